This design comes from an exercise in tuning for small area on the open sky130 flow, not from production work.
RTL that was checked went through simulation tests only; none was proved equivalent to the original.
Order is by start time. A run may have started before the one above it ended, and the first run may already hold edits.
Not every run is shown, and edits may drop behaviour that the tests do not exercise.
The RTL of run 3 was laid out without a check of its function.
No activity file was given, so power comes from the tool's default toggle rates.

==> design/flow/design.v <==
`timescale 1ns / 1ps
module clk_divider
    (
        input clk,  
        input rst,
        output tick  
    );
    integer counter_value;  
    reg divided_clk;
    localparam division_value = 2; 
    always@ (posedge clk)
        begin 
            if(rst)
                counter_value <= 0;
            else if(counter_value == division_value) 
                counter_value <= 1; 
            else
                counter_value <= counter_value + 1 ;     
        end
    always@(posedge clk)
        begin 
            if(rst)
                divided_clk <= 0;
            else if (counter_value == division_value) 
                divided_clk <= ~divided_clk;  
            else 
                divided_clk <= divided_clk;     
        end           
    assign tick = (counter_value == division_value) && !divided_clk;
endmodule
`timescale 1ns / 1ps
module horizontal_counter
    (
        input clk, 
        input rst, 
        input en, 
        output reg enable_v_counter, 
        output reg [15:0] h_count_value
    );
    always@(posedge clk)
     begin 
        if(rst)
            begin
                h_count_value <= 0;
                enable_v_counter <= 0;
            end
        else if(en)
        begin
        if(h_count_value < 799) 
            begin
                h_count_value <=  h_count_value + 1; 
                enable_v_counter <= 0;  
            end
        else 
            begin
                h_count_value <= 0;  
                enable_v_counter <= 1; 
            end
        end
     end               
endmodule
`timescale 1ns / 1ps
module vertical_counter
    (
        input clk, 
        input rst, 
        input en, 
        input enable_v_counter, 
        output reg [15:0] v_count_value
    );
    always@(posedge clk)
     begin 
     if(rst)
        v_count_value <= 0;
     else if(en && enable_v_counter) 
     begin   
        if(v_count_value < 524) 
            begin
                v_count_value <=  v_count_value + 1; 
            end
        else 
            begin
                v_count_value <= 0; 
            end
     end       
     end               
endmodule
`timescale 1ns / 1ps
module Draw_FSM_Rectangle # 
    (
        parameter horizontal_start_limit = 1,
        parameter vertical_start_limit = 1,
        parameter horizontal_end_limit = 1,
        parameter vertical_end_limit = 1, 
        parameter color = 0 
    )
    (
        input clk,
        input rst,
        input en,
        input [15:0] horizontal_actual_position,
        input [15:0] vertical_actual_position,
        output [18:0] addr, 
        output reg [11:0] data_out
    );
        reg [11:0] data; 
    always @(posedge clk)
    begin
                if(rst)
                data <= 12'b000000000000;
            else if(en)
            case(color)
                    0: data <= 12'b000000000000;   
                    1: data <= 12'b111100000000;   
                    2: data <= 12'b000011110000;   
                    3: data <= 12'b000000001111;   
                    4: data <= 12'b111111111111;   
                endcase    
    end
   always@(posedge clk)
        begin
            if(rst)
                data_out <= 12'b000000000000;
            else if(en)
            if(horizontal_actual_position >= horizontal_start_limit && 
               horizontal_actual_position <= horizontal_end_limit && 
               vertical_actual_position >= vertical_start_limit && 
               vertical_actual_position <= vertical_end_limit) 
               begin 
                    data_out <= data; 
               end
            else 
                begin
                    data_out <= 12'b000000000000; 
                end    
        end      
   assign addr = (vertical_actual_position * 800) + horizontal_actual_position;     
endmodule
`timescale 1ns / 1ps
module Draw_FSM_Left_Diagonal # 
    (
        parameter horizontal_start_limit = 1,
        parameter vertical_start_limit = 1,
        parameter horizontal_end_limit = 1,
        parameter vertical_end_limit = 1, 
        parameter color = 0, 
        parameter width = 1
    )
    (
        input clk,
        input rst,
        input en,
        input [15:0] horizontal_actual_position,
        input [15:0] vertical_actual_position,
        output [18:0] addr, 
        output reg [11:0] data_out
    );
        reg [11:0] data; 
    always @(posedge clk)
        begin
            if(rst)
                data <= 12'b000000000000;
            else if(en)
            case(color)
                0: data <= 12'b000000000000;   
                1: data <= 12'b111100000000;   
                2: data <= 12'b000011110000;   
                3: data <= 12'b000000001111;   
                4: data <= 12'b111111111111;   
            endcase    
        end    
    always @(posedge clk) 
        begin
            if(rst)
                data_out <= 12'b000000000000;
            else if(en)
            if(((horizontal_actual_position - horizontal_start_limit) == (vertical_actual_position - vertical_start_limit)) &&
                horizontal_actual_position   >=  horizontal_start_limit && 
                horizontal_actual_position  <=  horizontal_end_limit && 
                vertical_actual_position  >= vertical_start_limit && 
                vertical_actual_position  <= vertical_end_limit  )
                data_out <= data;
            else 
                data_out <= 12'b000000000000;
        end      
      assign addr = (vertical_actual_position * 800) + horizontal_actual_position;     
endmodule
`timescale 1ns / 1ps
module Draw_FSM_Right_Diagonal # 
    (
        parameter horizontal_start_limit = 1,
        parameter vertical_start_limit = 1,
        parameter horizontal_end_limit = 1,
        parameter vertical_end_limit = 1, 
        parameter color = 0, 
        parameter width = 1
    )
    (
        input clk,
        input rst,
        input en,
        input [15:0] horizontal_actual_position,
        input [15:0] vertical_actual_position,
        output [18:0] addr, 
        output reg [11:0] data_out
    );
        reg [11:0] data; 
    always @(posedge clk)
        begin
            if(rst)
                data <= 12'b000000000000;
            else if(en)
            case(color)
                0: data <= 12'b000000000000;   
                1: data <= 12'b111100000000;   
                2: data <= 12'b000011110000;   
                3: data <= 12'b000000001111;   
                4: data <= 12'b111111111111;   
            endcase    
        end    
    always @(posedge clk) 
        begin
            if(rst)
                data_out <= 12'b000000000000;
            else if(en)
            if(( -(horizontal_actual_position - horizontal_end_limit) == (vertical_actual_position - vertical_start_limit)) &&
                horizontal_actual_position   >=  horizontal_start_limit && 
                horizontal_actual_position  <=  horizontal_end_limit && 
                vertical_actual_position  >= vertical_start_limit && 
                vertical_actual_position  <= vertical_end_limit  )
                data_out <= data;
            else 
                data_out <= 12'b000000000000;
        end      
      assign addr = (vertical_actual_position * 800) + horizontal_actual_position;     
endmodule
`timescale 1ns / 1ps
module Draw_Symbol #
    (     
        parameter horizontal_start_limit = 1,
        parameter vertical_start_limit = 1,
        parameter color = 4,
        parameter offset = 1, 
        parameter isactive = 1,
        parameter number_of_fsm = 16
    )
    (
        input clk,
        input rst,
        output [18:0] address_write,
        output [11:0] data_write
    );
    wire tick_25Mhz;
    wire enable_v_counter; 
    wire [15:0] h_count_value; 
    wire [15:0] v_count_value;
    wire[11:0] data_write_wire[number_of_fsm-1 : 0];
    wire[18:0] address_write_wire[number_of_fsm-1 : 0];
    reg [18:0] address_test [number_of_fsm - 1 : 0]; 
    reg [11:0] data_test [number_of_fsm - 1 : 0];
    integer j;
    clk_divider m0
    (
        .clk(clk), 
        .rst(rst),
        .tick(tick_25Mhz)      
    );
    horizontal_counter m1
    (
        .clk(clk),
        .rst(rst),
        .en(tick_25Mhz), 
        .enable_v_counter(enable_v_counter), 
        .h_count_value(h_count_value)
    );
    vertical_counter m2
    (
        .clk(clk),
        .rst(rst),
        .en(tick_25Mhz), 
        .enable_v_counter(enable_v_counter), 
        .v_count_value(v_count_value)
    );
    generate
    case(offset)
     1:    
     begin
        Draw_FSM_Rectangle # 
          (.horizontal_start_limit(horizontal_start_limit), .vertical_start_limit(vertical_start_limit), .horizontal_end_limit(horizontal_start_limit), .vertical_end_limit(vertical_start_limit + 60), .color(color))
          m77
          ( .clk(clk), .rst(rst), .en(tick_25Mhz), .horizontal_actual_position(h_count_value), .vertical_actual_position(v_count_value), .addr(address_write_wire[0]), .data_out(data_write_wire[0]));   
        Draw_FSM_Left_Diagonal # 
          (.horizontal_start_limit(horizontal_start_limit), .vertical_start_limit(vertical_start_limit), .horizontal_end_limit(horizontal_start_limit + 60), .vertical_end_limit(vertical_start_limit + 60), .color(color), .width(2))
          m78
         (.clk(clk), .rst(rst), .en(tick_25Mhz), .horizontal_actual_position(h_count_value), .vertical_actual_position(v_count_value), .addr(address_write_wire[1]), .data_out(data_write_wire[1]));
        Draw_FSM_Right_Diagonal # 
          (.horizontal_start_limit(horizontal_start_limit + 60), .vertical_start_limit(vertical_start_limit), .horizontal_end_limit(horizontal_start_limit + 120), .vertical_end_limit(vertical_start_limit + 60), .color(color), .width(2))
          m79
         (.clk(clk), .rst(rst), .en(tick_25Mhz), .horizontal_actual_position(h_count_value), .vertical_actual_position(v_count_value), .addr(address_write_wire[2]), .data_out(data_write_wire[2]));
        Draw_FSM_Rectangle # 
          (.horizontal_start_limit(horizontal_start_limit + 120), .vertical_start_limit(vertical_start_limit), .horizontal_end_limit(horizontal_start_limit + 120), .vertical_end_limit(vertical_start_limit + 60), .color(color))
          m775
          ( .clk(clk), .rst(rst), .en(tick_25Mhz), .horizontal_actual_position(h_count_value), .vertical_actual_position(v_count_value), .addr(address_write_wire[3]), .data_out(data_write_wire[3]));   
     end                
     2:  
     begin
        Draw_FSM_Rectangle # 
          (.horizontal_start_limit(horizontal_start_limit), .vertical_start_limit(vertical_start_limit), .horizontal_end_limit(horizontal_start_limit), .vertical_end_limit(vertical_start_limit + 60), .color(color))
          m77
          ( .clk(clk), .rst(rst), .en(tick_25Mhz), .horizontal_actual_position(h_count_value), .vertical_actual_position(v_count_value), .addr(address_write_wire[0]), .data_out(data_write_wire[0]));   
        Draw_FSM_Rectangle # 
          (.horizontal_start_limit(horizontal_start_limit), .vertical_start_limit(vertical_start_limit), .horizontal_end_limit(horizontal_start_limit + 60), .vertical_end_limit(vertical_start_limit), .color(color))
          m78
          ( .clk(clk), .rst(rst), .en(tick_25Mhz), .horizontal_actual_position(h_count_value), .vertical_actual_position(v_count_value), .addr(address_write_wire[1]), .data_out(data_write_wire[1]));   
        Draw_FSM_Rectangle # 
          (.horizontal_start_limit(horizontal_start_limit), .vertical_start_limit(vertical_start_limit + 30), .horizontal_end_limit(horizontal_start_limit + 60), .vertical_end_limit(vertical_start_limit + 30), .color(color))
          m772
          ( .clk(clk), .rst(rst), .en(tick_25Mhz), .horizontal_actual_position(h_count_value), .vertical_actual_position(v_count_value), .addr(address_write_wire[2]), .data_out(data_write_wire[2]));   
        Draw_FSM_Rectangle # 
          (.horizontal_start_limit(horizontal_start_limit), .vertical_start_limit(vertical_start_limit + 60), .horizontal_end_limit(horizontal_start_limit + 60), .vertical_end_limit(vertical_start_limit + 60), .color(color))
          m771
          ( .clk(clk), .rst(rst), .en(tick_25Mhz), .horizontal_actual_position(h_count_value), .vertical_actual_position(v_count_value), .addr(address_write_wire[3]), .data_out(data_write_wire[3]));   
     end 
     3:  
     begin
        Draw_FSM_Rectangle # 
          (.horizontal_start_limit(horizontal_start_limit), .vertical_start_limit(vertical_start_limit), .horizontal_end_limit(horizontal_start_limit), .vertical_end_limit(vertical_start_limit + 60), .color(color))
          m77
          ( .clk(clk), .rst(rst), .en(tick_25Mhz), .horizontal_actual_position(h_count_value), .vertical_actual_position(v_count_value), .addr(address_write_wire[0]), .data_out(data_write_wire[0]));   
         Draw_FSM_Left_Diagonal # 
          (.horizontal_start_limit(horizontal_start_limit), .vertical_start_limit(vertical_start_limit), .horizontal_end_limit(horizontal_start_limit + 60), .vertical_end_limit(vertical_start_limit + 60), .color(color), .width(2))
          m78
         (.clk(clk), .rst(rst), .en(tick_25Mhz), .horizontal_actual_position(h_count_value), .vertical_actual_position(v_count_value), .addr(address_write_wire[1]), .data_out(data_write_wire[1]));
        Draw_FSM_Rectangle # 
          (.horizontal_start_limit(horizontal_start_limit + 60), .vertical_start_limit(vertical_start_limit), .horizontal_end_limit(horizontal_start_limit + 60), .vertical_end_limit(vertical_start_limit + 60), .color(color))
          m772
          ( .clk(clk), .rst(rst), .en(tick_25Mhz), .horizontal_actual_position(h_count_value), .vertical_actual_position(v_count_value), .addr(address_write_wire[2]), .data_out(data_write_wire[2]));   
     end
     4:  
     begin
        Draw_FSM_Rectangle # 
          (.horizontal_start_limit(horizontal_start_limit), .vertical_start_limit(vertical_start_limit), .horizontal_end_limit(horizontal_start_limit), .vertical_end_limit(vertical_start_limit + 60), .color(color))
          m771
          ( .clk(clk), .rst(rst), .en(tick_25Mhz), .horizontal_actual_position(h_count_value), .vertical_actual_position(v_count_value), .addr(address_write_wire[0]), .data_out(data_write_wire[0]));   
        Draw_FSM_Rectangle # 
          (.horizontal_start_limit(horizontal_start_limit), .vertical_start_limit(vertical_start_limit + 60), .horizontal_end_limit(horizontal_start_limit + 60), .vertical_end_limit(vertical_start_limit + 60), .color(color))
          m772
          ( .clk(clk), .rst(rst), .en(tick_25Mhz), .horizontal_actual_position(h_count_value), .vertical_actual_position(v_count_value), .addr(address_write_wire[1]), .data_out(data_write_wire[1]));   
        Draw_FSM_Rectangle # 
          (.horizontal_start_limit(horizontal_start_limit + 60), .vertical_start_limit(vertical_start_limit), .horizontal_end_limit(horizontal_start_limit + 60), .vertical_end_limit(vertical_start_limit + 60), .color(color))
          m773
          ( .clk(clk), .rst(rst), .en(tick_25Mhz), .horizontal_actual_position(h_count_value), .vertical_actual_position(v_count_value), .addr(address_write_wire[2]), .data_out(data_write_wire[2]));   
     end
     5:  
     begin
        Draw_FSM_Rectangle # 
          (.horizontal_start_limit(horizontal_start_limit), .vertical_start_limit(vertical_start_limit), .horizontal_end_limit(horizontal_start_limit), .vertical_end_limit(vertical_start_limit + 40), .color(color))
          m771
          ( .clk(clk), .rst(rst), .en(tick_25Mhz), .horizontal_actual_position(h_count_value), .vertical_actual_position(v_count_value), .addr(address_write_wire[0]), .data_out(data_write_wire[0]));   
        Draw_FSM_Rectangle # 
          (.horizontal_start_limit(horizontal_start_limit), .vertical_start_limit(vertical_start_limit), .horizontal_end_limit(horizontal_start_limit + 20), .vertical_end_limit(vertical_start_limit), .color(color))
          m772
          ( .clk(clk), .rst(rst), .en(tick_25Mhz), .horizontal_actual_position(h_count_value), .vertical_actual_position(v_count_value), .addr(address_write_wire[1]), .data_out(data_write_wire[1]));   
        Draw_FSM_Rectangle # 
          (.horizontal_start_limit(horizontal_start_limit + 20), .vertical_start_limit(vertical_start_limit), .horizontal_end_limit(horizontal_start_limit + 20), .vertical_end_limit(vertical_start_limit + 20), .color(color))
          m773
          ( .clk(clk), .rst(rst), .en(tick_25Mhz), .horizontal_actual_position(h_count_value), .vertical_actual_position(v_count_value), .addr(address_write_wire[2]), .data_out(data_write_wire[2]));   
        Draw_FSM_Rectangle # 
          (.horizontal_start_limit(horizontal_start_limit), .vertical_start_limit(vertical_start_limit + 20), .horizontal_end_limit(horizontal_start_limit + 20), .vertical_end_limit(vertical_start_limit + 20), .color(color))
          m774
          ( .clk(clk), .rst(rst), .en(tick_25Mhz), .horizontal_actual_position(h_count_value), .vertical_actual_position(v_count_value), .addr(address_write_wire[3]), .data_out(data_write_wire[3]));   
     end 
     6:  
     begin
        Draw_FSM_Rectangle # 
          (.horizontal_start_limit(horizontal_start_limit), .vertical_start_limit(vertical_start_limit), .horizontal_end_limit(horizontal_start_limit), .vertical_end_limit(vertical_start_limit + 40), .color(color))
          m771
          ( .clk(clk), .rst(rst), .en(tick_25Mhz), .horizontal_actual_position(h_count_value), .vertical_actual_position(v_count_value), .addr(address_write_wire[0]), .data_out(data_write_wire[0]));   
        Draw_FSM_Rectangle # 
          (.horizontal_start_limit(horizontal_start_limit), .vertical_start_limit(vertical_start_limit), .horizontal_end_limit(horizontal_start_limit + 40), .vertical_end_limit(vertical_start_limit), .color(color))
          m772
          ( .clk(clk), .rst(rst), .en(tick_25Mhz), .horizontal_actual_position(h_count_value), .vertical_actual_position(v_count_value), .addr(address_write_wire[1]), .data_out(data_write_wire[1]));   
        Draw_FSM_Rectangle # 
          (.horizontal_start_limit(horizontal_start_limit + 40), .vertical_start_limit(vertical_start_limit), .horizontal_end_limit(horizontal_start_limit + 40), .vertical_end_limit(vertical_start_limit + 40), .color(color))
          m773
          ( .clk(clk), .rst(rst), .en(tick_25Mhz), .horizontal_actual_position(h_count_value), .vertical_actual_position(v_count_value), .addr(address_write_wire[2]), .data_out(data_write_wire[2]));   
        Draw_FSM_Rectangle # 
          (.horizontal_start_limit(horizontal_start_limit), .vertical_start_limit(vertical_start_limit + 40), .horizontal_end_limit(horizontal_start_limit + 40), .vertical_end_limit(vertical_start_limit + 40), .color(color))
          m774
          ( .clk(clk), .rst(rst), .en(tick_25Mhz), .horizontal_actual_position(h_count_value), .vertical_actual_position(v_count_value), .addr(address_write_wire[3]), .data_out(data_write_wire[3]));   
     end
     7:  
     begin
        Draw_FSM_Rectangle # 
          (.horizontal_start_limit(horizontal_start_limit), .vertical_start_limit(vertical_start_limit), .horizontal_end_limit(horizontal_start_limit), .vertical_end_limit(vertical_start_limit + 40), .color(color))
          m77
          ( .clk(clk), .rst(rst), .en(tick_25Mhz), .horizontal_actual_position(h_count_value), .vertical_actual_position(v_count_value), .addr(address_write_wire[0]), .data_out(data_write_wire[0]));   
         Draw_FSM_Left_Diagonal # 
          (.horizontal_start_limit(horizontal_start_limit), .vertical_start_limit(vertical_start_limit), .horizontal_end_limit(horizontal_start_limit + 40), .vertical_end_limit(vertical_start_limit + 40), .color(color), .width(2))
          m78
         (.clk(clk), .rst(rst), .en(tick_25Mhz), .horizontal_actual_position(h_count_value), .vertical_actual_position(v_count_value), .addr(address_write_wire[1]), .data_out(data_write_wire[1]));
        Draw_FSM_Rectangle # 
          (.horizontal_start_limit(horizontal_start_limit + 40), .vertical_start_limit(vertical_start_limit), .horizontal_end_limit(horizontal_start_limit + 40), .vertical_end_limit(vertical_start_limit + 40), .color(color))
          m772
          ( .clk(clk), .rst(rst), .en(tick_25Mhz), .horizontal_actual_position(h_count_value), .vertical_actual_position(v_count_value), .addr(address_write_wire[2]), .data_out(data_write_wire[2]));   
     end
     8:  
     begin
        Draw_FSM_Rectangle # 
          (.horizontal_start_limit(horizontal_start_limit), .vertical_start_limit(vertical_start_limit), .horizontal_end_limit(horizontal_start_limit + 40), .vertical_end_limit(vertical_start_limit), .color(color))
          m771
          ( .clk(clk), .rst(rst), .en(tick_25Mhz), .horizontal_actual_position(h_count_value), .vertical_actual_position(v_count_value), .addr(address_write_wire[0]), .data_out(data_write_wire[0]));   
        Draw_FSM_Rectangle # 
          (.horizontal_start_limit(horizontal_start_limit), .vertical_start_limit(vertical_start_limit), .horizontal_end_limit(horizontal_start_limit), .vertical_end_limit(vertical_start_limit + 40), .color(color))
          m772
          ( .clk(clk), .rst(rst), .en(tick_25Mhz), .horizontal_actual_position(h_count_value), .vertical_actual_position(v_count_value), .addr(address_write_wire[1]), .data_out(data_write_wire[1]));   
        Draw_FSM_Rectangle # 
          (.horizontal_start_limit(horizontal_start_limit), .vertical_start_limit(vertical_start_limit + 40), .horizontal_end_limit(horizontal_start_limit + 40), .vertical_end_limit(vertical_start_limit + 40), .color(color))
          m773
          ( .clk(clk), .rst(rst), .en(tick_25Mhz), .horizontal_actual_position(h_count_value), .vertical_actual_position(v_count_value), .addr(address_write_wire[2]), .data_out(data_write_wire[2]));   
        Draw_FSM_Rectangle # 
          (.horizontal_start_limit(horizontal_start_limit + 40), .vertical_start_limit(vertical_start_limit + 20), .horizontal_end_limit(horizontal_start_limit + 40), .vertical_end_limit(vertical_start_limit + 40), .color(color))
          m774
          ( .clk(clk), .rst(rst), .en(tick_25Mhz), .horizontal_actual_position(h_count_value), .vertical_actual_position(v_count_value), .addr(address_write_wire[3]), .data_out(data_write_wire[3]));   
        Draw_FSM_Rectangle # 
          (.horizontal_start_limit(horizontal_start_limit + 35), .vertical_start_limit(vertical_start_limit + 20), .horizontal_end_limit(horizontal_start_limit + 45), .vertical_end_limit(vertical_start_limit + 20), .color(color))
          m777
          ( .clk(clk), .rst(rst), .en(tick_25Mhz), .horizontal_actual_position(h_count_value), .vertical_actual_position(v_count_value), .addr(address_write_wire[4]), .data_out(data_write_wire[4]));   
     end
     9:  
     begin
        Draw_FSM_Rectangle # 
          (.horizontal_start_limit(horizontal_start_limit), .vertical_start_limit(vertical_start_limit), .horizontal_end_limit(horizontal_start_limit + 40), .vertical_end_limit(vertical_start_limit), .color(color))
          m771
          ( .clk(clk), .rst(rst), .en(tick_25Mhz), .horizontal_actual_position(h_count_value), .vertical_actual_position(v_count_value), .addr(address_write_wire[0]), .data_out(data_write_wire[0]));   
        Draw_FSM_Rectangle # 
          (.horizontal_start_limit(horizontal_start_limit), .vertical_start_limit(vertical_start_limit), .horizontal_end_limit(horizontal_start_limit), .vertical_end_limit(vertical_start_limit + 20), .color(color))
          m772
          ( .clk(clk), .rst(rst), .en(tick_25Mhz), .horizontal_actual_position(h_count_value), .vertical_actual_position(v_count_value), .addr(address_write_wire[1]), .data_out(data_write_wire[1]));   
        Draw_FSM_Rectangle # 
          (.horizontal_start_limit(horizontal_start_limit), .vertical_start_limit(vertical_start_limit + 20), .horizontal_end_limit(horizontal_start_limit + 40), .vertical_end_limit(vertical_start_limit + 20), .color(color))
          m773
          ( .clk(clk), .rst(rst), .en(tick_25Mhz), .horizontal_actual_position(h_count_value), .vertical_actual_position(v_count_value), .addr(address_write_wire[2]), .data_out(data_write_wire[2]));   
        Draw_FSM_Rectangle # 
          (.horizontal_start_limit(horizontal_start_limit + 40), .vertical_start_limit(vertical_start_limit + 20), .horizontal_end_limit(horizontal_start_limit + 40), .vertical_end_limit(vertical_start_limit + 40), .color(color))
          m774
          ( .clk(clk), .rst(rst), .en(tick_25Mhz), .horizontal_actual_position(h_count_value), .vertical_actual_position(v_count_value), .addr(address_write_wire[3]), .data_out(data_write_wire[3]));   
        Draw_FSM_Rectangle # 
          (.horizontal_start_limit(horizontal_start_limit), .vertical_start_limit(vertical_start_limit + 40), .horizontal_end_limit(horizontal_start_limit + 40), .vertical_end_limit(vertical_start_limit + 40), .color(color))
          m777
          ( .clk(clk), .rst(rst), .en(tick_25Mhz), .horizontal_actual_position(h_count_value), .vertical_actual_position(v_count_value), .addr(address_write_wire[4]), .data_out(data_write_wire[4]));   
     end 
     10:  
     begin
         Draw_FSM_Right_Diagonal # 
          (.horizontal_start_limit(horizontal_start_limit), .vertical_start_limit(vertical_start_limit), .horizontal_end_limit(horizontal_start_limit + 40), .vertical_end_limit(vertical_start_limit + 40), .color(color), .width(2))
          m79
         (.clk(clk), .rst(rst), .en(tick_25Mhz), .horizontal_actual_position(h_count_value), .vertical_actual_position(v_count_value), .addr(address_write_wire[0]), .data_out(data_write_wire[0]));
        Draw_FSM_Left_Diagonal # 
          (.horizontal_start_limit(horizontal_start_limit+40), .vertical_start_limit(vertical_start_limit), .horizontal_end_limit(horizontal_start_limit + 80), .vertical_end_limit(vertical_start_limit + 40), .color(color), .width(2))
          m78
         (.clk(clk), .rst(rst), .en(tick_25Mhz), .horizontal_actual_position(h_count_value), .vertical_actual_position(v_count_value), .addr(address_write_wire[1]), .data_out(data_write_wire[1]));
         Draw_FSM_Rectangle # 
          (.horizontal_start_limit(horizontal_start_limit + 20), .vertical_start_limit(vertical_start_limit + 20), .horizontal_end_limit(horizontal_start_limit + 60), .vertical_end_limit(vertical_start_limit + 20), .color(color))
          m77
          ( .clk(clk), .rst(rst), .en(tick_25Mhz), .horizontal_actual_position(h_count_value), .vertical_actual_position(v_count_value), .addr(address_write_wire[2]), .data_out(data_write_wire[2]));   
     end
     11:  
     begin
        Draw_FSM_Rectangle # 
          (.horizontal_start_limit(horizontal_start_limit), .vertical_start_limit(vertical_start_limit), .horizontal_end_limit(horizontal_start_limit), .vertical_end_limit(vertical_start_limit + 40), .color(color))
          m771
          ( .clk(clk), .rst(rst), .en(tick_25Mhz), .horizontal_actual_position(h_count_value), .vertical_actual_position(v_count_value), .addr(address_write_wire[0]), .data_out(data_write_wire[0]));   
        Draw_FSM_Right_Diagonal # 
          (.horizontal_start_limit(horizontal_start_limit), .vertical_start_limit(vertical_start_limit), .horizontal_end_limit(horizontal_start_limit + 20), .vertical_end_limit(vertical_start_limit + 20), .color(color), .width(2))
          m79
         (.clk(clk), .rst(rst), .en(tick_25Mhz), .horizontal_actual_position(h_count_value), .vertical_actual_position(v_count_value), .addr(address_write_wire[1]), .data_out(data_write_wire[1]));
        Draw_FSM_Left_Diagonal # 
          (.horizontal_start_limit(horizontal_start_limit), .vertical_start_limit(vertical_start_limit + 20), .horizontal_end_limit(horizontal_start_limit + 20), .vertical_end_limit(vertical_start_limit + 40), .color(color), .width(2))
          m78
         (.clk(clk), .rst(rst), .en(tick_25Mhz), .horizontal_actual_position(h_count_value), .vertical_actual_position(v_count_value), .addr(address_write_wire[2]), .data_out(data_write_wire[2]));
     end
     12:  
     begin
        Draw_FSM_Rectangle # 
          (.horizontal_start_limit(horizontal_start_limit), .vertical_start_limit(vertical_start_limit), .horizontal_end_limit(horizontal_start_limit), .vertical_end_limit(vertical_start_limit + 40), .color(color))
          m77
          ( .clk(clk), .rst(rst), .en(tick_25Mhz), .horizontal_actual_position(h_count_value), .vertical_actual_position(v_count_value), .addr(address_write_wire[0]), .data_out(data_write_wire[0]));   
        Draw_FSM_Rectangle # 
          (.horizontal_start_limit(horizontal_start_limit), .vertical_start_limit(vertical_start_limit), .horizontal_end_limit(horizontal_start_limit + 40), .vertical_end_limit(vertical_start_limit), .color(color))
          m78
          ( .clk(clk), .rst(rst), .en(tick_25Mhz), .horizontal_actual_position(h_count_value), .vertical_actual_position(v_count_value), .addr(address_write_wire[1]), .data_out(data_write_wire[1]));   
        Draw_FSM_Rectangle # 
          (.horizontal_start_limit(horizontal_start_limit), .vertical_start_limit(vertical_start_limit + 20), .horizontal_end_limit(horizontal_start_limit + 40), .vertical_end_limit(vertical_start_limit + 20), .color(color))
          m772
          ( .clk(clk), .rst(rst), .en(tick_25Mhz), .horizontal_actual_position(h_count_value), .vertical_actual_position(v_count_value), .addr(address_write_wire[2]), .data_out(data_write_wire[2]));   
        Draw_FSM_Rectangle # 
          (.horizontal_start_limit(horizontal_start_limit), .vertical_start_limit(vertical_start_limit + 40), .horizontal_end_limit(horizontal_start_limit + 40), .vertical_end_limit(vertical_start_limit + 40), .color(color))
          m771
          ( .clk(clk), .rst(rst), .en(tick_25Mhz), .horizontal_actual_position(h_count_value), .vertical_actual_position(v_count_value), .addr(address_write_wire[3]), .data_out(data_write_wire[3]));   
     end
     13:  
     begin
        Draw_FSM_Rectangle # 
          (.horizontal_start_limit(horizontal_start_limit), .vertical_start_limit(vertical_start_limit), .horizontal_end_limit(horizontal_start_limit), .vertical_end_limit(vertical_start_limit + 40), .color(color))
          m77
          ( .clk(clk), .rst(rst), .en(tick_25Mhz), .horizontal_actual_position(h_count_value), .vertical_actual_position(v_count_value), .addr(address_write_wire[0]), .data_out(data_write_wire[0]));   
        Draw_FSM_Rectangle # 
          (.horizontal_start_limit(horizontal_start_limit), .vertical_start_limit(vertical_start_limit), .horizontal_end_limit(horizontal_start_limit + 40), .vertical_end_limit(vertical_start_limit), .color(color))
          m78
          ( .clk(clk), .rst(rst), .en(tick_25Mhz), .horizontal_actual_position(h_count_value), .vertical_actual_position(v_count_value), .addr(address_write_wire[1]), .data_out(data_write_wire[1]));   
        Draw_FSM_Rectangle # 
          (.horizontal_start_limit(horizontal_start_limit), .vertical_start_limit(vertical_start_limit + 40), .horizontal_end_limit(horizontal_start_limit + 40), .vertical_end_limit(vertical_start_limit + 40), .color(color))
          m771
          ( .clk(clk), .rst(rst), .en(tick_25Mhz), .horizontal_actual_position(h_count_value), .vertical_actual_position(v_count_value), .addr(address_write_wire[2]), .data_out(data_write_wire[2]));   
     end 
     14:  
     begin
        Draw_FSM_Rectangle # 
          (.horizontal_start_limit(horizontal_start_limit + 20), .vertical_start_limit(vertical_start_limit), .horizontal_end_limit(horizontal_start_limit + 20), .vertical_end_limit(vertical_start_limit), .color(color))
          m77
          ( .clk(clk), .rst(rst), .en(tick_25Mhz), .horizontal_actual_position(h_count_value), .vertical_actual_position(v_count_value), .addr(address_write_wire[0]), .data_out(data_write_wire[0]));   
        Draw_FSM_Rectangle # 
          (.horizontal_start_limit(horizontal_start_limit + 20), .vertical_start_limit(vertical_start_limit + 3), .horizontal_end_limit(horizontal_start_limit + 20), .vertical_end_limit(vertical_start_limit + 40), .color(color))
          m773
          ( .clk(clk), .rst(rst), .en(tick_25Mhz), .horizontal_actual_position(h_count_value), .vertical_actual_position(v_count_value), .addr(address_write_wire[1]), .data_out(data_write_wire[1]));   
     end
     15:  
     begin
        Draw_FSM_Left_Diagonal # 
          (.horizontal_start_limit(horizontal_start_limit), .vertical_start_limit(vertical_start_limit), .horizontal_end_limit(horizontal_start_limit + 40), .vertical_end_limit(vertical_start_limit + 40), .color(color), .width(2))
          m78
         (.clk(clk), .rst(rst), .en(tick_25Mhz), .horizontal_actual_position(h_count_value), .vertical_actual_position(v_count_value), .addr(address_write_wire[0]), .data_out(data_write_wire[0]));
        Draw_FSM_Right_Diagonal # 
          (.horizontal_start_limit(horizontal_start_limit + 40), .vertical_start_limit(vertical_start_limit), .horizontal_end_limit(horizontal_start_limit + 80), .vertical_end_limit(vertical_start_limit + 40), .color(color), .width(2))
          m79
         (.clk(clk), .rst(rst), .en(tick_25Mhz), .horizontal_actual_position(h_count_value), .vertical_actual_position(v_count_value), .addr(address_write_wire[1]), .data_out(data_write_wire[1]));
     end
     16:  
     begin
        Draw_FSM_Rectangle # 
          (.horizontal_start_limit(horizontal_start_limit + 40), .vertical_start_limit(vertical_start_limit), .horizontal_end_limit(horizontal_start_limit + 40), .vertical_end_limit(vertical_start_limit + 40), .color(color))
          m77
          ( .clk(clk), .rst(rst), .en(tick_25Mhz), .horizontal_actual_position(h_count_value), .vertical_actual_position(v_count_value), .addr(address_write_wire[0]), .data_out(data_write_wire[0]));   
        Draw_FSM_Rectangle # 
          (.horizontal_start_limit(horizontal_start_limit + 20), .vertical_start_limit(vertical_start_limit + 20), .horizontal_end_limit(horizontal_start_limit + 40), .vertical_end_limit(vertical_start_limit + 20), .color(color))
          m78
          ( .clk(clk), .rst(rst), .en(tick_25Mhz), .horizontal_actual_position(h_count_value), .vertical_actual_position(v_count_value), .addr(address_write_wire[1]), .data_out(data_write_wire[1]));   
        Draw_FSM_Rectangle # 
          (.horizontal_start_limit(horizontal_start_limit + 20), .vertical_start_limit(vertical_start_limit + 20), .horizontal_end_limit(horizontal_start_limit + 20), .vertical_end_limit(vertical_start_limit + 40), .color(color))
          m772
          ( .clk(clk), .rst(rst), .en(tick_25Mhz), .horizontal_actual_position(h_count_value), .vertical_actual_position(v_count_value), .addr(address_write_wire[2]), .data_out(data_write_wire[2]));   
        Draw_FSM_Rectangle # 
          (.horizontal_start_limit(horizontal_start_limit + 20), .vertical_start_limit(vertical_start_limit + 40), .horizontal_end_limit(horizontal_start_limit + 40), .vertical_end_limit(vertical_start_limit + 40), .color(color))
          m771
          ( .clk(clk), .rst(rst), .en(tick_25Mhz), .horizontal_actual_position(h_count_value), .vertical_actual_position(v_count_value), .addr(address_write_wire[3]), .data_out(data_write_wire[3]));   
     end
     17:  
     begin
        Draw_FSM_Rectangle # 
          (.horizontal_start_limit(horizontal_start_limit), .vertical_start_limit(vertical_start_limit), .horizontal_end_limit(horizontal_start_limit), .vertical_end_limit(vertical_start_limit + 40), .color(color))
          m771
          ( .clk(clk), .rst(rst), .en(tick_25Mhz), .horizontal_actual_position(h_count_value), .vertical_actual_position(v_count_value), .addr(address_write_wire[0]), .data_out(data_write_wire[0]));   
        Draw_FSM_Rectangle # 
          (.horizontal_start_limit(horizontal_start_limit), .vertical_start_limit(vertical_start_limit), .horizontal_end_limit(horizontal_start_limit + 20), .vertical_end_limit(vertical_start_limit), .color(color))
          m772
          ( .clk(clk), .rst(rst), .en(tick_25Mhz), .horizontal_actual_position(h_count_value), .vertical_actual_position(v_count_value), .addr(address_write_wire[1]), .data_out(data_write_wire[1]));   
        Draw_FSM_Rectangle # 
          (.horizontal_start_limit(horizontal_start_limit + 20), .vertical_start_limit(vertical_start_limit), .horizontal_end_limit(horizontal_start_limit + 20), .vertical_end_limit(vertical_start_limit + 20), .color(color))
          m773
          ( .clk(clk), .rst(rst), .en(tick_25Mhz), .horizontal_actual_position(h_count_value), .vertical_actual_position(v_count_value), .addr(address_write_wire[2]), .data_out(data_write_wire[2]));   
        Draw_FSM_Rectangle # 
          (.horizontal_start_limit(horizontal_start_limit), .vertical_start_limit(vertical_start_limit + 20), .horizontal_end_limit(horizontal_start_limit + 20), .vertical_end_limit(vertical_start_limit + 20), .color(color))
          m774
          ( .clk(clk), .rst(rst), .en(tick_25Mhz), .horizontal_actual_position(h_count_value), .vertical_actual_position(v_count_value), .addr(address_write_wire[3]), .data_out(data_write_wire[3]));   
        Draw_FSM_Left_Diagonal # 
          (.horizontal_start_limit(horizontal_start_limit), .vertical_start_limit(vertical_start_limit + 20), .horizontal_end_limit(horizontal_start_limit + 20), .vertical_end_limit(vertical_start_limit + 40), .color(color), .width(2))
          m78
         (.clk(clk), .rst(rst), .en(tick_25Mhz), .horizontal_actual_position(h_count_value), .vertical_actual_position(v_count_value), .addr(address_write_wire[4]), .data_out(data_write_wire[4]));
     end
     18:  
     begin
        Draw_FSM_Rectangle # 
          (.horizontal_start_limit(horizontal_start_limit), .vertical_start_limit(vertical_start_limit + 20), .horizontal_end_limit(horizontal_start_limit + 40), .vertical_end_limit(vertical_start_limit + 20), .color(color))
          m774
          ( .clk(clk), .rst(rst), .en(tick_25Mhz), .horizontal_actual_position(h_count_value), .vertical_actual_position(v_count_value), .addr(address_write_wire[0]), .data_out(data_write_wire[0]));   
        Draw_FSM_Left_Diagonal # 
          (.horizontal_start_limit(horizontal_start_limit + 20), .vertical_start_limit(vertical_start_limit), .horizontal_end_limit(horizontal_start_limit + 40), .vertical_end_limit(vertical_start_limit + 20), .color(color), .width(2))
          m78
         (.clk(clk), .rst(rst), .en(tick_25Mhz), .horizontal_actual_position(h_count_value), .vertical_actual_position(v_count_value), .addr(address_write_wire[1]), .data_out(data_write_wire[1]));
        Draw_FSM_Right_Diagonal # 
          (.horizontal_start_limit(horizontal_start_limit + 20), .vertical_start_limit(vertical_start_limit + 20), .horizontal_end_limit(horizontal_start_limit + 40), .vertical_end_limit(vertical_start_limit + 40), .color(color), .width(2))
          m79
         (.clk(clk), .rst(rst), .en(tick_25Mhz), .horizontal_actual_position(h_count_value), .vertical_actual_position(v_count_value), .addr(address_write_wire[2]), .data_out(data_write_wire[2]));
     end
     19:  
     begin
        Draw_FSM_Rectangle # 
          (.horizontal_start_limit(horizontal_start_limit + 20), .vertical_start_limit(vertical_start_limit), .horizontal_end_limit(horizontal_start_limit + 20), .vertical_end_limit(vertical_start_limit + 32), .color(color))
          m77
          ( .clk(clk), .rst(rst), .en(tick_25Mhz), .horizontal_actual_position(h_count_value), .vertical_actual_position(v_count_value), .addr(address_write_wire[0]), .data_out(data_write_wire[0]));   
        Draw_FSM_Rectangle # 
          (.horizontal_start_limit(horizontal_start_limit + 21), .vertical_start_limit(vertical_start_limit + 40), .horizontal_end_limit(horizontal_start_limit + 21), .vertical_end_limit(vertical_start_limit + 40), .color(color))
          m773
          ( .clk(clk), .rst(rst), .en(tick_25Mhz), .horizontal_actual_position(h_count_value), .vertical_actual_position(v_count_value), .addr(address_write_wire[1]), .data_out(data_write_wire[1]));   
     end
     20:  
     begin 
        Draw_FSM_Rectangle # 
          (.horizontal_start_limit(horizontal_start_limit + 20), .vertical_start_limit(vertical_start_limit + 10), .horizontal_end_limit(horizontal_start_limit + 20), .vertical_end_limit(vertical_start_limit + 10), .color(color))
          m77
          ( .clk(clk), .rst(rst), .en(tick_25Mhz), .horizontal_actual_position(h_count_value), .vertical_actual_position(v_count_value), .addr(address_write_wire[0]), .data_out(data_write_wire[0]));   
        Draw_FSM_Rectangle # 
          (.horizontal_start_limit(horizontal_start_limit + 20), .vertical_start_limit(vertical_start_limit + 30), .horizontal_end_limit(horizontal_start_limit + 20), .vertical_end_limit(vertical_start_limit + 30), .color(color))
          m773
          ( .clk(clk), .rst(rst), .en(tick_25Mhz), .horizontal_actual_position(h_count_value), .vertical_actual_position(v_count_value), .addr(address_write_wire[1]), .data_out(data_write_wire[1]));   
     end 
     21:  
     begin 
        Draw_FSM_Left_Diagonal # 
          (.horizontal_start_limit(horizontal_start_limit), .vertical_start_limit(vertical_start_limit), .horizontal_end_limit(horizontal_start_limit + 20), .vertical_end_limit(vertical_start_limit + 20), .color(color), .width(2))
          m78
         (.clk(clk), .rst(rst), .en(tick_25Mhz), .horizontal_actual_position(h_count_value), .vertical_actual_position(v_count_value), .addr(address_write_wire[0]), .data_out(data_write_wire[0]));
        Draw_FSM_Right_Diagonal # 
          (.horizontal_start_limit(horizontal_start_limit + 20), .vertical_start_limit(vertical_start_limit), .horizontal_end_limit(horizontal_start_limit + 40), .vertical_end_limit(vertical_start_limit + 20), .color(color), .width(2))
          m79
         (.clk(clk), .rst(rst), .en(tick_25Mhz), .horizontal_actual_position(h_count_value), .vertical_actual_position(v_count_value), .addr(address_write_wire[1]), .data_out(data_write_wire[1]));
        Draw_FSM_Rectangle # 
          (.horizontal_start_limit(horizontal_start_limit + 20), .vertical_start_limit(vertical_start_limit + 20), .horizontal_end_limit(horizontal_start_limit + 20), .vertical_end_limit(vertical_start_limit + 40), .color(color))
          m77
          ( .clk(clk), .rst(rst), .en(tick_25Mhz), .horizontal_actual_position(h_count_value), .vertical_actual_position(v_count_value), .addr(address_write_wire[2]), .data_out(data_write_wire[2]));   
     end
     22:  
     begin
        Draw_FSM_Rectangle # 
          (.horizontal_start_limit(horizontal_start_limit), .vertical_start_limit(vertical_start_limit), .horizontal_end_limit(horizontal_start_limit), .vertical_end_limit(vertical_start_limit + 40), .color(color))
          m771
          ( .clk(clk), .rst(rst), .en(tick_25Mhz), .horizontal_actual_position(h_count_value), .vertical_actual_position(v_count_value), .addr(address_write_wire[0]), .data_out(data_write_wire[0]));   
        Draw_FSM_Rectangle # 
          (.horizontal_start_limit(horizontal_start_limit), .vertical_start_limit(vertical_start_limit + 40), .horizontal_end_limit(horizontal_start_limit + 20), .vertical_end_limit(vertical_start_limit + 40), .color(color))
          m772
          ( .clk(clk), .rst(rst), .en(tick_25Mhz), .horizontal_actual_position(h_count_value), .vertical_actual_position(v_count_value), .addr(address_write_wire[1]), .data_out(data_write_wire[1]));   
        Draw_FSM_Rectangle # 
          (.horizontal_start_limit(horizontal_start_limit + 20), .vertical_start_limit(vertical_start_limit), .horizontal_end_limit(horizontal_start_limit + 20), .vertical_end_limit(vertical_start_limit + 40), .color(color))
          m773
          ( .clk(clk), .rst(rst), .en(tick_25Mhz), .horizontal_actual_position(h_count_value), .vertical_actual_position(v_count_value), .addr(address_write_wire[2]), .data_out(data_write_wire[2]));   
     end
     23:  
     begin
        Draw_FSM_Left_Diagonal # 
          (.horizontal_start_limit(horizontal_start_limit), .vertical_start_limit(vertical_start_limit), .horizontal_end_limit(horizontal_start_limit + 40), .vertical_end_limit(vertical_start_limit + 40), .color(color), .width(2))
          m78
         (.clk(clk), .rst(rst), .en(tick_25Mhz), .horizontal_actual_position(h_count_value), .vertical_actual_position(v_count_value), .addr(address_write_wire[0]), .data_out(data_write_wire[0]));
        Draw_FSM_Right_Diagonal # 
          (.horizontal_start_limit(horizontal_start_limit + 40), .vertical_start_limit(vertical_start_limit), .horizontal_end_limit(horizontal_start_limit + 80), .vertical_end_limit(vertical_start_limit + 40), .color(color), .width(2))
          m79
         (.clk(clk), .rst(rst), .en(tick_25Mhz), .horizontal_actual_position(h_count_value), .vertical_actual_position(v_count_value), .addr(address_write_wire[1]), .data_out(data_write_wire[1]));
        Draw_FSM_Left_Diagonal # 
          (.horizontal_start_limit(horizontal_start_limit + 20), .vertical_start_limit(vertical_start_limit), .horizontal_end_limit(horizontal_start_limit + 60), .vertical_end_limit(vertical_start_limit + 40), .color(color), .width(2))
          m782
         (.clk(clk), .rst(rst), .en(tick_25Mhz), .horizontal_actual_position(h_count_value), .vertical_actual_position(v_count_value), .addr(address_write_wire[2]), .data_out(data_write_wire[2]));
        Draw_FSM_Right_Diagonal # 
          (.horizontal_start_limit(horizontal_start_limit + 60), .vertical_start_limit(vertical_start_limit), .horizontal_end_limit(horizontal_start_limit + 100), .vertical_end_limit(vertical_start_limit + 40), .color(color), .width(2))
          m794
         (.clk(clk), .rst(rst), .en(tick_25Mhz), .horizontal_actual_position(h_count_value), .vertical_actual_position(v_count_value), .addr(address_write_wire[3]), .data_out(data_write_wire[3]));
     end
     24:  
     begin
        Draw_FSM_Rectangle # 
          (.horizontal_start_limit(horizontal_start_limit), .vertical_start_limit(vertical_start_limit), .horizontal_end_limit(horizontal_start_limit + 20), .vertical_end_limit(vertical_start_limit), .color(color))
          m771
          ( .clk(clk), .rst(rst), .en(tick_25Mhz), .horizontal_actual_position(h_count_value), .vertical_actual_position(v_count_value), .addr(address_write_wire[0]), .data_out(data_write_wire[0]));   
        Draw_FSM_Rectangle # 
          (.horizontal_start_limit(horizontal_start_limit), .vertical_start_limit(vertical_start_limit), .horizontal_end_limit(horizontal_start_limit), .vertical_end_limit(vertical_start_limit + 40), .color(color))
          m7712
          ( .clk(clk), .rst(rst), .en(tick_25Mhz), .horizontal_actual_position(h_count_value), .vertical_actual_position(v_count_value), .addr(address_write_wire[1]), .data_out(data_write_wire[1]));   
        Draw_FSM_Rectangle # 
          (.horizontal_start_limit(horizontal_start_limit + 20), .vertical_start_limit(vertical_start_limit), .horizontal_end_limit(horizontal_start_limit + 20), .vertical_end_limit(vertical_start_limit + 40), .color(color))
          m7713
          ( .clk(clk), .rst(rst), .en(tick_25Mhz), .horizontal_actual_position(h_count_value), .vertical_actual_position(v_count_value), .addr(address_write_wire[2]), .data_out(data_write_wire[2]));   
        Draw_FSM_Rectangle # 
          (.horizontal_start_limit(horizontal_start_limit), .vertical_start_limit(vertical_start_limit + 40 ), .horizontal_end_limit(horizontal_start_limit + 20), .vertical_end_limit(vertical_start_limit + 40), .color(color))
          m7715
          ( .clk(clk), .rst(rst), .en(tick_25Mhz), .horizontal_actual_position(h_count_value), .vertical_actual_position(v_count_value), .addr(address_write_wire[3]), .data_out(data_write_wire[3]));   
     end
     25:  
     begin 
        Draw_FSM_Rectangle # 
          (.horizontal_start_limit(horizontal_start_limit + 20), .vertical_start_limit(vertical_start_limit), .horizontal_end_limit(horizontal_start_limit + 20), .vertical_end_limit(vertical_start_limit + 40), .color(color))
          m771
          ( .clk(clk), .rst(rst), .en(tick_25Mhz), .horizontal_actual_position(h_count_value), .vertical_actual_position(v_count_value), .addr(address_write_wire[0]), .data_out(data_write_wire[0]));        
     end
     26:  
     begin 
        Draw_FSM_Rectangle # 
          (.horizontal_start_limit(horizontal_start_limit), .vertical_start_limit(vertical_start_limit), .horizontal_end_limit(horizontal_start_limit + 20), .vertical_end_limit(vertical_start_limit), .color(color))
          m771
          ( .clk(clk), .rst(rst), .en(tick_25Mhz), .horizontal_actual_position(h_count_value), .vertical_actual_position(v_count_value), .addr(address_write_wire[0]), .data_out(data_write_wire[0]));   
        Draw_FSM_Rectangle # 
          (.horizontal_start_limit(horizontal_start_limit + 20), .vertical_start_limit(vertical_start_limit), .horizontal_end_limit(horizontal_start_limit + 20), .vertical_end_limit(vertical_start_limit + 20), .color(color))
          m7712
          ( .clk(clk), .rst(rst), .en(tick_25Mhz), .horizontal_actual_position(h_count_value), .vertical_actual_position(v_count_value), .addr(address_write_wire[1]), .data_out(data_write_wire[1]));   
        Draw_FSM_Rectangle # 
          (.horizontal_start_limit(horizontal_start_limit), .vertical_start_limit(vertical_start_limit + 20), .horizontal_end_limit(horizontal_start_limit + 20), .vertical_end_limit(vertical_start_limit + 20), .color(color))
          m7713
          ( .clk(clk), .rst(rst), .en(tick_25Mhz), .horizontal_actual_position(h_count_value), .vertical_actual_position(v_count_value), .addr(address_write_wire[2]), .data_out(data_write_wire[2]));   
        Draw_FSM_Rectangle # 
          (.horizontal_start_limit(horizontal_start_limit), .vertical_start_limit(vertical_start_limit + 20), .horizontal_end_limit(horizontal_start_limit), .vertical_end_limit(vertical_start_limit + 40), .color(color))
          m7715
          ( .clk(clk), .rst(rst), .en(tick_25Mhz), .horizontal_actual_position(h_count_value), .vertical_actual_position(v_count_value), .addr(address_write_wire[3]), .data_out(data_write_wire[3]));   
        Draw_FSM_Rectangle # 
          (.horizontal_start_limit(horizontal_start_limit), .vertical_start_limit(vertical_start_limit + 40), .horizontal_end_limit(horizontal_start_limit + 20), .vertical_end_limit(vertical_start_limit + 40), .color(color))
          m7714
          ( .clk(clk), .rst(rst), .en(tick_25Mhz), .horizontal_actual_position(h_count_value), .vertical_actual_position(v_count_value), .addr(address_write_wire[4]), .data_out(data_write_wire[4]));   
     end 
     27:  
     begin 
        Draw_FSM_Rectangle # 
          (.horizontal_start_limit(horizontal_start_limit), .vertical_start_limit(vertical_start_limit), .horizontal_end_limit(horizontal_start_limit + 20), .vertical_end_limit(vertical_start_limit), .color(color))
          m771
          ( .clk(clk), .rst(rst), .en(tick_25Mhz), .horizontal_actual_position(h_count_value), .vertical_actual_position(v_count_value), .addr(address_write_wire[0]), .data_out(data_write_wire[0]));   
        Draw_FSM_Rectangle # 
          (.horizontal_start_limit(horizontal_start_limit), .vertical_start_limit(vertical_start_limit + 20), .horizontal_end_limit(horizontal_start_limit + 20), .vertical_end_limit(vertical_start_limit + 20), .color(color))
          m7713
          ( .clk(clk), .rst(rst), .en(tick_25Mhz), .horizontal_actual_position(h_count_value), .vertical_actual_position(v_count_value), .addr(address_write_wire[1]), .data_out(data_write_wire[1]));   
        Draw_FSM_Rectangle # 
          (.horizontal_start_limit(horizontal_start_limit), .vertical_start_limit(vertical_start_limit + 40), .horizontal_end_limit(horizontal_start_limit + 20), .vertical_end_limit(vertical_start_limit + 40), .color(color))
          m7714
          ( .clk(clk), .rst(rst), .en(tick_25Mhz), .horizontal_actual_position(h_count_value), .vertical_actual_position(v_count_value), .addr(address_write_wire[2]), .data_out(data_write_wire[2]));   
        Draw_FSM_Rectangle # 
          (.horizontal_start_limit(horizontal_start_limit + 20), .vertical_start_limit(vertical_start_limit), .horizontal_end_limit(horizontal_start_limit + 20), .vertical_end_limit(vertical_start_limit + 40), .color(color))
          m7715
          ( .clk(clk), .rst(rst), .en(tick_25Mhz), .horizontal_actual_position(h_count_value), .vertical_actual_position(v_count_value), .addr(address_write_wire[3]), .data_out(data_write_wire[3]));   
     end 
     28:  
     begin
        Draw_FSM_Rectangle # 
          (.horizontal_start_limit(horizontal_start_limit), .vertical_start_limit(vertical_start_limit), .horizontal_end_limit(horizontal_start_limit), .vertical_end_limit(vertical_start_limit + 20), .color(color))
          m771
          ( .clk(clk), .rst(rst), .en(tick_25Mhz), .horizontal_actual_position(h_count_value), .vertical_actual_position(v_count_value), .addr(address_write_wire[0]), .data_out(data_write_wire[0]));   
        Draw_FSM_Rectangle # 
          (.horizontal_start_limit(horizontal_start_limit + 20), .vertical_start_limit(vertical_start_limit), .horizontal_end_limit(horizontal_start_limit + 20), .vertical_end_limit(vertical_start_limit + 40), .color(color))
          m7714
          ( .clk(clk), .rst(rst), .en(tick_25Mhz), .horizontal_actual_position(h_count_value), .vertical_actual_position(v_count_value), .addr(address_write_wire[1]), .data_out(data_write_wire[1]));   
        Draw_FSM_Rectangle # 
          (.horizontal_start_limit(horizontal_start_limit), .vertical_start_limit(vertical_start_limit + 20), .horizontal_end_limit(horizontal_start_limit + 20), .vertical_end_limit(vertical_start_limit + 20), .color(color))
          m7715
          ( .clk(clk), .rst(rst), .en(tick_25Mhz), .horizontal_actual_position(h_count_value), .vertical_actual_position(v_count_value), .addr(address_write_wire[2]), .data_out(data_write_wire[2]));   
     end
     29:  
     begin 
        Draw_FSM_Rectangle # 
          (.horizontal_start_limit(horizontal_start_limit), .vertical_start_limit(vertical_start_limit), .horizontal_end_limit(horizontal_start_limit + 20), .vertical_end_limit(vertical_start_limit), .color(color))
          m771
          ( .clk(clk), .rst(rst), .en(tick_25Mhz), .horizontal_actual_position(h_count_value), .vertical_actual_position(v_count_value), .addr(address_write_wire[0]), .data_out(data_write_wire[0]));   
        Draw_FSM_Rectangle # 
          (.horizontal_start_limit(horizontal_start_limit), .vertical_start_limit(vertical_start_limit), .horizontal_end_limit(horizontal_start_limit), .vertical_end_limit(vertical_start_limit + 20), .color(color))
          m7712
          ( .clk(clk), .rst(rst), .en(tick_25Mhz), .horizontal_actual_position(h_count_value), .vertical_actual_position(v_count_value), .addr(address_write_wire[1]), .data_out(data_write_wire[1]));   
        Draw_FSM_Rectangle # 
          (.horizontal_start_limit(horizontal_start_limit), .vertical_start_limit(vertical_start_limit + 20), .horizontal_end_limit(horizontal_start_limit + 20), .vertical_end_limit(vertical_start_limit + 20), .color(color))
          m7713
          ( .clk(clk), .rst(rst), .en(tick_25Mhz), .horizontal_actual_position(h_count_value), .vertical_actual_position(v_count_value), .addr(address_write_wire[2]), .data_out(data_write_wire[2]));   
        Draw_FSM_Rectangle # 
          (.horizontal_start_limit(horizontal_start_limit + 20), .vertical_start_limit(vertical_start_limit + 20), .horizontal_end_limit(horizontal_start_limit + 20), .vertical_end_limit(vertical_start_limit + 40), .color(color))
          m7715
          ( .clk(clk), .rst(rst), .en(tick_25Mhz), .horizontal_actual_position(h_count_value), .vertical_actual_position(v_count_value), .addr(address_write_wire[3]), .data_out(data_write_wire[3]));   
        Draw_FSM_Rectangle # 
          (.horizontal_start_limit(horizontal_start_limit), .vertical_start_limit(vertical_start_limit + 40), .horizontal_end_limit(horizontal_start_limit + 20), .vertical_end_limit(vertical_start_limit + 40), .color(color))
          m7716
          ( .clk(clk), .rst(rst), .en(tick_25Mhz), .horizontal_actual_position(h_count_value), .vertical_actual_position(v_count_value), .addr(address_write_wire[4]), .data_out(data_write_wire[4]));   
     end
     30:  
     begin 
        Draw_FSM_Rectangle # 
          (.horizontal_start_limit(horizontal_start_limit), .vertical_start_limit(vertical_start_limit), .horizontal_end_limit(horizontal_start_limit + 20), .vertical_end_limit(vertical_start_limit), .color(color))
          m771
          ( .clk(clk), .rst(rst), .en(tick_25Mhz), .horizontal_actual_position(h_count_value), .vertical_actual_position(v_count_value), .addr(address_write_wire[0]), .data_out(data_write_wire[0]));   
        Draw_FSM_Rectangle # 
          (.horizontal_start_limit(horizontal_start_limit), .vertical_start_limit(vertical_start_limit), .horizontal_end_limit(horizontal_start_limit), .vertical_end_limit(vertical_start_limit + 40), .color(color))
          m7714
          ( .clk(clk), .rst(rst), .en(tick_25Mhz), .horizontal_actual_position(h_count_value), .vertical_actual_position(v_count_value), .addr(address_write_wire[1]), .data_out(data_write_wire[1]));   
        Draw_FSM_Rectangle # 
          (.horizontal_start_limit(horizontal_start_limit), .vertical_start_limit(vertical_start_limit + 20), .horizontal_end_limit(horizontal_start_limit + 20), .vertical_end_limit(vertical_start_limit + 20), .color(color))
          m7715
          ( .clk(clk), .rst(rst), .en(tick_25Mhz), .horizontal_actual_position(h_count_value), .vertical_actual_position(v_count_value), .addr(address_write_wire[2]), .data_out(data_write_wire[2]));   
        Draw_FSM_Rectangle # 
          (.horizontal_start_limit(horizontal_start_limit), .vertical_start_limit(vertical_start_limit + 40), .horizontal_end_limit(horizontal_start_limit + 20), .vertical_end_limit(vertical_start_limit + 40), .color(color))
          m7716
          ( .clk(clk), .rst(rst), .en(tick_25Mhz), .horizontal_actual_position(h_count_value), .vertical_actual_position(v_count_value), .addr(address_write_wire[3]), .data_out(data_write_wire[3]));   
        Draw_FSM_Rectangle # 
          (.horizontal_start_limit(horizontal_start_limit + 20), .vertical_start_limit(vertical_start_limit + 20), .horizontal_end_limit(horizontal_start_limit + 20), .vertical_end_limit(vertical_start_limit + 40), .color(color))
          m77161
          ( .clk(clk), .rst(rst), .en(tick_25Mhz), .horizontal_actual_position(h_count_value), .vertical_actual_position(v_count_value), .addr(address_write_wire[4]), .data_out(data_write_wire[4]));   
     end
     31:  
     begin
        Draw_FSM_Rectangle # 
          (.horizontal_start_limit(horizontal_start_limit), .vertical_start_limit(vertical_start_limit), .horizontal_end_limit(horizontal_start_limit + 20), .vertical_end_limit(vertical_start_limit), .color(color))
          m771
          ( .clk(clk), .rst(rst), .en(tick_25Mhz), .horizontal_actual_position(h_count_value), .vertical_actual_position(v_count_value), .addr(address_write_wire[0]), .data_out(data_write_wire[0]));   
        Draw_FSM_Rectangle # 
          (.horizontal_start_limit(horizontal_start_limit + 20), .vertical_start_limit(vertical_start_limit), .horizontal_end_limit(horizontal_start_limit + 20), .vertical_end_limit(vertical_start_limit + 40), .color(color))
          m7712
          ( .clk(clk), .rst(rst), .en(tick_25Mhz), .horizontal_actual_position(h_count_value), .vertical_actual_position(v_count_value), .addr(address_write_wire[1]), .data_out(data_write_wire[1]));   
     end 
     32:  
     begin
        Draw_FSM_Rectangle # 
          (.horizontal_start_limit(horizontal_start_limit), .vertical_start_limit(vertical_start_limit), .horizontal_end_limit(horizontal_start_limit + 20), .vertical_end_limit(vertical_start_limit), .color(color))
          m771
          ( .clk(clk), .rst(rst), .en(tick_25Mhz), .horizontal_actual_position(h_count_value), .vertical_actual_position(v_count_value), .addr(address_write_wire[0]), .data_out(data_write_wire[0]));   
        Draw_FSM_Rectangle # 
          (.horizontal_start_limit(horizontal_start_limit), .vertical_start_limit(vertical_start_limit + 20), .horizontal_end_limit(horizontal_start_limit + 20), .vertical_end_limit(vertical_start_limit + 20), .color(color))
          m7714
          ( .clk(clk), .rst(rst), .en(tick_25Mhz), .horizontal_actual_position(h_count_value), .vertical_actual_position(v_count_value), .addr(address_write_wire[1]), .data_out(data_write_wire[1]));   
        Draw_FSM_Rectangle # 
          (.horizontal_start_limit(horizontal_start_limit), .vertical_start_limit(vertical_start_limit + 40), .horizontal_end_limit(horizontal_start_limit + 20), .vertical_end_limit(vertical_start_limit + 40), .color(color))
          m7715
          ( .clk(clk), .rst(rst), .en(tick_25Mhz), .horizontal_actual_position(h_count_value), .vertical_actual_position(v_count_value), .addr(address_write_wire[2]), .data_out(data_write_wire[2]));   
        Draw_FSM_Rectangle # 
          (.horizontal_start_limit(horizontal_start_limit), .vertical_start_limit(vertical_start_limit), .horizontal_end_limit(horizontal_start_limit), .vertical_end_limit(vertical_start_limit + 40), .color(color))
          m7716
          ( .clk(clk), .rst(rst), .en(tick_25Mhz), .horizontal_actual_position(h_count_value), .vertical_actual_position(v_count_value), .addr(address_write_wire[3]), .data_out(data_write_wire[3]));   
        Draw_FSM_Rectangle # 
          (.horizontal_start_limit(horizontal_start_limit + 20), .vertical_start_limit(vertical_start_limit), .horizontal_end_limit(horizontal_start_limit + 20), .vertical_end_limit(vertical_start_limit + 40), .color(color))
          m7719
          ( .clk(clk), .rst(rst), .en(tick_25Mhz), .horizontal_actual_position(h_count_value), .vertical_actual_position(v_count_value), .addr(address_write_wire[4]), .data_out(data_write_wire[4]));   
     end
     33:  
     begin
        Draw_FSM_Rectangle # 
          (.horizontal_start_limit(horizontal_start_limit), .vertical_start_limit(vertical_start_limit), .horizontal_end_limit(horizontal_start_limit + 20), .vertical_end_limit(vertical_start_limit), .color(color))
          m771
          ( .clk(clk), .rst(rst), .en(tick_25Mhz), .horizontal_actual_position(h_count_value), .vertical_actual_position(v_count_value), .addr(address_write_wire[0]), .data_out(data_write_wire[0]));   
        Draw_FSM_Rectangle # 
          (.horizontal_start_limit(horizontal_start_limit), .vertical_start_limit(vertical_start_limit), .horizontal_end_limit(horizontal_start_limit), .vertical_end_limit(vertical_start_limit + 20), .color(color))
          m7715
          ( .clk(clk), .rst(rst), .en(tick_25Mhz), .horizontal_actual_position(h_count_value), .vertical_actual_position(v_count_value), .addr(address_write_wire[1]), .data_out(data_write_wire[1]));   
        Draw_FSM_Rectangle # 
          (.horizontal_start_limit(horizontal_start_limit), .vertical_start_limit(vertical_start_limit + 20), .horizontal_end_limit(horizontal_start_limit + 20), .vertical_end_limit(vertical_start_limit + 20), .color(color))
          m7716
          ( .clk(clk), .rst(rst), .en(tick_25Mhz), .horizontal_actual_position(h_count_value), .vertical_actual_position(v_count_value), .addr(address_write_wire[2]), .data_out(data_write_wire[2]));   
        Draw_FSM_Rectangle # 
          (.horizontal_start_limit(horizontal_start_limit + 20), .vertical_start_limit(vertical_start_limit), .horizontal_end_limit(horizontal_start_limit + 20), .vertical_end_limit(vertical_start_limit + 40), .color(color))
          m77111
          ( .clk(clk), .rst(rst), .en(tick_25Mhz), .horizontal_actual_position(h_count_value), .vertical_actual_position(v_count_value), .addr(address_write_wire[3]), .data_out(data_write_wire[3]));   
        Draw_FSM_Rectangle # 
          (.horizontal_start_limit(horizontal_start_limit), .vertical_start_limit(vertical_start_limit + 40), .horizontal_end_limit(horizontal_start_limit + 20), .vertical_end_limit(vertical_start_limit + 40), .color(color))
          m77142
          ( .clk(clk), .rst(rst), .en(tick_25Mhz), .horizontal_actual_position(h_count_value), .vertical_actual_position(v_count_value), .addr(address_write_wire[4]), .data_out(data_write_wire[4]));   
     end
     34:  
     begin
        Draw_FSM_Rectangle # 
          (.horizontal_start_limit(horizontal_start_limit), .vertical_start_limit(vertical_start_limit), .horizontal_end_limit(horizontal_start_limit), .vertical_end_limit(vertical_start_limit + 40), .color(color))
          m7716
          ( .clk(clk), .rst(rst), .en(tick_25Mhz), .horizontal_actual_position(h_count_value), .vertical_actual_position(v_count_value), .addr(address_write_wire[0]), .data_out(data_write_wire[0]));   
        Draw_FSM_Rectangle # 
          (.horizontal_start_limit(horizontal_start_limit), .vertical_start_limit(vertical_start_limit + 40), .horizontal_end_limit(horizontal_start_limit + 20), .vertical_end_limit(vertical_start_limit + 40), .color(color))
          m77164
          ( .clk(clk), .rst(rst), .en(tick_25Mhz), .horizontal_actual_position(h_count_value), .vertical_actual_position(v_count_value), .addr(address_write_wire[1]), .data_out(data_write_wire[1]));   
     end
    endcase    
    endgenerate
    reg [11:0] data_chain;
    always@(*)
        begin
            data_chain = data_test[0];
            for(j = 1; j < number_of_fsm; j = j + 1)
                data_chain = (data_chain != 0) ? ((data_write_wire[j] != 0) ? (data_chain & data_write_wire[j]) : data_chain) : data_write_wire[j];
        end
    always@(posedge clk)
        begin
            if(rst)
                begin
                    address_test[0] <= 0;
                    data_test[0] <= 0;
                    data_test[number_of_fsm - 1] <= 0;
                end
            else if(tick_25Mhz)
                begin
                    address_test[0] <= address_write_wire[0];
                    data_test[0] <= data_write_wire[0];
                    data_test[number_of_fsm - 1] <= data_chain;
                end
        end
  assign address_write = address_test[0]; 
  assign data_write = (isactive) ? data_test[number_of_fsm - 1] : 12'b000000000000 ;    
endmodule
`timescale 1ns / 1ps
module Draw_Frame # 
    (
        parameter select = 0,
        parameter number_of_fsm = 20 
    )
    (
        input clk,
        input rst,
        input isactive,
        output [18:0] address_write,
        output [11:0] data_write
    );
    wire tick_25Mhz;
    wire enable_v_counter; 
    wire [15:0] h_count_value; 
    wire [15:0] v_count_value; 
    wire[11:0] data_write_wire[number_of_fsm-1 : 0];
    wire[18:0] address_write_wire[number_of_fsm-1 : 0];
    reg [18:0] address_test [number_of_fsm - 1 : 0]; 
    reg [11:0] data_test [number_of_fsm - 1 : 0];
    integer j;
    clk_divider m0
    (
        .clk(clk), 
        .rst(rst),
        .tick(tick_25Mhz)      
    );
    horizontal_counter m1
    (
        .clk(clk),
        .rst(rst),
        .en(tick_25Mhz), 
        .enable_v_counter(enable_v_counter), 
        .h_count_value(h_count_value)
    );
    vertical_counter m2
    (
        .clk(clk),
        .rst(rst),
        .en(tick_25Mhz), 
        .enable_v_counter(enable_v_counter), 
        .v_count_value(v_count_value)
    );
    generate 
        case(select)
        1:   
            begin 
                Draw_FSM_Rectangle # 
                  (.horizontal_start_limit(144), .vertical_start_limit(35), .horizontal_end_limit(783), .vertical_end_limit(50), .color(2))
                  Up_Border
                  ( .clk(clk), .rst(rst), .en(tick_25Mhz), .horizontal_actual_position(h_count_value), .vertical_actual_position(v_count_value), .addr(address_write_wire[0]), .data_out(data_write_wire[0]));   
                Draw_FSM_Rectangle # 
                  (.horizontal_start_limit(144), .vertical_start_limit(499), .horizontal_end_limit(783), .vertical_end_limit(514), .color(2))
                  Down_Border
                  ( .clk(clk), .rst(rst), .en(tick_25Mhz), .horizontal_actual_position(h_count_value), .vertical_actual_position(v_count_value), .addr(address_write_wire[1]), .data_out(data_write_wire[1]));   
                Draw_FSM_Rectangle # 
                  (.horizontal_start_limit(144), .vertical_start_limit(35), .horizontal_end_limit(164), .vertical_end_limit(514), .color(2))
                  Left_Border
                  ( .clk(clk), .rst(rst), .en(tick_25Mhz), .horizontal_actual_position(h_count_value), .vertical_actual_position(v_count_value), .addr(address_write_wire[2]), .data_out(data_write_wire[2]));   
                Draw_FSM_Rectangle # 
                  (.horizontal_start_limit(763), .vertical_start_limit(35), .horizontal_end_limit(783), .vertical_end_limit(514), .color(2))
                  Right_Border
                  ( .clk(clk), .rst(rst), .en(tick_25Mhz), .horizontal_actual_position(h_count_value), .vertical_actual_position(v_count_value), .addr(address_write_wire[3]), .data_out(data_write_wire[3]));   
                Draw_Symbol #
                ( .horizontal_start_limit(284), .vertical_start_limit(70), .color(2), .offset(1), .isactive(1), .number_of_fsm(4))
                M_high
                ( .clk(clk), .rst(rst), .address_write(address_write_wire[4]), .data_write(data_write_wire[4]));
                Draw_Symbol #
                ( .horizontal_start_limit(424), .vertical_start_limit(70), .color(2), .offset(2), .isactive(1), .number_of_fsm(4))
                E_high
                ( .clk(clk), .rst(rst), .address_write(address_write_wire[5]), .data_write(data_write_wire[5]));   
                Draw_Symbol #
                ( .horizontal_start_limit(504), .vertical_start_limit(70), .color(2), .offset(3), .isactive(1), .number_of_fsm(3))
                N_high
                ( .clk(clk), .rst(rst), .address_write(address_write_wire[6]), .data_write(data_write_wire[6]));   
                Draw_Symbol #
                ( .horizontal_start_limit(580), .vertical_start_limit(70), .color(2), .offset(4), .isactive(1), .number_of_fsm(3))
                U_high
                ( .clk(clk), .rst(rst), .address_write(address_write_wire[7]), .data_write(data_write_wire[7]));
                Draw_Symbol #
                ( .horizontal_start_limit(354), .vertical_start_limit(200), .color(2), .offset(5), .isactive(1), .number_of_fsm(4))
                P
                ( .clk(clk), .rst(rst), .address_write(address_write_wire[8]), .data_write(data_write_wire[8]));   
                Draw_Symbol #
                ( .horizontal_start_limit(404), .vertical_start_limit(200), .color(2), .offset(6), .isactive(1), .number_of_fsm(4))
                O
                ( .clk(clk), .rst(rst), .address_write(address_write_wire[9]), .data_write(data_write_wire[9])); 
                Draw_Symbol #
                ( .horizontal_start_limit(474), .vertical_start_limit(200), .color(2), .offset(7), .isactive(1), .number_of_fsm(3))
                N
                ( .clk(clk), .rst(rst), .address_write(address_write_wire[10]), .data_write(data_write_wire[10]));
                Draw_Symbol #
                ( .horizontal_start_limit(534), .vertical_start_limit(200), .color(2), .offset(8), .isactive(1), .number_of_fsm(5))
                G
                ( .clk(clk), .rst(rst), .address_write(address_write_wire[11]), .data_write(data_write_wire[11]));   
                Draw_Symbol #
                ( .horizontal_start_limit(324), .vertical_start_limit(300), .color(2), .offset(9), .isactive(1), .number_of_fsm(5))
                S
                ( .clk(clk), .rst(rst), .address_write(address_write_wire[12]), .data_write(data_write_wire[12])); 
                Draw_Symbol #
                ( .horizontal_start_limit(384), .vertical_start_limit(300), .color(2), .offset(7), .isactive(1), .number_of_fsm(3))
                N2
                ( .clk(clk), .rst(rst), .address_write(address_write_wire[13]), .data_write(data_write_wire[13]));
                Draw_Symbol #
                ( .horizontal_start_limit(430), .vertical_start_limit(300), .color(2), .offset(10), .isactive(1), .number_of_fsm(3))
                A
                ( .clk(clk), .rst(rst), .address_write(address_write_wire[14]), .data_write(data_write_wire[14]));
                Draw_Symbol #
                ( .horizontal_start_limit(520), .vertical_start_limit(300), .color(2), .offset(11), .isactive(1), .number_of_fsm(3))
                K
                ( .clk(clk), .rst(rst), .address_write(address_write_wire[15]), .data_write(data_write_wire[15]));   
                Draw_Symbol #
                ( .horizontal_start_limit(564), .vertical_start_limit(300), .color(2), .offset(12), .isactive(1), .number_of_fsm(4))
                E
                ( .clk(clk), .rst(rst), .address_write(address_write_wire[16]), .data_write(data_write_wire[16])); 
                Draw_Symbol #
                ( .horizontal_start_limit(344), .vertical_start_limit(400), .color(2), .offset(16), .isactive(1), .number_of_fsm(4))
                D
                ( .clk(clk), .rst(rst), .address_write(address_write_wire[17]), .data_write(data_write_wire[17]));   
                Draw_Symbol #
                ( .horizontal_start_limit(404), .vertical_start_limit(400), .color(2), .offset(14), .isactive(1), .number_of_fsm(2))
                I
                ( .clk(clk), .rst(rst), .address_write(address_write_wire[18]), .data_write(data_write_wire[18])); 
                Draw_Symbol #
                ( .horizontal_start_limit(474), .vertical_start_limit(400), .color(2), .offset(7), .isactive(1), .number_of_fsm(3))
                N_2
                ( .clk(clk), .rst(rst), .address_write(address_write_wire[19]), .data_write(data_write_wire[19]));
                Draw_Symbol #
                ( .horizontal_start_limit(534), .vertical_start_limit(400), .color(2), .offset(6), .isactive(1), .number_of_fsm(4))
                O_2
                ( .clk(clk), .rst(rst), .address_write(address_write_wire[20]), .data_write(data_write_wire[20])); 
                Draw_FSM_Rectangle # 
                  (.horizontal_start_limit(334), .vertical_start_limit(180), .horizontal_end_limit(594), .vertical_end_limit(190), .color(2))
                  Up_Border_2
                  ( .clk(clk), .rst(rst), .en(tick_25Mhz), .horizontal_actual_position(h_count_value), .vertical_actual_position(v_count_value), .addr(address_write_wire[21]), .data_out(data_write_wire[21]));   
                Draw_FSM_Rectangle # 
                  (.horizontal_start_limit(334), .vertical_start_limit(250), .horizontal_end_limit(594), .vertical_end_limit(260), .color(2))
                  Down_Border_2
                  ( .clk(clk), .rst(rst), .en(tick_25Mhz), .horizontal_actual_position(h_count_value), .vertical_actual_position(v_count_value), .addr(address_write_wire[22]), .data_out(data_write_wire[22]));   
                Draw_FSM_Rectangle # 
                  (.horizontal_start_limit(334), .vertical_start_limit(180), .horizontal_end_limit(344), .vertical_end_limit(260), .color(2))
                  Left_Border_2
                  ( .clk(clk), .rst(rst), .en(tick_25Mhz), .horizontal_actual_position(h_count_value), .vertical_actual_position(v_count_value), .addr(address_write_wire[23]), .data_out(data_write_wire[23]));   
                Draw_FSM_Rectangle # 
                  (.horizontal_start_limit(584), .vertical_start_limit(180), .horizontal_end_limit(594), .vertical_end_limit(260), .color(2))
                  Right_Border_2
                  ( .clk(clk), .rst(rst), .en(tick_25Mhz), .horizontal_actual_position(h_count_value), .vertical_actual_position(v_count_value), .addr(address_write_wire[24]), .data_out(data_write_wire[24]));   
                Draw_Symbol #
                ( .horizontal_start_limit(284), .vertical_start_limit(200), .color(2), .offset(18), .isactive(1), .number_of_fsm(3))
                Arrow
                ( .clk(clk), .rst(rst), .address_write(address_write_wire[25]), .data_write(data_write_wire[25])); 
            end
        2:  
            begin 
                Draw_FSM_Rectangle # 
                  (.horizontal_start_limit(144), .vertical_start_limit(35), .horizontal_end_limit(783), .vertical_end_limit(50), .color(2))
                  Up_Border
                  ( .clk(clk), .rst(rst), .en(tick_25Mhz), .horizontal_actual_position(h_count_value), .vertical_actual_position(v_count_value), .addr(address_write_wire[0]), .data_out(data_write_wire[0]));   
                Draw_FSM_Rectangle # 
                  (.horizontal_start_limit(144), .vertical_start_limit(499), .horizontal_end_limit(783), .vertical_end_limit(514), .color(2))
                  Down_Border
                  ( .clk(clk), .rst(rst), .en(tick_25Mhz), .horizontal_actual_position(h_count_value), .vertical_actual_position(v_count_value), .addr(address_write_wire[1]), .data_out(data_write_wire[1]));   
                Draw_FSM_Rectangle # 
                  (.horizontal_start_limit(144), .vertical_start_limit(35), .horizontal_end_limit(164), .vertical_end_limit(514), .color(2))
                  Left_Border
                  ( .clk(clk), .rst(rst), .en(tick_25Mhz), .horizontal_actual_position(h_count_value), .vertical_actual_position(v_count_value), .addr(address_write_wire[2]), .data_out(data_write_wire[2]));   
                Draw_FSM_Rectangle # 
                  (.horizontal_start_limit(763), .vertical_start_limit(35), .horizontal_end_limit(783), .vertical_end_limit(514), .color(2))
                  Right_Border
                  ( .clk(clk), .rst(rst), .en(tick_25Mhz), .horizontal_actual_position(h_count_value), .vertical_actual_position(v_count_value), .addr(address_write_wire[3]), .data_out(data_write_wire[3]));   
                Draw_Symbol #
                ( .horizontal_start_limit(284), .vertical_start_limit(70), .color(2), .offset(1), .isactive(1), .number_of_fsm(4))
                M_high
                ( .clk(clk), .rst(rst), .address_write(address_write_wire[4]), .data_write(data_write_wire[4]));
                Draw_Symbol #
                ( .horizontal_start_limit(424), .vertical_start_limit(70), .color(2), .offset(2), .isactive(1), .number_of_fsm(4))
                E_high
                ( .clk(clk), .rst(rst), .address_write(address_write_wire[5]), .data_write(data_write_wire[5]));   
                Draw_Symbol #
                ( .horizontal_start_limit(504), .vertical_start_limit(70), .color(2), .offset(3), .isactive(1), .number_of_fsm(3))
                N_high
                ( .clk(clk), .rst(rst), .address_write(address_write_wire[6]), .data_write(data_write_wire[6]));   
                Draw_Symbol #
                ( .horizontal_start_limit(580), .vertical_start_limit(70), .color(2), .offset(4), .isactive(1), .number_of_fsm(3))
                U_high
                ( .clk(clk), .rst(rst), .address_write(address_write_wire[7]), .data_write(data_write_wire[7]));
                Draw_Symbol #
                ( .horizontal_start_limit(354), .vertical_start_limit(200), .color(2), .offset(5), .isactive(1), .number_of_fsm(4))
                P
                ( .clk(clk), .rst(rst), .address_write(address_write_wire[8]), .data_write(data_write_wire[8]));   
                Draw_Symbol #
                ( .horizontal_start_limit(404), .vertical_start_limit(200), .color(2), .offset(6), .isactive(1), .number_of_fsm(4))
                O
                ( .clk(clk), .rst(rst), .address_write(address_write_wire[9]), .data_write(data_write_wire[9])); 
                Draw_Symbol #
                ( .horizontal_start_limit(474), .vertical_start_limit(200), .color(2), .offset(7), .isactive(1), .number_of_fsm(3))
                N
                ( .clk(clk), .rst(rst), .address_write(address_write_wire[10]), .data_write(data_write_wire[10]));
                Draw_Symbol #
                ( .horizontal_start_limit(534), .vertical_start_limit(200), .color(2), .offset(8), .isactive(1), .number_of_fsm(5))
                G
                ( .clk(clk), .rst(rst), .address_write(address_write_wire[11]), .data_write(data_write_wire[11]));   
                Draw_Symbol #
                ( .horizontal_start_limit(324), .vertical_start_limit(300), .color(2), .offset(9), .isactive(1), .number_of_fsm(5))
                S
                ( .clk(clk), .rst(rst), .address_write(address_write_wire[12]), .data_write(data_write_wire[12])); 
                Draw_Symbol #
                ( .horizontal_start_limit(384), .vertical_start_limit(300), .color(2), .offset(7), .isactive(1), .number_of_fsm(3))
                N2
                ( .clk(clk), .rst(rst), .address_write(address_write_wire[13]), .data_write(data_write_wire[13]));
                Draw_Symbol #
                ( .horizontal_start_limit(430), .vertical_start_limit(300), .color(2), .offset(10), .isactive(1), .number_of_fsm(3))
                A
                ( .clk(clk), .rst(rst), .address_write(address_write_wire[14]), .data_write(data_write_wire[14]));
                Draw_Symbol #
                ( .horizontal_start_limit(520), .vertical_start_limit(300), .color(2), .offset(11), .isactive(1), .number_of_fsm(3))
                K
                ( .clk(clk), .rst(rst), .address_write(address_write_wire[15]), .data_write(data_write_wire[15]));   
                Draw_Symbol #
                ( .horizontal_start_limit(564), .vertical_start_limit(300), .color(2), .offset(12), .isactive(1), .number_of_fsm(4))
                E
                ( .clk(clk), .rst(rst), .address_write(address_write_wire[16]), .data_write(data_write_wire[16])); 
                Draw_Symbol #
                ( .horizontal_start_limit(344), .vertical_start_limit(400), .color(2), .offset(16), .isactive(1), .number_of_fsm(4))
                D
                ( .clk(clk), .rst(rst), .address_write(address_write_wire[17]), .data_write(data_write_wire[17]));   
                Draw_Symbol #
                ( .horizontal_start_limit(404), .vertical_start_limit(400), .color(2), .offset(14), .isactive(1), .number_of_fsm(2))
                I
                ( .clk(clk), .rst(rst), .address_write(address_write_wire[18]), .data_write(data_write_wire[18])); 
                Draw_Symbol #
                ( .horizontal_start_limit(474), .vertical_start_limit(400), .color(2), .offset(7), .isactive(1), .number_of_fsm(3))
                N_2
                ( .clk(clk), .rst(rst), .address_write(address_write_wire[19]), .data_write(data_write_wire[19]));
                Draw_Symbol #
                ( .horizontal_start_limit(534), .vertical_start_limit(400), .color(2), .offset(6), .isactive(1), .number_of_fsm(4))
                O_2
                ( .clk(clk), .rst(rst), .address_write(address_write_wire[20]), .data_write(data_write_wire[20]));
                Draw_FSM_Rectangle # 
                  (.horizontal_start_limit(314), .vertical_start_limit(280), .horizontal_end_limit(624), .vertical_end_limit(290), .color(2))
                  Up_Border_2
                  ( .clk(clk), .rst(rst), .en(tick_25Mhz), .horizontal_actual_position(h_count_value), .vertical_actual_position(v_count_value), .addr(address_write_wire[21]), .data_out(data_write_wire[21]));   
                Draw_FSM_Rectangle # 
                  (.horizontal_start_limit(314), .vertical_start_limit(350), .horizontal_end_limit(624), .vertical_end_limit(360), .color(2))
                  Down_Border_2
                  ( .clk(clk), .rst(rst), .en(tick_25Mhz), .horizontal_actual_position(h_count_value), .vertical_actual_position(v_count_value), .addr(address_write_wire[22]), .data_out(data_write_wire[22]));   
                Draw_FSM_Rectangle # 
                  (.horizontal_start_limit(314), .vertical_start_limit(280), .horizontal_end_limit(320), .vertical_end_limit(360), .color(2))
                  Left_Border_2
                  ( .clk(clk), .rst(rst), .en(tick_25Mhz), .horizontal_actual_position(h_count_value), .vertical_actual_position(v_count_value), .addr(address_write_wire[23]), .data_out(data_write_wire[23]));   
                Draw_FSM_Rectangle # 
                  (.horizontal_start_limit(618), .vertical_start_limit(280), .horizontal_end_limit(624), .vertical_end_limit(360), .color(2))
                  Right_Border_2
                  ( .clk(clk), .rst(rst), .en(tick_25Mhz), .horizontal_actual_position(h_count_value), .vertical_actual_position(v_count_value), .addr(address_write_wire[24]), .data_out(data_write_wire[24]));   
                Draw_Symbol #
                ( .horizontal_start_limit(264), .vertical_start_limit(300), .color(2), .offset(18), .isactive(1), .number_of_fsm(3))
                Arrow
                ( .clk(clk), .rst(rst), .address_write(address_write_wire[25]), .data_write(data_write_wire[25])); 
           end
        3:  
            begin
                Draw_FSM_Rectangle # 
                  (.horizontal_start_limit(144), .vertical_start_limit(35), .horizontal_end_limit(783), .vertical_end_limit(50), .color(2))
                  Up_Border
                  ( .clk(clk), .rst(rst), .en(tick_25Mhz), .horizontal_actual_position(h_count_value), .vertical_actual_position(v_count_value), .addr(address_write_wire[0]), .data_out(data_write_wire[0]));   
                Draw_FSM_Rectangle # 
                  (.horizontal_start_limit(144), .vertical_start_limit(499), .horizontal_end_limit(783), .vertical_end_limit(514), .color(2))
                  Down_Border
                  ( .clk(clk), .rst(rst), .en(tick_25Mhz), .horizontal_actual_position(h_count_value), .vertical_actual_position(v_count_value), .addr(address_write_wire[1]), .data_out(data_write_wire[1]));   
                Draw_FSM_Rectangle # 
                  (.horizontal_start_limit(144), .vertical_start_limit(35), .horizontal_end_limit(164), .vertical_end_limit(514), .color(2))
                  Left_Border
                  ( .clk(clk), .rst(rst), .en(tick_25Mhz), .horizontal_actual_position(h_count_value), .vertical_actual_position(v_count_value), .addr(address_write_wire[2]), .data_out(data_write_wire[2]));   
                Draw_FSM_Rectangle # 
                  (.horizontal_start_limit(763), .vertical_start_limit(35), .horizontal_end_limit(783), .vertical_end_limit(514), .color(2))
                  Right_Border
                  ( .clk(clk), .rst(rst), .en(tick_25Mhz), .horizontal_actual_position(h_count_value), .vertical_actual_position(v_count_value), .addr(address_write_wire[3]), .data_out(data_write_wire[3]));   
                Draw_Symbol #
                ( .horizontal_start_limit(284), .vertical_start_limit(70), .color(2), .offset(1), .isactive(1), .number_of_fsm(4))
                M_high
                ( .clk(clk), .rst(rst), .address_write(address_write_wire[4]), .data_write(data_write_wire[4]));
                Draw_Symbol #
                ( .horizontal_start_limit(424), .vertical_start_limit(70), .color(2), .offset(2), .isactive(1), .number_of_fsm(4))
                E_high
                ( .clk(clk), .rst(rst), .address_write(address_write_wire[5]), .data_write(data_write_wire[5]));   
                Draw_Symbol #
                ( .horizontal_start_limit(504), .vertical_start_limit(70), .color(2), .offset(3), .isactive(1), .number_of_fsm(3))
                N_high
                ( .clk(clk), .rst(rst), .address_write(address_write_wire[6]), .data_write(data_write_wire[6]));   
                Draw_Symbol #
                ( .horizontal_start_limit(580), .vertical_start_limit(70), .color(2), .offset(4), .isactive(1), .number_of_fsm(3))
                U_high
                ( .clk(clk), .rst(rst), .address_write(address_write_wire[7]), .data_write(data_write_wire[7]));
                Draw_Symbol #
                ( .horizontal_start_limit(354), .vertical_start_limit(200), .color(2), .offset(5), .isactive(1), .number_of_fsm(4))
                P
                ( .clk(clk), .rst(rst), .address_write(address_write_wire[8]), .data_write(data_write_wire[8]));   
                Draw_Symbol #
                ( .horizontal_start_limit(404), .vertical_start_limit(200), .color(2), .offset(6), .isactive(1), .number_of_fsm(4))
                O
                ( .clk(clk), .rst(rst), .address_write(address_write_wire[9]), .data_write(data_write_wire[9])); 
                Draw_Symbol #
                ( .horizontal_start_limit(474), .vertical_start_limit(200), .color(2), .offset(7), .isactive(1), .number_of_fsm(3))
                N
                ( .clk(clk), .rst(rst), .address_write(address_write_wire[10]), .data_write(data_write_wire[10]));
                Draw_Symbol #
                ( .horizontal_start_limit(534), .vertical_start_limit(200), .color(2), .offset(8), .isactive(1), .number_of_fsm(5))
                G
                ( .clk(clk), .rst(rst), .address_write(address_write_wire[11]), .data_write(data_write_wire[11]));   
                Draw_Symbol #
                ( .horizontal_start_limit(324), .vertical_start_limit(300), .color(2), .offset(9), .isactive(1), .number_of_fsm(5))
                S
                ( .clk(clk), .rst(rst), .address_write(address_write_wire[12]), .data_write(data_write_wire[12])); 
                Draw_Symbol #
                ( .horizontal_start_limit(384), .vertical_start_limit(300), .color(2), .offset(7), .isactive(1), .number_of_fsm(3))
                N2
                ( .clk(clk), .rst(rst), .address_write(address_write_wire[13]), .data_write(data_write_wire[13]));
                Draw_Symbol #
                ( .horizontal_start_limit(430), .vertical_start_limit(300), .color(2), .offset(10), .isactive(1), .number_of_fsm(3))
                A
                ( .clk(clk), .rst(rst), .address_write(address_write_wire[14]), .data_write(data_write_wire[14]));
                Draw_Symbol #
                ( .horizontal_start_limit(520), .vertical_start_limit(300), .color(2), .offset(11), .isactive(1), .number_of_fsm(3))
                K
                ( .clk(clk), .rst(rst), .address_write(address_write_wire[15]), .data_write(data_write_wire[15]));   
                Draw_Symbol #
                ( .horizontal_start_limit(564), .vertical_start_limit(300), .color(2), .offset(12), .isactive(1), .number_of_fsm(4))
                E
                ( .clk(clk), .rst(rst), .address_write(address_write_wire[16]), .data_write(data_write_wire[16])); 
                Draw_Symbol #
                ( .horizontal_start_limit(344), .vertical_start_limit(400), .color(2), .offset(16), .isactive(1), .number_of_fsm(4))
                D
                ( .clk(clk), .rst(rst), .address_write(address_write_wire[17]), .data_write(data_write_wire[17]));   
                Draw_Symbol #
                ( .horizontal_start_limit(404), .vertical_start_limit(400), .color(2), .offset(14), .isactive(1), .number_of_fsm(2))
                I
                ( .clk(clk), .rst(rst), .address_write(address_write_wire[18]), .data_write(data_write_wire[18])); 
                Draw_Symbol #
                ( .horizontal_start_limit(474), .vertical_start_limit(400), .color(2), .offset(7), .isactive(1), .number_of_fsm(3))
                N_2
                ( .clk(clk), .rst(rst), .address_write(address_write_wire[19]), .data_write(data_write_wire[19]));
                Draw_Symbol #
                ( .horizontal_start_limit(534), .vertical_start_limit(400), .color(2), .offset(6), .isactive(1), .number_of_fsm(4))
                O_2
                ( .clk(clk), .rst(rst), .address_write(address_write_wire[20]), .data_write(data_write_wire[20])); 
                Draw_FSM_Rectangle # 
                  (.horizontal_start_limit(334), .vertical_start_limit(380), .horizontal_end_limit(594), .vertical_end_limit(390), .color(2))
                  Up_Border_2
                  ( .clk(clk), .rst(rst), .en(tick_25Mhz), .horizontal_actual_position(h_count_value), .vertical_actual_position(v_count_value), .addr(address_write_wire[21]), .data_out(data_write_wire[21]));   
                Draw_FSM_Rectangle # 
                  (.horizontal_start_limit(334), .vertical_start_limit(450), .horizontal_end_limit(594), .vertical_end_limit(460), .color(2))
                  Down_Border_2
                  ( .clk(clk), .rst(rst), .en(tick_25Mhz), .horizontal_actual_position(h_count_value), .vertical_actual_position(v_count_value), .addr(address_write_wire[22]), .data_out(data_write_wire[22]));   
                Draw_FSM_Rectangle # 
                  (.horizontal_start_limit(334), .vertical_start_limit(380), .horizontal_end_limit(344), .vertical_end_limit(460), .color(2))
                  Left_Border_2
                  ( .clk(clk), .rst(rst), .en(tick_25Mhz), .horizontal_actual_position(h_count_value), .vertical_actual_position(v_count_value), .addr(address_write_wire[23]), .data_out(data_write_wire[23]));   
                Draw_FSM_Rectangle # 
                  (.horizontal_start_limit(584), .vertical_start_limit(380), .horizontal_end_limit(594), .vertical_end_limit(460), .color(2))
                  Right_Border_2
                  ( .clk(clk), .rst(rst), .en(tick_25Mhz), .horizontal_actual_position(h_count_value), .vertical_actual_position(v_count_value), .addr(address_write_wire[24]), .data_out(data_write_wire[24]));   
                Draw_Symbol #
                ( .horizontal_start_limit(284), .vertical_start_limit(400), .color(2), .offset(18), .isactive(1), .number_of_fsm(3))
                Arrow
                ( .clk(clk), .rst(rst), .address_write(address_write_wire[25]), .data_write(data_write_wire[25])); 
           end       
           4:   Draw_FSM_Rectangle # 
                  (.horizontal_start_limit(144), .vertical_start_limit(35), .horizontal_end_limit(783), .vertical_end_limit(50), .color(1))
                  Up_Border
                  ( .clk(clk), .rst(rst), .en(tick_25Mhz), .horizontal_actual_position(h_count_value), .vertical_actual_position(v_count_value), .addr(address_write_wire[0]), .data_out(data_write_wire[0]));   
           5: Draw_FSM_Rectangle # 
                  (.horizontal_start_limit(144), .vertical_start_limit(35), .horizontal_end_limit(783), .vertical_end_limit(50), .color(2))
                  Up_Border
                  ( .clk(clk), .rst(rst), .en(tick_25Mhz), .horizontal_actual_position(h_count_value), .vertical_actual_position(v_count_value), .addr(address_write_wire[0]), .data_out(data_write_wire[0]));   
           6: Draw_FSM_Rectangle # 
                  (.horizontal_start_limit(144), .vertical_start_limit(35), .horizontal_end_limit(783), .vertical_end_limit(50), .color(3))
                  Up_Border
                  ( .clk(clk), .rst(rst), .en(tick_25Mhz), .horizontal_actual_position(h_count_value), .vertical_actual_position(v_count_value), .addr(address_write_wire[0]), .data_out(data_write_wire[0]));   
        endcase
    endgenerate
    reg [11:0] data_chain;
    always@(*)
        begin
            data_chain = data_test[0];
            for(j = 1; j < number_of_fsm; j = j + 1)
                data_chain = (data_chain != 0) ? ((data_write_wire[j] != 0) ? (data_chain & data_write_wire[j]) : data_chain) : data_write_wire[j];
        end
    always@(posedge clk)
        begin
            if(rst)
                begin
                    address_test[0] <= 0;
                    data_test[0] <= 0;
                    data_test[number_of_fsm - 1] <= 0;
                end
            else if(tick_25Mhz)
                begin
                    address_test[0] <= address_write_wire[0];
                    data_test[0] <= data_write_wire[0];
                    data_test[number_of_fsm - 1] <= data_chain;
                end
        end
  assign address_write = address_test[0];
  assign data_write = (isactive) ? data_test[number_of_fsm - 1] : 12'b000000000000 ; 
endmodule
`timescale 1ns / 1ps
module menu_frames
    (
        input clk,
        input rst,
        input [1:0] frame_sel,
        output [18:0] address_write,
        output [11:0] data_write
    );
    wire [11:0] data_write_wire [2:0];
    wire [18:0] address_write_wire [2:0];
    wire sel_f1 = (frame_sel == 2'd0);
    wire sel_f2 = (frame_sel == 2'd1);
    wire sel_f3 = (frame_sel == 2'd2);
    Draw_Frame #
    (
        .select(1),
        .number_of_fsm(26)
    )
     Frame_1
    (
        .clk(clk),
        .rst(rst),
        .isactive(sel_f1),
        .address_write(address_write_wire[0]),
        .data_write(data_write_wire[0])
    );
    Draw_Frame #
    (
        .select(2),
        .number_of_fsm(26)
    )
     Frame_2
    (
        .clk(clk),
        .rst(rst),
        .isactive(sel_f2),
        .address_write(address_write_wire[1]),
        .data_write(data_write_wire[1])
    );
    Draw_Frame #
    (
        .select(3),
        .number_of_fsm(26)
    )
     Frame_3
    (
        .clk(clk),
        .rst(rst),
        .isactive(sel_f3),
        .address_write(address_write_wire[2]),
        .data_write(data_write_wire[2])
    );
    assign address_write = address_write_wire[0];
    assign data_write = (sel_f1) ? data_write_wire[0] : (sel_f2) ? data_write_wire[1] : (sel_f3) ? data_write_wire[2] : 12'b000000000000;
endmodule
==> design/flow/run.sh <==
#!/bin/bash
# synth_recipe.tcl (not shown) runs the flow's synth.tcl, then flattens the netlist and writes it again
# the make line also repeats each setting of config.mk as NAME=value (left out here)
make -C /OpenROAD-flow-scripts/flow DESIGN_CONFIG=/design/flow/config.mk WORK_HOME=/design/flow/orfs CLKGATE_MAP_FILE= SYNTH_SCRIPT=/design/flow/synth_recipe.tcl finish
==> design/flow/config.mk <==
export PLATFORM = sky130hd
export DESIGN_NAME = menu_frames
export DESIGN_NICKNAME = menu_frames
export VERILOG_FILES = /design/flow/design.v
export SDC_FILE = /design/flow/constraint.sdc
export NUM_CORES = 4
export LEC_CHECK = 0
export CAP_MARGIN = 20
export CORE_MARGIN = 2
export CORE_UTILIZATION = 40
export PLACE_DENSITY = 0.6
export SLEW_MARGIN = 20
==> design/flow/constraint.sdc <==
create_clock -name core_clock -period 10.0 [get_ports {clk}]
set_input_delay 2.0000 -clock core_clock [delete_from_list [all_inputs] [get_ports {clk}]]
set_output_delay 2.0000 -clock core_clock [all_outputs]
set_load 0.01 [all_outputs]
==> run_results.csv, run 1 <==
group,metric,value,unit
run_status,status,"finished clean",
global_routing,grt_pass1_wl,716,mm
clock_network,cts_hold_buf,0,
synth,async_flop_share,0,%
placed_design,portBuffers,26,
finish,postLayoutCoreUtil,44.4,%
global_routing,grt.total_usage,15.6,%
synth,synth_area,201000,sq um
synth,synth_edf_count,0,
global_routing,grt_max_degree,103,
sta,fin_setup_tns,0,ps
setup_path,arrival,3550,ps
sta,clock_skew,64.6,ps
placed_design,globalplace.congestion,0.836,
sta,setup_violations,0,
setup_path,end_kind,"output port",
floorplan,pin_count,35,
floorplan,coreArea,501000,sq um
clock_network,clk_path_buf_depth,4,
finish,drive_gt1_share,4.34,%
sta,tightestPinTransition,1070,ps
floorplan,initial_core_util,40.1,%
clock_network,cts.sinks,4168,
setup_path,worstSetupPathType,"in2out",
placed_design,hpwl,278,mm
synth,synthDistinctLibCells,114,
setup_path,start_kind,"input pin",
sta,max_slew_margin,28.0,%
drt,drtIter0Drc,8656,
sta,hold_viol_final,0,
sta,fin_crit,5550,ps
clock_network,cts_tree,"yes",
finish,nNetsFinal,24906,
power_and_ir_drop,worst_ir_drop_vdd,0.000146,V
drt,wl_per_cell,13.2,um
synth,synth_area_per_cell,8.11,sq um
synth,yosysSeqAreaShare,41.6,%
finish,fill_cells,49451,
run,maxCapViolations,0,
global_routing,grt-ovfl-total,0,
finish,final_cell_mix,"nor2_1 (4744), dfxtp_1 (4168), nand2_1 (2230)",
global_routing,grt_pass1_vias,151251,
clock_network,cts_buffers,456,
power_and_ir_drop,leakage,0.0794,uW
drt,drc,0,
power_and_ir_drop,powerDensity,162,nW/um^2
floorplan,dieArea,507000,sq um
clock_network,clk_latency,1010,ps
synth,synth_seq_cells,4168,
sta,fmax,180,MHz
drt,num_vias,161709,
finish,ff_latch_area,83400,sq um
sta,min_period_over_period,55.5,%
floorplan,num_rows,260,
floorplan,die_w,712,um
hold_path,hold_path_class,"reg2reg",
finish,syn_to_final_growth,10.7,%
sta,slew_viol_final,0,
drt,viasPerCell,5.15,
finish,final_common_cell,"nor2_1",
setup_path,required,8000,ps
synth,ys.warnings.count,205,
clock_network,clk_pin_slew,60,ps
drt,totalWireLength,415,mm
setup_path,cp_max_fo,4,
drt,dr.pass1.iters,5,
sta,grt_setup_unrepaired,"false",
clock_network,htreeDepth,5,
floorplan,die_h,712,um
clock_network,cts_setup_buffers,0,
synth,dominantRegCellSynth,"dfxtp_1",
global_routing,antenna_found_initial,8,
synth,syn_inst,24738,
clock_network,ctsRootBufferMaster,"clkbuf_16",
finish,multi_input_area,111000,sq um
clock_network,cts_resized,0,
drt,ant_nets,0,
## worst paths after layout
check             cells after the start  slack (ps)                           endpoint                                 startpoint
setup / recovery                      4        4450                      data_write[7]                               frame_sel[0]
hold / removal                        2         450  Frame_2.genblk1.E.data_test[0][6]  Frame_2.genblk1.E.genblk1.m77.data_out[6]
setup reg to reg                     18        5550        Frame_1.address_test[0][17]                Frame_1.m2.v_count_value[5]
hold reg to reg                       2         450  Frame_2.genblk1.E.data_test[0][6]  Frame_2.genblk1.E.genblk1.m77.data_out[6]
## worst max-delay path, cell delays in order
cell and delay [ps]:
clkdlybuf4s50_1 520, mux2i_1 110, o22ai_1 320, clkdlybuf4s50_1 600
## power by group
part	switching [uW]	total (uW)	internal, uW
sequential	275	17100	16800
clock	7020	17300	10300
combinational	1070	1540	466
total	8370	35900	27600
## area by class of cell
type                       instances  area share (%)
multi-input combinational      18850            49.9
timing repair buffer             125           0.518
sequential                      4168            37.5
clock buffer                     650            5.88
antenna                            1         0.00113
tap                             6681            3.76
inverter                         719            1.22
clock inverter                   189            1.13
## per-layer routing
metal  up-vias  global-route usage (%)  share of wire (%)
met3       601                    2.19                3.5
li1      84227                       -                  -
met4         4                    3.66                2.1
met2      1847                    25.8                 44
met5         -                       0             0.0058
met1     75030                    21.5                 50
## cells by family after synthesis
family | share of synthesized area (%)
compound gates | 8.57
xor+xnor | 13.4
fa+ha+maj | 3.66
buf+inv | 3.28
flops | 41.6
mux | 0.253
other cells | 0.00187
simple gates | 29.2
## cell usage after synthesis (all sizes together) (14+ instances only)
| master | instances | area share [%] |
|---|---|---|
| a21o | 33 | 0.12 |
| clkbuf | 914 | 1.7 |
| and3 | 627 | 2.0 |
| nor2 | 4751 | 8.9 |
| a41oi | 103 | 0.45 |
| nand2 | 2235 | 4.2 |
| mux2i | 44 | 0.22 |
| buf | 94 | 0.22 |
| nor4 | 721 | 2.4 |
| a2111o | 14 | 0.079 |
| a21boi | 16 | 0.060 |
| or4 | 70 | 0.26 |
| a21oi | 1251 | 3.1 |
| and2 | 169 | 0.53 |
| xor2 | 1648 | 7.2 |
| a22oi | 51 | 0.19 |
| a31oi | 380 | 1.2 |
| o31ai | 31 | 0.12 |
| o41ai | 34 | 0.15 |
| nor2b | 96 | 0.30 |
| nor3b | 36 | 0.13 |
| nand3 | 1145 | 2.9 |
| o21a | 41 | 0.15 |
| ha | 573 | 3.6 |
| nand4b | 40 | 0.17 |
| inv | 718 | 1.3 |
| o21ai | 570 | 1.4 |
| nand4 | 777 | 2.4 |
| a2111oi | 45 | 0.21 |
| nand3b | 36 | 0.13 |
| o22ai | 23 | 0.072 |
| dfxtp | 4168 | 42 |
| a32oi | 15 | 0.065 |
| a211oi | 98 | 0.37 |
| o2111ai | 22 | 0.096 |
| or3 | 362 | 1.1 |
| and4 | 202 | 0.88 |
| nand2b | 82 | 0.26 |
| nor4b | 122 | 0.56 |
| o211ai | 36 | 0.13 |
| xnor2 | 1424 | 6.2 |
| or2 | 57 | 0.18 |
| nor3 | 671 | 1.8 |
## through the flow
stage	hold slack, ps	total power, uW	cells	area, sq um	setup WS (ps)
2_1_floorplan	426	18500	24745	201000	5370
3_3_place_gp	434	19000	30523	206000	4450
3_5_place_dp	442	19000	30523	206000	4410
4_1_cts	446	36500	31362	222000	4400
5_1_grt	458	37500	31383	222000	4370
6_report	445	35900	31383	222000	4450
==> inputs of run 2 (changes only) <==
==> design/flow/design.v (replaced) <==
`timescale 1ns / 1ps
module menu_frames
    (
        input clk,
        input rst,
        input [1:0] frame_sel,
        output [18:0] address_write,
        output [11:0] data_write
    );
    reg [1:0] c;
    wire tick = (c == 2'd0);
    always @(posedge clk)
        if (rst) c <= 2'd2;
        else c <= c + 2'd1;
    reg [9:0] hp, vp;
    reg k1, k0;
    always @(posedge clk)
        if (rst) begin
            hp <= 10'd0; vp <= 10'd0; k1 <= 1'b1; k0 <= 1'b1;
        end else if (tick) begin
            k1 <= 1'b0;
            if (!k1) begin
                k0 <= 1'b0;
                hp <= (hp == 10'd799) ? 10'd0 : hp + 10'd1;
                if (hp == 10'd0 && !k0)
                    vp <= (vp == 10'd524) ? 10'd0 : vp + 10'd1;
            end
        end
    assign address_write = {({4'b0,vp} << 4) + ({4'b0,vp} << 3) + {4'b0,vp} + {9'b0,hp[9:5]}, hp[4:0]};
    wire [9:0] dl = hp - vp;
    wire [9:0] dr = hp + vp;
    wire common =
        (((vp[9] | (vp[8] | (vp[7] | (vp[6] | (vp[5] & (vp[4] | (vp[3] | (vp[2] | (vp[1] & vp[0]))))))))) & ~(vp[9] | (vp[8] | (vp[7] | (vp[6] | (vp[5] & (vp[4] & (vp[3] | (vp[2] | (vp[1] & vp[0])))))))))) & (((hp[9] | (hp[8] | (hp[7] & (hp[6] | (hp[5] | (hp[4] & (hp[3] | (hp[2] | (hp[1] | hp[0]))))))))) & ~(hp[9] & (hp[8] & (hp[7] | (hp[6] | (hp[5] | (hp[4] & (hp[3] | (hp[2] | hp[1]))))))))))) |
        (((vp[9] | (vp[8] | (vp[7] | (vp[6] | (vp[5] & (vp[4] & (vp[3] | (vp[2] | (vp[1] & vp[0]))))))))) & ~(vp[9] | (vp[8] | (vp[7] | (vp[6] & (vp[5] | (vp[4] | (vp[3] | (vp[2] & vp[1]))))))))) & (((hp[9] | (hp[8] | (hp[7] & (hp[6] | (hp[5] | (hp[4] & (hp[3] | (hp[2] | (hp[1] | hp[0]))))))))) & ~(hp[9] | (hp[8] | (hp[7] & (hp[6] | (hp[5] & (hp[4] | (hp[3] | (hp[2] & hp[1]))))))))) | ((hp[9] & (hp[8] | (hp[7] & (hp[6] & (hp[5] & (hp[4] & (hp[3] & hp[2]))))))) & ~(hp[9] & (hp[8] & (hp[7] | (hp[6] | (hp[5] | (hp[4] & (hp[3] | (hp[2] | (hp[1] | hp[0])))))))))))) |
        ((~vp[0] & vp[1] & vp[2] & ~vp[3] & ~vp[4] & ~vp[5] & vp[6] & ~vp[7] & ~vp[8] & ~vp[9]) & (((hp[9] | (hp[8] | (hp[7] & (hp[6] | (hp[5] | (hp[4] & (hp[3] | (hp[2] | (hp[1] | hp[0]))))))))) & ~(hp[9] | (hp[8] | (hp[7] & (hp[6] | (hp[5] & (hp[4] | (hp[3] | (hp[2] & hp[1]))))))))) | (hp[0] & hp[1] & hp[2] & hp[3] & hp[4] & ~hp[5] & ~hp[6] & ~hp[7] & hp[8] & ~hp[9]) | (~hp[0] & hp[1] & hp[2] & ~hp[3] & hp[4] & ~hp[5] & ~hp[6] & hp[7] & hp[8] & ~hp[9]) | ((hp[9] | (hp[8] & (hp[7] & (hp[6] | (hp[5] & (hp[4] | (hp[3] & (hp[2] | hp[1])))))))) & ~(hp[9] | (hp[8] & (hp[7] & (hp[6] & (hp[5] & (hp[4] | (hp[3] | (hp[2] & (hp[1] & hp[0])))))))))) | (hp[0] & hp[1] & ~hp[2] & hp[3] & hp[4] & hp[5] & hp[6] & hp[7] & hp[8] & ~hp[9]) | (~hp[0] & hp[1] & hp[2] & ~hp[3] & hp[4] & hp[5] & ~hp[6] & ~hp[7] & ~hp[8] & hp[9]) | (hp[0] & hp[1] & hp[2] & ~hp[3] & ~hp[4] & ~hp[5] & hp[6] & ~hp[7] & ~hp[8] & hp[9]) | (~hp[0] & hp[1] & ~hp[2] & ~hp[3] & ~hp[4] & ~hp[5] & ~hp[6] & hp[7] & ~hp[8] & hp[9]) | ((hp[9] & (hp[8] | (hp[7] & (hp[6] & (hp[5] & (hp[4] & (hp[3] & hp[2]))))))) & ~(hp[9] & (hp[8] & (hp[7] | (hp[6] | (hp[5] | (hp[4] & (hp[3] | (hp[2] | (hp[1] | hp[0])))))))))))) |
        (((vp[9] | (vp[8] | (vp[7] | (vp[6] & (vp[5] | (vp[4] | (vp[3] | (vp[2] & (vp[1] & vp[0]))))))))) & ~(vp[9] | (vp[8] | (vp[7] | (vp[6] & (vp[5] & (vp[4] | (vp[3] | vp[2])))))))) & (((hp[9] | (hp[8] | (hp[7] & (hp[6] | (hp[5] | (hp[4] & (hp[3] | (hp[2] | (hp[1] | hp[0]))))))))) & ~(hp[9] | (hp[8] | (hp[7] & (hp[6] | (hp[5] & (hp[4] | (hp[3] | (hp[2] & hp[1]))))))))) | (hp[0] & hp[1] & hp[2] & hp[3] & hp[4] & ~hp[5] & ~hp[6] & ~hp[7] & hp[8] & ~hp[9]) | (~hp[0] & hp[1] & hp[2] & ~hp[3] & hp[4] & ~hp[5] & ~hp[6] & hp[7] & hp[8] & ~hp[9]) | (hp[0] & hp[1] & ~hp[2] & hp[3] & ~hp[4] & hp[5] & ~hp[6] & hp[7] & hp[8] & ~hp[9]) | (hp[0] & hp[1] & ~hp[2] & hp[3] & hp[4] & hp[5] & hp[6] & hp[7] & hp[8] & ~hp[9]) | (~hp[0] & hp[1] & hp[2] & ~hp[3] & hp[4] & hp[5] & ~hp[6] & ~hp[7] & ~hp[8] & hp[9]) | (hp[0] & hp[1] & hp[2] & ~hp[3] & ~hp[4] & ~hp[5] & hp[6] & ~hp[7] & ~hp[8] & hp[9]) | (~hp[0] & hp[1] & ~hp[2] & ~hp[3] & ~hp[4] & ~hp[5] & ~hp[6] & hp[7] & ~hp[8] & hp[9]) | ((hp[9] & (hp[8] | (hp[7] & (hp[6] & (hp[5] & (hp[4] & (hp[3] & hp[2]))))))) & ~(hp[9] & (hp[8] & (hp[7] | (hp[6] | (hp[5] | (hp[4] & (hp[3] | (hp[2] | (hp[1] | hp[0])))))))))))) |
        ((~vp[0] & ~vp[1] & vp[2] & ~vp[3] & ~vp[4] & vp[5] & vp[6] & ~vp[7] & ~vp[8] & ~vp[9]) & (((hp[9] | (hp[8] | (hp[7] & (hp[6] | (hp[5] | (hp[4] & (hp[3] | (hp[2] | (hp[1] | hp[0]))))))))) & ~(hp[9] | (hp[8] | (hp[7] & (hp[6] | (hp[5] & (hp[4] | (hp[3] | (hp[2] & hp[1]))))))))) | (hp[0] & hp[1] & hp[2] & hp[3] & hp[4] & ~hp[5] & ~hp[6] & ~hp[7] & hp[8] & ~hp[9]) | (~hp[0] & hp[1] & hp[2] & ~hp[3] & hp[4] & ~hp[5] & ~hp[6] & hp[7] & hp[8] & ~hp[9]) | ((hp[9] | (hp[8] & (hp[7] & (hp[6] | (hp[5] & (hp[4] | (hp[3] & (hp[2] | hp[1])))))))) & ~(hp[9] | (hp[8] & (hp[7] & (hp[6] & (hp[5] & (hp[4] | (hp[3] | (hp[2] & (hp[1] & hp[0])))))))))) | (hp[0] & hp[1] & ~hp[2] & hp[3] & hp[4] & hp[5] & hp[6] & hp[7] & hp[8] & ~hp[9]) | (~hp[0] & hp[1] & hp[2] & ~hp[3] & hp[4] & hp[5] & ~hp[6] & ~hp[7] & ~hp[8] & hp[9]) | (hp[0] & hp[1] & hp[2] & ~hp[3] & ~hp[4] & ~hp[5] & hp[6] & ~hp[7] & ~hp[8] & hp[9]) | (~hp[0] & hp[1] & ~hp[2] & ~hp[3] & ~hp[4] & ~hp[5] & ~hp[6] & hp[7] & ~hp[8] & hp[9]) | ((hp[9] & (hp[8] | (hp[7] & (hp[6] & (hp[5] & (hp[4] & (hp[3] & hp[2]))))))) & ~(hp[9] & (hp[8] & (hp[7] | (hp[6] | (hp[5] | (hp[4] & (hp[3] | (hp[2] | (hp[1] | hp[0])))))))))))) |
        (((vp[9] | (vp[8] | (vp[7] | (vp[6] & (vp[5] & (vp[4] | (vp[3] | (vp[2] & (vp[1] | vp[0]))))))))) & ~(vp[9] | (vp[8] | (vp[7] & (vp[6] | (vp[5] | (vp[4] | (vp[3] | (vp[2] | vp[1]))))))))) & (((hp[9] | (hp[8] | (hp[7] & (hp[6] | (hp[5] | (hp[4] & (hp[3] | (hp[2] | (hp[1] | hp[0]))))))))) & ~(hp[9] | (hp[8] | (hp[7] & (hp[6] | (hp[5] & (hp[4] | (hp[3] | (hp[2] & hp[1]))))))))) | (hp[0] & hp[1] & hp[2] & hp[3] & hp[4] & ~hp[5] & ~hp[6] & ~hp[7] & hp[8] & ~hp[9]) | (~hp[0] & hp[1] & hp[2] & ~hp[3] & hp[4] & ~hp[5] & ~hp[6] & hp[7] & hp[8] & ~hp[9]) | (hp[0] & hp[1] & ~hp[2] & hp[3] & ~hp[4] & hp[5] & ~hp[6] & hp[7] & hp[8] & ~hp[9]) | (hp[0] & hp[1] & ~hp[2] & hp[3] & hp[4] & hp[5] & hp[6] & hp[7] & hp[8] & ~hp[9]) | (~hp[0] & hp[1] & hp[2] & ~hp[3] & hp[4] & hp[5] & ~hp[6] & ~hp[7] & ~hp[8] & hp[9]) | (hp[0] & hp[1] & hp[2] & ~hp[3] & ~hp[4] & ~hp[5] & hp[6] & ~hp[7] & ~hp[8] & hp[9]) | (~hp[0] & hp[1] & ~hp[2] & ~hp[3] & ~hp[4] & ~hp[5] & ~hp[6] & hp[7] & ~hp[8] & hp[9]) | ((hp[9] & (hp[8] | (hp[7] & (hp[6] & (hp[5] & (hp[4] & (hp[3] & hp[2]))))))) & ~(hp[9] & (hp[8] & (hp[7] | (hp[6] | (hp[5] | (hp[4] & (hp[3] | (hp[2] | (hp[1] | hp[0])))))))))))) |
        ((~vp[0] & vp[1] & ~vp[2] & ~vp[3] & ~vp[4] & ~vp[5] & ~vp[6] & vp[7] & ~vp[8] & ~vp[9]) & (((hp[9] | (hp[8] | (hp[7] & (hp[6] | (hp[5] | (hp[4] & (hp[3] | (hp[2] | (hp[1] | hp[0]))))))))) & ~(hp[9] | (hp[8] | (hp[7] & (hp[6] | (hp[5] & (hp[4] | (hp[3] | (hp[2] & hp[1]))))))))) | (hp[0] & hp[1] & hp[2] & hp[3] & hp[4] & ~hp[5] & ~hp[6] & ~hp[7] & hp[8] & ~hp[9]) | (~hp[0] & hp[1] & hp[2] & ~hp[3] & hp[4] & ~hp[5] & ~hp[6] & hp[7] & hp[8] & ~hp[9]) | ((hp[9] | (hp[8] & (hp[7] & (hp[6] | (hp[5] & (hp[4] | (hp[3] & (hp[2] | hp[1])))))))) & ~(hp[9] | (hp[8] & (hp[7] & (hp[6] & (hp[5] & (hp[4] | (hp[3] | (hp[2] & (hp[1] & hp[0])))))))))) | (hp[0] & hp[1] & ~hp[2] & hp[3] & hp[4] & hp[5] & hp[6] & hp[7] & hp[8] & ~hp[9]) | (~hp[0] & hp[1] & hp[2] & ~hp[3] & hp[4] & hp[5] & ~hp[6] & ~hp[7] & ~hp[8] & hp[9]) | ((hp[9] & (hp[8] | (hp[7] | (hp[6] & (hp[5] | (hp[4] | (hp[3] | (hp[2] & hp[1])))))))) & ~(hp[9] & (hp[8] | (hp[7] & (hp[6] | (hp[5] | (hp[4] | (hp[3] | (hp[2] | (hp[1] & hp[0])))))))))) | ((hp[9] & (hp[8] | (hp[7] & (hp[6] & (hp[5] & (hp[4] & (hp[3] & hp[2]))))))) & ~(hp[9] & (hp[8] & (hp[7] | (hp[6] | (hp[5] | (hp[4] & (hp[3] | (hp[2] | (hp[1] | hp[0])))))))))))) |
        (((vp[9] | (vp[8] | (vp[7] & (vp[6] | (vp[5] | (vp[4] | (vp[3] | (vp[2] | (vp[1] & vp[0]))))))))) & ~(vp[9] | (vp[8] | (vp[7] & (vp[6] & (vp[5] | (vp[4] | vp[3]))))))) & (((hp[9] | (hp[8] | (hp[7] & (hp[6] | (hp[5] | (hp[4] & (hp[3] | (hp[2] | (hp[1] | hp[0]))))))))) & ~(hp[9] | (hp[8] | (hp[7] & (hp[6] | (hp[5] & (hp[4] | (hp[3] | (hp[2] & hp[1]))))))))) | ((hp[9] & (hp[8] | (hp[7] & (hp[6] & (hp[5] & (hp[4] & (hp[3] & hp[2]))))))) & ~(hp[9] & (hp[8] & (hp[7] | (hp[6] | (hp[5] | (hp[4] & (hp[3] | (hp[2] | (hp[1] | hp[0])))))))))))) |
        ((~vp[0] & ~vp[1] & ~vp[2] & vp[3] & ~vp[4] & ~vp[5] & vp[6] & vp[7] & ~vp[8] & ~vp[9]) & (((hp[9] | (hp[8] | (hp[7] & (hp[6] | (hp[5] | (hp[4] & (hp[3] | (hp[2] | (hp[1] | hp[0]))))))))) & ~(hp[9] | (hp[8] | (hp[7] & (hp[6] | (hp[5] & (hp[4] | (hp[3] | (hp[2] & hp[1]))))))))) | ((hp[9] | (hp[8] & (hp[7] | (hp[6] & (hp[5] & (hp[4] | (hp[3] | hp[2]))))))) & ~(hp[9] | (hp[8] & (hp[7] | (hp[6] & (hp[5] & (hp[4] & (hp[3] & (hp[2] | (hp[1] | hp[0])))))))))) | ((hp[9] | (hp[8] & (hp[7] & (hp[6] | (hp[5] | (hp[4] & (hp[3] | (hp[2] & hp[1])))))))) & ~(hp[9] | (hp[8] & (hp[7] & (hp[6] | (hp[5] & (hp[4] & (hp[3] & (hp[2] & (hp[1] & hp[0])))))))))) | (hp[0] & ~hp[1] & hp[2] & hp[3] & hp[4] & ~hp[5] & hp[6] & hp[7] & hp[8] & ~hp[9]) | (~hp[0] & ~hp[1] & hp[2] & ~hp[3] & ~hp[4] & ~hp[5] & ~hp[6] & ~hp[7] & ~hp[8] & hp[9]) | ((hp[9] & (hp[8] | (hp[7] | (hp[6] | (hp[5] | (hp[4] & hp[3])))))) & ~(hp[9] & (hp[8] | (hp[7] | (hp[6] & (hp[5] | (hp[4] | (hp[3] | (hp[2] | hp[1]))))))))) | ((hp[9] & (hp[8] | (hp[7] & (hp[6] & (hp[5] & (hp[4] & (hp[3] & hp[2]))))))) & ~(hp[9] & (hp[8] & (hp[7] | (hp[6] | (hp[5] | (hp[4] & (hp[3] | (hp[2] | (hp[1] | hp[0])))))))))))) |
        (((vp[9] | (vp[8] | (vp[7] & (vp[6] & (vp[5] | (vp[4] | (vp[3] & (vp[2] | (vp[1] | vp[0]))))))))) & ~(vp[9] | (vp[8] | (vp[7] & (vp[6] & (vp[5] | (vp[4] & (vp[3] & vp[2])))))))) & (((hp[9] | (hp[8] | (hp[7] & (hp[6] | (hp[5] | (hp[4] & (hp[3] | (hp[2] | (hp[1] | hp[0]))))))))) & ~(hp[9] | (hp[8] | (hp[7] & (hp[6] | (hp[5] & (hp[4] | (hp[3] | (hp[2] & hp[1]))))))))) | (hp[0] & ~hp[1] & hp[2] & ~hp[3] & ~hp[4] & hp[5] & hp[6] & ~hp[7] & hp[8] & ~hp[9]) | (~hp[0] & ~hp[1] & ~hp[2] & hp[3] & hp[4] & hp[5] & hp[6] & ~hp[7] & hp[8] & ~hp[9]) | (hp[0] & hp[1] & hp[2] & ~hp[3] & hp[4] & ~hp[5] & ~hp[6] & hp[7] & hp[8] & ~hp[9]) | (~hp[0] & hp[1] & hp[2] & hp[3] & hp[4] & hp[5] & ~hp[6] & hp[7] & hp[8] & ~hp[9]) | (hp[0] & ~hp[1] & hp[2] & hp[3] & hp[4] & ~hp[5] & hp[6] & hp[7] & hp[8] & ~hp[9]) | (~hp[0] & ~hp[1] & hp[2] & ~hp[3] & ~hp[4] & ~hp[5] & ~hp[6] & ~hp[7] & ~hp[8] & hp[9]) | (~hp[0] & ~hp[1] & ~hp[2] & hp[3] & hp[4] & ~hp[5] & ~hp[6] & ~hp[7] & ~hp[8] & hp[9]) | ((hp[9] & (hp[8] | (hp[7] & (hp[6] & (hp[5] & (hp[4] & (hp[3] & hp[2]))))))) & ~(hp[9] & (hp[8] & (hp[7] | (hp[6] | (hp[5] | (hp[4] & (hp[3] | (hp[2] | (hp[1] | hp[0])))))))))))) |
        ((~vp[0] & ~vp[1] & vp[2] & vp[3] & vp[4] & ~vp[5] & vp[6] & vp[7] & ~vp[8] & ~vp[9]) & (((hp[9] | (hp[8] | (hp[7] & (hp[6] | (hp[5] | (hp[4] & (hp[3] | (hp[2] | (hp[1] | hp[0]))))))))) & ~(hp[9] | (hp[8] | (hp[7] & (hp[6] | (hp[5] & (hp[4] | (hp[3] | (hp[2] & hp[1]))))))))) | ((hp[9] | (hp[8] & (hp[7] | (hp[6] & (hp[5] & (hp[4] | (hp[3] | hp[2]))))))) & ~(hp[9] | (hp[8] & (hp[7] | (hp[6] & (hp[5] & (hp[4] & (hp[3] & (hp[2] | (hp[1] | hp[0])))))))))) | (hp[0] & hp[1] & hp[2] & ~hp[3] & hp[4] & ~hp[5] & ~hp[6] & hp[7] & hp[8] & ~hp[9]) | (~hp[0] & hp[1] & hp[2] & hp[3] & hp[4] & hp[5] & ~hp[6] & hp[7] & hp[8] & ~hp[9]) | (hp[0] & ~hp[1] & hp[2] & hp[3] & hp[4] & ~hp[5] & hp[6] & hp[7] & hp[8] & ~hp[9]) | (~hp[0] & ~hp[1] & hp[2] & ~hp[3] & ~hp[4] & ~hp[5] & ~hp[6] & ~hp[7] & ~hp[8] & hp[9]) | (~hp[0] & ~hp[1] & ~hp[2] & hp[3] & hp[4] & ~hp[5] & ~hp[6] & ~hp[7] & ~hp[8] & hp[9]) | ((hp[9] & (hp[8] | (hp[7] | (hp[6] | (hp[5] & (hp[4] & (hp[3] & (hp[2] | (hp[1] & hp[0]))))))))) & ~(hp[9] & (hp[8] | (hp[7] | (hp[6] & (hp[5] | (hp[4] | (hp[3] | (hp[2] & hp[1]))))))))) | ((hp[9] & (hp[8] | (hp[7] & (hp[6] & (hp[5] & (hp[4] & (hp[3] & hp[2]))))))) & ~(hp[9] & (hp[8] & (hp[7] | (hp[6] | (hp[5] | (hp[4] & (hp[3] | (hp[2] | (hp[1] | hp[0])))))))))))) |
        (((vp[9] | (vp[8] | (vp[7] & (vp[6] & (vp[5] | (vp[4] & (vp[3] & (vp[2] & (vp[1] | vp[0]))))))))) & ~(vp[9] | (vp[8] | (vp[7] & (vp[6] & (vp[5] & vp[4])))))) & (((hp[9] | (hp[8] | (hp[7] & (hp[6] | (hp[5] | (hp[4] & (hp[3] | (hp[2] | (hp[1] | hp[0]))))))))) & ~(hp[9] | (hp[8] | (hp[7] & (hp[6] | (hp[5] & (hp[4] | (hp[3] | (hp[2] & hp[1]))))))))) | (hp[0] & ~hp[1] & hp[2] & ~hp[3] & ~hp[4] & hp[5] & hp[6] & ~hp[7] & hp[8] & ~hp[9]) | (hp[0] & hp[1] & hp[2] & ~hp[3] & hp[4] & ~hp[5] & ~hp[6] & hp[7] & hp[8] & ~hp[9]) | (~hp[0] & hp[1] & hp[2] & hp[3] & hp[4] & hp[5] & ~hp[6] & hp[7] & hp[8] & ~hp[9]) | (hp[0] & ~hp[1] & hp[2] & hp[3] & hp[4] & ~hp[5] & hp[6] & hp[7] & hp[8] & ~hp[9]) | (~hp[0] & ~hp[1] & hp[2] & ~hp[3] & ~hp[4] & ~hp[5] & ~hp[6] & ~hp[7] & ~hp[8] & hp[9]) | (~hp[0] & ~hp[1] & ~hp[2] & hp[3] & hp[4] & ~hp[5] & ~hp[6] & ~hp[7] & ~hp[8] & hp[9]) | (~hp[0] & ~hp[1] & ~hp[2] & ~hp[3] & ~hp[4] & ~hp[5] & hp[6] & ~hp[7] & ~hp[8] & hp[9]) | ((hp[9] & (hp[8] | (hp[7] & (hp[6] & (hp[5] & (hp[4] & (hp[3] & hp[2]))))))) & ~(hp[9] & (hp[8] & (hp[7] | (hp[6] | (hp[5] | (hp[4] & (hp[3] | (hp[2] | (hp[1] | hp[0])))))))))))) |
        ((~vp[0] & ~vp[1] & ~vp[2] & ~vp[3] & vp[4] & vp[5] & vp[6] & vp[7] & ~vp[8] & ~vp[9]) & (((hp[9] | (hp[8] | (hp[7] & (hp[6] | (hp[5] | (hp[4] & (hp[3] | (hp[2] | (hp[1] | hp[0]))))))))) & ~(hp[9] | (hp[8] | (hp[7] & (hp[6] | (hp[5] & (hp[4] | (hp[3] | (hp[2] & hp[1]))))))))) | (hp[0] & ~hp[1] & hp[2] & ~hp[3] & ~hp[4] & hp[5] & hp[6] & ~hp[7] & hp[8] & ~hp[9]) | ((hp[9] | (hp[8] & (hp[7] & (hp[6] | (hp[5] | (hp[4] & (hp[3] | (hp[2] & hp[1])))))))) & ~(hp[9] | (hp[8] & (hp[7] & (hp[6] | (hp[5] & (hp[4] & (hp[3] & (hp[2] & (hp[1] & hp[0])))))))))) | (hp[0] & ~hp[1] & hp[2] & hp[3] & hp[4] & ~hp[5] & hp[6] & hp[7] & hp[8] & ~hp[9]) | (~hp[0] & ~hp[1] & hp[2] & ~hp[3] & ~hp[4] & ~hp[5] & ~hp[6] & ~hp[7] & ~hp[8] & hp[9]) | ((hp[9] & (hp[8] | (hp[7] | (hp[6] | (hp[5] | (hp[4] & hp[3])))))) & ~(hp[9] & (hp[8] | (hp[7] | (hp[6] & (hp[5] | (hp[4] | (hp[3] | (hp[2] | (hp[1] | hp[0])))))))))) | ((hp[9] & (hp[8] | (hp[7] & (hp[6] & (hp[5] & (hp[4] & (hp[3] & hp[2]))))))) & ~(hp[9] & (hp[8] & (hp[7] | (hp[6] | (hp[5] | (hp[4] & (hp[3] | (hp[2] | (hp[1] | hp[0])))))))))))) |
        (((vp[9] | (vp[8] | (vp[7] & (vp[6] & (vp[5] & (vp[4] & (vp[3] | (vp[2] | (vp[1] | vp[0]))))))))) & ~(vp[9] | (vp[8] & (vp[7] | (vp[6] | (vp[5] & (vp[4] | (vp[3] & vp[2])))))))) & (((hp[9] | (hp[8] | (hp[7] & (hp[6] | (hp[5] | (hp[4] & (hp[3] | (hp[2] | (hp[1] | hp[0]))))))))) & ~(hp[9] | (hp[8] | (hp[7] & (hp[6] | (hp[5] & (hp[4] | (hp[3] | (hp[2] & hp[1]))))))))) | ((hp[9] & (hp[8] | (hp[7] & (hp[6] & (hp[5] & (hp[4] & (hp[3] & hp[2]))))))) & ~(hp[9] & (hp[8] & (hp[7] | (hp[6] | (hp[5] | (hp[4] & (hp[3] | (hp[2] | (hp[1] | hp[0])))))))))))) |
        ((~vp[0] & ~vp[1] & vp[2] & vp[3] & ~vp[4] & vp[5] & ~vp[6] & ~vp[7] & vp[8] & ~vp[9]) & (((hp[9] | (hp[8] | (hp[7] & (hp[6] | (hp[5] | (hp[4] & (hp[3] | (hp[2] | (hp[1] | hp[0]))))))))) & ~(hp[9] | (hp[8] | (hp[7] & (hp[6] | (hp[5] & (hp[4] | (hp[3] | (hp[2] & hp[1]))))))))) | ((hp[9] | (hp[8] & (hp[7] | (hp[6] & (hp[5] | (hp[4] | (hp[3] | (hp[2] & hp[1])))))))) & ~(hp[9] | (hp[8] & (hp[7] | (hp[6] & (hp[5] & hp[4])))))) | (hp[0] & hp[1] & ~hp[2] & ~hp[3] & ~hp[4] & ~hp[5] & ~hp[6] & hp[7] & hp[8] & ~hp[9]) | (~hp[0] & hp[1] & ~hp[2] & hp[3] & ~hp[4] & hp[5] & ~hp[6] & hp[7] & hp[8] & ~hp[9]) | (hp[0] & hp[1] & ~hp[2] & hp[3] & ~hp[4] & ~hp[5] & ~hp[6] & ~hp[7] & ~hp[8] & hp[9]) | ((hp[9] & (hp[8] | (hp[7] | (hp[6] | (hp[5] & (hp[4] & (hp[3] | (hp[2] & hp[1])))))))) & ~(hp[9] & (hp[8] | (hp[7] | (hp[6] & (hp[5] | (hp[4] & (hp[3] & (hp[2] & (hp[1] & hp[0])))))))))) | ((hp[9] & (hp[8] | (hp[7] & (hp[6] & (hp[5] & (hp[4] & (hp[3] & hp[2]))))))) & ~(hp[9] & (hp[8] & (hp[7] | (hp[6] | (hp[5] | (hp[4] & (hp[3] | (hp[2] | (hp[1] | hp[0])))))))))))) |
        (((vp[9] | (vp[8] & (vp[7] | (vp[6] | (vp[5] & (vp[4] | (vp[3] & (vp[2] & (vp[1] | vp[0]))))))))) & ~(vp[9] | (vp[8] & (vp[7] | vp[6])))) & (((hp[9] | (hp[8] | (hp[7] & (hp[6] | (hp[5] | (hp[4] & (hp[3] | (hp[2] | (hp[1] | hp[0]))))))))) & ~(hp[9] | (hp[8] | (hp[7] & (hp[6] | (hp[5] & (hp[4] | (hp[3] | (hp[2] & hp[1]))))))))) | (~hp[0] & hp[1] & hp[2] & ~hp[3] & ~hp[4] & ~hp[5] & hp[6] & ~hp[7] & hp[8] & ~hp[9]) | (hp[0] & hp[1] & ~hp[2] & ~hp[3] & ~hp[4] & ~hp[5] & ~hp[6] & hp[7] & hp[8] & ~hp[9]) | (~hp[0] & hp[1] & ~hp[2] & hp[3] & ~hp[4] & hp[5] & ~hp[6] & hp[7] & hp[8] & ~hp[9]) | (hp[0] & hp[1] & ~hp[2] & hp[3] & ~hp[4] & ~hp[5] & ~hp[6] & ~hp[7] & ~hp[8] & hp[9]) | (hp[0] & hp[1] & hp[2] & ~hp[3] & hp[4] & hp[5] & ~hp[6] & ~hp[7] & ~hp[8] & hp[9]) | ((hp[9] & (hp[8] | (hp[7] & (hp[6] & (hp[5] & (hp[4] & (hp[3] & hp[2]))))))) & ~(hp[9] & (hp[8] & (hp[7] | (hp[6] | (hp[5] | (hp[4] & (hp[3] | (hp[2] | (hp[1] | hp[0])))))))))))) |
        ((~vp[0] & ~vp[1] & ~vp[2] & ~vp[3] & ~vp[4] & ~vp[5] & vp[6] & ~vp[7] & vp[8] & ~vp[9]) & (((hp[9] | (hp[8] | (hp[7] & (hp[6] | (hp[5] | (hp[4] & (hp[3] | (hp[2] | (hp[1] | hp[0]))))))))) & ~(hp[9] | (hp[8] | (hp[7] & (hp[6] | (hp[5] & (hp[4] | (hp[3] | (hp[2] & hp[1]))))))))) | ((hp[9] | (hp[8] & (hp[7] | (hp[6] & (hp[5] | (hp[4] | (hp[3] | (hp[2] & hp[1])))))))) & ~(hp[9] | (hp[8] & (hp[7] | (hp[6] & (hp[5] & (hp[4] | (hp[3] & (hp[2] & (hp[1] & hp[0])))))))))) | (hp[0] & hp[1] & ~hp[2] & ~hp[3] & ~hp[4] & ~hp[5] & ~hp[6] & hp[7] & hp[8] & ~hp[9]) | (~hp[0] & hp[1] & ~hp[2] & hp[3] & ~hp[4] & hp[5] & ~hp[6] & hp[7] & hp[8] & ~hp[9]) | ((hp[9] | (hp[8] & (hp[7] & (hp[6] & (hp[5] | (hp[4] | (hp[3] | hp[2]))))))) & ~(hp[9] | (hp[8] & (hp[7] & (hp[6] & (hp[5] & (hp[4] | (hp[3] & (hp[2] & (hp[1] | hp[0])))))))))) | (hp[0] & hp[1] & ~hp[2] & hp[3] & ~hp[4] & ~hp[5] & ~hp[6] & ~hp[7] & ~hp[8] & hp[9]) | ((hp[9] & (hp[8] | (hp[7] | (hp[6] | (hp[5] & (hp[4] & (hp[3] | (hp[2] & hp[1])))))))) & ~(hp[9] & (hp[8] | (hp[7] | (hp[6] & (hp[5] | (hp[4] & (hp[3] & (hp[2] & (hp[1] & hp[0])))))))))) | ((hp[9] & (hp[8] | (hp[7] & (hp[6] & (hp[5] & (hp[4] & (hp[3] & hp[2]))))))) & ~(hp[9] & (hp[8] & (hp[7] | (hp[6] | (hp[5] | (hp[4] & (hp[3] | (hp[2] | (hp[1] | hp[0])))))))))))) |
        (((vp[9] | (vp[8] & (vp[7] | (vp[6] & (vp[5] | (vp[4] | (vp[3] | (vp[2] | (vp[1] | vp[0]))))))))) & ~(vp[9] | (vp[8] & (vp[7] | (vp[6] & (vp[5] | (vp[4] & (vp[3] | vp[2])))))))) & (((hp[9] | (hp[8] | (hp[7] & (hp[6] | (hp[5] | (hp[4] & (hp[3] | (hp[2] | (hp[1] | hp[0]))))))))) & ~(hp[9] | (hp[8] | (hp[7] & (hp[6] | (hp[5] & (hp[4] | (hp[3] | (hp[2] & hp[1]))))))))) | (~hp[0] & hp[1] & hp[2] & hp[3] & ~hp[4] & hp[5] & hp[6] & ~hp[7] & hp[8] & ~hp[9]) | (hp[0] & hp[1] & ~hp[2] & ~hp[3] & ~hp[4] & ~hp[5] & ~hp[6] & hp[7] & hp[8] & ~hp[9]) | (~hp[0] & hp[1] & ~hp[2] & hp[3] & ~hp[4] & hp[5] & ~hp[6] & hp[7] & hp[8] & ~hp[9]) | (hp[0] & hp[1] & ~hp[2] & hp[3] & ~hp[4] & ~hp[5] & ~hp[6] & ~hp[7] & ~hp[8] & hp[9]) | (hp[0] & hp[1] & hp[2] & ~hp[3] & hp[4] & hp[5] & ~hp[6] & ~hp[7] & ~hp[8] & hp[9]) | ((hp[9] & (hp[8] | (hp[7] & (hp[6] & (hp[5] & (hp[4] & (hp[3] & hp[2]))))))) & ~(hp[9] & (hp[8] & (hp[7] | (hp[6] | (hp[5] | (hp[4] & (hp[3] | (hp[2] | (hp[1] | hp[0])))))))))))) |
        ((~vp[0] & ~vp[1] & vp[2] & ~vp[3] & vp[4] & ~vp[5] & vp[6] & ~vp[7] & vp[8] & ~vp[9]) & (((hp[9] | (hp[8] | (hp[7] & (hp[6] | (hp[5] | (hp[4] & (hp[3] | (hp[2] | (hp[1] | hp[0]))))))))) & ~(hp[9] | (hp[8] | (hp[7] & (hp[6] | (hp[5] & (hp[4] | (hp[3] | (hp[2] & hp[1]))))))))) | ((hp[9] | (hp[8] & (hp[7] | (hp[6] & (hp[5] | (hp[4] | (hp[3] | (hp[2] & hp[1])))))))) & ~(hp[9] | (hp[8] & (hp[7] | (hp[6] & (hp[5] & (hp[4] | (hp[3] & (hp[2] & (hp[1] & hp[0])))))))))) | (hp[0] & hp[1] & ~hp[2] & ~hp[3] & ~hp[4] & ~hp[5] & ~hp[6] & hp[7] & hp[8] & ~hp[9]) | (~hp[0] & hp[1] & ~hp[2] & hp[3] & ~hp[4] & hp[5] & ~hp[6] & hp[7] & hp[8] & ~hp[9]) | (hp[0] & hp[1] & ~hp[2] & hp[3] & ~hp[4] & ~hp[5] & ~hp[6] & ~hp[7] & ~hp[8] & hp[9]) | ((hp[9] & (hp[8] | (hp[7] | (hp[6] | (hp[5] & (hp[4] & (hp[3] | (hp[2] & hp[1])))))))) & ~(hp[9] & (hp[8] | (hp[7] | (hp[6] & (hp[5] | (hp[4] & (hp[3] & (hp[2] & (hp[1] & hp[0])))))))))) | ((hp[9] & (hp[8] | (hp[7] & (hp[6] & (hp[5] & (hp[4] & (hp[3] & hp[2]))))))) & ~(hp[9] & (hp[8] & (hp[7] | (hp[6] | (hp[5] | (hp[4] & (hp[3] | (hp[2] | (hp[1] | hp[0])))))))))))) |
        (((vp[9] | (vp[8] & (vp[7] | (vp[6] & (vp[5] | (vp[4] & (vp[3] | (vp[2] & (vp[1] | vp[0]))))))))) & ~(vp[9] | (vp[8] & (vp[7] & (vp[6] | (vp[5] | vp[4])))))) & (((hp[9] | (hp[8] | (hp[7] & (hp[6] | (hp[5] | (hp[4] & (hp[3] | (hp[2] | (hp[1] | hp[0]))))))))) & ~(hp[9] | (hp[8] | (hp[7] & (hp[6] | (hp[5] & (hp[4] | (hp[3] | (hp[2] & hp[1]))))))))) | ((hp[9] & (hp[8] | (hp[7] & (hp[6] & (hp[5] & (hp[4] & (hp[3] & hp[2]))))))) & ~(hp[9] & (hp[8] & (hp[7] | (hp[6] | (hp[5] | (hp[4] & (hp[3] | (hp[2] | (hp[1] | hp[0])))))))))))) |
        ((~vp[0] & ~vp[1] & ~vp[2] & ~vp[3] & vp[4] & ~vp[5] & ~vp[6] & vp[7] & vp[8] & ~vp[9]) & (((hp[9] | (hp[8] | (hp[7] & (hp[6] | (hp[5] | (hp[4] & (hp[3] | (hp[2] | (hp[1] | hp[0]))))))))) & ~(hp[9] | (hp[8] | (hp[7] & (hp[6] | (hp[5] & (hp[4] | (hp[3] | (hp[2] & hp[1]))))))))) | (hp[0] & hp[1] & ~hp[2] & ~hp[3] & ~hp[4] & ~hp[5] & ~hp[6] & hp[7] & hp[8] & ~hp[9]) | (hp[0] & hp[1] & ~hp[2] & hp[3] & ~hp[4] & hp[5] & ~hp[6] & hp[7] & hp[8] & ~hp[9]) | (hp[0] & ~hp[1] & hp[2] & hp[3] & hp[4] & ~hp[5] & hp[6] & hp[7] & hp[8] & ~hp[9]) | (~hp[0] & ~hp[1] & hp[2] & ~hp[3] & ~hp[4] & ~hp[5] & ~hp[6] & ~hp[7] & ~hp[8] & hp[9]) | ((hp[9] & (hp[8] | (hp[7] | (hp[6] | (hp[5] | (hp[4] & hp[3])))))) & ~(hp[9] & (hp[8] | (hp[7] | (hp[6] & (hp[5] | (hp[4] | (hp[3] | (hp[2] | (hp[1] | hp[0])))))))))) | ((hp[9] & (hp[8] | (hp[7] & (hp[6] & (hp[5] & (hp[4] & (hp[3] & hp[2]))))))) & ~(hp[9] & (hp[8] & (hp[7] | (hp[6] | (hp[5] | (hp[4] & (hp[3] | (hp[2] | (hp[1] | hp[0])))))))))))) |
        (((vp[9] | (vp[8] & (vp[7] & (vp[6] | (vp[5] | (vp[4] & (vp[3] | (vp[2] | (vp[1] | vp[0]))))))))) & ~(vp[9] | (vp[8] & (vp[7] & (vp[6] | (vp[5] | (vp[4] & (vp[3] | (vp[2] | (vp[1] & vp[0])))))))))) & (((hp[9] | (hp[8] | (hp[7] & (hp[6] | (hp[5] | (hp[4] & (hp[3] | (hp[2] | (hp[1] | hp[0]))))))))) & ~(hp[9] | (hp[8] | (hp[7] & (hp[6] | (hp[5] & (hp[4] | (hp[3] | (hp[2] & hp[1]))))))))) | (hp[0] & hp[1] & ~hp[2] & ~hp[3] & ~hp[4] & ~hp[5] & ~hp[6] & hp[7] & hp[8] & ~hp[9]) | (hp[0] & ~hp[1] & hp[2] & hp[3] & hp[4] & ~hp[5] & hp[6] & hp[7] & hp[8] & ~hp[9]) | (~hp[0] & ~hp[1] & hp[2] & ~hp[3] & ~hp[4] & ~hp[5] & ~hp[6] & ~hp[7] & ~hp[8] & hp[9]) | (hp[0] & ~hp[1] & ~hp[2] & hp[3] & hp[4] & ~hp[5] & ~hp[6] & ~hp[7] & ~hp[8] & hp[9]) | (~hp[0] & ~hp[1] & ~hp[2] & ~hp[3] & ~hp[4] & ~hp[5] & hp[6] & ~hp[7] & ~hp[8] & hp[9]) | ((hp[9] & (hp[8] | (hp[7] & (hp[6] & (hp[5] & (hp[4] & (hp[3] & hp[2]))))))) & ~(hp[9] & (hp[8] & (hp[7] | (hp[6] | (hp[5] | (hp[4] & (hp[3] | (hp[2] | (hp[1] | hp[0])))))))))))) |
        (((vp[9] | (vp[8] & (vp[7] & (vp[6] | (vp[5] | (vp[4] & (vp[3] | (vp[2] | (vp[1] & vp[0]))))))))) & ~(vp[9] | (vp[8] & (vp[7] & (vp[6] | (vp[5] & (vp[4] | (vp[3] | vp[2])))))))) & (((hp[9] | (hp[8] | (hp[7] & (hp[6] | (hp[5] | (hp[4] & (hp[3] | (hp[2] | (hp[1] | hp[0]))))))))) & ~(hp[9] | (hp[8] | (hp[7] & (hp[6] | (hp[5] & (hp[4] | (hp[3] | (hp[2] & hp[1]))))))))) | (hp[0] & hp[1] & ~hp[2] & ~hp[3] & ~hp[4] & ~hp[5] & ~hp[6] & hp[7] & hp[8] & ~hp[9]) | (~hp[0] & hp[1] & ~hp[2] & hp[3] & ~hp[4] & hp[5] & ~hp[6] & hp[7] & hp[8] & ~hp[9]) | (hp[0] & ~hp[1] & hp[2] & hp[3] & hp[4] & ~hp[5] & hp[6] & hp[7] & hp[8] & ~hp[9]) | (~hp[0] & ~hp[1] & hp[2] & ~hp[3] & ~hp[4] & ~hp[5] & ~hp[6] & ~hp[7] & ~hp[8] & hp[9]) | (hp[0] & ~hp[1] & ~hp[2] & hp[3] & hp[4] & ~hp[5] & ~hp[6] & ~hp[7] & ~hp[8] & hp[9]) | (~hp[0] & ~hp[1] & ~hp[2] & ~hp[3] & ~hp[4] & ~hp[5] & hp[6] & ~hp[7] & ~hp[8] & hp[9]) | ((hp[9] & (hp[8] | (hp[7] & (hp[6] & (hp[5] & (hp[4] & (hp[3] & hp[2]))))))) & ~(hp[9] & (hp[8] & (hp[7] | (hp[6] | (hp[5] | (hp[4] & (hp[3] | (hp[2] | (hp[1] | hp[0])))))))))))) |
        ((~vp[0] & ~vp[1] & vp[2] & ~vp[3] & ~vp[4] & vp[5] & ~vp[6] & vp[7] & vp[8] & ~vp[9]) & (((hp[9] | (hp[8] | (hp[7] & (hp[6] | (hp[5] | (hp[4] & (hp[3] | (hp[2] | (hp[1] | hp[0]))))))))) & ~(hp[9] | (hp[8] | (hp[7] & (hp[6] | (hp[5] & (hp[4] | (hp[3] | (hp[2] & hp[1]))))))))) | ((hp[9] | (hp[8] & (hp[7] | (hp[6] & (hp[5] & (hp[4] | (hp[3] & (hp[2] & hp[1])))))))) & ~(hp[9] | (hp[8] & (hp[7] & (hp[6] | (hp[5] | (hp[4] | (hp[3] | hp[2])))))))) | (~hp[0] & hp[1] & ~hp[2] & hp[3] & ~hp[4] & hp[5] & ~hp[6] & hp[7] & hp[8] & ~hp[9]) | (hp[0] & ~hp[1] & hp[2] & hp[3] & hp[4] & ~hp[5] & hp[6] & hp[7] & hp[8] & ~hp[9]) | (~hp[0] & ~hp[1] & hp[2] & ~hp[3] & ~hp[4] & ~hp[5] & ~hp[6] & ~hp[7] & ~hp[8] & hp[9]) | (hp[0] & ~hp[1] & ~hp[2] & hp[3] & hp[4] & ~hp[5] & ~hp[6] & ~hp[7] & ~hp[8] & hp[9]) | (~hp[0] & ~hp[1] & ~hp[2] & ~hp[3] & ~hp[4] & ~hp[5] & hp[6] & ~hp[7] & ~hp[8] & hp[9]) | ((hp[9] & (hp[8] | (hp[7] & (hp[6] & (hp[5] & (hp[4] & (hp[3] & hp[2]))))))) & ~(hp[9] & (hp[8] & (hp[7] | (hp[6] | (hp[5] | (hp[4] & (hp[3] | (hp[2] | (hp[1] | hp[0])))))))))))) |
        (((vp[9] | (vp[8] & (vp[7] & (vp[6] | (vp[5] & (vp[4] | (vp[3] | (vp[2] & (vp[1] | vp[0]))))))))) & ~(vp[9] | (vp[8] & (vp[7] & (vp[6] | (vp[5] & (vp[4] & vp[3]))))))) & (((hp[9] | (hp[8] | (hp[7] & (hp[6] | (hp[5] | (hp[4] & (hp[3] | (hp[2] | (hp[1] | hp[0]))))))))) & ~(hp[9] | (hp[8] | (hp[7] & (hp[6] | (hp[5] & (hp[4] | (hp[3] | (hp[2] & hp[1]))))))))) | (~hp[0] & hp[1] & hp[2] & hp[3] & ~hp[4] & hp[5] & hp[6] & ~hp[7] & hp[8] & ~hp[9]) | (hp[0] & hp[1] & ~hp[2] & ~hp[3] & ~hp[4] & ~hp[5] & ~hp[6] & hp[7] & hp[8] & ~hp[9]) | (~hp[0] & hp[1] & ~hp[2] & hp[3] & ~hp[4] & hp[5] & ~hp[6] & hp[7] & hp[8] & ~hp[9]) | (hp[0] & ~hp[1] & hp[2] & hp[3] & hp[4] & ~hp[5] & hp[6] & hp[7] & hp[8] & ~hp[9]) | (~hp[0] & ~hp[1] & hp[2] & ~hp[3] & ~hp[4] & ~hp[5] & ~hp[6] & ~hp[7] & ~hp[8] & hp[9]) | (hp[0] & ~hp[1] & ~hp[2] & hp[3] & hp[4] & ~hp[5] & ~hp[6] & ~hp[7] & ~hp[8] & hp[9]) | (~hp[0] & ~hp[1] & ~hp[2] & ~hp[3] & ~hp[4] & ~hp[5] & hp[6] & ~hp[7] & ~hp[8] & hp[9]) | ((hp[9] & (hp[8] | (hp[7] & (hp[6] & (hp[5] & (hp[4] & (hp[3] & hp[2]))))))) & ~(hp[9] & (hp[8] & (hp[7] | (hp[6] | (hp[5] | (hp[4] & (hp[3] | (hp[2] | (hp[1] | hp[0])))))))))))) |
        ((~vp[0] & ~vp[1] & ~vp[2] & vp[3] & vp[4] & vp[5] & ~vp[6] & vp[7] & vp[8] & ~vp[9]) & (((hp[9] | (hp[8] | (hp[7] & (hp[6] | (hp[5] | (hp[4] & (hp[3] | (hp[2] | (hp[1] | hp[0]))))))))) & ~(hp[9] | (hp[8] | (hp[7] & (hp[6] | (hp[5] & (hp[4] | (hp[3] | (hp[2] & hp[1]))))))))) | ((hp[9] | (hp[8] & (hp[7] | (hp[6] & (hp[5] & (hp[4] | (hp[3] & (hp[2] & hp[1])))))))) & ~(hp[9] | (hp[8] & (hp[7] & (hp[6] | (hp[5] | (hp[4] | (hp[3] | hp[2])))))))) | (~hp[0] & hp[1] & ~hp[2] & hp[3] & ~hp[4] & hp[5] & ~hp[6] & hp[7] & hp[8] & ~hp[9]) | (hp[0] & ~hp[1] & hp[2] & hp[3] & hp[4] & ~hp[5] & hp[6] & hp[7] & hp[8] & ~hp[9]) | (~hp[0] & ~hp[1] & hp[2] & ~hp[3] & ~hp[4] & ~hp[5] & ~hp[6] & ~hp[7] & ~hp[8] & hp[9]) | ((hp[9] & (hp[8] | (hp[7] | (hp[6] | (hp[5] | (hp[4] & hp[3])))))) & ~(hp[9] & (hp[8] | (hp[7] | (hp[6] & (hp[5] | (hp[4] | (hp[3] | (hp[2] | (hp[1] | hp[0])))))))))) | ((hp[9] & (hp[8] | (hp[7] & (hp[6] & (hp[5] & (hp[4] & (hp[3] & hp[2]))))))) & ~(hp[9] & (hp[8] & (hp[7] | (hp[6] | (hp[5] | (hp[4] & (hp[3] | (hp[2] | (hp[1] | hp[0])))))))))))) |
        (((vp[9] | (vp[8] & (vp[7] & (vp[6] | (vp[5] & (vp[4] & (vp[3] & (vp[2] | (vp[1] | vp[0]))))))))) & ~(vp[9] | (vp[8] & (vp[7] & (vp[6] & (vp[5] & (vp[4] & (vp[3] | (vp[2] | (vp[1] & vp[0])))))))))) & (((hp[9] | (hp[8] | (hp[7] & (hp[6] | (hp[5] | (hp[4] & (hp[3] | (hp[2] | (hp[1] | hp[0]))))))))) & ~(hp[9] | (hp[8] | (hp[7] & (hp[6] | (hp[5] & (hp[4] | (hp[3] | (hp[2] & hp[1]))))))))) | ((hp[9] & (hp[8] | (hp[7] & (hp[6] & (hp[5] & (hp[4] & (hp[3] & hp[2]))))))) & ~(hp[9] & (hp[8] & (hp[7] | (hp[6] | (hp[5] | (hp[4] & (hp[3] | (hp[2] | (hp[1] | hp[0])))))))))))) |
        (((vp[9] | (vp[8] & (vp[7] & (vp[6] & (vp[5] & (vp[4] & (vp[3] | (vp[2] | (vp[1] & vp[0]))))))))) & ~(vp[9] & (vp[8] | (vp[7] | (vp[6] | (vp[5] | (vp[4] | (vp[3] | (vp[2] | (vp[1] & vp[0])))))))))) & (((hp[9] | (hp[8] | (hp[7] & (hp[6] | (hp[5] | (hp[4] & (hp[3] | (hp[2] | (hp[1] | hp[0]))))))))) & ~(hp[9] & (hp[8] & (hp[7] | (hp[6] | (hp[5] | (hp[4] & (hp[3] | (hp[2] | (hp[1] | hp[0])))))))))))) |
        (((vp[9] | (vp[8] | (vp[7] | (vp[6] & (vp[5] | (vp[4] | (vp[3] | (vp[2] & vp[1])))))))) & ~(vp[9] | (vp[8] | (vp[7] & (vp[6] | (vp[5] | (vp[4] | (vp[3] | (vp[2] | (vp[1] & vp[0])))))))))) & (~dl[0] & ~dl[1] & ~dl[2] & dl[3] & dl[4] & ~dl[5] & dl[6] & dl[7] & ~dl[8] & ~dl[9])) |
        (((vp[9] | (vp[8] | (vp[7] | (vp[6] & (vp[5] | (vp[4] | (vp[3] | (vp[2] & vp[1])))))))) & ~(vp[9] | (vp[8] | (vp[7] & (vp[6] | (vp[5] | (vp[4] | (vp[3] | (vp[2] | (vp[1] & vp[0])))))))))) & (~dr[0] & ~dr[1] & dr[2] & dr[3] & dr[4] & ~dr[5] & dr[6] & dr[7] & dr[8] & ~dr[9])) |
        (((vp[9] | (vp[8] | (vp[7] | (vp[6] & (vp[5] | (vp[4] | (vp[3] | (vp[2] & vp[1])))))))) & ~(vp[9] | (vp[8] | (vp[7] & (vp[6] | (vp[5] | (vp[4] | (vp[3] | (vp[2] | (vp[1] & vp[0])))))))))) & (~dl[0] & ~dl[1] & dl[2] & ~dl[3] & dl[4] & dl[5] & ~dl[6] & dl[7] & dl[8] & ~dl[9])) |
        (((vp[9] | (vp[8] | (vp[7] & (vp[6] & (vp[5] | (vp[4] | vp[3])))))) & ~(vp[9] | (vp[8] | (vp[7] & (vp[6] & (vp[5] & (vp[4] & (vp[3] | (vp[2] | (vp[1] | vp[0])))))))))) & (~dl[0] & ~dl[1] & dl[2] & ~dl[3] & dl[4] & ~dl[5] & ~dl[6] & ~dl[7] & dl[8] & ~dl[9])) |
        (((vp[9] | (vp[8] & (vp[7] | (vp[6] | (vp[5] & (vp[4] | (vp[3] & vp[2]))))))) & ~(vp[9] | (vp[8] & (vp[7] | (vp[6] & (vp[5] | (vp[4] & (vp[3] | (vp[2] & (vp[1] | vp[0])))))))))) & (~dl[0] & dl[1] & dl[2] & ~dl[3] & dl[4] & ~dl[5] & dl[6] & ~dl[7] & ~dl[8] & ~dl[9])) |
        (((vp[9] | (vp[8] & (vp[7] | (vp[6] | (vp[5] & (vp[4] | (vp[3] & vp[2]))))))) & ~(vp[9] | (vp[8] & (vp[7] | (vp[6] & (vp[5] | (vp[4] & (vp[3] | (vp[2] & (vp[1] | vp[0])))))))))) & (dr[0] & ~dr[1] & dr[2] & ~dr[3] & ~dr[4] & ~dr[5] & ~dr[6] & ~dr[7] & dr[8] & dr[9])) |
        (((vp[9] | (vp[8] & (vp[7] | (vp[6] | (vp[5] & (vp[4] | (vp[3] & vp[2]))))))) & ~(vp[9] | (vp[8] & (vp[7] | (vp[6] & (vp[5] | (vp[4] & (vp[3] | (vp[2] & (vp[1] | vp[0])))))))))) & (~dl[0] & ~dl[1] & dl[2] & dl[3] & ~dl[4] & dl[5] & ~dl[6] & dl[7] & ~dl[8] & ~dl[9])) |
        (((vp[9] | (vp[8] & (vp[7] | (vp[6] | (vp[5] & (vp[4] | (vp[3] & vp[2]))))))) & ~(vp[9] | (vp[8] & (vp[7] | (vp[6] & (vp[5] | (vp[4] | (vp[3] | (vp[2] | (vp[1] | vp[0])))))))))) & (~dr[0] & dr[1] & ~dr[2] & dr[3] & ~dr[4] & ~dr[5] & dr[6] & ~dr[7] & dr[8] & dr[9])) |
        (((vp[9] | (vp[8] & (vp[7] | vp[6]))) & ~(vp[9] | (vp[8] & (vp[7] | (vp[6] & (vp[5] | (vp[4] & (vp[3] | (vp[2] & (vp[1] | vp[0])))))))))) & (~dl[0] & dl[1] & ~dl[2] & dl[3] & ~dl[4] & ~dl[5] & dl[6] & dl[7] & ~dl[8] & ~dl[9])) |
        (((vp[9] | (vp[8] & (vp[7] & (vp[6] | (vp[5] | vp[4]))))) & ~(vp[9] | (vp[8] & (vp[7] & (vp[6] | (vp[5] & (vp[4] & (vp[3] & (vp[2] | (vp[1] | vp[0])))))))))) & (~dl[0] & ~dl[1] & dl[2] & dl[3] & ~dl[4] & ~dl[5] & dl[6] & ~dl[7] & ~dl[8] & ~dl[9]));
    wire f1 =
        (((vp[9] | (vp[8] | (vp[7] & (vp[6] | (vp[5] & (vp[4] & (vp[3] | vp[2]))))))) & ~(vp[9] | (vp[8] | (vp[7] & (vp[6] | (vp[5] & (vp[4] & (vp[3] & (vp[2] & (vp[1] & vp[0])))))))))) & (((hp[9] | (hp[8] & (hp[7] | (hp[6] & (hp[5] | (hp[4] | (hp[3] & (hp[2] & (hp[1] & hp[0]))))))))) & ~(hp[9] & (hp[8] | (hp[7] | (hp[6] & (hp[5] | (hp[4] & (hp[3] | hp[2])))))))))) |
        (((vp[9] | (vp[8] | (vp[7] & (vp[6] | (vp[5] & (vp[4] & (vp[3] & (vp[2] & (vp[1] & vp[0]))))))))) & ~(vp[9] | (vp[8] | (vp[7] & (vp[6] & (vp[5] | (vp[4] & (vp[3] & vp[2])))))))) & (((hp[9] | (hp[8] & (hp[7] | (hp[6] & (hp[5] | (hp[4] | (hp[3] & (hp[2] & (hp[1] & hp[0]))))))))) & ~(hp[9] | (hp[8] & (hp[7] | (hp[6] & (hp[5] | (hp[4] & (hp[3] & (hp[2] | hp[1]))))))))) | ((hp[9] & (hp[8] | (hp[7] | (hp[6] & (hp[5] | (hp[4] | (hp[3] & (hp[2] | (hp[1] | hp[0]))))))))) & ~(hp[9] & (hp[8] | (hp[7] | (hp[6] & (hp[5] | (hp[4] & (hp[3] | hp[2])))))))))) |
        ((~vp[0] & ~vp[1] & vp[2] & vp[3] & vp[4] & ~vp[5] & vp[6] & vp[7] & ~vp[8] & ~vp[9]) & (((hp[9] | (hp[8] & (hp[7] | (hp[6] | (hp[5] | (hp[4] & (hp[3] & (hp[2] & (hp[1] & hp[0]))))))))) & ~(hp[9] | (hp[8] & (hp[7] | (hp[6] & (hp[5] | (hp[4] | hp[3]))))))) | ((hp[9] | (hp[8] & (hp[7] | (hp[6] & (hp[5] | (hp[4] | (hp[3] & (hp[2] & (hp[1] & hp[0]))))))))) & ~(hp[9] | (hp[8] & (hp[7] | (hp[6] & (hp[5] | (hp[4] & (hp[3] & (hp[2] | hp[1]))))))))) | ((hp[9] & (hp[8] | (hp[7] | (hp[6] & (hp[5] | (hp[4] | (hp[3] & (hp[2] | (hp[1] | hp[0]))))))))) & ~(hp[9] & (hp[8] | (hp[7] | (hp[6] & (hp[5] | (hp[4] & (hp[3] | hp[2])))))))))) |
        (((vp[9] | (vp[8] | (vp[7] & (vp[6] & (vp[5] | (vp[4] & (vp[3] & (vp[2] & (vp[1] | vp[0]))))))))) & ~(vp[9] | (vp[8] | (vp[7] & (vp[6] & (vp[5] & (vp[4] & (vp[3] & (vp[2] | vp[1]))))))))) & (((hp[9] | (hp[8] & (hp[7] | (hp[6] & (hp[5] | (hp[4] | (hp[3] & (hp[2] & (hp[1] & hp[0]))))))))) & ~(hp[9] | (hp[8] & (hp[7] | (hp[6] & (hp[5] | (hp[4] & (hp[3] & (hp[2] | hp[1]))))))))) | ((hp[9] & (hp[8] | (hp[7] | (hp[6] & (hp[5] | (hp[4] | (hp[3] & (hp[2] | (hp[1] | hp[0]))))))))) & ~(hp[9] & (hp[8] | (hp[7] | (hp[6] & (hp[5] | (hp[4] & (hp[3] | hp[2])))))))))) |
        (((vp[9] | (vp[8] | (vp[7] & (vp[6] & (vp[5] & (vp[4] & (vp[3] & (vp[2] | vp[1])))))))) & ~(vp[9] | (vp[8] & (vp[7] | (vp[6] | (vp[5] | (vp[4] | (vp[3] | (vp[2] & (vp[1] | vp[0])))))))))) & (((hp[9] | (hp[8] & (hp[7] | (hp[6] & (hp[5] | (hp[4] | (hp[3] & (hp[2] & (hp[1] & hp[0]))))))))) & ~(hp[9] & (hp[8] | (hp[7] | (hp[6] & (hp[5] | (hp[4] & (hp[3] | hp[2])))))))))) |
        (((vp[9] | (vp[8] | (vp[7] & (vp[6] & (vp[5] | (vp[4] | vp[3])))))) & ~(vp[9] | (vp[8] | (vp[7] & (vp[6] & (vp[5] | (vp[4] & (vp[3] & (vp[2] & (vp[1] | vp[0])))))))))) & (~dl[0] & dl[1] & ~dl[2] & dl[3] & ~dl[4] & dl[5] & dl[6] & ~dl[7] & ~dl[8] & ~dl[9])) |
        (((vp[9] | (vp[8] | (vp[7] & (vp[6] & (vp[5] | (vp[4] & (vp[3] & vp[2]))))))) & ~(vp[9] | (vp[8] | (vp[7] & (vp[6] & (vp[5] & (vp[4] & (vp[3] | (vp[2] | (vp[1] | vp[0])))))))))) & (~dr[0] & dr[1] & ~dr[2] & ~dr[3] & ~dr[4] & dr[5] & ~dr[6] & ~dr[7] & ~dr[8] & dr[9]));
    wire f2 =
        (((vp[9] | (vp[8] & (vp[7] | (vp[6] | (vp[5] | (vp[4] & vp[3])))))) & ~(vp[9] | (vp[8] & (vp[7] | (vp[6] | (vp[5] & (vp[4] | (vp[3] | (vp[2] | (vp[1] & vp[0])))))))))) & (((hp[9] | (hp[8] & (hp[7] | (hp[6] | (hp[5] & (hp[4] & (hp[3] & (hp[2] | (hp[1] & hp[0]))))))))) & ~(hp[9] & (hp[8] | (hp[7] | (hp[6] & (hp[5] & (hp[4] & (hp[3] | (hp[2] | hp[1]))))))))))) |
        (((vp[9] | (vp[8] & (vp[7] | (vp[6] | (vp[5] & (vp[4] | (vp[3] | (vp[2] | (vp[1] & vp[0]))))))))) & ~(vp[9] | (vp[8] & (vp[7] | vp[6])))) & (((hp[9] | (hp[8] & (hp[7] | (hp[6] | (hp[5] & (hp[4] & (hp[3] & (hp[2] | (hp[1] & hp[0]))))))))) & ~(hp[9] | (hp[8] & (hp[7] | (hp[6] & (hp[5] | (hp[4] | (hp[3] | (hp[2] | hp[1]))))))))) | ((hp[9] & (hp[8] | (hp[7] | (hp[6] & (hp[5] & (hp[4] | (hp[3] & (hp[2] | (hp[1] & hp[0]))))))))) & ~(hp[9] & (hp[8] | (hp[7] | (hp[6] & (hp[5] & (hp[4] & (hp[3] | (hp[2] | hp[1]))))))))))) |
        ((~vp[0] & ~vp[1] & ~vp[2] & ~vp[3] & ~vp[4] & ~vp[5] & vp[6] & ~vp[7] & vp[8] & ~vp[9]) & (((hp[9] | (hp[8] & (hp[7] | (hp[6] | (hp[5] | (hp[4] | (hp[3] & (hp[2] | (hp[1] & hp[0]))))))))) & ~(hp[9] | (hp[8] & (hp[7] | (hp[6] | (hp[5] & (hp[4] & (hp[3] | hp[2])))))))) | ((hp[9] | (hp[8] & (hp[7] | (hp[6] | (hp[5] & (hp[4] & (hp[3] & (hp[2] | (hp[1] & hp[0]))))))))) & ~(hp[9] | (hp[8] & (hp[7] | (hp[6] & (hp[5] | (hp[4] | (hp[3] | (hp[2] | hp[1]))))))))) | ((hp[9] & (hp[8] | (hp[7] | (hp[6] & (hp[5] & (hp[4] | (hp[3] & (hp[2] | (hp[1] & hp[0]))))))))) & ~(hp[9] & (hp[8] | (hp[7] | (hp[6] & (hp[5] & (hp[4] & (hp[3] | (hp[2] | hp[1]))))))))))) |
        (((vp[9] | (vp[8] & (vp[7] | (vp[6] & (vp[5] | (vp[4] | (vp[3] | (vp[2] | (vp[1] | vp[0]))))))))) & ~(vp[9] | (vp[8] & (vp[7] | (vp[6] & (vp[5] | (vp[4] & (vp[3] & (vp[2] & vp[1]))))))))) & (((hp[9] | (hp[8] & (hp[7] | (hp[6] | (hp[5] & (hp[4] & (hp[3] & (hp[2] | (hp[1] & hp[0]))))))))) & ~(hp[9] | (hp[8] & (hp[7] | (hp[6] & (hp[5] | (hp[4] | (hp[3] | (hp[2] | hp[1]))))))))) | ((hp[9] & (hp[8] | (hp[7] | (hp[6] & (hp[5] & (hp[4] | (hp[3] & (hp[2] | (hp[1] & hp[0]))))))))) & ~(hp[9] & (hp[8] | (hp[7] | (hp[6] & (hp[5] & (hp[4] & (hp[3] | (hp[2] | hp[1]))))))))))) |
        (((vp[9] | (vp[8] & (vp[7] | (vp[6] & (vp[5] | (vp[4] & (vp[3] & (vp[2] & vp[1])))))))) & ~(vp[9] | (vp[8] & (vp[7] | (vp[6] & (vp[5] & (vp[4] | (vp[3] & (vp[2] | (vp[1] | vp[0])))))))))) & (((hp[9] | (hp[8] & (hp[7] | (hp[6] | (hp[5] & (hp[4] & (hp[3] & (hp[2] | (hp[1] & hp[0]))))))))) & ~(hp[9] & (hp[8] | (hp[7] | (hp[6] & (hp[5] & (hp[4] & (hp[3] | (hp[2] | hp[1]))))))))))) |
        (((vp[9] | (vp[8] & (vp[7] | (vp[6] | (vp[5] & (vp[4] | (vp[3] & vp[2]))))))) & ~(vp[9] | (vp[8] & (vp[7] | (vp[6] & (vp[5] | (vp[4] | (vp[3] | (vp[2] | (vp[1] | vp[0])))))))))) & (~dl[0] & dl[1] & ~dl[2] & ~dl[3] & dl[4] & dl[5] & dl[6] & dl[7] & dl[8] & dl[9])) |
        (((vp[9] | (vp[8] & (vp[7] | vp[6]))) & ~(vp[9] | (vp[8] & (vp[7] | (vp[6] & (vp[5] | (vp[4] & (vp[3] | (vp[2] & (vp[1] | vp[0])))))))))) & (~dr[0] & dr[1] & ~dr[2] & ~dr[3] & dr[4] & dr[5] & dr[6] & ~dr[7] & ~dr[8] & dr[9]));
    wire f3 =
        (((vp[9] | (vp[8] & (vp[7] | (vp[6] & (vp[5] & (vp[4] & (vp[3] & vp[2]))))))) & ~(vp[9] | (vp[8] & (vp[7] & (vp[6] | (vp[5] | (vp[4] | (vp[3] | (vp[2] & (vp[1] & vp[0])))))))))) & (((hp[9] | (hp[8] & (hp[7] | (hp[6] & (hp[5] | (hp[4] | (hp[3] & (hp[2] & (hp[1] & hp[0]))))))))) & ~(hp[9] & (hp[8] | (hp[7] | (hp[6] & (hp[5] | (hp[4] & (hp[3] | hp[2])))))))))) |
        (((vp[9] | (vp[8] & (vp[7] & (vp[6] | (vp[5] | (vp[4] | (vp[3] | (vp[2] & (vp[1] & vp[0]))))))))) & ~(vp[9] | (vp[8] & (vp[7] & (vp[6] | (vp[5] & (vp[4] | (vp[3] | vp[2])))))))) & (((hp[9] | (hp[8] & (hp[7] | (hp[6] & (hp[5] | (hp[4] | (hp[3] & (hp[2] & (hp[1] & hp[0]))))))))) & ~(hp[9] | (hp[8] & (hp[7] | (hp[6] & (hp[5] | (hp[4] & (hp[3] & (hp[2] | hp[1]))))))))) | ((hp[9] & (hp[8] | (hp[7] | (hp[6] & (hp[5] | (hp[4] | (hp[3] & (hp[2] | (hp[1] | hp[0]))))))))) & ~(hp[9] & (hp[8] | (hp[7] | (hp[6] & (hp[5] | (hp[4] & (hp[3] | hp[2])))))))))) |
        ((~vp[0] & ~vp[1] & vp[2] & ~vp[3] & ~vp[4] & vp[5] & ~vp[6] & vp[7] & vp[8] & ~vp[9]) & (((hp[9] | (hp[8] & (hp[7] | (hp[6] | (hp[5] | (hp[4] & (hp[3] & (hp[2] & (hp[1] & hp[0]))))))))) & ~(hp[9] | (hp[8] & (hp[7] | (hp[6] & (hp[5] | (hp[4] | hp[3]))))))) | ((hp[9] | (hp[8] & (hp[7] | (hp[6] & (hp[5] | (hp[4] | (hp[3] & (hp[2] & (hp[1] & hp[0]))))))))) & ~(hp[9] | (hp[8] & (hp[7] | (hp[6] & (hp[5] | (hp[4] & (hp[3] & (hp[2] | hp[1]))))))))) | ((hp[9] & (hp[8] | (hp[7] | (hp[6] & (hp[5] | (hp[4] | (hp[3] & (hp[2] | (hp[1] | hp[0]))))))))) & ~(hp[9] & (hp[8] | (hp[7] | (hp[6] & (hp[5] | (hp[4] & (hp[3] | hp[2])))))))))) |
        (((vp[9] | (vp[8] & (vp[7] & (vp[6] | (vp[5] & (vp[4] | (vp[3] | (vp[2] & (vp[1] | vp[0]))))))))) & ~(vp[9] | (vp[8] & (vp[7] & (vp[6] & (vp[5] | (vp[4] | (vp[3] | (vp[2] | vp[1]))))))))) & (((hp[9] | (hp[8] & (hp[7] | (hp[6] & (hp[5] | (hp[4] | (hp[3] & (hp[2] & (hp[1] & hp[0]))))))))) & ~(hp[9] | (hp[8] & (hp[7] | (hp[6] & (hp[5] | (hp[4] & (hp[3] & (hp[2] | hp[1]))))))))) | ((hp[9] & (hp[8] | (hp[7] | (hp[6] & (hp[5] | (hp[4] | (hp[3] & (hp[2] | (hp[1] | hp[0]))))))))) & ~(hp[9] & (hp[8] | (hp[7] | (hp[6] & (hp[5] | (hp[4] & (hp[3] | hp[2])))))))))) |
        (((vp[9] | (vp[8] & (vp[7] & (vp[6] & (vp[5] | (vp[4] | (vp[3] | (vp[2] | vp[1])))))))) & ~(vp[9] | (vp[8] & (vp[7] & (vp[6] & (vp[5] | (vp[4] | (vp[3] & (vp[2] & (vp[1] | vp[0])))))))))) & (((hp[9] | (hp[8] & (hp[7] | (hp[6] & (hp[5] | (hp[4] | (hp[3] & (hp[2] & (hp[1] & hp[0]))))))))) & ~(hp[9] & (hp[8] | (hp[7] | (hp[6] & (hp[5] | (hp[4] & (hp[3] | hp[2])))))))))) |
        (((vp[9] | (vp[8] & (vp[7] & (vp[6] | (vp[5] | vp[4]))))) & ~(vp[9] | (vp[8] & (vp[7] & (vp[6] | (vp[5] & (vp[4] | (vp[3] | (vp[2] & (vp[1] | vp[0])))))))))) & (~dl[0] & dl[1] & ~dl[2] & ~dl[3] & ~dl[4] & dl[5] & ~dl[6] & dl[7] & dl[8] & dl[9])) |
        (((vp[9] | (vp[8] & (vp[7] & (vp[6] | (vp[5] & (vp[4] | (vp[3] | vp[2]))))))) & ~(vp[9] | (vp[8] & (vp[7] & (vp[6] | (vp[5] & (vp[4] & (vp[3] & (vp[2] | (vp[1] | vp[0])))))))))) & (~dr[0] & dr[1] & ~dr[2] & dr[3] & ~dr[4] & dr[5] & dr[6] & dr[7] & ~dr[8] & dr[9]));
    wire pix = (frame_sel == 2'd0) ? (common | f1) :
               (frame_sel == 2'd1) ? (common | f2) :
               (frame_sel == 2'd2) ? (common | f3) : 1'b0;
    assign data_write = {4'b0000, {4{pix}}, 4'b0000};
endmodule
==> run_results.csv, run 2 <==
group,metric,value,unit
synth,synthTopCellsByArea,"ha_1 (15%), dfxtp_1 (8.3%), xnor2_1 (5.4%)",
finish,n_antenna_cell,0,
synth,yosysSeqAreaShare,8.27,%
clock_network,cts_setup_buffers,0,
finish,fill_cells,1508,
floorplan,initial_core_util,40.5,%
clock_network,cts_hold_buf,0,
sta,setup_ws,2800,ps
hold_path,hold_path_class,"reg2reg",
sta,min_period_over_period,72.0,%
setup_path,end_kind,"output port",
placed_design,placed_cells,966,
clock_network,clk_pin_slew,70,ps
global_routing,grt_max_degree,40,
finish,syn_to_final_growth,6.26,%
clock_network,cts_resized,0,
run_status,status,"finished clean",
synth,synth_common_cells,"nor2_1 (75), ha_1 (69), nand2_1 (53)",
run,maxCapViolations,0,
synth,synth.top_cell.area_share,14.9,%
floorplan,coreArea,14400,sq um
synth,synthDistinctLibCells,95,
drt,num_vias,6251,
floorplan,die_w,125,um
clock_network,htreeDepth,1,
drt,drtIter0Drc,635,
clock_network,ctsRootBufferMaster,"clkbuf_16",
sta,fmax,139,MHz
synth,synth_seq_cells,24,
finish,ff_latch_area,480,sq um
placed_design,dp_slack,3270,ps
synth,yosysMostFrequentCell,"nor2_1",
synth,synth_edf_count,0,
floorplan,num_rows,44,
synth,syn_inst,799,
sta,grt_setup_unrepaired,"false",
drt,wl_per_cell,21.0,um
global_routing,antenna_found_initial,0,
floorplan,pin_count,35,
sta,clock_skew,3.04,ps
drt,dr.pass1.iters,5,
sta,slew_viol_final,0,
drt,viasPerCell,6.44,
synth,synth_area,5810,sq um
finish,final_common_cell,"nor2_1",
clock_network,clk_path_buf_depth,2,
synth,ys.warnings.count,1,
global_routing,grt_pass1_wl,32.8,mm
finish,nNetsFinal,870,
setup_path,cp_max_fo,26,
placed_design,globalplace.congestion,0.993,
synth,synth_area_per_cell,7.28,sq um
sta,fin_crit,7200,ps
global_routing,grt_pass1_vias,5770,
synth,yosysTopAreaCell,"ha_1",
setup_path,required,8000,ps
drt,totalWireLength,20.4,mm
sta,max_slew_margin,28.5,%
setup_path,start_kind,"flip-flop",
floorplan,dieArea,15500,sq um
finish,final_cell_mix,"nor2_1 (75), ha_1 (69), nand2_1 (53)",
sta,setup_violations,0,
synth,async_flop_share,0,%
setup_path,arrival,5200,ps
global_routing,grt-ovfl-total,0,
drt,drc,0,
drt,ant_nets,0,
finish,drive_gt1_share,5.73,%
sta,tightestPinTransition,1070,ps
clock_network,cts.sinks,24,
finish,multi_input_area,4900,sq um
clock_network,cts_tree,"yes",
global_routing,grt.total_usage,25.6,%
setup_path,worstSetupPathType,"reg2out",
global_routing,grtUsageMet2,38.8,%
synth,dominantRegCellSynth,"dfxtp_1",
global_routing,top_usage_layer,"met2",
clock_network,cts_buffers,3,
placed_design,portBuffers,26,
finish,finalNonFillerCells,970,
global_routing,grtUsageMet1,38.5,%
sta,hold_viol_final,0,
global_routing,use_met3,3.91,%
floorplan,die_h,125,um
placed_design,hpwl,15.7,mm
clock_network,clk_latency,270,ps
sta,fin_setup_tns,0,ps
## run 2: cell types whose count changed after synthesis, sizes merged, moves of 712 or more
cell,previous run,this run
xnor2,1424,37
xor2,1648,7
nor4,721,9
nand2,2235,53
nand4,777,22
nor2,4751,75
nand3,1145,39
dfxtp,4168,24
clkbuf,914,18
a21oi,1251,39
## run 2: logic make-up (layout without fill, tap and decap cells)
group / count (synthesis) / count (layout) / synth area share (%)
xor gates and xnor gates: 44 / 44 / 6.76
buffers and inverters: 95 / 75 / 7.86
AOI/OAI and AO/OA: 205 / 205 / 25.2
DFF: 24 / 24 / 8.27
and+or+nand+nor: 346 / 346 / 32.7
adders and majority gates: 79 / 79 / 18.3
other: 1 / 8 / 0.0645
muxes: 5 / 5 / 0.904
## run 2: path summary, 6_finish.rpt
check             start            end  slack [ps]  cells past startpoint
setup reg to reg  hp[3]          vp[9]        6750                      6
setup / recovery  vp[6]  data_write[6]        2800                     11
hold / removal     c[0]           c[0]         410                      1
hold reg to reg    c[0]           c[0]         410                      1
## run 2: final cells by class
| class | count | share of cell area, % |
|---|---|---|
| clock inverters | 1 | 0.486 |
| well taps | 184 | 3.73 |
| repair buffers | 34 | 5.19 |
| multi-input cells | 687 | 79.4 |
| inverters | 37 | 2.25 |
| flip-flops and latches | 24 | 7.78 |
| clock buffers | 3 | 1.22 |
## run 2: metrics by stage
| step | instance area (sq um) | hold slack [ps] | util, % |
|---|---|---|---|
| final | 6180 | 413 | 43.0 |
| after global routing | 6180 | 452 | 43.0 |
| after detailed placement | 6070 | 404 | 42.3 |
| after CTS | 6180 | 415 | 43.0 |
| after global placement | 6070 | 402 | 42.3 |
| after floorplan | 5840 | 388 | - |
## run 2: routing by layer
layer / vias to the layer above / part of all wire (%)
met5: - / 0
met4: 0 / 2.5
met3: 53 / 9.3
met2: 376 / 43
met1: 2892 / 45
li1: 2930 / -
## run 2: critical path: stages, from the launching register on
cell and delay (ps):
dfxtp_1 1030, inv_1 440, ha_1 570, clkinv_1 300, a221o_1 410, a211oi_1 380
nand3_1 190, o41ai_1 390, nor3b_1 100, and4_1 170, a32oi_1 340, clkdlybuf4s50_1 610
Power of run 2 is not shown: the default activity estimate is doubtful for this run.
==> inputs of run 3 (changes only) <==
==> design/flow/design.v (replaced) <==
module menu_frames(clk, rst, frame_sel, address_write, data_write);
  input clk;
  wire clk;
  input rst;
  wire rst;
  input [1:0] frame_sel;
  wire [1:0] frame_sel;
  output [18:0] address_write;
  wire [18:0] address_write;
  output [11:0] data_write;
  wire [11:0] data_write;
  wire _0000_;
  wire _0001_;
  wire _0002_;
  wire _0003_;
  wire _0004_;
  wire _0005_;
  wire _0006_;
  wire _0007_;
  wire _0008_;
  wire _0009_;
  wire _0010_;
  wire _0011_;
  wire _0012_;
  wire _0013_;
  wire _0014_;
  wire _0015_;
  wire _0016_;
  wire _0017_;
  wire _0018_;
  wire _0019_;
  wire _0020_;
  wire _0021_;
  wire _0022_;
  wire _0023_;
  wire _0024_;
  wire _0025_;
  wire _0026_;
  wire _0027_;
  wire _0028_;
  wire _0029_;
  wire _0030_;
  wire _0031_;
  wire _0032_;
  wire _0033_;
  wire _0034_;
  wire _0035_;
  wire _0036_;
  wire _0037_;
  wire _0038_;
  wire _0039_;
  wire _0040_;
  wire _0041_;
  wire _0042_;
  wire _0043_;
  wire _0044_;
  wire _0045_;
  wire _0046_;
  wire _0047_;
  wire _0048_;
  wire _0049_;
  wire _0050_;
  wire _0051_;
  wire _0052_;
  wire _0053_;
  wire _0054_;
  wire _0055_;
  wire _0056_;
  wire _0057_;
  wire _0058_;
  wire _0059_;
  wire _0060_;
  wire _0061_;
  wire _0062_;
  wire _0063_;
  wire _0064_;
  wire _0065_;
  wire _0066_;
  wire _0067_;
  wire _0068_;
  wire _0069_;
  wire _0070_;
  wire _0071_;
  wire _0072_;
  wire _0073_;
  wire _0074_;
  wire _0075_;
  wire _0076_;
  wire _0077_;
  wire _0078_;
  wire _0079_;
  wire _0080_;
  wire _0081_;
  wire _0082_;
  wire _0083_;
  wire _0084_;
  wire _0085_;
  wire _0086_;
  wire _0087_;
  wire _0088_;
  wire _0089_;
  wire _0090_;
  wire _0091_;
  wire _0092_;
  wire _0093_;
  wire _0094_;
  wire _0095_;
  wire _0096_;
  wire _0097_;
  wire _0098_;
  wire _0099_;
  wire _0100_;
  wire _0101_;
  wire _0102_;
  wire _0103_;
  wire _0104_;
  wire _0105_;
  wire _0106_;
  wire _0107_;
  wire _0108_;
  wire _0109_;
  wire _0110_;
  wire _0111_;
  wire _0112_;
  wire _0113_;
  wire _0114_;
  wire _0115_;
  wire _0116_;
  wire _0117_;
  wire _0118_;
  wire _0119_;
  wire _0120_;
  wire _0121_;
  wire _0122_;
  wire _0123_;
  wire _0124_;
  wire _0125_;
  wire _0126_;
  wire _0127_;
  wire _0128_;
  wire _0129_;
  wire _0130_;
  wire _0131_;
  wire _0132_;
  wire _0133_;
  wire _0134_;
  wire _0135_;
  wire _0136_;
  wire _0137_;
  wire _0138_;
  wire _0139_;
  wire _0140_;
  wire _0141_;
  wire _0142_;
  wire _0143_;
  wire _0144_;
  wire _0145_;
  wire _0146_;
  wire _0147_;
  wire _0148_;
  wire _0149_;
  wire _0150_;
  wire _0151_;
  wire _0152_;
  wire _0153_;
  wire _0154_;
  wire _0155_;
  wire _0156_;
  wire _0157_;
  wire _0158_;
  wire _0159_;
  wire _0160_;
  wire _0161_;
  wire _0162_;
  wire _0163_;
  wire _0164_;
  wire _0165_;
  wire _0166_;
  wire _0167_;
  wire _0168_;
  wire _0169_;
  wire _0170_;
  wire _0171_;
  wire _0172_;
  wire _0173_;
  wire _0174_;
  wire _0175_;
  wire _0176_;
  wire _0177_;
  wire _0178_;
  wire _0179_;
  wire _0180_;
  wire _0181_;
  wire _0182_;
  wire _0183_;
  wire _0184_;
  wire _0185_;
  wire _0186_;
  wire _0187_;
  wire _0188_;
  wire _0189_;
  wire _0190_;
  wire _0191_;
  wire _0192_;
  wire _0193_;
  wire _0194_;
  wire _0195_;
  wire _0196_;
  wire _0197_;
  wire _0198_;
  wire _0199_;
  wire _0200_;
  wire _0201_;
  wire _0202_;
  wire _0203_;
  wire _0204_;
  wire _0205_;
  wire _0206_;
  wire _0207_;
  wire _0208_;
  wire _0209_;
  wire _0210_;
  wire _0211_;
  wire _0212_;
  wire _0213_;
  wire _0214_;
  wire _0215_;
  wire _0216_;
  wire _0217_;
  wire _0218_;
  wire _0219_;
  wire _0220_;
  wire _0221_;
  wire _0222_;
  wire _0223_;
  wire _0224_;
  wire _0225_;
  wire _0226_;
  wire _0227_;
  wire _0228_;
  wire _0229_;
  wire _0230_;
  wire _0231_;
  wire _0232_;
  wire _0233_;
  wire _0234_;
  wire _0235_;
  wire _0236_;
  wire _0237_;
  wire _0238_;
  wire _0239_;
  wire _0240_;
  wire _0241_;
  wire _0242_;
  wire _0243_;
  wire _0244_;
  wire _0245_;
  wire _0246_;
  wire _0247_;
  wire _0248_;
  wire _0249_;
  wire _0250_;
  wire _0251_;
  wire _0252_;
  wire _0253_;
  wire _0254_;
  wire _0255_;
  wire _0256_;
  wire _0257_;
  wire _0258_;
  wire _0259_;
  wire _0260_;
  wire _0261_;
  wire _0262_;
  wire _0263_;
  wire _0264_;
  wire _0265_;
  wire _0266_;
  wire _0267_;
  wire _0268_;
  wire _0269_;
  wire _0270_;
  wire _0271_;
  wire _0272_;
  wire _0273_;
  wire _0274_;
  wire _0275_;
  wire _0276_;
  wire _0277_;
  wire _0278_;
  wire _0279_;
  wire _0280_;
  wire _0281_;
  wire _0282_;
  wire _0283_;
  wire _0284_;
  wire _0285_;
  wire _0286_;
  wire _0287_;
  wire _0288_;
  wire _0289_;
  wire _0290_;
  wire _0291_;
  wire _0292_;
  wire _0293_;
  wire _0294_;
  wire _0295_;
  wire _0296_;
  wire _0297_;
  wire _0298_;
  wire _0299_;
  wire _0300_;
  wire _0301_;
  wire _0302_;
  wire _0303_;
  wire _0304_;
  wire _0305_;
  wire _0306_;
  wire _0307_;
  wire _0308_;
  wire _0309_;
  wire _0310_;
  wire _0311_;
  wire _0312_;
  wire _0313_;
  wire _0314_;
  wire _0315_;
  wire _0316_;
  wire _0317_;
  wire _0318_;
  wire _0319_;
  wire _0320_;
  wire _0321_;
  wire _0322_;
  wire _0323_;
  wire _0324_;
  wire _0325_;
  wire _0326_;
  wire _0327_;
  wire _0328_;
  wire _0329_;
  wire _0330_;
  wire _0331_;
  wire _0332_;
  wire _0333_;
  wire _0334_;
  wire _0335_;
  wire _0336_;
  wire _0337_;
  wire _0338_;
  wire _0339_;
  wire _0340_;
  wire _0341_;
  wire _0342_;
  wire _0343_;
  wire _0344_;
  wire _0345_;
  wire _0346_;
  wire _0347_;
  wire _0348_;
  wire _0349_;
  wire _0350_;
  wire _0351_;
  wire _0352_;
  wire _0353_;
  wire _0354_;
  wire _0355_;
  wire _0356_;
  wire _0357_;
  wire _0358_;
  wire _0359_;
  wire _0360_;
  wire _0361_;
  wire _0362_;
  wire _0363_;
  wire _0364_;
  wire _0365_;
  wire _0366_;
  wire _0367_;
  wire _0368_;
  wire _0369_;
  wire _0370_;
  wire _0371_;
  wire _0372_;
  wire _0373_;
  wire _0374_;
  wire _0375_;
  wire _0376_;
  wire _0377_;
  wire _0378_;
  wire _0379_;
  wire _0380_;
  wire _0381_;
  wire _0382_;
  wire _0383_;
  wire _0384_;
  wire _0385_;
  wire _0386_;
  wire _0387_;
  wire _0388_;
  wire _0389_;
  wire _0390_;
  wire _0391_;
  wire _0392_;
  wire _0393_;
  wire _0394_;
  wire _0395_;
  wire _0396_;
  wire _0397_;
  wire _0398_;
  wire _0399_;
  wire _0400_;
  wire _0401_;
  wire _0402_;
  wire _0403_;
  wire _0404_;
  wire _0405_;
  wire _0406_;
  wire _0407_;
  wire _0408_;
  wire _0409_;
  wire _0410_;
  wire _0411_;
  wire _0412_;
  wire _0413_;
  wire _0414_;
  wire _0415_;
  wire _0416_;
  wire _0417_;
  wire _0418_;
  wire _0419_;
  wire _0420_;
  wire _0421_;
  wire _0422_;
  wire _0423_;
  wire _0424_;
  wire _0425_;
  wire _0426_;
  wire _0427_;
  wire _0428_;
  wire _0429_;
  wire _0430_;
  wire _0431_;
  wire _0432_;
  wire _0433_;
  wire _0434_;
  wire _0435_;
  wire _0436_;
  wire _0437_;
  wire _0438_;
  wire _0439_;
  wire _0440_;
  wire _0441_;
  wire _0442_;
  wire _0443_;
  wire _0444_;
  wire _0445_;
  wire _0446_;
  wire _0447_;
  wire _0448_;
  wire _0449_;
  wire _0450_;
  wire _0451_;
  wire _0452_;
  wire _0453_;
  wire _0454_;
  wire _0455_;
  wire _0456_;
  wire _0457_;
  wire _0458_;
  wire _0459_;
  wire _0460_;
  wire _0461_;
  wire _0462_;
  wire _0463_;
  wire _0464_;
  wire _0465_;
  wire _0466_;
  wire _0467_;
  wire _0468_;
  wire _0469_;
  wire _0470_;
  wire _0471_;
  wire _0472_;
  wire _0473_;
  wire _0474_;
  wire _0475_;
  wire _0476_;
  wire _0477_;
  wire _0478_;
  wire _0479_;
  wire _0480_;
  wire _0481_;
  wire _0482_;
  wire _0483_;
  wire _0484_;
  wire _0485_;
  wire _0486_;
  wire _0487_;
  wire _0488_;
  wire _0489_;
  wire _0490_;
  wire _0491_;
  wire _0492_;
  wire _0493_;
  wire _0494_;
  wire _0495_;
  wire _0496_;
  wire _0497_;
  wire _0498_;
  wire _0499_;
  wire _0500_;
  wire _0501_;
  wire _0502_;
  wire _0503_;
  wire _0504_;
  wire _0505_;
  wire _0506_;
  wire _0507_;
  wire _0508_;
  wire _0509_;
  wire _0510_;
  wire _0511_;
  wire _0512_;
  wire _0513_;
  wire _0514_;
  wire _0515_;
  wire _0516_;
  wire _0517_;
  wire _0518_;
  wire _0519_;
  wire _0520_;
  wire _0521_;
  wire _0522_;
  wire _0523_;
  wire _0524_;
  wire _0525_;
  wire _0526_;
  wire _0527_;
  wire _0528_;
  wire _0529_;
  wire _0530_;
  wire _0531_;
  wire _0532_;
  wire _0533_;
  wire _0534_;
  wire _0535_;
  wire _0536_;
  wire _0537_;
  wire _0538_;
  wire _0539_;
  wire _0540_;
  wire _0541_;
  wire _0542_;
  wire _0543_;
  wire _0544_;
  wire _0545_;
  wire _0546_;
  wire _0547_;
  wire _0548_;
  wire _0549_;
  wire _0550_;
  wire _0551_;
  wire _0552_;
  wire _0553_;
  wire _0554_;
  wire _0555_;
  wire _0556_;
  wire _0557_;
  wire _0558_;
  wire _0559_;
  wire _0560_;
  wire _0561_;
  wire _0562_;
  wire _0563_;
  wire _0564_;
  wire _0565_;
  wire _0566_;
  wire _0567_;
  wire _0568_;
  wire _0569_;
  wire _0570_;
  wire _0571_;
  wire _0572_;
  wire _0573_;
  wire _0574_;
  wire _0575_;
  wire _0576_;
  wire _0577_;
  wire _0578_;
  wire _0579_;
  wire _0580_;
  wire _0581_;
  wire _0582_;
  wire _0583_;
  wire _0584_;
  wire _0585_;
  wire _0586_;
  wire _0587_;
  wire _0588_;
  wire _0589_;
  wire _0590_;
  wire _0591_;
  wire _0592_;
  wire _0593_;
  wire _0594_;
  wire _0595_;
  wire _0596_;
  wire _0597_;
  wire _0598_;
  wire _0599_;
  wire _0600_;
  wire _0601_;
  wire _0602_;
  wire _0603_;
  wire _0604_;
  wire _0605_;
  wire _0606_;
  wire _0607_;
  wire _0608_;
  wire _0609_;
  wire _0610_;
  wire _0611_;
  wire _0612_;
  wire _0613_;
  wire _0614_;
  wire _0615_;
  wire _0616_;
  wire _0617_;
  wire _0618_;
  wire _0619_;
  wire _0620_;
  wire _0621_;
  wire _0622_;
  wire _0623_;
  wire _0624_;
  wire _0625_;
  wire _0626_;
  wire _0627_;
  wire _0628_;
  wire _0629_;
  wire _0630_;
  wire _0631_;
  wire [1:0] _0632_;
  wire [1:0] _0633_;
  reg [1:0] c;
  wire [9:0] hp;
  reg k0;
  reg k1;
  wire pix;
  reg [9:0] vp;
  assign _0558_ = vp[6] & ~(vp[5]);
  assign _0569_ = ~_0558_;
  assign _0580_ = vp[6] | ~(vp[5]);
  assign _0591_ = vp[9] ? _0580_ : _0569_;
  assign _0599_ = _0591_ ^ vp[7];
  assign _0604_ = _0580_ & ~(_0558_);
  assign _0605_ = _0604_ ^ vp[9];
  assign _0606_ = ~_0605_;
  assign _0607_ = ~vp[2];
  assign _0608_ = ~vp[6];
  assign _0609_ = ~vp[3];
  assign _0610_ = ~((_0607_ & _0608_) | _0609_);
  assign _0611_ = ~vp[4];
  assign _0612_ = ~((_0610_ | _0611_) & vp[7]);
  assign _0613_ = ~((vp[2] & vp[6]) | vp[3]);
  assign _0614_ = _0611_ & ~(_0610_);
  assign _0615_ = ~vp[7];
  assign _0616_ = ~((_0613_ & _0615_) | _0611_);
  assign _0617_ = ~((_0612_ | _0613_) & (_0614_ | _0616_));
  assign _0618_ = _0610_ | _0613_;
  assign _0619_ = ~(vp[2] & vp[5]);
  assign _0620_ = vp[3] ^ vp[6];
  assign _0621_ = ~(_0619_ | _0620_);
  assign _0622_ = _0618_ & ~(_0621_);
  assign _0623_ = vp[4] ^ vp[7];
  assign _0624_ = ~_0623_;
  assign _0625_ = _0622_ ^ _0624_;
  assign _0626_ = ~_0625_;
  assign _0627_ = vp[5] & ~(vp[2]);
  assign _0628_ = vp[2] & ~(vp[5]);
  assign _0629_ = ~(_0627_ | _0628_);
  assign _0630_ = hp[6] & vp[1];
  assign _0631_ = hp[5] & vp[0];
  assign _0023_ = hp[6] | vp[1];
  assign _0024_ = ~((_0630_ | _0631_) & _0023_);
  assign _0025_ = ~(hp[7] | vp[2]);
  assign _0026_ = ~(hp[7] & vp[2]);
  assign _0027_ = ~((_0024_ | _0025_) & _0026_);
  assign _0028_ = vp[0] & ~(_0027_);
  assign _0029_ = hp[8] | vp[3];
  assign _0030_ = _0028_ & ~(_0029_);
  assign _0031_ = ~(hp[9] ^ vp[1]);
  assign _0032_ = _0030_ | _0031_;
  assign _0033_ = ~(hp[8] & vp[3]);
  assign _0034_ = _0033_ | _0028_;
  assign _0035_ = _0027_ & ~(vp[0]);
  assign _0036_ = _0029_ ? _0035_ : _0028_;
  assign _0037_ = _0034_ & ~(_0036_);
  assign _0038_ = _0031_ ^ vp[4];
  assign _0039_ = _0037_ & ~(_0038_);
  assign _0040_ = ~vp[0];
  assign _0041_ = ~((_0032_ | _0039_) & (_0034_ | _0040_));
  assign _0042_ = _0031_ & ~(_0611_);
  assign _0043_ = ~hp[9];
  assign _0044_ = ~((_0043_ & vp[1]) | _0040_);
  assign _0045_ = _0037_ ? _0044_ : _0042_;
  assign _0046_ = ~_0031_;
  assign _0047_ = ~(vp[0] | vp[1]);
  assign _0048_ = vp[0] & vp[1];
  assign _0049_ = _0047_ | _0048_;
  assign _0050_ = _0046_ & ~(_0049_);
  assign _0051_ = ~(_0045_ | _0050_);
  assign _0052_ = ~(_0041_ ^ _0051_);
  assign _0053_ = _0051_ & ~(_0041_);
  assign _0054_ = ~((_0629_ & _0052_) | _0053_);
  assign _0055_ = vp[1] & ~(_0050_);
  assign _0056_ = _0628_ ^ _0620_;
  assign _0057_ = _0055_ & _0056_;
  assign _0058_ = ~(_0055_ | _0056_);
  assign _0059_ = ~_0058_;
  assign _0060_ = ~((_0054_ | _0057_) & _0059_);
  assign _0061_ = ~_0621_;
  assign _0062_ = ~((_0626_ | _0060_) & (_0061_ | _0624_));
  assign _0063_ = ~(_0617_ | _0062_);
  assign _0064_ = ~(vp[5] | vp[8]);
  assign _0065_ = vp[5] & vp[8];
  assign _0066_ = ~_0065_;
  assign _0067_ = ~((_0063_ | _0064_) & _0066_);
  assign _0068_ = _0617_ & _0062_;
  assign _0069_ = _0068_ ? _0066_ : _0067_;
  assign _0070_ = _0069_ ^ _0616_;
  assign _0071_ = _0616_ | ~(_0069_);
  assign _0072_ = ~((_0606_ & _0070_) | (_0071_ & _0067_));
  assign _0073_ = ~vp[8];
  assign _0074_ = ~((vp[6] & _0073_) | vp[5]);
  assign _0075_ = ~((_0599_ | _0072_) & _0074_);
  assign _0076_ = vp[8] & ~(vp[6]);
  assign _0077_ = ~_0076_;
  assign _0078_ = ~(_0075_ & _0077_);
  assign _0079_ = _0078_ | _0615_;
  assign _0080_ = ~((_0075_ & _0077_) | vp[7]);
  assign _0081_ = ~(_0080_ & vp[9]);
  assign _0082_ = ~((_0079_ | vp[4]) & _0081_);
  assign _0083_ = ~(vp[6] ^ vp[7]);
  assign _0084_ = _0591_ & ~(_0083_);
  assign _0085_ = _0084_ ^ _0073_;
  assign _0086_ = ~(_0069_ ^ _0616_);
  assign _0087_ = _0069_ & ~(_0616_);
  assign _0088_ = ~_0067_;
  assign _0089_ = ~((_0605_ | _0086_) & (_0087_ | _0088_));
  assign _0090_ = _0599_ | ~(_0089_);
  assign address_write[16] = _0085_ ^ _0090_;
  assign _0091_ = ~((address_write[16] & _0080_) | (_0079_ & vp[9]));
  assign _0092_ = _0079_ | vp[9];
  assign address_write[17] = ~((_0082_ & address_write[16]) | (_0091_ & _0092_));
  assign _0633_[1] = c[1] ^ c[0];
  assign _0093_ = vp[8] & ~(_0080_);
  assign _0094_ = _0079_ & vp[9];
  assign address_write[18] = _0094_ ? _0073_ : _0093_;
  assign _0095_ = _0605_ | _0086_;
  assign _0096_ = _0066_ | ~(_0068_);
  assign _0097_ = _0599_ ^ _0089_;
  assign address_write[15] = ~((_0095_ | _0096_) & _0097_);
  assign address_write[12] = _0626_ ^ _0060_;
  assign address_write[9] = _0038_ ^ _0037_;
  assign _0632_[0] = ~c[0];
  assign address_write[10] = ~(_0629_ ^ _0052_);
  assign _0098_ = hp[6] ^ vp[1];
  assign address_write[6] = _0098_ ^ _0631_;
  assign _0099_ = _0026_ & ~(_0025_);
  assign address_write[7] = ~(_0024_ ^ _0099_);
  assign address_write[5] = hp[5] ^ vp[0];
  assign _0100_ = _0048_ & ~(_0607_);
  assign _0101_ = vp[4] & vp[5];
  assign _0102_ = ~(_0101_ & vp[3]);
  assign _0103_ = _0100_ & ~(_0102_);
  assign _0104_ = _0103_ & ~(_0608_);
  assign _0105_ = _0104_ & ~(_0615_);
  assign _0021_ = _0105_ ^ vp[8];
  assign _0020_ = _0104_ ^ vp[7];
  assign _0019_ = _0103_ ^ vp[6];
  assign _0106_ = vp[3] & vp[4];
  assign _0107_ = ~(_0106_ & _0100_);
  assign _0108_ = ~vp[5];
  assign _0018_ = ~((_0107_ & _0108_) | _0103_);
  assign _0109_ = ~(_0100_ & vp[3]);
  assign _0017_ = ~((_0109_ & _0611_) | (_0106_ & _0100_));
  assign _0110_ = _0100_ ^ vp[3];
  assign _0111_ = _0047_ & ~(_0607_);
  assign _0112_ = ~(vp[4] | vp[5]);
  assign _0113_ = ~(_0112_ & vp[9]);
  assign _0114_ = vp[7] | vp[8];
  assign _0115_ = _0608_ & ~(_0114_);
  assign _0116_ = _0113_ | ~(_0115_);
  assign _0117_ = _0111_ & ~(_0116_);
  assign _0016_ = _0110_ & ~(_0117_);
  assign _0118_ = _0607_ & ~(_0048_);
  assign _0119_ = ~(_0118_ | _0100_);
  assign _0120_ = _0117_ & ~(_0609_);
  assign _0015_ = _0119_ & ~(_0120_);
  assign _0014_ = ~_0049_;
  assign _0013_ = _0040_ & ~(_0120_);
  assign _0121_ = address_write[4] & hp[5];
  assign _0122_ = ~address_write[3];
  assign _0123_ = _0121_ & ~(_0122_);
  assign _0124_ = address_write[1] & address_write[0];
  assign _0125_ = ~address_write[2];
  assign _0126_ = _0124_ & ~(_0125_);
  assign _0127_ = _0123_ & _0126_;
  assign _0128_ = ~hp[6];
  assign _0129_ = _0127_ & ~(_0128_);
  assign _0130_ = ~hp[7];
  assign _0131_ = _0129_ & ~(_0130_);
  assign _0132_ = ~hp[8];
  assign _0133_ = _0131_ ^ _0132_;
  assign _0134_ = address_write[3] & address_write[4];
  assign _0135_ = ~_0134_;
  assign _0136_ = _0126_ & ~(_0135_);
  assign _0137_ = _0125_ & ~(_0124_);
  assign _0138_ = _0137_ | ~(_0123_);
  assign _0139_ = ~(hp[6] | hp[7]);
  assign _0140_ = ~(_0138_ & _0139_);
  assign _0141_ = _0136_ & ~(_0140_);
  assign _0142_ = ~(hp[8] & hp[9]);
  assign _0143_ = _0141_ & ~(_0142_);
  assign _0011_ = ~(_0133_ | _0143_);
  assign _0010_ = _0129_ ^ hp[7];
  assign _0144_ = _0127_ | hp[6];
  assign _0009_ = _0144_ & ~(_0129_);
  assign _0145_ = ~_0136_;
  assign _0146_ = ~hp[5];
  assign _0147_ = ~((_0145_ & _0146_) | _0127_);
  assign _0008_ = _0147_ & ~(_0143_);
  assign _0148_ = ~((_0126_ & address_write[3]) | address_write[4]);
  assign _0007_ = ~(_0148_ | _0136_);
  assign _0006_ = _0126_ ^ address_write[3];
  assign _0005_ = ~(_0137_ | _0126_);
  assign _0004_ = address_write[1] ^ address_write[0];
  assign _0003_ = ~address_write[0];
  assign _0002_ = c[1] | c[0];
  assign _0000_ = ~(_0002_ | k1);
  assign _0149_ = ~(_0057_ | _0058_);
  assign address_write[11] = _0149_ ^ _0054_;
  assign _0150_ = _0139_ & ~(k0);
  assign _0151_ = ~(address_write[1] | address_write[2]);
  assign _0152_ = ~(hp[8] | hp[9]);
  assign _0153_ = ~(_0151_ & _0152_);
  assign _0154_ = _0150_ & ~(_0153_);
  assign _0155_ = address_write[0] | address_write[3];
  assign _0156_ = ~(address_write[4] | hp[5]);
  assign _0157_ = _0155_ | ~(_0156_);
  assign _0158_ = _0157_ | ~(_0000_);
  assign _0001_ = _0154_ & ~(_0158_);
  assign _0159_ = ~(_0063_ | _0068_);
  assign _0160_ = ~(_0064_ | _0065_);
  assign address_write[13] = _0159_ ^ _0160_;
  assign _0161_ = hp[8] & ~(hp[9]);
  assign _0162_ = _0161_ & ~(_0130_);
  assign _0163_ = ~(_0162_ & _0128_);
  assign _0164_ = address_write[1] & ~(_0163_);
  assign _0165_ = address_write[3] & hp[5];
  assign _0166_ = ~_0165_;
  assign _0167_ = _0164_ & ~(_0166_);
  assign _0168_ = _0167_ & ~(address_write[4]);
  assign _0169_ = _0168_ & _0137_;
  assign _0170_ = hp[9] & ~(hp[8]);
  assign _0171_ = _0170_ & _0139_;
  assign _0172_ = hp[5] ? address_write[4] : _0125_;
  assign _0173_ = ~(address_write[3] | address_write[2]);
  assign _0174_ = ~_0173_;
  assign _0175_ = ~(_0172_ & _0174_);
  assign _0176_ = _0175_ | _0134_;
  assign _0177_ = _0171_ & ~(_0176_);
  assign _0178_ = ~(_0173_ & _0156_);
  assign _0179_ = _0178_ | _0163_;
  assign _0180_ = _0124_ & ~(_0179_);
  assign _0181_ = ~((_0177_ & _0124_) | _0180_);
  assign _0182_ = _0169_ | ~(_0181_);
  assign _0183_ = ~(hp[5] & hp[6]);
  assign _0184_ = ~(hp[5] | hp[6]);
  assign _0185_ = _0183_ & ~(_0184_);
  assign _0186_ = ~_0151_;
  assign _0187_ = address_write[1] & address_write[2];
  assign _0188_ = _0607_ & ~(_0187_);
  assign _0189_ = _0186_ & ~(_0188_);
  assign _0190_ = ~(address_write[3] & vp[3]);
  assign _0191_ = ~(address_write[3] | vp[3]);
  assign _0192_ = _0190_ & ~(_0191_);
  assign _0193_ = ~(_0189_ ^ _0192_);
  assign _0194_ = ~(_0185_ & _0193_);
  assign _0195_ = _0189_ | ~(_0192_);
  assign _0196_ = _0195_ & ~(_0191_);
  assign _0197_ = ~(address_write[4] ^ vp[4]);
  assign _0198_ = ~_0197_;
  assign _0199_ = _0196_ ^ _0198_;
  assign _0200_ = ~(_0194_ | _0199_);
  assign _0201_ = ~(address_write[0] ^ vp[0]);
  assign _0202_ = hp[7] & ~(_0201_);
  assign _0203_ = ~(address_write[1] ^ vp[1]);
  assign _0204_ = ~(_0202_ & _0203_);
  assign _0205_ = vp[2] & ~(address_write[2]);
  assign _0206_ = address_write[2] & ~(vp[2]);
  assign _0207_ = ~(_0205_ | _0206_);
  assign _0208_ = _0207_ ^ address_write[1];
  assign _0209_ = _0204_ | _0208_;
  assign _0210_ = _0200_ & ~(_0209_);
  assign _0211_ = address_write[4] & vp[4];
  assign _0212_ = ~((_0196_ & _0198_) | _0211_);
  assign _0213_ = ~(hp[5] ^ vp[5]);
  assign _0214_ = ~_0213_;
  assign _0215_ = _0212_ ^ _0214_;
  assign _0216_ = hp[7] ^ vp[7];
  assign _0217_ = ~((hp[6] & _0608_) | hp[5]);
  assign _0218_ = _0151_ & ~(address_write[3]);
  assign _0219_ = address_write[3] & ~(vp[3]);
  assign _0220_ = _0197_ ? _0219_ : vp[3];
  assign _0221_ = _0192_ & ~(_0220_);
  assign _0222_ = ~address_write[4];
  assign _0223_ = ~((_0218_ | _0221_) & (_0222_ | vp[4]));
  assign _0224_ = ~((address_write[4] | _0611_) & _0223_);
  assign _0225_ = ~((_0217_ & _0224_) | (_0128_ & vp[6]));
  assign _0226_ = _0216_ ^ _0225_;
  assign _0227_ = _0198_ & ~(_0192_);
  assign _0228_ = ~_0227_;
  assign _0229_ = ~_0221_;
  assign _0230_ = ~((_0207_ & address_write[1]) | _0206_);
  assign _0231_ = _0230_ ? _0229_ : _0228_;
  assign _0232_ = _0231_ | _0203_;
  assign _0233_ = _0226_ & ~(_0232_);
  assign _0234_ = _0203_ | _0208_;
  assign _0235_ = ~(_0234_ & _0201_);
  assign _0236_ = _0224_ ^ _0214_;
  assign _0237_ = _0235_ | _0236_;
  assign _0238_ = _0213_ & ~(_0224_);
  assign _0239_ = ~((hp[5] & _0108_) | _0238_);
  assign _0240_ = ~(hp[6] ^ vp[6]);
  assign _0241_ = _0239_ ^ _0240_;
  assign _0242_ = ~(_0237_ | _0241_);
  assign _0243_ = ~((_0210_ & _0215_) | (_0233_ & _0242_));
  assign _0244_ = _0227_ | ~(_0220_);
  assign _0245_ = _0205_ ? _0228_ : _0244_;
  assign _0246_ = ~_0201_;
  assign _0247_ = _0246_ | _0207_;
  assign _0248_ = _0203_ & ~(_0247_);
  assign _0249_ = _0245_ | ~(_0248_);
  assign _0250_ = _0249_ | _0226_;
  assign _0251_ = ~_0236_;
  assign _0252_ = _0241_ & ~(_0251_);
  assign _0253_ = _0250_ | ~(_0252_);
  assign _0254_ = ~(hp[5] | hp[7]);
  assign _0255_ = ~(_0170_ & hp[6]);
  assign _0256_ = _0254_ & ~(_0255_);
  assign _0257_ = address_write[4] & ~(_0173_);
  assign _0258_ = _0256_ & ~(_0257_);
  assign _0259_ = _0171_ | _0258_;
  assign _0260_ = _0139_ | ~(_0161_);
  assign _0261_ = ~((_0254_ & _0148_) | _0260_);
  assign _0262_ = ~(_0259_ | _0261_);
  assign _0263_ = ~((_0243_ & _0253_) | _0262_);
  assign _0264_ = vp[9] | ~(vp[8]);
  assign _0265_ = _0264_ | vp[7];
  assign _0266_ = _0265_ | _0580_;
  assign _0267_ = ~(_0266_ | _0614_);
  assign _0268_ = vp[2] & ~(_0047_);
  assign _0269_ = ~((_0268_ | vp[3]) & vp[4]);
  assign _0270_ = _0265_ | _0569_;
  assign _0271_ = _0269_ & ~(_0270_);
  assign _0272_ = ~((_0182_ | _0263_) & (_0267_ | _0271_));
  assign _0273_ = _0112_ | vp[6];
  assign _0274_ = _0264_ | _0615_;
  assign _0275_ = ~(_0273_ | _0274_);
  assign _0276_ = ~(vp[2] | vp[3]);
  assign _0277_ = ~(_0276_ & _0108_);
  assign _0278_ = _0275_ & ~(_0277_);
  assign _0279_ = ~(address_write[3] | address_write[4]);
  assign _0280_ = ~((_0256_ & _0279_) | _0125_);
  assign _0281_ = ~_0280_;
  assign _0282_ = ~((_0281_ & _0124_) | (_0161_ & _0141_));
  assign _0283_ = _0282_ | ~(_0168_);
  assign _0284_ = ~(address_write[3] | hp[5]);
  assign _0285_ = _0284_ & ~(_0003_);
  assign _0286_ = _0128_ ? hp[5] : _0151_;
  assign _0287_ = _0279_ & ~(_0187_);
  assign _0288_ = ~((_0287_ & _0254_) | _0139_);
  assign _0289_ = _0170_ & ~(_0288_);
  assign _0290_ = ~((_0286_ | _0134_) & _0289_);
  assign _0291_ = _0285_ | _0290_;
  assign _0292_ = ~(_0283_ & _0291_);
  assign _0293_ = ~((_0166_ | _0125_) & _0178_);
  assign _0294_ = _0162_ & ~(_0128_);
  assign _0295_ = _0293_ | ~(_0294_);
  assign _0296_ = vp[3] | vp[4];
  assign _0297_ = _0607_ & ~(_0296_);
  assign _0298_ = _0121_ | ~(_0297_);
  assign _0299_ = _0298_ | _0270_;
  assign _0300_ = _0256_ & ~(_0136_);
  assign _0301_ = _0122_ & ~(_0187_);
  assign _0302_ = _0301_ | ~(_0121_);
  assign _0303_ = _0171_ & ~(_0302_);
  assign _0304_ = _0300_ | _0303_;
  assign _0305_ = _0161_ & ~(hp[7]);
  assign _0306_ = _0121_ | ~(_0305_);
  assign _0307_ = _0288_ & ~(_0306_);
  assign _0308_ = ~((_0118_ & _0609_) | _0611_);
  assign _0309_ = _0118_ & ~(_0296_);
  assign _0310_ = _0308_ | _0309_;
  assign _0311_ = _0310_ & _0271_;
  assign _0312_ = ~((_0165_ & _0187_) | _0121_);
  assign _0313_ = _0312_ | ~(_0305_);
  assign _0314_ = ~((_0313_ | _0128_) & _0179_);
  assign _0315_ = _0311_ & ~(_0314_);
  assign _0316_ = _0267_ & ~(vp[4]);
  assign _0317_ = ~((_0304_ | _0307_) & (_0315_ | _0316_));
  assign _0318_ = ~((_0295_ | _0299_) & _0317_);
  assign _0319_ = ~((_0278_ & _0292_) | _0318_);
  assign _0320_ = ~_0047_;
  assign _0321_ = ~(address_write[0] | address_write[4]);
  assign _0322_ = _0305_ & _0321_;
  assign _0323_ = _0297_ | _0108_;
  assign _0324_ = _0047_ & ~(vp[2]);
  assign _0325_ = ~((_0324_ | _0102_) & _0275_);
  assign _0326_ = ~(_0323_ | _0325_);
  assign _0327_ = ~((_0322_ | _0106_) & (_0326_ | _0271_));
  assign _0328_ = _0291_ & ~(_0314_);
  assign _0329_ = _0267_ & ~(_0157_);
  assign _0330_ = _0296_ | ~(_0275_);
  assign _0331_ = _0111_ & ~(_0330_);
  assign _0332_ = ~((_0329_ & _0307_) | (_0331_ & _0314_));
  assign _0333_ = ~((_0327_ | _0328_) & _0332_);
  assign _0334_ = ~(_0047_ & vp[4]);
  assign _0335_ = _0291_ | hp[5];
  assign _0336_ = _0289_ & _0140_;
  assign _0337_ = _0183_ | ~(_0305_);
  assign _0338_ = _0134_ & ~(_0151_);
  assign _0339_ = address_write[0] & address_write[4];
  assign _0340_ = _0339_ & ~(_0122_);
  assign _0341_ = ~((_0279_ & _0125_) | _0340_);
  assign _0342_ = _0338_ | ~(_0341_);
  assign _0343_ = ~(_0337_ | _0342_);
  assign _0344_ = _0106_ & ~(_0607_);
  assign _0345_ = _0344_ | vp[5];
  assign _0346_ = vp[8] | vp[9];
  assign _0347_ = _0346_ | _0615_;
  assign _0348_ = _0347_ | _0101_;
  assign _0349_ = _0112_ & ~(vp[3]);
  assign _0350_ = vp[6] & ~(_0349_);
  assign _0351_ = _0348_ | ~(_0350_);
  assign _0352_ = _0345_ & ~(_0351_);
  assign _0353_ = ~((_0336_ | _0343_) & _0352_);
  assign _0354_ = ~((_0334_ & _0335_) | _0353_);
  assign _0355_ = ~(_0333_ | _0354_);
  assign _0356_ = ~(_0287_ & address_write[0]);
  assign _0357_ = _0343_ & ~(_0356_);
  assign _0358_ = hp[5] | ~(address_write[2]);
  assign _0359_ = _0358_ | address_write[1];
  assign _0360_ = _0279_ & ~(address_write[0]);
  assign _0361_ = ~((_0294_ & _0340_) | (_0171_ & _0360_));
  assign _0362_ = ~(_0359_ | _0361_);
  assign _0363_ = _0357_ | _0362_;
  assign _0364_ = _0291_ & ~(_0363_);
  assign _0365_ = ~((_0301_ | _0222_) & _0146_);
  assign _0366_ = ~(_0365_ & _0162_);
  assign _0367_ = ~(_0366_ | _0144_);
  assign _0368_ = ~_0367_;
  assign _0369_ = vp[6] & ~(vp[3]);
  assign _0370_ = ~(_0324_ & _0369_);
  assign _0371_ = _0347_ | ~(_0101_);
  assign _0372_ = _0370_ | _0371_;
  assign _0373_ = ~((_0364_ & _0368_) | _0372_);
  assign _0374_ = _0355_ & ~(_0373_);
  assign _0375_ = ~((_0319_ | _0320_) & _0374_);
  assign _0376_ = _0343_ | ~(_0290_);
  assign _0377_ = ~(_0134_ & hp[6]);
  assign _0378_ = _0324_ & ~(vp[4]);
  assign _0379_ = _0377_ & ~(_0378_);
  assign _0380_ = ~(_0379_ | _0345_);
  assign _0381_ = ~((_0376_ | _0367_) & _0380_);
  assign _0382_ = _0003_ ? _0165_ : _0284_;
  assign _0383_ = address_write[2] & address_write[4];
  assign _0384_ = ~(_0382_ & _0383_);
  assign _0385_ = _0164_ & ~(_0384_);
  assign _0386_ = _0363_ | _0385_;
  assign _0387_ = _0381_ & ~(_0386_);
  assign _0388_ = _0342_ | _0335_;
  assign _0389_ = ~((_0387_ & _0388_) | _0351_);
  assign _0390_ = _0375_ | _0389_;
  assign _0391_ = _0218_ | _0222_;
  assign _0392_ = _0391_ & _0184_;
  assign _0393_ = ~_0339_;
  assign _0394_ = ~((_0392_ & _0393_) | _0130_);
  assign _0395_ = ~_0152_;
  assign _0396_ = _0392_ & ~(hp[7]);
  assign _0397_ = ~((_0394_ | _0395_) & (_0396_ | _0142_));
  assign _0398_ = ~(vp[4] & vp[7]);
  assign _0399_ = ~(vp[5] & vp[6]);
  assign _0400_ = ~(_0399_ | _0264_);
  assign _0401_ = _0398_ | ~(_0400_);
  assign _0402_ = _0339_ & ~(_0142_);
  assign _0403_ = ~((_0401_ & _0116_) | _0402_);
  assign _0404_ = ~(_0309_ | _0580_);
  assign _0405_ = ~_0404_;
  assign _0406_ = ~((_0405_ & _0115_) | vp[9]);
  assign _0407_ = _0132_ & ~(_0377_);
  assign _0408_ = ~((_0407_ & _0293_) | _0152_);
  assign _0409_ = _0408_ | _0130_;
  assign _0410_ = _0287_ | _0146_;
  assign _0411_ = ~((_0410_ & _0128_) | hp[9]);
  assign _0412_ = _0308_ | ~(_0115_);
  assign _0413_ = ~(_0142_ | _0339_);
  assign _0414_ = _0412_ & ~(_0413_);
  assign _0415_ = ~((_0409_ | _0411_) & _0414_);
  assign _0416_ = ~((_0403_ & _0310_) | (_0406_ & _0415_));
  assign _0417_ = _0193_ | ~(_0215_);
  assign _0418_ = ~(_0558_ & _0146_);
  assign _0419_ = hp[6] & ~(hp[7]);
  assign _0420_ = _0184_ & ~(_0130_);
  assign _0421_ = ~((_0418_ & _0419_) | (_0420_ & _0558_));
  assign _0422_ = ~_0161_;
  assign _0423_ = _0421_ | _0422_;
  assign _0424_ = ~vp[1];
  assign _0425_ = _0004_ | ~(_0201_);
  assign _0426_ = _0424_ & ~(_0425_);
  assign _0427_ = ~_0208_;
  assign _0428_ = ~(_0207_ & _0004_);
  assign _0429_ = ~(_0428_ | _0246_);
  assign _0430_ = ~((_0426_ & _0427_) | (_0429_ & vp[1]));
  assign _0431_ = _0423_ | _0430_;
  assign _0432_ = _0199_ & ~(_0431_);
  assign _0433_ = _0349_ & _0118_;
  assign _0434_ = _0615_ ? vp[6] : _0433_;
  assign _0435_ = vp[6] & ~(vp[1]);
  assign _0436_ = _0620_ & ~(_0628_);
  assign _0437_ = ~((_0435_ | _0436_) & _0349_);
  assign _0438_ = _0346_ | ~(_0437_);
  assign _0439_ = _0434_ & ~(_0438_);
  assign _0440_ = _0208_ & ~(_0425_);
  assign _0441_ = vp[1] ? _0440_ : _0429_;
  assign _0442_ = ~(_0267_ & _0171_);
  assign _0443_ = _0441_ & ~(_0442_);
  assign _0444_ = ~_0199_;
  assign _0445_ = ~((_0432_ & _0439_) | (_0443_ & _0444_));
  assign _0446_ = ~((_0397_ | _0416_) & (_0417_ | _0445_));
  assign _0447_ = ~((_0162_ & _0123_) | address_write[2]);
  assign _0448_ = ~(_0447_ ^ _0167_);
  assign _0449_ = ~_0282_;
  assign _0450_ = vp[5] | ~(vp[1]);
  assign _0451_ = ~((_0450_ | vp[0]) & (_0320_ | _0607_));
  assign _0452_ = _0296_ | ~(_0162_);
  assign _0453_ = _0451_ & ~(_0452_);
  assign _0454_ = ~(_0410_ | _0360_);
  assign _0455_ = _0128_ & ~(_0454_);
  assign _0456_ = _0453_ & ~(_0455_);
  assign _0457_ = ~((_0190_ | _0186_) & (_0197_ | vp[3]));
  assign _0458_ = ~((address_write[4] & vp[3]) | _0151_);
  assign _0459_ = _0458_ & ~(_0191_);
  assign _0460_ = ~(_0457_ | _0459_);
  assign _0461_ = ~((_0460_ | hp[6]) & _0454_);
  assign _0462_ = ~((_0448_ & _0449_) | (_0456_ & _0461_));
  assign _0463_ = ~(address_write[2] | address_write[4]);
  assign _0464_ = ~((_0383_ | _0170_) & (_0463_ | _0161_));
  assign _0465_ = _0420_ & ~(_0464_);
  assign _0466_ = address_write[1] & ~(_0155_);
  assign _0467_ = ~((_0465_ | _0303_) & _0466_);
  assign _0468_ = _0462_ & _0467_;
  assign _0469_ = ~_0439_;
  assign _0470_ = _0277_ | _0048_;
  assign _0471_ = _0362_ | _0180_;
  assign _0472_ = ~((_0470_ & _0169_) | _0471_);
  assign _0473_ = _0341_ | _0186_;
  assign _0474_ = _0473_ | _0335_;
  assign _0475_ = _0472_ & _0474_;
  assign _0476_ = ~((_0468_ | _0469_) & (_0475_ | _0325_));
  assign _0477_ = _0446_ | _0476_;
  assign _0478_ = _0390_ | _0477_;
  assign _0479_ = _0170_ & ~(hp[7]);
  assign _0480_ = ~((_0162_ | _0479_) & _0248_);
  assign _0481_ = ~(_0480_ | _0231_);
  assign _0482_ = _0481_ & ~(_0351_);
  assign _0483_ = ~_0226_;
  assign _0484_ = ~((_0482_ & _0241_) | _0483_);
  assign _0485_ = _0480_ | _0325_;
  assign _0486_ = _0245_ | _0241_;
  assign _0487_ = _0485_ | _0486_;
  assign _0488_ = ~_0170_;
  assign _0489_ = _0347_ | _0488_;
  assign _0490_ = _0288_ & ~(_0489_);
  assign _0491_ = ~((_0481_ & _0252_) | (_0490_ & vp[1]));
  assign _0492_ = ~((address_write[1] | _0424_) & _0161_);
  assign _0493_ = _0207_ & ~(_0492_);
  assign _0494_ = ~(_0493_ & _0221_);
  assign _0495_ = _0494_ | ~(_0242_);
  assign _0496_ = ~(_0491_ & _0495_);
  assign _0497_ = ~(_0271_ & hp[9]);
  assign _0498_ = ~(hp[8] ^ vp[8]);
  assign _0499_ = _0234_ | _0246_;
  assign _0500_ = _0498_ | _0499_;
  assign _0501_ = _0500_ | _0486_;
  assign _0502_ = ~((_0497_ | _0501_) & _0483_);
  assign _0503_ = ~((_0496_ & _0439_) | (_0502_ & _0251_));
  assign _0504_ = ~((_0484_ & _0487_) | _0503_);
  assign _0505_ = _0478_ | _0504_;
  assign _0506_ = _0272_ & ~(_0505_);
  assign _0507_ = ~(_0267_ & _0139_);
  assign _0508_ = _0499_ | _0422_;
  assign _0509_ = _0507_ | _0508_;
  assign _0510_ = _0509_ | _0251_;
  assign _0511_ = _0271_ & _0193_;
  assign _0512_ = _0511_ & _0199_;
  assign _0513_ = _0441_ & _0305_;
  assign _0514_ = hp[6] & vp[5];
  assign _0515_ = _0146_ & ~(_0211_);
  assign _0516_ = _0128_ & ~(_0515_);
  assign _0517_ = _0121_ | _0108_;
  assign _0518_ = ~((_0514_ & _0156_) | (_0516_ & _0517_));
  assign _0519_ = _0513_ & ~(_0518_);
  assign _0520_ = ~frame_sel[0];
  assign _0521_ = ~((_0512_ & _0519_) | _0520_);
  assign _0522_ = ~((_0510_ | _0231_) & _0521_);
  assign _0523_ = ~((_0174_ & _0121_) | (_0156_ & _0137_));
  assign _0524_ = ~(_0523_ & _0324_);
  assign _0525_ = _0524_ | _0422_;
  assign _0526_ = _0106_ | vp[5];
  assign _0527_ = _0399_ | ~(_0296_);
  assign _0528_ = ~((_0526_ | vp[6]) & (_0527_ | _0378_));
  assign _0529_ = _0391_ | _0183_;
  assign _0530_ = ~((_0529_ & _0479_) | (_0161_ & _0140_));
  assign _0531_ = ~((_0525_ | _0437_) & (_0528_ | _0530_));
  assign _0532_ = hp[5] & ~(_0161_);
  assign _0533_ = _0288_ ? _0532_ : _0161_;
  assign _0534_ = _0222_ & ~(_0161_);
  assign _0535_ = _0156_ & ~(_0151_);
  assign _0536_ = ~((_0534_ | _0535_) & (_0137_ | _0122_));
  assign _0537_ = _0344_ & ~(_0424_);
  assign _0538_ = _0537_ | _0569_;
  assign _0539_ = ~((_0533_ & _0536_) | (_0538_ & _0405_));
  assign _0540_ = _0539_ | _0265_;
  assign _0541_ = _0531_ & ~(_0540_);
  assign _0542_ = ~(_0522_ | _0541_);
  assign _0543_ = _0274_ | _0350_;
  assign _0544_ = ~((_0627_ | vp[4]) & _0460_);
  assign _0545_ = _0544_ | _0508_;
  assign _0546_ = _0262_ & ~(_0545_);
  assign _0547_ = ~((_0321_ & _0151_) | _0279_);
  assign _0548_ = ~(_0547_ & _0258_);
  assign _0549_ = _0254_ & ~(_0338_);
  assign _0550_ = ~(_0549_ & _0261_);
  assign _0551_ = _0548_ & _0550_;
  assign _0552_ = ~_0551_;
  assign _0553_ = ~((_0546_ & _0252_) | _0552_);
  assign _0554_ = _0193_ | ~(_0326_);
  assign _0555_ = ~(_0554_ | _0199_);
  assign _0556_ = _0305_ & _0111_;
  assign _0557_ = ~((_0284_ | _0128_) & _0556_);
  assign _0559_ = ~((_0184_ & _0145_) | _0557_);
  assign _0560_ = _0330_ | ~(_0559_);
  assign _0561_ = ~(_0560_ & frame_sel[1]);
  assign _0562_ = ~((_0555_ & _0519_) | _0561_);
  assign _0563_ = ~((_0543_ | _0553_) & _0562_);
  assign _0564_ = _0542_ & ~(_0563_);
  assign _0565_ = ~((_0268_ & vp[3]) | _0274_);
  assign _0566_ = ~(_0565_ & _0112_);
  assign _0567_ = ~((_0435_ & _0276_) | _0566_);
  assign _0568_ = ~(_0016_ & _0608_);
  assign _0570_ = ~((_0567_ & _0568_) | (_0400_ & _0344_));
  assign _0571_ = ~(_0570_ | _0262_);
  assign _0572_ = ~((_0571_ | _0563_) & (_0522_ | _0541_));
  assign _0573_ = _0019_ & ~(_0347_);
  assign _0574_ = ~(_0559_ & _0054_);
  assign _0575_ = ~(_0574_ & _0551_);
  assign _0576_ = _0345_ | hp[9];
  assign _0577_ = ~(_0576_ | _0351_);
  assign _0578_ = _0577_ & _0236_;
  assign _0579_ = ~(_0578_ & _0226_);
  assign _0581_ = ~(frame_sel[0] | frame_sel[1]);
  assign _0582_ = _0372_ & ~(_0352_);
  assign _0583_ = _0582_ | _0215_;
  assign _0584_ = ~(_0513_ & _0200_);
  assign _0585_ = ~(_0276_ | _0371_);
  assign _0586_ = _0607_ ? _0424_ : _0620_;
  assign _0587_ = ~(_0586_ & _0019_);
  assign _0588_ = ~(_0268_ | _0265_);
  assign _0589_ = _0349_ & ~(vp[6]);
  assign _0590_ = ~((_0585_ & _0587_) | (_0588_ & _0589_));
  assign _0592_ = ~((_0583_ | _0584_) & (_0590_ | _0262_));
  assign _0593_ = _0581_ & ~(_0592_);
  assign _0594_ = ~((_0579_ | _0501_) & _0593_);
  assign _0595_ = ~((_0573_ & _0575_) | _0594_);
  assign pix = ~((_0506_ | _0564_) & (_0572_ | _0595_));
  assign _0596_ = ~(_0028_ | _0035_);
  assign _0597_ = ~(_0033_ & _0029_);
  assign address_write[8] = _0596_ ^ _0597_;
  assign address_write[14] = _0605_ ^ _0086_;
  assign _0598_ = _0105_ & ~(_0073_);
  assign _0600_ = _0598_ ^ vp[9];
  assign _0022_ = _0600_ & ~(_0120_);
  assign _0601_ = ~(_0162_ & _0129_);
  assign _0602_ = ~(_0601_ & _0488_);
  assign _0603_ = _0011_ & ~(_0043_);
  assign _0012_ = _0602_ | _0603_;
  always @(posedge clk)
    if (rst) vp[0] <= 1'h0;
    else if (_0001_) vp[0] <= _0013_;
  always @(posedge clk)
    if (rst) vp[1] <= 1'h0;
    else if (_0001_) vp[1] <= _0014_;
  always @(posedge clk)
    if (rst) vp[2] <= 1'h0;
    else if (_0001_) vp[2] <= _0015_;
  always @(posedge clk)
    if (rst) vp[3] <= 1'h0;
    else if (_0001_) vp[3] <= _0016_;
  always @(posedge clk)
    if (rst) vp[4] <= 1'h0;
    else if (_0001_) vp[4] <= _0017_;
  always @(posedge clk)
    if (rst) vp[5] <= 1'h0;
    else if (_0001_) vp[5] <= _0018_;
  always @(posedge clk)
    if (rst) vp[6] <= 1'h0;
    else if (_0001_) vp[6] <= _0019_;
  always @(posedge clk)
    if (rst) vp[7] <= 1'h0;
    else if (_0001_) vp[7] <= _0020_;
  always @(posedge clk)
    if (rst) vp[8] <= 1'h0;
    else if (_0001_) vp[8] <= _0021_;
  always @(posedge clk)
    if (rst) vp[9] <= 1'h0;
    else if (_0001_) vp[9] <= _0022_;
  reg \address_write_reg[0] ;
  always @(posedge clk)
    if (rst) \address_write_reg[0]  <= 1'h0;
    else if (_0000_) \address_write_reg[0]  <= _0003_;
  assign address_write[0] = \address_write_reg[0] ;
  reg \address_write_reg[1] ;
  always @(posedge clk)
    if (rst) \address_write_reg[1]  <= 1'h0;
    else if (_0000_) \address_write_reg[1]  <= _0004_;
  assign address_write[1] = \address_write_reg[1] ;
  reg \address_write_reg[2] ;
  always @(posedge clk)
    if (rst) \address_write_reg[2]  <= 1'h0;
    else if (_0000_) \address_write_reg[2]  <= _0005_;
  assign address_write[2] = \address_write_reg[2] ;
  reg \address_write_reg[3] ;
  always @(posedge clk)
    if (rst) \address_write_reg[3]  <= 1'h0;
    else if (_0000_) \address_write_reg[3]  <= _0006_;
  assign address_write[3] = \address_write_reg[3] ;
  reg \address_write_reg[4] ;
  always @(posedge clk)
    if (rst) \address_write_reg[4]  <= 1'h0;
    else if (_0000_) \address_write_reg[4]  <= _0007_;
  assign address_write[4] = \address_write_reg[4] ;
  reg \hp_reg[5] ;
  always @(posedge clk)
    if (rst) \hp_reg[5]  <= 1'h0;
    else if (_0000_) \hp_reg[5]  <= _0008_;
  assign hp[5] = \hp_reg[5] ;
  reg \hp_reg[6] ;
  always @(posedge clk)
    if (rst) \hp_reg[6]  <= 1'h0;
    else if (_0000_) \hp_reg[6]  <= _0009_;
  assign hp[6] = \hp_reg[6] ;
  reg \hp_reg[7] ;
  always @(posedge clk)
    if (rst) \hp_reg[7]  <= 1'h0;
    else if (_0000_) \hp_reg[7]  <= _0010_;
  assign hp[7] = \hp_reg[7] ;
  reg \hp_reg[8] ;
  always @(posedge clk)
    if (rst) \hp_reg[8]  <= 1'h0;
    else if (_0000_) \hp_reg[8]  <= _0011_;
  assign hp[8] = \hp_reg[8] ;
  reg \hp_reg[9] ;
  always @(posedge clk)
    if (rst) \hp_reg[9]  <= 1'h0;
    else if (_0000_) \hp_reg[9]  <= _0012_;
  assign hp[9] = \hp_reg[9] ;
  always @(posedge clk)
    if (rst) k0 <= 1'h1;
    else if (_0000_) k0 <= 1'h0;
  always @(posedge clk)
    if (rst) c[0] <= 1'h0;
    else c[0] <= _0632_[0];
  always @(posedge clk)
    if (rst) c[1] <= 1'h1;
    else c[1] <= _0633_[1];
  always @(posedge clk)
    if (rst) k1 <= 1'h1;
    else if (!_0002_) k1 <= 1'h0;
  assign _0633_[0] = _0632_[0];
  assign _0632_[1] = c[1];
  assign hp[4:0] = address_write[4:0];
  assign data_write = { 4'h0, pix, pix, pix, pix, 4'h0 };
endmodule
==> run_results.csv, run 3 <==
group,metric,value,unit
sta,fin_crit,8920,ps
clock_network,cts_hold_buf,0,
setup_path,worstReg2RegStart,"address_write_reg[0]",
synth,synth_edf_count,0,
sta,setup_ws,1080,ps
sta,tightestPinTransition,1030,ps
synth,synth_seq_cells,24,
setup_path,crit_slowest_cell,"dfxtp_1",
clock_network,ctsRootBufferMaster,"clkbuf_8",
sta,fmax,112,MHz
global_routing,grtUsageMet1,41.9,%
floorplan,num_rows,38,
placed_design,globalplace.congestion,0.985,
drt,ant_nets,0,
drt,drtIter0Drc,678,
floorplan,pin_count,35,
sta,clock_skew,4.15,ps
sta,slew_viol_final,0,
sta,hold_viol_final,0,
synth,synthTopCellsByArea,"ha_1 (15%), dfxtp_1 (11%), nand2_1 (4.9%)",
synth,ys.warnings.count,1,
synth,synth_top_family_by_area,"simple AND/OR/NAND/NOR gates",
clock_network,cts.sinks,24,
finish,final_cell_mix,"nand2_1 (58), ha_1 (55), nor2_1 (53)",
synth,synthMuxAreaShare,0.901,%
global_routing,grt_pass1_wl,26.9,mm
run,maxCapViolations,0,
finish,syn_to_final_growth,6.98,%
drt,dr.pass1.iters,5,
finish,n_antenna_cell,0,
synth,synth.top_cell.area_share,15.5,%
global_routing,grt-ovfl-total,0,
placed_design,dp_slack,1470,ps
synth,synth_area,4440,sq um
floorplan,dieArea,12000,sq um
setup_path,required,8000,ps
setup_path,cpMostUsedCell,"ha_1",
sta,setup_violations,0,
clock_network,clk_latency,280,ps
drt,wl_per_cell,22.4,um
clock_network,htreeDepth,1,
synth,yosysSeqAreaShare,10.8,%
global_routing,grt_max_degree,38,
synth,synthSimpleGateAreaFrac,30.0,%
setup_path,worstSetupPathType,"reg2out",
synth,yosysTopAreaCell,"ha_1",
finish,ff_latch_area,480,sq um
drt,num_vias,4902,
drt,viasPerCell,6.38,
setup_path,startpoint,"vp[2]",
floorplan,initial_core_util,41.0,%
sta,max_slew_margin,30.1,%
setup_path,max_stage_delay,750,ps
floorplan,die_w,109,um
clock_network,cts_resized,0,
clock_network,cts_setup_buffers,0,
synth,synth_common_cells,"nand2_1 (58), ha_1 (55), nor2_1 (53), inv_1 (45), a21oi_1 (39)",
finish,largest_reg_flops,10,
hold_path,hp-start,"c[0]",
placed_design,hpwl,13.1,mm
finish,final_common_cell,"nand2_1",
finish,drive_gt1_share,4.30,%
synth,yosysMostFrequentCell,"nand2_1",
synth,synth_area_per_cell,6.98,sq um
setup_path,ff2ff_setup_slack,7110,ps
setup_path,end_kind,"output port",
global_routing,top_usage_layer,"met2",
global_routing,antenna_found_initial,0,
drt,drc,0,
hold_path,hold_path_class,"reg2reg",
synth,synthDistinctLibCells,70,
setup_path,cp_max_fo,18,
synth,async_flop_share,0,%
setup_path,arrival,6920,ps
clock_network,clk_pin_slew,90,ps
finish,nNetsFinal,697,
sta,min_period_over_period,89.2,%
floorplan,coreArea,10800,sq um
global_routing,use_met3,4.21,%
synth,synthAdderAreaFrac,19.5,%
sta,fin_setup_tns,0,ps
synth,dominantRegCellSynth,"dfxtp_1",
clock_network,cts_tree,"yes",
synth,syn_inst,637,
floorplan,die_h,109,um
global_routing,grt.total_usage,29.4,%
sta,grt_setup_unrepaired,"false",
drt,totalWireLength,17.2,mm
placed_design,portBuffers,26,
run_status,status,"finished clean",
global_routing,grt_pass1_vias,4444,
clock_network,clk_path_buf_depth,2,
synth,synth_compound_area_share,24.6,%
global_routing,grtUsageMet2,44.7,%
clock_network,cts_buffers,3,
synth,synthXorXnorAreaFrac,3.15,%
finish,fill_cells,1160,
finish,multi_input_area,3500,sq um
setup_path,start_kind,"flip-flop",
run 3: cell count changes after synthesis, sizes merged, moves of 12 or more:
cell / delta
nand2b: -13
nand3: -13
xnor2: -26
ha: -14
o21ai: -13
nor2: -20
inv: +12
run 3: path summary, 6_finish.rpt:
path                                           to  cells past startpoint
worst min register to register               c[0]                      1
worst max register to register          hp_reg[9]                     10
worst min-delay path                         c[0]                      1
worst max-delay path            address_write[17]                     28
run 3: area by class of cell:
| class | instances | share of cell area [%] |
|---|---|---|
| clock buffers | 3 | 0.868 |
| clock inverters | 1 | 0.632 |
| inverters | 48 | 3.79 |
| multi-input cells | 515 | 73.7 |
| flip-flops and latches | 24 | 10.1 |
| well taps | 140 | 3.68 |
| repair buffers | 37 | 7.21 |
run 3: kinds of logic (layout without fill, tap and decap cells):
logic type | count (synthesis) | after routing
and+or+nand+nor | 263 | 263
AOI/OAI and AO/OA | 160 | 160
buffers and inverters | 105 | 89
adders and majority gates | 64 | 64
DFF | 24 | 24
xor gates and xnor gates | 16 | 16
muxes | 4 | 4
other | 1 | 8
run 3: metrics by stage:
step	util [%]	hold WS [ps]	area, sq um	instances
6_report	43.9	414	4750	768
5_1_grt	43.9	451	4750	768
4_1_cts	43.9	420	4750	768
3_5_place_dp	43.2	407	4680	764
3_3_place_gp	43.2	405	4680	764
2_1_floorplan	-	393	4470	644
run 3: critical path, delay by kind of cell (launching register included):
kind	cells	cell delay, ps
fa+ha+maj	10	2670
compound gates	7	1180
buf+inv	5	1140
flops	1	750
simple gates	4	510
xor+xnor	2	370
run 3: per-layer routing:
layer	up-vias	routed length [um]
li1	2261	-
met1	2306	7470
met2	292	7470
met3	43	1580
met4	0	673
met5	-	0
Power of run 3 is not shown: the default activity estimate is doubtful for this run.
==> inputs of run 4 (changes only) <==
==> design/flow/design.v: back to that of run 2 <==
==> design/flow/flow/run.sh (new file) <==
#!/bin/bash
# Layout flow: the standard synthesis, then the combinational logic between
# the registers is re-mapped for area with ABC's deepsyn (registers, their names
# and cell types untouched), then the standard flow from floorplan to finish.
set -euo pipefail
HERE=$PWD
R=$HERE/orfs/results/$FLOW_PLATFORM/menu_frames/base
LIB=$FLOW_HOME/platforms/sky130hd/lib/sky130_fd_sc_hd__tt_025C_1v80.lib
T=${REOPT_SECONDS:-90}

bash standard.sh synth > log_standard_synth.txt 2>&1
cp $R/1_2_yosys.v $HERE/standard_1_2_yosys.v

# cells marked don't-use on the platform
DU=$(grep -o 'cell *( *"\?sky130_fd_sc_hd__\(probe\|lpflow\)[a-z0-9_]*' $LIB | sed 's/.*(\s*"\?//' | sort -u | sed 's/^/-dont_use /' | tr '\n' ' ')

pids=()
for s in 1 2 3 4; do
  sed -e "s/@T@/$T/" -e "s/@S@/$s/" flow/deep.abc.in > deep_$s.abc
  cat > reopt_$s.ys <<EOY
read_liberty -ignore_miss_func $LIB
read_verilog $HERE/standard_1_2_yosys.v
hierarchy -top $FLOW_TOP
setattr -mod -set keep_hierarchy 1 sky130_fd_sc_hd__dfxtp_1
flatten
abc -liberty $LIB $DU -script $HERE/deep_$s.abc
opt_clean -purge
hilomap -singleton -hicell sky130_fd_sc_hd__conb_1 HI -locell sky130_fd_sc_hd__conb_1 LO
insbuf -buf sky130_fd_sc_hd__buf_4 A X
opt_clean -purge
blackbox sky130_fd_sc_hd__dfxtp_1
tee -o $HERE/reopt_$s.stat stat -liberty $LIB
check -assert
write_verilog -noattr -nohex -nodec $HERE/reopt_$s.v
EOY
  yosys -s reopt_$s.ys > log_reopt_$s.txt 2>&1 &
  pids+=($!)
done
for p in "${pids[@]}"; do wait $p || true; done

best=""; besta=""
for s in 1 2 3 4; do
  [[ -s reopt_$s.v && -s reopt_$s.stat ]] || continue
  a=$(grep -i "chip area for module" reopt_$s.stat | awk '{print $NF}')
  echo "seed $s area $a" >> log_reopt_choice.txt
  if [[ -z "$besta" ]] || awk "BEGIN{exit !($a < $besta)}"; then best=$s; besta=$a; fi
done
if [[ -n "$best" ]]; then
  echo "using seed $best" >> log_reopt_choice.txt
  cp reopt_$best.v $R/1_2_yosys.v
  rm -f $R/1_synth.odb $R/1_synth.sdc
else
  echo "no re-mapped netlist, keeping the standard one" >> log_reopt_choice.txt
fi

bash standard.sh finish > log_standard_finish.txt 2>&1
==> design/flow/flow/deep.abc.in (new file) <==
strash
&get -n
&deepsyn -T @T@ -S @S@
&put
dch -f
map -a
topo
==> design/flow/standard.sh (new file) <==
#!/bin/bash
# synth_recipe.tcl (not shown) runs the flow's synth.tcl, then flattens the netlist and writes it again
# the make line also repeats each setting of config.mk as NAME=value (left out here)
make -C /OpenROAD-flow-scripts/flow DESIGN_CONFIG=/design/flow/config.mk WORK_HOME=/design/flow/orfs CLKGATE_MAP_FILE= SYNTH_SCRIPT=/design/flow/synth_recipe.tcl "${@:-finish}"
removed: design/flow/run.sh
==> run_results.csv, run 4 <==
group,metric,value,unit
setup_path,ff2ff_setup_slack,6750,ps
synth,synth_area,5810,sq um
sta,clock_skew,3.04,ps
sta,slew_viol_final,0,
clock_network,clk_latency,270,ps
finish,final_common_cell,"nor2_1",
sta,tightestPinTransition,1070,ps
synth,async_flop_share,0,%
sta,fmax,139,MHz
sta,max_slew_margin,28.5,%
drt,dr.pass1.iters,5,
run_status,status,"finished clean",
sta,fin_crit,7200,ps
clock_network,htreeDepth,1,
floorplan,num_rows,44,
setup_path,arrival,5200,ps
setup_path,end_kind,"output port",
placed_design,globalplace.congestion,0.993,
finish,final_cell_mix,"nor2_1 (75), ha_1 (69), nand2_1 (53)",
hold_path,min_path_cells,1,
sta,fin_setup_tns,0,ps
global_routing,grt_pass1_wl,32.8,mm
sta,hold_slack,413,ps
synth,yosysMostFrequentCell,"nor2_1",
drt,ant_nets,0,
clock_network,cts_tree,"yes",
floorplan,dieArea,15500,sq um
synth,ys.warnings.count,1,
synth,yosysSeqAreaShare,8.27,%
synth,synthDistinctLibCells,95,
synth,synth_seq_cells,24,
clock_network,cts_setup_buffers,0,
synth,synth_common_cells,"nor2_1 (75), ha_1 (69), nand2_1 (53)",
drt,drtIter0Drc,635,
placed_design,hpwl,15.7,mm
global_routing,antenna_found_initial,0,
sta,grt_setup_unrepaired,"false",
setup_path,required,8000,ps
global_routing,use_met3,3.91,%
finish,drive_gt1_share,5.73,%
setup_path,timing.rr.end,"vp[9]",
floorplan,die_h,125,um
clock_network,clk_path_buf_depth,2,
drt,drc,0,
floorplan,pin_count,35,
setup_path,r2r_cells,6,
global_routing,grtUsageMet2,38.8,%
setup_path,worstReg2RegStart,"hp[3]",
setup_path,worstSetupPathType,"reg2out",
clock_network,cts_buffers,3,
synth,synth.top_cell.area_share,14.9,%
synth,yosysTopAreaCell,"ha_1",
clock_network,ctsRootBufferMaster,"clkbuf_16",
global_routing,grt.total_usage,25.6,%
run,maxCapViolations,0,
clock_network,cts_hold_buf,0,
clock_network,clk_pin_slew,70,ps
floorplan,initial_core_util,40.5,%
floorplan,coreArea,14400,sq um
setup_path,cp_max_fo,26,
global_routing,grt_max_degree,40,
finish,syn_to_final_growth,6.26,%
synth,syn_inst,799,
drt,num_vias,6251,
synth,synth_area_per_cell,7.28,sq um
sta,min_period_over_period,72.0,%
global_routing,grt_pass1_vias,5770,
hold_path,hp-start,"c[0]",
finish,final_area,6180,sq um
clock_network,cts_resized,0,
finish,nNetsFinal,870,
global_routing,grtUsageMet1,38.5,%
hold_path,hold_path_class,"reg2reg",
drt,viasPerCell,6.44,
synth,synthTopCellsByArea,"ha_1 (15%), dfxtp_1 (8.3%), xnor2_1 (5.4%)",
drt,wl_per_cell,21.0,um
setup_path,start_kind,"flip-flop",
sta,setup_violations,0,
sta,hold_viol_final,0,
placed_design,portBuffers,26,
clock_network,cts.sinks,24,
global_routing,grt-ovfl-total,0,
global_routing,top_usage_layer,"met2",
placed_design,post_dp_cell_area,6070,sq um
synth,dominantRegCellSynth,"dfxtp_1",
floorplan,die_w,125,um
finish,n_antenna_cell,0,
hold_path,holdPathEnd,"c[0]",
synth,synth_edf_count,0,
drt,totalWireLength,20.4,mm
## run 4: worst max path at each step
stage / to / startpoint / slack (ps) / depth (start not counted)
floorplan: data_write[4] / vp[4] / 4420 / 14
global placement: data_write[6] / vp[6] / 3160 / 11
detailed placement: data_write[6] / vp[6] / 3270 / 11
CTS: data_write[6] / vp[6] / 2960 / 11
global route: data_write[6] / vp[6] / 2580 / 11
finish: data_write[6] / vp[6] / 2800 / 11
## run 4: kinds of logic after synthesis
group           count (synthesis)  share of synthesized area [%]
other cells                     1                         0.0645
simple gates                  346                           32.7
flops                          24                           8.27
buf+inv                        95                           7.86
fa+ha+maj                      79                           18.3
xor+xnor                       44                           6.76
mux                             5                          0.904
compound gates                205                           25.2
## run 4: metrics by stage
step	setup WS, ps	utilization (%)	instances
floorplan	4420	-	806
global placement	3160	42.3	966
detailed placement	3270	42.3	966
CTS	2960	43.0	970
global route	2580	43.0	970
finish	2800	43.0	970
## run 4: critical path, cell delays in order, from the launching register on
cell             delay [ps]
dfxtp_1                1030
inv_1                   440
ha_1                    570
clkinv_1                300
a221o_1                 410
a211oi_1                380
nand3_1                 190
o41ai_1                 390
nor3b_1                 100
and4_1                  170
a32oi_1                 340
clkdlybuf4s50_1         610
## run 4: final cells by class
type	instances	area, sq um
Clock buffer	3	75.1
Clock inverter	1	30.0
Fill cell	1508	8190
Inverter	37	139
Multi-Input combinational cell	687	4900
Sequential cell	24	480
Tap cell	184	230
Timing Repair Buffer	34	320
## run 4: per-layer routing
metal / vias to the layer above / wire length (um)
met3: 53 / 1880
met4: 0 / 516
met1: 2892 / 9140
met2: 376 / 8820
li1: 2930 / -
met5: - / 0
Power of run 4 is not shown: the default activity estimate is doubtful for this run.
==> inputs of run 5 (changes only) <==
--- a/design/flow/design.v
+++ b/design/flow/design.v
@@ -15,4 +15,6 @@
     reg [9:0] hp, vp;
     reg k1, k0;
+    wire h_end = hp[9] & hp[8] & (&hp[4:0]);    
+    wire v_end = vp[9] & vp[3] & vp[2];          
     always @(posedge clk)
         if (rst) begin
@@ -22,12 +24,12 @@
             if (!k1) begin
                 k0 <= 1'b0;
-                hp <= (hp == 10'd799) ? 10'd0 : hp + 10'd1;
+                hp <= h_end ? 10'd0 : hp + 10'd1;
                 if (hp == 10'd0 && !k0)
-                    vp <= (vp == 10'd524) ? 10'd0 : vp + 10'd1;
+                    vp <= v_end ? 10'd0 : vp + 10'd1;
             end
         end
     assign address_write = {({4'b0,vp} << 4) + ({4'b0,vp} << 3) + {4'b0,vp} + {9'b0,hp[9:5]}, hp[4:0]};
-    wire [9:0] dl = hp - vp;
-    wire [9:0] dr = hp + vp;
+    wire [6-1:0] dl = hp[6-1:0] - vp[6-1:0];
+    wire [6-1:0] dr = hp[6-1:0] + vp[6-1:0];
     wire common =
         (((vp[9] | (vp[8] | (vp[7] | (vp[6] | (vp[5] & (vp[4] | (vp[3] | (vp[2] | (vp[1] & vp[0]))))))))) & ~(vp[9] | (vp[8] | (vp[7] | (vp[6] | (vp[5] & (vp[4] & (vp[3] | (vp[2] | (vp[1] & vp[0])))))))))) & (((hp[9] | (hp[8] | (hp[7] & (hp[6] | (hp[5] | (hp[4] & (hp[3] | (hp[2] | (hp[1] | hp[0]))))))))) & ~(hp[9] & (hp[8] & (hp[7] | (hp[6] | (hp[5] | (hp[4] & (hp[3] | (hp[2] | hp[1]))))))))))) |
@@ -59,14 +61,14 @@
         (((vp[9] | (vp[8] & (vp[7] & (vp[6] | (vp[5] & (vp[4] & (vp[3] & (vp[2] | (vp[1] | vp[0]))))))))) & ~(vp[9] | (vp[8] & (vp[7] & (vp[6] & (vp[5] & (vp[4] & (vp[3] | (vp[2] | (vp[1] & vp[0])))))))))) & (((hp[9] | (hp[8] | (hp[7] & (hp[6] | (hp[5] | (hp[4] & (hp[3] | (hp[2] | (hp[1] | hp[0]))))))))) & ~(hp[9] | (hp[8] | (hp[7] & (hp[6] | (hp[5] & (hp[4] | (hp[3] | (hp[2] & hp[1]))))))))) | ((hp[9] & (hp[8] | (hp[7] & (hp[6] & (hp[5] & (hp[4] & (hp[3] & hp[2]))))))) & ~(hp[9] & (hp[8] & (hp[7] | (hp[6] | (hp[5] | (hp[4] & (hp[3] | (hp[2] | (hp[1] | hp[0])))))))))))) |
         (((vp[9] | (vp[8] & (vp[7] & (vp[6] & (vp[5] & (vp[4] & (vp[3] | (vp[2] | (vp[1] & vp[0]))))))))) & ~(vp[9] & (vp[8] | (vp[7] | (vp[6] | (vp[5] | (vp[4] | (vp[3] | (vp[2] | (vp[1] & vp[0])))))))))) & (((hp[9] | (hp[8] | (hp[7] & (hp[6] | (hp[5] | (hp[4] & (hp[3] | (hp[2] | (hp[1] | hp[0]))))))))) & ~(hp[9] & (hp[8] & (hp[7] | (hp[6] | (hp[5] | (hp[4] & (hp[3] | (hp[2] | (hp[1] | hp[0])))))))))))) |
-        (((vp[9] | (vp[8] | (vp[7] | (vp[6] & (vp[5] | (vp[4] | (vp[3] | (vp[2] & vp[1])))))))) & ~(vp[9] | (vp[8] | (vp[7] & (vp[6] | (vp[5] | (vp[4] | (vp[3] | (vp[2] | (vp[1] & vp[0])))))))))) & (~dl[0] & ~dl[1] & ~dl[2] & dl[3] & dl[4] & ~dl[5] & dl[6] & dl[7] & ~dl[8] & ~dl[9])) |
-        (((vp[9] | (vp[8] | (vp[7] | (vp[6] & (vp[5] | (vp[4] | (vp[3] | (vp[2] & vp[1])))))))) & ~(vp[9] | (vp[8] | (vp[7] & (vp[6] | (vp[5] | (vp[4] | (vp[3] | (vp[2] | (vp[1] & vp[0])))))))))) & (~dr[0] & ~dr[1] & dr[2] & dr[3] & dr[4] & ~dr[5] & dr[6] & dr[7] & dr[8] & ~dr[9])) |
-        (((vp[9] | (vp[8] | (vp[7] | (vp[6] & (vp[5] | (vp[4] | (vp[3] | (vp[2] & vp[1])))))))) & ~(vp[9] | (vp[8] | (vp[7] & (vp[6] | (vp[5] | (vp[4] | (vp[3] | (vp[2] | (vp[1] & vp[0])))))))))) & (~dl[0] & ~dl[1] & dl[2] & ~dl[3] & dl[4] & dl[5] & ~dl[6] & dl[7] & dl[8] & ~dl[9])) |
-        (((vp[9] | (vp[8] | (vp[7] & (vp[6] & (vp[5] | (vp[4] | vp[3])))))) & ~(vp[9] | (vp[8] | (vp[7] & (vp[6] & (vp[5] & (vp[4] & (vp[3] | (vp[2] | (vp[1] | vp[0])))))))))) & (~dl[0] & ~dl[1] & dl[2] & ~dl[3] & dl[4] & ~dl[5] & ~dl[6] & ~dl[7] & dl[8] & ~dl[9])) |
-        (((vp[9] | (vp[8] & (vp[7] | (vp[6] | (vp[5] & (vp[4] | (vp[3] & vp[2]))))))) & ~(vp[9] | (vp[8] & (vp[7] | (vp[6] & (vp[5] | (vp[4] & (vp[3] | (vp[2] & (vp[1] | vp[0])))))))))) & (~dl[0] & dl[1] & dl[2] & ~dl[3] & dl[4] & ~dl[5] & dl[6] & ~dl[7] & ~dl[8] & ~dl[9])) |
-        (((vp[9] | (vp[8] & (vp[7] | (vp[6] | (vp[5] & (vp[4] | (vp[3] & vp[2]))))))) & ~(vp[9] | (vp[8] & (vp[7] | (vp[6] & (vp[5] | (vp[4] & (vp[3] | (vp[2] & (vp[1] | vp[0])))))))))) & (dr[0] & ~dr[1] & dr[2] & ~dr[3] & ~dr[4] & ~dr[5] & ~dr[6] & ~dr[7] & dr[8] & dr[9])) |
-        (((vp[9] | (vp[8] & (vp[7] | (vp[6] | (vp[5] & (vp[4] | (vp[3] & vp[2]))))))) & ~(vp[9] | (vp[8] & (vp[7] | (vp[6] & (vp[5] | (vp[4] & (vp[3] | (vp[2] & (vp[1] | vp[0])))))))))) & (~dl[0] & ~dl[1] & dl[2] & dl[3] & ~dl[4] & dl[5] & ~dl[6] & dl[7] & ~dl[8] & ~dl[9])) |
-        (((vp[9] | (vp[8] & (vp[7] | (vp[6] | (vp[5] & (vp[4] | (vp[3] & vp[2]))))))) & ~(vp[9] | (vp[8] & (vp[7] | (vp[6] & (vp[5] | (vp[4] | (vp[3] | (vp[2] | (vp[1] | vp[0])))))))))) & (~dr[0] & dr[1] & ~dr[2] & dr[3] & ~dr[4] & ~dr[5] & dr[6] & ~dr[7] & dr[8] & dr[9])) |
-        (((vp[9] | (vp[8] & (vp[7] | vp[6]))) & ~(vp[9] | (vp[8] & (vp[7] | (vp[6] & (vp[5] | (vp[4] & (vp[3] | (vp[2] & (vp[1] | vp[0])))))))))) & (~dl[0] & dl[1] & ~dl[2] & dl[3] & ~dl[4] & ~dl[5] & dl[6] & dl[7] & ~dl[8] & ~dl[9])) |
-        (((vp[9] | (vp[8] & (vp[7] & (vp[6] | (vp[5] | vp[4]))))) & ~(vp[9] | (vp[8] & (vp[7] & (vp[6] | (vp[5] & (vp[4] & (vp[3] & (vp[2] | (vp[1] | vp[0])))))))))) & (~dl[0] & ~dl[1] & dl[2] & dl[3] & ~dl[4] & ~dl[5] & dl[6] & ~dl[7] & ~dl[8] & ~dl[9]));
+        (((hp[9] | (hp[8] & (hp[7] | (hp[6] | (hp[5] | (hp[4] & (hp[3] & (hp[2] & hp[1])))))))) & ~(hp[9] | (hp[8] & (hp[7] | (hp[6] & (hp[5] | (hp[4] & (hp[3] & (hp[2] | (hp[1] & hp[0])))))))))) & ((vp[9] | (vp[8] | (vp[7] | (vp[6] & (vp[5] | (vp[4] | (vp[3] | (vp[2] & vp[1])))))))) & ~(vp[9] | (vp[8] | (vp[7] & (vp[6] | (vp[5] | (vp[4] | (vp[3] | (vp[2] | (vp[1] & vp[0])))))))))) & (~dl[0] & ~dl[1] & ~dl[2] & dl[3] & dl[4] & ~dl[5])) |
+        (((hp[9] | (hp[8] & (hp[7] | (hp[6] & (hp[5] | (hp[4] & (hp[3] & (hp[2] | hp[1])))))))) & ~(hp[9] | (hp[8] & (hp[7] & (hp[6] | (hp[5] | (hp[4] & (hp[3] | (hp[2] & (hp[1] & hp[0])))))))))) & ((vp[9] | (vp[8] | (vp[7] | (vp[6] & (vp[5] | (vp[4] | (vp[3] | (vp[2] & vp[1])))))))) & ~(vp[9] | (vp[8] | (vp[7] & (vp[6] | (vp[5] | (vp[4] | (vp[3] | (vp[2] | (vp[1] & vp[0])))))))))) & (~dr[0] & ~dr[1] & dr[2] & dr[3] & dr[4] & ~dr[5])) |
+        (((hp[9] | (hp[8] & (hp[7] & (hp[6] & (hp[5] & (hp[4] & (hp[3] & (hp[2] | hp[1])))))))) & ~(hp[9] & (hp[8] | (hp[7] | (hp[6] | (hp[5] & (hp[4] & (hp[3] | (hp[2] & (hp[1] & hp[0])))))))))) & ((vp[9] | (vp[8] | (vp[7] | (vp[6] & (vp[5] | (vp[4] | (vp[3] | (vp[2] & vp[1])))))))) & ~(vp[9] | (vp[8] | (vp[7] & (vp[6] | (vp[5] | (vp[4] | (vp[3] | (vp[2] | (vp[1] & vp[0])))))))))) & (~dl[0] & ~dl[1] & dl[2] & ~dl[3] & dl[4] & dl[5])) |
+        (((hp[9] | (hp[8] & (hp[7] & (hp[6] & (hp[5] | (hp[4] & (hp[3] & hp[2]))))))) & ~(hp[9] & (hp[8] | (hp[7] | (hp[6] | (hp[5] | (hp[4] | (hp[3] | (hp[2] & (hp[1] | hp[0])))))))))) & ((vp[9] | (vp[8] | (vp[7] & (vp[6] & (vp[5] | (vp[4] | vp[3])))))) & ~(vp[9] | (vp[8] | (vp[7] & (vp[6] & (vp[5] & (vp[4] & (vp[3] | (vp[2] | (vp[1] | vp[0])))))))))) & (~dl[0] & ~dl[1] & dl[2] & ~dl[3] & dl[4] & ~dl[5])) |
+        (((hp[9] | (hp[8] & (hp[7] & (hp[6] | (hp[5] | (hp[4] | (hp[3] | (hp[2] | hp[1])))))))) & ~(hp[9] | (hp[8] & (hp[7] & (hp[6] | (hp[5] & (hp[4] | (hp[3] & (hp[2] | (hp[1] & hp[0])))))))))) & ((vp[9] | (vp[8] & (vp[7] | (vp[6] | (vp[5] & (vp[4] | (vp[3] & vp[2]))))))) & ~(vp[9] | (vp[8] & (vp[7] | (vp[6] & (vp[5] | (vp[4] & (vp[3] | (vp[2] & (vp[1] | vp[0])))))))))) & (~dl[0] & dl[1] & dl[2] & ~dl[3] & dl[4] & ~dl[5])) |
+        (((hp[9] | (hp[8] & (hp[7] & (hp[6] | (hp[5] & (hp[4] & (hp[3] | (hp[2] | (hp[1] | hp[0]))))))))) & ~(hp[9] | (hp[8] & (hp[7] & (hp[6] & (hp[5] | (hp[4] & (hp[3] & (hp[2] | hp[1]))))))))) & ((vp[9] | (vp[8] & (vp[7] | (vp[6] | (vp[5] & (vp[4] | (vp[3] & vp[2]))))))) & ~(vp[9] | (vp[8] & (vp[7] | (vp[6] & (vp[5] | (vp[4] & (vp[3] | (vp[2] & (vp[1] | vp[0])))))))))) & (dr[0] & ~dr[1] & dr[2] & ~dr[3] & ~dr[4] & ~dr[5])) |
+        (((hp[9] | (hp[8] & (hp[7] & (hp[6] & (hp[5] | (hp[4] & hp[3])))))) & ~(hp[9] & (hp[8] | (hp[7] | (hp[6] | (hp[5] | (hp[4] | (hp[3] | (hp[2] | (hp[1] | hp[0])))))))))) & ((vp[9] | (vp[8] & (vp[7] | (vp[6] | (vp[5] & (vp[4] | (vp[3] & vp[2]))))))) & ~(vp[9] | (vp[8] & (vp[7] | (vp[6] & (vp[5] | (vp[4] & (vp[3] | (vp[2] & (vp[1] | vp[0])))))))))) & (~dl[0] & ~dl[1] & dl[2] & dl[3] & ~dl[4] & dl[5])) |
+        (((hp[9] & (hp[8] | (hp[7] | (hp[6] | (hp[5] | (hp[4] | (hp[3] & (hp[2] | hp[1])))))))) & ~(hp[9] & (hp[8] | (hp[7] | (hp[6] | (hp[5] | (hp[4] & (hp[3] & (hp[2] & (hp[1] & hp[0])))))))))) & ((vp[9] | (vp[8] & (vp[7] | (vp[6] | (vp[5] & (vp[4] | (vp[3] & vp[2]))))))) & ~(vp[9] | (vp[8] & (vp[7] | (vp[6] & (vp[5] | (vp[4] | (vp[3] | (vp[2] | (vp[1] | vp[0])))))))))) & (~dr[0] & dr[1] & ~dr[2] & dr[3] & ~dr[4] & ~dr[5])) |
+        (((hp[9] & (hp[8] | (hp[7] | (hp[6] | (hp[5] | (hp[4] | (hp[3] & (hp[2] | hp[1])))))))) & ~(hp[9] & (hp[8] | (hp[7] | (hp[6] | (hp[5] | (hp[4] & (hp[3] & (hp[2] & (hp[1] & hp[0])))))))))) & ((vp[9] | (vp[8] & (vp[7] | vp[6]))) & ~(vp[9] | (vp[8] & (vp[7] | (vp[6] & (vp[5] | (vp[4] & (vp[3] | (vp[2] & (vp[1] | vp[0])))))))))) & (~dl[0] & dl[1] & ~dl[2] & dl[3] & ~dl[4] & ~dl[5])) |
+        (((hp[9] | (hp[8] & (hp[7] & (hp[6] & (hp[5] | (hp[4] & (hp[3] & hp[2]))))))) & ~(hp[9] & (hp[8] | (hp[7] | (hp[6] | (hp[5] | (hp[4] | (hp[3] | (hp[2] & (hp[1] | hp[0])))))))))) & ((vp[9] | (vp[8] & (vp[7] & (vp[6] | (vp[5] | vp[4]))))) & ~(vp[9] | (vp[8] & (vp[7] & (vp[6] | (vp[5] & (vp[4] & (vp[3] & (vp[2] | (vp[1] | vp[0])))))))))) & (~dl[0] & ~dl[1] & dl[2] & dl[3] & ~dl[4] & ~dl[5]));
     wire f1 =
         (((vp[9] | (vp[8] | (vp[7] & (vp[6] | (vp[5] & (vp[4] & (vp[3] | vp[2]))))))) & ~(vp[9] | (vp[8] | (vp[7] & (vp[6] | (vp[5] & (vp[4] & (vp[3] & (vp[2] & (vp[1] & vp[0])))))))))) & (((hp[9] | (hp[8] & (hp[7] | (hp[6] & (hp[5] | (hp[4] | (hp[3] & (hp[2] & (hp[1] & hp[0]))))))))) & ~(hp[9] & (hp[8] | (hp[7] | (hp[6] & (hp[5] | (hp[4] & (hp[3] | hp[2])))))))))) |
@@ -75,6 +77,6 @@
         (((vp[9] | (vp[8] | (vp[7] & (vp[6] & (vp[5] | (vp[4] & (vp[3] & (vp[2] & (vp[1] | vp[0]))))))))) & ~(vp[9] | (vp[8] | (vp[7] & (vp[6] & (vp[5] & (vp[4] & (vp[3] & (vp[2] | vp[1]))))))))) & (((hp[9] | (hp[8] & (hp[7] | (hp[6] & (hp[5] | (hp[4] | (hp[3] & (hp[2] & (hp[1] & hp[0]))))))))) & ~(hp[9] | (hp[8] & (hp[7] | (hp[6] & (hp[5] | (hp[4] & (hp[3] & (hp[2] | hp[1]))))))))) | ((hp[9] & (hp[8] | (hp[7] | (hp[6] & (hp[5] | (hp[4] | (hp[3] & (hp[2] | (hp[1] | hp[0]))))))))) & ~(hp[9] & (hp[8] | (hp[7] | (hp[6] & (hp[5] | (hp[4] & (hp[3] | hp[2])))))))))) |
         (((vp[9] | (vp[8] | (vp[7] & (vp[6] & (vp[5] & (vp[4] & (vp[3] & (vp[2] | vp[1])))))))) & ~(vp[9] | (vp[8] & (vp[7] | (vp[6] | (vp[5] | (vp[4] | (vp[3] | (vp[2] & (vp[1] | vp[0])))))))))) & (((hp[9] | (hp[8] & (hp[7] | (hp[6] & (hp[5] | (hp[4] | (hp[3] & (hp[2] & (hp[1] & hp[0]))))))))) & ~(hp[9] & (hp[8] | (hp[7] | (hp[6] & (hp[5] | (hp[4] & (hp[3] | hp[2])))))))))) |
-        (((vp[9] | (vp[8] | (vp[7] & (vp[6] & (vp[5] | (vp[4] | vp[3])))))) & ~(vp[9] | (vp[8] | (vp[7] & (vp[6] & (vp[5] | (vp[4] & (vp[3] & (vp[2] & (vp[1] | vp[0])))))))))) & (~dl[0] & dl[1] & ~dl[2] & dl[3] & ~dl[4] & dl[5] & dl[6] & ~dl[7] & ~dl[8] & ~dl[9])) |
-        (((vp[9] | (vp[8] | (vp[7] & (vp[6] & (vp[5] | (vp[4] & (vp[3] & vp[2]))))))) & ~(vp[9] | (vp[8] | (vp[7] & (vp[6] & (vp[5] & (vp[4] & (vp[3] | (vp[2] | (vp[1] | vp[0])))))))))) & (~dr[0] & dr[1] & ~dr[2] & ~dr[3] & ~dr[4] & dr[5] & ~dr[6] & ~dr[7] & ~dr[8] & dr[9]));
+        (((hp[9] | (hp[8] & (hp[7] | (hp[6] | (hp[5] & (hp[4] & (hp[3] | (hp[2] | hp[1])))))))) & ~(hp[9] | (hp[8] & (hp[7] | (hp[6] & (hp[5] | (hp[4] | (hp[3] | (hp[2] & (hp[1] & hp[0])))))))))) & ((vp[9] | (vp[8] | (vp[7] & (vp[6] & (vp[5] | (vp[4] | vp[3])))))) & ~(vp[9] | (vp[8] | (vp[7] & (vp[6] & (vp[5] | (vp[4] & (vp[3] & (vp[2] & (vp[1] | vp[0])))))))))) & (~dl[0] & dl[1] & ~dl[2] & dl[3] & ~dl[4] & dl[5])) |
+        (((hp[9] | (hp[8] & (hp[7] | (hp[6] | (hp[5] & (hp[4] & (hp[3] | (hp[2] | hp[1])))))))) & ~(hp[9] | (hp[8] & (hp[7] | (hp[6] & (hp[5] | (hp[4] | (hp[3] | (hp[2] & (hp[1] & hp[0])))))))))) & ((vp[9] | (vp[8] | (vp[7] & (vp[6] & (vp[5] | (vp[4] & (vp[3] & vp[2]))))))) & ~(vp[9] | (vp[8] | (vp[7] & (vp[6] & (vp[5] & (vp[4] & (vp[3] | (vp[2] | (vp[1] | vp[0])))))))))) & (~dr[0] & dr[1] & ~dr[2] & ~dr[3] & ~dr[4] & dr[5]));
     wire f2 =
         (((vp[9] | (vp[8] & (vp[7] | (vp[6] | (vp[5] | (vp[4] & vp[3])))))) & ~(vp[9] | (vp[8] & (vp[7] | (vp[6] | (vp[5] & (vp[4] | (vp[3] | (vp[2] | (vp[1] & vp[0])))))))))) & (((hp[9] | (hp[8] & (hp[7] | (hp[6] | (hp[5] & (hp[4] & (hp[3] & (hp[2] | (hp[1] & hp[0]))))))))) & ~(hp[9] & (hp[8] | (hp[7] | (hp[6] & (hp[5] & (hp[4] & (hp[3] | (hp[2] | hp[1]))))))))))) |
@@ -83,6 +85,6 @@
         (((vp[9] | (vp[8] & (vp[7] | (vp[6] & (vp[5] | (vp[4] | (vp[3] | (vp[2] | (vp[1] | vp[0]))))))))) & ~(vp[9] | (vp[8] & (vp[7] | (vp[6] & (vp[5] | (vp[4] & (vp[3] & (vp[2] & vp[1]))))))))) & (((hp[9] | (hp[8] & (hp[7] | (hp[6] | (hp[5] & (hp[4] & (hp[3] & (hp[2] | (hp[1] & hp[0]))))))))) & ~(hp[9] | (hp[8] & (hp[7] | (hp[6] & (hp[5] | (hp[4] | (hp[3] | (hp[2] | hp[1]))))))))) | ((hp[9] & (hp[8] | (hp[7] | (hp[6] & (hp[5] & (hp[4] | (hp[3] & (hp[2] | (hp[1] & hp[0]))))))))) & ~(hp[9] & (hp[8] | (hp[7] | (hp[6] & (hp[5] & (hp[4] & (hp[3] | (hp[2] | hp[1]))))))))))) |
         (((vp[9] | (vp[8] & (vp[7] | (vp[6] & (vp[5] | (vp[4] & (vp[3] & (vp[2] & vp[1])))))))) & ~(vp[9] | (vp[8] & (vp[7] | (vp[6] & (vp[5] & (vp[4] | (vp[3] & (vp[2] | (vp[1] | vp[0])))))))))) & (((hp[9] | (hp[8] & (hp[7] | (hp[6] | (hp[5] & (hp[4] & (hp[3] & (hp[2] | (hp[1] & hp[0]))))))))) & ~(hp[9] & (hp[8] | (hp[7] | (hp[6] & (hp[5] & (hp[4] & (hp[3] | (hp[2] | hp[1]))))))))))) |
-        (((vp[9] | (vp[8] & (vp[7] | (vp[6] | (vp[5] & (vp[4] | (vp[3] & vp[2]))))))) & ~(vp[9] | (vp[8] & (vp[7] | (vp[6] & (vp[5] | (vp[4] | (vp[3] | (vp[2] | (vp[1] | vp[0])))))))))) & (~dl[0] & dl[1] & ~dl[2] & ~dl[3] & dl[4] & dl[5] & dl[6] & dl[7] & dl[8] & dl[9])) |
-        (((vp[9] | (vp[8] & (vp[7] | vp[6]))) & ~(vp[9] | (vp[8] & (vp[7] | (vp[6] & (vp[5] | (vp[4] & (vp[3] | (vp[2] & (vp[1] | vp[0])))))))))) & (~dr[0] & dr[1] & ~dr[2] & ~dr[3] & dr[4] & dr[5] & dr[6] & ~dr[7] & ~dr[8] & dr[9]));
+        (((hp[9] | (hp[8] & (hp[7] | (hp[6] | (hp[5] | (hp[4] & (hp[3] & (hp[2] & hp[1])))))))) & ~(hp[9] | (hp[8] & (hp[7] | (hp[6] | (hp[5] & (hp[4] & (hp[3] | (hp[2] | (hp[1] & hp[0])))))))))) & ((vp[9] | (vp[8] & (vp[7] | (vp[6] | (vp[5] & (vp[4] | (vp[3] & vp[2]))))))) & ~(vp[9] | (vp[8] & (vp[7] | (vp[6] & (vp[5] | (vp[4] | (vp[3] | (vp[2] | (vp[1] | vp[0])))))))))) & (~dl[0] & dl[1] & ~dl[2] & ~dl[3] & dl[4] & dl[5])) |
+        (((hp[9] | (hp[8] & (hp[7] | (hp[6] | (hp[5] | (hp[4] & (hp[3] & (hp[2] & hp[1])))))))) & ~(hp[9] | (hp[8] & (hp[7] | (hp[6] | (hp[5] & (hp[4] & (hp[3] | (hp[2] | (hp[1] & hp[0])))))))))) & ((vp[9] | (vp[8] & (vp[7] | vp[6]))) & ~(vp[9] | (vp[8] & (vp[7] | (vp[6] & (vp[5] | (vp[4] & (vp[3] | (vp[2] & (vp[1] | vp[0])))))))))) & (~dr[0] & dr[1] & ~dr[2] & ~dr[3] & dr[4] & dr[5]));
     wire f3 =
         (((vp[9] | (vp[8] & (vp[7] | (vp[6] & (vp[5] & (vp[4] & (vp[3] & vp[2]))))))) & ~(vp[9] | (vp[8] & (vp[7] & (vp[6] | (vp[5] | (vp[4] | (vp[3] | (vp[2] & (vp[1] & vp[0])))))))))) & (((hp[9] | (hp[8] & (hp[7] | (hp[6] & (hp[5] | (hp[4] | (hp[3] & (hp[2] & (hp[1] & hp[0]))))))))) & ~(hp[9] & (hp[8] | (hp[7] | (hp[6] & (hp[5] | (hp[4] & (hp[3] | hp[2])))))))))) |
@@ -91,6 +93,6 @@
         (((vp[9] | (vp[8] & (vp[7] & (vp[6] | (vp[5] & (vp[4] | (vp[3] | (vp[2] & (vp[1] | vp[0]))))))))) & ~(vp[9] | (vp[8] & (vp[7] & (vp[6] & (vp[5] | (vp[4] | (vp[3] | (vp[2] | vp[1]))))))))) & (((hp[9] | (hp[8] & (hp[7] | (hp[6] & (hp[5] | (hp[4] | (hp[3] & (hp[2] & (hp[1] & hp[0]))))))))) & ~(hp[9] | (hp[8] & (hp[7] | (hp[6] & (hp[5] | (hp[4] & (hp[3] & (hp[2] | hp[1]))))))))) | ((hp[9] & (hp[8] | (hp[7] | (hp[6] & (hp[5] | (hp[4] | (hp[3] & (hp[2] | (hp[1] | hp[0]))))))))) & ~(hp[9] & (hp[8] | (hp[7] | (hp[6] & (hp[5] | (hp[4] & (hp[3] | hp[2])))))))))) |
         (((vp[9] | (vp[8] & (vp[7] & (vp[6] & (vp[5] | (vp[4] | (vp[3] | (vp[2] | vp[1])))))))) & ~(vp[9] | (vp[8] & (vp[7] & (vp[6] & (vp[5] | (vp[4] | (vp[3] & (vp[2] & (vp[1] | vp[0])))))))))) & (((hp[9] | (hp[8] & (hp[7] | (hp[6] & (hp[5] | (hp[4] | (hp[3] & (hp[2] & (hp[1] & hp[0]))))))))) & ~(hp[9] & (hp[8] | (hp[7] | (hp[6] & (hp[5] | (hp[4] & (hp[3] | hp[2])))))))))) |
-        (((vp[9] | (vp[8] & (vp[7] & (vp[6] | (vp[5] | vp[4]))))) & ~(vp[9] | (vp[8] & (vp[7] & (vp[6] | (vp[5] & (vp[4] | (vp[3] | (vp[2] & (vp[1] | vp[0])))))))))) & (~dl[0] & dl[1] & ~dl[2] & ~dl[3] & ~dl[4] & dl[5] & ~dl[6] & dl[7] & dl[8] & dl[9])) |
-        (((vp[9] | (vp[8] & (vp[7] & (vp[6] | (vp[5] & (vp[4] | (vp[3] | vp[2]))))))) & ~(vp[9] | (vp[8] & (vp[7] & (vp[6] | (vp[5] & (vp[4] & (vp[3] & (vp[2] | (vp[1] | vp[0])))))))))) & (~dr[0] & dr[1] & ~dr[2] & dr[3] & ~dr[4] & dr[5] & dr[6] & dr[7] & ~dr[8] & dr[9]));
+        (((hp[9] | (hp[8] & (hp[7] | (hp[6] | (hp[5] & (hp[4] & (hp[3] | (hp[2] | hp[1])))))))) & ~(hp[9] | (hp[8] & (hp[7] | (hp[6] & (hp[5] | (hp[4] | (hp[3] | (hp[2] & (hp[1] & hp[0])))))))))) & ((vp[9] | (vp[8] & (vp[7] & (vp[6] | (vp[5] | vp[4]))))) & ~(vp[9] | (vp[8] & (vp[7] & (vp[6] | (vp[5] & (vp[4] | (vp[3] | (vp[2] & (vp[1] | vp[0])))))))))) & (~dl[0] & dl[1] & ~dl[2] & ~dl[3] & ~dl[4] & dl[5])) |
+        (((hp[9] | (hp[8] & (hp[7] | (hp[6] | (hp[5] & (hp[4] & (hp[3] | (hp[2] | hp[1])))))))) & ~(hp[9] | (hp[8] & (hp[7] | (hp[6] & (hp[5] | (hp[4] | (hp[3] | (hp[2] & (hp[1] & hp[0])))))))))) & ((vp[9] | (vp[8] & (vp[7] & (vp[6] | (vp[5] & (vp[4] | (vp[3] | vp[2]))))))) & ~(vp[9] | (vp[8] & (vp[7] & (vp[6] | (vp[5] & (vp[4] & (vp[3] & (vp[2] | (vp[1] | vp[0])))))))))) & (~dr[0] & dr[1] & ~dr[2] & dr[3] & ~dr[4] & dr[5]));
     wire pix = (frame_sel == 2'd0) ? (common | f1) :
                (frame_sel == 2'd1) ? (common | f2) :
--- a/design/flow/flow/run.sh
+++ b/design/flow/flow/run.sh
@@ -23,13 +23,15 @@
 hierarchy -top $FLOW_TOP
 setattr -mod -set keep_hierarchy 1 sky130_fd_sc_hd__dfxtp_1
-flatten
+flatten -noscopeinfo
+opt_clean
 abc -liberty $LIB $DU -script $HERE/deep_$s.abc
+splitnets
 opt_clean -purge
-hilomap -singleton -hicell sky130_fd_sc_hd__conb_1 HI -locell sky130_fd_sc_hd__conb_1 LO
-insbuf -buf sky130_fd_sc_hd__buf_4 A X
+hilomap -hicell sky130_fd_sc_hd__conb_1 HI -locell sky130_fd_sc_hd__conb_1 LO
+insbuf -buf sky130_fd_sc_hd__buf_1 A X
 opt_clean -purge
 blackbox sky130_fd_sc_hd__dfxtp_1
 tee -o $HERE/reopt_$s.stat stat -liberty $LIB
-check -assert
+check
 write_verilog -noattr -nohex -nodec $HERE/reopt_$s.v
 EOY
==> run_results.csv, run 5 <==
group,metric,value,unit
sta,min_period_over_period,74.6,%
setup_path,cp_max_fo,11,
synth,ys.warnings.count,1,
hold_path,hold_path_class,"reg2reg",
clock_network,cts_buffers,3,
sta,fin_setup_tns,0,ps
synth,synth_area_per_cell,5.22,sq um
sta,slew_viol_final,0,
finish,multi_input_area,2530,sq um
global_routing,grt-ovfl-total,0,
setup_path,start_kind,"flip-flop",
global_routing,grt_pass1_wl,25.0,mm
setup_path,required,8000,ps
clock_network,cts.sinks,24,
placed_design,hpwl,12.5,mm
placed_design,portBuffers,26,
clock_network,ctsRootBufferMaster,"clkbuf_8",
drt,drtIter0Drc,643,
global_routing,grt_pass1_vias,4602,
drt,dr.pass1.iters,8,
synth,syn_inst,666,
clock_network,cts_setup_buffers,0,
floorplan,initial_core_util,40.5,%
synth,synth_area,3480,sq um
drt,viasPerCell,6.29,
drt,wl_per_cell,20.0,um
sta,fmax,134,MHz
sta,hold_viol_final,0,
finish,final_cell_mix,"nor2_1 (185), clkinv_1 (110), nand2_1 (67)",
clock_network,clk_latency,280,ps
finish,drive_gt1_share,2.20,%
floorplan,die_w,97.3,um
drt,drc,0,
setup_path,end_kind,"output port",
floorplan,dieArea,9460,sq um
global_routing,grt.total_usage,32.9,%
finish,final_common_cell,"nor2_1",
clock_network,clk_pin_slew,90,ps
finish,n_antenna_cell,0,
finish,syn_to_final_growth,12.3,%
clock_network,cts_tree,"yes",
clock_network,cts_resized,0,
clock_network,cts_hold_buf,0,
finish,nNetsFinal,688,
sta,clock_skew,3.62,ps
clock_network,clk_path_buf_depth,2,
sta,fin_crit,7460,ps
setup_path,arrival,5460,ps
floorplan,pin_count,35,
floorplan,num_rows,34,
clock_network,htreeDepth,1,
sta,max_slew_margin,39.0,%
setup_path,worstSetupPathType,"reg2out",
run_status,status,"finished clean",
global_routing,grt_max_degree,19,
placed_design,globalplace.congestion,1.10,
floorplan,coreArea,8590,sq um
run,maxCapViolations,0,
drt,totalWireLength,15.8,mm
floorplan,die_h,97.3,um
sta,setup_violations,0,
finish,ff_latch_area,480,sq um
finish,fill_cells,957,
sta,grt_setup_unrepaired,"false",
global_routing,antenna_found_initial,0,
drt,num_vias,4978,
drt,ant_nets,0,
sta,tightestPinTransition,916,ps
[run 5: per-stage QoR]
step / area (sq um) / cells / setup WS, ps / util, % / hold WS, ps
after detailed placement: 3840 / 787 / 2900 / 44.7 / 438
after floorplan: 3480 / 666 / 3830 / - / 411
after global placement: 3840 / 787 / 3040 / 44.7 / 420
final: 3910 / 791 / 2540 / 45.5 / 454
after global routing: 3910 / 791 / 2050 / 45.5 / 479
after CTS: 3910 / 791 / 2590 / 45.5 / 454
[run 5: final timing paths]
check                      endpoint  slack (ps)  cells past startpoint  start
hold reg to reg                c[0]         450                      1   c[0]
hold / removal                 c[0]         450                      1   c[0]
setup reg to reg              vp[8]        6060                     13  hp[2]
setup / recovery  address_write[18]        2540                     26  vp[4]
[run 5: layout make-up]
type                       count  area share, %
timing repair buffer          29           7.23
inverter                     110           10.6
tap                          108           3.46
clock inverter                 1          0.768
clock buffer                   3           1.06
sequential                    24           12.3
multi-input combinational    516           64.6
[run 5: critical path, cell delays in order, from the launching register on]
cell             delay (ps)
dfxtp_1                 660
clkinv_1                540
nor2_1                  300
nor2_1                  110
xor2_1                  220
nand4_1                 140
nand2_1                 120
nor2_1                   50
nor2_1                  130
xor2_1                  190
nand2_1                  90
nand2_1                  80
xor2_1                   90
nor2_1                  100
nor2_1                   70
a21oi_1                 200
nor2_1                   70
nor2_1                  100
a21oi_1                  70
o21ai_0                 390
nand4_1                 150
o221ai_1                120
clkinv_1                150
o211ai_1                260
a21oi_1                 100
o22ai_1                 120
clkdlybuf4s50_1         560
[run 5: routing by layer]
layer | vias to the layer above | GRT usage [%] | routed length (um)
met2 | 396 | 52.1 | 6880
met1 | 2213 | 42.6 | 6030
li1 | 2267 | - | -
met4 | 0 | 17.1 | 991
met5 | - | 0 | 0
met3 | 102 | 6.33 | 1890
Power of run 5 is not shown: the default activity estimate is doubtful for this run.
==> inputs of run 6 (changes only) <==
--- a/design/flow/flow/run.sh
+++ b/design/flow/flow/run.sh
@@ -17,5 +17,7 @@
 pids=()
 for s in 1 2 3 4; do
-  sed -e "s/@T@/$T/" -e "s/@S@/$s/" flow/deep.abc.in > deep_$s.abc
+  # seeds 1-3 map with amap, seed 4 with &nf
+  if [[ $s == 4 ]]; then tail=flow/map_nf.abc.in; else tail=flow/map_amap.abc.in; fi
+  sed -e "s/@T@/$T/" -e "s/@S@/$s/" flow/deep.abc.in $tail > deep_$s.abc
   cat > reopt_$s.ys <<EOY
 read_liberty -ignore_miss_func $LIB
@@ -56,3 +58,7 @@
 fi
 
+# every port still gets its own buffer, of the smallest buffer cell; the clock
+# net gets one level of clkbuf_8 (24 registers) and no dummy balancing load
+export BUFFER_PORTS_ARGS="-buffer_cell sky130_fd_sc_hd__buf_1"
+export CTS_ARGS="-sink_clustering_enable -repair_clock_nets -dont_use_dummy_load -buf_list sky130_fd_sc_hd__clkbuf_8 -sink_clustering_size 30 -sink_clustering_max_diameter 200"
 bash standard.sh finish > log_standard_finish.txt 2>&1
==> design/flow/flow/deep.abc.in (replaced) <==
strash
&get -n
&deepsyn -T @T@ -S @S@
&put
==> design/flow/flow/map_amap.abc.in (new file) <==
dch -f
amap
topo
==> design/flow/flow/map_nf.abc.in (new file) <==
&get -n
&dch -f
&nf -R 1000
&put
topo
==> run_results.csv, run 6 <==
group,metric,value,unit
floorplan,num_rows,33,
global_routing,grt_max_degree,17,
clock_network,clk_latency,280,ps
sta,tightestPinTransition,1150,ps
setup_path,ff2ff_setup_slack,6310,ps
finish,drive_gt1_share,0.644,%
setup_path,worstReg2RegStart,"hp[2]",
clock_network,cts.sinks,24,
sta,max_slew_margin,23.3,%
drt,totalWireLength,14.5,mm
clock_network,cts_setup_buffers,0,
sta,fin_crit,7970,ps
placed_design,portBuffers,26,
placed_design,post_dp_cell_area,3470,sq um
setup_path,arrival,5970,ps
setup_path,r2r_cells,11,
finish,final_cell_mix,"nor2_1 (155), clkinv_1 (74), nand2_1 (68)",
sta,hold_viol_final,0,
clock_network,clk_path_buf_depth,2,
clock_network,cts_buffers,3,
synth,ys.warnings.count,1,
setup_path,cp_max_fo,16,
global_routing,grt_pass1_vias,4078,
setup_path,max_stage_delay,730,ps
global_routing,grt-ovfl-total,0,
clock_network,cts_tree,"yes",
global_routing,grt.total_usage,32.6,%
setup_path,required,8000,ps
clock_network,htreeDepth,1,
drt,dr.pass1.iters,6,
placed_design,hpwl,11.5,mm
synth,synth_area,3290,sq um
setup_path,crit_slowest_cell,"dfxtp_1",
setup_path,end_kind,"output port",
drt,viasPerCell,6.47,
global_routing,antenna_found_initial,0,
clock_network,ctsRootBufferMaster,"clkbuf_8",
sta,fmax,125,MHz
floorplan,initial_core_util,40.6,%
drt,num_vias,4697,
finish,nNetsFinal,627,
sta,setup_violations,0,
clock_network,clk_pin_slew,100,ps
finish,final_area,3510,sq um
finish,syn_to_final_growth,6.66,%
finish,n_antenna_cell,0,
setup_path,cpMostUsedCell,"nand2_1",
synth,syn_inst,607,
floorplan,dieArea,8970,sq um
setup_path,timing.rr.end,"vp[5]",
floorplan,die_w,94.7,um
hold_path,holdPathEnd,"k0",
floorplan,die_h,94.7,um
drt,wl_per_cell,20.0,um
hold_path,min_path_cells,2,
placed_design,globalplace.congestion,1.10,
clock_network,cts_hold_buf,0,
sta,grt_setup_unrepaired,"false",
floorplan,coreArea,8090,sq um
sta,min_period_over_period,79.7,%
sta,slew_viol_final,0,
synth,synth_area_per_cell,5.42,sq um
drt,drc,0,
run_status,status,"finished clean",
clock_network,cts_resized,0,
setup_path,worstSetupPathType,"reg2out",
floorplan,pin_count,35,
hold_path,hp-start,"k0",
drt,drtIter0Drc,604,
setup_path,start_kind,"flip-flop",
hold_path,hold_path_class,"reg2reg",
finish,fill_cells,938,
global_routing,grt_pass1_wl,22.3,mm
drt,ant_nets,0,
sta,fin_setup_tns,0,ps
run,maxCapViolations,0,
finish,final_common_cell,"nor2_1",
sta,clock_skew,9.69,ps
run 6: cell type report:
class	instances	area [sq um]	area share [%]
Tap cell	105	131	3.74
Clock buffer	3	41.3	1.18
Multi-Input combinational cell	493	2470	70.5
Inverter	74	278	7.92
Timing Repair Buffer	27	105	3.00
Sequential cell	24	480	13.7
run 6: worst max-delay path by stage:
stage                     startpoint                end
final                          hp[5]  address_write[18]
after floorplan                hp[5]  address_write[18]
after global routing           hp[5]  address_write[18]
after global placement         hp[5]  address_write[18]
after detailed placement       hp[5]  address_write[18]
after CTS                      hp[5]  address_write[18]
run 6: critical path, delay by kind of cell (launching register included):
family	cells	cell delay [ps]
compound gates	15	2460
buf+inv	5	1150
flops	1	730
simple gates	11	1310
run 6: routing by layer:
layer | wire length, um | share of wire, % | global-route usage [%]
met2 | 5770 | 40 | 46.7
met4 | 707 | 4.9 | 14.3
met3 | 1740 | 12 | 6.70
met1 | 6320 | 43 | 46.7
met5 | 0 | 0 | 0
run 6: per-stage QoR:
stage | worst slack [ps] | instances | hold WS [ps] | util, %
CTS | 2190 | 726 | 480 | 43.4
global placement | 2840 | 723 | 422 | 42.8
global route | 1430 | 726 | 510 | 43.4
finish | 2030 | 726 | 480 | 43.4
floorplan | 3390 | 607 | 411 | -
detailed placement | 2530 | 723 | 462 | 42.8
Power of run 6 is not shown: the default activity estimate is doubtful for this run.
==> inputs of run 7 (changes only) <==
--- a/design/flow/flow/run.sh
+++ b/design/flow/flow/run.sh
@@ -7,5 +7,5 @@
 R=$HERE/orfs/results/$FLOW_PLATFORM/menu_frames/base
 LIB=$FLOW_HOME/platforms/sky130hd/lib/sky130_fd_sc_hd__tt_025C_1v80.lib
-T=${REOPT_SECONDS:-90}
+T=${REOPT_SECONDS:-150}
 
 bash standard.sh synth > log_standard_synth.txt 2>&1
@@ -15,8 +15,8 @@
 DU=$(grep -o 'cell *( *"\?sky130_fd_sc_hd__\(probe\|lpflow\)[a-z0-9_]*' $LIB | sed 's/.*(\s*"\?//' | sort -u | sed 's/^/-dont_use /' | tr '\n' ' ')
 
+for wave in "1 2 3 4" "5 6 7 8"; do
 pids=()
-for s in 1 2 3 4; do
-  # seeds 1-3 map with amap, seed 4 with &nf
-  if [[ $s == 4 ]]; then tail=flow/map_nf.abc.in; else tail=flow/map_amap.abc.in; fi
+for s in $wave; do
+  tail=flow/map_amap.abc.in
   sed -e "s/@T@/$T/" -e "s/@S@/$s/" flow/deep.abc.in $tail > deep_$s.abc
   cat > reopt_$s.ys <<EOY
@@ -42,10 +42,18 @@
 done
 for p in "${pids[@]}"; do wait $p || true; done
+done
 
+# sanity bounds: same register count as the standard netlist, and no implausible shrink
+std_ff=$(grep -c "sky130_fd_sc_hd__dfxtp_1 " $HERE/standard_1_2_yosys.v || true)
+std_area=$(grep -i "chip area for module" orfs/reports/$FLOW_PLATFORM/menu_frames/base/synth_stat.txt | awk '{print $NF}')
+echo "standard: $std_ff registers, area $std_area" >> log_reopt_choice.txt
 best=""; besta=""
-for s in 1 2 3 4; do
+for s in 1 2 3 4 5 6 7 8; do
   [[ -s reopt_$s.v && -s reopt_$s.stat ]] || continue
   a=$(grep -i "chip area for module" reopt_$s.stat | awk '{print $NF}')
-  echo "seed $s area $a" >> log_reopt_choice.txt
+  ff=$(grep -c "sky130_fd_sc_hd__dfxtp_1 " reopt_$s.v || true)
+  echo "seed $s area $a registers $ff" >> log_reopt_choice.txt
+  [[ "$ff" == "$std_ff" ]] || continue
+  awk "BEGIN{exit !($a > 0.4 * $std_area)}" || continue
   if [[ -z "$besta" ]] || awk "BEGIN{exit !($a < $besta)}"; then best=$s; besta=$a; fi
 done
removed: design/flow/flow/map_nf.abc.in
==> run_results.csv, run 7 <==
group,metric,value,unit
setup_path,required,8000,ps
setup_path,arrival,5400,ps
clock_network,clk_pin_slew,90,ps
placed_design,portBuffers,26,
finish,syn_to_final_growth,6.50,%
finish,final_cell_mix,"nor2_1 (170), clkinv_1 (73), nand2_1 (56)",
setup_path,end_kind,"output port",
finish,fill_cells,867,
drt,viasPerCell,6.56,
setup_path,ff2ff_setup_slack,6640,ps
clock_network,cts_buffers,3,
finish,final_common_cell,"nor2_1",
clock_network,clk_path_buf_depth,2,
finish,multi_input_area,2450,sq um
clock_network,clk_latency,270,ps
global_routing,grt.total_usage,30.1,%
setup_path,startpoint,"hp[5]",
drt,drtIter0Drc,813,
setup_path,cpMostUsedCell,"nand2_1",
sta,min_period_over_period,74.0,%
clock_network,htreeDepth,1,
sta,tightestPinTransition,962,ps
drt,dr.pass1.iters,7,
hold_path,min_path_cells,1,
clock_network,cts_resized,0,
floorplan,dieArea,8880,sq um
setup_path,worstReg2RegStart,"hp[2]",
floorplan,initial_core_util,41.7,%
drt,ant_nets,0,
sta,setup_violations,0,
setup_path,worstSetupPathType,"reg2out",
drt,num_vias,4665,
setup_path,crit_slowest_cell,"dfxtp_1",
sta,fin_crit,7400,ps
setup_path,worstSetupEndpoint,"address_write[17]",
clock_network,cts_tree,"yes",
sta,hold_viol_final,0,
sta,slew_viol_final,0,
finish,ff_latch_area,480,sq um
finish,nNetsFinal,615,
synth,synth_area,3260,sq um
synth,syn_inst,596,
placed_design,hpwl,10.1,mm
setup_path,timing.rr.end,"vp[8]",
floorplan,die_h,94.2,um
floorplan,pin_count,35,
sta,setup_ws,2600,ps
hold_path,hp-start,"c[0]",
synth,ys.warnings.count,1,
sta,clock_skew,16.4,ps
drt,drc,0,
finish,drive_gt1_share,0.657,%
drt,totalWireLength,13.2,mm
sta,fmax,135,MHz
placed_design,dp_slack,3040,ps
setup_path,start_kind,"flip-flop",
global_routing,grt-ovfl-total,0,
floorplan,coreArea,7810,sq um
sta,fin_setup_tns,0,ps
setup_path,path_buf_inv,5,
clock_network,cts_hold_buf,0,
setup_path,cp_max_fo,16,
setup_path,cpLargestDelayFamily,"compound AO/OA/AOI/OAI gates",
setup_path,max_stage_delay,630,ps
sta,grt_setup_unrepaired,"false",
global_routing,grt_pass1_vias,4074,
placed_design,globalplace.congestion,1.15,
sta,max_slew_margin,35.6,%
setup_path,r2r_cells,13,
synth,synth_area_per_cell,5.46,sq um
global_routing,grt_max_degree,20,
global_routing,grt_pass1_wl,21.1,mm
global_routing,antenna_found_initial,0,
finish,n_antenna_cell,0,
clock_network,cts.sinks,24,
run,maxCapViolations,0,
sta,hold_slack,456,ps
hold_path,hold_path_class,"reg2reg",
clock_network,cts_setup_buffers,0,
drt,wl_per_cell,18.6,um
setup_path,path_depth,32,
floorplan,num_rows,32,
floorplan,die_w,94.2,um
clock_network,ctsRootBufferMaster,"clkbuf_8",
run_status,status,"finished clean",
==> run 7: worst min-delay path by stage <==
stage / to / slack [ps]
detailed placement: c[0] / 440
global placement: c[0] / 420
floorplan: c[0] / 410
global route: c[0] / 480
CTS: c[0] / 460
finish: c[0] / 460
==> run 7: final cells by class <==
type                            count  area share (%)
Inverter                           73            7.90
Multi-Input combinational cell    483            70.6
Clock buffer                        3            1.19
Timing Repair Buffer               26            2.81
Sequential cell                    24            13.9
Tap cell                          102            3.68
==> run 7: per-layer routing <==
metal	GRT usage (%)	wire, um	up-vias
li1	-	-	2141
met1	41.0	5430	2079
met2	42.9	5230	365
met3	6.26	1670	80
met4	18.2	893	0
met5	0	0	-
==> run 7: worst register-to-register path: stages (launching register included) <==
cell and delay, ps:
dfxtp_1 480, nor2_1 450, nand3_1 170, or3_1 360
nor2_1 120, nand4_1 230, nor2_1 230, clkinv_1 110
nor2_1 150, clkinv_1 130, nor2_1 250, nand2_1 150
nor3_1 310, nor3_1 80
==> run 7: per-stage QoR <==
stage               utilization (%)  area, sq um  instances
global placement               43.8         3420        708
finish                         44.4         3470        711
global route                   44.4         3470        711
detailed placement             43.9         3430        708
floorplan                         -         3260        596
CTS                            44.4         3470        711
Power of run 7 is not shown: the default activity estimate is doubtful for this run.
==> inputs of run 8 (changes only) <==
--- a/design/flow/flow/run.sh
+++ b/design/flow/flow/run.sh
@@ -7,5 +7,5 @@
 R=$HERE/orfs/results/$FLOW_PLATFORM/menu_frames/base
 LIB=$FLOW_HOME/platforms/sky130hd/lib/sky130_fd_sc_hd__tt_025C_1v80.lib
-T=${REOPT_SECONDS:-150}
+T=${REOPT_SECONDS:-50}
 
 bash standard.sh synth > log_standard_synth.txt 2>&1
@@ -19,5 +19,5 @@
 for s in $wave; do
   tail=flow/map_amap.abc.in
-  sed -e "s/@T@/$T/" -e "s/@S@/$s/" flow/deep.abc.in $tail > deep_$s.abc
+  sed -e "s/@T@/$T/" -e "s/@S@/$s/" -e "s/@S2@/$((s + 10))/" -e "s/@S3@/$((s + 20))/" flow/deep.abc.in $tail > deep_$s.abc
   cat > reopt_$s.ys <<EOY
 read_liberty -ignore_miss_func $LIB
==> design/flow/flow/deep.abc.in (replaced) <==
strash
&get -n
&deepsyn -T @T@ -S @S@
&deepsyn -T @T@ -S @S2@
&deepsyn -T @T@ -S @S3@
&put
==> run_results.csv, run 8 <==
group,metric,value,unit
drt,dr.pass1.iters,7,
clock_network,cts_setup_buffers,0,
setup_path,start_kind,"flip-flop",
sta,slew_viol_final,0,
clock_network,clk_path_buf_depth,2,
clock_network,clk_pin_slew,70,ps
sta,fin_setup_tns,0,ps
sta,clock_skew,10.9,ps
drt,num_vias,4688,
floorplan,pin_count,35,
floorplan,die_h,95.3,um
drt,drtIter0Drc,805,
global_routing,grt_pass1_wl,22.6,mm
drt,drc,0,
placed_design,globalplace.congestion,1.06,
floorplan,initial_core_util,41.0,%
setup_path,cp_max_fo,21,
finish,final_area,3550,sq um
finish,nNetsFinal,626,
drt,wl_per_cell,20.4,um
floorplan,num_rows,33,
placed_design,post_dp_cell_area,3510,sq um
drt,totalWireLength,14.8,mm
run_status,status,"finished clean",
clock_network,cts_resized,0,
setup_path,cpMostUsedCell,"o21ai_0",
global_routing,grt_pass1_vias,4142,
sta,fin_crit,7630,ps
clock_network,clk_latency,260,ps
setup_path,arrival,5630,ps
setup_path,max_stage_delay,550,ps
global_routing,grtUsageMet2,51.6,%
global_routing,top_usage_layer,"met2",
setup_path,crit_slowest_cell,"clkinv_1",
clock_network,htreeDepth,1,
global_routing,grt_max_degree,22,
sta,fmax,131,MHz
run,maxCapViolations,0,
floorplan,die_w,95.3,um
synth,syn_inst,606,
setup_path,worstSetupPathType,"reg2out",
synth,ys.warnings.count,1,
finish,n_antenna_cell,0,
global_routing,grtUsageMet1,45.3,%
finish,syn_to_final_growth,6.53,%
global_routing,use_met3,4.51,%
finish,final_cell_mix,"nor2_1 (151), clkinv_1 (75), nand2_1 (60)",
synth,synth_area,3330,sq um
clock_network,cts_tree,"yes",
hold_path,hold_path_class,"reg2reg",
finish,drive_gt1_share,0.645,%
synth,synth_area_per_cell,5.50,sq um
finish,postLayoutCoreUtil,43.6,%
sta,grt_setup_unrepaired,"false",
sta,max_slew_margin,28.0,%
floorplan,dieArea,9080,sq um
sta,tightestPinTransition,1070,ps
sta,min_period_over_period,76.3,%
clock_network,cts_buffers,3,
placed_design,portBuffers,26,
global_routing,grt-ovfl-total,0,
clock_network,ctsRootBufferMaster,"clkbuf_8",
floorplan,coreArea,8130,sq um
placed_design,hpwl,11.8,mm
global_routing,grt.total_usage,32.8,%
drt,viasPerCell,6.47,
drt,ant_nets,0,
setup_path,end_kind,"output port",
global_routing,antenna_found_initial,0,
sta,hold_viol_final,0,
clock_network,cts_hold_buf,0,
sta,setup_violations,0,
clock_network,cts.sinks,24,
setup_path,required,8000,ps
finish,final_common_cell,"nor2_1",
[run 8: stage by stage]
stage / setup slack, ps / hold WS, ps / cells
2_1_floorplan: 3650 / 399 / 606
3_3_place_gp: 3050 / 412 / 722
3_5_place_dp: 2820 / 421 / 722
4_1_cts: 2510 / 438 / 725
5_1_grt: 1700 / 471 / 725
6_report: 2370 / 435 / 725
[run 8: cell type report]
cell class / instances / area [sq um]
Clock buffer: 3 / 41.3
Fill cell: 918 / 4580
Inverter: 75 / 282
Multi-Input combinational cell: 491 / 2510
Sequential cell: 24 / 480
Tap cell: 105 / 131
Timing Repair Buffer: 27 / 105
[run 8: final timing paths]
| kind | from | to | slack [ps] | cells after the start |
|---|---|---|---|---|
| setup / recovery | hp[5] | address_write[18] | 2370 | 30 |
| hold / removal | c[0] | c[0] | 440 | 1 |
| setup reg to reg | hp[2] | vp[8] | 6470 | 10 |
| hold reg to reg | c[0] | c[0] | 440 | 1 |
[run 8: critical path: cells and delay by family (launching register included)]
kind            cells  cell delay (ps)
buf+inv             3              830
flops               1              480
compound gates     12             1910
simple gates       15             2180
[run 8: per-layer routing]
metal | share of wire, % | up-vias
li1 | - | 2197
met1 | 41 | 2117
met2 | 43 | 314
met3 | 11 | 60
met4 | 4.6 | 0
met5 | 0 | -
Power of run 8 is not shown: the default activity estimate is doubtful for this run.
--- run 9: outline of the changes from run 8 ---
new, not shown: design/flow/flow/netlist.v
--- a/design/flow/flow/run.sh
+++ b/design/flow/flow/run.sh
@@ -1,6 +1,7 @@
 #!/bin/bash
 # Layout flow: the standard synthesis, then the combinational logic between
-# the registers is re-mapped for area with ABC's deepsyn (registers, their names
-# and cell types untouched), then the standard flow from floorplan to finish.
+# the registers is re-mapped for area with ABC's deepsyn + amap (registers, their
+# names and cell types untouched), then the standard flow from floorplan to
+# finish. Every tool's output goes to a log_*.txt file in this folder.
 set -euo pipefail
 HERE=$PWD
@@ -12,4 +13,15 @@
 cp $R/1_2_yosys.v $HERE/standard_1_2_yosys.v
 
+want=$(cat flow/netlist.sha256 2>/dev/null || true)
+std_ff=$(grep -c "sky130_fd_sc_hd__dfxtp_1 " $HERE/standard_1_2_yosys.v || true)
+cache_ff=$(grep -c "sky130_fd_sc_hd__dfxtp_1 " flow/netlist.v 2>/dev/null || true)
+have=$(sha256sum $HERE/standard_1_2_yosys.v | awk '{print $1}')
+best=""
+if [[ -s flow/netlist.v && "$want" == "$have" && "$std_ff" == "$cache_ff" ]] && ! grep -q "lpflow\|probe" flow/netlist.v; then
+  echo "standard netlist $have matches flow/netlist.v" >> log_reopt_choice.txt
+  cp flow/netlist.v reopt_cached.v
+  best=cached
+else
+echo "standard netlist $have, flow/netlist.v made from ${want:-none}: re-mapping here" >> log_reopt_choice.txt
 # cells marked don't-use on the platform
 DU=$(grep -o 'cell *( *"\?sky130_fd_sc_hd__\(probe\|lpflow\)[a-z0-9_]*' $LIB | sed 's/.*(\s*"\?//' | sort -u | sed 's/^/-dont_use /' | tr '\n' ' ')
@@ -48,5 +60,5 @@
 std_area=$(grep -i "chip area for module" orfs/reports/$FLOW_PLATFORM/menu_frames/base/synth_stat.txt | awk '{print $NF}')
 echo "standard: $std_ff registers, area $std_area" >> log_reopt_choice.txt
-best=""; besta=""
+besta=""
 for s in 1 2 3 4 5 6 7 8; do
   [[ -s reopt_$s.v && -s reopt_$s.stat ]] || continue
@@ -58,4 +70,5 @@
   if [[ -z "$besta" ]] || awk "BEGIN{exit !($a < $besta)}"; then best=$s; besta=$a; fi
 done
+fi
 if [[ -n "$best" ]]; then
   echo "using seed $best" >> log_reopt_choice.txt
@@ -67,5 +80,5 @@
 
 # every port still gets its own buffer, of the smallest buffer cell; the clock
-# net gets one level of clkbuf_8 (24 registers) and no dummy balancing load
+# tree is built of clkbuf_8 only, without a dummy balancing load
 export BUFFER_PORTS_ARGS="-buffer_cell sky130_fd_sc_hd__buf_1"
 export CTS_ARGS="-sink_clustering_enable -repair_clock_nets -dont_use_dummy_load -buf_list sky130_fd_sc_hd__clkbuf_8 -sink_clustering_size 30 -sink_clustering_max_diameter 200"
==> design/flow/flow/netlist.sha256 (new file) <==
7b694c8c42812b582a4b712f332916d6a3b17c619cdcae59f1da424d4c265943
==> run_results.csv, run 9 <==
group,metric,value,unit
sta,min_period_over_period,84.7,%
sta,setup_violations,0,
sta,fin_crit,8470,ps
run_status,status,"finished clean",
run,maxCapViolations,0,
clock_network,htreeDepth,1,
sta,fmax,118,MHz
placed_design,hpwl,12.2,mm
synth,synth_area_per_cell,5.47,sq um
placed_design,placed_cells,725,
global_routing,grtUsageMet1,45.8,%
drt,drtIter0Drc,831,
finish,fill_cells,962,
setup_path,start_kind,"flip-flop",
floorplan,num_rows,33,
sta,tightestPinTransition,1090,ps
setup_path,cpMostUsedCell,"o21ai_0",
drt,totalWireLength,15.2,mm
drt,viasPerCell,6.49,
global_routing,grt_max_degree,19,
sta,fin_setup_tns,0,ps
placed_design,globalplace.congestion,1.12,
setup_path,crit_slowest_cell,"dfxtp_1",
global_routing,grt_pass1_vias,4192,
finish,finalNonFillerCells,728,
global_routing,grt-ovfl-total,0,
setup_path,required,8000,ps
placed_design,portBuffers,26,
floorplan,initial_core_util,40.9,%
setup_path,path_buf_inv,4,
clock_network,cts_hold_buf,0,
global_routing,use_met3,6.48,%
finish,drive_gt1_share,0.803,%
clock_network,cts_setup_buffers,0,
clock_network,ctsRootBufferMaster,"clkbuf_8",
drt,wl_per_cell,20.9,um
global_routing,grt_pass1_wl,23.4,mm
floorplan,dieArea,9070,sq um
setup_path,cpLargestDelayFamily,"compound AO/OA/AOI/OAI gates",
setup_path,worstSetupPathType,"reg2out",
finish,nNetsFinal,629,
sta,hold_viol_final,0,
drt,ant_nets,0,
global_routing,grt.total_usage,34.1,%
setup_path,cp_max_fo,12,
floorplan,die_h,95.2,um
drt,dr.pass1.iters,6,
setup_path,end_kind,"output port",
drt,drc,0,
finish,syn_to_final_growth,6.77,%
clock_network,cts_buffers,3,
setup_path,arrival,6470,ps
clock_network,clk_pin_slew,90,ps
sta,grt_setup_unrepaired,"false",
sta,max_slew_margin,25.5,%
clock_network,clk_latency,270,ps
setup_path,max_stage_delay,570,ps
synth,syn_inst,608,
clock_network,cts_resized,0,
floorplan,pin_count,35,
global_routing,antenna_found_initial,0,
sta,slew_viol_final,0,
global_routing,grtUsageMet2,51.7,%
synth,ys.warnings.count,1,
placed_design,post_dp_cell_area,3510,sq um
finish,final_area,3550,sq um
clock_network,cts.sinks,24,
finish,n_antenna_cell,0,
hold_path,hold_path_class,"reg2reg",
floorplan,coreArea,8130,sq um
clock_network,clk_path_buf_depth,2,
synth,synth_area,3330,sq um
clock_network,cts_tree,"yes",
floorplan,die_w,95.2,um
sta,clock_skew,14.3,ps
global_routing,top_usage_layer,"met2",
finish,final_common_cell,"nor2_1",
finish,final_cell_mix,"nor2_1 (138), clkinv_1 (84), nand2_1 (67)",
drt,num_vias,4727,
run 9: area by class of cell:
type                       count  area (sq um)  share of cell area (%)
inverter                      84           315                    8.87
multi-input combinational    484          2470                    69.6
sequential                    24           480                    13.5
tap                          105           131                    3.70
timing repair buffer          28           113                    3.17
clock buffer                   3          41.3                    1.16
run 9: worst paths after layout:
kind         start                end  slack, ps  depth (start not counted)
min           c[0]               c[0]        430                          1
min reg2reg   c[0]               c[0]        430                          1
max          hp[5]  address_write[17]       1530                         31
max reg2reg  hp[2]              vp[9]       6400                         13
run 9: layer usage:
metal / vias to the layer above / routed length, um / share of wire [%]
met4: 0 / 915 / 6.0
li1: 2188 / - / -
met2: 335 / 6460 / 42
met1: 2138 / 6190 / 41
met5: - / 0 / 0
met3: 66 / 1660 / 11
run 9: stage by stage:
step	setup slack (ps)	utilization [%]	hold WS (ps)
6_report	1530	43.7	433
3_3_place_gp	2350	43.2	409
4_1_cts	1630	43.7	437
3_5_place_dp	1960	43.2	421
2_1_floorplan	3000	-	399
5_1_grt	687	43.7	455
Power of run 9 is not shown: the default activity estimate is doubtful for this run.
==> inputs of run 10 (changes only) <==
==> design/flow/flow/netlist.v (replaced) <==
module menu_frames(clk, rst, frame_sel, address_write, data_write);
input clk;
input rst;
input [1:0] frame_sel;
output [18:0] address_write;
output [11:0] data_write;
wire n0,n1,n2,n3,n4,n5,n6,n7,n8,n9,n10,n11,n12,n13,n14,n15,n16,n17,n18,n19;
wire n20,n21,n22,n23,n24,n25,n26,n27,n28,n29,n30,n31,n32,n33,n34,n35,n36,n37,n38,n39;
wire n40,n41,n42,n43,n44,n45,n46,n47,n48,n49,n50,n51,n52,n53,n54,n55,n56,n57,n58,n59;
wire n60,n61,n62,n63,n64,n65,n66,n67,n68,n69,n70,n71,n72,n73,n74,n75,n76,n77,n78,n79;
wire n80,n81,n82,n83,n84,n85,n86,n87,n88,n89,n90,n91,n92,n93,n94,n95,n96,n97,n98,n99;
wire n100,n101,n102,n103,n104,n105,n106,n107,n108,n109,n110,n111,n112,n113,n114,n115,n116,n117,n118,n119;
wire n120,n121,n122,n123,n124,n125,n126,n127,n128,n129,n130,n131,n132,n133,n134,n135,n136,n137,n138,n139;
wire n140,n141,n142,n143,n144,n145,n146,n147,n148,n149,n150,n151,n152,n153,n154,n155,n156,n157,n158,n159;
wire n160,n161,n162,n163,n164,n165,n166,n167,n168,n169,n170,n171,n172,n173,n174,n175,n176,n177,n178,n179;
wire n180,n181,n182,n183,n184,n185,n186,n187,n188,n189,n190,n191,n192,n193,n194,n195,n196,n197,n198,n199;
wire n200,n201,n202,n203,n204,n205,n206,n207,n208,n209,n210,n211,n212,n213,n214,n215,n216,n217,n218,n219;
wire n220,n221,n222,n223,n224,n225,n226,n227,n228,n229,n230,n231,n232,n233,n234,n235,n236,n237,n238,n239;
wire n240,n241,n242,n243,n244,n245,n246,n247,n248,n249,n250,n251,n252,n253,n254,n255,n256,n257,n258,n259;
wire n260,n261,n262,n263,n264,n265,n266,n267,n268,n269,n270,n271,n272,n273,n274,n275,n276,n277,n278,n279;
wire n280,n281,n282,n283,n284,n285,n286,n287,n288,n289,n290,n291,n292,n293,n294,n295,n296,n297,n298,n299;
wire n300,n301,n302,n303,n304,n305,n306,n307,n308,n309,n310,n311,n312,n313,n314,n315,n316,n317,n318,n319;
wire n320,n321,n322,n323,n324,n325,n326,n327,n328,n329,n330,n331,n332,n333,n334,n335,n336,n337,n338,n339;
wire n340,n341,n342,n343,n344,n345,n346,n347,n348,n349,n350,n351,n352,n353,n354,n355,n356,n357,n358,n359;
wire n360,n361,n362,n363,n364,n365,n366,n367,n368,n369,n370,n371,n372,n373,n374,n375,n376,n377,n378,n379;
wire n380,n381,n382,n383,n384,n385,n386,n387,n388,n389,n390,n391,n392,n393,n394,n395,n396,n397,n398,n399;
wire n400,n401,n402,n403,n404,n405,n406,n407,n408,n409,n410,n411,n412,n413,n414,n415,n416,n417,n418,n419;
wire n420,n421,n422,n423,n424,n425,n426,n427,n428,n429,n430,n431,n432,n433,n434,n435,n436,n437,n438,n439;
wire n440,n441,n442,n443,n444,n445,n446,n447,n448,n449,n450,n451,n452,n453,n454,n455,n456,n457,n458,n459;
wire n460,n461,n462,n463,n464,n465,n466,n467,n468,n469,n470,n471,n472,n473,n474,n475,n476,n477,n478,n479;
wire n480,n481,n482,n483,n484,n485,n486,n487,n488,n489,n490,n491,n492,n493,n494,n495,n496,n497,n498,n499;
wire n500,n501,n502,n503,n504,n505,n506,n507,n508,n509,n510,n511,n512,n513,n514,n515,n516,n517,n518,n519;
wire n520,n521,n522,n523,n524,n525,n526,n527,n528,n529,n530,n531,n532,n533,n534,n535,n536,n537,n538,n539;
wire n540,n541,n542;
sky130_fd_sc_hd__conb_1 u0 (.LO(n0));
sky130_fd_sc_hd__conb_1 u1 (.LO(n1));
sky130_fd_sc_hd__conb_1 u2 (.LO(n2));
sky130_fd_sc_hd__conb_1 u3 (.LO(n3));
sky130_fd_sc_hd__conb_1 u4 (.LO(n4));
sky130_fd_sc_hd__conb_1 u5 (.LO(n5));
sky130_fd_sc_hd__conb_1 u6 (.LO(n6));
sky130_fd_sc_hd__conb_1 u7 (.LO(n7));
sky130_fd_sc_hd__buf_1 u8 (.A(n4),.X(data_write[0]));
sky130_fd_sc_hd__buf_1 u9 (.A(n5),.X(data_write[1]));
sky130_fd_sc_hd__buf_1 u10 (.A(n6),.X(data_write[2]));
sky130_fd_sc_hd__buf_1 u11 (.A(n7),.X(data_write[3]));
sky130_fd_sc_hd__buf_1 u12 (.A(data_write[4]),.X(data_write[5]));
sky130_fd_sc_hd__buf_1 u13 (.A(data_write[4]),.X(data_write[6]));
sky130_fd_sc_hd__buf_1 u14 (.A(data_write[4]),.X(data_write[7]));
sky130_fd_sc_hd__buf_1 u15 (.A(n0),.X(data_write[8]));
sky130_fd_sc_hd__buf_1 u16 (.A(n1),.X(data_write[9]));
sky130_fd_sc_hd__buf_1 u17 (.A(n2),.X(data_write[10]));
sky130_fd_sc_hd__buf_1 u18 (.A(n3),.X(data_write[11]));
sky130_fd_sc_hd__buf_1 u19 (.A(n8),.X(address_write[0]));
sky130_fd_sc_hd__buf_1 u20 (.A(n9),.X(address_write[1]));
sky130_fd_sc_hd__buf_1 u21 (.A(n10),.X(address_write[2]));
sky130_fd_sc_hd__buf_1 u22 (.A(n11),.X(address_write[3]));
sky130_fd_sc_hd__buf_1 u23 (.A(n12),.X(address_write[4]));
sky130_fd_sc_hd__clkinv_1 u24 (.A(n13),.Y(n14));
sky130_fd_sc_hd__clkinv_1 u25 (.A(n15),.Y(n16));
sky130_fd_sc_hd__clkinv_1 u26 (.A(n17),.Y(n18));
sky130_fd_sc_hd__nor2_1 u27 (.A(n19),.B(n18),.Y(n20));
sky130_fd_sc_hd__clkinv_1 u28 (.A(n21),.Y(n22));
sky130_fd_sc_hd__clkinv_1 u29 (.A(n19),.Y(n23));
sky130_fd_sc_hd__clkinv_1 u30 (.A(n24),.Y(n25));
sky130_fd_sc_hd__nor2_1 u31 (.A(n25),.B(n19),.Y(n26));
sky130_fd_sc_hd__clkinv_1 u32 (.A(n26),.Y(n27));
sky130_fd_sc_hd__o21ai_0 u33 (.A1(n24),.A2(n23),.B1(n27),.Y(n28));
sky130_fd_sc_hd__nor2_1 u34 (.A(n15),.B(n28),.Y(n29));
sky130_fd_sc_hd__nor2_1 u35 (.A(n22),.B(n29),.Y(n30));
sky130_fd_sc_hd__nor2_1 u36 (.A(n14),.B(n17),.Y(n31));
sky130_fd_sc_hd__nor2_1 u37 (.A(n13),.B(n18),.Y(n32));
sky130_fd_sc_hd__nor2_1 u38 (.A(n31),.B(n32),.Y(n33));
sky130_fd_sc_hd__clkinv_1 u39 (.A(n33),.Y(n34));
sky130_fd_sc_hd__o22ai_1 u40 (.A1(n26),.A2(n33),.B1(n27),.B2(n34),.Y(n35));
sky130_fd_sc_hd__o22ai_1 u41 (.A1(n15),.A2(n22),.B1(n16),.B2(n21),.Y(n36));
sky130_fd_sc_hd__clkinv_1 u42 (.A(n37),.Y(n38));
sky130_fd_sc_hd__nor2_1 u43 (.A(n24),.B(n38),.Y(n39));
sky130_fd_sc_hd__clkinv_1 u44 (.A(n40),.Y(n41));
sky130_fd_sc_hd__nor2_1 u45 (.A(n41),.B(n17),.Y(n42));
sky130_fd_sc_hd__nor2_1 u46 (.A(n40),.B(n18),.Y(n43));
sky130_fd_sc_hd__nor2_1 u47 (.A(n42),.B(n43),.Y(n44));
sky130_fd_sc_hd__nand2_1 u48 (.A(n39),.B(n44),.Y(n45));
sky130_fd_sc_hd__o21ai_0 u49 (.A1(n39),.A2(n44),.B1(n45),.Y(n46));
sky130_fd_sc_hd__clkinv_1 u50 (.A(n47),.Y(n48));
sky130_fd_sc_hd__clkinv_1 u51 (.A(n49),.Y(n50));
sky130_fd_sc_hd__nor2_1 u52 (.A(n49),.B(n48),.Y(n51));
sky130_fd_sc_hd__o22ai_1 u53 (.A1(n50),.A2(n47),.B1(n22),.B2(n51),.Y(n52));
sky130_fd_sc_hd__nor2_1 u54 (.A(n53),.B(n52),.Y(n54));
sky130_fd_sc_hd__a21oi_1 u55 (.A1(n53),.A2(n52),.B1(n54),.Y(n55));
sky130_fd_sc_hd__a21oi_1 u56 (.A1(n24),.A2(n38),.B1(n39),.Y(n56));
sky130_fd_sc_hd__nand2_1 u57 (.A(n55),.B(n56),.Y(n57));
sky130_fd_sc_hd__o21ai_0 u58 (.A1(n53),.A2(n52),.B1(n57),.Y(n58));
sky130_fd_sc_hd__nand2_1 u59 (.A(n48),.B(n58),.Y(n59));
sky130_fd_sc_hd__o21ai_0 u60 (.A1(n48),.A2(n58),.B1(n59),.Y(n60));
sky130_fd_sc_hd__o21a_1 u61 (.A1(n55),.A2(n56),.B1(n57),.X(n61));
sky130_fd_sc_hd__clkinv_1 u62 (.A(n62),.Y(n63));
sky130_fd_sc_hd__nand2_1 u63 (.A(n63),.B(n53),.Y(n64));
sky130_fd_sc_hd__a21oi_1 u64 (.A1(n49),.A2(n48),.B1(n51),.Y(n65));
sky130_fd_sc_hd__nor2_1 u65 (.A(n21),.B(n65),.Y(n66));
sky130_fd_sc_hd__a21oi_1 u66 (.A1(n21),.A2(n65),.B1(n66),.Y(n67));
sky130_fd_sc_hd__nor2_1 u67 (.A(n64),.B(n67),.Y(n68));
sky130_fd_sc_hd__a21oi_1 u68 (.A1(n64),.A2(n67),.B1(n68),.Y(n69));
sky130_fd_sc_hd__o21ai_0 u69 (.A1(n63),.A2(n53),.B1(n64),.Y(n70));
sky130_fd_sc_hd__clkinv_1 u70 (.A(n71),.Y(n72));
sky130_fd_sc_hd__clkinv_1 u71 (.A(n73),.Y(n74));
sky130_fd_sc_hd__clkinv_1 u72 (.A(n75),.Y(n76));
sky130_fd_sc_hd__clkinv_1 u73 (.A(n53),.Y(n77));
sky130_fd_sc_hd__nor2_1 u74 (.A(n76),.B(n77),.Y(n78));
sky130_fd_sc_hd__clkinv_1 u75 (.A(n78),.Y(n79));
sky130_fd_sc_hd__o22ai_1 u76 (.A1(n74),.A2(n48),.B1(n73),.B2(n47),.Y(n80));
sky130_fd_sc_hd__o22ai_1 u77 (.A1(n74),.A2(n48),.B1(n79),.B2(n80),.Y(n81));
sky130_fd_sc_hd__a22oi_1 u78 (.A1(n37),.A2(n71),.B1(n38),.B2(n72),.Y(n82));
sky130_fd_sc_hd__nand2_1 u79 (.A(n81),.B(n82),.Y(n83));
sky130_fd_sc_hd__o21a_1 u80 (.A1(n38),.A2(n72),.B1(n83),.X(n84));
sky130_fd_sc_hd__nor2_1 u81 (.A(n40),.B(n70),.Y(n85));
sky130_fd_sc_hd__a21oi_1 u82 (.A1(n40),.A2(n70),.B1(n85),.Y(n86));
sky130_fd_sc_hd__nand2_1 u83 (.A(n84),.B(n86),.Y(n87));
sky130_fd_sc_hd__o21ai_0 u84 (.A1(n40),.A2(n70),.B1(n87),.Y(n88));
sky130_fd_sc_hd__nand2_1 u85 (.A(n69),.B(n88),.Y(n89));
sky130_fd_sc_hd__o21ai_0 u86 (.A1(n64),.A2(n67),.B1(n89),.Y(n90));
sky130_fd_sc_hd__nand2_1 u87 (.A(n61),.B(n90),.Y(n91));
sky130_fd_sc_hd__clkinv_1 u88 (.A(n91),.Y(n92));
sky130_fd_sc_hd__nor2_1 u89 (.A(n46),.B(n60),.Y(n93));
sky130_fd_sc_hd__a21oi_1 u90 (.A1(n46),.A2(n60),.B1(n93),.Y(n94));
sky130_fd_sc_hd__nand2_1 u91 (.A(n92),.B(n94),.Y(n95));
sky130_fd_sc_hd__o211ai_1 u92 (.A1(n46),.A2(n60),.B1(n59),.C1(n95),.Y(n96));
sky130_fd_sc_hd__nor2_1 u93 (.A(n38),.B(n41),.Y(n97));
sky130_fd_sc_hd__clkinv_1 u94 (.A(n97),.Y(n98));
sky130_fd_sc_hd__o221ai_1 u95 (.A1(n17),.A2(n98),.B1(n37),.B2(n42),.C1(n45),.Y(n99));
sky130_fd_sc_hd__nand2_1 u96 (.A(n96),.B(n99),.Y(n100));
sky130_fd_sc_hd__o21ai_0 u97 (.A1(n96),.A2(n99),.B1(n100),.Y(n101));
sky130_fd_sc_hd__nor2_1 u98 (.A(n36),.B(n101),.Y(n102));
sky130_fd_sc_hd__o22ai_1 u99 (.A1(n15),.A2(n22),.B1(n36),.B2(n101),.Y(n103));
sky130_fd_sc_hd__nor2_1 u100 (.A(n28),.B(n103),.Y(n104));
sky130_fd_sc_hd__a21oi_1 u101 (.A1(n28),.A2(n103),.B1(n104),.Y(n105));
sky130_fd_sc_hd__nand2_1 u102 (.A(n100),.B(n105),.Y(n106));
sky130_fd_sc_hd__o21ai_0 u103 (.A1(n41),.A2(n18),.B1(n98),.Y(n107));
sky130_fd_sc_hd__o21a_1 u104 (.A1(n100),.A2(n105),.B1(n106),.X(n108));
sky130_fd_sc_hd__nand2_1 u105 (.A(n107),.B(n108),.Y(n109));
sky130_fd_sc_hd__o21a_1 u106 (.A1(n102),.A2(n106),.B1(n109),.X(n110));
sky130_fd_sc_hd__nand2_1 u107 (.A(n30),.B(n35),.Y(n111));
sky130_fd_sc_hd__o21ai_0 u108 (.A1(n30),.A2(n35),.B1(n111),.Y(n112));
sky130_fd_sc_hd__nor2_1 u109 (.A(n110),.B(n112),.Y(n113));
sky130_fd_sc_hd__a21oi_1 u110 (.A1(n30),.A2(n35),.B1(n113),.Y(n114));
sky130_fd_sc_hd__clkinv_1 u111 (.A(n114),.Y(n115));
sky130_fd_sc_hd__nor2_1 u112 (.A(n24),.B(n115),.Y(n116));
sky130_fd_sc_hd__nor2_1 u113 (.A(n23),.B(n17),.Y(n117));
sky130_fd_sc_hd__nor2_1 u114 (.A(n116),.B(n117),.Y(n118));
sky130_fd_sc_hd__o32a_1 u115 (.A1(n16),.A2(n20),.A3(n118),.B1(n15),.B2(n117),.X(n119));
sky130_fd_sc_hd__nand2_1 u116 (.A(n19),.B(n14),.Y(n120));
sky130_fd_sc_hd__nor2_1 u117 (.A(n15),.B(n120),.Y(n121));
sky130_fd_sc_hd__o21ai_0 u118 (.A1(n18),.A2(n116),.B1(n121),.Y(n122));
sky130_fd_sc_hd__o21ai_0 u119 (.A1(n14),.A2(n119),.B1(n122),.Y(n123));
sky130_fd_sc_hd__nor2_1 u120 (.A(n16),.B(n13),.Y(n124));
sky130_fd_sc_hd__nor2_1 u121 (.A(n117),.B(n124),.Y(n125));
sky130_fd_sc_hd__nor3_1 u122 (.A(n25),.B(n125),.C(n114),.Y(n126));
sky130_fd_sc_hd__nand3_1 u123 (.A(n23),.B(n14),.C(n15),.Y(n127));
sky130_fd_sc_hd__nor2_1 u124 (.A(n18),.B(n127),.Y(n128));
sky130_fd_sc_hd__or3_1 u125 (.A(n123),.B(n126),.C(n128),.X(address_write[17]));
sky130_fd_sc_hd__nor2_1 u126 (.A(n79),.B(n80),.Y(n129));
sky130_fd_sc_hd__a21oi_1 u127 (.A1(n79),.A2(n80),.B1(n129),.Y(address_write[6]));
sky130_fd_sc_hd__a21oi_1 u128 (.A1(n76),.A2(n77),.B1(n78),.Y(address_write[5]));
sky130_fd_sc_hd__o21ai_0 u129 (.A1(n84),.A2(n86),.B1(n87),.Y(address_write[8]));
sky130_fd_sc_hd__nor2_1 u130 (.A(n12),.B(n8),.Y(n130));
sky130_fd_sc_hd__nor3_1 u131 (.A(n49),.B(n62),.C(n131),.Y(n132));
sky130_fd_sc_hd__nor2_1 u132 (.A(n133),.B(n134),.Y(n135));
sky130_fd_sc_hd__clkinv_1 u133 (.A(n135),.Y(n136));
sky130_fd_sc_hd__nor2_1 u134 (.A(n137),.B(n136),.Y(n138));
sky130_fd_sc_hd__nor2_1 u135 (.A(n10),.B(n9),.Y(n139));
sky130_fd_sc_hd__clkinv_1 u136 (.A(n139),.Y(n140));
sky130_fd_sc_hd__nor2_1 u137 (.A(n75),.B(n11),.Y(n141));
sky130_fd_sc_hd__clkinv_1 u138 (.A(n141),.Y(n142));
sky130_fd_sc_hd__nand2_1 u139 (.A(n74),.B(n72),.Y(n143));
sky130_fd_sc_hd__nor3_1 u140 (.A(n140),.B(n142),.C(n143),.Y(n144));
sky130_fd_sc_hd__nand4_1 u141 (.A(n130),.B(n132),.C(n138),.D(n144),.Y(n145));
sky130_fd_sc_hd__nor2_1 u142 (.A(n77),.B(n145),.Y(n146));
sky130_fd_sc_hd__clkinv_1 u143 (.A(n146),.Y(n147));
sky130_fd_sc_hd__nor2_1 u144 (.A(n48),.B(n147),.Y(n148));
sky130_fd_sc_hd__clkinv_1 u145 (.A(rst),.Y(n149));
sky130_fd_sc_hd__o31ai_1 u146 (.A1(n14),.A2(n98),.A3(n145),.B1(n149),.Y(n150));
sky130_fd_sc_hd__a211oi_1 u147 (.A1(n48),.A2(n147),.B1(n148),.C1(n150),.Y(n151));
sky130_fd_sc_hd__clkinv_1 u148 (.A(n148),.Y(n152));
sky130_fd_sc_hd__nand2_1 u149 (.A(n37),.B(n47),.Y(n153));
sky130_fd_sc_hd__nor2_1 u150 (.A(n147),.B(n153),.Y(n154));
sky130_fd_sc_hd__a211oi_1 u151 (.A1(n38),.A2(n152),.B1(n150),.C1(n154),.Y(n155));
sky130_fd_sc_hd__nor2_1 u152 (.A(n40),.B(n154),.Y(n156));
sky130_fd_sc_hd__nor2_1 u153 (.A(n77),.B(n48),.Y(n157));
sky130_fd_sc_hd__nor4b_1 u154 (.A(n145),.B(n41),.C(n38),.D_N(n157),.Y(n158));
sky130_fd_sc_hd__nor3_1 u155 (.A(n156),.B(n158),.C(n150),.Y(n159));
sky130_fd_sc_hd__nor2_1 u156 (.A(n22),.B(n98),.Y(n160));
sky130_fd_sc_hd__clkinv_1 u157 (.A(n160),.Y(n161));
sky130_fd_sc_hd__nor2_1 u158 (.A(n152),.B(n161),.Y(n162));
sky130_fd_sc_hd__nor2_1 u159 (.A(n21),.B(n158),.Y(n163));
sky130_fd_sc_hd__nor3_1 u160 (.A(n150),.B(n162),.C(n163),.Y(n164));
sky130_fd_sc_hd__nand2_1 u161 (.A(n24),.B(n162),.Y(n165));
sky130_fd_sc_hd__nor2_1 u162 (.A(n18),.B(n165),.Y(n166));
sky130_fd_sc_hd__nand2_1 u163 (.A(n15),.B(n166),.Y(n167));
sky130_fd_sc_hd__nor2_1 u164 (.A(n23),.B(n167),.Y(n168));
sky130_fd_sc_hd__nor2_1 u165 (.A(n13),.B(n168),.Y(n169));
sky130_fd_sc_hd__nor2_1 u166 (.A(n150),.B(n169),.Y(n170));
sky130_fd_sc_hd__clkinv_1 u167 (.A(n11),.Y(n171));
sky130_fd_sc_hd__clkinv_1 u168 (.A(n10),.Y(n172));
sky130_fd_sc_hd__clkinv_1 u169 (.A(n8),.Y(n173));
sky130_fd_sc_hd__clkinv_1 u170 (.A(n138),.Y(n174));
sky130_fd_sc_hd__nor2_1 u171 (.A(n173),.B(n174),.Y(n175));
sky130_fd_sc_hd__nand2_1 u172 (.A(n9),.B(n175),.Y(n176));
sky130_fd_sc_hd__nor2_1 u173 (.A(n172),.B(n176),.Y(n177));
sky130_fd_sc_hd__clkinv_1 u174 (.A(n177),.Y(n178));
sky130_fd_sc_hd__nor2_1 u175 (.A(n171),.B(n178),.Y(n179));
sky130_fd_sc_hd__nand2_1 u176 (.A(n12),.B(n179),.Y(n180));
sky130_fd_sc_hd__nor3_1 u177 (.A(n76),.B(n74),.C(n180),.Y(n181));
sky130_fd_sc_hd__nand2_1 u178 (.A(n71),.B(n181),.Y(n182));
sky130_fd_sc_hd__nor2_1 u179 (.A(n63),.B(n182),.Y(n183));
sky130_fd_sc_hd__nor2_1 u180 (.A(n49),.B(n183),.Y(n184));
sky130_fd_sc_hd__nand2_1 u181 (.A(n49),.B(n62),.Y(n185));
sky130_fd_sc_hd__o21ai_0 u182 (.A1(n180),.A2(n185),.B1(n149),.Y(n186));
sky130_fd_sc_hd__nor2_1 u183 (.A(n184),.B(n186),.Y(n187));
sky130_fd_sc_hd__nand2_1 u184 (.A(n131),.B(n174),.Y(n188));
sky130_fd_sc_hd__nand2_1 u185 (.A(n149),.B(n188),.Y(n189));
sky130_fd_sc_hd__nand2_1 u186 (.A(n137),.B(n136),.Y(n190));
sky130_fd_sc_hd__nand2_1 u187 (.A(n149),.B(n190),.Y(n191));
sky130_fd_sc_hd__nor2_1 u188 (.A(n24),.B(n162),.Y(n192));
sky130_fd_sc_hd__a211oi_1 u189 (.A1(n24),.A2(n162),.B1(n150),.C1(n192),.Y(n193));
sky130_fd_sc_hd__a211oi_1 u190 (.A1(n18),.A2(n165),.B1(n150),.C1(n166),.Y(n194));
sky130_fd_sc_hd__nor2_1 u191 (.A(n15),.B(n166),.Y(n195));
sky130_fd_sc_hd__a211oi_1 u192 (.A1(n15),.A2(n166),.B1(n150),.C1(n195),.Y(n196));
sky130_fd_sc_hd__a211oi_1 u193 (.A1(n23),.A2(n167),.B1(n150),.C1(n168),.Y(n197));
sky130_fd_sc_hd__a211oi_1 u194 (.A1(n173),.A2(n174),.B1(rst),.C1(n175),.Y(n198));
sky130_fd_sc_hd__o21ai_0 u195 (.A1(n9),.A2(n175),.B1(n149),.Y(n199));
sky130_fd_sc_hd__a21oi_1 u196 (.A1(n9),.A2(n175),.B1(n199),.Y(n200));
sky130_fd_sc_hd__a211oi_1 u197 (.A1(n172),.A2(n176),.B1(rst),.C1(n177),.Y(n201));
sky130_fd_sc_hd__a211oi_1 u198 (.A1(n171),.A2(n178),.B1(rst),.C1(n179),.Y(n202));
sky130_fd_sc_hd__o211a_1 u199 (.A1(n12),.A2(n179),.B1(n149),.C1(n180),.X(n203));
sky130_fd_sc_hd__clkinv_1 u200 (.A(n12),.Y(n204));
sky130_fd_sc_hd__nor2_1 u201 (.A(n204),.B(n171),.Y(n205));
sky130_fd_sc_hd__clkinv_1 u202 (.A(n205),.Y(n206));
sky130_fd_sc_hd__nor2_1 u203 (.A(n76),.B(n206),.Y(n207));
sky130_fd_sc_hd__clkinv_1 u204 (.A(n207),.Y(n208));
sky130_fd_sc_hd__nor2_1 u205 (.A(n178),.B(n208),.Y(n209));
sky130_fd_sc_hd__a211oi_1 u206 (.A1(n76),.A2(n180),.B1(n209),.C1(n186),.Y(n210));
sky130_fd_sc_hd__nor2_1 u207 (.A(n73),.B(n209),.Y(n211));
sky130_fd_sc_hd__nor3_1 u208 (.A(n181),.B(n186),.C(n211),.Y(n212));
sky130_fd_sc_hd__o21ai_0 u209 (.A1(n71),.A2(n181),.B1(n182),.Y(n213));
sky130_fd_sc_hd__nor2_1 u210 (.A(n186),.B(n213),.Y(n214));
sky130_fd_sc_hd__a211oi_1 u211 (.A1(n63),.A2(n182),.B1(n183),.C1(n186),.Y(n215));
sky130_fd_sc_hd__nor2_1 u212 (.A(rst),.B(n134),.Y(n216));
sky130_fd_sc_hd__a211oi_1 u213 (.A1(n77),.A2(n145),.B1(n150),.C1(n146),.Y(n217));
sky130_fd_sc_hd__nor2_1 u214 (.A(n24),.B(n21),.Y(n218));
sky130_fd_sc_hd__nand2_1 u215 (.A(n15),.B(n218),.Y(n219));
sky130_fd_sc_hd__clkinv_1 u216 (.A(n43),.Y(n220));
sky130_fd_sc_hd__nor2_1 u217 (.A(n37),.B(n47),.Y(n221));
sky130_fd_sc_hd__clkinv_1 u218 (.A(n221),.Y(n222));
sky130_fd_sc_hd__nor3_1 u219 (.A(n77),.B(n17),.C(n153),.Y(n223));
sky130_fd_sc_hd__nor3_1 u220 (.A(n120),.B(n42),.C(n223),.Y(n224));
sky130_fd_sc_hd__o21ai_0 u221 (.A1(n220),.A2(n222),.B1(n224),.Y(n225));
sky130_fd_sc_hd__nor2_1 u222 (.A(n53),.B(n47),.Y(n226));
sky130_fd_sc_hd__clkinv_1 u223 (.A(n226),.Y(n227));
sky130_fd_sc_hd__nor2_1 u224 (.A(n21),.B(n227),.Y(n228));
sky130_fd_sc_hd__nor2_1 u225 (.A(n21),.B(n97),.Y(n229));
sky130_fd_sc_hd__nor3_1 u226 (.A(n24),.B(n228),.C(n229),.Y(n230));
sky130_fd_sc_hd__nor2_1 u227 (.A(n49),.B(n63),.Y(n231));
sky130_fd_sc_hd__clkinv_1 u228 (.A(n231),.Y(n232));
sky130_fd_sc_hd__nand2_1 u229 (.A(n73),.B(n72),.Y(n233));
sky130_fd_sc_hd__nor2_1 u230 (.A(n232),.B(n233),.Y(n234));
sky130_fd_sc_hd__clkinv_1 u231 (.A(n234),.Y(n235));
sky130_fd_sc_hd__nand2_1 u232 (.A(n71),.B(n231),.Y(n236));
sky130_fd_sc_hd__nand2_1 u233 (.A(n49),.B(n63),.Y(n237));
sky130_fd_sc_hd__nor2_1 u234 (.A(n143),.B(n237),.Y(n238));
sky130_fd_sc_hd__clkinv_1 u235 (.A(n238),.Y(n239));
sky130_fd_sc_hd__nor2_1 u236 (.A(n233),.B(n237),.Y(n240));
sky130_fd_sc_hd__nand2_1 u237 (.A(n12),.B(n10),.Y(n241));
sky130_fd_sc_hd__nor2_1 u238 (.A(n75),.B(n205),.Y(n242));
sky130_fd_sc_hd__nand2_1 u239 (.A(n76),.B(n234),.Y(n243));
sky130_fd_sc_hd__nand2_1 u240 (.A(n76),.B(n8),.Y(n244));
sky130_fd_sc_hd__nor2_1 u241 (.A(n11),.B(n244),.Y(n245));
sky130_fd_sc_hd__nand2_1 u242 (.A(n204),.B(n245),.Y(n246));
sky130_fd_sc_hd__clkinv_1 u243 (.A(n9),.Y(n247));
sky130_fd_sc_hd__a21oi_1 u244 (.A1(n72),.A2(n246),.B1(n247),.Y(n248));
sky130_fd_sc_hd__nor2_1 u245 (.A(n247),.B(n173),.Y(n249));
sky130_fd_sc_hd__a21oi_1 u246 (.A1(n10),.A2(n249),.B1(n12),.Y(n250));
sky130_fd_sc_hd__nor3_1 u247 (.A(n243),.B(n248),.C(n250),.Y(n251));
sky130_fd_sc_hd__a31oi_1 u248 (.A1(n240),.A2(n241),.A3(n242),.B1(n251),.Y(n252));
sky130_fd_sc_hd__o2111a_1 u249 (.A1(n76),.A2(n235),.B1(n236),.C1(n239),.D1(n252),.X(n253));
sky130_fd_sc_hd__a2111o_1 u250 (.A1(n161),.A2(n219),.B1(n225),.C1(n230),.D1(n253),.X(n254));
sky130_fd_sc_hd__nor2_1 u251 (.A(n172),.B(n247),.Y(n255));
sky130_fd_sc_hd__nor2_1 u252 (.A(n11),.B(n255),.Y(n256));
sky130_fd_sc_hd__clkinv_1 u253 (.A(n256),.Y(n257));
sky130_fd_sc_hd__nor2_1 u254 (.A(n143),.B(n232),.Y(n258));
sky130_fd_sc_hd__nor2_1 u255 (.A(n11),.B(n140),.Y(n259));
sky130_fd_sc_hd__nor2_1 u256 (.A(n204),.B(n76),.Y(n260));
sky130_fd_sc_hd__clkinv_1 u257 (.A(n260),.Y(n261));
sky130_fd_sc_hd__nor2_1 u258 (.A(n259),.B(n261),.Y(n262));
sky130_fd_sc_hd__nand2_1 u259 (.A(n258),.B(n262),.Y(n263));
sky130_fd_sc_hd__o21ai_0 u260 (.A1(n243),.A2(n257),.B1(n263),.Y(n264));
sky130_fd_sc_hd__nor2_1 u261 (.A(n48),.B(n9),.Y(n265));
sky130_fd_sc_hd__nor2_1 u262 (.A(n38),.B(n10),.Y(n266));
sky130_fd_sc_hd__a21oi_1 u263 (.A1(n38),.A2(n10),.B1(n266),.Y(n267));
sky130_fd_sc_hd__nor2_1 u264 (.A(n47),.B(n247),.Y(n268));
sky130_fd_sc_hd__clkinv_1 u265 (.A(n267),.Y(n269));
sky130_fd_sc_hd__o22ai_1 u266 (.A1(n77),.A2(n173),.B1(n53),.B2(n8),.Y(n270));
sky130_fd_sc_hd__o221ai_1 u267 (.A1(n265),.A2(n267),.B1(n268),.B2(n269),.C1(n270),.Y(n271));
sky130_fd_sc_hd__o22ai_1 u268 (.A1(n24),.A2(n76),.B1(n25),.B2(n75),.Y(n272));
sky130_fd_sc_hd__o22ai_1 u269 (.A1(n12),.A2(n22),.B1(n204),.B2(n21),.Y(n273));
sky130_fd_sc_hd__nor3_1 u270 (.A(n41),.B(n11),.C(n273),.Y(n274));
sky130_fd_sc_hd__a21oi_1 u271 (.A1(n204),.A2(n21),.B1(n274),.Y(n275));
sky130_fd_sc_hd__nor2_1 u272 (.A(n272),.B(n275),.Y(n276));
sky130_fd_sc_hd__a21oi_1 u273 (.A1(n272),.A2(n275),.B1(n276),.Y(n277));
sky130_fd_sc_hd__nor2_1 u274 (.A(n271),.B(n277),.Y(n278));
sky130_fd_sc_hd__o22ai_1 u275 (.A1(n40),.A2(n171),.B1(n41),.B2(n11),.Y(n279));
sky130_fd_sc_hd__a31oi_1 u276 (.A1(n41),.A2(n11),.A3(n273),.B1(n274),.Y(n280));
sky130_fd_sc_hd__nand2_1 u277 (.A(n279),.B(n280),.Y(n281));
sky130_fd_sc_hd__o32ai_1 u278 (.A1(n139),.A2(n273),.A3(n279),.B1(n140),.B2(n281),.Y(n282));
sky130_fd_sc_hd__nor2_1 u279 (.A(n8),.B(n140),.Y(n283));
sky130_fd_sc_hd__clkinv_1 u280 (.A(n283),.Y(n284));
sky130_fd_sc_hd__a21oi_1 u281 (.A1(n11),.A2(n284),.B1(n12),.Y(n285));
sky130_fd_sc_hd__a211oi_1 u282 (.A1(n140),.A2(n205),.B1(n252),.C1(n285),.Y(n286));
sky130_fd_sc_hd__o21ai_0 u283 (.A1(n37),.A2(n255),.B1(n140),.Y(n287));
sky130_fd_sc_hd__nand2_1 u284 (.A(n279),.B(n287),.Y(n288));
sky130_fd_sc_hd__o21ai_0 u285 (.A1(n40),.A2(n11),.B1(n288),.Y(n289));
sky130_fd_sc_hd__nand2_1 u286 (.A(n273),.B(n289),.Y(n290));
sky130_fd_sc_hd__o21ai_0 u287 (.A1(n273),.A2(n289),.B1(n290),.Y(n291));
sky130_fd_sc_hd__clkinv_1 u288 (.A(n291),.Y(n292));
sky130_fd_sc_hd__o21ai_0 u289 (.A1(n279),.A2(n287),.B1(n288),.Y(n293));
sky130_fd_sc_hd__clkinv_1 u290 (.A(n293),.Y(n294));
sky130_fd_sc_hd__nor2_1 u291 (.A(n77),.B(n173),.Y(n295));
sky130_fd_sc_hd__nor2_1 u292 (.A(n268),.B(n265),.Y(n296));
sky130_fd_sc_hd__nor2_1 u293 (.A(n47),.B(n9),.Y(n297));
sky130_fd_sc_hd__nor2_1 u294 (.A(n269),.B(n297),.Y(n298));
sky130_fd_sc_hd__a21oi_1 u295 (.A1(n269),.A2(n297),.B1(n298),.Y(n299));
sky130_fd_sc_hd__nor4_1 u296 (.A(n53),.B(n8),.C(n296),.D(n269),.Y(n300));
sky130_fd_sc_hd__a31oi_1 u297 (.A1(n295),.A2(n296),.A3(n299),.B1(n300),.Y(n301));
sky130_fd_sc_hd__nor2_1 u298 (.A(n294),.B(n301),.Y(n302));
sky130_fd_sc_hd__nand2_1 u299 (.A(n10),.B(n249),.Y(n303));
sky130_fd_sc_hd__o21ai_0 u300 (.A1(n303),.A2(n206),.B1(n76),.Y(n304));
sky130_fd_sc_hd__nand2_1 u301 (.A(n258),.B(n304),.Y(n305));
sky130_fd_sc_hd__o21ai_0 u302 (.A1(n11),.A2(n243),.B1(n305),.Y(n306));
sky130_fd_sc_hd__a21oi_1 u303 (.A1(n77),.A2(n218),.B1(n228),.Y(n307));
sky130_fd_sc_hd__nor3_1 u304 (.A(n40),.B(n307),.C(n221),.Y(n308));
sky130_fd_sc_hd__a32oi_1 u305 (.A1(n264),.A2(n292),.A3(n302),.B1(n306),.B2(n308),.Y(n309));
sky130_fd_sc_hd__nor2_1 u306 (.A(n25),.B(n309),.Y(n310));
sky130_fd_sc_hd__a311oi_1 u307 (.A1(n264),.A2(n278),.A3(n282),.B1(n286),.C1(n310),.Y(n311));
sky130_fd_sc_hd__or4_1 u308 (.A(n16),.B(n120),.C(n311),.D(n118),.X(n312));
sky130_fd_sc_hd__nand2_1 u309 (.A(n160),.B(n226),.Y(n313));
sky130_fd_sc_hd__nor2_1 u310 (.A(n25),.B(n22),.Y(n314));
sky130_fd_sc_hd__clkinv_1 u311 (.A(n314),.Y(n315));
sky130_fd_sc_hd__nand2_1 u312 (.A(n41),.B(n218),.Y(n316));
sky130_fd_sc_hd__nand3_1 u313 (.A(n128),.B(n315),.C(n316),.Y(n317));
sky130_fd_sc_hd__nor2_1 u314 (.A(n313),.B(n317),.Y(n318));
sky130_fd_sc_hd__clkinv_1 u315 (.A(n121),.Y(n319));
sky130_fd_sc_hd__nor2_1 u316 (.A(n319),.B(n316),.Y(n320));
sky130_fd_sc_hd__nand2_1 u317 (.A(n38),.B(n41),.Y(n321));
sky130_fd_sc_hd__nor2_1 u318 (.A(n320),.B(n321),.Y(n322));
sky130_fd_sc_hd__clkinv_1 u319 (.A(n320),.Y(n323));
sky130_fd_sc_hd__nor2_1 u320 (.A(n38),.B(n226),.Y(n324));
sky130_fd_sc_hd__o22a_1 u321 (.A1(n323),.A2(n324),.B1(n127),.B2(n315),.X(n325));
sky130_fd_sc_hd__nor2_1 u322 (.A(n18),.B(n222),.Y(n326));
sky130_fd_sc_hd__nor4_1 u323 (.A(n43),.B(n322),.C(n325),.D(n326),.Y(n327));
sky130_fd_sc_hd__clkinv_1 u324 (.A(n327),.Y(n328));
sky130_fd_sc_hd__a211oi_1 u325 (.A1(n40),.A2(n223),.B1(n328),.C1(n253),.Y(n329));
sky130_fd_sc_hd__nand2_1 u326 (.A(n264),.B(n292),.Y(n330));
sky130_fd_sc_hd__o21ai_0 u327 (.A1(n12),.A2(n21),.B1(n290),.Y(n331));
sky130_fd_sc_hd__nand2_1 u328 (.A(n331),.B(n272),.Y(n332));
sky130_fd_sc_hd__o21ai_0 u329 (.A1(n331),.A2(n272),.B1(n332),.Y(n333));
sky130_fd_sc_hd__nor2_1 u330 (.A(n293),.B(n301),.Y(n334));
sky130_fd_sc_hd__nand2_1 u331 (.A(n333),.B(n334),.Y(n335));
sky130_fd_sc_hd__nor2b_1 u332 (.A(n279),.B_N(n273),.Y(n336));
sky130_fd_sc_hd__nor2_1 u333 (.A(n266),.B(n281),.Y(n337));
sky130_fd_sc_hd__a21oi_1 u334 (.A1(n266),.A2(n336),.B1(n337),.Y(n338));
sky130_fd_sc_hd__nor2_1 u335 (.A(n271),.B(n338),.Y(n339));
sky130_fd_sc_hd__a31oi_1 u336 (.A1(n25),.A2(n339),.A3(n264),.B1(n286),.Y(n340));
sky130_fd_sc_hd__o21ai_0 u337 (.A1(n330),.A2(n335),.B1(n340),.Y(n341));
sky130_fd_sc_hd__o21a_1 u338 (.A1(n128),.A2(n327),.B1(n341),.X(n342));
sky130_fd_sc_hd__a2111oi_0 u339 (.A1(n306),.A2(n318),.B1(frame_sel[1]),.C1(n329),.D1(n342),.Y(n343));
sky130_fd_sc_hd__nor2_1 u340 (.A(n40),.B(n324),.Y(n344));
sky130_fd_sc_hd__nor3_1 u341 (.A(n24),.B(n18),.C(n319),.Y(n345));
sky130_fd_sc_hd__o21ai_0 u342 (.A1(n22),.A2(n344),.B1(n345),.Y(n346));
sky130_fd_sc_hd__o21ai_0 u343 (.A1(n38),.A2(n255),.B1(n140),.Y(n347));
sky130_fd_sc_hd__nor2_1 u344 (.A(n336),.B(n347),.Y(n348));
sky130_fd_sc_hd__a21oi_1 u345 (.A1(n280),.A2(n347),.B1(n348),.Y(n349));
sky130_fd_sc_hd__nor4_1 u346 (.A(n25),.B(n17),.C(n319),.D(n229),.Y(n350));
sky130_fd_sc_hd__nor4_1 u347 (.A(n18),.B(n222),.C(n53),.D(n323),.Y(n351));
sky130_fd_sc_hd__nor2_1 u348 (.A(n10),.B(n249),.Y(n352));
sky130_fd_sc_hd__nor2_1 u349 (.A(n171),.B(n352),.Y(n353));
sky130_fd_sc_hd__nor2_1 u350 (.A(n12),.B(n75),.Y(n354));
sky130_fd_sc_hd__a22oi_1 u351 (.A1(n12),.A2(n10),.B1(n76),.B2(n172),.Y(n355));
sky130_fd_sc_hd__nor3_1 u352 (.A(n205),.B(n355),.C(n141),.Y(n356));
sky130_fd_sc_hd__nor3_1 u353 (.A(n354),.B(n356),.C(n207),.Y(n357));
sky130_fd_sc_hd__o22ai_1 u354 (.A1(n207),.A2(n351),.B1(n353),.B2(n357),.Y(n358));
sky130_fd_sc_hd__nand2_1 u355 (.A(n258),.B(n358),.Y(n359));
sky130_fd_sc_hd__a31oi_1 u356 (.A1(n349),.A2(n350),.A3(n278),.B1(n359),.Y(n360));
sky130_fd_sc_hd__o31ai_1 u357 (.A1(n292),.A2(n346),.A3(n335),.B1(n360),.Y(n361));
sky130_fd_sc_hd__nor2_1 u358 (.A(n157),.B(n321),.Y(n362));
sky130_fd_sc_hd__a2111oi_0 u359 (.A1(n77),.A2(n326),.B1(n25),.C1(n43),.D1(n362),.Y(n363));
sky130_fd_sc_hd__nand2_1 u360 (.A(n17),.B(n153),.Y(n364));
sky130_fd_sc_hd__a21oi_1 u361 (.A1(n40),.A2(n364),.B1(n22),.Y(n365));
sky130_fd_sc_hd__clkinv_1 u362 (.A(n240),.Y(n366));
sky130_fd_sc_hd__nor2_1 u363 (.A(n262),.B(n366),.Y(n367));
sky130_fd_sc_hd__nor3_1 u364 (.A(n231),.B(n367),.C(n238),.Y(n368));
sky130_fd_sc_hd__nand2_1 u365 (.A(n259),.B(n354),.Y(n369));
sky130_fd_sc_hd__nor2_1 u366 (.A(n235),.B(n369),.Y(n370));
sky130_fd_sc_hd__nand2_1 u367 (.A(n75),.B(n353),.Y(n371));
sky130_fd_sc_hd__a211oi_1 u368 (.A1(n261),.A2(n371),.B1(n262),.C1(n366),.Y(n372));
sky130_fd_sc_hd__nor2_1 u369 (.A(n24),.B(n18),.Y(n373));
sky130_fd_sc_hd__nor2_1 u370 (.A(n25),.B(n17),.Y(n374));
sky130_fd_sc_hd__o32ai_1 u371 (.A1(n258),.A2(n370),.A3(n372),.B1(n373),.B2(n374),.Y(n375));
sky130_fd_sc_hd__o41ai_1 u372 (.A1(n363),.A2(n365),.A3(n218),.A4(n368),.B1(n375),.Y(n376));
sky130_fd_sc_hd__nand4_1 u373 (.A(frame_sel[0]),.B(n121),.C(n361),.D(n376),.Y(n377));
sky130_fd_sc_hd__a32oi_1 u374 (.A1(frame_sel[1]),.A2(n254),.A3(n312),.B1(n343),.B2(n377),.Y(n378));
sky130_fd_sc_hd__nor3_1 u375 (.A(n12),.B(n10),.C(n11),.Y(n379));
sky130_fd_sc_hd__nor3_1 u376 (.A(n76),.B(n235),.C(n379),.Y(n380));
sky130_fd_sc_hd__clkinv_1 u377 (.A(n354),.Y(n381));
sky130_fd_sc_hd__nor2_1 u378 (.A(n257),.B(n381),.Y(n382));
sky130_fd_sc_hd__nor2_1 u379 (.A(n233),.B(n382),.Y(n383));
sky130_fd_sc_hd__a41oi_1 u380 (.A1(n74),.A2(n71),.A3(n352),.A4(n382),.B1(n383),.Y(n384));
sky130_fd_sc_hd__o21a_1 u381 (.A1(n204),.A2(n353),.B1(n384),.X(n385));
sky130_fd_sc_hd__nor2_1 u382 (.A(n366),.B(n304),.Y(n386));
sky130_fd_sc_hd__a21oi_1 u383 (.A1(n234),.A2(n381),.B1(n386),.Y(n387));
sky130_fd_sc_hd__a22oi_1 u384 (.A1(n76),.A2(n234),.B1(n260),.B2(n238),.Y(n388));
sky130_fd_sc_hd__o22ai_1 u385 (.A1(n260),.A2(n387),.B1(n256),.B2(n388),.Y(n389));
sky130_fd_sc_hd__a21oi_1 u386 (.A1(n11),.A2(n284),.B1(n385),.Y(n390));
sky130_fd_sc_hd__o22ai_1 u387 (.A1(n380),.A2(n385),.B1(n389),.B2(n390),.Y(n391));
sky130_fd_sc_hd__nor4_1 u388 (.A(n24),.B(n160),.C(n238),.D(n391),.Y(n392));
sky130_fd_sc_hd__a31oi_1 u389 (.A1(n76),.A2(n283),.A3(n238),.B1(n392),.Y(n393));
sky130_fd_sc_hd__nand2_1 u390 (.A(n171),.B(n173),.Y(n394));
sky130_fd_sc_hd__nor2_1 u391 (.A(n172),.B(n238),.Y(n395));
sky130_fd_sc_hd__nor2_1 u392 (.A(n74),.B(n236),.Y(n396));
sky130_fd_sc_hd__nand3_1 u393 (.A(n8),.B(n205),.C(n396),.Y(n397));
sky130_fd_sc_hd__o31ai_1 u394 (.A1(n12),.A2(n394),.A3(n395),.B1(n397),.Y(n398));
sky130_fd_sc_hd__o2111ai_1 u395 (.A1(n10),.A2(n240),.B1(n76),.C1(n247),.D1(n398),.Y(n399));
sky130_fd_sc_hd__clkinv_1 u396 (.A(n399),.Y(n400));
sky130_fd_sc_hd__nor2_1 u397 (.A(n206),.B(n393),.Y(n401));
sky130_fd_sc_hd__nor2_1 u398 (.A(n76),.B(n171),.Y(n402));
sky130_fd_sc_hd__clkinv_1 u399 (.A(n402),.Y(n403));
sky130_fd_sc_hd__nor2_1 u400 (.A(n8),.B(n403),.Y(n404));
sky130_fd_sc_hd__nor2_1 u401 (.A(n73),.B(n236),.Y(n405));
sky130_fd_sc_hd__o211ai_1 u402 (.A1(n245),.A2(n404),.B1(n9),.C1(n405),.Y(n406));
sky130_fd_sc_hd__nor2_1 u403 (.A(n241),.B(n406),.Y(n407));
sky130_fd_sc_hd__nand4_1 u404 (.A(n171),.B(n250),.C(n8),.D(n380),.Y(n408));
sky130_fd_sc_hd__a21oi_1 u405 (.A1(n313),.A2(n408),.B1(n391),.Y(n409));
sky130_fd_sc_hd__a2111oi_0 u406 (.A1(n393),.A2(n400),.B1(n401),.C1(n407),.D1(n409),.Y(n410));
sky130_fd_sc_hd__or3_1 u407 (.A(n15),.B(n117),.C(n17),.X(n411));
sky130_fd_sc_hd__nor2_1 u408 (.A(n314),.B(n411),.Y(n412));
sky130_fd_sc_hd__nor2_1 u409 (.A(n142),.B(n284),.Y(n413));
sky130_fd_sc_hd__o21ai_0 u410 (.A1(n354),.A2(n413),.B1(n74),.Y(n414));
sky130_fd_sc_hd__nor3_1 u411 (.A(n73),.B(n260),.C(n413),.Y(n415));
sky130_fd_sc_hd__a31oi_1 u412 (.A1(n10),.A2(n402),.A3(n73),.B1(n50),.Y(n416));
sky130_fd_sc_hd__nor4_1 u413 (.A(n72),.B(n62),.C(n354),.D(n416),.Y(n417));
sky130_fd_sc_hd__o221ai_1 u414 (.A1(n49),.A2(n415),.B1(n12),.B2(n256),.C1(n417),.Y(n418));
sky130_fd_sc_hd__o31a_1 u415 (.A1(n71),.A2(n414),.A3(n185),.B1(n418),.X(n419));
sky130_fd_sc_hd__clkinv_1 u416 (.A(n255),.Y(n420));
sky130_fd_sc_hd__a21oi_1 u417 (.A1(n204),.A2(n420),.B1(n235),.Y(n421));
sky130_fd_sc_hd__nand2_1 u418 (.A(n141),.B(n350),.Y(n422));
sky130_fd_sc_hd__o21ai_0 u419 (.A1(n346),.A2(n403),.B1(n422),.Y(n423));
sky130_fd_sc_hd__clkinv_1 u420 (.A(n346),.Y(n424));
sky130_fd_sc_hd__nor2_1 u421 (.A(n424),.B(n350),.Y(n425));
sky130_fd_sc_hd__nor3_1 u422 (.A(n12),.B(n10),.C(n406),.Y(n426));
sky130_fd_sc_hd__a31oi_1 u423 (.A1(n249),.A2(n238),.A3(n356),.B1(n426),.Y(n427));
sky130_fd_sc_hd__o21ai_0 u424 (.A1(n172),.A2(n403),.B1(n261),.Y(n428));
sky130_fd_sc_hd__a21oi_1 u425 (.A1(n76),.A2(n379),.B1(n428),.Y(n429));
sky130_fd_sc_hd__nand3_1 u426 (.A(n396),.B(n429),.C(n351),.Y(n430));
sky130_fd_sc_hd__o21ai_0 u427 (.A1(n425),.A2(n427),.B1(n430),.Y(n431));
sky130_fd_sc_hd__a31oi_1 u428 (.A1(n130),.A2(n421),.A3(n423),.B1(n431),.Y(n432));
sky130_fd_sc_hd__nor2_1 u429 (.A(n22),.B(n362),.Y(n433));
sky130_fd_sc_hd__a21oi_1 u430 (.A1(n22),.A2(n362),.B1(n433),.Y(n434));
sky130_fd_sc_hd__nor2_1 u431 (.A(n73),.B(n260),.Y(n435));
sky130_fd_sc_hd__o21ai_0 u432 (.A1(n139),.A2(n403),.B1(n435),.Y(n436));
sky130_fd_sc_hd__nor2_1 u433 (.A(n236),.B(n436),.Y(n437));
sky130_fd_sc_hd__nor2_1 u434 (.A(n437),.B(n421),.Y(n438));
sky130_fd_sc_hd__nor2_1 u435 (.A(n429),.B(n438),.Y(n439));
sky130_fd_sc_hd__nand2_1 u436 (.A(n22),.B(n350),.Y(n440));
sky130_fd_sc_hd__o31ai_1 u437 (.A1(n346),.A2(n434),.A3(n439),.B1(n440),.Y(n441));
sky130_fd_sc_hd__nor2_1 u438 (.A(n16),.B(n120),.Y(n442));
sky130_fd_sc_hd__nor2_1 u439 (.A(n13),.B(n434),.Y(n443));
sky130_fd_sc_hd__a21oi_1 u440 (.A1(n22),.A2(n362),.B1(n14),.Y(n444));
sky130_fd_sc_hd__nor3_1 u441 (.A(n411),.B(n443),.C(n444),.Y(n445));
sky130_fd_sc_hd__a31oi_1 u442 (.A1(n17),.A2(n442),.A3(n433),.B1(n445),.Y(n446));
sky130_fd_sc_hd__o22ai_1 u443 (.A1(n24),.A2(n13),.B1(n25),.B2(n14),.Y(n447));
sky130_fd_sc_hd__nor2_1 u444 (.A(n71),.B(n414),.Y(n448));
sky130_fd_sc_hd__a211oi_1 u445 (.A1(n144),.A2(n434),.B1(n185),.C1(n448),.Y(n449));
sky130_fd_sc_hd__a211oi_1 u446 (.A1(n71),.A2(n414),.B1(n49),.C1(n62),.Y(n450));
sky130_fd_sc_hd__nor4_1 u447 (.A(n446),.B(n447),.C(n449),.D(n450),.Y(n451));
sky130_fd_sc_hd__a31oi_1 u448 (.A1(n226),.A2(n389),.A3(n441),.B1(n451),.Y(n452));
sky130_fd_sc_hd__o311ai_0 u449 (.A1(n13),.A2(n412),.A3(n419),.B1(n432),.C1(n452),.Y(n453));
sky130_fd_sc_hd__o32ai_1 u450 (.A1(n157),.A2(n321),.A3(n219),.B1(n15),.B2(n18),.Y(n454));
sky130_fd_sc_hd__o2111ai_1 u451 (.A1(n316),.A2(n364),.B1(n23),.C1(n14),.D1(n454),.Y(n455));
sky130_fd_sc_hd__clkinv_1 u452 (.A(n455),.Y(n456));
sky130_fd_sc_hd__nor2_1 u453 (.A(n208),.B(n396),.Y(n457));
sky130_fd_sc_hd__a21oi_1 u454 (.A1(n208),.A2(n239),.B1(n457),.Y(n458));
sky130_fd_sc_hd__a31o_1 u455 (.A1(n456),.A2(n458),.A3(n349),.B1(n277),.X(n459));
sky130_fd_sc_hd__o22ai_1 u456 (.A1(n354),.A2(n396),.B1(n381),.B2(n238),.Y(n460));
sky130_fd_sc_hd__nor2_1 u457 (.A(n345),.B(n350),.Y(n461));
sky130_fd_sc_hd__nor4_1 u458 (.A(n460),.B(n461),.C(n415),.D(n338),.Y(n462));
sky130_fd_sc_hd__o21ai_0 u459 (.A1(n41),.A2(n315),.B1(n442),.Y(n463));
sky130_fd_sc_hd__o21a_1 u460 (.A1(n338),.A2(n463),.B1(n317),.X(n464));
sky130_fd_sc_hd__nor2_1 u461 (.A(n460),.B(n464),.Y(n465));
sky130_fd_sc_hd__nor2_1 u462 (.A(n17),.B(n218),.Y(n466));
sky130_fd_sc_hd__o22ai_1 u463 (.A1(n268),.A2(n465),.B1(n349),.B2(n466),.Y(n467));
sky130_fd_sc_hd__clkinv_1 u464 (.A(n461),.Y(n468));
sky130_fd_sc_hd__a31oi_1 u465 (.A1(n468),.A2(n437),.A3(n349),.B1(n296),.Y(n469));
sky130_fd_sc_hd__nor2_1 u466 (.A(n75),.B(n373),.Y(n470));
sky130_fd_sc_hd__nor2_1 u467 (.A(n258),.B(n470),.Y(n471));
sky130_fd_sc_hd__a2111oi_0 u468 (.A1(n235),.A2(n470),.B1(n471),.C1(n280),.D1(n455),.Y(n472));
sky130_fd_sc_hd__o31ai_1 u469 (.A1(n265),.A2(n269),.A3(n472),.B1(n270),.Y(n473));
sky130_fd_sc_hd__a311oi_1 u470 (.A1(n269),.A2(n277),.A3(n467),.B1(n469),.C1(n473),.Y(n474));
sky130_fd_sc_hd__a31o_1 u471 (.A1(n238),.A2(n424),.A3(n339),.B1(n474),.X(n475));
sky130_fd_sc_hd__o21a_1 u472 (.A1(n459),.A2(n462),.B1(n475),.X(n476));
sky130_fd_sc_hd__nor2_1 u473 (.A(n220),.B(n315),.Y(n477));
sky130_fd_sc_hd__a311oi_1 u474 (.A1(n40),.A2(n17),.A3(n218),.B1(n19),.C1(n477),.Y(n478));
sky130_fd_sc_hd__nand4b_1 u475 (.A_N(n478),.B(n124),.C(n226),.D(n38),.Y(n479));
sky130_fd_sc_hd__nor2_1 u476 (.A(n242),.B(n239),.Y(n480));
sky130_fd_sc_hd__nor2_1 u477 (.A(n366),.B(n369),.Y(n481));
sky130_fd_sc_hd__a21oi_1 u478 (.A1(n206),.A2(n380),.B1(n481),.Y(n482));
sky130_fd_sc_hd__nor2_1 u479 (.A(n21),.B(n482),.Y(n483));
sky130_fd_sc_hd__clkinv_1 u480 (.A(n242),.Y(n484));
sky130_fd_sc_hd__nor2_1 u481 (.A(n204),.B(n420),.Y(n485));
sky130_fd_sc_hd__o221ai_1 u482 (.A1(n484),.A2(n485),.B1(n303),.B2(n208),.C1(n405),.Y(n486));
sky130_fd_sc_hd__clkinv_1 u483 (.A(n463),.Y(n487));
sky130_fd_sc_hd__nor4_1 u484 (.A(n17),.B(n487),.C(n426),.D(n439),.Y(n488));
sky130_fd_sc_hd__a31oi_1 u485 (.A1(n17),.A2(n486),.A3(n408),.B1(n488),.Y(n489));
sky130_fd_sc_hd__nor2_1 u486 (.A(n371),.B(n428),.Y(n490));
sky130_fd_sc_hd__a21oi_1 u487 (.A1(n405),.A2(n490),.B1(n480),.Y(n491));
sky130_fd_sc_hd__o32a_1 u488 (.A1(n24),.A2(n321),.A3(n227),.B1(n140),.B2(n244),.X(n492));
sky130_fd_sc_hd__nand3_1 u489 (.A(n25),.B(n75),.C(n362),.Y(n493));
sky130_fd_sc_hd__nand2_1 u490 (.A(n426),.B(n493),.Y(n494));
sky130_fd_sc_hd__o2111a_1 u491 (.A1(n21),.A2(n321),.B1(n24),.C1(n75),.D1(n130),.X(n495));
sky130_fd_sc_hd__o21ai_0 u492 (.A1(n308),.A2(n495),.B1(n439),.Y(n496));
sky130_fd_sc_hd__o2111ai_1 u493 (.A1(n491),.A2(n492),.B1(n487),.C1(n494),.D1(n496),.Y(n497));
sky130_fd_sc_hd__o31ai_1 u494 (.A1(n480),.A2(n483),.A3(n489),.B1(n497),.Y(n498));
sky130_fd_sc_hd__nor2_1 u495 (.A(n463),.B(n466),.Y(n499));
sky130_fd_sc_hd__a221oi_1 u496 (.A1(n463),.A2(n479),.B1(n399),.B2(n498),.C1(n499),.Y(n500));
sky130_fd_sc_hd__o32ai_1 u497 (.A1(n73),.A2(n72),.A3(n484),.B1(n233),.B2(n242),.Y(n501));
sky130_fd_sc_hd__a41oi_1 u498 (.A1(n293),.A2(n501),.A3(n456),.A4(n270),.B1(n292),.Y(n502));
sky130_fd_sc_hd__nor2_1 u499 (.A(n76),.B(n74),.Y(n503));
sky130_fd_sc_hd__nor4_1 u500 (.A(n72),.B(n503),.C(n270),.D(n435),.Y(n504));
sky130_fd_sc_hd__o311a_1 u501 (.A1(n76),.A2(n140),.A3(n394),.B1(n504),.C1(n294),.X(n505));
sky130_fd_sc_hd__a21oi_1 u502 (.A1(n468),.A2(n505),.B1(n291),.Y(n506));
sky130_fd_sc_hd__nand2_1 u503 (.A(n295),.B(n296),.Y(n507));
sky130_fd_sc_hd__o21ai_0 u504 (.A1(n295),.A2(n296),.B1(n507),.Y(n508));
sky130_fd_sc_hd__nor4_1 u505 (.A(n232),.B(n299),.C(n506),.D(n508),.Y(n509));
sky130_fd_sc_hd__a31oi_1 u506 (.A1(n350),.A2(n302),.A3(n238),.B1(n509),.Y(n510));
sky130_fd_sc_hd__nor3_1 u507 (.A(n333),.B(n502),.C(n510),.Y(n511));
sky130_fd_sc_hd__a21oi_1 u508 (.A1(n47),.A2(n18),.B1(n248),.Y(n512));
sky130_fd_sc_hd__or3_1 u509 (.A(n237),.B(n384),.C(n512),.X(n513));
sky130_fd_sc_hd__o21ai_0 u510 (.A1(n143),.A2(n232),.B1(n394),.Y(n514));
sky130_fd_sc_hd__or2_0 u511 (.A(n304),.B(n405),.X(n515));
sky130_fd_sc_hd__o2111ai_1 u512 (.A1(n76),.A2(n238),.B1(n485),.C1(n514),.D1(n515),.Y(n516));
sky130_fd_sc_hd__nand2_1 u513 (.A(n171),.B(n250),.Y(n517));
sky130_fd_sc_hd__nand2_1 u514 (.A(n503),.B(n517),.Y(n518));
sky130_fd_sc_hd__nand3_1 u515 (.A(n172),.B(n249),.C(n207),.Y(n519));
sky130_fd_sc_hd__o21ai_0 u516 (.A1(n308),.A2(n490),.B1(n518),.Y(n520));
sky130_fd_sc_hd__o21ai_0 u517 (.A1(n518),.A2(n519),.B1(n520),.Y(n521));
sky130_fd_sc_hd__nand4_1 u518 (.A(n71),.B(n231),.C(n436),.D(n521),.Y(n522));
sky130_fd_sc_hd__a31oi_1 u519 (.A1(n513),.A2(n516),.A3(n522),.B1(n455),.Y(n523));
sky130_fd_sc_hd__nor2_1 u520 (.A(n511),.B(n523),.Y(n524));
sky130_fd_sc_hd__nor4b_1 u521 (.A(n453),.B(n476),.C(n500),.D_N(n524),.Y(n525));
sky130_fd_sc_hd__o21ai_0 u522 (.A1(n317),.A2(n410),.B1(n525),.Y(n526));
sky130_fd_sc_hd__nor2_1 u523 (.A(n378),.B(n526),.Y(n527));
sky130_fd_sc_hd__nand2b_1 u524 (.A_N(n343),.B(frame_sel[0]),.Y(n528));
sky130_fd_sc_hd__nor2b_1 u525 (.A(n527),.B_N(n528),.Y(data_write[4]));
sky130_fd_sc_hd__nor3_1 u526 (.A(n24),.B(n18),.C(n13),.Y(n529));
sky130_fd_sc_hd__nor2_1 u527 (.A(n25),.B(n32),.Y(n530));
sky130_fd_sc_hd__o22ai_1 u528 (.A1(n19),.A2(n34),.B1(n529),.B2(n530),.Y(n531));
sky130_fd_sc_hd__a21oi_1 u529 (.A1(n15),.A2(n531),.B1(n529),.Y(n532));
sky130_fd_sc_hd__nand2_1 u530 (.A(n15),.B(n531),.Y(n533));
sky130_fd_sc_hd__o21ai_0 u531 (.A1(n15),.A2(n531),.B1(n533),.Y(n534));
sky130_fd_sc_hd__nand2_1 u532 (.A(n115),.B(n534),.Y(n535));
sky130_fd_sc_hd__nor2_1 u533 (.A(n117),.B(n20),.Y(n536));
sky130_fd_sc_hd__nor2_1 u534 (.A(n535),.B(n536),.Y(n537));
sky130_fd_sc_hd__a21oi_1 u535 (.A1(n535),.A2(n536),.B1(n537),.Y(n538));
sky130_fd_sc_hd__nand2_1 u536 (.A(n532),.B(n538),.Y(n539));
sky130_fd_sc_hd__o21ai_0 u537 (.A1(n532),.A2(n538),.B1(n539),.Y(address_write[16]));
sky130_fd_sc_hd__o21a_1 u538 (.A1(n107),.A2(n108),.B1(n109),.X(address_write[13]));
sky130_fd_sc_hd__o21ai_0 u539 (.A1(n69),.A2(n88),.B1(n89),.Y(address_write[9]));
sky130_fd_sc_hd__a21oi_1 u540 (.A1(n110),.A2(n112),.B1(n113),.Y(address_write[14]));
sky130_fd_sc_hd__o21a_1 u541 (.A1(n115),.A2(n534),.B1(n535),.X(address_write[15]));
sky130_fd_sc_hd__o21ai_0 u542 (.A1(n61),.A2(n90),.B1(n91),.Y(address_write[10]));
sky130_fd_sc_hd__a21o_1 u543 (.A1(n36),.A2(n101),.B1(n102),.X(address_write[12]));
sky130_fd_sc_hd__o21ai_0 u544 (.A1(n92),.A2(n94),.B1(n95),.Y(address_write[11]));
sky130_fd_sc_hd__clkinv_1 u545 (.A(n123),.Y(n540));
sky130_fd_sc_hd__o32ai_1 u546 (.A1(n23),.A2(n31),.A3(n123),.B1(n19),.B2(n540),.Y(address_write[18]));
sky130_fd_sc_hd__o21a_1 u547 (.A1(n81),.A2(n82),.B1(n83),.X(address_write[7]));
sky130_fd_sc_hd__a21oi_1 u548 (.A1(n133),.A2(n134),.B1(n135),.Y(n541));
sky130_fd_sc_hd__or2_0 u549 (.A(rst),.B(n541),.X(n542));
sky130_fd_sc_hd__dfxtp_1 \c[0]$_SDFF_PP0_ (.CLK(clk),.D(n216),.Q(n134));
sky130_fd_sc_hd__dfxtp_1 \c[1]$_SDFF_PP1_ (.CLK(clk),.D(n542),.Q(n133));
sky130_fd_sc_hd__dfxtp_1 \hp[0]$_SDFFE_PP0P_ (.CLK(clk),.D(n198),.Q(n8));
sky130_fd_sc_hd__dfxtp_1 \hp[1]$_SDFFE_PP0P_ (.CLK(clk),.D(n200),.Q(n9));
sky130_fd_sc_hd__dfxtp_1 \hp[2]$_SDFFE_PP0P_ (.CLK(clk),.D(n201),.Q(n10));
sky130_fd_sc_hd__dfxtp_1 \hp[3]$_SDFFE_PP0P_ (.CLK(clk),.D(n202),.Q(n11));
sky130_fd_sc_hd__dfxtp_1 \hp[4]$_SDFFE_PP0P_ (.CLK(clk),.D(n203),.Q(n12));
sky130_fd_sc_hd__dfxtp_1 \hp[5]$_SDFFE_PP0P_ (.CLK(clk),.D(n210),.Q(n75));
sky130_fd_sc_hd__dfxtp_1 \hp[6]$_SDFFE_PP0P_ (.CLK(clk),.D(n212),.Q(n73));
sky130_fd_sc_hd__dfxtp_1 \hp[7]$_SDFFE_PP0P_ (.CLK(clk),.D(n214),.Q(n71));
sky130_fd_sc_hd__dfxtp_1 \hp[8]$_SDFFE_PP0P_ (.CLK(clk),.D(n215),.Q(n62));
sky130_fd_sc_hd__dfxtp_1 \hp[9]$_SDFFE_PP0P_ (.CLK(clk),.D(n187),.Q(n49));
sky130_fd_sc_hd__dfxtp_1 \k0$_SDFFE_PP1P_ (.CLK(clk),.D(n189),.Q(n131));
sky130_fd_sc_hd__dfxtp_1 \k1$_SDFFE_PP1N_ (.CLK(clk),.D(n191),.Q(n137));
sky130_fd_sc_hd__dfxtp_1 \vp[0]$_SDFFE_PP0P_ (.CLK(clk),.D(n217),.Q(n53));
sky130_fd_sc_hd__dfxtp_1 \vp[1]$_SDFFE_PP0P_ (.CLK(clk),.D(n151),.Q(n47));
sky130_fd_sc_hd__dfxtp_1 \vp[2]$_SDFFE_PP0P_ (.CLK(clk),.D(n155),.Q(n37));
sky130_fd_sc_hd__dfxtp_1 \vp[3]$_SDFFE_PP0P_ (.CLK(clk),.D(n159),.Q(n40));
sky130_fd_sc_hd__dfxtp_1 \vp[4]$_SDFFE_PP0P_ (.CLK(clk),.D(n164),.Q(n21));
sky130_fd_sc_hd__dfxtp_1 \vp[5]$_SDFFE_PP0P_ (.CLK(clk),.D(n193),.Q(n24));
sky130_fd_sc_hd__dfxtp_1 \vp[6]$_SDFFE_PP0P_ (.CLK(clk),.D(n194),.Q(n17));
sky130_fd_sc_hd__dfxtp_1 \vp[7]$_SDFFE_PP0P_ (.CLK(clk),.D(n196),.Q(n15));
sky130_fd_sc_hd__dfxtp_1 \vp[8]$_SDFFE_PP0P_ (.CLK(clk),.D(n197),.Q(n19));
sky130_fd_sc_hd__dfxtp_1 \vp[9]$_SDFFE_PP0P_ (.CLK(clk),.D(n170),.Q(n13));
endmodule
==> run_results.csv, run 10 <==
group,metric,value,unit
hold_path,hp-start,"c[0]",
drt,drc,0,
synth,synth_area_per_cell,5.57,sq um
global_routing,antenna_found_initial,0,
sta,fin_crit,7840,ps
drt,dr.pass1.iters,5,
drt,viasPerCell,6.48,
setup_path,worstReg2RegStart,"hp[2]",
setup_path,arrival,5840,ps
global_routing,grt-ovfl-total,0,
clock_network,ctsRootBufferMaster,"clkbuf_8",
finish,drive_gt1_share,1.02,%
run_status,status,"finished clean",
setup_path,r2r_cells,15,
setup_path,worstSetupPathType,"reg2out",
clock_network,cts_hold_buf,0,
sta,clock_skew,11.2,ps
setup_path,cpMostUsedCell,"nand2_1",
finish,final_cell_mix,"nor2_1 (150), clkinv_1 (64), nand2_1 (60)",
clock_network,clk_path_buf_depth,2,
floorplan,coreArea,7730,sq um
setup_path,end_kind,"output port",
floorplan,die_h,93.4,um
drt,ant_nets,0,
placed_design,globalplace.congestion,1.09,
global_routing,grt.total_usage,31.5,%
synth,synth_area,3200,sq um
synth,syn_inst,574,
setup_path,ff2ff_setup_slack,6560,ps
drt,wl_per_cell,19.6,um
setup_path,timing.rr.end,"vp[9]",
drt,totalWireLength,13.6,mm
setup_path,start_kind,"flip-flop",
global_routing,grt_pass1_vias,3956,
sta,min_period_over_period,78.4,%
synth,ys.warnings.count,1,
sta,grt_setup_unrepaired,"false",
global_routing,grt_max_degree,22,
clock_network,clk_latency,260,ps
sta,tightestPinTransition,764,ps
hold_path,min_path_cells,1,
finish,multi_input_area,2420,sq um
run,maxCapViolations,0,
clock_network,clk_pin_slew,80,ps
sta,fin_setup_tns,0,ps
finish,ff_latch_area,480,sq um
floorplan,dieArea,8730,sq um
floorplan,num_rows,32,
placed_design,portBuffers,26,
sta,fmax,127,MHz
sta,setup_violations,0,
floorplan,die_w,93.4,um
floorplan,pin_count,35,
finish,nNetsFinal,595,
drt,drtIter0Drc,729,
setup_path,cp_max_fo,21,
hold_path,hold_path_class,"reg2reg",
sta,hold_viol_final,0,
clock_network,htreeDepth,1,
setup_path,max_stage_delay,630,ps
clock_network,cts_resized,0,
sta,slew_viol_final,0,
global_routing,grt_pass1_wl,21.7,mm
clock_network,cts_buffers,3,
drt,num_vias,4475,
placed_design,hpwl,10.7,mm
finish,n_antenna_cell,0,
setup_path,crit_slowest_cell,"clkinv_1",
clock_network,cts.sinks,24,
sta,max_slew_margin,47.7,%
finish,syn_to_final_growth,7.08,%
setup_path,required,8000,ps
clock_network,cts_setup_buffers,0,
hold_path,holdPathEnd,"c[0]",
finish,fill_cells,843,
finish,final_common_cell,"nor2_1",
clock_network,cts_tree,"yes",
floorplan,initial_core_util,41.4,%
[run 10: area by class of cell]
type	count	share of cell area [%]
clock buffer	3	1.21
inverter	64	7.01
sequential	24	14.0
multi-input combinational	470	70.7
timing repair buffer	28	3.29
tap	102	3.73
[run 10: worst max-delay path by stage]
stage | end | depth (start not counted) | slack (ps) | from
2_1_floorplan | data_write[5] | 33 | 3330 | hp[5]
3_3_place_gp | data_write[4] | 33 | 2730 | hp[5]
3_5_place_dp | data_write[6] | 33 | 2570 | hp[5]
4_1_cts | data_write[6] | 33 | 2250 | hp[5]
5_1_grt | data_write[6] | 33 | 1510 | hp[5]
6_report | data_write[6] | 33 | 2160 | hp[5]
[run 10: metal layers]
layer  GRT usage [%]  up-vias  share of wire, %
li1                -     2103                 -
met1            44.0     2002                43
met2            47.1      310                42
met3            3.46       60               9.8
met4            16.7        0               5.3
met5               0        -                 0
[run 10: critical path: cells and delay by family, from the launching register on]
family	cells	cell delay (ps)
buffers and inverters	5	1170
DFF	1	510
AOI/OAI and AO/OA	12	1750
and+or+nand+nor	16	2130
[run 10: per-stage QoR]
| step | cells | area [sq um] | worst slack, ps | hold WS (ps) | utilization (%) |
|---|---|---|---|---|---|
| floorplan | 574 | 3200 | 3330 | 398 | - |
| global placement | 688 | 3380 | 2730 | 408 | 43.7 |
| detailed placement | 688 | 3380 | 2570 | 418 | 43.7 |
| CTS | 691 | 3420 | 2250 | 442 | 44.3 |
| global route | 691 | 3420 | 1510 | 461 | 44.3 |
| finish | 691 | 3420 | 2160 | 436 | 44.3 |
Power of run 10 is not shown: the default activity estimate is doubtful for this run.
==> inputs of run 11 (changes only) <==
--- a/design/flow/config.mk
+++ b/design/flow/config.mk
@@ -6,7 +6,7 @@
 export NUM_CORES = 4
 export LEC_CHECK = 0
-export CAP_MARGIN = 20
+export CAP_MARGIN = 0
 export CORE_MARGIN = 2
 export CORE_UTILIZATION = 40
 export PLACE_DENSITY = 0.6
-export SLEW_MARGIN = 20
+export SLEW_MARGIN = 0
==> run_results.csv, run 11 <==
group,metric,value,unit
run_status,status,"finished clean",
setup_path,max_stage_delay,630,ps
setup_path,start_kind,"flip-flop",
sta,clock_skew,11.2,ps
sta,grt_setup_unrepaired,"false",
drt,viasPerCell,6.46,
sta,tightestPinTransition,1100,ps
floorplan,die_w,93.4,um
global_routing,grt_max_degree,22,
drt,dr.pass1.iters,6,
sta,fin_setup_tns,0,ps
finish,ff_latch_area,480,sq um
sta,setup_ws,2140,ps
placed_design,globalplace.congestion,1.09,
placed_design,dp_slack,2570,ps
synth,ys.warnings.count,1,
floorplan,num_rows,32,
hold_path,hp-start,"c[0]",
finish,finalNonFillerCells,691,
sta,hold_viol_final,0,
finish,fill_cells,843,
placed_design,portBuffers,26,
sta,fin_crit,7860,ps
clock_network,clk_latency,260,ps
floorplan,die_h,93.4,um
floorplan,initial_core_util,41.4,%
global_routing,grt_pass1_vias,3956,
synth,synth_area,3200,sq um
setup_path,timing.rr.end,"vp[8]",
clock_network,cts_tree,"yes",
finish,syn_to_final_growth,6.92,%
setup_path,cpMostUsedCell,"nand2_1",
clock_network,cts_buffers,3,
setup_path,ff2ff_setup_slack,6570,ps
finish,final_cell_mix,"nor2_1 (150), clkinv_1 (64), nand2_1 (60)",
clock_network,cts_setup_buffers,0,
sta,min_period_over_period,78.6,%
synth,syn_inst,574,
setup_path,arrival,5860,ps
hold_path,hold_path_class,"reg2reg",
setup_path,end_kind,"output port",
clock_network,clk_path_buf_depth,2,
setup_path,worstReg2RegStart,"hp[2]",
clock_network,cts.sinks,24,
finish,drive_gt1_share,0.849,%
setup_path,r2r_cells,14,
drt,totalWireLength,13.6,mm
clock_network,clk_pin_slew,80,ps
setup_path,cp_max_fo,21,
sta,fmax,127,MHz
finish,nNetsFinal,595,
drt,num_vias,4462,
global_routing,antenna_found_initial,0,
finish,multi_input_area,2420,sq um
global_routing,grt_pass1_wl,21.7,mm
setup_path,required,8000,ps
clock_network,htreeDepth,1,
sta,hold_slack,436,ps
finish,n_antenna_cell,0,
drt,wl_per_cell,19.7,um
drt,drtIter0Drc,700,
global_routing,grt-ovfl-total,0,
sta,setup_violations,0,
sta,slew_viol_final,0,
setup_path,path_buf_inv,5,
setup_path,crit_slowest_cell,"clkinv_1",
floorplan,dieArea,8730,sq um
clock_network,cts_hold_buf,0,
sta,max_slew_margin,26.1,%
global_routing,grt.total_usage,31.5,%
placed_design,hpwl,10.7,mm
hold_path,min_path_cells,1,
placed_design,placed_cells,688,
run,maxCapViolations,0,
hold_path,holdPathEnd,"c[0]",
drt,drc,0,
finish,final_common_cell,"nor2_1",
setup_path,cpLargestDelayFamily,"simple AND/OR/NAND/NOR gates",
setup_path,worstSetupPathType,"reg2out",
synth,synth_area_per_cell,5.57,sq um
drt,ant_nets,0,
floorplan,pin_count,35,
clock_network,cts_resized,0,
clock_network,ctsRootBufferMaster,"clkbuf_8",
floorplan,coreArea,7730,sq um
## run 11: final cells by class
| type | instances | area share (%) |
|---|---|---|
| Multi-Input combinational cell | 470 | 70.7 |
| Sequential cell | 24 | 14.1 |
| Inverter | 64 | 7.03 |
| Tap cell | 102 | 3.73 |
| Timing Repair Buffer | 28 | 3.29 |
| Clock buffer | 3 | 1.21 |
## run 11: worst reg2reg max path: stages, from the launching register on
cell,delay [ps]
dfxtp_1,510
nor2_1,300
clkinv_1,310
nor3_1,390
nand4_1,280
nor2_1,220
clkinv_1,120
nor2_1,160
clkinv_1,110
nor2_1,220
nand2_1,100
nor2_1,240
nand2_1,110
nor2_1,150
a211oi_1,50
## run 11: stage by stage
step           utilization [%]  cell area (sq um)
3_5_place_dp              43.7               3380
5_1_grt                   44.3               3420
6_report                  44.3               3420
4_1_cts                   44.3               3420
3_3_place_gp              43.7               3380
2_1_floorplan                -               3200
## run 11: worst max path at each step
stage / slack [ps] / endpoint / start / cells after the start
2_1_floorplan: 3330 / data_write[5] / hp[5] / 33
3_3_place_gp: 2730 / data_write[4] / hp[5] / 33
3_5_place_dp: 2570 / data_write[6] / hp[5] / 33
4_1_cts: 2250 / data_write[6] / hp[5] / 33
5_1_grt: 1510 / data_write[6] / hp[5] / 33
6_report: 2140 / data_write[6] / hp[5] / 33
## run 11: metal layers
| metal | global-route usage (%) | up-vias | share of wire (%) |
|---|---|---|---|
| li1 | - | 2094 | - |
| met1 | 44.0 | 1993 | 42 |
| met2 | 47.1 | 321 | 42 |
| met3 | 3.46 | 54 | 11 |
| met4 | 16.7 | 0 | 5.4 |
| met5 | 0 | - | 0 |
Power of run 11 is not shown: the default activity estimate is doubtful for this run.
==> inputs of run 12 (changes only) <==
--- a/design/flow/config.mk
+++ b/design/flow/config.mk
@@ -8,5 +8,5 @@
 export CAP_MARGIN = 0
 export CORE_MARGIN = 2
-export CORE_UTILIZATION = 40
-export PLACE_DENSITY = 0.6
+export CORE_UTILIZATION = 60
+export PLACE_DENSITY = 0.8
 export SLEW_MARGIN = 0
==> run_results.csv, run 12 <==
group,metric,value,unit
clock_network,clk_pin_slew,80,ps
clock_network,cts.sinks,24,
sta,fmax,126,MHz
run_status,status,"finished clean",
drt,drc,0,
drt,num_vias,4699,
run,maxCapViolations,0,
placed_design,hpwl,9.55,mm
sta,max_slew_margin,19.9,%
setup_path,crit_slowest_cell,"clkinv_1",
sta,grt_setup_unrepaired,"false",
clock_network,cts_tree,"yes",
placed_design,portBuffers,26,
global_routing,antenna_found_initial,0,
sta,fin_setup_tns,0,ps
sta,min_period_over_period,79.2,%
finish,final_cell_mix,"nor2_1 (150), clkinv_1 (64), nand2_1 (60)",
finish,drive_gt1_share,0.849,%
placed_design,globalplace.congestion,1.21,
synth,synth_area,3200,sq um
finish,final_common_cell,"nor2_1",
finish,n_antenna_cell,0,
floorplan,pin_count,35,
synth,synth_area_per_cell,5.57,sq um
synth,ys.warnings.count,1,
drt,wl_per_cell,19.6,um
clock_network,cts_buffers,3,
floorplan,coreArea,5140,sq um
drt,drtIter0Drc,992,
setup_path,start_kind,"flip-flop",
synth,syn_inst,574,
drt,dr.pass1.iters,16,
drt,totalWireLength,12.9,mm
global_routing,grt_max_degree,22,
setup_path,arrival,5920,ps
setup_path,max_stage_delay,580,ps
finish,syn_to_final_growth,5.67,%
clock_network,cts_hold_buf,0,
drt,viasPerCell,7.13,
sta,clock_skew,13.5,ps
floorplan,die_w,77.0,um
setup_path,end_kind,"output port",
sta,tightestPinTransition,1190,ps
floorplan,initial_core_util,62.2,%
setup_path,worstSetupPathType,"reg2out",
finish,fill_cells,523,
finish,nNetsFinal,595,
clock_network,cts_resized,0,
hold_path,hold_path_class,"reg2reg",
global_routing,grt-ovfl-total,0,
global_routing,grt.total_usage,42.1,%
floorplan,num_rows,26,
drt,ant_nets,0,
setup_path,cp_max_fo,21,
floorplan,dieArea,5930,sq um
sta,hold_viol_final,0,
clock_network,cts_setup_buffers,0,
clock_network,htreeDepth,1,
clock_network,clk_latency,270,ps
sta,fin_crit,7920,ps
floorplan,die_h,77.0,um
clock_network,ctsRootBufferMaster,"clkbuf_8",
sta,slew_viol_final,0,
setup_path,cpMostUsedCell,"nand2_1",
clock_network,clk_path_buf_depth,2,
setup_path,required,8000,ps
global_routing,grt_pass1_wl,20.4,mm
sta,setup_violations,0,
global_routing,grt_pass1_vias,4189,
run 12: metal layers:
layer  global-route usage [%]  vias up  part of all wire, %
li1                         -     2103                    -
met1                     52.8     2001                   35
met2                     67.8      473                   42
met3                     8.94      122                   16
met4                     21.8        0                  7.5
met5                        0        -                    0
run 12: final timing paths:
kind | start | to | slack (ps) | depth (start not counted)
max | hp[5] | data_write[4] | 2080 | 33
min | c[0] | c[0] | 440 | 1
max reg2reg | hp[2] | vp[8] | 6380 | 14
min reg2reg | c[0] | c[0] | 440 | 1
run 12: layout make-up:
type | instances | area, sq um | area share [%]
flip-flops and latches | 24 | 480 | 14.2
inverters | 64 | 240 | 7.11
well taps | 70 | 87.6 | 2.59
multi-input cells | 470 | 2420 | 71.5
repair buffers | 28 | 113 | 3.33
clock buffers | 3 | 41.3 | 1.22
run 12: worst max-delay path: cells and delay by family, from the launching register on:
kind	cells	cell delay (ps)
and+or+nand+nor	16	2130
DFF	1	490
AOI/OAI and AO/OA	12	1890
buffers and inverters	5	1140
run 12: per-stage QoR:
step                area, sq um  setup slack, ps  hold slack [ps]  util (%)  cells
floorplan                  3200             3330              398         -    574
global placement           3340             2920              409      64.9    656
global route               3380             1510              464      65.7    659
finish                     3380             2080              445      65.7    659
CTS                        3380             2260              442      65.7    659
detailed placement         3340             2640              426      64.9    656
Power of run 12 is not shown: the default activity estimate is doubtful for this run.

## static timing again, ports no longer ideal
The flow's constraints put no driver on any port. The routed layouts listed below were extracted and timed again, unchanged, in two steps. Step 1, drivers: a clkbuf_16 drives clk and a buf_2 each remaining input, both assumed. Step 2 also shifts input and output timing later by t, the mid clock arrival at the registers, as if the neighbouring blocks saw the same clock. a / b / c = ideal / step 1 / step 2; a / b = the first two.
run | t, ns | slack for setup (ns) | hold slack, ns
run 1 | 1.091 | 4.453 / 4.424 / 4.424 | 0.445 / 0.445 / 0.445
run 2 | 0.299 | 2.803 / 2.770 / 3.070 | 0.413 / 0.413 / 0.413
run 3 | 0.299 | 1.081 / 1.056 / 1.355 | 0.414 / 0.414 / 0.414
run 4 | 0.299 | 2.803 / 2.770 / 3.070 | 0.413 / 0.413 / 0.413
run 5 | 0.303 | 2.541 / 2.512 / 2.815 | 0.454 / 0.454 / 0.454
run 6 | 0.309 | 2.028 / 1.996 / 2.305 | 0.480 / 0.480 / 0.480
run 7 | 0.288 | 2.596 / 2.571 / 2.859 | 0.456 / 0.456 / 0.456
run 8 | 0.281 | 2.369 / 2.344 / 2.626 | 0.435 / 0.435 / 0.435
run 9 | 0.285 | 1.526 / 1.500 / 1.785 | 0.433 / 0.433 / 0.433
run 10 | 0.277 | 2.155 / 2.132 / 2.409 | 0.436 / 0.436 / 0.436
run 11 | 0.278 | 2.138 / 2.115 / 2.393 | 0.436 / 0.436 / 0.436
run 12 | 0.283 | 2.084 / 2.061 / 2.344 | 0.445 / 0.445 / 0.445
After both steps setup and hold are still met in every run listed. For run 1, which loses most, drivers alone change the setup slack by -0.029 ns; drivers and shift together by -0.029 ns.
